From an optimization exercise on the open Yosys and OpenROAD flow, aimed at small area, a short achievable clock period and few clock cycles; shortcuts taken in it are not production practice.
At most, simulation tests tie the RTL to the original design; equivalence was not proved.
Order is by start time. A run may have started before the one above it ended, and the first run may already hold edits.
Not every run is shown, and edits may drop behaviour that the tests do not exercise.
Only the layout flow was run in runs 6 to 8, 11, 13 and 14; the RTL was not checked for function there.
Power is estimated from default activity; no workload was simulated.

$ cat flow/config.mk
export PLATFORM = sky130hd
export DESIGN_NAME = matrix_cpu
export DESIGN_NICKNAME = matrix_cpu
export VERILOG_FILES = /design/flow/design.v
export SDC_FILE = /design/flow/constraint.sdc
export NUM_CORES = 8
export LEC_CHECK = 0
export CAP_MARGIN = 80
export CORE_MARGIN = 2
export CORE_UTILIZATION = 50
export SLEW_MARGIN = 80
$ cat flow/constraint.sdc
create_clock -name core_clock -period 11.0 [get_ports {clk}]
set_input_delay 2.2000 -clock core_clock [delete_from_list [all_inputs] [get_ports {clk}]]
set_output_delay 2.2000 -clock core_clock [all_outputs]
set_load 0.01 [all_outputs]
$ cat flow/design.v
`timescale 1ns / 1ns
module program_counter (address, enable, clk, reset);
output reg [3:0] address;
input wire enable;    
input wire clk, reset;
wire [3:0] offset = 4'b0001;
always @ (posedge clk)
  if (reset)
     address <= 4'b0000;
  else if (enable)
     address <= address + offset;
endmodule
`timescale 1ns / 1ns
module instr_mem(data,          
                 data_instr,
				 data_dest,
				 data_src1,
				 data_src2,
				 data_scalar,
				 read_data,     
				 data_from_bus,
				 reset, clk);
output reg [26:0] data;  
output wire [4:0] data_instr;
output wire [6:0] data_dest;
output wire [6:0] data_src1;
output wire [6:0] data_src2;
output wire [7:0] data_scalar;
input wire read_data;
input wire [26:0] data_from_bus;
input wire reset, clk;
always @ (posedge clk)
begin
	if(reset)                
	  begin
		data <= 27'b0;
	  end
	else if(read_data)       
	  begin
		data <= data_from_bus;  
	  end  
end  
assign data_instr  = data[26:22];
assign data_dest   = data[21:15];
assign data_src1   = data[14:8];
assign data_src2   = data[7:1];
assign data_scalar = data[7:0];
endmodule
`timescale 1ns / 1ns
module exe_engine (read_from,      
				   not_read_from,
				   write_to,
				   not_write_to,
				   add_en,
				   scale_en,
				   mult_en,
				   transpose_en,
				   add_or_sub,
                   instr,         
				   reset, clk); 
output reg read_from,
           not_read_from,      
		   write_to,
		   not_write_to,
		   add_en,
		   scale_en,
		   mult_en,
		   transpose_en,
		   add_or_sub;
input wire [4:0] instr;
input clk, reset;
parameter add       = 3'b000;
parameter sub       = 3'b001;
parameter scale     = 3'b010;
parameter mult      = 3'b011;
parameter transpose = 3'b100;
parameter stop      = 3'b111;
always @ (posedge clk)
begin
	if (reset)
	begin
		read_from     <= 1'b0;
		not_read_from <= 1'b1;
		write_to      <= 1'b0;
		not_write_to  <= 1'b1;
		add_en        <= 1'b0;
		scale_en      <= 1'b0;
		mult_en       <= 1'b0;
		transpose_en  <= 1'b0;
		add_or_sub    <= 1'b0;
	end
	else
	begin
	read_from     <= instr[0];
	write_to      <= instr[1];
	not_read_from <= !instr[0];
	not_write_to  <= !instr[1];
	case (instr[4:2])  
		add       : begin  
					    add_en       <= 1'b1;  
					    scale_en     <= 1'b0;
					    mult_en      <= 1'b0;
					    transpose_en <= 1'b0;
					    add_or_sub   <= 1'b0;  
					end
		sub       : begin  
					    add_en       <= 1'b1;  
					    scale_en     <= 1'b0;
					    mult_en      <= 1'b0;
					    transpose_en <= 1'b0;
					    add_or_sub   <= 1'b1;  
				    end
		scale  	  : begin  
					    add_en       <= 1'b0; 
					    scale_en     <= 1'b1;  
					    mult_en      <= 1'b0;
					    transpose_en <= 1'b0;
					    add_or_sub   <= 1'b0;  
					end
		mult      : begin  
					    add_en       <= 1'b0; 
					    scale_en     <= 1'b0; 
					    mult_en      <= 1'b1;  
					    transpose_en <= 1'b0;
					    add_or_sub   <= 1'b0;  
					end
		transpose : begin  
					    add_en       <= 1'b0; 
					    scale_en     <= 1'b0; 
					    mult_en      <= 1'b0; 
					    transpose_en <= 1'b1;  
					    add_or_sub   <= 1'b0;  
					end
		default   : begin  
					    add_en       <= 1'b0; 
					    scale_en     <= 1'b0; 
					    mult_en      <= 1'b0; 
					    transpose_en <= 1'b0; 
					    add_or_sub   <= 1'b0;
					end
	endcase  
	end
end  
endmodule
`timescale 1ns / 1ns
module output_reg(data, write_data, data_to_write, reset, clk);
output wire [255:0] data;  
input wire write_data;
input wire [255:0] data_to_write;
input wire reset, clk;
reg [255:0] mem ;  
always @ (posedge clk)
  begin
	if(reset)
	  begin
		mem <= 256'b0;  
	  end  
	else
	  begin
		if(write_data)  
		  begin
			mem <= data_to_write;  
		  end   
	  end  
  end  
assign data = mem;
endmodule
`timescale 1ns / 1ns
module add_sub (m_out,  
                m1,     
				m2, 
				select_op, enable, reset, clk); 
output reg [255:0] m_out;  
input wire [255:0] m1; 
input wire [255:0] m2;
input wire select_op, enable, clk, reset;
reg [15:0] mA [3:0][3:0];  
reg [15:0] mB [3:0][3:0];  
reg [15:0] mR [3:0][3:0];  
integer row, col;  
integer sum;  
always @ (posedge clk)
  begin
	if(enable)  
	  begin
		for(row = 0; row < 4; row=row+1)  
		  begin
			for(col = 0; col < 4; col=col+1)
			  begin
				mA[row][col] = m1[ (col*16 + row*64) +15 -: 16 ];  
			  end  
		  end  
		for(row = 0; row < 4; row=row+1)  
		  begin
			for(col = 0; col < 4; col=col+1)
			  begin
				mB[row][col] = m2[ (col*16 + row*64) +15 -: 16 ];  
			  end  
		  end  
	    for(row = 0; row < 4; row=row+1)  
	      begin
		    for(col = 0; col < 4; col=col+1)
		      begin
			    if(select_op)             
				  begin
				    mR[row][col] = mA[row][col] - mB[row][col];  
				  end  
			    else                      
				  begin
					mR[row][col] = mA[row][col] + mB[row][col];  
				  end  
		      end  
	      end  
	    for(row = 0; row < 4; row=row+1)  
	      begin
		    for(col = 0; col < 4; col=col+1)
		      begin
		    	m_out[ (col*16 + row*64) +15 -: 16 ] <= mR[row][col];
		      end  
	      end  
	  end  
	else  
	  begin
		m_out <= m_out;  
	  end  
  end  
endmodule
`timescale 1ns / 1ns
module scale_matrix (m_out,      
                     matrix,     
				     scalar, 
				     enable, reset, clk); 
input wire [255:0] matrix; 
input wire [7:0]   scalar;
input wire enable, reset, clk;
reg [15:0] m [3:0][3:0];  
reg [15:0] m_result [3:0][3:0];  
output reg [255:0] m_out;  
integer row, col;  
always @ (posedge clk)
  begin
	if(enable)  
	  begin
		for(row = 0; row < 4; row=row+1)  
		  begin
			for(col = 0; col < 4; col=col+1)
			  begin
				m[row][col] = matrix[ (col*16 + row*64) +15 -: 16 ];  
			  end  
		  end  
	    for(row = 0; row < 4; row=row+1)  
	      begin
		    for(col = 0; col < 4; col=col+1)
		      begin
			    m_result[row][col] = (scalar) * (m[row][col]);
		      end  
	      end  
	    for(row = 0; row < 4; row=row+1)  
	      begin
		    for(col = 0; col < 4; col=col+1)
		      begin
		    	m_out[ (col*16 + row*64) +15 -: 16 ] <= m_result[row][col];
		      end  
	      end  
	  end  
	  else  
	    begin
	      m_out <= m_out;  
	    end  
  end  
endmodule
`timescale 1ns / 1ns
module matrix_mult (m_out,  
                    m1,     
				    m2, 
				    enable, reset, clk); 
output reg [255:0] m_out;  
input wire [255:0] m1; 
input wire [255:0] m2;
input wire enable, clk, reset;
reg [15:0] mA [3:0][3:0];  
reg [15:0] mB [3:0][3:0];  
reg [15:0] mR [3:0][3:0];  
integer row, col, i;  
integer sum;  
always @ (posedge clk)
  begin
	if(enable)  
	  begin
		for(row = 0; row < 4; row=row+1)  
		  begin
			for(col = 0; col < 4; col=col+1)
			  begin
				mA[row][col] = m1[ (col*16 + row*64) +15 -: 16 ];  
			  end  
		  end  
		for(row = 0; row < 4; row=row+1)  
		  begin
			for(col = 0; col < 4; col=col+1)
			  begin
				mB[row][col] = m2[ (col*16 + row*64) +15 -: 16 ];  
			  end  
		  end  
	    for(row = 0; row < 4; row=row+1)  
	      begin
		    for(col = 0; col < 4; col=col+1)
		      begin
				sum = 0;
		    	for(i = 0; i < 4; i=i+1)
				  begin
				    sum = sum + mA[row][i] * mB[i][col];
					mR[row][col] = sum;
				  end  
		      end  
	      end  
	    for(row = 0; row < 4; row=row+1)  
	      begin
		    for(col = 0; col < 4; col=col+1)
		      begin
		    	m_out[ (col*16 + row*64) +15 -: 16 ] <= mR[row][col];
		      end  
	      end  
	  end  
	  else  
	    begin
	      m_out <= m_out;  
	    end  
  end  
endmodule
`timescale 1ns / 1ns
module transpose (m_out,      
                  matrix,     
			      enable, reset, clk); 
input wire [255:0] matrix; 
input wire enable, reset, clk;
reg [15:0] m [3:0][3:0];  
reg [15:0] m_result [3:0][3:0];  
output reg [255:0] m_out;  
integer row, col;  
always @ (posedge clk)
  begin
	if(enable)  
	  begin
		for(row = 0; row < 4; row=row+1)  
		  begin
			for(col = 0; col < 4; col=col+1)
			  begin
				m[row][col] = matrix[ (col*16 + row*64) +15 -: 16 ];  
			  end  
		  end  
	    for(row = 0; row < 4; row=row+1)  
	      begin
		    for(col = 0; col < 4; col=col+1)
		      begin
			    m_result[row][col] = m[col][row];  
		      end  
	      end  
	    for(row = 0; row < 4; row=row+1)  
	      begin
		    for(col = 0; col < 4; col=col+1)
		      begin
		    	m_out[ (col*16 + row*64) +15 -: 16 ] <= m_result[row][col];
		      end  
	      end  
	  end  
	else  
	  begin
	    m_out <= m_out;  
	  end  
  end  
endmodule
`timescale 1ns / 1ns
module matrix_cpu (
    input  wire         clk,
    input  wire         reset,
    input  wire         start,
    output wire         done,
    output wire [3:0]   imem_addr,
    input  wire [26:0]  imem_data,
    output wire [6:0]   mem_rd1_addr,
    input  wire [255:0] mem_rd1_data,
    output wire [6:0]   mem_rd2_addr,
    input  wire [255:0] mem_rd2_data,
    output wire         mem_we,
    output wire [6:0]   mem_waddr,
    output wire [255:0] mem_wdata
);
localparam S_IDLE   = 3'd0;
localparam S_FETCH  = 3'd1;
localparam S_DECODE = 3'd2;
localparam S_EXEC   = 3'd3;
localparam S_WB     = 3'd4;
reg [2:0] state;
wire launch = (state == S_IDLE) && start;
wire [3:0] address_of_next_instruction;
program_counter pc (address_of_next_instruction,
                    (state == S_FETCH),
                    clk, reset | launch);
assign imem_addr = address_of_next_instruction;
wire [26:0] current_opcode;
wire [4:0] instr;
wire [6:0] dest;
wire [6:0] src1;
wire [6:0] src2;
wire [7:0] scalar;
instr_mem instruction_mem (current_opcode,
                           instr,
                           dest,
                           src1,
                           src2,
                           scalar,
                           (state == S_FETCH),
                           imem_data,
                           reset, clk);
wire r_reg, not_r_reg, w_reg, not_w_reg;
wire enable_add, enable_scale, enable_mult, enable_transpose, add_or_sub;
exe_engine execution_engine(r_reg,
                            not_r_reg,
                            w_reg,
                            not_w_reg,
                            enable_add,
                            enable_scale,
                            enable_mult,
                            enable_transpose,
                            add_or_sub,
                            instr,
                            reset, clk);
wire [255:0] reg_data;
wire [255:0] output_of_math;
wire any_en = enable_add | enable_scale | enable_mult | enable_transpose;
output_reg output_register(reg_data,
                           (state == S_WB) & w_reg & any_en,
                           output_of_math,
                           reset, clk);
assign mem_rd1_addr = src1;
assign mem_rd2_addr = src2;
reg [255:0] src1_data;
reg [255:0] src2_data;
always @ (posedge clk)
  begin
    if (state == S_DECODE)
      begin
        src1_data <= instr[0] ? reg_data : mem_rd1_data;
        src2_data <= mem_rd2_data;
      end
  end
wire [255:0] add_out, scale_out, mult_out, transpose_out;
wire in_exec = (state == S_EXEC);
add_sub addition_subtraction(add_out,
                             src1_data,
                             src2_data,
                             add_or_sub, enable_add & in_exec, reset, clk);
scale_matrix scale (scale_out,
                    src1_data,
                    scalar,
                    enable_scale & in_exec,
                    reset, clk);
matrix_mult multiplier(mult_out,
                       src1_data,
                       src2_data,
                       enable_mult & in_exec, reset, clk);
transpose transp(transpose_out,
                 src1_data,
                 enable_transpose & in_exec,
                 reset, clk);
assign output_of_math = enable_add   ? add_out   :
                        enable_scale ? scale_out :
                        enable_mult  ? mult_out  :
                                       transpose_out;
assign mem_we    = (state == S_WB) & not_w_reg & any_en;
assign mem_waddr = dest;
assign mem_wdata = output_of_math;
always @ (posedge clk)
  begin
    if (reset)
      state <= S_IDLE;
    else
      case (state)
        S_IDLE   : if (start) state <= S_FETCH;
        S_FETCH  : state <= S_DECODE;
        S_DECODE : state <= (instr[4:2] == 3'b111) ? S_IDLE : S_EXEC;
        S_EXEC   : state <= S_WB;
        S_WB     : state <= S_FETCH;
        default  : state <= S_IDLE;
      endcase
  end
assign done = (state == S_IDLE);
endmodule
$ cat flow/run.sh
#!/bin/bash
# synth_recipe.tcl (not shown) runs the flow's synth.tcl, then flattens the netlist and writes it again
# the make line also repeats each setting of config.mk as NAME=value (left out here)
make -C /OpenROAD-flow-scripts/flow DESIGN_CONFIG=/design/flow/config.mk WORK_HOME=/design/flow/orfs CLKGATE_MAP_FILE= SYNTH_SCRIPT=/design/flow/synth_recipe.tcl finish
==> run summary, run 1 <==
DRT iter0 DRCs=37.6k; hold_buf cts=0; critical path's slowest cell=fa_1; CTS Buffer Depth=4; die area=0.789 mm^2; ANT nets after route=0; share of cells above drive strength 1=0.113; most common library cell in the layout ignoring fill and taps=inv_1; Final Setup Violations=0; antenna violations before repair=341; Synth Area in XOR/XNOR=0.0677; most frequent CP cell=fa_1; drt via density=5.77; Compound-Gate Fraction of Synth Area=0.0287; synthesized area per cell=9.22 um^2; Syn Inst Count=42.4k; global-route wire length before repair=2530000 um; Min-Delay Path Class=reg2reg; CP Capture Type=flop; placed cells=54.1k; status=complete, no violations; I/O Buffers=824; # Max-Cap Violations=0; Rel. slew slack=0.754; TritonCTS Buffers=242; DR pass1 iterations=7; post-CTS setup buffers=0; final non-filler cell total=55.0k; H-tree depth=4; die height=888 um; CTS tree=built; Area growth syn-to-layout=18.6%; Layout Nets=55.2k; Wirelength per Cell=33.2 um; Core Rows=324; sequential fraction of the synthesis area=0.133; Filler Cell Count=67.2k; flops & latches, synth=1833; FF-to-FF path depth=32; Adder-Cell Fraction of Synth Area=0.482; Syn. warnings=19; Synth cell types=73; post-cts gate resize count=0; Worst-Margin Slew=0.369 ns; Net Count, Synth=53.7k; largest net degree at the start of global routing=43; placement-stage worst setup slack=1.60 ns; Sink Count=1833; crit path DAT=10.51 ns; Skew-Pair Late Insertion Delay=1.17 ns; crit path launch=src2_data[18]; CTS clk-pin slew, worst paths=0.06 ns; width of the die=888 um; simple-gate share of the synthesized area=0.157; Root Buffer=clkbuf_16; hold path depth=2; Highest Clock Rate=0.103 GHz; via count=317k; number of placed I/O pins=825; Synth Cell Area=0.391 mm^2; post-synthesis mux area share=0.0143; post-route cell area=0.464 mm^2; hpwl dp=1510000 um; RSZ-0062 raised after global routing=no; final worst slack=1.27 ns; Max stage delay on crit path=0.65 ns; overflow left after global routing=0; fin crit share=0.884; reg2reg start=src2_data[18]; share of flip-flops with an asynchronous set or reset=0; Hold Fails Final Rpt=0; largest family of logic cells by synthesized area=adder cells; Fin Clk Skew=0.150 ns; GR Util All Layers=0.461; Main synth FF type=edfxtp_1; core area=0.779 mm^2; Placement Cell Area=0.451 mm^2; # DRC=0; gpl congestion=1.05; Initial Util=0.502; vias in the first global route=327k; critical path peak fanout=6; CP Class=reg2reg; startpoint types=flop; max-slew violations=0; final wirelength=1820000 um; hold_sp=instruction_mem.data[12]; number of synthesized flops with an enable pin=1536; WP data required=11.78 ns; fin crit period=9.73 ns; most frequent cells in the layout=inv_1, fa_1, nand2_1, and2_1, ha_1
## critical path, delay by kind of cell (launching register included)
kind,cells,cell delay [ns]
flip-flops,1,0.33
AO/OA/AOI/OAI,2,0.29
adder cells (fa/ha/maj),11,5.61
XOR/XNOR,1,0.09
buffers and inverters,15,2.76
AND/OR/NAND/NOR,3,0.33
## layer usage
| layer | wire (um) | global-route usage |
|---|---|---|
| met3 | 255000 | 0.179 |
| met4 | 177000 | 0.350 |
| met1 | 655000 | 0.573 |
| met2 | 737000 | 0.646 |
| met5 | 1380 | 0.00841 |
## cells in the mapped netlist (14+ instances only)
cell,n,area (um^2)
a211oi_1,261,1960
a21o_1,148,1110
a21oi_1,441,2210
a31oi_1,35,219
and2_1,4779,29900
and3_1,40,250
buf_1,166,623
buf_2,253,1270
buf_4,21,158
clkbuf_1,2051,7700
dfxtp_1,297,5950
edfxtp_1,1536,46100
fa_1,7216,144000
ha_1,3509,43900
inv_1,9568,35900
mux2_2,256,2880
mux2i_1,272,2720
nand2_1,5802,21800
nand2b_1,57,357
nand3_1,53,265
nor2_1,921,3460
nor2b_1,588,3680
nor3_1,161,806
nor3b_1,14,105
nor4_1,29,181
o21a_1,58,435
o21ai_0,134,671
o21ai_1,52,260
o21bai_1,114,856
o31ai_1,269,2020
o41a_1,20,225
o41ai_1,22,193
or2_2,16,100
or3_1,35,219
xnor2_1,2454,21500
xor2_1,564,4940
## flip-flops by register name, indices dropped and copies added, names as in the netlist
| signal | flops |
|---|---|
| addition_subtraction.m_out | 256 |
| multiplier.m_out | 256 |
| output_register.mem | 256 |
| scale.m_out | 256 |
| src1_data | 256 |
| src2_data | 256 |
| transp.m_out | 256 |
| instruction_mem.data | 27 |
| pc.address | 4 |
| state | 3 |
| execution_engine.add_en | 1 |
| execution_engine.add_or_sub | 1 |
| execution_engine.mult_en | 1 |
| execution_engine.not_write_to | 1 |
| execution_engine.scale_en | 1 |
| execution_engine.transpose_en | 1 |
| execution_engine.write_to | 1 |
## stage by stage
step           hold slack [ns]   TNS, ns  utilization
2_1_floorplan            0.421  -1360.78            -
3_3_place_gp             0.441         0        0.533
3_5_place_dp             0.449         0        0.580
4_1_cts                  0.458         0        0.590
5_1_grt                  0.481         0        0.595
6_report                 0.456         0        0.595
## area by class of cell
type	count	area (um^2)	share of cell area
diodes	445	1110	0.00240
clock buffers	310	6670	0.0144
clock inverters	144	1450	0.00312
inverters	9582	36200	0.0782
multi-input cells	28481	304000	0.655
flip-flops and latches	1833	52100	0.112
well taps	10432	13100	0.0282
repair buffers	3813	49100	0.106
## path summary, 6_finish.rpt
check	end	slack (ns)
setup / recovery	multiplier.m_out[31]	1.27
hold / removal	instruction_mem.data[12]	0.46
setup reg to reg	multiplier.m_out[31]	1.27
hold reg to reg	instruction_mem.data[12]	0.46
## cell families after synthesis
group                    after synthesis
AO/OA/AOI/OAI                       1664
XOR/XNOR                            3019
adder cells (fa/ha/maj)            10725
buffers and inverters              12078
flip-flops                          1833
multiplexers                         528
AND/OR/NAND/NOR                    12545
Testbench counts, summed over its fixed seeds: cycles 28,476.
Power of run 1 is left out: the tool's default activity adds up to more than one toggle a clock period on the data nets, which glitch-free logic cannot reach.
==> run 2: changes to the inputs <==
==> flow/design.v (replaced) <==
`timescale 1ns / 1ns
module program_counter (address, enable, clear, clk, reset);
output reg [3:0] address;
input wire enable, clear;
input wire clk, reset;
always @ (posedge clk)
  if (reset | clear)
     address <= 4'b0000;
  else if (enable)
     address <= address + 4'b0001;
endmodule
`timescale 1ns / 1ns
module exe_engine (
    input  wire        reset, start, busy,
    input  wire [26:0] instr,
    input  wire        xv, x_last, x_w,
    input  wire [6:0]  x_dest,
    input  wire        w_mem, w_out,
    input  wire [6:0]  wdest,
    output wire        accept, consume, fwd_a, fwd_b, stop_now
);
wire [2:0] op   = instr[26:24];
wire compute    = ~op[2] | (op[1:0] == 2'b00);      
wire is_stop    = (op == 3'b111);
wire r_out      = instr[22];
wire uses_s2    = ~op[2] & ~(op[1] & ~op[0]);       
wire [6:0] s1   = instr[14:8];
wire [6:0] s2   = instr[7:1];
wire x_free = ~xv | x_last;
wire haz = xv & ( x_w & r_out |
                 ~x_w & (~r_out & (s1 == x_dest) | uses_s2 & (s2 == x_dest)));
wire run = ~reset & (busy | start);
assign accept   = run & compute & x_free & ~haz;
assign consume  = accept | run & ~compute & ~is_stop;
assign stop_now = run & is_stop & (~xv | x_last & x_w);
assign fwd_a    = r_out ? w_out : w_mem & (s1 == wdest);
assign fwd_b    = w_mem & (s2 == wdest);
endmodule
`timescale 1ns / 1ns
module output_reg(data, write_data, data_to_write, reset, clk);
output reg [255:0] data;
input wire write_data;
input wire [255:0] data_to_write;
input wire reset, clk;
always @ (posedge clk)
  if (reset)
    data <= 256'b0;
  else if (write_data)
    data <= data_to_write;
endmodule
`timescale 1ns / 1ns
module matrix_mult (
    output wire [255:0] m_out,
    input  wire [255:0] a, b, acc,
    input  wire         c_add, c_sub, c_scl, c_mul, c_tr, acc_en,
    input  wire [63:0]  y
);
genvar r, c;
generate
for (c = 0; c < 4; c = c + 1) begin : col
    for (r = 0; r < 4; r = r + 1) begin : row
        wire [15:0] z = acc_en ? acc[r*64 + c*16 +: 16] :
                        (c_add | c_sub) ? (b[r*64 + c*16 +: 16] ^ {16{c_sub}}) :
                        c_tr ? a[c*64 + r*16 +: 16] : 16'd0;
        mac16 u (.x(a[r*64 + c*16 +: 16]), .y(y[c*16 +: 16]), .z(z), .cin(c_sub),
                 .o(m_out[r*64 + c*16 +: 16]));
    end
end
endgenerate
endmodule
module mac16(input [15:0] x, y, z, input cin, output [15:0] o);
wire p1;
wire p2;
wire p3;
wire p4;
wire p5;
wire p6;
wire p7;
wire p8;
wire p9;
wire p10;
wire p11;
wire p12;
wire p13;
wire p14;
wire p15;
wire p16;
wire p17;
wire p18;
wire p19;
wire p20;
wire p21;
wire p22;
wire p23;
wire p24;
wire p25;
wire p26;
wire p27;
wire p28;
wire p29;
wire p30;
wire p31;
wire p32;
wire p33;
wire p34;
wire p35;
wire p36;
wire p37;
wire p38;
wire p39;
wire p40;
wire p41;
wire p42;
wire p43;
wire p44;
wire p45;
wire p46;
wire p47;
wire p48;
wire p49;
wire p50;
wire p51;
wire p52;
wire p53;
wire p54;
wire p55;
wire p56;
wire p57;
wire p58;
wire p59;
wire p60;
wire p61;
wire p62;
wire p63;
wire p64;
wire p65;
wire p66;
wire p67;
wire p68;
wire p69;
wire p70;
wire p71;
wire p72;
wire p73;
wire p74;
wire p75;
wire p76;
wire p77;
wire p78;
wire p79;
wire p80;
wire p81;
wire p82;
wire p83;
wire p84;
wire p85;
wire p86;
wire p87;
wire p88;
wire p89;
wire p90;
wire p91;
wire p92;
wire p93;
wire p94;
wire p95;
wire p96;
wire p97;
wire p98;
wire p99;
wire p100;
wire p101;
wire p102;
wire p103;
wire p104;
wire p105;
wire p106;
wire p107;
wire p108;
wire p109;
wire p110;
wire p111;
wire p112;
wire p113;
wire p114;
wire p115;
wire p116;
wire p117;
wire p118;
wire p119;
wire p120;
wire p121;
wire p122;
wire p123;
wire p124;
wire p125;
wire p126;
wire p127;
wire p128;
wire p129;
wire p130;
wire p131;
wire p132;
wire p133;
wire p134;
wire p135;
wire p136;
wire s137;
wire c138;
wire s139;
wire c140;
wire s141;
wire c142;
wire s143;
wire c144;
wire s145;
wire c146;
wire s147;
wire c148;
wire s149;
wire c150;
wire s151;
wire c152;
wire s153;
wire c154;
wire s155;
wire c156;
wire s157;
wire c158;
wire s159;
wire c160;
wire s161;
wire c162;
wire s163;
wire c164;
wire s165;
wire c166;
wire s167;
wire c168;
wire s169;
wire c170;
wire s171;
wire c172;
wire s173;
wire c174;
wire s175;
wire c176;
wire s177;
wire c178;
wire s179;
wire c180;
wire s181;
wire c182;
wire s183;
wire c184;
wire s185;
wire c186;
wire s187;
wire c188;
wire s189;
wire c190;
wire s191;
wire c192;
wire s193;
wire c194;
wire s195;
wire c196;
wire s197;
wire c198;
wire s199;
wire c200;
wire s201;
wire c202;
wire s203;
wire c204;
wire s205;
wire c206;
wire s207;
wire c208;
wire s209;
wire c210;
wire s211;
wire c212;
wire s213;
wire c214;
wire s215;
wire c216;
wire s217;
wire c218;
wire s219;
wire c220;
wire s221;
wire c222;
wire s223;
wire c224;
wire s225;
wire c226;
wire s227;
wire c228;
wire s229;
wire c230;
wire s231;
wire c232;
wire s233;
wire c234;
wire s235;
wire c236;
wire s237;
wire c238;
wire s239;
wire c240;
wire s241;
wire c242;
wire s243;
wire c244;
wire s245;
wire c246;
wire s247;
wire c248;
wire s249;
wire c250;
wire s251;
wire c252;
wire s253;
wire c254;
wire s255;
wire c256;
wire s257;
wire c258;
wire s259;
wire c260;
wire s261;
wire c262;
wire s263;
wire c264;
wire s265;
wire c266;
wire s267;
wire c268;
wire s269;
wire c270;
wire s271;
wire c272;
wire s273;
wire c274;
wire s275;
wire c276;
wire s277;
wire c278;
wire s279;
wire c280;
wire s281;
wire c282;
wire s283;
wire c284;
wire s285;
wire c286;
wire s287;
wire c288;
wire s289;
wire c290;
wire s291;
wire c292;
wire s293;
wire c294;
wire s295;
wire c296;
wire s297;
wire c298;
wire s299;
wire c300;
wire s301;
wire c302;
wire s303;
wire c304;
wire s305;
wire c306;
wire s307;
wire c308;
wire s309;
wire c310;
wire s311;
wire c312;
wire s313;
wire c314;
wire s315;
wire c316;
wire s317;
wire c318;
wire s319;
wire c320;
wire s321;
wire c322;
wire s323;
wire c324;
wire s325;
wire c326;
wire s327;
wire c328;
wire s329;
wire c330;
wire s331;
wire c332;
wire s333;
wire c334;
wire s335;
wire c336;
wire s337;
wire c338;
wire s339;
wire c340;
wire s341;
wire c342;
wire s343;
wire c344;
wire s345;
wire c346;
wire s347;
wire c348;
wire s349;
wire c350;
wire s351;
wire c352;
wire s353;
wire c354;
wire s355;
wire c356;
wire s357;
wire c358;
wire s359;
wire c360;
wire s361;
wire c362;
wire s363;
wire c364;
wire s365;
wire c366;
wire s367;
wire c368;
wire s369;
wire c370;
wire s371;
wire c372;
wire s373;
wire c374;
wire s375;
wire c376;
wire s377;
wire c378;
assign p1 = x[0] & y[0];
assign p2 = x[1] & y[0];
assign p3 = x[2] & y[0];
assign p4 = x[3] & y[0];
assign p5 = x[4] & y[0];
assign p6 = x[5] & y[0];
assign p7 = x[6] & y[0];
assign p8 = x[7] & y[0];
assign p9 = x[8] & y[0];
assign p10 = x[9] & y[0];
assign p11 = x[10] & y[0];
assign p12 = x[11] & y[0];
assign p13 = x[12] & y[0];
assign p14 = x[13] & y[0];
assign p15 = x[14] & y[0];
assign p16 = x[15] & y[0];
assign p17 = x[0] & y[1];
assign p18 = x[1] & y[1];
assign p19 = x[2] & y[1];
assign p20 = x[3] & y[1];
assign p21 = x[4] & y[1];
assign p22 = x[5] & y[1];
assign p23 = x[6] & y[1];
assign p24 = x[7] & y[1];
assign p25 = x[8] & y[1];
assign p26 = x[9] & y[1];
assign p27 = x[10] & y[1];
assign p28 = x[11] & y[1];
assign p29 = x[12] & y[1];
assign p30 = x[13] & y[1];
assign p31 = x[14] & y[1];
assign p32 = x[0] & y[2];
assign p33 = x[1] & y[2];
assign p34 = x[2] & y[2];
assign p35 = x[3] & y[2];
assign p36 = x[4] & y[2];
assign p37 = x[5] & y[2];
assign p38 = x[6] & y[2];
assign p39 = x[7] & y[2];
assign p40 = x[8] & y[2];
assign p41 = x[9] & y[2];
assign p42 = x[10] & y[2];
assign p43 = x[11] & y[2];
assign p44 = x[12] & y[2];
assign p45 = x[13] & y[2];
assign p46 = x[0] & y[3];
assign p47 = x[1] & y[3];
assign p48 = x[2] & y[3];
assign p49 = x[3] & y[3];
assign p50 = x[4] & y[3];
assign p51 = x[5] & y[3];
assign p52 = x[6] & y[3];
assign p53 = x[7] & y[3];
assign p54 = x[8] & y[3];
assign p55 = x[9] & y[3];
assign p56 = x[10] & y[3];
assign p57 = x[11] & y[3];
assign p58 = x[12] & y[3];
assign p59 = x[0] & y[4];
assign p60 = x[1] & y[4];
assign p61 = x[2] & y[4];
assign p62 = x[3] & y[4];
assign p63 = x[4] & y[4];
assign p64 = x[5] & y[4];
assign p65 = x[6] & y[4];
assign p66 = x[7] & y[4];
assign p67 = x[8] & y[4];
assign p68 = x[9] & y[4];
assign p69 = x[10] & y[4];
assign p70 = x[11] & y[4];
assign p71 = x[0] & y[5];
assign p72 = x[1] & y[5];
assign p73 = x[2] & y[5];
assign p74 = x[3] & y[5];
assign p75 = x[4] & y[5];
assign p76 = x[5] & y[5];
assign p77 = x[6] & y[5];
assign p78 = x[7] & y[5];
assign p79 = x[8] & y[5];
assign p80 = x[9] & y[5];
assign p81 = x[10] & y[5];
assign p82 = x[0] & y[6];
assign p83 = x[1] & y[6];
assign p84 = x[2] & y[6];
assign p85 = x[3] & y[6];
assign p86 = x[4] & y[6];
assign p87 = x[5] & y[6];
assign p88 = x[6] & y[6];
assign p89 = x[7] & y[6];
assign p90 = x[8] & y[6];
assign p91 = x[9] & y[6];
assign p92 = x[0] & y[7];
assign p93 = x[1] & y[7];
assign p94 = x[2] & y[7];
assign p95 = x[3] & y[7];
assign p96 = x[4] & y[7];
assign p97 = x[5] & y[7];
assign p98 = x[6] & y[7];
assign p99 = x[7] & y[7];
assign p100 = x[8] & y[7];
assign p101 = x[0] & y[8];
assign p102 = x[1] & y[8];
assign p103 = x[2] & y[8];
assign p104 = x[3] & y[8];
assign p105 = x[4] & y[8];
assign p106 = x[5] & y[8];
assign p107 = x[6] & y[8];
assign p108 = x[7] & y[8];
assign p109 = x[0] & y[9];
assign p110 = x[1] & y[9];
assign p111 = x[2] & y[9];
assign p112 = x[3] & y[9];
assign p113 = x[4] & y[9];
assign p114 = x[5] & y[9];
assign p115 = x[6] & y[9];
assign p116 = x[0] & y[10];
assign p117 = x[1] & y[10];
assign p118 = x[2] & y[10];
assign p119 = x[3] & y[10];
assign p120 = x[4] & y[10];
assign p121 = x[5] & y[10];
assign p122 = x[0] & y[11];
assign p123 = x[1] & y[11];
assign p124 = x[2] & y[11];
assign p125 = x[3] & y[11];
assign p126 = x[4] & y[11];
assign p127 = x[0] & y[12];
assign p128 = x[1] & y[12];
assign p129 = x[2] & y[12];
assign p130 = x[3] & y[12];
assign p131 = x[0] & y[13];
assign p132 = x[1] & y[13];
assign p133 = x[2] & y[13];
assign p134 = x[0] & y[14];
assign p135 = x[1] & y[14];
assign p136 = x[0] & y[15];
assign s137 = p13 ^ p28;
assign c138 = p13 & p28;
assign s139 = p14 ^ p29 ^ p43;
assign c140 = (p14 & p29) | (p14 & p43) | (p29 & p43);
assign s141 = p56 ^ p68;
assign c142 = p56 & p68;
assign s143 = p15 ^ p30 ^ p44;
assign c144 = (p15 & p30) | (p15 & p44) | (p30 & p44);
assign s145 = p57 ^ p69 ^ p80;
assign c146 = (p57 & p69) | (p57 & p80) | (p69 & p80);
assign s147 = p90 ^ p99;
assign c148 = p90 & p99;
assign s149 = p16 ^ p31 ^ p45;
assign c150 = (p16 & p31) | (p16 & p45) | (p31 & p45);
assign s151 = p58 ^ p70 ^ p81;
assign c152 = (p58 & p70) | (p58 & p81) | (p70 & p81);
assign s153 = p91 ^ p100 ^ p108;
assign c154 = (p91 & p100) | (p91 & p108) | (p100 & p108);
assign s155 = p115 ^ p121;
assign c156 = p115 & p121;
assign s157 = p9 ^ p24;
assign c158 = p9 & p24;
assign s159 = p10 ^ p25 ^ p39;
assign c160 = (p10 & p25) | (p10 & p39) | (p25 & p39);
assign s161 = p52 ^ p64;
assign c162 = p52 & p64;
assign s163 = p11 ^ p26 ^ p40;
assign c164 = (p11 & p26) | (p11 & p40) | (p26 & p40);
assign s165 = p53 ^ p65 ^ p76;
assign c166 = (p53 & p65) | (p53 & p76) | (p65 & p76);
assign s167 = p86 ^ p95;
assign c168 = p86 & p95;
assign s169 = p12 ^ p27 ^ p41;
assign c170 = (p12 & p27) | (p12 & p41) | (p27 & p41);
assign s171 = p54 ^ p66 ^ p77;
assign c172 = (p54 & p66) | (p54 & p77) | (p66 & p77);
assign s173 = p87 ^ p96 ^ p104;
assign c174 = (p87 & p96) | (p87 & p104) | (p96 & p104);
assign s175 = p111 ^ p117;
assign c176 = p111 & p117;
assign s177 = s137 ^ p42 ^ p55;
assign c178 = (s137 & p42) | (s137 & p55) | (p42 & p55);
assign s179 = p67 ^ p78 ^ p88;
assign c180 = (p67 & p78) | (p67 & p88) | (p78 & p88);
assign s181 = p97 ^ p105 ^ p112;
assign c182 = (p97 & p105) | (p97 & p112) | (p105 & p112);
assign s183 = p118 ^ p123 ^ p127;
assign c184 = (p118 & p123) | (p118 & p127) | (p123 & p127);
assign s185 = c138 ^ s139 ^ s141;
assign c186 = (c138 & s139) | (c138 & s141) | (s139 & s141);
assign s187 = p79 ^ p89 ^ p98;
assign c188 = (p79 & p89) | (p79 & p98) | (p89 & p98);
assign s189 = p106 ^ p113 ^ p119;
assign c190 = (p106 & p113) | (p106 & p119) | (p113 & p119);
assign s191 = p124 ^ p128 ^ p131;
assign c192 = (p124 & p128) | (p124 & p131) | (p128 & p131);
assign s193 = c140 ^ c142 ^ s143;
assign c194 = (c140 & c142) | (c140 & s143) | (c142 & s143);
assign s195 = s145 ^ s147 ^ p107;
assign c196 = (s145 & s147) | (s145 & p107) | (s147 & p107);
assign s197 = p114 ^ p120 ^ p125;
assign c198 = (p114 & p120) | (p114 & p125) | (p120 & p125);
assign s199 = p129 ^ p132 ^ p134;
assign c200 = (p129 & p132) | (p129 & p134) | (p132 & p134);
assign s201 = c144 ^ c146 ^ c148;
assign c202 = (c144 & c146) | (c144 & c148) | (c146 & c148);
assign s203 = s149 ^ s151 ^ s153;
assign c204 = (s149 & s151) | (s149 & s153) | (s151 & s153);
assign s205 = s155 ^ p126 ^ p130;
assign c206 = (s155 & p126) | (s155 & p130) | (p126 & p130);
assign s207 = p133 ^ p135 ^ p136;
assign c208 = (p133 & p135) | (p133 & p136) | (p135 & p136);
assign s209 = p6 ^ p21;
assign c210 = p6 & p21;
assign s211 = p7 ^ p22 ^ p36;
assign c212 = (p7 & p22) | (p7 & p36) | (p22 & p36);
assign s213 = p49 ^ p61;
assign c214 = p49 & p61;
assign s215 = p8 ^ p23 ^ p37;
assign c216 = (p8 & p23) | (p8 & p37) | (p23 & p37);
assign s217 = p50 ^ p62 ^ p73;
assign c218 = (p50 & p62) | (p50 & p73) | (p62 & p73);
assign s219 = p83 ^ p92;
assign c220 = p83 & p92;
assign s221 = s157 ^ p38 ^ p51;
assign c222 = (s157 & p38) | (s157 & p51) | (p38 & p51);
assign s223 = p63 ^ p74 ^ p84;
assign c224 = (p63 & p74) | (p63 & p84) | (p74 & p84);
assign s225 = p93 ^ p101 ^ z[8];
assign c226 = (p93 & p101) | (p93 & z[8]) | (p101 & z[8]);
assign s227 = c158 ^ s159 ^ s161;
assign c228 = (c158 & s159) | (c158 & s161) | (s159 & s161);
assign s229 = p75 ^ p85 ^ p94;
assign c230 = (p75 & p85) | (p75 & p94) | (p85 & p94);
assign s231 = p102 ^ p109 ^ z[9];
assign c232 = (p102 & p109) | (p102 & z[9]) | (p109 & z[9]);
assign s233 = c160 ^ c162 ^ s163;
assign c234 = (c160 & c162) | (c160 & s163) | (c162 & s163);
assign s235 = s165 ^ s167 ^ p103;
assign c236 = (s165 & s167) | (s165 & p103) | (s167 & p103);
assign s237 = p110 ^ p116 ^ z[10];
assign c238 = (p110 & p116) | (p110 & z[10]) | (p116 & z[10]);
assign s239 = c164 ^ c166 ^ c168;
assign c240 = (c164 & c166) | (c164 & c168) | (c166 & c168);
assign s241 = s169 ^ s171 ^ s173;
assign c242 = (s169 & s171) | (s169 & s173) | (s171 & s173);
assign s243 = s175 ^ p122 ^ z[11];
assign c244 = (s175 & p122) | (s175 & z[11]) | (p122 & z[11]);
assign s245 = c170 ^ c172 ^ c174;
assign c246 = (c170 & c172) | (c170 & c174) | (c172 & c174);
assign s247 = c176 ^ s177 ^ s179;
assign c248 = (c176 & s177) | (c176 & s179) | (s177 & s179);
assign s249 = s181 ^ s183 ^ z[12];
assign c250 = (s181 & s183) | (s181 & z[12]) | (s183 & z[12]);
assign s251 = c178 ^ c180 ^ c182;
assign c252 = (c178 & c180) | (c178 & c182) | (c180 & c182);
assign s253 = c184 ^ s185 ^ s187;
assign c254 = (c184 & s185) | (c184 & s187) | (s185 & s187);
assign s255 = s189 ^ s191 ^ z[13];
assign c256 = (s189 & s191) | (s189 & z[13]) | (s191 & z[13]);
assign s257 = c186 ^ c188 ^ c190;
assign c258 = (c186 & c188) | (c186 & c190) | (c188 & c190);
assign s259 = c192 ^ s193 ^ s195;
assign c260 = (c192 & s193) | (c192 & s195) | (s193 & s195);
assign s261 = s197 ^ s199 ^ z[14];
assign c262 = (s197 & s199) | (s197 & z[14]) | (s199 & z[14]);
assign s263 = c194 ^ c196 ^ c198;
assign c264 = (c194 & c196) | (c194 & c198) | (c196 & c198);
assign s265 = c200 ^ s201 ^ s203;
assign c266 = (c200 & s201) | (c200 & s203) | (s201 & s203);
assign s267 = s205 ^ s207 ^ z[15];
assign c268 = (s205 & s207) | (s205 & z[15]) | (s207 & z[15]);
assign s269 = p4 ^ p19;
assign c270 = p4 & p19;
assign s271 = p5 ^ p20 ^ p34;
assign c272 = (p5 & p20) | (p5 & p34) | (p20 & p34);
assign s273 = p47 ^ p59;
assign c274 = p47 & p59;
assign s275 = s209 ^ p35 ^ p48;
assign c276 = (s209 & p35) | (s209 & p48) | (p35 & p48);
assign s277 = p60 ^ p71 ^ z[5];
assign c278 = (p60 & p71) | (p60 & z[5]) | (p71 & z[5]);
assign s279 = c210 ^ s211 ^ s213;
assign c280 = (c210 & s211) | (c210 & s213) | (s211 & s213);
assign s281 = p72 ^ p82 ^ z[6];
assign c282 = (p72 & p82) | (p72 & z[6]) | (p82 & z[6]);
assign s283 = c212 ^ c214 ^ s215;
assign c284 = (c212 & c214) | (c212 & s215) | (c214 & s215);
assign s285 = s217 ^ s219 ^ z[7];
assign c286 = (s217 & s219) | (s217 & z[7]) | (s219 & z[7]);
assign s287 = c216 ^ c218 ^ c220;
assign c288 = (c216 & c218) | (c216 & c220) | (c218 & c220);
assign s289 = s221 ^ s223 ^ s225;
assign c290 = (s221 & s223) | (s221 & s225) | (s223 & s225);
assign s291 = c222 ^ c224 ^ c226;
assign c292 = (c222 & c224) | (c222 & c226) | (c224 & c226);
assign s293 = s227 ^ s229 ^ s231;
assign c294 = (s227 & s229) | (s227 & s231) | (s229 & s231);
assign s295 = c228 ^ c230 ^ c232;
assign c296 = (c228 & c230) | (c228 & c232) | (c230 & c232);
assign s297 = s233 ^ s235 ^ s237;
assign c298 = (s233 & s235) | (s233 & s237) | (s235 & s237);
assign s299 = c234 ^ c236 ^ c238;
assign c300 = (c234 & c236) | (c234 & c238) | (c236 & c238);
assign s301 = s239 ^ s241 ^ s243;
assign c302 = (s239 & s241) | (s239 & s243) | (s241 & s243);
assign s303 = c240 ^ c242 ^ c244;
assign c304 = (c240 & c242) | (c240 & c244) | (c242 & c244);
assign s305 = s245 ^ s247 ^ s249;
assign c306 = (s245 & s247) | (s245 & s249) | (s247 & s249);
assign s307 = c246 ^ c248 ^ c250;
assign c308 = (c246 & c248) | (c246 & c250) | (c248 & c250);
assign s309 = s251 ^ s253 ^ s255;
assign c310 = (s251 & s253) | (s251 & s255) | (s253 & s255);
assign s311 = c252 ^ c254 ^ c256;
assign c312 = (c252 & c254) | (c252 & c256) | (c254 & c256);
assign s313 = s257 ^ s259 ^ s261;
assign c314 = (s257 & s259) | (s257 & s261) | (s259 & s261);
assign s315 = c258 ^ c260 ^ c262;
assign c316 = (c258 & c260) | (c258 & c262) | (c260 & c262);
assign s317 = s263 ^ s265 ^ s267;
assign c318 = (s263 & s265) | (s263 & s267) | (s265 & s267);
assign s319 = p3 ^ p18;
assign c320 = p3 & p18;
assign s321 = s269 ^ p33 ^ p46;
assign c322 = (s269 & p33) | (s269 & p46) | (p33 & p46);
assign s323 = c270 ^ s271 ^ s273;
assign c324 = (c270 & s271) | (c270 & s273) | (s271 & s273);
assign s325 = c272 ^ c274 ^ s275;
assign c326 = (c272 & c274) | (c272 & s275) | (c274 & s275);
assign s327 = c276 ^ c278 ^ s279;
assign c328 = (c276 & c278) | (c276 & s279) | (c278 & s279);
assign s329 = c280 ^ c282 ^ s283;
assign c330 = (c280 & c282) | (c280 & s283) | (c282 & s283);
assign s331 = c284 ^ c286 ^ s287;
assign c332 = (c284 & c286) | (c284 & s287) | (c286 & s287);
assign s333 = c288 ^ c290 ^ s291;
assign c334 = (c288 & c290) | (c288 & s291) | (c290 & s291);
assign s335 = c292 ^ c294 ^ s295;
assign c336 = (c292 & c294) | (c292 & s295) | (c294 & s295);
assign s337 = c296 ^ c298 ^ s299;
assign c338 = (c296 & c298) | (c296 & s299) | (c298 & s299);
assign s339 = c300 ^ c302 ^ s303;
assign c340 = (c300 & c302) | (c300 & s303) | (c302 & s303);
assign s341 = c304 ^ c306 ^ s307;
assign c342 = (c304 & c306) | (c304 & s307) | (c306 & s307);
assign s343 = c308 ^ c310 ^ s311;
assign c344 = (c308 & c310) | (c308 & s311) | (c310 & s311);
assign s345 = c312 ^ c314 ^ s315;
assign c346 = (c312 & c314) | (c312 & s315) | (c314 & s315);
assign s347 = p1 ^ z[0];
assign c348 = p1 & z[0];
assign s349 = p2 ^ p17 ^ z[1];
assign c350 = (p2 & p17) | (p2 & z[1]) | (p17 & z[1]);
assign s351 = s319 ^ p32 ^ z[2];
assign c352 = (s319 & p32) | (s319 & z[2]) | (p32 & z[2]);
assign s353 = c320 ^ s321 ^ z[3];
assign c354 = (c320 & s321) | (c320 & z[3]) | (s321 & z[3]);
assign s355 = c322 ^ s323 ^ z[4];
assign c356 = (c322 & s323) | (c322 & z[4]) | (s323 & z[4]);
assign s357 = c324 ^ s325 ^ s277;
assign c358 = (c324 & s325) | (c324 & s277) | (s325 & s277);
assign s359 = c326 ^ s327 ^ s281;
assign c360 = (c326 & s327) | (c326 & s281) | (s327 & s281);
assign s361 = c328 ^ s329 ^ s285;
assign c362 = (c328 & s329) | (c328 & s285) | (s329 & s285);
assign s363 = c330 ^ s331 ^ s289;
assign c364 = (c330 & s331) | (c330 & s289) | (s331 & s289);
assign s365 = c332 ^ s333 ^ s293;
assign c366 = (c332 & s333) | (c332 & s293) | (s333 & s293);
assign s367 = c334 ^ s335 ^ s297;
assign c368 = (c334 & s335) | (c334 & s297) | (s335 & s297);
assign s369 = c336 ^ s337 ^ s301;
assign c370 = (c336 & s337) | (c336 & s301) | (s337 & s301);
assign s371 = c338 ^ s339 ^ s305;
assign c372 = (c338 & s339) | (c338 & s305) | (s339 & s305);
assign s373 = c340 ^ s341 ^ s309;
assign c374 = (c340 & s341) | (c340 & s309) | (s341 & s309);
assign s375 = c342 ^ s343 ^ s313;
assign c376 = (c342 & s343) | (c342 & s313) | (s343 & s313);
assign s377 = c344 ^ s345 ^ s317;
assign c378 = (c344 & s345) | (c344 & s317) | (s345 & s317);
wire [15:0] ra = {c376, c374, c372, c370, c368, c366, c364, c362, c360, c358, c356, c354, c352, c350, c348, s347};
wire [15:0] rb = {s377, s375, s373, s371, s369, s367, s365, s363, s361, s359, s357, s355, s353, s351, s349, cin};
assign o = ra + rb;
endmodule
`timescale 1ns / 1ns
module matrix_cpu (
    input  wire         clk,
    input  wire         reset,
    input  wire         start,
    output wire         done,
    output wire [3:0]   imem_addr,
    input  wire [26:0]  imem_data,
    output wire [6:0]   mem_rd1_addr,
    input  wire [255:0] mem_rd1_data,
    output wire [6:0]   mem_rd2_addr,
    input  wire [255:0] mem_rd2_data,
    output wire         mem_we,
    output wire [6:0]   mem_waddr,
    output wire [255:0] mem_wdata
);
wire [255:0] out_q;         
reg  [255:0] opa, opb;      
reg  [255:0] res;           
reg  [63:0]  yv;            
reg          busy;          
wire [3:0]   pc;
reg          xv;            
reg          c_add, c_sub, c_scl, c_mul, c_tr;
reg          x_w;
reg  [6:0]   x_dest;
reg  [1:0]   k;             
reg          acc_en;        
reg          w_mem, w_out;
reg  [6:0]   wdest;
wire x_last = ~c_mul | (k == 2'd3);
wire        accept, consume, fwd_a, fwd_b, stop_now;
exe_engine ctl (
    .reset(reset), .start(start), .busy(busy), .instr(imem_data),
    .xv(xv), .x_last(x_last), .x_w(x_w), .x_dest(x_dest),
    .w_mem(w_mem), .w_out(w_out), .wdest(wdest),
    .accept(accept), .consume(consume), .fwd_a(fwd_a), .fwd_b(fwd_b),
    .stop_now(stop_now)
);
program_counter pcr (.address(pc), .clk(clk), .reset(reset),
                     .clear(~busy & ~start | stop_now),
                     .enable(consume));
assign imem_addr    = pc;
assign mem_rd1_addr = imem_data[14:8];
assign mem_rd2_addr = imem_data[7:1];
wire [2:0] op = imem_data[26:24];
wire [255:0] opa_rot, opb_rot;
genvar r, c;
generate
for (r = 0; r < 4; r = r + 1) begin : rot_r
    for (c = 0; c < 4; c = c + 1) begin : rot_c
        assign opa_rot[r*64 + c*16 +: 16] = opa[r*64 + ((c+1)%4)*16 +: 16];
        assign opb_rot[r*64 + c*16 +: 16] = opb[((r+1)%4)*64 + c*16 +: 16];
    end
end
endgenerate
wire [255:0] opb_in = fwd_b ? res : mem_rd2_data;
always @(posedge clk) begin
    if (accept) begin
        opa <= fwd_a ? res : (imem_data[22] ? out_q : mem_rd1_data);
        opb <= opb_in;
    end else begin
        opa <= opa_rot;
        opb <= opb_rot;
    end
end
generate
for (c = 0; c < 4; c = c + 1) begin : ycol
    always @(posedge clk)
        if (accept)
            yv[c*16 +: 16] <= (op == 3'b011) ? opb_in[c*64 + c*16 +: 16] :
                              (op == 3'b010) ? {8'b0, imem_data[7:0]} :
                              {15'd0, op[2:1] == 2'b00};
        else
            yv[c*16 +: 16] <= opb_rot[c*64 + c*16 +: 16];
end
endgenerate
always @(posedge clk) begin
    if (accept) begin
        c_add    <= (op == 3'b000);
        c_sub    <= (op == 3'b001);
        c_scl    <= (op == 3'b010);
        c_mul    <= (op == 3'b011);
        c_tr     <= (op == 3'b100);
        x_w      <= imem_data[23];
        x_dest   <= imem_data[21:15];
    end
end
wire [255:0] mac_out;
matrix_mult mm (
    .m_out(mac_out), .a(opa), .b(opb), .acc(res),
    .c_add(c_add), .c_sub(c_sub), .c_scl(c_scl), .c_mul(c_mul), .c_tr(c_tr),
    .acc_en(acc_en), .y(yv)
);
always @(posedge clk)
    res <= mac_out;
always @(posedge clk) begin
    if (reset) begin
        busy   <= 1'b0;
        xv     <= 1'b0;
        w_mem  <= 1'b0;
        w_out  <= 1'b0;
        k      <= 2'd0;
        acc_en <= 1'b0;
    end else begin
        busy   <= (busy | start) & ~stop_now;
        xv     <= accept | xv & ~x_last;
        w_mem  <= xv & x_last & ~x_w;
        w_out  <= xv & x_last & x_w;
        if (xv & c_mul) k <= k + 2'd1;
        acc_en <= xv & ~x_last;
    end
end
always @(posedge clk)
    if (xv & x_last) wdest <= x_dest;
output_reg outr (.data(out_q), .write_data(w_out), .data_to_write(res),
                 .reset(reset), .clk(clk));
assign done      = ~busy;
assign mem_we    = w_mem;
assign mem_waddr = wdest;
assign mem_wdata = res;
endmodule
==> flow/config.mk (replaced) <==
export PLATFORM = sky130hd
export DESIGN_NAME = matrix_cpu
export DESIGN_NICKNAME = matrix_cpu
export VERILOG_FILES = /design/flow/design.v
export SDC_FILE = /design/flow/constraint.sdc
export NUM_CORES = 8
export LEC_CHECK = 0
export CAP_MARGIN = 20
export CORE_MARGIN = 2
export CORE_UTILIZATION = 55
export SETUP_SLACK_MARGIN = 5
export SLEW_MARGIN = 20
==> run summary, run 2 <==
setup slack, reg-to-reg=5.15 ns (+3.88 ns); Adder-Cell Fraction of Synth Area=0.311 (-0.171); fin crit share=0.531 (-0.353); CTS tree=built; number of placed I/O pins=825 (unchanged); I/O Buffers=824 (unchanged); hold_sp=k[1]; drt via density=6.02 (+4.5%); fin crit period=5.85 ns (-3.88 ns); Psw=18.3 mW; RSZ-0062 raised after global routing=yes; Area growth syn-to-layout=12.8%; Gate power share=0.634; FF-to-FF path depth=20 (-38%); TritonCTS Buffers=139 (-43%); Net Count, Synth=16.2k (-70%); CTS clk-pin slew, worst paths=0.06 ns (about the same); Layout Nets=16.5k (-70%); hold path depth=2 (unchanged); number of synthesized flops with an enable pin=19 (-99%); cell area power density=283 mW/mm^2; Hold WS=0.469 ns (+0.0131 ns); placed cells=16.6k (-69%); post-synth top area share=0.260 (-0.110); Hold Path End=k[1]; Worst-Margin Slew=1.30 ns (+0.932 ns); Compound-Gate Fraction of Synth Area=0.104 (+0.0755); switching portion of total power=0.500; Synth cell types=65 (-11%); Root Buffer=clkbuf_16; share of flip-flops with an asynchronous set or reset=0 (unchanged); Synth Area in XOR/XNOR=0.0544 (-0.0133); WP data required=11.71 ns (-0.07 ns); largest net degree at the start of global routing=201 (+370%); Filler Cell Count=18.3k (-73%); final wirelength=497000 um (-73%); hpwl dp=365000 um (-76%); setup TNS=0 ns (unchanged); vias in the first global route=101k (-69%); GR Util All Layers=0.462 (+0.000628); ANT nets after route=0 (unchanged); # DRC=0 (unchanged); flops & latches, synth=1118 (-39%); DRT iter0 DRCs=11.9k (-68%); most frequent cells after synthesis=nand2_1, inv_1, fa_1, and2_1, dfxtp_1; synth top area cells=fa_1, dfxtp_1, nand2_1; die height=461 um (-48%); synthesized area per cell=8.37 um^2 (-9.3%); Highest Clock Rate=0.171 GHz (+66%); H-tree depth=4 (unchanged); Hold Fails Final Rpt=0 (unchanged); final worst slack=5.15 ns (+3.88 ns); Final Setup Violations=0 (unchanged); most common library cell in the layout ignoring fill and taps=nand2_1; Synth Cell Area=0.115 mm^2 (-71%); via count=102k (-68%); final non-filler cell total=16.9k (-69%); Fin Clk Skew=0.0342 ns (-0.115 ns); die area=0.212 mm^2 (-73%); Skew-Pair Late Insertion Delay=0.84 ns (-0.33 ns); # Max-Cap Violations=0 (unchanged); Leakage=57.1 nW; CP Class=reg2reg; Reg power frac=0.232; startpoint types=flop; hold_buf cts=0 (unchanged); end of the worst register-to-register path=res[95]; placement-stage worst setup slack=4.83 ns (+3.23 ns); Min-Delay Path Class=reg2reg; Synth area leader=fa_1; sequential fraction of the synthesis area=0.197 (+0.0636); maximum VDD drop=0.439 mV; most frequent cells in the layout=nand2_1, inv_1, fa_1, and2_1, dfxtp_1; status=complete, no violations; post-synthesis mux area share=0.0674 (+0.0530); DR pass1 iterations=6 (-1); P_int=18.3 mW; gpl congestion=1.01 (-4.2%); overflow left after global routing=0 (unchanged); antenna violations before repair=58 (-83%); Rel. slew slack=0.131 (-0.623); core area=0.207 mm^2 (-73%); CTS Buffer Depth=3 (-1); reg2reg start=c_sub; Core Rows=167 (-48%); max-slew violations=0 (unchanged); Wirelength per Cell=29.4 um (-11%); most numerous cell in the Yosys netlist=nand2_1; share of cells above drive strength 1=0.0359 (-0.0775); Final Total Pwr=36.6 mW; largest family of logic cells by synthesized area=adder cells; global-route wire length before repair=705000 um (-72%); Syn. warnings=3 (-16); Syn Inst Count=13.7k (-68%); Main synth FF type=dfxtp_1; critical path peak fanout=111 (+105); Sink Count=1118 (-39%); width of the die=461 um (-48%); simple-gate share of the synthesized area=0.170 (+0.0125); Initial Util=0.553 (+0.0514); crit path DAT=6.56 ns (-3.95 ns); CP Capture Type=flop; Clk pwr share=0.133
## run 2: cell types whose count changed in the layout (fill, tap and decap cells not counted), sizes merged, moves of 771 or more
cell | before | now
nand2 | 5802 | 2173
inv | 9609 | 1939
o21ai | 186 | 957
dfxtp | 297 | 1099
and2 | 4779 | 1179
fa | 7216 | 1488
xnor2 | 2455 | 549
buf | 2804 | 214
ha | 3509 | 466
edfxtp | 1536 | 19
## run 2: layout make-up
cell class / count / area (um^2) / area share
Sequential cell: 1118 / 22600 / 0.175
Clock buffer: 183 / 3920 / 0.0303
Inverter: 1929 / 7240 / 0.0560
Tap cell: 2788 / 3490 / 0.0270
Timing Repair Buffer: 1038 / 10200 / 0.0786
Antenna cell: 34 / 85.1 / 0.000658
Clock inverter: 71 / 812 / 0.00628
Multi-Input combinational cell: 9770 / 81000 / 0.626
## run 2: kinds of logic after synthesis
kind of cell / count (synthesis)
xor+xnor: 712
compound gates: 2058
flops: 1118
fa+ha+maj: 1954
mux: 772
simple gates: 4274
buf+inv: 2822
## run 2: power groups by stage
stage                     logic (mW)  registers (mW)  clock network (mW)
after global placement          22.1            8.34                   0
after detailed placement        22.7            8.33                   0
after global routing            25.8            8.35                5.05
final                           23.2            8.50                4.88
after floorplan                 16.4            6.49                   0
after CTS                       22.9            8.25                4.89
## run 2: metrics by stage
step,util,instance area (um^2)
after floorplan,-,115000
after global placement,0.600,124000
after detailed placement,0.600,124000
after CTS,0.623,129000
after global routing,0.624,129000
final,0.624,129000
## run 2: worst max-delay path by stage
stage	from	to	slack [ns]	cells past startpoint
after floorplan	c_sub	res[95]	5.51	22
after global placement	c_tr	res[111]	4.90	22
after detailed placement	c_tr	res[159]	4.83	22
after CTS	c_add	res[15]	5.10	20
after global routing	c_sub	res[95]	4.90	20
final	c_sub	res[95]	5.15	20
## run 2: critical path, stage by stage (launching register included)
cell and delay, ns:
edfxtp_1 0.54, buf_12 0.45, buf_4 0.51, a221oi_1 0.10, a211oi_1 0.26, a21o_1 0.15, fa_1 0.42, inv_1 0.08
fa_1 0.20, inv_1 0.07, fa_1 0.51, inv_1 0.05, fa_1 0.50, inv_1 0.04, ha_1 0.36, a21oi_1 0.26
nand2_1 0.11, a41o_1 0.22, a31oi_1 0.34, o21ai_0 0.18, xnor2_1 0.15
## run 2: metal layers
layer | GRT usage | part of all wire
met1 | 0.578 | 0.36
met2 | 0.676 | 0.42
met3 | 0.123 | 0.12
met4 | 0.363 | 0.092
met5 | 0 | 0.00044
## run 2: repair_timing
item	CTS	global route
setup buffers	0	2
setup endpoints to repair	4	40
endpoints found under the hold margin	0	0
cloned	0	4
gates resized for setup	2	20
pin swaps	0	0
Testbench counts for the RTL of run 2, summed over its fixed seeds: cycles 12,545.
==> run 3: changes to the inputs <==
==> flow/design.v (replaced) <==
`timescale 1ns / 1ns
module program_counter (address, enable, clear, clk, reset);
output reg [3:0] address;
input wire enable, clear;
input wire clk, reset;
always @ (posedge clk)
  if (reset | clear)
     address <= 4'b0000;
  else if (enable)
     address <= address + 4'b0001;
endmodule
`timescale 1ns / 1ns
module exe_engine (
    input  wire        reset, start, busy,
    input  wire [26:0] instr,
    input  wire        xv, x_last, x_w,
    input  wire [6:0]  x_dest,
    input  wire        w_mem, w_out,
    input  wire [6:0]  wdest,
    output wire        accept, consume, fwd_a, fwd_b, stop_now
);
wire [2:0] op   = instr[26:24];
wire compute    = ~op[2] | (op[1:0] == 2'b00);      
wire is_stop    = (op == 3'b111);
wire r_out      = instr[22];
wire uses_s2    = ~op[2] & ~(op[1] & ~op[0]);       
wire [6:0] s1   = instr[14:8];
wire [6:0] s2   = instr[7:1];
wire x_free = ~xv | x_last;
wire haz = xv & ( x_w & r_out |
                 ~x_w & (~r_out & (s1 == x_dest) | uses_s2 & (s2 == x_dest)));
wire run = ~reset & (busy | start);
assign accept   = run & compute & x_free & ~haz;
assign consume  = accept | run & ~compute & ~is_stop;
assign stop_now = run & is_stop & (~xv | x_last & x_w);
assign fwd_a    = r_out ? w_out : w_mem & (s1 == wdest);
assign fwd_b    = w_mem & (s2 == wdest);
endmodule
`timescale 1ns / 1ns
module output_reg(data, write_data, data_to_write, reset, clk);
output reg [255:0] data;
input wire write_data;
input wire [255:0] data_to_write;
input wire reset, clk;
always @ (posedge clk)
  if (reset)
    data <= 256'b0;
  else if (write_data)
    data <= data_to_write;
endmodule
`timescale 1ns / 1ns
module matrix_mult (
    output wire [255:0] m_out,
    input  wire [255:0] a, z,
    input  wire [95:0]  y,
    input  wire         cin
);
genvar r, c;
generate
for (c = 0; c < 4; c = c + 1) begin : col
    for (r = 0; r < 4; r = r + 1) begin : row
        mac16 u (.x(a[r*64 + c*16 +: 16]), .bo(y[c*24 +: 8]), .bt(y[c*24 + 8 +: 8]), .bn(y[c*24 + 16 +: 8]),
                 .z(z[r*64 + c*16 +: 16]), .cin(cin),
                 .o(m_out[r*64 + c*16 +: 16]));
    end
end
endgenerate
endmodule
module mac16(input [15:0] x, input [7:0] bo, bt, bn, input [15:0] z, input cin, output [15:0] o);
wire p1;
wire p2;
wire p3;
wire p4;
wire p5;
wire p6;
wire p7;
wire p8;
wire p9;
wire p10;
wire p11;
wire p12;
wire p13;
wire p14;
wire p15;
wire p16;
wire p17;
wire p18;
wire p19;
wire p20;
wire p21;
wire p22;
wire p23;
wire p24;
wire p25;
wire p26;
wire p27;
wire p28;
wire p29;
wire p30;
wire p31;
wire p32;
wire p33;
wire p34;
wire p35;
wire p36;
wire p37;
wire p38;
wire p39;
wire p40;
wire p41;
wire p42;
wire p43;
wire p44;
wire p45;
wire p46;
wire p47;
wire p48;
wire p49;
wire p50;
wire p51;
wire p52;
wire p53;
wire p54;
wire p55;
wire p56;
wire p57;
wire p58;
wire p59;
wire p60;
wire p61;
wire p62;
wire p63;
wire p64;
wire p65;
wire p66;
wire p67;
wire p68;
wire p69;
wire p70;
wire p71;
wire p72;
wire s73;
wire c74;
wire s75;
wire c76;
wire s77;
wire c78;
wire s79;
wire c80;
wire s81;
wire c82;
wire s83;
wire c84;
wire s85;
wire c86;
wire s87;
wire c88;
wire s89;
wire c90;
wire s91;
wire c92;
wire s93;
wire c94;
wire s95;
wire c96;
wire s97;
wire c98;
wire s99;
wire c100;
wire s101;
wire c102;
wire s103;
wire c104;
wire s105;
wire c106;
wire s107;
wire c108;
wire s109;
wire c110;
wire s111;
wire c112;
wire s113;
wire c114;
wire s115;
wire c116;
wire s117;
wire c118;
wire s119;
wire c120;
wire s121;
wire c122;
wire s123;
wire c124;
wire s125;
wire c126;
wire s127;
wire c128;
wire s129;
wire c130;
wire s131;
wire c132;
wire s133;
wire c134;
wire s135;
wire c136;
wire s137;
wire c138;
wire s139;
wire c140;
wire s141;
wire c142;
wire s143;
wire c144;
wire s145;
wire c146;
wire s147;
wire c148;
wire s149;
wire c150;
wire s151;
wire c152;
wire s153;
wire c154;
wire s155;
wire c156;
wire s157;
wire c158;
wire s159;
wire c160;
wire s161;
wire c162;
wire s163;
wire c164;
wire s165;
wire c166;
wire s167;
wire c168;
wire s169;
wire c170;
wire s171;
wire c172;
wire s173;
wire c174;
wire s175;
wire c176;
wire s177;
wire c178;
wire s179;
wire c180;
wire s181;
wire c182;
wire s183;
wire c184;
wire s185;
wire c186;
wire s187;
wire c188;
wire s189;
wire c190;
wire s191;
wire c192;
wire s193;
wire c194;
wire s195;
wire c196;
wire s197;
wire c198;
wire s199;
wire c200;
wire s201;
wire c202;
wire s203;
wire c204;
wire s205;
wire c206;
wire s207;
wire c208;
wire s209;
wire c210;
wire s211;
wire c212;
wire s213;
wire c214;
wire s215;
wire c216;
wire s217;
wire c218;
assign p1 = bn[0] ^ ((bo[0] & x[0]) | (bt[0] & 1'b0));
assign p2 = bn[0] ^ ((bo[0] & x[1]) | (bt[0] & x[0]));
assign p3 = bn[0] ^ ((bo[0] & x[2]) | (bt[0] & x[1]));
assign p4 = bn[0] ^ ((bo[0] & x[3]) | (bt[0] & x[2]));
assign p5 = bn[0] ^ ((bo[0] & x[4]) | (bt[0] & x[3]));
assign p6 = bn[0] ^ ((bo[0] & x[5]) | (bt[0] & x[4]));
assign p7 = bn[0] ^ ((bo[0] & x[6]) | (bt[0] & x[5]));
assign p8 = bn[0] ^ ((bo[0] & x[7]) | (bt[0] & x[6]));
assign p9 = bn[0] ^ ((bo[0] & x[8]) | (bt[0] & x[7]));
assign p10 = bn[0] ^ ((bo[0] & x[9]) | (bt[0] & x[8]));
assign p11 = bn[0] ^ ((bo[0] & x[10]) | (bt[0] & x[9]));
assign p12 = bn[0] ^ ((bo[0] & x[11]) | (bt[0] & x[10]));
assign p13 = bn[0] ^ ((bo[0] & x[12]) | (bt[0] & x[11]));
assign p14 = bn[0] ^ ((bo[0] & x[13]) | (bt[0] & x[12]));
assign p15 = bn[0] ^ ((bo[0] & x[14]) | (bt[0] & x[13]));
assign p16 = bn[0] ^ ((bo[0] & x[15]) | (bt[0] & x[14]));
assign p17 = bn[1] ^ ((bo[1] & x[0]) | (bt[1] & 1'b0));
assign p18 = bn[1] ^ ((bo[1] & x[1]) | (bt[1] & x[0]));
assign p19 = bn[1] ^ ((bo[1] & x[2]) | (bt[1] & x[1]));
assign p20 = bn[1] ^ ((bo[1] & x[3]) | (bt[1] & x[2]));
assign p21 = bn[1] ^ ((bo[1] & x[4]) | (bt[1] & x[3]));
assign p22 = bn[1] ^ ((bo[1] & x[5]) | (bt[1] & x[4]));
assign p23 = bn[1] ^ ((bo[1] & x[6]) | (bt[1] & x[5]));
assign p24 = bn[1] ^ ((bo[1] & x[7]) | (bt[1] & x[6]));
assign p25 = bn[1] ^ ((bo[1] & x[8]) | (bt[1] & x[7]));
assign p26 = bn[1] ^ ((bo[1] & x[9]) | (bt[1] & x[8]));
assign p27 = bn[1] ^ ((bo[1] & x[10]) | (bt[1] & x[9]));
assign p28 = bn[1] ^ ((bo[1] & x[11]) | (bt[1] & x[10]));
assign p29 = bn[1] ^ ((bo[1] & x[12]) | (bt[1] & x[11]));
assign p30 = bn[1] ^ ((bo[1] & x[13]) | (bt[1] & x[12]));
assign p31 = bn[2] ^ ((bo[2] & x[0]) | (bt[2] & 1'b0));
assign p32 = bn[2] ^ ((bo[2] & x[1]) | (bt[2] & x[0]));
assign p33 = bn[2] ^ ((bo[2] & x[2]) | (bt[2] & x[1]));
assign p34 = bn[2] ^ ((bo[2] & x[3]) | (bt[2] & x[2]));
assign p35 = bn[2] ^ ((bo[2] & x[4]) | (bt[2] & x[3]));
assign p36 = bn[2] ^ ((bo[2] & x[5]) | (bt[2] & x[4]));
assign p37 = bn[2] ^ ((bo[2] & x[6]) | (bt[2] & x[5]));
assign p38 = bn[2] ^ ((bo[2] & x[7]) | (bt[2] & x[6]));
assign p39 = bn[2] ^ ((bo[2] & x[8]) | (bt[2] & x[7]));
assign p40 = bn[2] ^ ((bo[2] & x[9]) | (bt[2] & x[8]));
assign p41 = bn[2] ^ ((bo[2] & x[10]) | (bt[2] & x[9]));
assign p42 = bn[2] ^ ((bo[2] & x[11]) | (bt[2] & x[10]));
assign p43 = bn[3] ^ ((bo[3] & x[0]) | (bt[3] & 1'b0));
assign p44 = bn[3] ^ ((bo[3] & x[1]) | (bt[3] & x[0]));
assign p45 = bn[3] ^ ((bo[3] & x[2]) | (bt[3] & x[1]));
assign p46 = bn[3] ^ ((bo[3] & x[3]) | (bt[3] & x[2]));
assign p47 = bn[3] ^ ((bo[3] & x[4]) | (bt[3] & x[3]));
assign p48 = bn[3] ^ ((bo[3] & x[5]) | (bt[3] & x[4]));
assign p49 = bn[3] ^ ((bo[3] & x[6]) | (bt[3] & x[5]));
assign p50 = bn[3] ^ ((bo[3] & x[7]) | (bt[3] & x[6]));
assign p51 = bn[3] ^ ((bo[3] & x[8]) | (bt[3] & x[7]));
assign p52 = bn[3] ^ ((bo[3] & x[9]) | (bt[3] & x[8]));
assign p53 = bn[4] ^ ((bo[4] & x[0]) | (bt[4] & 1'b0));
assign p54 = bn[4] ^ ((bo[4] & x[1]) | (bt[4] & x[0]));
assign p55 = bn[4] ^ ((bo[4] & x[2]) | (bt[4] & x[1]));
assign p56 = bn[4] ^ ((bo[4] & x[3]) | (bt[4] & x[2]));
assign p57 = bn[4] ^ ((bo[4] & x[4]) | (bt[4] & x[3]));
assign p58 = bn[4] ^ ((bo[4] & x[5]) | (bt[4] & x[4]));
assign p59 = bn[4] ^ ((bo[4] & x[6]) | (bt[4] & x[5]));
assign p60 = bn[4] ^ ((bo[4] & x[7]) | (bt[4] & x[6]));
assign p61 = bn[5] ^ ((bo[5] & x[0]) | (bt[5] & 1'b0));
assign p62 = bn[5] ^ ((bo[5] & x[1]) | (bt[5] & x[0]));
assign p63 = bn[5] ^ ((bo[5] & x[2]) | (bt[5] & x[1]));
assign p64 = bn[5] ^ ((bo[5] & x[3]) | (bt[5] & x[2]));
assign p65 = bn[5] ^ ((bo[5] & x[4]) | (bt[5] & x[3]));
assign p66 = bn[5] ^ ((bo[5] & x[5]) | (bt[5] & x[4]));
assign p67 = bn[6] ^ ((bo[6] & x[0]) | (bt[6] & 1'b0));
assign p68 = bn[6] ^ ((bo[6] & x[1]) | (bt[6] & x[0]));
assign p69 = bn[6] ^ ((bo[6] & x[2]) | (bt[6] & x[1]));
assign p70 = bn[6] ^ ((bo[6] & x[3]) | (bt[6] & x[2]));
assign p71 = bn[7] ^ ((bo[7] & x[0]) | (bt[7] & 1'b0));
assign p72 = bn[7] ^ ((bo[7] & x[1]) | (bt[7] & x[0]));
assign s73 = p15 ^ p29;
assign c74 = p15 & p29;
assign s75 = p16 ^ p30;
assign c76 = p16 & p30;
assign s77 = p9 ^ p23;
assign c78 = p9 & p23;
assign s79 = p10 ^ p24;
assign c80 = p10 & p24;
assign s81 = p11 ^ p25 ^ p37;
assign c82 = (p11 & p25) | (p11 & p37) | (p25 & p37);
assign s83 = p47 ^ p55;
assign c84 = p47 & p55;
assign s85 = p12 ^ p26 ^ p38;
assign c86 = (p12 & p26) | (p12 & p38) | (p26 & p38);
assign s87 = p48 ^ p56;
assign c88 = p48 & p56;
assign s89 = p13 ^ p27 ^ p39;
assign c90 = (p13 & p27) | (p13 & p39) | (p27 & p39);
assign s91 = p49 ^ p57 ^ p63;
assign c92 = (p49 & p57) | (p49 & p63) | (p57 & p63);
assign s93 = p67 ^ bn[6];
assign c94 = p67 & bn[6];
assign s95 = p14 ^ p28 ^ p40;
assign c96 = (p14 & p28) | (p14 & p40) | (p28 & p40);
assign s97 = p50 ^ p58 ^ p64;
assign c98 = (p50 & p58) | (p50 & p64) | (p58 & p64);
assign s99 = p68 ^ z[13];
assign c100 = p68 & z[13];
assign s101 = s73 ^ p41 ^ p51;
assign c102 = (s73 & p41) | (s73 & p51) | (p41 & p51);
assign s103 = p59 ^ p65 ^ p69;
assign c104 = (p59 & p65) | (p59 & p69) | (p65 & p69);
assign s105 = p71 ^ bn[7] ^ z[14];
assign c106 = (p71 & bn[7]) | (p71 & z[14]) | (bn[7] & z[14]);
assign s107 = c74 ^ s75 ^ p42;
assign c108 = (c74 & s75) | (c74 & p42) | (s75 & p42);
assign s109 = p52 ^ p60 ^ p66;
assign c110 = (p52 & p60) | (p52 & p66) | (p60 & p66);
assign s111 = p70 ^ p72 ^ z[15];
assign c112 = (p70 & p72) | (p70 & z[15]) | (p72 & z[15]);
assign s113 = p5 ^ p19;
assign c114 = p5 & p19;
assign s115 = p6 ^ p20;
assign c116 = p6 & p20;
assign s117 = p7 ^ p21 ^ p33;
assign c118 = (p7 & p21) | (p7 & p33) | (p21 & p33);
assign s119 = p43 ^ bn[3];
assign c120 = p43 & bn[3];
assign s121 = p8 ^ p22 ^ p34;
assign c122 = (p8 & p22) | (p8 & p34) | (p22 & p34);
assign s123 = p44 ^ z[7];
assign c124 = p44 & z[7];
assign s125 = s77 ^ p35 ^ p45;
assign c126 = (s77 & p35) | (s77 & p45) | (p35 & p45);
assign s127 = p53 ^ bn[4] ^ z[8];
assign c128 = (p53 & bn[4]) | (p53 & z[8]) | (bn[4] & z[8]);
assign s129 = c78 ^ s79 ^ p36;
assign c130 = (c78 & s79) | (c78 & p36) | (s79 & p36);
assign s131 = p46 ^ p54 ^ z[9];
assign c132 = (p46 & p54) | (p46 & z[9]) | (p54 & z[9]);
assign s133 = c80 ^ s81 ^ s83;
assign c134 = (c80 & s81) | (c80 & s83) | (s81 & s83);
assign s135 = p61 ^ bn[5] ^ z[10];
assign c136 = (p61 & bn[5]) | (p61 & z[10]) | (bn[5] & z[10]);
assign s137 = c82 ^ c84 ^ s85;
assign c138 = (c82 & c84) | (c82 & s85) | (c84 & s85);
assign s139 = s87 ^ p62 ^ z[11];
assign c140 = (s87 & p62) | (s87 & z[11]) | (p62 & z[11]);
assign s141 = c86 ^ c88 ^ s89;
assign c142 = (c86 & c88) | (c86 & s89) | (c88 & s89);
assign s143 = s91 ^ s93 ^ z[12];
assign c144 = (s91 & s93) | (s91 & z[12]) | (s93 & z[12]);
assign s145 = c90 ^ c92 ^ c94;
assign c146 = (c90 & c92) | (c90 & c94) | (c92 & c94);
assign s147 = s95 ^ s97 ^ s99;
assign c148 = (s95 & s97) | (s95 & s99) | (s97 & s99);
assign s149 = c96 ^ c98 ^ c100;
assign c150 = (c96 & c98) | (c96 & c100) | (c98 & c100);
assign s151 = s101 ^ s103 ^ s105;
assign c152 = (s101 & s103) | (s101 & s105) | (s103 & s105);
assign s153 = c102 ^ c104 ^ c106;
assign c154 = (c102 & c104) | (c102 & c106) | (c104 & c106);
assign s155 = s107 ^ s109 ^ s111;
assign c156 = (s107 & s109) | (s107 & s111) | (s109 & s111);
assign s157 = p1 ^ bn[0];
assign c158 = p1 & bn[0];
assign s159 = p3 ^ p17;
assign c160 = p3 & p17;
assign s161 = p4 ^ p18;
assign c162 = p4 & p18;
assign s163 = s113 ^ p31 ^ bn[2];
assign c164 = (s113 & p31) | (s113 & bn[2]) | (p31 & bn[2]);
assign s165 = c114 ^ s115 ^ p32;
assign c166 = (c114 & s115) | (c114 & p32) | (s115 & p32);
assign s167 = c116 ^ s117 ^ s119;
assign c168 = (c116 & s117) | (c116 & s119) | (s117 & s119);
assign s169 = c118 ^ c120 ^ s121;
assign c170 = (c118 & c120) | (c118 & s121) | (c120 & s121);
assign s171 = c122 ^ c124 ^ s125;
assign c172 = (c122 & c124) | (c122 & s125) | (c124 & s125);
assign s173 = c126 ^ c128 ^ s129;
assign c174 = (c126 & c128) | (c126 & s129) | (c128 & s129);
assign s175 = c130 ^ c132 ^ s133;
assign c176 = (c130 & c132) | (c130 & s133) | (c132 & s133);
assign s177 = c134 ^ c136 ^ s137;
assign c178 = (c134 & c136) | (c134 & s137) | (c136 & s137);
assign s179 = c138 ^ c140 ^ s141;
assign c180 = (c138 & c140) | (c138 & s141) | (c140 & s141);
assign s181 = c142 ^ c144 ^ s145;
assign c182 = (c142 & c144) | (c142 & s145) | (c144 & s145);
assign s183 = c146 ^ c148 ^ s149;
assign c184 = (c146 & c148) | (c146 & s149) | (c148 & s149);
assign s185 = c150 ^ c152 ^ s153;
assign c186 = (c150 & c152) | (c150 & s153) | (c152 & s153);
assign s187 = s157 ^ z[0];
assign c188 = s157 & z[0];
assign s189 = c158 ^ p2 ^ z[1];
assign c190 = (c158 & p2) | (c158 & z[1]) | (p2 & z[1]);
assign s191 = s159 ^ bn[1] ^ z[2];
assign c192 = (s159 & bn[1]) | (s159 & z[2]) | (bn[1] & z[2]);
assign s193 = c160 ^ s161 ^ z[3];
assign c194 = (c160 & s161) | (c160 & z[3]) | (s161 & z[3]);
assign s195 = c162 ^ s163 ^ z[4];
assign c196 = (c162 & s163) | (c162 & z[4]) | (s163 & z[4]);
assign s197 = c164 ^ s165 ^ z[5];
assign c198 = (c164 & s165) | (c164 & z[5]) | (s165 & z[5]);
assign s199 = c166 ^ s167 ^ z[6];
assign c200 = (c166 & s167) | (c166 & z[6]) | (s167 & z[6]);
assign s201 = c168 ^ s169 ^ s123;
assign c202 = (c168 & s169) | (c168 & s123) | (s169 & s123);
assign s203 = c170 ^ s171 ^ s127;
assign c204 = (c170 & s171) | (c170 & s127) | (s171 & s127);
assign s205 = c172 ^ s173 ^ s131;
assign c206 = (c172 & s173) | (c172 & s131) | (s173 & s131);
assign s207 = c174 ^ s175 ^ s135;
assign c208 = (c174 & s175) | (c174 & s135) | (s175 & s135);
assign s209 = c176 ^ s177 ^ s139;
assign c210 = (c176 & s177) | (c176 & s139) | (s177 & s139);
assign s211 = c178 ^ s179 ^ s143;
assign c212 = (c178 & s179) | (c178 & s143) | (s179 & s143);
assign s213 = c180 ^ s181 ^ s147;
assign c214 = (c180 & s181) | (c180 & s147) | (s181 & s147);
assign s215 = c182 ^ s183 ^ s151;
assign c216 = (c182 & s183) | (c182 & s151) | (s183 & s151);
assign s217 = c184 ^ s185 ^ s155;
assign c218 = (c184 & s185) | (c184 & s155) | (s185 & s155);
wire [15:0] ra = {c216, c214, c212, c210, c208, c206, c204, c202, c200, c198, c196, c194, c192, c190, c188, s187};
wire [15:0] rb = {s217, s215, s213, s211, s209, s207, s205, s203, s201, s199, s197, s195, s193, s191, s189, cin};
assign o = ra + rb;
endmodule
`timescale 1ns / 1ns
module matrix_cpu (
    input  wire         clk,
    input  wire         reset,
    input  wire         start,
    output wire         done,
    output wire [3:0]   imem_addr,
    input  wire [26:0]  imem_data,
    output wire [6:0]   mem_rd1_addr,
    input  wire [255:0] mem_rd1_data,
    output wire [6:0]   mem_rd2_addr,
    input  wire [255:0] mem_rd2_data,
    output wire         mem_we,
    output wire [6:0]   mem_waddr,
    output wire [255:0] mem_wdata
);
wire [255:0] out_q;         
reg  [255:0] opa;           
reg  [95:0]  ycur;          
reg  [191:0] ynext;         
function [23:0] booth;
    input [15:0] y;
    integer d;
    reg [16:0] yy;
    begin
        yy = {y, 1'b0};
        for (d = 0; d < 8; d = d + 1) begin
            booth[d]      = yy[2*d+1] ^ yy[2*d];                        
            booth[8 + d]  = (yy[2*d+2 -: 3] == 3'b011) | (yy[2*d+2 -: 3] == 3'b100);  
            booth[16 + d] = yy[2*d+2];                                   
        end
    end
endfunction
reg  [255:0] zr;            
reg  [255:0] res;           
reg          busy;          
wire [3:0]   pc;
reg          xv;            
reg          c_mul, c_sub;
reg          x_w;
reg  [6:0]   x_dest;
reg  [1:0]   k;             
reg          w_mem, w_out;
reg  [6:0]   wdest;
wire x_last = ~c_mul | (k == 2'd3);
wire        accept, consume, fwd_a, fwd_b, stop_now;
exe_engine ctl (
    .reset(reset), .start(start), .busy(busy), .instr(imem_data),
    .xv(xv), .x_last(x_last), .x_w(x_w), .x_dest(x_dest),
    .w_mem(w_mem), .w_out(w_out), .wdest(wdest),
    .accept(accept), .consume(consume), .fwd_a(fwd_a), .fwd_b(fwd_b),
    .stop_now(stop_now)
);
program_counter pcr (.address(pc), .clk(clk), .reset(reset),
                     .clear(~busy & ~start | stop_now),
                     .enable(consume));
assign imem_addr    = pc;
assign mem_rd1_addr = imem_data[14:8];
assign mem_rd2_addr = imem_data[7:1];
wire [2:0] op   = imem_data[26:24];
wire i_add = (op == 3'b000);
wire i_sub = (op == 3'b001);
wire i_scl = (op == 3'b010);
wire i_mul = (op == 3'b011);
wire i_tr  = (op == 3'b100);
wire [255:0] s1 = fwd_a ? res : (imem_data[22] ? out_q : mem_rd1_data);
wire [255:0] s2 = fwd_b ? res : mem_rd2_data;
wire [255:0] mac_out;
genvar r, c, j;
generate
for (r = 0; r < 4; r = r + 1) begin : g_r
    for (c = 0; c < 4; c = c + 1) begin : g_c
        always @(posedge clk)
            opa[r*64 + c*16 +: 16] <= accept ? s1[r*64 + c*16 +: 16]
                                             : opa[r*64 + ((c+1)%4)*16 +: 16];
        always @(posedge clk)
            zr[r*64 + c*16 +: 16] <= ~accept ? mac_out[r*64 + c*16 +: 16] :
                                     (i_add | i_sub) ? s2[r*64 + c*16 +: 16] ^ {16{i_sub}} :
                                     i_tr ? s1[c*64 + r*16 +: 16] : 16'd0;
    end
end
for (c = 0; c < 4; c = c + 1) begin : g_y
    wire [15:0] y_first = i_mul ? s2[c*64 + c*16 +: 16] :
                          i_scl ? {8'b0, imem_data[7:0]} :
                          {15'd0, i_add | i_sub};
    wire [15:0] y_now = accept ? y_first : ynext[c*48 +: 16];
    always @(posedge clk)
        ycur[c*24 +: 24] <= booth(y_now);
    for (j = 1; j < 4; j = j + 1) begin : g_yj
        always @(posedge clk)
            ynext[c*48 + (j-1)*16 +: 16] <= accept ? s2[((c+j)%4)*64 + c*16 +: 16] :
                                            (j < 3) ? ynext[c*48 + j*16 +: 16] : 16'd0;
    end
end
endgenerate
always @(posedge clk) begin
    if (accept) begin
        c_mul    <= i_mul;
        c_sub    <= i_sub;
        x_w      <= imem_data[23];
        x_dest   <= imem_data[21:15];
    end
end
matrix_mult mm (.m_out(mac_out), .a(opa), .y(ycur), .z(zr), .cin(c_sub));
always @(posedge clk)
    res <= mac_out;
always @(posedge clk) begin
    if (reset) begin
        busy   <= 1'b0;
        xv     <= 1'b0;
        w_mem  <= 1'b0;
        w_out  <= 1'b0;
        k      <= 2'd0;
    end else begin
        busy   <= (busy | start) & ~stop_now;
        xv     <= accept | xv & ~x_last;
        w_mem  <= xv & x_last & ~x_w;
        w_out  <= xv & x_last & x_w;
        if (xv & c_mul) k <= k + 2'd1;
    end
end
always @(posedge clk)
    if (xv & x_last) wdest <= x_dest;
output_reg outr (.data(out_q), .write_data(w_out), .data_to_write(res),
                 .reset(reset), .clk(clk));
assign done      = ~busy;
assign mem_we    = w_mem;
assign mem_waddr = wdest;
assign mem_wdata = res;
endmodule
==> flow/flow/run.sh (new file) <==
#!/bin/bash
set -euo pipefail
export SETUP_SLACK_MARGIN=6.5
bash standard.sh > make.log 2>&1
==> flow/standard.sh (new file) <==
#!/bin/bash
# synth_recipe.tcl (not shown) runs the flow's synth.tcl, then flattens the netlist and writes it again
# the make line also repeats each setting of config.mk as NAME=value (left out here)
make -C /OpenROAD-flow-scripts/flow DESIGN_CONFIG=/design/flow/config.mk WORK_HOME=/design/flow/orfs CLKGATE_MAP_FILE= SYNTH_SCRIPT=/design/flow/synth_recipe.tcl "${@:-finish}"
--- a/flow/config.mk
+++ b/flow/config.mk
@@ -8,5 +8,4 @@
 export CAP_MARGIN = 20
 export CORE_MARGIN = 2
 export CORE_UTILIZATION = 55
-export SETUP_SLACK_MARGIN = 5
 export SLEW_MARGIN = 20
removed: flow/run.sh
==> run summary, run 3 <==
crit path launch=ycur[24]; vias in the first global route=98.0k (-3.4%); antenna violations before repair=63 (+8.6%); # Max-Cap Violations=0 (unchanged); Final Setup Violations=0 (unchanged); crit path DAT=5.62 ns (-0.94 ns); ANT nets after route=0 (unchanged); Wirelength per Cell=34.8 um (+18%); flops & latches, synth=1339 (+20%); fin crit period=4.85 ns (-1.00 ns); largest net degree at the start of global routing=142 (-29%); GR Util All Layers=0.513 (+0.0508); Syn Inst Count=11.8k (-14%); reg2reg start=ycur[24]; H-tree depth=4 (unchanged); CP Capture Type=flop; final wirelength=526000 um (+5.7%); sequential fraction of the synthesis area=0.251 (+0.0545); core area=0.194 mm^2 (-6.2%); most numerous cell in the Yosys netlist=inv_1; overflow left after global routing=0 (unchanged); hpwl dp=354000 um (-3.1%); end of the worst register-to-register path=zr[95]; Synth Cell Area=0.107 mm^2 (-6.4%); RSZ-0062 raised after global routing=yes; CP Class=reg2reg; drt via density=6.58 (+9.3%); Main synth FF type=dfxtp_1; global-route wire length before repair=726000 um (+2.9%); CTS clk-pin slew, worst paths=0.07 ns (about the same); Worst-Margin Slew=1.34 ns (+0.0426 ns); Highest Clock Rate=0.206 GHz (+21%); status=complete, no violations; critical path peak fanout=4 (-96%); most frequent cells after synthesis=inv_1, dfxtp_1, xnor2_1, a22oi_1, mux2i_1; WP data required=11.77 ns (+0.06 ns); CTS tree=built; # DRC=0 (unchanged); crit path to=zr[95]; setup TNS=0 ns (unchanged); DRT iter0 DRCs=13.3k (+11%); most common library cell in the layout ignoring fill and taps=inv_1; DR pass1 iterations=7 (+1); Net Count, Synth=13.6k (-16%); Core Rows=162 (-3.0%); die height=446 um (-3.2%); most frequent cells in the layout=inv_1, xnor2_1, dfxtp_1, a22oi_1, mux2i_1; number of synthesized flops with an enable pin=17 (-2); gpl congestion=1.03 (+1.9%); Min-Delay Path Class=reg2reg; FF-to-FF path depth=16 (-20%); Syn. warnings=3 (unchanged); Root Buffer=clkbuf_16; Synth area leader=dfxtp_1; hold_buf cts=0 (unchanged); die area=0.199 mm^2 (-6.4%); max-slew violations=0 (unchanged); CTS Buffer Depth=3 (unchanged); via count=99.4k (-2.5%); Sink Count=1339 (+20%); Skew-Pair Late Insertion Delay=0.88 ns (+0.04 ns); post-synth top area share=0.247 (-0.0132); fin crit share=0.440 (-0.0910); share of flip-flops with an asynchronous set or reset=0 (unchanged); Initial Util=0.552 (-0.00110); width of the die=446 um (-3.2%); share of cells above drive strength 1=0.145 (+0.109); startpoint types=flop; Layout Nets=14.2k (-14%); I/O Buffers=824 (unchanged); synthesized area per cell=9.10 um^2 (+8.8%); Fin Clk Skew=0.0313 ns (-0.00294 ns); setup slack, reg-to-reg=6.15 ns (+1.00 ns); Synth cell types=73 (+12%); number of placed I/O pins=825 (unchanged); synth top area cells=dfxtp_1, fa_1, xnor2_1; Rel. slew slack=0.0981 (-0.0332); TritonCTS Buffers=154 (+11%); Area growth syn-to-layout=23.1%; Hold Fails Final Rpt=0 (unchanged)
[run 3: changes by cell type in the layout (fill, tap and decap cells not counted), sizes merged, moves of 150 or more]
cell,change
a22oi,+1037
fa,-736
dfxtp,+223
xnor2,+659
o21ai,-506
xor2,+397
a21oi,-192
o21a,+150
mux2,+172
inv,-573
nand2,-1556
buf,+344
and2,-1127
[run 3: critical path, stage by stage, from the launching register on]
cell     delay [ns]
dfxtp_4        0.40
buf_16         0.17
buf_12         0.13
a22oi_2        0.20
xnor2_2        0.10
fa_1           0.56
fa_1           0.43
fa_1           0.50
inv_2          0.04
fa_1           0.50
inv_1          0.05
ha_2           0.18
or3_4          0.40
o221a_4        0.31
o41ai_4        0.42
xnor2_2        0.16
o21a_1         0.20
[run 3: cell type report]
type | count | area, um^2
Antenna cell | 45 | 113
Multi-Input combinational cell | 8147 | 74600
Inverter | 1355 | 5120
Clock buffer | 224 | 4530
Clock inverter | 56 | 927
Sequential cell | 1339 | 27400
Tap cell | 2542 | 3180
Fill cell | 15533 | 62200
Timing Repair Buffer | 1402 | 16200
[run 3: timing repair]
action | in CTS | in global routing
gates cloned | 66 | 7
pin swaps | 189 | 241
resized for setup | 926 | 399
setup buffers | 213 | 95
setup endpoints to repair | 900 | 280
[run 3: cell families (layout without fill, tap and decap cells)]
| logic type | count (synthesis) | count (layout) | share of synthesized area |
|---|---|---|---|
| other | 0 | 45 | 0 |
| adders and majority gates | 1242 | 1242 | 0.197 |
| AOI/OAI and AO/OA | 2472 | 2472 | 0.160 |
| DFF | 1339 | 1339 | 0.251 |
| and+or+nand+nor | 1688 | 1690 | 0.0648 |
| xor gates and xnor gates | 1768 | 1768 | 0.144 |
| muxes | 975 | 975 | 0.0956 |
| buffers and inverters | 2310 | 3037 | 0.0861 |
[run 3: metal layers]
metal,global-route usage,vias up,part of all wire
li1,-,40576,-
met1,0.616,48581,0.35
met2,0.721,7862,0.41
met3,0.174,2382,0.13
met4,0.467,34,0.11
met5,0,-,0.00042
[run 3: worst min-delay path by stage]
stage                          start         end  slack, ns  cells after the start
final                      ynext[91]   ynext[75]       0.43                      2
after global routing       ynext[91]   ynext[75]       0.45                      2
after CTS                  ynext[71]   ynext[55]       0.42                      2
after detailed placement   ynext[67]   ynext[51]       0.42                      2
after global placement    ynext[142]  ynext[126]       0.41                      2
after floorplan           ynext[168]  ynext[152]       0.40                      2
[run 3: through the flow]
stage / cell area [um^2] / std cells / setup slack, ns / utilization / hold WS [ns]
after floorplan: 108000 / 11794 / 6.46 / - / 0.401
after global placement: 117000 / 14404 / 4.24 / 0.600 / 0.413
after detailed placement: 117000 / 14404 / 4.23 / 0.600 / 0.417
after CTS: 129000 / 14963 / 6.19 / 0.665 / 0.422
after global routing: 132000 / 15078 / 6.09 / 0.679 / 0.447
final: 132000 / 15110 / 6.15 / 0.680 / 0.426
Testbench counts for the RTL of run 3, summed over its fixed seeds: cycles 12,545.
Power of run 3 is left out: the tool's default activity adds up to more than one toggle a clock period on the data nets, which glitch-free logic cannot reach.
==> run 4: changes to the inputs <==
==> flow/flow/run.sh (replaced) <==
#!/bin/bash
set -euo pipefail
export SETUP_SLACK_MARGIN=6.3
export BUFFER_PORTS_ARGS="-buffer_cell sky130_fd_sc_hd__buf_2"
bash standard.sh > make.log 2>&1
==> run summary, run 4 <==
most frequent cells in the layout=inv_1, dfxtp_1, xnor2_1, a22oi_1, buf_2; die height=446 um (unchanged); RSZ-0062 raised after global routing=yes; I/O Buffers=824 (unchanged); largest net degree at the start of global routing=163 (+15%); core area=0.194 mm^2 (unchanged); status=complete, no violations; setup TNS=0 ns (unchanged); Initial Util=0.552 (unchanged); Area growth syn-to-layout=18.5%; Hold WS=0.435 ns (+0.00902 ns); reg2reg start=opa[229]; most frequent cells after synthesis=inv_1, dfxtp_1, xnor2_1, a22oi_1, mux2i_1; Skew-Pair Late Insertion Delay=0.90 ns (+0.02 ns); H-tree depth=4 (unchanged); fin crit period=4.91 ns (+0.0682 ns); Root Buffer=clkbuf_16; final wirelength=534000 um (+1.6%); Synth area leader=dfxtp_1; Wirelength per Cell=35.4 um (+1.7%); sequential fraction of the synthesis area=0.251 (unchanged); CTS clk-pin slew, worst paths=0.07 ns (about the same); width of the die=446 um (unchanged); Core Rows=162 (unchanged); Sink Count=1339 (unchanged); Rel. slew slack=0.142 (+0.0440); Final Setup Violations=0 (unchanged); CTS tree=built; CP Capture Type=flop; Net Count, Synth=13.6k (unchanged); end of the worst register-to-register path=zr[239]; via count=99.5k (+0.093%); post-synth top area share=0.247 (unchanged); critical path peak fanout=12 (+8); synthesized area per cell=9.10 um^2 (unchanged); Layout Nets=14.2k (-0.23%); Main synth FF type=dfxtp_1; DR pass1 iterations=7 (unchanged); TritonCTS Buffers=159 (+3.2%); number of synthesized flops with an enable pin=17 (unchanged); GR Util All Layers=0.516 (+0.00338); Hold Fails Final Rpt=0 (unchanged); placed cells=14.4k (+0.16%); hold_sp=ynext[34]; # DRC=0 (unchanged); Worst-Margin Slew=1.28 ns (-0.0655 ns); Synth cell types=73 (unchanged); CP Class=reg2reg; hold path depth=2 (unchanged); antenna violations before repair=51 (-19%); area occupied by multi-input gates=0.0742 mm^2 (-0.58%); synth top area cells=dfxtp_1, fa_1, xnor2_1; WP data required=11.78 ns (about the same); fin crit share=0.447 (+0.00620); share of flip-flops with an asynchronous set or reset=0 (unchanged); number of placed I/O pins=825 (unchanged); final non-filler cell total=15.1k (-0.17%); die area=0.199 mm^2 (unchanged); Syn Inst Count=11.8k (unchanged); crit path DAT=5.69 ns (+0.07 ns); share of cells above drive strength 1=0.199 (+0.0537); FF-to-FF path depth=17 (+1); global-route wire length before repair=730000 um (+0.49%); Synth Cell Area=0.107 mm^2 (unchanged); gpl congestion=1.02 (-1.0%); crit path launch=opa[229]; hold_buf cts=0 (unchanged); max-slew violations=0 (unchanged); # Max-Cap Violations=0 (unchanged); hpwl dp=358000 um (+1.3%); Highest Clock Rate=0.204 GHz (-1.4%); Seq. cell area=0.0274 mm^2 (-0.21%); DRT iter0 DRCs=14.3k (+8.1%); flops & latches, synth=1339 (unchanged); setup slack, reg-to-reg=6.09 ns (-0.07 ns); vias in the first global route=96.5k (-1.5%); drt via density=6.60 (+0.27%); Hold Path End=ynext[18]; ANT nets after route=0 (unchanged); most common library cell in the layout ignoring fill and taps=inv_1; Syn. warnings=3 (unchanged); Filler Cell Count=16.0k (+2.9%); CTS Buffer Depth=3 (unchanged); Min-Delay Path Class=reg2reg; overflow left after global routing=0 (unchanged); Fin Clk Skew=0.0331 ns (+0.00176 ns); most numerous cell in the Yosys netlist=inv_1; startpoint types=flop
## run 4: cell counts after synthesis
Identical to the previous run, type by type.
## run 4: through the flow
| stage | area [um^2] | setup slack, ns | util |
|---|---|---|---|
| 2_1_floorplan | 108000 | 6.30 | - |
| 3_3_place_gp | 113000 | 4.25 | 0.579 |
| 3_5_place_dp | 113000 | 4.14 | 0.579 |
| 4_1_cts | 124000 | 6.13 | 0.639 |
| 5_1_grt | 127000 | 6.00 | 0.654 |
| 6_report | 127000 | 6.09 | 0.654 |
## run 4: kinds of logic (layout without fill, tap and decap cells)
kind of cell | Yosys count | in the layout | synth area share
AOI/OAI and AO/OA | 2472 | 2472 | 0.160
xor gates and xnor gates | 1768 | 1768 | 0.144
adders and majority gates | 1242 | 1242 | 0.197
buffers and inverters | 2310 | 3017 | 0.0861
DFF | 1339 | 1339 | 0.251
muxes | 975 | 975 | 0.0956
other | 0 | 39 | 0
and+or+nand+nor | 1688 | 1690 | 0.0648
## run 4: worst max-delay path by stage
| stage | end | depth (start not counted) | slack [ns] |
|---|---|---|---|
| after CTS | zr[239] | 18 | 6.13 |
| final | zr[239] | 17 | 6.09 |
| after global routing | zr[239] | 18 | 6.00 |
| after detailed placement | ycur[58] | 13 | 4.14 |
| after floorplan | zr[63] | 20 | 6.30 |
| after global placement | ycur[35] | 13 | 4.25 |
## run 4: layer usage
| layer | track usage | routed length, um | vias to the layer above |
|---|---|---|---|
| li1 | - | - | 40531 |
| met1 | 0.619 | 185000 | 48944 |
| met5 | 0.000977 | 175 | - |
| met2 | 0.726 | 215000 | 7740 |
| met4 | 0.478 | 61500 | 26 |
| met3 | 0.172 | 71700 | 2286 |
## run 4: timing repair
action,CTS,global route
endpoints found under the setup margin,805,181
pin swaps,160,252
cloned,57,12
setup buffers,177,75
resized for setup,641,427
## run 4: layout make-up
type,instances,area share
timing repair inverter,2,0.000138
clock inverter,78,0.00748
clock buffer,219,0.0357
inverter,1355,0.0404
antenna,39,0.000767
tap,2542,0.0250
sequential,1339,0.215
timing repair buffer,1363,0.0917
multi-input combinational,8147,0.584
## run 4: critical path: stages (launching register included)
cell	delay, ns
dfxtp_4	0.52
a22oi_2	0.16
xor2_2	0.20
fa_1	0.51
fa_1	0.49
inv_1	0.05
fa_1	0.49
inv_2	0.04
fa_1	0.51
inv_2	0.05
ha_4	0.16
or3_4	0.40
a2111oi_4	0.39
o31ai_2	0.12
a21o_1	0.24
a21oi_4	0.20
xnor2_2	0.10
o21a_1	0.17
Power of run 4 is left out for the same reason.
==> run 5: changes to the inputs <==
==> flow/flow/run.sh (replaced) <==
#!/bin/bash
set -euo pipefail
export SETUP_SLACK_MARGIN=6.0
export BUFFER_PORTS_ARGS="-buffer_cell sky130_fd_sc_hd__buf_2"
bash standard.sh > make.log 2>&1
--- a/flow/config.mk
+++ b/flow/config.mk
@@ -7,5 +7,5 @@
 export LEC_CHECK = 0
 export CAP_MARGIN = 20
 export CORE_MARGIN = 2
-export CORE_UTILIZATION = 55
+export CORE_UTILIZATION = 65
 export SLEW_MARGIN = 20
==> run summary, run 5 <==
Buf/Inv on CP=4 (+1); share of cells above drive strength 1=0.151 (-0.0479); hold_sp=ynext[143]; Hold Fails Final Rpt=0 (unchanged); Syn Inst Count=11.8k (unchanged); CTS Buffer Depth=3 (unchanged); WP data required=11.72 ns (-0.06 ns); Rel. slew slack=0.0799 (-0.0622); most common library cell in the layout ignoring fill and taps=inv_1; overflow left after global routing=0 (unchanged); Hold Path End=ynext[127]; fin crit period=5.09 ns (+0.181 ns); synth top area cells=dfxtp_1, fa_1, xnor2_1; Syn. warnings=3 (unchanged); GR Util All Layers=0.542 (+0.0255); CP Class=in2reg; CP top delay family=buffers and inverters; DR pass1 iterations=8 (+1); Min-Delay Path Class=reg2reg; Main synth FF type=dfxtp_1; CP Capture Type=flop; most frequent cells in the layout=inv_1, xnor2_1, dfxtp_1, a22oi_1, buf_2; most numerous cell in the Yosys netlist=inv_1; Max stage delay on crit path=0.93 ns (+0.41 ns); crit-path cells=buf_12 -> nand2_1 -> or2_2 -> buf_4 -> clkinv_1 -> buf_4 -> a21oi_2 -> a21oi_1 -> nand2_1 -> nand2_1 -> ha_1 -> mux2_1; Sink Count=1339 (unchanged); width of the die=410 um (-7.9%); Area growth syn-to-layout=12.3%; CTS clk-pin slew, worst paths=0.06 ns (about the same); most frequent CP cell=nand2_1; antenna violations before repair=56 (+9.8%); setup TNS=0 ns (unchanged); Core Rows=149 (-8.0%); Final Setup Violations=0 (unchanged); H-tree depth=4 (unchanged); sequential fraction of the synthesis area=0.251 (unchanged); share of flip-flops with an asynchronous set or reset=0 (unchanged); end of the worst register-to-register path=zr[143]; ANT nets after route=0 (unchanged); # DRC=0 (unchanged); Synth cell types=73 (unchanged); hpwl dp=339000 um (-5.3%); Root Buffer=clkbuf_16; hold_buf cts=0 (unchanged); reg2reg start=opa[135]; Net Count, Synth=13.6k (unchanged); Synth area leader=dfxtp_1; die area=0.168 mm^2 (-15%); post-synth top area share=0.247 (unchanged); critical path's slowest cell=a21oi_2; fin crit share=0.463 (+0.0164); hold path depth=2 (unchanged); crit path DAT=5.81 ns (+0.12 ns); DRT iter0 DRCs=14.8k (+3.4%); CTS tree=built; RSZ-0062 raised after global routing=no; synthesized area per cell=9.10 um^2 (unchanged); I/O Buffers=824 (unchanged); Fin Clk Skew=0.0289 ns (-0.00416 ns); FF-to-FF path depth=15 (-2); setup slack, reg-to-reg=6.05 ns (-0.04 ns); largest net degree at the start of global routing=193 (+18%); final wirelength=475000 um (-11%); number of placed I/O pins=825 (unchanged); Wirelength per Cell=32.8 um (-7.3%); # Max-Cap Violations=0 (unchanged); Skew-Pair Late Insertion Delay=0.86 ns (-0.04 ns); gpl congestion=1.07 (+5.0%); critical path peak fanout=70 (+58); Initial Util=0.653 (+0.101); die height=410 um (-7.9%); max-slew violations=0 (unchanged); drt via density=6.79 (+2.9%); Layout Nets=13.9k (-1.7%); global-route wire length before repair=662000 um (-9.3%); via count=98.4k (-1.2%); vias in the first global route=95.1k (-1.4%); core area=0.164 mm^2 (-15%); Synth Cell Area=0.107 mm^2 (unchanged); TritonCTS Buffers=154 (-3.1%); status=complete, no violations; startpoint types=input pin; most frequent cells after synthesis=inv_1, dfxtp_1, xnor2_1, a22oi_1, mux2i_1; number of synthesized flops with an enable pin=17 (unchanged); Highest Clock Rate=0.196 GHz (-3.5%); flops & latches, synth=1339 (unchanged); Worst-Margin Slew=1.37 ns (+0.0875 ns); Hold WS=0.428 ns (-0.00691 ns)
-- run 5: cell counts after synthesis --
Identical to the previous run, type by type.
-- run 5: cells by family (layout without fill, tap and decap cells) --
family          count (synthesis)  in the layout  share of synthesized area
other cells                     0             57                          0
compound gates               2472           2472                      0.160
buf+inv                      2310           2759                     0.0861
simple gates                 1688           1690                     0.0648
xor+xnor                     1768           1768                      0.144
mux                           975            975                     0.0956
fa+ha+maj                    1242           1242                      0.197
flops                        1339           1339                      0.251
-- run 5: layer usage --
layer,GRT usage,wire length (um),vias to the layer above
met3,0.222,76800,2491
met4,0.454,50900,34
li1,-,-,40005
met5,0.0175,922,-
met1,0.651,160000,47180
met2,0.749,187000,8663
-- run 5: worst max-delay path by stage --
stage                             start  endpoint  slack, ns  cells past startpoint
after floorplan                 ycur[9]    zr[15]       6.03                     18
after global placement    imem_data[11]  ycur[63]       4.64                     12
after detailed placement  imem_data[24]  ycur[63]       4.58                     12
after CTS                      ycur[41]    zr[31]       5.95                     17
after global routing           ycur[72]    zr[63]       5.95                     19
final                     imem_data[24]  ycur[34]       5.91                     12
-- run 5: tightest hold or removal path, cell delays in order (launching register included) --
cell and delay [ns]:
dfxtp_1 0.30, nand2_1 0.05, o21ai_1 0.05
-- run 5: cell type report --
| cell class | count | area, um^2 |
|---|---|---|
| fill | 12403 | 43900 |
| multi-input combinational | 8147 | 71800 |
| tap | 2189 | 2740 |
| antenna | 57 | 143 |
| clock inverter | 71 | 813 |
| sequential | 1339 | 27300 |
| clock buffer | 207 | 4430 |
| timing repair inverter | 1 | 8.76 |
| timing repair buffer | 1125 | 8160 |
| inverter | 1355 | 5110 |
-- run 5: per-stage QoR --
step	setup slack [ns]	cell area, um^2	utilization	instances
floorplan	6.03	107000	-	11794
finish	5.91	121000	0.733	14491
global route	5.95	120000	0.732	14448
CTS	5.95	119000	0.723	14390
global placement	4.64	112000	0.679	14030
detailed placement	4.58	112000	0.679	14031
-- run 5: what timing repair did --
action / CTS / global route
setup buffers: 62 / 28
gates cloned: 19 / 14
endpoints found under the setup margin: 318 / 119
pin swaps: 7 / 54
gates resized for setup: 230 / 236
Power of run 5 is left out for the same reason.
==> run 6: changes to the inputs <==
--- a/flow/design.v
+++ b/flow/design.v
@@ -281,10 +281,6 @@
 wire c212;
 wire s213;
 wire c214;
-wire s215;
-wire c216;
-wire s217;
-wire c218;
 assign p1 = bn[0] ^ ((bo[0] & x[0]) | (bt[0] & 1'b0));
 assign p2 = bn[0] ^ ((bo[0] & x[1]) | (bt[0] & x[0]));
 assign p3 = bn[0] ^ ((bo[0] & x[2]) | (bt[0] & x[1]));
@@ -355,156 +351,152 @@
 assign p68 = bn[6] ^ ((bo[6] & x[1]) | (bt[6] & x[0]));
 assign p69 = bn[6] ^ ((bo[6] & x[2]) | (bt[6] & x[1]));
 assign p70 = bn[6] ^ ((bo[6] & x[3]) | (bt[6] & x[2]));
-assign p71 = bn[7] ^ ((bo[7] & x[0]) | (bt[7] & 1'b0));
-assign p72 = bn[7] ^ ((bo[7] & x[1]) | (bt[7] & x[0]));
-assign s73 = p15 ^ p29;
-assign c74 = p15 & p29;
-assign s75 = p16 ^ p30;
-assign c76 = p16 & p30;
-assign s77 = p9 ^ p23;
-assign c78 = p9 & p23;
-assign s79 = p10 ^ p24;
-assign c80 = p10 & p24;
-assign s81 = p11 ^ p25 ^ p37;
-assign c82 = (p11 & p25) | (p11 & p37) | (p25 & p37);
-assign s83 = p47 ^ p55;
-assign c84 = p47 & p55;
-assign s85 = p12 ^ p26 ^ p38;
-assign c86 = (p12 & p26) | (p12 & p38) | (p26 & p38);
-assign s87 = p48 ^ p56;
-assign c88 = p48 & p56;
-assign s89 = p13 ^ p27 ^ p39;
-assign c90 = (p13 & p27) | (p13 & p39) | (p27 & p39);
-assign s91 = p49 ^ p57 ^ p63;
-assign c92 = (p49 & p57) | (p49 & p63) | (p57 & p63);
-assign s93 = p67 ^ bn[6];
-assign c94 = p67 & bn[6];
-assign s95 = p14 ^ p28 ^ p40;
-assign c96 = (p14 & p28) | (p14 & p40) | (p28 & p40);
-assign s97 = p50 ^ p58 ^ p64;
-assign c98 = (p50 & p58) | (p50 & p64) | (p58 & p64);
-assign s99 = p68 ^ z[13];
-assign c100 = p68 & z[13];
-assign s101 = s73 ^ p41 ^ p51;
-assign c102 = (s73 & p41) | (s73 & p51) | (p41 & p51);
-assign s103 = p59 ^ p65 ^ p69;
-assign c104 = (p59 & p65) | (p59 & p69) | (p65 & p69);
-assign s105 = p71 ^ bn[7] ^ z[14];
-assign c106 = (p71 & bn[7]) | (p71 & z[14]) | (bn[7] & z[14]);
-assign s107 = c74 ^ s75 ^ p42;
-assign c108 = (c74 & s75) | (c74 & p42) | (s75 & p42);
-assign s109 = p52 ^ p60 ^ p66;
-assign c110 = (p52 & p60) | (p52 & p66) | (p60 & p66);
-assign s111 = p70 ^ p72 ^ z[15];
-assign c112 = (p70 & p72) | (p70 & z[15]) | (p72 & z[15]);
-assign s113 = p5 ^ p19;
-assign c114 = p5 & p19;
-assign s115 = p6 ^ p20;
-assign c116 = p6 & p20;
-assign s117 = p7 ^ p21 ^ p33;
-assign c118 = (p7 & p21) | (p7 & p33) | (p21 & p33);
-assign s119 = p43 ^ bn[3];
-assign c120 = p43 & bn[3];
-assign s121 = p8 ^ p22 ^ p34;
-assign c122 = (p8 & p22) | (p8 & p34) | (p22 & p34);
-assign s123 = p44 ^ z[7];
-assign c124 = p44 & z[7];
-assign s125 = s77 ^ p35 ^ p45;
-assign c126 = (s77 & p35) | (s77 & p45) | (p35 & p45);
-assign s127 = p53 ^ bn[4] ^ z[8];
-assign c128 = (p53 & bn[4]) | (p53 & z[8]) | (bn[4] & z[8]);
-assign s129 = c78 ^ s79 ^ p36;
-assign c130 = (c78 & s79) | (c78 & p36) | (s79 & p36);
-assign s131 = p46 ^ p54 ^ z[9];
-assign c132 = (p46 & p54) | (p46 & z[9]) | (p54 & z[9]);
-assign s133 = c80 ^ s81 ^ s83;
-assign c134 = (c80 & s81) | (c80 & s83) | (s81 & s83);
-assign s135 = p61 ^ bn[5] ^ z[10];
-assign c136 = (p61 & bn[5]) | (p61 & z[10]) | (bn[5] & z[10]);
+assign p71 = bo[7] & x[0];
+assign p72 = (bo[7] & (x[1] ^ (bn[7] & x[0]))) | (bt[7] & x[0]);
+assign s73 = p9 ^ p23;
+assign c74 = p9 & p23;
+assign s75 = p10 ^ p24;
+assign c76 = p10 & p24;
+assign s77 = p11 ^ p25 ^ p37;
+assign c78 = (p11 & p25) | (p11 & p37) | (p25 & p37);
+assign s79 = p47 ^ p55;
+assign c80 = p47 & p55;
+assign s81 = p12 ^ p26 ^ p38;
+assign c82 = (p12 & p26) | (p12 & p38) | (p26 & p38);
+assign s83 = p48 ^ p56;
+assign c84 = p48 & p56;
+assign s85 = p13 ^ p27 ^ p39;
+assign c86 = (p13 & p27) | (p13 & p39) | (p27 & p39);
+assign s87 = p49 ^ p57 ^ p63;
+assign c88 = (p49 & p57) | (p49 & p63) | (p57 & p63);
+assign s89 = p67 ^ bn[6];
+assign c90 = p67 & bn[6];
+assign s91 = p14 ^ p28 ^ p40;
+assign c92 = (p14 & p28) | (p14 & p40) | (p28 & p40);
+assign s93 = p50 ^ p58 ^ p64;
+assign c94 = (p50 & p58) | (p50 & p64) | (p58 & p64);
+assign s95 = p68 ^ z[13];
+assign c96 = p68 & z[13];
+assign s97 = p15 ^ p29 ^ p41;
+assign c98 = (p15 & p29) | (p15 & p41) | (p29 & p41);
+assign s99 = p51 ^ p59 ^ p65;
+assign c100 = (p51 & p59) | (p51 & p65) | (p59 & p65);
+assign s101 = p69 ^ p71 ^ z[14];
+assign c102 = (p69 & p71) | (p69 & z[14]) | (p71 & z[14]);
+assign s103 = p16 ^ p30 ^ p42;
+assign c104 = (p16 & p30) | (p16 & p42) | (p30 & p42);
+assign s105 = p52 ^ p60 ^ p66;
+assign c106 = (p52 & p60) | (p52 & p66) | (p60 & p66);
+assign s107 = p70 ^ p72 ^ z[15];
+assign c108 = (p70 & p72) | (p70 & z[15]) | (p72 & z[15]);
+assign s109 = p5 ^ p19;
+assign c110 = p5 & p19;
+assign s111 = p6 ^ p20;
+assign c112 = p6 & p20;
+assign s113 = p7 ^ p21 ^ p33;
+assign c114 = (p7 & p21) | (p7 & p33) | (p21 & p33);
+assign s115 = p43 ^ bn[3];
+assign c116 = p43 & bn[3];
+assign s117 = p8 ^ p22 ^ p34;
+assign c118 = (p8 & p22) | (p8 & p34) | (p22 & p34);
+assign s119 = p44 ^ z[7];
+assign c120 = p44 & z[7];
+assign s121 = s73 ^ p35 ^ p45;
+assign c122 = (s73 & p35) | (s73 & p45) | (p35 & p45);
+assign s123 = p53 ^ bn[4] ^ z[8];
+assign c124 = (p53 & bn[4]) | (p53 & z[8]) | (bn[4] & z[8]);
+assign s125 = c74 ^ s75 ^ p36;
+assign c126 = (c74 & s75) | (c74 & p36) | (s75 & p36);
+assign s127 = p46 ^ p54 ^ z[9];
+assign c128 = (p46 & p54) | (p46 & z[9]) | (p54 & z[9]);
+assign s129 = c76 ^ s77 ^ s79;
+assign c130 = (c76 & s77) | (c76 & s79) | (s77 & s79);
+assign s131 = p61 ^ bn[5] ^ z[10];
+assign c132 = (p61 & bn[5]) | (p61 & z[10]) | (bn[5] & z[10]);
+assign s133 = c78 ^ c80 ^ s81;
+assign c134 = (c78 & c80) | (c78 & s81) | (c80 & s81);
+assign s135 = s83 ^ p62 ^ z[11];
+assign c136 = (s83 & p62) | (s83 & z[11]) | (p62 & z[11]);
 assign s137 = c82 ^ c84 ^ s85;
 assign c138 = (c82 & c84) | (c82 & s85) | (c84 & s85);
-assign s139 = s87 ^ p62 ^ z[11];
-assign c140 = (s87 & p62) | (s87 & z[11]) | (p62 & z[11]);
-assign s141 = c86 ^ c88 ^ s89;
-assign c142 = (c86 & c88) | (c86 & s89) | (c88 & s89);
-assign s143 = s91 ^ s93 ^ z[12];
-assign c144 = (s91 & s93) | (s91 & z[12]) | (s93 & z[12]);
-assign s145 = c90 ^ c92 ^ c94;
-assign c146 = (c90 & c92) | (c90 & c94) | (c92 & c94);
-assign s147 = s95 ^ s97 ^ s99;
-assign c148 = (s95 & s97) | (s95 & s99) | (s97 & s99);
-assign s149 = c96 ^ c98 ^ c100;
-assign c150 = (c96 & c98) | (c96 & c100) | (c98 & c100);
-assign s151 = s101 ^ s103 ^ s105;
-assign c152 = (s101 & s103) | (s101 & s105) | (s103 & s105);
-assign s153 = c102 ^ c104 ^ c106;
-assign c154 = (c102 & c104) | (c102 & c106) | (c104 & c106);
-assign s155 = s107 ^ s109 ^ s111;
-assign c156 = (s107 & s109) | (s107 & s111) | (s109 & s111);
-assign s157 = p1 ^ bn[0];
-assign c158 = p1 & bn[0];
-assign s159 = p3 ^ p17;
-assign c160 = p3 & p17;
-assign s161 = p4 ^ p18;
-assign c162 = p4 & p18;
-assign s163 = s113 ^ p31 ^ bn[2];
-assign c164 = (s113 & p31) | (s113 & bn[2]) | (p31 & bn[2]);
-assign s165 = c114 ^ s115 ^ p32;
-assign c166 = (c114 & s115) | (c114 & p32) | (s115 & p32);
-assign s167 = c116 ^ s117 ^ s119;
-assign c168 = (c116 & s117) | (c116 & s119) | (s117 & s119);
-assign s169 = c118 ^ c120 ^ s121;
-assign c170 = (c118 & c120) | (c118 & s121) | (c120 & s121);
-assign s171 = c122 ^ c124 ^ s125;
-assign c172 = (c122 & c124) | (c122 & s125) | (c124 & s125);
-assign s173 = c126 ^ c128 ^ s129;
-assign c174 = (c126 & c128) | (c126 & s129) | (c128 & s129);
-assign s175 = c130 ^ c132 ^ s133;
-assign c176 = (c130 & c132) | (c130 & s133) | (c132 & s133);
-assign s177 = c134 ^ c136 ^ s137;
-assign c178 = (c134 & c136) | (c134 & s137) | (c136 & s137);
-assign s179 = c138 ^ c140 ^ s141;
-assign c180 = (c138 & c140) | (c138 & s141) | (c140 & s141);
-assign s181 = c142 ^ c144 ^ s145;
-assign c182 = (c142 & c144) | (c142 & s145) | (c144 & s145);
-assign s183 = c146 ^ c148 ^ s149;
-assign c184 = (c146 & c148) | (c146 & s149) | (c148 & s149);
-assign s185 = c150 ^ c152 ^ s153;
-assign c186 = (c150 & c152) | (c150 & s153) | (c152 & s153);
-assign s187 = s157 ^ z[0];
-assign c188 = s157 & z[0];
-assign s189 = c158 ^ p2 ^ z[1];
-assign c190 = (c158 & p2) | (c158 & z[1]) | (p2 & z[1]);
-assign s191 = s159 ^ bn[1] ^ z[2];
-assign c192 = (s159 & bn[1]) | (s159 & z[2]) | (bn[1] & z[2]);
-assign s193 = c160 ^ s161 ^ z[3];
-assign c194 = (c160 & s161) | (c160 & z[3]) | (s161 & z[3]);
-assign s195 = c162 ^ s163 ^ z[4];
-assign c196 = (c162 & s163) | (c162 & z[4]) | (s163 & z[4]);
-assign s197 = c164 ^ s165 ^ z[5];
-assign c198 = (c164 & s165) | (c164 & z[5]) | (s165 & z[5]);
-assign s199 = c166 ^ s167 ^ z[6];
-assign c200 = (c166 & s167) | (c166 & z[6]) | (s167 & z[6]);
-assign s201 = c168 ^ s169 ^ s123;
-assign c202 = (c168 & s169) | (c168 & s123) | (s169 & s123);
-assign s203 = c170 ^ s171 ^ s127;
-assign c204 = (c170 & s171) | (c170 & s127) | (s171 & s127);
-assign s205 = c172 ^ s173 ^ s131;
-assign c206 = (c172 & s173) | (c172 & s131) | (s173 & s131);
-assign s207 = c174 ^ s175 ^ s135;
-assign c208 = (c174 & s175) | (c174 & s135) | (s175 & s135);
-assign s209 = c176 ^ s177 ^ s139;
-assign c210 = (c176 & s177) | (c176 & s139) | (s177 & s139);
-assign s211 = c178 ^ s179 ^ s143;
-assign c212 = (c178 & s179) | (c178 & s143) | (s179 & s143);
-assign s213 = c180 ^ s181 ^ s147;
-assign c214 = (c180 & s181) | (c180 & s147) | (s181 & s147);
-assign s215 = c182 ^ s183 ^ s151;
-assign c216 = (c182 & s183) | (c182 & s151) | (s183 & s151);
-assign s217 = c184 ^ s185 ^ s155;
-assign c218 = (c184 & s185) | (c184 & s155) | (s185 & s155);
-wire [15:0] ra = {c216, c214, c212, c210, c208, c206, c204, c202, c200, c198, c196, c194, c192, c190, c188, s187};
-wire [15:0] rb = {s217, s215, s213, s211, s209, s207, s205, s203, s201, s199, s197, s195, s193, s191, s189, cin};
+assign s139 = s87 ^ s89 ^ z[12];
+assign c140 = (s87 & s89) | (s87 & z[12]) | (s89 & z[12]);
+assign s141 = c86 ^ c88 ^ c90;
+assign c142 = (c86 & c88) | (c86 & c90) | (c88 & c90);
+assign s143 = s91 ^ s93 ^ s95;
+assign c144 = (s91 & s93) | (s91 & s95) | (s93 & s95);
+assign s145 = c92 ^ c94 ^ c96;
+assign c146 = (c92 & c94) | (c92 & c96) | (c94 & c96);
+assign s147 = s97 ^ s99 ^ s101;
+assign c148 = (s97 & s99) | (s97 & s101) | (s99 & s101);
+assign s149 = c98 ^ c100 ^ c102;
+assign c150 = (c98 & c100) | (c98 & c102) | (c100 & c102);
+assign s151 = s103 ^ s105 ^ s107;
+assign c152 = (s103 & s105) | (s103 & s107) | (s105 & s107);
+assign s153 = p1 ^ bn[0];
+assign c154 = p1 & bn[0];
+assign s155 = p3 ^ p17;
+assign c156 = p3 & p17;
+assign s157 = p4 ^ p18;
+assign c158 = p4 & p18;
+assign s159 = s109 ^ p31 ^ bn[2];
+assign c160 = (s109 & p31) | (s109 & bn[2]) | (p31 & bn[2]);
+assign s161 = c110 ^ s111 ^ p32;
+assign c162 = (c110 & s111) | (c110 & p32) | (s111 & p32);
+assign s163 = c112 ^ s113 ^ s115;
+assign c164 = (c112 & s113) | (c112 & s115) | (s113 & s115);
+assign s165 = c114 ^ c116 ^ s117;
+assign c166 = (c114 & c116) | (c114 & s117) | (c116 & s117);
+assign s167 = c118 ^ c120 ^ s121;
+assign c168 = (c118 & c120) | (c118 & s121) | (c120 & s121);
+assign s169 = c122 ^ c124 ^ s125;
+assign c170 = (c122 & c124) | (c122 & s125) | (c124 & s125);
+assign s171 = c126 ^ c128 ^ s129;
+assign c172 = (c126 & c128) | (c126 & s129) | (c128 & s129);
+assign s173 = c130 ^ c132 ^ s133;
+assign c174 = (c130 & c132) | (c130 & s133) | (c132 & s133);
+assign s175 = c134 ^ c136 ^ s137;
+assign c176 = (c134 & c136) | (c134 & s137) | (c136 & s137);
+assign s177 = c138 ^ c140 ^ s141;
+assign c178 = (c138 & c140) | (c138 & s141) | (c140 & s141);
+assign s179 = c142 ^ c144 ^ s145;
+assign c180 = (c142 & c144) | (c142 & s145) | (c144 & s145);
+assign s181 = c146 ^ c148 ^ s149;
+assign c182 = (c146 & c148) | (c146 & s149) | (c148 & s149);
+assign s183 = s153 ^ z[0];
+assign c184 = s153 & z[0];
+assign s185 = c154 ^ p2 ^ z[1];
+assign c186 = (c154 & p2) | (c154 & z[1]) | (p2 & z[1]);
+assign s187 = s155 ^ bn[1] ^ z[2];
+assign c188 = (s155 & bn[1]) | (s155 & z[2]) | (bn[1] & z[2]);
+assign s189 = c156 ^ s157 ^ z[3];
+assign c190 = (c156 & s157) | (c156 & z[3]) | (s157 & z[3]);
+assign s191 = c158 ^ s159 ^ z[4];
+assign c192 = (c158 & s159) | (c158 & z[4]) | (s159 & z[4]);
+assign s193 = c160 ^ s161 ^ z[5];
+assign c194 = (c160 & s161) | (c160 & z[5]) | (s161 & z[5]);
+assign s195 = c162 ^ s163 ^ z[6];
+assign c196 = (c162 & s163) | (c162 & z[6]) | (s163 & z[6]);
+assign s197 = c164 ^ s165 ^ s119;
+assign c198 = (c164 & s165) | (c164 & s119) | (s165 & s119);
+assign s199 = c166 ^ s167 ^ s123;
+assign c200 = (c166 & s167) | (c166 & s123) | (s167 & s123);
+assign s201 = c168 ^ s169 ^ s127;
+assign c202 = (c168 & s169) | (c168 & s127) | (s169 & s127);
+assign s203 = c170 ^ s171 ^ s131;
+assign c204 = (c170 & s171) | (c170 & s131) | (s171 & s131);
+assign s205 = c172 ^ s173 ^ s135;
+assign c206 = (c172 & s173) | (c172 & s135) | (s173 & s135);
+assign s207 = c174 ^ s175 ^ s139;
+assign c208 = (c174 & s175) | (c174 & s139) | (s175 & s139);
+assign s209 = c176 ^ s177 ^ s143;
+assign c210 = (c176 & s177) | (c176 & s143) | (s177 & s143);
+assign s211 = c178 ^ s179 ^ s147;
+assign c212 = (c178 & s179) | (c178 & s147) | (s179 & s147);
+assign s213 = c180 ^ s181 ^ s151;
+assign c214 = (c180 & s181) | (c180 & s151) | (s181 & s151);
+wire [15:0] ra = {c212, c210, c208, c206, c204, c202, c200, c198, c196, c194, c192, c190, c188, c186, c184, s183};
+wire [15:0] rb = {s213, s211, s209, s207, s205, s203, s201, s199, s197, s195, s193, s191, s189, s187, s185, cin};
 assign o = ra + rb;
 endmodule
 `timescale 1ns / 1ns
==> flow/flow/run.sh (replaced) <==
#!/bin/bash
set -euo pipefail
export SETUP_SLACK_MARGIN=6.2
export BUFFER_PORTS_ARGS="-buffer_cell sky130_fd_sc_hd__buf_2"
bash standard.sh > make.log 2>&1
==> run summary, run 6 <==
RSZ-0062 raised after global routing=yes; Root Buffer=clkbuf_16; DR pass1 iterations=10 (+2); hold_sp=ynext[190]; gpl congestion=1.05 (-1.0%); Net Count, Synth=13.7k (+0.62%); Seq. cell area=0.0274 mm^2 (+0.41%); placement-stage worst setup slack=4.28 ns (-0.303 ns); critical path's slowest cell=a21oi_2; width of the die=411 um (+0.15%); reg2reg start=ycur[64]; die area=0.169 mm^2 (+0.30%); crit-path cells=buf_2 -> or2_2 -> buf_4 -> clkinv_1 -> buf_4 -> a21oi_2 -> a21oi_2 -> mux2i_4 -> inv_1 -> ha_1 -> mux2_4; final worst slack=6.03 ns (+0.120 ns); CTS clk-pin slew, worst paths=0.07 ns (about the same); synthesized area per cell=9.07 um^2 (-0.41%); Synth cell types=73 (unchanged); # Max-Cap Violations=0 (unchanged); H-tree depth=4 (unchanged); Min-Delay Path Class=reg2reg; Layout Nets=14.1k (+1.4%); number of synthesized flops with an enable pin=17 (unchanged); core area=0.165 mm^2 (+0.23%); CTS tree=built; Highest Clock Rate=0.201 GHz (+2.4%); WP data required=11.73 ns (about the same); fin crit share=0.452 (-0.0109); Area growth syn-to-layout=15.4%; overflow left after global routing=0 (unchanged); CP Class=in2reg; Sink Count=1339 (unchanged); Max stage delay on crit path=0.78 ns (-0.15 ns); Fin Clk Skew=0.0417 ns (+0.0128 ns); Synth area leader=dfxtp_1; setup slack, reg-to-reg=6.10 ns (+0.05 ns); Final Setup Violations=0 (unchanged); Adder-Cell Fraction of Synth Area=0.198 (+0.000519); placed cells=14.1k (+0.56%); post-synth top area share=0.246 (-0.000745); fin crit period=4.97 ns (-0.120 ns); hpwl dp=335000 um (-1.2%); drt via density=6.94 (+2.3%); Core Rows=149 (unchanged); largest family of logic cells by synthesized area=adder cells; hold path depth=2 (unchanged); Initial Util=0.653 (about the same); most numerous cell in the Yosys netlist=dfxtp_1; Syn Inst Count=11.9k (+0.71%); I/O Buffers=824 (unchanged); vias in the first global route=97.5k (+2.5%); synth top area cells=dfxtp_1, fa_1, xnor2_1; area occupied by multi-input gates=0.0736 mm^2 (+2.4%); number of placed I/O pins=825 (unchanged); crit path DAT=5.71 ns (-0.10 ns); status=complete, no violations; Rel. slew slack=0.132 (+0.0517); ANT nets after route=0 (unchanged); sequential fraction of the synthesis area=0.251 (-0.000759); global-route wire length before repair=685000 um (+3.6%); Synth Area in XOR/XNOR=0.141 (-0.00310); Wirelength per Cell=34.2 um (+4.2%); share of flip-flops with an asynchronous set or reset=0 (unchanged); Syn. warnings=3 (unchanged); largest net degree at the start of global routing=183 (-5.2%); die height=411 um (+0.15%); critical path peak fanout=36 (-49%); startpoint types=input pin; Hold Path End=ynext[174]; Filler Cell Count=11.8k (-4.6%); # DRC=0 (unchanged); GR Util All Layers=0.561 (+0.0191); final wirelength=502000 um (+5.7%); hold_buf cts=0 (unchanged); most frequent cells after synthesis=dfxtp_1, inv_1, xnor2_1, a22oi_1, mux2i_1; end of the worst register-to-register path=zr[110]; setup TNS=0 ns (unchanged); FF-to-FF path depth=18 (+3); CTS Buffer Depth=3 (unchanged); most frequent cells in the layout=inv_1, dfxtp_1, xnor2_1, a22oi_1, buf_2; TritonCTS Buffers=151 (-1.9%); Skew-Pair Late Insertion Delay=0.86 ns (about the same); flops & latches, synth=1339 (unchanged); DRT iter0 DRCs=17.1k (+16%); CP Capture Type=flop; final non-filler cell total=14.7k (+1.4%); post-synthesis mux area share=0.0964 (+0.000769); max-slew violations=0 (unchanged); Hold Fails Final Rpt=0 (unchanged); Synth Cell Area=0.108 mm^2 (+0.30%); Worst-Margin Slew=1.29 ns (-0.0767 ns); simple-gate share of the synthesized area=0.0675 (+0.00269); most common library cell in the layout ignoring fill and taps=inv_1; via count=102k (+3.7%); share of cells above drive strength 1=0.178 (+0.0270); Compound-Gate Fraction of Synth Area=0.163 (+0.00247); antenna violations before repair=57 (+1.8%); Main synth FF type=dfxtp_1
## run 6: changes by cell type in the layout (fill, tap and decap cells not counted), moves of 39 or more
cell | before | now
a21oi_1 | 308 | 347
o21ai_1 | 283 | 10
mux2_4 | 77 | 20
a22oi_1 | 1013 | 936
inv_1 | 1349 | 1295
a22oi_2 | 24 | 90
mux2_2 | 65 | 120
ha_1 | 483 | 424
o21ai_0 | 162 | 446
xnor2_1 | 1196 | 1098
buf_4 | 165 | 216
## run 6: layout make-up
class                      instances  area share
clock inverter                    67     0.00620
timing repair inverter             2    0.000262
timing repair buffer            1249      0.0825
sequential                      1339       0.220
inverter                        1321      0.0403
tap                             2189      0.0220
antenna                           55     0.00111
clock buffer                     209      0.0354
multi-input combinational       8257       0.592
## run 6: kinds of logic (layout without fill, tap and decap cells)
kind of cell	count (synthesis)	after routing
AOI/OAI and AO/OA	2566	2566
buffers and inverters	2284	2848
xor gates and xnor gates	1733	1733
and+or+nand+nor	1730	1732
DFF	1339	1339
adders and majority gates	1242	1242
muxes	984	984
other	0	55
## run 6: worst max-delay path: cells and delay by family
| kind | cells | cell delay, ns |
|---|---|---|
| buf+inv | 5 | 1.42 |
| compound gates | 2 | 1.06 |
| mux | 2 | 0.56 |
| fa+ha+maj | 1 | 0.20 |
| simple gates | 1 | 0.16 |
## run 6: per-stage QoR
step	hold slack, ns	area, um^2	utilization
after CTS	0.416	121000	0.733
after global placement	0.405	112000	0.681
after detailed placement	0.412	112000	0.681
final	0.425	124000	0.754
after global routing	0.439	124000	0.754
after floorplan	0.401	108000	-
## run 6: worst max-delay path by stage
stage / start / to / slack (ns) / depth (start not counted)
after floorplan: ycur[56] / zr[173] / 6.19 / 21
after global placement: imem_data[24] / ycur[14] / 4.40 / 13
after detailed placement: imem_data[24] / ycur[14] / 4.28 / 13
after CTS: ycur[41] / zr[94] / 6.14 / 17
after global routing: ycur[49] / zr[110] / 6.02 / 16
final: imem_data[26] / ycur[34] / 6.03 / 11
## run 6: what timing repair did
item | CTS | global route
endpoints found under the setup margin | 633 | 251
pin swaps | 49 | 191
buffers inserted | 86 | 95
gates cloned | 42 | 23
gates resized for setup | 355 | 465
## run 6: routing by layer
metal,GRT usage,wire (um)
met2,0.762,192000
met5,0.00141,790
met1,0.659,165000
met4,0.463,56000
met3,0.279,88000
Power of run 6 is left out for the same reason.
==> run 7: changes to the inputs <==
--- a/flow/design.v
+++ b/flow/design.v
@@ -580,13 +580,12 @@
                                      i_tr ? s1[c*64 + r*16 +: 16] : 16'd0;
     end
 end
+wire [23:0] y_const = i_scl ? booth({8'b0, imem_data[7:0]}) :
+                      {16'd0, 7'd0, i_add | i_sub};
 for (c = 0; c < 4; c = c + 1) begin : g_y
-    wire [15:0] y_first = i_mul ? s2[c*64 + c*16 +: 16] :
-                          i_scl ? {8'b0, imem_data[7:0]} :
-                          {15'd0, i_add | i_sub};
-    wire [15:0] y_now = accept ? y_first : ynext[c*48 +: 16];
+    wire [23:0] y_first = i_mul ? booth(s2[c*64 + c*16 +: 16]) : y_const;
     always @(posedge clk)
-        ycur[c*24 +: 24] <= booth(y_now);
+        ycur[c*24 +: 24] <= accept ? y_first : booth(ynext[c*48 +: 16]);
     for (j = 1; j < 4; j = j + 1) begin : g_yj
         always @(posedge clk)
             ynext[c*48 + (j-1)*16 +: 16] <= accept ? s2[((c+j)%4)*64 + c*16 +: 16] :
==> flow/flow/run.sh (replaced) <==
#!/bin/bash
set -euo pipefail
export SETUP_SLACK_MARGIN=6.0
export BUFFER_PORTS_ARGS="-buffer_cell sky130_fd_sc_hd__buf_2"
bash standard.sh > make.log 2>&1
--- a/flow/config.mk
+++ b/flow/config.mk
@@ -7,5 +7,5 @@
 export LEC_CHECK = 0
 export CAP_MARGIN = 20
 export CORE_MARGIN = 2
-export CORE_UTILIZATION = 65
+export CORE_UTILIZATION = 55
 export SLEW_MARGIN = 20
==> run summary, run 7 <==
placed cells=15.0k (+6.2%); crit path to=zr[111]; final wirelength=521000 um (+3.9%); Syn Inst Count=12.3k (+3.4%); number of synthesized flops with an enable pin=17 (unchanged); share of flip-flops with an asynchronous set or reset=0 (unchanged); Initial Util=0.553 (-0.0999); crit path launch=imem_data[24]; sequential fraction of the synthesis area=0.247 (-0.00338); synth top area cells=dfxtp_1, fa_1, xnor2_1; Crit. path cell count=8 (-3); CP Capture Type=flop; critical path's slowest cell=nand2b_4; crit-path cells=buf_8 -> buf_6 -> nand2b_2 -> buf_4 -> nand2b_4 -> buf_12 -> o221ai_1 -> o21a_1; DRT iter0 DRCs=14.5k (-15%); CTS clk-pin slew, worst paths=0.07 ns (about the same); Filler Cell Count=17.2k (+45%); CTS tree=built; end of the worst register-to-register path=zr[30]; Synth cell types=80 (+9.6%); most frequent cells in the layout=inv_1, dfxtp_1, xnor2_1, a22oi_1, mux2i_1; final non-filler cell total=15.4k (+5.1%); Fin Clk Skew=0.0498 ns (+0.00806 ns); Final Setup Violations=0 (unchanged); Synth Cell Area=0.109 mm^2 (+1.4%); WP data required=11.77 ns (+0.04 ns); width of the die=449 um (+9.4%); setup slack, reg-to-reg=5.99 ns (-0.11 ns); CP top delay family=buffers and inverters; Max stage delay on crit path=0.65 ns (-0.13 ns); Skew-Pair Late Insertion Delay=0.88 ns (+0.02 ns); hpwl dp=372000 um (+11%); Synth area leader=dfxtp_1; status=complete, no violations; Rel. slew slack=0.122 (-0.00923); flops & latches, synth=1339 (unchanged); Net Count, Synth=14.1k (+3.4%); Buf/Inv on CP=4 (-1); Min-Delay Path Class=reg2reg; H-tree depth=4 (unchanged); most numerous cell in the Yosys netlist=inv_1; Worst-Margin Slew=1.32 ns (+0.0275 ns); vias in the first global route=97.1k (-0.39%); startpoint types=input pin; die height=449 um (+9.4%); # Max-Cap Violations=0 (unchanged); largest net degree at the start of global routing=267 (+46%); # DRC=0 (unchanged); Area growth syn-to-layout=13.2%; CTS Buffer Depth=3 (unchanged); RSZ-0062 raised after global routing=yes; setup TNS=0 ns (unchanged); Hold Fails Final Rpt=0 (unchanged); Core Rows=163 (+9.4%); Highest Clock Rate=0.197 GHz (-2.0%); core area=0.197 mm^2 (+20%); antenna violations before repair=45 (-21%); CP Class=in2reg; Main synth FF type=dfxtp_1; global-route wire length before repair=718000 um (+4.7%); fin crit share=0.461 (+0.00916); Sink Count=1339 (unchanged); via count=101k (-0.93%); drt via density=6.54 (-5.8%); gpl congestion=1.03 (-2.3%); DR pass1 iterations=7 (-3); TritonCTS Buffers=157 (+4.0%); critical path peak fanout=104 (+190%); die area=0.202 mm^2 (+20%); share of cells above drive strength 1=0.145 (-0.0330); synthesized area per cell=8.88 um^2 (-2.0%); reg2reg start=ycur[24]; fin crit period=5.07 ns (+0.101 ns); number of placed I/O pins=825 (unchanged); most frequent cells after synthesis=inv_1, dfxtp_1, xnor2_1, a22oi_1, mux2i_1; I/O Buffers=824 (unchanged); GR Util All Layers=0.492 (-0.0685); max-slew violations=0 (unchanged); Layout Nets=14.5k (+2.7%); ANT nets after route=0 (unchanged); most common library cell in the layout ignoring fill and taps=inv_1; overflow left after global routing=0 (unchanged); Wirelength per Cell=33.8 um (-1.2%); crit path DAT=5.84 ns (+0.13 ns); FF-to-FF path depth=13 (-5); Root Buffer=clkbuf_16; Syn. warnings=3 (unchanged); post-synth top area share=0.242 (-0.00332)
## run 7: repair_timing
action,4_1_cts,5_1_grt
setup endpoints to repair,807,516
hold endpoints to repair,0,0
pin swaps,7,49
gates cloned,14,21
hold buffers,0,0
setup buffers,49,47
gates resized for setup,258,243
## run 7: worst reg2reg max path, stage by stage (launching register included)
cell	delay, ns
dfxtp_4	0.39
buf_6	0.20
buf_4	0.18
a22oi_1	0.26
xor2_1	0.60
fa_1	0.54
fa_1	0.55
inv_1	0.05
fa_1	0.51
ha_1	0.38
nand2b_1	0.42
a21oi_1	0.62
a211oi_1	0.13
nand3_1	0.12
## run 7: final cells by class
type	count	area (um^2)	area share
diodes	39	97.6	0.000790
clock buffers	214	4460	0.0361
clock inverters	73	951	0.00769
inverters	1401	5280	0.0427
multi-input cells	8566	73500	0.595
flip-flops and latches	1339	27300	0.221
well taps	2640	3300	0.0267
repair buffers	1169	8610	0.0696
repair inverters	1	8.76	0.0000709
## run 7: logic make-up (layout without fill, tap and decap cells)
| group | after synthesis | count (layout) | share of synthesized area |
|---|---|---|---|
| AOI/OAI and AO/OA | 2669 | 2669 | 0.163 |
| DFF | 1339 | 1339 | 0.247 |
| other | 0 | 39 | 0 |
| adders and majority gates | 1304 | 1304 | 0.202 |
| buffers and inverters | 2383 | 2858 | 0.0861 |
| and+or+nand+nor | 1924 | 1926 | 0.0745 |
| xor gates and xnor gates | 1733 | 1733 | 0.140 |
| muxes | 934 | 934 | 0.0867 |
## run 7: worst min-delay path by stage
| stage | start | to | slack [ns] | cells past startpoint |
|---|---|---|---|---|
| 6_report | ynext[144] | ycur[72] | 0.43 | 2 |
| 5_1_grt | ynext[66] | ynext[50] | 0.45 | 2 |
| 4_1_cts | ynext[144] | ycur[72] | 0.42 | 2 |
| 3_5_place_dp | ynext[28] | ynext[12] | 0.41 | 2 |
| 3_3_place_gp | ynext[76] | ynext[60] | 0.41 | 2 |
| 2_1_floorplan | ynext[16] | ynext[0] | 0.40 | 2 |
## run 7: layer usage
layer  GRT usage  up-vias  share of wire  wire length (um)
li1            -    41649              -                 -
met1       0.614    49497           0.36            186000
met2       0.696     7725           0.40            210000
met3       0.132     2147           0.13             66700
met4       0.438       22           0.11             58900
met5           0        -        0.00027               143
## run 7: stage by stage
stage / setup WS, ns / hold WS (ns) / utilization / instance area [um^2]
after floorplan: 6.00 / 0.401 / - / 109000
after global placement: 4.47 / 0.407 / 0.580 / 114000
after detailed placement: 4.34 / 0.410 / 0.580 / 114000
after CTS: 5.94 / 0.420 / 0.617 / 122000
after global routing: 5.84 / 0.447 / 0.626 / 124000
final: 5.93 / 0.426 / 0.627 / 124000
Power of run 7 is not shown: the default activity estimate is doubtful for this run.
==> run 8: changes to the inputs <==
--- a/flow/config.mk
+++ b/flow/config.mk
@@ -8,4 +8,5 @@
 export CAP_MARGIN = 20
 export CORE_MARGIN = 2
 export CORE_UTILIZATION = 55
+export CTS_BUF_LIST = sky130_fd_sc_hd__clkbuf_8
 export SLEW_MARGIN = 20
==> run summary, run 8 <==
width of the die=449 um (unchanged); critical path's slowest cell=a21oi_1; H-tree depth=4 (unchanged); share of flip-flops with an asynchronous set or reset=0 (unchanged); Hold Fails Final Rpt=0 (unchanged); ANT nets after route=0 (unchanged); Placement Cell Area=0.114 mm^2 (unchanged); Main synth FF type=dfxtp_1; CTS clk-pin slew, worst paths=0.07 ns (about the same); drt via density=6.49 (-0.86%); Fin Clk Skew=0.0914 ns (+0.0417 ns); sequential fraction of the synthesis area=0.247 (unchanged); # Max-Cap Violations=0 (unchanged); # DRC=0 (unchanged); Highest Clock Rate=0.192 GHz (-2.8%); DRT iter0 DRCs=14.1k (-3.0%); Syn Inst Count=12.3k (unchanged); Area growth syn-to-layout=12.8%; Final Util=0.624 (-0.00249); synth top area cells=dfxtp_1, fa_1, xnor2_1; status=complete, no violations; I/O Buffers=824 (unchanged); Layout Nets=14.6k (+0.53%); WP data required=11.89 ns (+0.12 ns); final non-filler cell total=15.6k (+0.89%); Worst-Margin Slew=1.30 ns (-0.0131 ns); Synth Cell Area=0.109 mm^2 (unchanged); GR Util All Layers=0.492 (-0.000697); DR pass1 iterations=9 (+2); fin crit period=5.22 ns (+0.145 ns); antenna violations before repair=51 (+13%); CTS Buffer Depth=3 (unchanged); flops & latches, synth=1339 (unchanged); die height=449 um (unchanged); post-synth top area share=0.242 (unchanged); most common library cell in the layout ignoring fill and taps=inv_1; crit path DAT=6.11 ns (+0.27 ns); RSZ-0062 raised after global routing=yes; setup slack, reg-to-reg=5.96 ns (-0.03 ns); hpwl dp=372000 um (unchanged); most numerous cell in the Yosys netlist=inv_1; number of placed I/O pins=825 (unchanged); hold_buf cts=0 (unchanged); most frequent cells in the layout=inv_1, dfxtp_1, xnor2_1, a22oi_1, mux2i_1; die area=0.202 mm^2 (unchanged); crit-path cells=buf_8 -> buf_4 -> nand2_1 -> o41ai_4 -> buf_4 -> buf_4 -> nor2_1 -> a21oi_1 -> o22ai_1 -> nand2_1 -> o21ai_0; Min-Delay Path Class=reg2reg; Rel. slew slack=0.106 (-0.0161); final wirelength=520000 um (-0.33%); vias in the first global route=97.7k (+0.59%); core area=0.197 mm^2 (unchanged); Initial Util=0.553 (unchanged); gpl congestion=1.03 (unchanged); Synth cell types=80 (unchanged); share of cells above drive strength 1=0.150 (+0.00464); Max stage delay on crit path=0.77 ns (+0.12 ns); synthesized area per cell=8.88 um^2 (unchanged); fin crit share=0.475 (+0.0132); most frequent CP cell=buf_4; most frequent cells after synthesis=inv_1, dfxtp_1, xnor2_1, a22oi_1, mux2i_1; CTS tree=built; Buf/Inv on CP=4 (unchanged); placed cells=15.0k (unchanged); via count=101k (+0.023%); Net Count, Synth=14.1k (unchanged); TritonCTS Buffers=238 (+52%); largest net degree at the start of global routing=267 (unchanged); CP Capture Type=flop; Skew-Pair Late Insertion Delay=1.11 ns (+0.23 ns); overflow left after global routing=0 (unchanged); global-route wire length before repair=717000 um (about the same); post-route cell area=0.123 mm^2 (-0.40%); CP Class=in2reg; Wirelength per Cell=33.4 um (-1.2%); Root Buffer=clkbuf_8; number of synthesized flops with an enable pin=17 (unchanged); Sink Count=1339 (unchanged); startpoint types=input pin; critical path peak fanout=53 (-49%); CP top delay family=buffers and inverters; Final Setup Violations=0 (unchanged); max-slew violations=0 (unchanged); Core Rows=163 (unchanged); Synth area leader=dfxtp_1; Syn. warnings=3 (unchanged); setup TNS=0 ns (unchanged)
==> run 8: cell count changes in the layout (fill, tap and decap cells not counted), sizes merged <==
cell      delta
buf          -3
clkbuf      +90
clkinv       -7
bufbuf       -1
diode        -1
bufinv       -3
clkinvlp     +4
inv         +59
==> run 8: cell type report <==
| type | instances | area [um^2] |
|---|---|---|
| Sequential cell | 1339 | 27300 |
| Tap cell | 2640 | 3300 |
| Inverter | 1401 | 5290 |
| Clock inverter | 127 | 951 |
| Clock buffer | 303 | 4170 |
| Multi-Input combinational cell | 8566 | 73500 |
| Antenna cell | 38 | 95.1 |
| Fill cell | 17365 | 74100 |
| Timing Repair Buffer | 1166 | 8470 |
==> run 8: metrics by stage <==
stage	hold WS, ns	worst slack [ns]
floorplan	0.401	6.00
global placement	0.407	4.47
detailed placement	0.410	4.34
CTS	0.396	5.98
global route	0.438	5.82
finish	0.417	5.78
==> run 8: path summary, 6_finish.rpt <==
| kind | startpoint | end | depth (start not counted) |
|---|---|---|---|
| setup / recovery | imem_data[22] | zr[85] | 11 |
| hold / removal | ynext[187] | ynext[171] | 2 |
| setup reg to reg | ycur[37] | zr[94] | 16 |
| hold reg to reg | ynext[187] | ynext[171] | 2 |
==> run 8: cells by family after synthesis <==
group	after synthesis	share of synthesized area
compound gates	2669	0.163
xor+xnor	1733	0.140
fa+ha+maj	1304	0.202
buf+inv	2383	0.0861
flops	1339	0.247
mux	934	0.0867
simple gates	1924	0.0745
==> run 8: layer usage <==
layer | global-route usage | wire [um] | up-vias
met5 | 0 | 271 | -
met4 | 0.437 | 56600 | 32
met3 | 0.136 | 67500 | 2081
met2 | 0.694 | 211000 | 7705
met1 | 0.612 | 185000 | 49413
li1 | - | - | 41832
==> run 8: repair_timing <==
item	CTS	global route
gates resized for setup	238	230
endpoints found under the setup margin	572	517
pin swaps	6	40
gates cloned	10	21
setup buffers	49	45
==> run 8: worst min-delay path, stage by stage (launching register included) <==
cell and delay (ns):
dfxtp_1 0.31, nand2_1 0.04, o21ai_0 0.07
Power of run 8 is not shown: the default activity estimate is doubtful for this run.
==> run 9: changes to the inputs <==
==> flow/design.v: back to that of run 3 <==
--- a/flow/config.mk
+++ b/flow/config.mk
@@ -8,5 +8,4 @@
 export CAP_MARGIN = 20
 export CORE_MARGIN = 2
 export CORE_UTILIZATION = 55
-export CTS_BUF_LIST = sky130_fd_sc_hd__clkbuf_8
 export SLEW_MARGIN = 20
==> run summary, run 9 <==
Syn. warnings=3 (unchanged); Synth Cell Area=0.107 mm^2 (-1.6%); Final Setup Violations=0 (unchanged); share of cells above drive strength 1=0.155 (+0.00543); number of placed I/O pins=825 (unchanged); Wirelength per Cell=33.2 um (-0.61%); via count=95.9k (-5.1%); hold_sp=ynext[72]; Placement Cell Area=0.112 mm^2 (-1.8%); die area=0.199 mm^2 (-1.6%); CTS clk-pin slew, worst paths=0.06 ns (about the same); synthesized area per cell=9.10 um^2 (+2.5%); CP Capture Type=flop; Net Count, Synth=13.6k (-3.9%); Hold Path End=ynext[56]; global-route wire length before repair=678000 um (-5.4%); fin crit share=0.453 (-0.0217); DRT iter0 DRCs=12.2k (-13%); Sink Count=1339 (unchanged); CP Class=reg2reg; fin crit period=4.98 ns (-0.239 ns); max-slew violations=0 (unchanged); ANT nets after route=0 (unchanged); die height=446 um (-0.82%); Rel. slew slack=0.136 (+0.0299); GR Util All Layers=0.474 (-0.0174); overflow left after global routing=0 (unchanged); Fin Clk Skew=0.0691 ns (-0.0223 ns); WP data required=11.73 ns (-0.16 ns); DR pass1 iterations=8 (-1); setup TNS=0 ns (unchanged); Area growth syn-to-layout=13.5%; placement-stage worst setup slack=3.80 ns (-0.548 ns); flops & latches, synth=1339 (unchanged); core area=0.194 mm^2 (-1.4%); vias in the first global route=93.2k (-4.6%); most numerous cell in the Yosys netlist=inv_1; Core Rows=162 (-0.61%); sequential fraction of the synthesis area=0.251 (+0.00414); final wirelength=493000 um (-5.1%); width of the die=446 um (-0.82%); crit path launch=ycur[42]; CTS Buffer Depth=3 (unchanged); H-tree depth=4 (unchanged); Initial Util=0.552 (-0.00119); Filler Cell Count=16.7k (-3.9%); crit path DAT=5.71 ns (-0.40 ns); post-synth top area share=0.247 (+0.00406); most frequent cells in the layout=inv_1, xnor2_1, dfxtp_1, a22oi_1, buf_2; I/O Buffers=824 (unchanged); Layout Nets=14.0k (-4.1%); Worst-Margin Slew=1.29 ns (-0.0161 ns); Syn Inst Count=11.8k (-4.0%); TritonCTS Buffers=159 (-33%); # Max-Cap Violations=0 (unchanged); hpwl dp=354000 um (-4.8%); largest net degree at the start of global routing=152 (-43%); Root Buffer=clkbuf_16; Min-Delay Path Class=reg2reg; CTS tree=built; reg2reg start=ycur[42]; antenna violations before repair=51 (unchanged); RSZ-0062 raised after global routing=yes; most frequent cells after synthesis=inv_1, dfxtp_1, xnor2_1, a22oi_1, mux2i_1; Main synth FF type=dfxtp_1; hold_buf cts=0 (unchanged); post-route cell area=0.122 mm^2 (-1.0%); final worst slack=6.02 ns (+0.239 ns); Highest Clock Rate=0.201 GHz (+4.8%); startpoint types=flop; end of the worst register-to-register path=zr[31]; hold path depth=2 (unchanged); FF-to-FF path depth=16 (unchanged); Skew-Pair Late Insertion Delay=0.88 ns (-0.23 ns); status=complete, no violations; most common library cell in the layout ignoring fill and taps=inv_1; Synth cell types=73 (-8.8%); drt via density=6.45 (-0.64%); gpl congestion=1.02 (-0.70%); critical path peak fanout=23 (-57%); synth top area cells=dfxtp_1, fa_1, xnor2_1; Synth area leader=dfxtp_1; share of flip-flops with an asynchronous set or reset=0 (unchanged); number of synthesized flops with an enable pin=17 (unchanged); Hold Fails Final Rpt=0 (unchanged); # DRC=0 (unchanged); setup slack, reg-to-reg=6.02 ns (+0.06 ns)
==> run 9: how the worst max path moves through the flow <==
stage	to	slack, ns	cells past startpoint
final	zr[31]	6.02	16
after global routing	zr[175]	5.89	16
after CTS	zr[191]	6.00	19
after detailed placement	ycur[82]	3.80	14
after global placement	ycur[84]	3.85	14
after floorplan	zr[15]	6.03	18
==> run 9: logic make-up (layout without fill, tap and decap cells) <==
kind of cell | Yosys count | in the layout | synth area share
AOI/OAI and AO/OA | 2472 | 2472 | 0.160
xor gates and xnor gates | 1768 | 1768 | 0.144
adders and majority gates | 1242 | 1242 | 0.197
buffers and inverters | 2310 | 2823 | 0.0861
DFF | 1339 | 1339 | 0.251
muxes | 975 | 975 | 0.0956
other | 0 | 30 | 0
and+or+nand+nor | 1688 | 1689 | 0.0648
==> run 9: per-layer routing <==
| metal | global-route usage | part of all wire |
|---|---|---|
| met1 | 0.595 | 0.37 |
| met2 | 0.687 | 0.41 |
| met3 | 0.126 | 0.12 |
| met4 | 0.379 | 0.10 |
| met5 | 0 | 0.00051 |
==> run 9: stage by stage <==
| stage | hold WS [ns] | util | instances |
|---|---|---|---|
| 3_3_place_gp | 0.412 | 0.578 | 14408 |
| 5_1_grt | 0.430 | 0.627 | 14862 |
| 3_5_place_dp | 0.414 | 0.578 | 14408 |
| 4_1_cts | 0.423 | 0.616 | 14765 |
| 6_report | 0.431 | 0.627 | 14880 |
| 2_1_floorplan | 0.401 | - | 11794 |
==> run 9: layout make-up <==
cell class	instances	area, um^2	area share
Tap cell	2542	3180	0.0261
Timing Repair Buffer	1178	8750	0.0718
Multi-Input combinational cell	8146	71800	0.590
Antenna cell	30	75.1	0.000616
Timing Repair inverter	1	8.76	0.0000719
Inverter	1355	5120	0.0420
Sequential cell	1339	27300	0.224
Clock inverter	65	1030	0.00848
Clock buffer	224	4540	0.0372
==> run 9: what timing repair did <==
| item | CTS | global route |
|---|---|---|
| pin swaps | 5 | 56 |
| endpoints found under the setup margin | 718 | 232 |
| endpoints found under the hold margin | 0 | 0 |
| resized for setup | 233 | 256 |
| buffers inserted | 53 | 59 |
| cloned | 15 | 25 |
==> run 9: worst max-delay path, stage by stage (launching register included) <==
cell and delay [ns]:
dfxtp_4 0.57, buf_8 0.36, xor2_1 0.23, fa_1 0.48, fa_1 0.51, inv_1 0.05, fa_1 0.47, inv_1 0.05
fa_1 0.49, inv_1 0.04, ha_1 0.33, o21a_1 0.19, nor2_1 0.17, a211oi_1 0.12, o41ai_2 0.36, xnor2_1 0.19
o21a_1 0.20
Testbench counts for the RTL of run 9, summed over its fixed seeds: cycles 12,545.
Power of run 9 is not shown: default switching activity piles up to over one toggle a cycle in this logic, so the estimate is an artifact.
==> run 10: changes to the inputs <==
--- a/flow/config.mk
+++ b/flow/config.mk
@@ -5,7 +5,9 @@
 export SDC_FILE = /design/flow/constraint.sdc
 export NUM_CORES = 8
 export LEC_CHECK = 0
-export CAP_MARGIN = 20
+export CAP_MARGIN = 10
 export CORE_MARGIN = 2
 export CORE_UTILIZATION = 55
-export SLEW_MARGIN = 20
+export CTS_CLUSTER_DIAMETER = 90
+export CTS_CLUSTER_SIZE = 22
+export SLEW_MARGIN = 10
==> run summary, run 10 <==
share of cells above drive strength 1=0.147 (-0.00823); DR pass1 iterations=7 (-1); end of the worst register-to-register path=zr[159]; hold_buf cts=0 (unchanged); vias in the first global route=92.5k (-0.67%); CTS clk-pin slew, worst paths=0.10 ns (+0.04 ns); Sink Count=1339 (unchanged); hold_sp=ynext[95]; H-tree depth=3 (-1); post-synth top area share=0.247 (unchanged); synthesized area per cell=9.10 um^2 (unchanged); core area=0.194 mm^2 (unchanged); die height=446 um (unchanged); Root Buffer=clkbuf_16; GR Util All Layers=0.474 (about the same); largest net degree at the start of global routing=152 (unchanged); Highest Clock Rate=0.198 GHz (-1.5%); Syn. warnings=3 (unchanged); crit path DAT=5.70 ns (about the same); max-slew violations=0 (unchanged); Main synth FF type=dfxtp_1; CP Class=in2reg; ANT nets after route=0 (unchanged); Final Setup Violations=0 (unchanged); hpwl dp=354000 um (about the same); # DRC=0 (unchanged); overflow left after global routing=0 (unchanged); met2 wire len=204000 um (about the same); fin crit share=0.460 (+0.00669); Synth area leader=dfxtp_1; Final Util=0.613 (-0.0139); Synth Cell Area=0.107 mm^2 (unchanged); Net Count, Synth=13.6k (unchanged); Initial Util=0.552 (unchanged); Filler Cell Count=16.9k (+1.6%); TritonCTS Buffers=87 (-45%); Core Rows=162 (unchanged); wl on met1=181000 um (+0.17%); Wirelength per Cell=33.4 um (+0.79%); CTS Buffer Depth=3 (unchanged); sequential fraction of the synthesis area=0.251 (unchanged); DRT iter0 DRCs=12.5k (+2.7%); setup slack, reg-to-reg=6.05 ns (+0.03 ns); drt via density=6.50 (+0.84%); global-route wire length before repair=678000 um (-0.10%); WP data required=11.65 ns (-0.08 ns); CP Capture Type=flop; share of flip-flops with an asynchronous set or reset=0 (unchanged); via count=95.7k (-0.23%); Area growth syn-to-layout=11.0%; Hold Path End=ynext[79]; routed wl met3=58400 um (-1.3%); status=complete, no violations; RSZ-0062 raised after global routing=yes; die area=0.199 mm^2 (unchanged); Min-Delay Path Class=reg2reg; I/O Buffers=824 (unchanged); FF-to-FF path depth=15 (-1); Hold Fails Final Rpt=0 (unchanged); most frequent cells after synthesis=inv_1, dfxtp_1, xnor2_1, a22oi_1, mux2i_1; hold path depth=2 (unchanged); Synth cell types=73 (unchanged); most common library cell in the layout ignoring fill and taps=inv_1; Worst-Margin Slew=1.45 ns (+0.164 ns); Rel. slew slack=0.0323 (-0.104); gpl congestion=1.02 (unchanged); antenna violations before repair=53 (+3.9%); final wirelength=492000 um (-0.29%); flops & latches, synth=1339 (unchanged); setup TNS=0 ns (unchanged); synth top area cells=dfxtp_1, fa_1, xnor2_1; highest metal used=met5; number of placed I/O pins=825 (unchanged); most numerous cell in the Yosys netlist=inv_1; # Max-Cap Violations=0 (unchanged); reg2reg start=ycur[32]; CTS tree=built; startpoint types=input pin; Syn Inst Count=11.8k (unchanged); Fin Clk Skew=0.0638 ns (-0.00538 ns); critical path peak fanout=151 (+560%); Skew-Pair Late Insertion Delay=0.83 ns (-0.05 ns); Layout Nets=13.9k (-0.55%); number of synthesized flops with an enable pin=17 (unchanged); most frequent cells in the layout=inv_1, xnor2_1, dfxtp_1, a22oi_1, buf_2; width of the die=446 um (unchanged); fin crit period=5.05 ns (+0.0736 ns)
## run 10: cell counts after synthesis
Identical to the previous run, type by type.
## run 10: worst max-delay path: stages
cell and delay [ns]:
buf_16 0.18, nand3b_1 0.25, o41ai_4 0.35, buf_12 0.57
buf_12 0.49, o21ai_1 0.55, a221oi_1 0.72, nor2_1 0.08
## run 10: area by class of cell
type,instances,area [um^2],share of cell area
tap,2542,3180,0.0267
sequential,1339,27300,0.229
clock inverter,41,632,0.00530
inverter,1355,5120,0.0430
antenna,26,65.1,0.000546
timing repair inverter,1,8.76,0.0000735
clock buffer,98,2270,0.0191
timing repair buffer,1173,8690,0.0730
multi-input combinational,8146,71800,0.603
## run 10: what timing repair did
item / CTS / global route
cloned: 20 / 19
gates resized for setup: 238 / 255
endpoints found under the setup margin: 721 / 184
pin swaps: 4 / 53
setup buffers: 58 / 50
## run 10: layer usage
layer,up-vias,global-route usage
met1,47449,0.598
met3,1656,0.123
li1,39876,-
met2,6668,0.687
met5,-,0
met4,34,0.375
## run 10: worst max path at each step
stage | startpoint | to | slack, ns | cells past startpoint
final | imem_data[22] | zr[144] | 5.95 | 8
after global routing | ycur[72] | zr[191] | 5.91 | 21
after CTS | ycur[24] | zr[159] | 6.00 | 15
after detailed placement | imem_data[22] | ycur[82] | 3.82 | 14
after global placement | imem_data[22] | ycur[84] | 3.85 | 14
after floorplan | ycur[9] | zr[15] | 6.03 | 18
## run 10: cell families after synthesis
kind of cell / after synthesis / synth area share
xor gates and xnor gates: 1768 / 0.144
AOI/OAI and AO/OA: 2472 / 0.160
adders and majority gates: 1242 / 0.197
and+or+nand+nor: 1688 / 0.0648
DFF: 1339 / 0.251
muxes: 975 / 0.0956
buffers and inverters: 2310 / 0.0861
## run 10: per-stage QoR
| step | hold slack, ns | instance area [um^2] | instances | worst slack, ns |
|---|---|---|---|---|
| 3_5_place_dp | 0.416 | 112000 | 14408 | 3.82 |
| 2_1_floorplan | 0.401 | 107000 | 11794 | 6.03 |
| 3_3_place_gp | 0.412 | 112000 | 14408 | 3.85 |
| 6_report | 0.407 | 119000 | 14721 | 5.95 |
| 5_1_grt | 0.445 | 119000 | 14700 | 5.91 |
| 4_1_cts | 0.430 | 117000 | 14625 | 6.00 |
Power of run 10 is left out for the same reason.
==> run 11: changes to the inputs <==
==> flow/design.v: back to that of run 7 <==
==> run summary, run 11 <==
status=complete, no violations; Wirelength per Cell=33.7 um (+0.85%); Skew-Pair Late Insertion Delay=0.81 ns (-0.02 ns); antenna violations before repair=45 (-15%); Hold WS=0.412 ns (+0.00532 ns); most frequent cells in the layout=inv_1, dfxtp_1, xnor2_1, a22oi_1, mux2i_1; core area=0.197 mm^2 (+1.5%); die area=0.202 mm^2 (+1.7%); Initial Util=0.553 (+0.00119); Final Util=0.614 (+0.00125); Synth Cell Area=0.109 mm^2 (+1.7%); crit path launch=ycur[27]; Synth Area in XOR/XNOR=0.140 (-0.00468); critical path peak fanout=30 (-80%); share of flip-flops with an asynchronous set or reset=0 (unchanged); CTS tree=built; critical path's slowest cell=fa_1; fin crit period=5.06 ns (+0.00958 ns); most frequent cells after synthesis=inv_1, dfxtp_1, xnor2_1, a22oi_1, mux2i_1; TritonCTS Buffers=87 (unchanged); GR Util All Layers=0.490 (+0.0154); final non-filler cell total=15.3k (+3.9%); vias in the first global route=96.1k (+3.8%); CTS Buffer Depth=3 (unchanged); post-synthesis mux area share=0.0867 (-0.00885); FF-to-FF path depth=16 (+1); synth top area cells=dfxtp_1, fa_1, xnor2_1; flops & latches, synth=1339 (unchanged); H-tree depth=3 (unchanged); Min-Delay Path Class=reg2reg; number of synthesized flops with an enable pin=17 (unchanged); crit path DAT=5.74 ns (+0.04 ns); Synth area leader=dfxtp_1; Rel. slew slack=0.0412 (+0.00895); CP Capture Type=flop; crit path to=zr[94]; max-slew violations=0 (unchanged); Filler Cell Count=17.4k (+2.7%); largest net degree at the start of global routing=267 (+76%); most common library cell in the layout ignoring fill and taps=inv_1; Adder-Cell Fraction of Synth Area=0.202 (+0.00496); Syn. warnings=3 (unchanged); number of placed I/O pins=825 (unchanged); Net Count, Synth=14.1k (+4.1%); die height=449 um (+0.83%); sequential fraction of the synthesis area=0.247 (-0.00414); I/O Buffers=824 (unchanged); Area growth syn-to-layout=11.0% (about the same); Sink Count=1339 (unchanged); reg2reg start=ycur[27]; RSZ-0062 raised after global routing=yes; DRT iter0 DRCs=14.2k (+13%); CP top delay family=adder cells; WP data required=11.67 ns (+0.02 ns); fin crit share=0.460 (+0.000871); Syn Inst Count=12.3k (+4.2%); # DRC=0 (unchanged); final wirelength=515000 um (+4.8%); Buf/Inv on CP=5 (+2); largest family of logic cells by synthesized area=adder cells; global-route wire length before repair=715000 um (+5.4%); share of cells above drive strength 1=0.139 (-0.00825); Root Buffer=clkbuf_16; Hold Fails Final Rpt=0 (unchanged); hpwl dp=371000 um (+4.9%); Layout Nets=14.4k (+3.8%); synthesized area per cell=8.88 um^2 (-2.4%); # Max-Cap Violations=0 (unchanged); Compound-Gate Fraction of Synth Area=0.163 (+0.00294); overflow left after global routing=0 (unchanged); CP Class=reg2reg; simple-gate share of the synthesized area=0.0745 (+0.00971); ANT nets after route=0 (unchanged); Crit. path cell count=16 (+8); Max stage delay on crit path=0.57 ns (-0.15 ns); Fin Clk Skew=0.0658 ns (+0.00206 ns); Highest Clock Rate=0.197 GHz (-0.19%); width of the die=449 um (+0.83%); Core Rows=163 (+0.62%); placed cells=15.0k (+4.0%); Main synth FF type=dfxtp_1; post-synth top area share=0.242 (-0.00406); drt via density=6.50 (about the same); DR pass1 iterations=10 (+3); via count=99.4k (+3.9%); Synth cell types=80 (+9.6%); most numerous cell in the Yosys netlist=inv_1; gpl congestion=1.03 (+0.70%); end of the worst register-to-register path=zr[94]; Final Setup Violations=0 (unchanged); hold_buf cts=0 (unchanged); Worst-Margin Slew=1.44 ns (-0.0134 ns); setup slack, reg-to-reg=5.94 ns (-0.11 ns); CTS clk-pin slew, worst paths=0.10 ns (about the same); crit-path cells=buf_12 -> a22oi_1 -> xor2_1 -> fa_1 -> inv_1 -> fa_1 -> fa_1 -> inv_1 -> fa_1 -> inv_1 -> ha_1 -> inv_1 -> nand3b_1 -> a22oi_1 -> a31oi_2 -> o311ai_1; setup TNS=0 ns (unchanged); startpoint types=flop
run 11: changes by cell type in the layout (fill, tap and decap cells not counted), moves of 45 or more:
| cell | delta |
|---|---|
| xnor2_1 | -89 |
| nand2_1 | +150 |
| xor2_1 | +46 |
| nand3_1 | +52 |
| a21oi_1 | +99 |
| o21ai_0 | +376 |
| mux2_4 | -77 |
| o21a_1 | -45 |
| o21ai_1 | -268 |
| a221oi_1 | -50 |
| o22ai_1 | +74 |
| inv_1 | +45 |
run 11: worst reg2reg max path, delay by kind of cell, from the launching register on:
family,cells,cell delay [ns]
flip-flops,1,0.50
AO/OA/AOI/OAI,4,1.06
adder cells (fa/ha/maj),5,2.36
AND/OR/NAND/NOR,1,0.32
buffers and inverters,5,0.53
XOR/XNOR,1,0.19
run 11: routing by layer:
metal  up-vias  routed length, um  GRT usage
met2      7218             209000      0.695
met1     48887             185000      0.608
li1      41427                  -          -
met5         -                280          0
met4        34              56200      0.432
met3      1867              64400      0.134
run 11: kinds of logic (layout without fill, tap and decap cells):
kind of cell             Yosys count  in the layout
multiplexers                     934            934
flip-flops                      1339           1339
AO/OA/AOI/OAI                   2669           2669
adder cells (fa/ha/maj)         1304           1304
other                              0             27
XOR/XNOR                        1733           1733
AND/OR/NAND/NOR                 1924           1926
buffers and inverters           2383           2719
run 11: repair_timing:
item,CTS,global route
gates resized for setup,269,273
setup buffers,51,55
pin swaps,7,42
cloned,14,14
hold endpoints to repair,0,0
setup endpoints to repair,816,513
run 11: metrics by stage:
stage,instance area (um^2),setup slack [ns]
final,121000,5.94
after global routing,121000,5.87
after CTS,119000,5.96
after detailed placement,114000,4.32
after global placement,114000,4.47
after floorplan,109000,6.00
run 11: how the worst min path moves through the flow:
stage,startpoint,to,slack (ns),depth (start not counted)
2_1_floorplan,ynext[16],ynext[0],0.40,2
3_3_place_gp,ynext[76],ynext[60],0.41,2
3_5_place_dp,ynext[71],ynext[55],0.41,2
4_1_cts,ynext[78],ynext[62],0.41,2
5_1_grt,ynext[78],ynext[62],0.44,2
6_report,ynext[182],ynext[166],0.41,2
run 11: final cells by class:
| class | instances | area [um^2] | area share |
|---|---|---|---|
| diodes | 27 | 67.6 | 0.000558 |
| clock buffers | 108 | 2420 | 0.0200 |
| clock inverters | 37 | 508 | 0.00419 |
| inverters | 1401 | 5280 | 0.0436 |
| multi-input cells | 8566 | 73700 | 0.608 |
| flip-flops and latches | 1339 | 27400 | 0.226 |
| well taps | 2640 | 3300 | 0.0273 |
| repair buffers | 1172 | 8510 | 0.0702 |
| repair inverters | 1 | 8.76 | 0.0000723 |
Power of run 11 is not shown: the default activity estimate is doubtful for this run.
==> run 12: changes to the inputs <==
==> flow/design.v: back to that of run 3 <==
==> flow/flow/run.sh (replaced) <==
#!/bin/bash
set -euo pipefail
export SETUP_SLACK_MARGIN=6.0
export BUFFER_PORTS_ARGS="-buffer_cell sky130_fd_sc_hd__buf_1"
bash standard.sh > make.log 2>&1
==> run summary, run 12 <==
flops & latches, synth=1339 (unchanged); drt via density=6.49 (-0.23%); vias in the first global route=92.5k (-3.8%); number of placed I/O pins=825 (unchanged); Filler Cell Count=17.1k (-1.7%); gpl congestion=1.06 (+3.1%); Main synth FF type=dfxtp_1; CTS Buffer Depth=3 (unchanged); ANT nets after route=0 (unchanged); status=complete, no violations; CTS clk-pin slew, worst paths=0.09 ns (about the same); CP Class=in2reg; share of cells above drive strength 1=0.0791 (-0.0594); met2 GRT Util=0.687 (-0.00854); Sink Count=1339 (unchanged); Core Rows=162 (-0.61%); met3 Use GR=0.134 (-0.000502); crit path to=ycur[11]; Synth Cell Area=0.107 mm^2 (-1.6%); critical path peak fanout=29 (-3.3%); sequential fraction of the synthesis area=0.251 (+0.00414); overflow left after global routing=0 (unchanged); most numerous cell in the Yosys netlist=inv_1; die height=446 um (-0.82%); Hold Fails Final Rpt=0 (unchanged); Synth area leader=dfxtp_1; most frequent cells after synthesis=inv_1, dfxtp_1, xnor2_1, a22oi_1, mux2i_1; share of flip-flops with an asynchronous set or reset=0 (unchanged); die area=0.199 mm^2 (-1.6%); Rel. slew slack=0.0729 (+0.0317); max-slew violations=0 (unchanged); I/O Buffers=824 (unchanged); Final Util=0.607 (-0.00728); GR Util All Layers=0.483 (-0.00686); setup slack, reg-to-reg=6.06 ns (+0.12 ns); Skew-Pair Late Insertion Delay=0.80 ns (about the same); Fin Clk Skew=0.0444 ns (-0.0214 ns); fin crit period=5.01 ns (-0.0537 ns); # Max-Cap Violations=0 (unchanged); RSZ-0062 raised after global routing=yes; synth top area cells=dfxtp_1, fa_1, xnor2_1; via count=95.5k (-4.0%); number of synthesized flops with an enable pin=17 (unchanged); Highest Clock Rate=0.200 GHz (+1.1%); area occupied by multi-input gates=0.0719 mm^2 (-2.4%); Syn. warnings=3 (unchanged); end of the worst register-to-register path=zr[143]; Root Buffer=clkbuf_16; Worst-Margin Slew=1.35 ns (-0.0862 ns); DRT iter0 DRCs=12.0k (-15%); crit path launch=imem_data[5]; M1 GR Usage=0.598 (-0.00984); antenna violations before repair=47 (+4.4%); final wirelength=502000 um (-2.6%); CP Capture Type=flop; grt peak-use layer=met2; # DRC=0 (unchanged); Area growth syn-to-layout=9.88%; Layout Nets=13.9k (-3.8%); Wirelength per Cell=34.1 um (+1.2%); Seq. cell area=0.0273 mm^2 (-0.10%); Min-Delay Path Class=reg2reg; most common library cell in the layout ignoring fill and taps=inv_1; setup TNS=0 ns (unchanged); crit path DAT=5.68 ns (-0.06 ns); DR pass1 iterations=8 (-2); width of the die=446 um (-0.82%); Final Setup Violations=0 (unchanged); startpoint types=input pin; global-route wire length before repair=686000 um (-3.9%); largest net degree at the start of global routing=145 (-46%); hpwl dp=361000 um (-2.9%); Initial Util=0.552 (-0.00119); TritonCTS Buffers=89 (+2.3%); core area=0.194 mm^2 (-1.4%); Synth cell types=73 (-8.8%); H-tree depth=3 (unchanged); most frequent cells in the layout=inv_1, xnor2_1, dfxtp_1, a22oi_1, buf_1; Net Count, Synth=13.6k (-3.9%); post-synth top area share=0.247 (+0.00406); reg2reg start=opa[134]; synthesized area per cell=9.10 um^2 (+2.5%); Syn Inst Count=11.8k (-4.0%); CTS tree=built; FF-to-FF path depth=15 (-1); fin crit share=0.456 (-0.00488); WP data required=11.67 ns (about the same)
==> run 12: cell types whose count changed after synthesis, moves of 53 or more <==
cell	delta
o21ai_0	-375
o21ai_1	+270
nand2_1	-150
a21oi_1	-113
xnor2_1	+88
mux2_4	+77
o22ai_1	-74
nand3_1	-53
==> run 12: worst min-delay path by stage <==
stage,from,to,slack (ns),cells after the start
after floorplan,ynext[168],ynext[152],0.40,2
after global placement,ynext[73],ynext[57],0.42,2
after detailed placement,ynext[74],ynext[58],0.42,2
after CTS,ynext[41],ynext[25],0.43,2
after global routing,ynext[32],ynext[16],0.45,2
final,ynext[41],ynext[25],0.42,2
==> run 12: layer usage <==
metal,routed length (um),vias up,share of wire
met3,62900,1775,0.13
met1,181000,46983,0.36
met4,53100,26,0.11
met5,173,-,0.00034
li1,-,39858,-
met2,205000,6825,0.41
==> run 12: timing repair <==
| action | in CTS | in global routing |
|---|---|---|
| setup buffers | 48 | 38 |
| hold endpoints to repair | 0 | 0 |
| gates resized for setup | 274 | 236 |
| endpoints found under the setup margin | 461 | 160 |
| hold buffers | 0 | 0 |
| cloned | 15 | 18 |
| pin swaps | 5 | 46 |
==> run 12: cell families (layout without fill, tap and decap cells) <==
group | Yosys count | count (layout) | share of synthesized area
muxes | 975 | 975 | 0.0956
DFF | 1339 | 1339 | 0.251
adders and majority gates | 1242 | 1242 | 0.197
other | 0 | 31 | 0
buffers and inverters | 2310 | 2658 | 0.0861
AOI/OAI and AO/OA | 2472 | 2472 | 0.160
xor gates and xnor gates | 1768 | 1768 | 0.144
and+or+nand+nor | 1688 | 1688 | 0.0648
==> run 12: area by class of cell <==
type	count	share of cell area
flip-flops and latches	1339	0.232
repair buffers	1153	0.0628
clock buffers	102	0.0198
clock inverters	48	0.00523
diodes	31	0.000658
inverters	1355	0.0434
well taps	2542	0.0270
multi-input cells	8145	0.609
==> run 12: worst max-delay path, cell delays in order <==
cell and delay (ns):
buf_1 0.39, xnor2_1 0.19, nand4_1 0.17, nor2_4 0.16, buf_6 0.46, buf_6 0.40, mux2i_1 0.64, a211oi_1 0.19
a21oi_2 0.21, inv_1 0.10, ha_1 0.20, mux2_1 0.28
==> run 12: per-stage QoR <==
stage | instance area, um^2 | cells | hold WS [ns] | setup WS, ns
2_1_floorplan | 107000 | 11794 | 0.401 | 6.03
3_3_place_gp | 111000 | 14414 | 0.417 | 4.66
3_5_place_dp | 111000 | 14415 | 0.415 | 4.70
4_1_cts | 116000 | 14628 | 0.426 | 5.93
5_1_grt | 118000 | 14692 | 0.448 | 5.92
6_report | 118000 | 14715 | 0.420 | 5.99
Testbench counts for the RTL of run 12, summed over its fixed seeds: cycles 12,545.
Power of run 12 is not shown: the default activity estimate is doubtful for this run.
==> run 13: changes to the inputs <==
--- a/flow/design.v
+++ b/flow/design.v
@@ -52,15 +52,15 @@
 module matrix_mult (
     output wire [255:0] m_out,
     input  wire [255:0] a, z,
-    input  wire [95:0]  y,
-    input  wire         cin
+    input  wire [95:0]  y, yn
 );
 genvar r, c;
 generate
 for (c = 0; c < 4; c = c + 1) begin : col
     for (r = 0; r < 4; r = r + 1) begin : row
-        mac16 u (.x(a[r*64 + c*16 +: 16]), .bo(y[c*24 +: 8]), .bt(y[c*24 + 8 +: 8]), .bn(y[c*24 + 16 +: 8]),
-                 .z(z[r*64 + c*16 +: 16]), .cin(cin),
+        wire [23:0] yc = (r < 2) ? y[c*24 +: 24] : ~yn[c*24 +: 24];
+        mac16 u (.x(a[r*64 + c*16 +: 16]), .bo(yc[7:0]), .bt(yc[15:8]), .bn(yc[23:16]),
+                 .z(z[r*64 + c*16 +: 16]), .cin(1'b0),
                  .o(m_out[r*64 + c*16 +: 16]));
     end
 end
@@ -281,10 +281,6 @@
 wire c212;
 wire s213;
 wire c214;
-wire s215;
-wire c216;
-wire s217;
-wire c218;
 assign p1 = bn[0] ^ ((bo[0] & x[0]) | (bt[0] & 1'b0));
 assign p2 = bn[0] ^ ((bo[0] & x[1]) | (bt[0] & x[0]));
 assign p3 = bn[0] ^ ((bo[0] & x[2]) | (bt[0] & x[1]));
@@ -355,156 +351,152 @@
 assign p68 = bn[6] ^ ((bo[6] & x[1]) | (bt[6] & x[0]));
 assign p69 = bn[6] ^ ((bo[6] & x[2]) | (bt[6] & x[1]));
 assign p70 = bn[6] ^ ((bo[6] & x[3]) | (bt[6] & x[2]));
-assign p71 = bn[7] ^ ((bo[7] & x[0]) | (bt[7] & 1'b0));
-assign p72 = bn[7] ^ ((bo[7] & x[1]) | (bt[7] & x[0]));
-assign s73 = p15 ^ p29;
-assign c74 = p15 & p29;
-assign s75 = p16 ^ p30;
-assign c76 = p16 & p30;
-assign s77 = p9 ^ p23;
-assign c78 = p9 & p23;
-assign s79 = p10 ^ p24;
-assign c80 = p10 & p24;
-assign s81 = p11 ^ p25 ^ p37;
-assign c82 = (p11 & p25) | (p11 & p37) | (p25 & p37);
-assign s83 = p47 ^ p55;
-assign c84 = p47 & p55;
-assign s85 = p12 ^ p26 ^ p38;
-assign c86 = (p12 & p26) | (p12 & p38) | (p26 & p38);
-assign s87 = p48 ^ p56;
-assign c88 = p48 & p56;
-assign s89 = p13 ^ p27 ^ p39;
-assign c90 = (p13 & p27) | (p13 & p39) | (p27 & p39);
-assign s91 = p49 ^ p57 ^ p63;
-assign c92 = (p49 & p57) | (p49 & p63) | (p57 & p63);
-assign s93 = p67 ^ bn[6];
-assign c94 = p67 & bn[6];
-assign s95 = p14 ^ p28 ^ p40;
-assign c96 = (p14 & p28) | (p14 & p40) | (p28 & p40);
-assign s97 = p50 ^ p58 ^ p64;
-assign c98 = (p50 & p58) | (p50 & p64) | (p58 & p64);
-assign s99 = p68 ^ z[13];
-assign c100 = p68 & z[13];
-assign s101 = s73 ^ p41 ^ p51;
-assign c102 = (s73 & p41) | (s73 & p51) | (p41 & p51);
-assign s103 = p59 ^ p65 ^ p69;
-assign c104 = (p59 & p65) | (p59 & p69) | (p65 & p69);
-assign s105 = p71 ^ bn[7] ^ z[14];
-assign c106 = (p71 & bn[7]) | (p71 & z[14]) | (bn[7] & z[14]);
-assign s107 = c74 ^ s75 ^ p42;
-assign c108 = (c74 & s75) | (c74 & p42) | (s75 & p42);
-assign s109 = p52 ^ p60 ^ p66;
-assign c110 = (p52 & p60) | (p52 & p66) | (p60 & p66);
-assign s111 = p70 ^ p72 ^ z[15];
-assign c112 = (p70 & p72) | (p70 & z[15]) | (p72 & z[15]);
-assign s113 = p5 ^ p19;
-assign c114 = p5 & p19;
-assign s115 = p6 ^ p20;
-assign c116 = p6 & p20;
-assign s117 = p7 ^ p21 ^ p33;
-assign c118 = (p7 & p21) | (p7 & p33) | (p21 & p33);
-assign s119 = p43 ^ bn[3];
-assign c120 = p43 & bn[3];
-assign s121 = p8 ^ p22 ^ p34;
-assign c122 = (p8 & p22) | (p8 & p34) | (p22 & p34);
-assign s123 = p44 ^ z[7];
-assign c124 = p44 & z[7];
-assign s125 = s77 ^ p35 ^ p45;
-assign c126 = (s77 & p35) | (s77 & p45) | (p35 & p45);
-assign s127 = p53 ^ bn[4] ^ z[8];
-assign c128 = (p53 & bn[4]) | (p53 & z[8]) | (bn[4] & z[8]);
-assign s129 = c78 ^ s79 ^ p36;
-assign c130 = (c78 & s79) | (c78 & p36) | (s79 & p36);
-assign s131 = p46 ^ p54 ^ z[9];
-assign c132 = (p46 & p54) | (p46 & z[9]) | (p54 & z[9]);
-assign s133 = c80 ^ s81 ^ s83;
-assign c134 = (c80 & s81) | (c80 & s83) | (s81 & s83);
-assign s135 = p61 ^ bn[5] ^ z[10];
-assign c136 = (p61 & bn[5]) | (p61 & z[10]) | (bn[5] & z[10]);
+assign p71 = bo[7] & x[0];
+assign p72 = (bo[7] & (x[1] ^ (bn[7] & x[0]))) | (bt[7] & x[0]);
+assign s73 = p9 ^ p23;
+assign c74 = p9 & p23;
+assign s75 = p10 ^ p24;
+assign c76 = p10 & p24;
+assign s77 = p11 ^ p25 ^ p37;
+assign c78 = (p11 & p25) | (p11 & p37) | (p25 & p37);
+assign s79 = p47 ^ p55;
+assign c80 = p47 & p55;
+assign s81 = p12 ^ p26 ^ p38;
+assign c82 = (p12 & p26) | (p12 & p38) | (p26 & p38);
+assign s83 = p48 ^ p56;
+assign c84 = p48 & p56;
+assign s85 = p13 ^ p27 ^ p39;
+assign c86 = (p13 & p27) | (p13 & p39) | (p27 & p39);
+assign s87 = p49 ^ p57 ^ p63;
+assign c88 = (p49 & p57) | (p49 & p63) | (p57 & p63);
+assign s89 = p67 ^ bn[6];
+assign c90 = p67 & bn[6];
+assign s91 = p14 ^ p28 ^ p40;
+assign c92 = (p14 & p28) | (p14 & p40) | (p28 & p40);
+assign s93 = p50 ^ p58 ^ p64;
+assign c94 = (p50 & p58) | (p50 & p64) | (p58 & p64);
+assign s95 = p68 ^ z[13];
+assign c96 = p68 & z[13];
+assign s97 = p15 ^ p29 ^ p41;
+assign c98 = (p15 & p29) | (p15 & p41) | (p29 & p41);
+assign s99 = p51 ^ p59 ^ p65;
+assign c100 = (p51 & p59) | (p51 & p65) | (p59 & p65);
+assign s101 = p69 ^ p71 ^ z[14];
+assign c102 = (p69 & p71) | (p69 & z[14]) | (p71 & z[14]);
+assign s103 = p16 ^ p30 ^ p42;
+assign c104 = (p16 & p30) | (p16 & p42) | (p30 & p42);
+assign s105 = p52 ^ p60 ^ p66;
+assign c106 = (p52 & p60) | (p52 & p66) | (p60 & p66);
+assign s107 = p70 ^ p72 ^ z[15];
+assign c108 = (p70 & p72) | (p70 & z[15]) | (p72 & z[15]);
+assign s109 = p5 ^ p19;
+assign c110 = p5 & p19;
+assign s111 = p6 ^ p20;
+assign c112 = p6 & p20;
+assign s113 = p7 ^ p21 ^ p33;
+assign c114 = (p7 & p21) | (p7 & p33) | (p21 & p33);
+assign s115 = p43 ^ bn[3];
+assign c116 = p43 & bn[3];
+assign s117 = p8 ^ p22 ^ p34;
+assign c118 = (p8 & p22) | (p8 & p34) | (p22 & p34);
+assign s119 = p44 ^ z[7];
+assign c120 = p44 & z[7];
+assign s121 = s73 ^ p35 ^ p45;
+assign c122 = (s73 & p35) | (s73 & p45) | (p35 & p45);
+assign s123 = p53 ^ bn[4] ^ z[8];
+assign c124 = (p53 & bn[4]) | (p53 & z[8]) | (bn[4] & z[8]);
+assign s125 = c74 ^ s75 ^ p36;
+assign c126 = (c74 & s75) | (c74 & p36) | (s75 & p36);
+assign s127 = p46 ^ p54 ^ z[9];
+assign c128 = (p46 & p54) | (p46 & z[9]) | (p54 & z[9]);
+assign s129 = c76 ^ s77 ^ s79;
+assign c130 = (c76 & s77) | (c76 & s79) | (s77 & s79);
+assign s131 = p61 ^ bn[5] ^ z[10];
+assign c132 = (p61 & bn[5]) | (p61 & z[10]) | (bn[5] & z[10]);
+assign s133 = c78 ^ c80 ^ s81;
+assign c134 = (c78 & c80) | (c78 & s81) | (c80 & s81);
+assign s135 = s83 ^ p62 ^ z[11];
+assign c136 = (s83 & p62) | (s83 & z[11]) | (p62 & z[11]);
 assign s137 = c82 ^ c84 ^ s85;
 assign c138 = (c82 & c84) | (c82 & s85) | (c84 & s85);
-assign s139 = s87 ^ p62 ^ z[11];
-assign c140 = (s87 & p62) | (s87 & z[11]) | (p62 & z[11]);
-assign s141 = c86 ^ c88 ^ s89;
-assign c142 = (c86 & c88) | (c86 & s89) | (c88 & s89);
-assign s143 = s91 ^ s93 ^ z[12];
-assign c144 = (s91 & s93) | (s91 & z[12]) | (s93 & z[12]);
-assign s145 = c90 ^ c92 ^ c94;
-assign c146 = (c90 & c92) | (c90 & c94) | (c92 & c94);
-assign s147 = s95 ^ s97 ^ s99;
-assign c148 = (s95 & s97) | (s95 & s99) | (s97 & s99);
-assign s149 = c96 ^ c98 ^ c100;
-assign c150 = (c96 & c98) | (c96 & c100) | (c98 & c100);
-assign s151 = s101 ^ s103 ^ s105;
-assign c152 = (s101 & s103) | (s101 & s105) | (s103 & s105);
-assign s153 = c102 ^ c104 ^ c106;
-assign c154 = (c102 & c104) | (c102 & c106) | (c104 & c106);
-assign s155 = s107 ^ s109 ^ s111;
-assign c156 = (s107 & s109) | (s107 & s111) | (s109 & s111);
-assign s157 = p1 ^ bn[0];
-assign c158 = p1 & bn[0];
-assign s159 = p3 ^ p17;
-assign c160 = p3 & p17;
-assign s161 = p4 ^ p18;
-assign c162 = p4 & p18;
-assign s163 = s113 ^ p31 ^ bn[2];
-assign c164 = (s113 & p31) | (s113 & bn[2]) | (p31 & bn[2]);
-assign s165 = c114 ^ s115 ^ p32;
-assign c166 = (c114 & s115) | (c114 & p32) | (s115 & p32);
-assign s167 = c116 ^ s117 ^ s119;
-assign c168 = (c116 & s117) | (c116 & s119) | (s117 & s119);
-assign s169 = c118 ^ c120 ^ s121;
-assign c170 = (c118 & c120) | (c118 & s121) | (c120 & s121);
-assign s171 = c122 ^ c124 ^ s125;
-assign c172 = (c122 & c124) | (c122 & s125) | (c124 & s125);
-assign s173 = c126 ^ c128 ^ s129;
-assign c174 = (c126 & c128) | (c126 & s129) | (c128 & s129);
-assign s175 = c130 ^ c132 ^ s133;
-assign c176 = (c130 & c132) | (c130 & s133) | (c132 & s133);
-assign s177 = c134 ^ c136 ^ s137;
-assign c178 = (c134 & c136) | (c134 & s137) | (c136 & s137);
-assign s179 = c138 ^ c140 ^ s141;
-assign c180 = (c138 & c140) | (c138 & s141) | (c140 & s141);
-assign s181 = c142 ^ c144 ^ s145;
-assign c182 = (c142 & c144) | (c142 & s145) | (c144 & s145);
-assign s183 = c146 ^ c148 ^ s149;
-assign c184 = (c146 & c148) | (c146 & s149) | (c148 & s149);
-assign s185 = c150 ^ c152 ^ s153;
-assign c186 = (c150 & c152) | (c150 & s153) | (c152 & s153);
-assign s187 = s157 ^ z[0];
-assign c188 = s157 & z[0];
-assign s189 = c158 ^ p2 ^ z[1];
-assign c190 = (c158 & p2) | (c158 & z[1]) | (p2 & z[1]);
-assign s191 = s159 ^ bn[1] ^ z[2];
-assign c192 = (s159 & bn[1]) | (s159 & z[2]) | (bn[1] & z[2]);
-assign s193 = c160 ^ s161 ^ z[3];
-assign c194 = (c160 & s161) | (c160 & z[3]) | (s161 & z[3]);
-assign s195 = c162 ^ s163 ^ z[4];
-assign c196 = (c162 & s163) | (c162 & z[4]) | (s163 & z[4]);
-assign s197 = c164 ^ s165 ^ z[5];
-assign c198 = (c164 & s165) | (c164 & z[5]) | (s165 & z[5]);
-assign s199 = c166 ^ s167 ^ z[6];
-assign c200 = (c166 & s167) | (c166 & z[6]) | (s167 & z[6]);
-assign s201 = c168 ^ s169 ^ s123;
-assign c202 = (c168 & s169) | (c168 & s123) | (s169 & s123);
-assign s203 = c170 ^ s171 ^ s127;
-assign c204 = (c170 & s171) | (c170 & s127) | (s171 & s127);
-assign s205 = c172 ^ s173 ^ s131;
-assign c206 = (c172 & s173) | (c172 & s131) | (s173 & s131);
-assign s207 = c174 ^ s175 ^ s135;
-assign c208 = (c174 & s175) | (c174 & s135) | (s175 & s135);
-assign s209 = c176 ^ s177 ^ s139;
-assign c210 = (c176 & s177) | (c176 & s139) | (s177 & s139);
-assign s211 = c178 ^ s179 ^ s143;
-assign c212 = (c178 & s179) | (c178 & s143) | (s179 & s143);
-assign s213 = c180 ^ s181 ^ s147;
-assign c214 = (c180 & s181) | (c180 & s147) | (s181 & s147);
-assign s215 = c182 ^ s183 ^ s151;
-assign c216 = (c182 & s183) | (c182 & s151) | (s183 & s151);
-assign s217 = c184 ^ s185 ^ s155;
-assign c218 = (c184 & s185) | (c184 & s155) | (s185 & s155);
-wire [15:0] ra = {c216, c214, c212, c210, c208, c206, c204, c202, c200, c198, c196, c194, c192, c190, c188, s187};
-wire [15:0] rb = {s217, s215, s213, s211, s209, s207, s205, s203, s201, s199, s197, s195, s193, s191, s189, cin};
+assign s139 = s87 ^ s89 ^ z[12];
+assign c140 = (s87 & s89) | (s87 & z[12]) | (s89 & z[12]);
+assign s141 = c86 ^ c88 ^ c90;
+assign c142 = (c86 & c88) | (c86 & c90) | (c88 & c90);
+assign s143 = s91 ^ s93 ^ s95;
+assign c144 = (s91 & s93) | (s91 & s95) | (s93 & s95);
+assign s145 = c92 ^ c94 ^ c96;
+assign c146 = (c92 & c94) | (c92 & c96) | (c94 & c96);
+assign s147 = s97 ^ s99 ^ s101;
+assign c148 = (s97 & s99) | (s97 & s101) | (s99 & s101);
+assign s149 = c98 ^ c100 ^ c102;
+assign c150 = (c98 & c100) | (c98 & c102) | (c100 & c102);
+assign s151 = s103 ^ s105 ^ s107;
+assign c152 = (s103 & s105) | (s103 & s107) | (s105 & s107);
+assign s153 = p1 ^ bn[0];
+assign c154 = p1 & bn[0];
+assign s155 = p3 ^ p17;
+assign c156 = p3 & p17;
+assign s157 = p4 ^ p18;
+assign c158 = p4 & p18;
+assign s159 = s109 ^ p31 ^ bn[2];
+assign c160 = (s109 & p31) | (s109 & bn[2]) | (p31 & bn[2]);
+assign s161 = c110 ^ s111 ^ p32;
+assign c162 = (c110 & s111) | (c110 & p32) | (s111 & p32);
+assign s163 = c112 ^ s113 ^ s115;
+assign c164 = (c112 & s113) | (c112 & s115) | (s113 & s115);
+assign s165 = c114 ^ c116 ^ s117;
+assign c166 = (c114 & c116) | (c114 & s117) | (c116 & s117);
+assign s167 = c118 ^ c120 ^ s121;
+assign c168 = (c118 & c120) | (c118 & s121) | (c120 & s121);
+assign s169 = c122 ^ c124 ^ s125;
+assign c170 = (c122 & c124) | (c122 & s125) | (c124 & s125);
+assign s171 = c126 ^ c128 ^ s129;
+assign c172 = (c126 & c128) | (c126 & s129) | (c128 & s129);
+assign s173 = c130 ^ c132 ^ s133;
+assign c174 = (c130 & c132) | (c130 & s133) | (c132 & s133);
+assign s175 = c134 ^ c136 ^ s137;
+assign c176 = (c134 & c136) | (c134 & s137) | (c136 & s137);
+assign s177 = c138 ^ c140 ^ s141;
+assign c178 = (c138 & c140) | (c138 & s141) | (c140 & s141);
+assign s179 = c142 ^ c144 ^ s145;
+assign c180 = (c142 & c144) | (c142 & s145) | (c144 & s145);
+assign s181 = c146 ^ c148 ^ s149;
+assign c182 = (c146 & c148) | (c146 & s149) | (c148 & s149);
+assign s183 = s153 ^ z[0];
+assign c184 = s153 & z[0];
+assign s185 = c154 ^ p2 ^ z[1];
+assign c186 = (c154 & p2) | (c154 & z[1]) | (p2 & z[1]);
+assign s187 = s155 ^ bn[1] ^ z[2];
+assign c188 = (s155 & bn[1]) | (s155 & z[2]) | (bn[1] & z[2]);
+assign s189 = c156 ^ s157 ^ z[3];
+assign c190 = (c156 & s157) | (c156 & z[3]) | (s157 & z[3]);
+assign s191 = c158 ^ s159 ^ z[4];
+assign c192 = (c158 & s159) | (c158 & z[4]) | (s159 & z[4]);
+assign s193 = c160 ^ s161 ^ z[5];
+assign c194 = (c160 & s161) | (c160 & z[5]) | (s161 & z[5]);
+assign s195 = c162 ^ s163 ^ z[6];
+assign c196 = (c162 & s163) | (c162 & z[6]) | (s163 & z[6]);
+assign s197 = c164 ^ s165 ^ s119;
+assign c198 = (c164 & s165) | (c164 & s119) | (s165 & s119);
+assign s199 = c166 ^ s167 ^ s123;
+assign c200 = (c166 & s167) | (c166 & s123) | (s167 & s123);
+assign s201 = c168 ^ s169 ^ s127;
+assign c202 = (c168 & s169) | (c168 & s127) | (s169 & s127);
+assign s203 = c170 ^ s171 ^ s131;
+assign c204 = (c170 & s171) | (c170 & s131) | (s171 & s131);
+assign s205 = c172 ^ s173 ^ s135;
+assign c206 = (c172 & s173) | (c172 & s135) | (s173 & s135);
+assign s207 = c174 ^ s175 ^ s139;
+assign c208 = (c174 & s175) | (c174 & s139) | (s175 & s139);
+assign s209 = c176 ^ s177 ^ s143;
+assign c210 = (c176 & s177) | (c176 & s143) | (s177 & s143);
+assign s211 = c178 ^ s179 ^ s147;
+assign c212 = (c178 & s179) | (c178 & s147) | (s179 & s147);
+assign s213 = c180 ^ s181 ^ s151;
+assign c214 = (c180 & s181) | (c180 & s151) | (s181 & s151);
+wire [15:0] ra = {c212, c210, c208, c206, c204, c202, c200, c198, c196, c194, c192, c190, c188, c186, c184, s183};
+wire [15:0] rb = {s213, s211, s209, s207, s205, s203, s201, s199, s197, s195, s193, s191, s189, s187, s185, cin};
 assign o = ra + rb;
 endmodule
 `timescale 1ns / 1ns
@@ -526,6 +518,7 @@
 wire [255:0] out_q;         
 reg  [255:0] opa;           
 reg  [95:0]  ycur;          
+reg  [95:0]  ycurn;         
 reg  [191:0] ynext;         
 function [23:0] booth;
     input [15:0] y;
@@ -545,7 +538,7 @@
 reg          busy;          
 wire [3:0]   pc;
 reg          xv;            
-reg          c_mul, c_sub;
+reg          c_mul;
 reg          x_w;
 reg  [6:0]   x_dest;
 reg  [1:0]   k;             
@@ -580,21 +573,27 @@
 for (r = 0; r < 4; r = r + 1) begin : g_r
     for (c = 0; c < 4; c = c + 1) begin : g_c
         always @(posedge clk)
-            opa[r*64 + c*16 +: 16] <= accept ? s1[r*64 + c*16 +: 16]
-                                             : opa[r*64 + ((c+1)%4)*16 +: 16];
+            opa[r*64 + c*16 +: 16] <= ~accept ? opa[r*64 + ((c+1)%4)*16 +: 16] :
+                                      (i_add | i_sub) ? s2[r*64 + c*16 +: 16] :
+                                      s1[r*64 + c*16 +: 16];
         always @(posedge clk)
             zr[r*64 + c*16 +: 16] <= ~accept ? mac_out[r*64 + c*16 +: 16] :
-                                     (i_add | i_sub) ? s2[r*64 + c*16 +: 16] ^ {16{i_sub}} :
+                                     (i_add | i_sub) ? s1[r*64 + c*16 +: 16] :
                                      i_tr ? s1[c*64 + r*16 +: 16] : 16'd0;
     end
 end
+wire [23:0] y_const = i_scl ? booth({8'b0, imem_data[7:0]}) :
+                      i_add ? 24'h000001 :
+                      i_sub ? 24'hFF0001 : 24'd0;
 for (c = 0; c < 4; c = c + 1) begin : g_y
-    wire [15:0] y_first = i_mul ? s2[c*64 + c*16 +: 16] :
-                          i_scl ? {8'b0, imem_data[7:0]} :
-                          {15'd0, i_add | i_sub};
-    wire [15:0] y_now = accept ? y_first : ynext[c*48 +: 16];
-    always @(posedge clk)
-        ycur[c*24 +: 24] <= booth(y_now);
+    wire [23:0] y_first = ~i_mul ? y_const :
+                          fwd_b ? booth(res[c*64 + c*16 +: 16]) :
+                          booth(mem_rd2_data[c*64 + c*16 +: 16]);
+    wire [23:0] y_next = accept ? y_first : booth(ynext[c*48 +: 16]);
+    always @(posedge clk) begin
+        ycur[c*24 +: 24]  <= y_next;
+        ycurn[c*24 +: 24] <= ~y_next;
+    end
     for (j = 1; j < 4; j = j + 1) begin : g_yj
         always @(posedge clk)
             ynext[c*48 + (j-1)*16 +: 16] <= accept ? s2[((c+j)%4)*64 + c*16 +: 16] :
@@ -605,12 +604,11 @@
 always @(posedge clk) begin
     if (accept) begin
         c_mul    <= i_mul;
-        c_sub    <= i_sub;
         x_w      <= imem_data[23];
         x_dest   <= imem_data[21:15];
     end
 end
-matrix_mult mm (.m_out(mac_out), .a(opa), .y(ycur), .z(zr), .cin(c_sub));
+matrix_mult mm (.m_out(mac_out), .a(opa), .y(ycur), .yn(ycurn), .z(zr));
 always @(posedge clk)
     res <= mac_out;
 always @(posedge clk) begin
==> run summary, run 13 <==
Hold Fails Final Rpt=0 (unchanged); Placement Cell Area=0.117 mm^2 (+4.9%); ANT nets after route=0 (unchanged); Net Count, Synth=15.0k (+10%); die height=456 um (+2.2%); Synth area leader=dfxtp_1; largest net degree at the start of global routing=182 (+26%); Hold WS=0.444 ns (+0.0235 ns); share of cells above drive strength 1=0.0880 (+0.00887); sequential fraction of the synthesis area=0.257 (+0.00582); crit path to=zr[137]; hpwl dp=435000 um (+21%); end of the worst register-to-register path=zr[201]; flops & latches, synth=1434 (+7.1%); Sink Count=1434 (+7.1%); CTS clk-pin slew, worst paths=0.09 ns (about the same); CP Capture Type=flop; WP data required=11.78 ns (+0.11 ns); antenna violations before repair=97 (+110%); via count=110k (+15%); H-tree depth=3 (unchanged); Worst-Margin Slew=1.53 ns (+0.178 ns); CTS tree=built; crit path DAT=5.95 ns (+0.27 ns); simple-gate share of the synthesized area=0.0859 (+0.0210); # DRC=0 (unchanged); global-route wire length before repair=802000 um (+17%); reg2reg start=ycurn[1]; Synth Cell Area=0.112 mm^2 (+4.6%); Adder-Cell Fraction of Synth Area=0.204 (+0.00645); post-synthesis mux area share=0.0718 (-0.0238); post-route cell area=0.126 mm^2 (+7.0%); gpl congestion=1.12 (+5.7%); I/O Buffers=824 (unchanged); final non-filler cell total=16.4k (+11%); synthesized area per cell=8.59 um^2 (-5.7%); most frequent cells after synthesis=inv_1, dfxtp_1, xnor2_1, nor2_1, nand2_1; Compound-Gate Fraction of Synth Area=0.172 (+0.0113); Initial Util=0.554 (+0.00213); Min-Delay Path Class=reg2reg; vias in the first global route=102k (+11%); Area growth syn-to-layout=12.5%; most numerous cell in the Yosys netlist=inv_1; width of the die=456 um (+2.2%); RSZ-0062 raised after global routing=yes; overflow left after global routing=0 (unchanged); fin crit period=5.17 ns (+0.163 ns); die area=0.208 mm^2 (+4.5%); CP Class=in2reg; largest family of logic cells by synthesized area=adder cells; fin crit share=0.470 (+0.0148); hold_buf cts=0 (unchanged); Highest Clock Rate=0.193 GHz (-3.2%); number of placed I/O pins=825 (unchanged); setup slack, reg-to-reg=5.91 ns (-0.15 ns); SO Viols=capacitance limit, slew limit; Synth cell types=74 (+1.4%); FF-to-FF path depth=15 (unchanged); GR Util All Layers=0.545 (+0.0624); Rel. slew slack=-0.0269 (-0.0998); critical path peak fanout=52 (+79%); post-synth top area share=0.253 (+0.00630); most frequent cells in the layout=inv_1, dfxtp_1, nor2_1, xnor2_1, nand2_1; Synth Area in XOR/XNOR=0.118 (-0.0269); setup TNS=0 ns (unchanged); most common library cell in the layout ignoring fill and taps=inv_1; number of synthesized flops with an enable pin=16 (-1); DR pass1 iterations=11 (+3); CTS Buffer Depth=3 (unchanged); Skew-Pair Late Insertion Delay=0.86 ns (+0.06 ns); crit path launch=imem_data[22]; DRT iter0 DRCs=18.4k (+53%); Main synth FF type=dfxtp_1; Layout Nets=15.5k (+12%); Syn Inst Count=13.1k (+11%); final wirelength=596000 um (+19%); # Max-Cap Violations=2 (+2); Syn. warnings=3 (unchanged); startpoint types=input pin; core area=0.203 mm^2 (+4.2%); TritonCTS Buffers=95 (+6.7%); Fin Clk Skew=0.0561 ns (+0.0117 ns); synth top area cells=dfxtp_1, fa_1, xnor2_1; Root Buffer=clkbuf_16; max-slew violations=8 (+8); status=failed layout checks; placed cells=15.9k (+10%); Final Setup Violations=0 (unchanged); share of flip-flops with an asynchronous set or reset=0 (unchanged); Wirelength per Cell=36.3 um (+6.6%); drt via density=6.69 (+3.1%); Core Rows=165 (+1.9%)
[run 13: cell count changes in the layout (fill, tap and decap cells not counted), moves of 192 or more]
| cell | delta |
|---|---|
| nand2_1 | +292 |
| buf_4 | +197 |
| o21ai_1 | -202 |
| o22ai_1 | +496 |
| xor2_1 | -192 |
| o21ai_0 | +388 |
| a22oi_1 | -522 |
| a21oi_1 | +212 |
| inv_1 | +211 |
| nor2_1 | +299 |
[run 13: cells by family (layout without fill, tap and decap cells)]
group                    count (synthesis)  count (layout)
AO/OA/AOI/OAI                         2984            2984
XOR/XNOR                              1495            1495
adder cells (fa/ha/maj)               1368            1368
buffers and inverters                 2635            3214
flip-flops                            1434            1434
multiplexers                           803             803
other                                    0              63
AND/OR/NAND/NOR                       2359            2359
[run 13: timing repair]
item / CTS / global route
buffers inserted: 110 / 162
pin swaps: 13 / 121
setup endpoints to repair: 425 / 225
gates cloned: 19 / 20
gates resized for setup: 343 / 402
[run 13: area by class of cell]
| class | count | area (um^2) |
|---|---|---|
| Fill cell | 17678 | 76300 |
| Multi-Input combinational cell | 9009 | 74200 |
| Sequential cell | 1434 | 29200 |
| Timing Repair Buffer | 1390 | 9640 |
| Inverter | 1667 | 6570 |
| Tap cell | 2672 | 3340 |
| Clock buffer | 103 | 2420 |
| Clock inverter | 53 | 687 |
| Antenna cell | 63 | 158 |
| Timing Repair inverter | 1 | 5.00 |
[run 13: how the worst min path moves through the flow]
stage / cells past startpoint / start / slack [ns] / end
floorplan: 2 / ynext[16] / 0.40 / ynext[0]
global placement: 2 / ynext[136] / 0.41 / ynext[120]
detailed placement: 2 / ynext[136] / 0.42 / ynext[120]
CTS: 2 / ynext[136] / 0.44 / ynext[120]
global route: 2 / ynext[133] / 0.46 / ynext[117]
finish: 2 / ynext[133] / 0.44 / ynext[117]
[run 13: critical path, cell delays in order]
cell and delay, ns:
clkbuf_8 0.38, buf_4 0.55, buf_6 0.63, mux2i_1 0.26
o21ai_1 1.21, a221oi_2 0.35, nor2_1 0.22
[run 13: metal layers]
metal	up-vias	share of wire	GRT usage
met5	-	0.00065	0.0117
met4	44	0.12	0.475
met3	2863	0.17	0.253
met2	9781	0.38	0.734
met1	52520	0.34	0.646
li1	44390	-	-
[run 13: through the flow]
| step | util | setup WS [ns] |
|---|---|---|
| after global placement | 0.577 | 4.50 |
| final | 0.623 | 5.83 |
| after global routing | 0.623 | 5.83 |
| after detailed placement | 0.577 | 4.49 |
| after CTS | 0.606 | 5.97 |
| after floorplan | - | 6.06 |
Power of run 13 is left out: the tool's default activity adds up to more than one toggle a clock period on the data nets, which glitch-free logic cannot reach.
==> run 14: changes to the inputs <==
==> flow/design.v: back to that of run 6 <==
==> run summary, run 14 <==
status=complete, no violations; synth top area cells=dfxtp_1, fa_1, xnor2_1; Syn Inst Count=11.9k (-9.2%); CP Class=in2reg; most common library cell in the layout ignoring fill and taps=inv_1; CTS Buffer Depth=3 (unchanged); Max stage delay on crit path=0.72 ns (-0.49 ns); # Max-Cap Violations=0 (-2); Sink Count=1339 (-6.6%); Hold Fails Final Rpt=0 (unchanged); WP data required=11.70 ns (-0.08 ns); core area=0.195 mm^2 (-3.8%); number of placed I/O pins=825 (unchanged); Final Setup Violations=0 (unchanged); Core Rows=162 (-1.8%); CTS clk-pin slew, worst paths=0.09 ns (about the same); critical path peak fanout=30 (-42%); Synth Cell Area=0.108 mm^2 (-4.1%); Synth cell types=73 (-1.4%); number of synthesized flops with an enable pin=17 (+1); die height=446 um (-2.1%); Worst-Margin Slew=1.38 ns (-0.149 ns); synthesized area per cell=9.07 um^2 (+5.6%); Initial Util=0.553 (-0.00161); gpl congestion=1.04 (-7.5%); Highest Clock Rate=0.192 GHz (-0.69%); Root Buffer=clkbuf_16; fin crit share=0.474 (+0.00329); ANT nets after route=0 (unchanged); setup TNS=0 ns (unchanged); Net Count, Synth=13.7k (-8.8%); Wirelength per Cell=34.5 um (-5.0%); vias in the first global route=92.7k (-9.5%); Skew-Pair Late Insertion Delay=0.83 ns (-0.03 ns); share of flip-flops with an asynchronous set or reset=0 (unchanged); Seq. cell area=0.0273 mm^2 (-6.5%); CTS tree=built; Min-Delay Path Class=reg2reg; antenna violations before repair=55 (-43%); crit-path cells=clkbuf_8 -> nand2_2 -> or2_4 -> clkinv_1 -> buf_6 -> a21oi_2 -> a21oi_1 -> mux2i_4 -> inv_1 -> ha_1 -> mux2_4; max-slew violations=0 (-8); DRT iter0 DRCs=13.7k (-26%); hpwl dp=358000 um (-18%); Main synth FF type=dfxtp_1; via count=97.8k (-11%); Rel. slew slack=0.0532 (+0.0800); Syn. warnings=3 (unchanged); crit path DAT=5.91 ns (-0.04 ns); I/O Buffers=824 (unchanged); most frequent cells after synthesis=dfxtp_1, inv_1, xnor2_1, a22oi_1, mux2i_1; width of the die=446 um (-2.1%); Area growth syn-to-layout=11.1%; CP Capture Type=flop; H-tree depth=3 (unchanged); die area=0.199 mm^2 (-4.1%); # DRC=0 (unchanged); Filler Cell Count=17.1k (-3.0%); area occupied by multi-input gates=0.0725 mm^2 (-2.3%); fin crit period=5.21 ns (+0.0362 ns); sequential fraction of the synthesis area=0.251 (-0.00658); DR pass1 iterations=9 (-2); largest net degree at the start of global routing=174 (-4.4%); Layout Nets=14.0k (-9.6%); Synth area leader=dfxtp_1; final wirelength=517000 um (-13%); GR Util All Layers=0.490 (-0.0552); critical path's slowest cell=a21oi_2; overflow left after global routing=0 (unchanged); most frequent cells in the layout=inv_1, dfxtp_1, xnor2_1, a22oi_1, buf_1; TritonCTS Buffers=90 (-5.3%); global-route wire length before repair=695000 um (-13%); startpoint types=input pin; most numerous cell in the Yosys netlist=dfxtp_1; setup slack, reg-to-reg=5.95 ns (+0.04 ns); flops & latches, synth=1339 (-6.6%); post-synth top area share=0.246 (-0.00704); Fin Clk Skew=0.0470 ns (-0.00911 ns); RSZ-0062 raised after global routing=yes; drt via density=6.53 (-2.3%); share of cells above drive strength 1=0.0854 (-0.00261)
## run 14: area by class of cell
cell class                 count  area share
clock buffer                 106      0.0205
inverter                    1321      0.0418
sequential                  1339       0.228
timing repair inverter         2    0.000230
tap                         2624      0.0274
timing repair buffer        1220      0.0691
multi-input combinational   8258       0.606
clock inverter                49     0.00554
antenna                       56     0.00117
## run 14: final timing paths
kind	startpoint	endpoint	depth (start not counted)
setup reg to reg	ycur[64]	zr[239]	20
hold / removal	ynext[80]	ynext[64]	2
hold reg to reg	ynext[80]	ynext[64]	2
setup / recovery	imem_data[24]	ycur[34]	11
## run 14: stage by stage
step	area [um^2]	hold slack [ns]	utilization	worst slack, ns	std cells
after CTS	117000	0.427	0.603	5.99	14817
after floorplan	108000	0.401	-	6.02	11878
final	120000	0.426	0.614	5.79	14975
after detailed placement	112000	0.412	0.575	3.91	14580
after global routing	120000	0.442	0.614	5.87	14945
after global placement	112000	0.406	0.575	4.04	14580
## run 14: logic make-up (layout without fill, tap and decap cells)
group / Yosys count / in the layout / share of synthesized area
AOI/OAI and AO/OA: 2566 / 2566 / 0.163
buffers and inverters: 2284 / 2698 / 0.0835
xor gates and xnor gates: 1733 / 1733 / 0.141
and+or+nand+nor: 1730 / 1733 / 0.0675
DFF: 1339 / 1339 / 0.251
adders and majority gates: 1242 / 1242 / 0.198
muxes: 984 / 984 / 0.0964
other: 0 / 56 / 0
## run 14: repair_timing
| item | CTS | global route |
|---|---|---|
| hold buffers | 0 | 0 |
| resized for setup | 260 | 264 |
| setup endpoints to repair | 729 | 155 |
| pin swaps | 7 | 56 |
| cloned | 24 | 29 |
| buffers inserted | 58 | 71 |
## run 14: per-layer routing
metal / GRT usage / vias to the layer above / wire length (um)
met2: 0.692 / 7299 / 208000
met1: 0.609 / 48035 / 183000
li1: - / 40413 / -
met5: 0 / - / 301
met3: 0.138 / 2061 / 66400
met4: 0.434 / 38 / 59100
## run 14: worst max-delay path: cells and delay by family
family	cells	cell delay (ns)
buf+inv	4	1.13
compound gates	2	0.95
simple gates	2	0.85
mux	2	0.50
fa+ha+maj	1	0.20
Power of run 14 is not shown: the default activity estimate is doubtful for this run.
==> run 15: changes to the inputs <==
==> flow/design.v: back to that of run 3 <==
--- a/flow/config.mk
+++ b/flow/config.mk
@@ -7,7 +7,7 @@
 export LEC_CHECK = 0
 export CAP_MARGIN = 10
 export CORE_MARGIN = 2
-export CORE_UTILIZATION = 55
+export CORE_UTILIZATION = 50
 export CTS_CLUSTER_DIAMETER = 90
 export CTS_CLUSTER_SIZE = 22
 export SLEW_MARGIN = 10
==> run summary, run 15 <==
WP data required=11.73 ns (+0.03 ns); antenna violations before repair=43 (-22%); most frequent cells after synthesis=inv_1, dfxtp_1, xnor2_1, a22oi_1, mux2i_1; RSZ-0062 raised after global routing=yes; Net Count, Synth=13.6k (-0.61%); Hold Path End=ynext[62]; via count=95.7k (-2.2%); Hold WS=0.438 ns (+0.0124 ns); share of flip-flops with an asynchronous set or reset=0 (unchanged); Final Setup Violations=0 (unchanged); ANT nets after route=0 (unchanged); Placement Cell Area=0.112 mm^2 (-0.24%); DRT iter0 DRCs=12.1k (-11%); H-tree depth=3 (unchanged); I/O Buffers=824 (unchanged); Highest Clock Rate=0.197 GHz (+2.8%); post-synth top area share=0.247 (+0.000745); Synth area leader=dfxtp_1; die area=0.218 mm^2 (+9.6%); synthesized area per cell=9.10 um^2 (+0.41%); hold path depth=2 (unchanged); Syn. warnings=3 (unchanged); Sink Count=1339 (unchanged); Initial Util=0.502 (-0.0511); TritonCTS Buffers=94 (+4.4%); global-route wire length before repair=692000 um (-0.49%); sequential fraction of the synthesis area=0.251 (+0.000759); met2 GRT Util=0.637 (-0.0551); Fin Clk Skew=0.0483 ns (+0.00137 ns); Synth cell types=73 (unchanged); # Max-Cap Violations=0 (unchanged); fin crit period=5.07 ns (-0.142 ns); Syn Inst Count=11.8k (-0.71%); DR pass1 iterations=9 (unchanged); most common library cell in the layout ignoring fill and taps=inv_1; Skew-Pair Late Insertion Delay=0.83 ns (about the same); end of the worst register-to-register path=zr[239]; Hold Fails Final Rpt=0 (unchanged); GR Util All Layers=0.442 (-0.0478); CTS tree=built; Main synth FF type=dfxtp_1; vias in the first global route=92.6k (-0.065%); number of synthesized flops with an enable pin=17 (unchanged); Core Rows=170 (+4.9%); most frequent cells in the layout=inv_1, xnor2_1, dfxtp_1, a22oi_1, buf_1; Root Buffer=clkbuf_16; CP Class=in2reg; Worst-Margin Slew=1.40 ns (+0.0172 ns); M1 GR Usage=0.555 (-0.0540); Layout Nets=13.9k (-0.63%); critical path peak fanout=80 (+170%); gpl congestion=1.03 (-0.92%); CP Capture Type=flop; Wirelength per Cell=34.0 um (-1.5%); most numerous cell in the Yosys netlist=inv_1; Min-Delay Path Class=reg2reg; Rel. slew slack=0.0618 (+0.00864); CTS Buffer Depth=3 (unchanged); # DRC=0 (unchanged); fin crit share=0.461 (-0.0129); hpwl dp=360000 um (+0.63%); width of the die=467 um (+4.7%); final wirelength=512000 um (-0.90%); hold_sp=ynext[78]; Synth Cell Area=0.107 mm^2 (-0.30%); grt peak-use layer=met2; post-route cell area=0.119 mm^2 (-0.18%); FF-to-FF path depth=17 (-15%); CTS clk-pin slew, worst paths=0.09 ns (about the same); share of cells above drive strength 1=0.0846 (-0.000812); drt via density=6.35 (-2.8%); number of placed I/O pins=825 (unchanged); Filler Cell Count=19.6k (+15%); setup slack, reg-to-reg=5.99 ns (+0.04 ns); met3 Use GR=0.140 (+0.00223); Area growth syn-to-layout=11.3%; core area=0.214 mm^2 (+9.9%); setup TNS=0 ns (unchanged); startpoint types=input pin; max-slew violations=0 (unchanged); die height=467 um (+4.7%); flops & latches, synth=1339 (unchanged); crit path DAT=5.80 ns (-0.11 ns); hold_buf cts=0 (unchanged); Final Util=0.558 (-0.0561); overflow left after global routing=0 (unchanged); synth top area cells=dfxtp_1, fa_1, xnor2_1; reg2reg start=opa[233]; status=complete, no violations; largest net degree at the start of global routing=148 (-15%)
## run 15: cell count changes in the layout (fill, tap and decap cells not counted), moves of 53 or more
| cell | delta |
|---|---|
| mux2_2 | -55 |
| mux2_4 | +57 |
| a21oi_1 | -53 |
| o21ai_1 | +271 |
| xnor2_1 | +73 |
| o21ai_0 | -281 |
## run 15: through the flow
step	worst slack (ns)	cells
after detailed placement	4.51	14705
after CTS	5.89	14951
after global placement	4.48	14705
after global routing	5.83	15059
final	5.93	15073
after floorplan	6.03	11794
## run 15: worst max-delay path, stage by stage
cell	delay [ns]
clkbuf_8	0.27
nand3b_1	0.29
o41ai_4	0.34
buf_4	0.43
buf_4	0.75
nor2_1	0.12
a21oi_1	0.96
o221ai_1	0.21
o21a_1	0.15
## run 15: repair_timing
item                       4_1_cts  5_1_grt
pin swaps                        3       53
cloned                          16       32
resized for setup              245      258
hold endpoints to repair         0        0
setup endpoints to repair      356      107
buffers inserted                65       66
## run 15: layout make-up
type                    count  area (um^2)  area share
flip-flops and latches   1339        27300       0.229
repair buffers           1206         8230      0.0689
well taps                2838         3550      0.0297
multi-input cells        8146        71900       0.602
diodes                     23         57.6    0.000482
clock buffers             108         2540      0.0213
inverters                1355         5120      0.0429
clock inverters            57          744     0.00623
repair inverters            1         8.76   0.0000733
## run 15: cells by family (layout without fill, tap and decap cells)
| family | after synthesis | count (layout) | synth area share |
|---|---|---|---|
| AO/OA/AOI/OAI | 2472 | 2472 | 0.160 |
| XOR/XNOR | 1768 | 1768 | 0.144 |
| adder cells (fa/ha/maj) | 1242 | 1242 | 0.197 |
| buffers and inverters | 2310 | 2727 | 0.0861 |
| flip-flops | 1339 | 1339 | 0.251 |
| multiplexers | 975 | 975 | 0.0956 |
| other | 0 | 23 | 0 |
| AND/OR/NAND/NOR | 1688 | 1689 | 0.0648 |
## run 15: worst max-delay path by stage
stage	start	slack, ns	end
after global placement	imem_data[22]	4.48	ycur[82]
final	imem_data[22]	5.93	zr[216]
after global routing	ycur[60]	5.83	zr[239]
after CTS	ycur[65]	5.89	zr[239]
after detailed placement	imem_data[22]	4.51	ycur[82]
after floorplan	ycur[9]	6.03	zr[15]
## run 15: layer usage
metal	vias up	part of all wire
li1	39947	-
met1	47310	0.37
met2	6703	0.40
met3	1748	0.13
met4	24	0.097
met5	-	0.00029
Testbench counts for the RTL of run 15, summed over its fixed seeds: cycles 12,545.
Power of run 15 is not shown: the default activity estimate is doubtful for this run.
==> run 16: changes to the inputs <==
--- a/flow/config.mk
+++ b/flow/config.mk
@@ -7,7 +7,8 @@
 export LEC_CHECK = 0
 export CAP_MARGIN = 10
 export CORE_MARGIN = 2
-export CORE_UTILIZATION = 50
+export CORE_UTILIZATION = 55
 export CTS_CLUSTER_DIAMETER = 90
 export CTS_CLUSTER_SIZE = 22
+export PLACE_DENSITY = 0.7
 export SLEW_MARGIN = 10
==> run summary, run 16 <==
status=complete, no violations; most numerous cell in the Yosys netlist=inv_1; CTS Buffer Depth=3 (unchanged); Worst-Margin Slew=1.32 ns (-0.0756 ns); I/O Buffers=824 (unchanged); Hold Fails Final Rpt=0 (unchanged); Max stage delay on crit path=1.00 ns (+0.04 ns); antenna violations before repair=36 (-16%); Seq. cell area=0.0273 mm^2 (-0.11%); Placement Cell Area=0.111 mm^2 (-0.31%); # DRC=0 (unchanged); Fin Clk Skew=0.0538 ns (+0.00551 ns); # Max-Cap Violations=0 (unchanged); Synth area leader=dfxtp_1; post-route cell area=0.118 mm^2 (-1.1%); CP Capture Type=flop; CTS tree=built; CP Class=in2reg; placed cells=14.4k (-2.0%); max-slew violations=0 (unchanged); synthesized area per cell=9.10 um^2 (unchanged); Layout Nets=13.9k (-0.34%); Filler Cell Count=16.9k (-14%); setup TNS=0 ns (unchanged); fin crit share=0.458 (-0.00254); sequential fraction of the synthesis area=0.251 (unchanged); vias in the first global route=92.7k (+0.0065%); hold_buf cts=0 (unchanged); hpwl dp=353000 um (-2.0%); ANT nets after route=0 (unchanged); startpoint types=input pin; most frequent cells after synthesis=inv_1, dfxtp_1, xnor2_1, a22oi_1, mux2i_1; most frequent cells in the layout=inv_1, xnor2_1, dfxtp_1, a22oi_1, buf_1; share of flip-flops with an asynchronous set or reset=0 (unchanged); overflow left after global routing=0 (unchanged); GR Util All Layers=0.476 (+0.0341); TritonCTS Buffers=86 (-8.5%); Net Count, Synth=13.6k (unchanged); share of cells above drive strength 1=0.0803 (-0.00431); fin crit period=5.04 ns (-0.0279 ns); Final Setup Violations=0 (unchanged); gpl congestion=1.05 (+2.1%); drt via density=6.54 (+2.9%); Skew-Pair Late Insertion Delay=0.81 ns (-0.02 ns); die area=0.199 mm^2 (-9.0%); Main synth FF type=dfxtp_1; number of placed I/O pins=825 (unchanged); via count=96.2k (+0.45%); critical path peak fanout=52 (-35%); crit-path cells=buf_2 -> xnor2_1 -> nand4_1 -> nor2_4 -> buf_12 -> mux2i_1 -> a211oi_1 -> a21oi_2 -> inv_1 -> ha_1 -> mux2_1; RSZ-0062 raised after global routing=yes; Core Rows=162 (-4.7%); area occupied by multi-input gates=0.0721 mm^2 (+0.30%); global-route wire length before repair=680000 um (-1.6%); die height=446 um (-4.6%); Rel. slew slack=0.0932 (+0.0314); final non-filler cell total=14.7k (-2.4%); Highest Clock Rate=0.198 GHz (+0.55%); Sink Count=1339 (unchanged); Wirelength per Cell=33.7 um (-0.99%); DRT iter0 DRCs=13.7k (+14%); Synth Cell Area=0.107 mm^2 (unchanged); Area growth syn-to-layout=10.0%; most common library cell in the layout ignoring fill and taps=inv_1; synth top area cells=dfxtp_1, fa_1, xnor2_1; critical path's slowest cell=mux2i_1; number of synthesized flops with an enable pin=17 (unchanged); core area=0.194 mm^2 (-9.2%); Initial Util=0.552 (+0.0506); crit path DAT=5.71 ns (-0.09 ns); post-synth top area share=0.247 (unchanged); H-tree depth=3 (unchanged); final wirelength=495000 um (-3.4%); Root Buffer=clkbuf_16; width of the die=446 um (-4.6%); Min-Delay Path Class=reg2reg; WP data required=11.67 ns (-0.06 ns); DR pass1 iterations=8 (-1); largest net degree at the start of global routing=167 (+13%); CTS clk-pin slew, worst paths=0.10 ns (about the same); Synth cell types=73 (unchanged); Syn Inst Count=11.8k (unchanged); flops & latches, synth=1339 (unchanged); Syn. warnings=3 (unchanged)
==> run 16: worst max-delay path: cells and delay by family <==
family / cells / cell delay, ns
buf+inv: 3 / 0.77
xor+xnor: 1 / 0.18
compound gates: 2 / 0.42
simple gates: 2 / 0.36
mux: 2 / 1.30
fa+ha+maj: 1 / 0.20
==> run 16: cell type report <==
class / instances / area share
inverters: 1355 / 0.0433
flip-flops and latches: 1339 / 0.231
repair buffers: 1166 / 0.0640
clock inverters: 40 / 0.00416
repair inverters: 1 / 0.0000742
diodes: 21 / 0.000445
multi-input cells: 8146 / 0.611
clock buffers: 98 / 0.0194
well taps: 2542 / 0.0269
==> run 16: cell families (layout without fill, tap and decap cells) <==
kind of cell / count (synthesis) / after routing / synth area share
adder cells (fa/ha/maj): 1242 / 1242 / 0.197
other: 0 / 21 / 0
XOR/XNOR: 1768 / 1768 / 0.144
buffers and inverters: 2310 / 2660 / 0.0861
AO/OA/AOI/OAI: 2472 / 2472 / 0.160
AND/OR/NAND/NOR: 1688 / 1689 / 0.0648
multiplexers: 975 / 975 / 0.0956
flip-flops: 1339 / 1339 / 0.251
==> run 16: final timing paths <==
kind / start / end / slack (ns) / cells past startpoint
worst max-delay path: imem_data[3] / ycur[10] / 5.96 / 11
worst min-delay path: ynext[76] / ynext[60] / 0.43 / 2
worst max register to register: opa[37] / zr[47] / 6.03 / 17
worst min register to register: ynext[76] / ynext[60] / 0.43 / 2
==> run 16: per-layer routing <==
metal,up-vias,part of all wire,wire [um],track usage
li1,39863,-,-,-
met1,47067,0.35,175000,0.584
met2,7276,0.41,201000,0.677
met3,1931,0.13,64800,0.145
met4,26,0.11,53900,0.415
met5,-,0.00036,176,0
==> run 16: repair_timing <==
| item | in CTS | in global routing |
|---|---|---|
| endpoints found under the setup margin | 708 | 210 |
| gates cloned | 14 | 17 |
| endpoints found under the hold margin | 0 | 0 |
| gates resized for setup | 278 | 258 |
| buffers inserted | 46 | 64 |
| pin swaps | 7 | 62 |
==> run 16: per-stage QoR <==
stage           util  setup WS, ns  hold slack, ns
6_report       0.608          5.96           0.427
5_1_grt        0.607          5.87           0.453
4_1_cts        0.597          6.00           0.435
3_5_place_dp   0.573          4.03           0.419
3_3_place_gp   0.573          4.06           0.416
2_1_floorplan      -          6.03           0.401
Power of run 16 is not shown: the default activity estimate is doubtful for this run.
==> run 17: changes to the inputs <==
==> flow/flow/run.sh (replaced) <==
#!/bin/bash
set -euo pipefail
export SETUP_SLACK_MARGIN=6.4
export BUFFER_PORTS_ARGS="-buffer_cell sky130_fd_sc_hd__buf_1"
bash standard.sh > make.log 2>&1
--- a/flow/config.mk
+++ b/flow/config.mk
@@ -10,5 +10,4 @@
 export CORE_UTILIZATION = 55
 export CTS_CLUSTER_DIAMETER = 90
 export CTS_CLUSTER_SIZE = 22
-export PLACE_DENSITY = 0.7
 export SLEW_MARGIN = 10
==> run summary, run 17 <==
status=complete, no violations; Root Buffer=clkbuf_16; sequential fraction of the synthesis area=0.251 (unchanged); Syn. warnings=3 (unchanged); Wirelength per Cell=35.4 um (+5.2%); most frequent cells after synthesis=inv_1, dfxtp_1, xnor2_1, a22oi_1, mux2i_1; setup TNS=0 ns (unchanged); crit path DAT=5.63 ns (-0.08 ns); ANT nets after route=0 (unchanged); H-tree depth=3 (unchanged); Highest Clock Rate=0.203 GHz (+2.5%); gpl congestion=1.05 (-0.28%); RSZ-0062 raised after global routing=yes; Hold Fails Final Rpt=0 (unchanged); startpoint types=flop; Buf/Inv on CP=5 (+2); critical path peak fanout=3 (-94%); Seq. cell area=0.0274 mm^2 (+0.28%); most common library cell in the layout ignoring fill and taps=inv_1; most frequent CP cell=fa_1; DRT iter0 DRCs=14.0k (+2.0%); DR pass1 iterations=7 (-1); vias in the first global route=94.7k (+2.2%); CP Class=reg2reg; Core Rows=162 (unchanged); die height=446 um (unchanged); overflow left after global routing=0 (unchanged); fin crit period=4.91 ns (-0.125 ns); post-synth top area share=0.247 (unchanged); # DRC=0 (unchanged); fin crit share=0.447 (-0.0114); critical path's slowest cell=fa_1; Filler Cell Count=16.6k (-2.0%); CP Capture Type=flop; area occupied by multi-input gates=0.0744 mm^2 (+3.2%); CTS clk-pin slew, worst paths=0.09 ns (about the same); crit-path cells=buf_12 -> buf_16 -> a22oi_2 -> xor2_1 -> fa_1 -> fa_1 -> inv_1 -> fa_1 -> inv_2 -> fa_1 -> inv_2 -> ha_4 -> or3_4 -> a2111oi_4 -> o31ai_2 -> a21o_1 -> a21oi_2 -> xnor2_1 -> o21a_1; Syn Inst Count=11.8k (unchanged); width of the die=446 um (unchanged); via count=98.8k (+2.7%); global-route wire length before repair=720000 um (+5.8%); share of cells above drive strength 1=0.133 (+0.0528); Skew-Pair Late Insertion Delay=0.82 ns (about the same); CTS Buffer Depth=3 (unchanged); hold path depth=2 (unchanged); Synth cell types=73 (unchanged); TritonCTS Buffers=87 (+1.2%); CTS tree=built; Worst-Margin Slew=1.38 ns (+0.0589 ns); hold_buf cts=0 (unchanged); hpwl dp=358000 um (+1.4%); Rel. slew slack=0.0529 (-0.0404); Min-Delay Path Class=reg2reg; Synth area leader=dfxtp_1; Initial Util=0.552 (unchanged); core area=0.194 mm^2 (unchanged); antenna violations before repair=58 (+61%); Final Setup Violations=0 (unchanged); max-slew violations=0 (unchanged); Sink Count=1339 (unchanged); Synth Cell Area=0.107 mm^2 (unchanged); FF-to-FF path depth=19 (+2); die area=0.199 mm^2 (unchanged); flops & latches, synth=1339 (unchanged); number of placed I/O pins=825 (unchanged); synthesized area per cell=9.10 um^2 (unchanged); Main synth FF type=dfxtp_1; number of synthesized flops with an enable pin=17 (unchanged); Net Count, Synth=13.6k (unchanged); Area growth syn-to-layout=15.9%; # Max-Cap Violations=0 (unchanged); most numerous cell in the Yosys netlist=inv_1; Max stage delay on crit path=0.52 ns (-0.48 ns); share of flip-flops with an asynchronous set or reset=0 (unchanged); GR Util All Layers=0.509 (+0.0331); I/O Buffers=824 (unchanged); Layout Nets=14.1k (+1.8%); final wirelength=530000 um (+7.1%); WP data required=11.71 ns (+0.04 ns); most frequent cells in the layout=inv_1, dfxtp_1, xnor2_1, a22oi_1, mux2i_1; Crit. path cell count=19 (+8); drt via density=6.59 (+0.84%); Fin Clk Skew=0.0476 ns (-0.00627 ns); largest net degree at the start of global routing=154 (-7.8%); CP top delay family=adder cells; synth top area cells=dfxtp_1, fa_1, xnor2_1
run 17: cell counts after synthesis:
Identical to the previous run, type by type.
run 17: layout make-up:
class | count | area share
inverters | 1355 | 0.0411
repair inverters | 1 | 0.0000704
flip-flops and latches | 1339 | 0.220
diodes | 33 | 0.000664
well taps | 2542 | 0.0256
clock buffers | 100 | 0.0183
repair buffers | 1413 | 0.0909
clock inverters | 51 | 0.00503
multi-input cells | 8147 | 0.598
run 17: worst paths after layout:
check	start	end	slack [ns]
worst max-delay path	ycur[82]	zr[63]	6.09
worst min-delay path	ynext[68]	ynext[52]	0.43
worst max register to register	ycur[82]	zr[63]	6.09
worst min register to register	ynext[68]	ynext[52]	0.43
run 17: worst register-to-register path: stages (launching register included):
cell       delay, ns
dfxtp_4         0.36
buf_12          0.13
buf_16          0.14
a22oi_2         0.20
xor2_1          0.23
fa_1            0.49
fa_1            0.51
inv_1           0.05
fa_1            0.50
inv_2           0.04
fa_1            0.53
inv_2           0.05
ha_4            0.15
or3_4           0.37
a2111oi_4       0.28
o31ai_2         0.14
a21o_1          0.21
a21oi_2         0.17
xnor2_1         0.11
o21a_1          0.18
run 17: logic make-up (layout without fill, tap and decap cells):
family | Yosys count | count (layout) | synth area share
compound gates | 2472 | 2472 | 0.160
fa+ha+maj | 1242 | 1242 | 0.197
other cells | 0 | 33 | 0
flops | 1339 | 1339 | 0.251
xor+xnor | 1768 | 1768 | 0.144
buf+inv | 2310 | 2920 | 0.0861
mux | 975 | 975 | 0.0956
simple gates | 1688 | 1690 | 0.0648
run 17: per-layer routing:
| metal | wire (um) | vias up | global-route usage |
|---|---|---|---|
| li1 | - | 40385 | - |
| met3 | 69900 | 2074 | 0.157 |
| met5 | 448 | - | 0 |
| met4 | 58500 | 46 | 0.446 |
| met1 | 187000 | 48661 | 0.627 |
| met2 | 214000 | 7607 | 0.719 |
run 17: timing repair:
action                     CTS  global route
pin swaps                  101           279
setup endpoints to repair  849           386
cloned                      53            18
buffers inserted           181           130
gates resized for setup    681           513
run 17: stage by stage:
stage                     worst slack (ns)  hold WS, ns  utilization  cell area [um^2]  std cells
final                                 6.09        0.434        0.640            124000      14981
after global routing                  5.92        0.439        0.640            124000      14962
after CTS                             6.14        0.429        0.619            120000      14800
after detailed placement              4.22        0.419        0.574            111000      14415
after global placement                4.28        0.410        0.574            111000      14415
after floorplan                       6.36        0.401            -            108000      11794
Power of run 17 is left out: the tool's default activity adds up to more than one toggle a clock period on the data nets, which glitch-free logic cannot reach.
==> run 18: changes to the inputs <==
==> flow/flow/run.sh (replaced) <==
#!/bin/bash
set -euo pipefail
export SETUP_SLACK_MARGIN=6.2
export BUFFER_PORTS_ARGS="-buffer_cell sky130_fd_sc_hd__buf_1"
bash standard.sh > make.log 2>&1
==> run summary, run 18 <==
number of synthesized flops with an enable pin=17 (unchanged); synth top area cells=dfxtp_1, fa_1, xnor2_1; vias in the first global route=92.1k (-2.7%); # DRC=0 (unchanged); crit-path cells=buf_4 -> buf_12 -> buf_4 -> mux2i_1 -> o21ai_0 -> a221oi_1 -> nor2_1; CP top delay family=buffers and inverters; global-route wire length before repair=683000 um (-5.0%); Layout Nets=13.9k (-1.5%); Hold WS=0.432 ns (-0.00214 ns); Initial Util=0.552 (unchanged); setup slack, reg-to-reg=6.21 ns (+0.12 ns); most frequent cells after synthesis=inv_1, dfxtp_1, xnor2_1, a22oi_1, mux2i_1; width of the die=446 um (unchanged); WP data required=11.71 ns (about the same); die area=0.199 mm^2 (unchanged); sequential fraction of the synthesis area=0.251 (unchanged); Core Rows=162 (unchanged); ANT nets after route=0 (unchanged); Main synth FF type=dfxtp_1; antenna violations before repair=41 (-29%); TritonCTS Buffers=87 (unchanged); H-tree depth=3 (unchanged); most common library cell in the layout ignoring fill and taps=inv_1; Crit. path cell count=7 (-12); critical path peak fanout=73 (+70); status=complete, no violations; GR Util All Layers=0.480 (-0.0293); hpwl dp=354000 um (-1.1%); most numerous cell in the Yosys netlist=inv_1; CP Capture Type=flop; die height=446 um (unchanged); CTS Buffer Depth=3 (unchanged); Min-Delay Path Class=reg2reg; CP Class=in2reg; CTS tree=built; max-slew violations=0 (unchanged); post-synth top area share=0.247 (unchanged); Area growth syn-to-layout=11.2%; crit path to=zr[148]; Final Setup Violations=0 (unchanged); flops & latches, synth=1339 (unchanged); share of flip-flops with an asynchronous set or reset=0 (unchanged); crit path DAT=5.59 ns (-0.04 ns); FF-to-FF path depth=19 (unchanged); synthesized area per cell=9.10 um^2 (unchanged); startpoint types=input pin; core area=0.194 mm^2 (unchanged); Hold Fails Final Rpt=0 (unchanged); Root Buffer=clkbuf_16; Synth cell types=73 (unchanged); end of the worst register-to-register path=zr[63]; hold_buf cts=0 (unchanged); Placement Cell Area=0.111 mm^2 (-0.13%); Synth area leader=dfxtp_1; DR pass1 iterations=8 (+1); setup TNS=0 ns (unchanged); gpl congestion=1.02 (-2.2%); number of placed I/O pins=825 (unchanged); Synth Cell Area=0.107 mm^2 (unchanged); crit path launch=imem_data[22]; I/O Buffers=824 (unchanged); DRT iter0 DRCs=13.0k (-7.3%); Wirelength per Cell=33.8 um (-4.5%); most frequent CP cell=buf_4; Skew-Pair Late Insertion Delay=0.81 ns (about the same); overflow left after global routing=0 (unchanged); drt via density=6.45 (-2.2%); post-route cell area=0.119 mm^2 (-4.0%); Worst-Margin Slew=1.37 ns (-0.0115 ns); critical path's slowest cell=o21ai_0; Filler Cell Count=17.0k (+2.5%); Final Util=0.614 (-0.0257); final wirelength=499000 um (-5.9%); most frequent cells in the layout=inv_1, xnor2_1, dfxtp_1, a22oi_1, buf_1; fin crit share=0.443 (-0.00386); Highest Clock Rate=0.205 GHz (+0.87%); CTS clk-pin slew, worst paths=0.09 ns (about the same); Max stage delay on crit path=0.92 ns (+0.40 ns); largest net degree at the start of global routing=155 (+0.65%); Net Count, Synth=13.6k (unchanged); Syn. warnings=3 (unchanged); share of cells above drive strength 1=0.0936 (-0.0395); Fin Clk Skew=0.0495 ns (+0.00192 ns); Buf/Inv on CP=3 (-2); Syn Inst Count=11.8k (unchanged); Sink Count=1339 (unchanged); fin crit period=4.87 ns (-0.0424 ns); RSZ-0062 raised after global routing=yes; reg2reg start=ycur[75]; # Max-Cap Violations=0 (unchanged); via count=95.1k (-3.7%); Rel. slew slack=0.0772 (+0.0243)
-- run 18: tightest hold or removal path: cells and delay by family, from the launching register on --
family | cells | cell delay, ns
AOI/OAI and AO/OA | 1 | 0.05
DFF | 1 | 0.31
and+or+nand+nor | 1 | 0.05
-- run 18: layout make-up --
class / instances / area [um^2] / area share
Antenna cell: 18 / 45.0 / 0.000377
Clock buffer: 94 / 2210 / 0.0185
Clock inverter: 50 / 577 / 0.00483
Inverter: 1355 / 5130 / 0.0429
Multi-Input combinational cell: 8147 / 72600 / 0.608
Sequential cell: 1339 / 27400 / 0.230
Tap cell: 2542 / 3180 / 0.0266
Timing Repair Buffer: 1204 / 8190 / 0.0686
Timing Repair inverter: 1 / 8.76 / 0.0000734
-- run 18: cells by family after synthesis --
| logic type | synth area share |
|---|---|
| xor gates and xnor gates | 0.144 |
| and+or+nand+nor | 0.0648 |
| adders and majority gates | 0.197 |
| AOI/OAI and AO/OA | 0.160 |
| buffers and inverters | 0.0861 |
| DFF | 0.251 |
| muxes | 0.0956 |
-- run 18: worst min path at each step --
stage,from,end,slack [ns],depth (start not counted)
6_report,ynext[47],ynext[31],0.43,2
5_1_grt,ynext[40],ynext[24],0.44,2
4_1_cts,ynext[47],ynext[31],0.43,2
3_5_place_dp,ynext[72],ynext[56],0.42,2
3_3_place_gp,ynext[66],ynext[50],0.42,2
2_1_floorplan,ynext[168],ynext[152],0.40,2
-- run 18: per-layer routing --
metal,share of wire,GRT usage
met3,0.12,0.129
met2,0.41,0.689
met5,0.00040,0
met4,0.10,0.388
met1,0.37,0.605
-- run 18: repair_timing --
action / in CTS / in global routing
pin swaps: 51 / 99
setup buffers: 83 / 40
cloned: 30 / 17
gates resized for setup: 405 / 306
setup endpoints to repair: 646 / 172
-- run 18: stage by stage --
stage	cells	setup slack (ns)
CTS	14675	6.19
global route	14746	6.05
finish	14750	6.13
detailed placement	14418	4.39
floorplan	11794	6.13
global placement	14418	4.39
Power of run 18 is not shown: the default activity estimate is doubtful for this run.
==> run 19: changes to the inputs <==
--- a/flow/config.mk
+++ b/flow/config.mk
@@ -10,4 +10,5 @@
 export CORE_UTILIZATION = 55
 export CTS_CLUSTER_DIAMETER = 90
 export CTS_CLUSTER_SIZE = 22
+export PLACE_DENSITY = 0.7
 export SLEW_MARGIN = 10
==> run summary, run 19 <==
status=failed layout checks; SO Viols=slew limit; Hold Path End=ynext[73]; die area=0.199 mm^2 (unchanged); Fin Clk Skew=0.0612 ns (+0.0117 ns); Hold Fails Final Rpt=0 (unchanged); FF-to-FF path depth=16 (-3); Syn Inst Count=11.8k (unchanged); Synth Cell Area=0.107 mm^2 (unchanged); simple-gate share of the synthesized area=0.0648 (unchanged); Compound-Gate Fraction of Synth Area=0.160 (unchanged); RSZ-0062 raised after global routing=yes; hold_sp=ynext[89]; CTS clk-pin slew, worst paths=0.10 ns (about the same); Filler Cell Count=16.6k (-2.4%); crit-path cells=clkbuf_4 -> buf_12 -> buf_6 -> mux2i_1 -> o21ai_0 -> a221oi_1 -> nor2_1; GR Util All Layers=0.499 (+0.0189); post-synthesis mux area share=0.0956 (unchanged); Main synth FF type=dfxtp_1; Syn. warnings=3 (unchanged); Initial Util=0.552 (unchanged); Root Buffer=clkbuf_16; critical path peak fanout=105 (+44%); hold path depth=2 (unchanged); CP Class=in2reg; area occupied by multi-input gates=0.0731 mm^2 (+0.59%); Layout Nets=14.0k (+0.50%); wl on met1=178000 um (-2.3%); share of cells above drive strength 1=0.105 (+0.0111); gpl congestion=1.04 (+1.7%); vias in the first global route=95.6k (+3.7%); Synth area leader=dfxtp_1; Final Util=0.623 (+0.00922); core area=0.194 mm^2 (unchanged); CP Capture Type=flop; # Max-Cap Violations=1 (+1); I/O Buffers=824 (unchanged); setup TNS=0 ns (unchanged); Highest Clock Rate=0.196 GHz (-4.3%); antenna violations before repair=33 (-20%); largest family of logic cells by synthesized area=adder cells; Core Rows=162 (unchanged); most common library cell in the layout ignoring fill and taps=inv_1; die height=446 um (unchanged); number of placed I/O pins=825 (unchanged); number of synthesized flops with an enable pin=17 (unchanged); highest metal used=met5; flops & latches, synth=1339 (unchanged); overflow left after global routing=0 (unchanged); Wirelength per Cell=35.0 um (+3.6%); largest net degree at the start of global routing=156 (+0.65%); most numerous cell in the Yosys netlist=inv_1; Adder-Cell Fraction of Synth Area=0.197 (unchanged); DR pass1 iterations=9 (+1); DRT iter0 DRCs=14.6k (+12%); Hold WS=0.434 ns (+0.00255 ns); most frequent cells in the layout=inv_1, xnor2_1, dfxtp_1, a22oi_1, buf_1; final wirelength=519000 um (+4.1%); reg2reg start=ycur[57]; max-slew violations=59 (+59); # DRC=0 (unchanged); width of the die=446 um (unchanged); global-route wire length before repair=709000 um (+3.8%); sequential fraction of the synthesis area=0.251 (unchanged); Area growth syn-to-layout=12.9%; fin crit share=0.463 (+0.0201); Skew-Pair Late Insertion Delay=0.83 ns (+0.02 ns); fin crit period=5.09 ns (+0.221 ns); Sink Count=1339 (unchanged); share of flip-flops with an asynchronous set or reset=0 (unchanged); startpoint types=input pin; post-synth top area share=0.247 (unchanged); via count=98.7k (+3.7%); synth top area cells=dfxtp_1, fa_1, xnor2_1; crit path DAT=5.82 ns (+0.23 ns); Final Setup Violations=0 (unchanged); H-tree depth=3 (unchanged); TritonCTS Buffers=91 (+4.6%); Max stage delay on crit path=0.79 ns (-0.13 ns); Synth cell types=73 (unchanged); Seq. cell area=0.0274 mm^2 (-0.13%); CTS Buffer Depth=3 (unchanged); setup slack, reg-to-reg=6.07 ns (-0.14 ns); WP data required=11.73 ns (+0.02 ns); hpwl dp=357000 um (+0.91%); most frequent cells after synthesis=inv_1, dfxtp_1, xnor2_1, a22oi_1, mux2i_1; Synth Area in XOR/XNOR=0.144 (unchanged); final non-filler cell total=14.8k (+0.47%); placed cells=14.4k (-0.035%); routed wl met3=74000 um (+19%); critical path's slowest cell=o21ai_0; drt via density=6.66 (+3.3%); Rel. slew slack=-0.0683 (-0.145); met2 wire len=207000 um (+1.6%); CTS tree=built; end of the worst register-to-register path=zr[174]; Net Count, Synth=13.6k (unchanged); ANT nets after route=0 (unchanged); synthesized area per cell=9.10 um^2 (unchanged); Worst-Margin Slew=1.60 ns (+0.233 ns); Min-Delay Path Class=reg2reg
-- run 19: layout make-up --
type                    instances  area share
diodes                         14    0.000289
well taps                    2542      0.0262
multi-input cells            8147       0.603
flip-flops and latches       1339       0.226
inverters                    1355      0.0423
clock buffers                  98      0.0193
repair buffers               1269      0.0766
clock inverters                54     0.00640
repair inverters                1   0.0000723
-- run 19: cell families (layout without fill, tap and decap cells) --
group	count (synthesis)	count (layout)
DFF	1339	1339
buffers and inverters	2310	2777
and+or+nand+nor	1688	1690
AOI/OAI and AO/OA	2472	2472
xor gates and xnor gates	1768	1768
adders and majority gates	1242	1242
muxes	975	975
other	0	14
-- run 19: critical path, delay by kind of cell --
family                 cells  cell delay [ns]
muxes                      1             0.18
AOI/OAI and AO/OA          2             1.10
and+or+nand+nor            1             0.19
buffers and inverters      3             1.31
-- run 19: per-stage QoR --
step / cell area [um^2] / setup slack [ns]
2_1_floorplan: 107000 / 6.13
3_3_place_gp: 111000 / 3.82
3_5_place_dp: 111000 / 3.83
4_1_cts: 119000 / 6.01
5_1_grt: 121000 / 5.93
6_report: 121000 / 5.91
-- run 19: repair_timing --
item | CTS | global route
resized for setup | 496 | 342
endpoints found under the setup margin | 736 | 292
buffers inserted | 115 | 65
pin swaps | 67 | 155
cloned | 43 | 17
hold buffers | 0 | 0
-- run 19: worst max path at each step --
| stage | end | cells after the start | from | slack (ns) |
|---|---|---|---|---|
| after floorplan | zr[63] | 18 | ycur[90] | 6.13 |
| after global placement | ycur[81] | 14 | imem_data[24] | 3.82 |
| after detailed placement | ycur[81] | 14 | imem_data[24] | 3.83 |
| after CTS | ycur[35] | 14 | imem_data[25] | 6.01 |
| after global routing | zr[174] | 16 | ycur[57] | 5.93 |
| final | zr[154] | 7 | imem_data[22] | 5.91 |
-- run 19: layer usage --
layer | up-vias | global-route usage
li1 | 40084 | -
met1 | 48244 | 0.595
met2 | 7901 | 0.704
met3 | 2384 | 0.185
met4 | 40 | 0.435
met5 | - | 0
Power of run 19 is left out: the tool's default activity adds up to more than one toggle a clock period on the data nets, which glitch-free logic cannot reach.
==> run 20: changes to the inputs <==
--- a/flow/design.v
+++ b/flow/design.v
@@ -540,7 +540,8 @@
         end
     end
 endfunction
-reg  [255:0] zr;            
+reg  [255:0] zc;            
+reg          acc_en;        
 reg  [255:0] res;           
 reg          busy;          
 wire [3:0]   pc;
@@ -583,8 +584,7 @@
             opa[r*64 + c*16 +: 16] <= accept ? s1[r*64 + c*16 +: 16]
                                              : opa[r*64 + ((c+1)%4)*16 +: 16];
         always @(posedge clk)
-            zr[r*64 + c*16 +: 16] <= ~accept ? mac_out[r*64 + c*16 +: 16] :
-                                     (i_add | i_sub) ? s2[r*64 + c*16 +: 16] ^ {16{i_sub}} :
+            zc[r*64 + c*16 +: 16] <= (i_add | i_sub) ? s2[r*64 + c*16 +: 16] ^ {16{i_sub}} :
                                      i_tr ? s1[c*64 + r*16 +: 16] : 16'd0;
     end
 end
@@ -610,7 +610,7 @@
         x_dest   <= imem_data[21:15];
     end
 end
-matrix_mult mm (.m_out(mac_out), .a(opa), .y(ycur), .z(zr), .cin(c_sub));
+matrix_mult mm (.m_out(mac_out), .a(opa), .y(ycur), .z(acc_en ? res : zc), .cin(c_sub));
 always @(posedge clk)
     res <= mac_out;
 always @(posedge clk) begin
@@ -620,12 +620,14 @@
         w_mem  <= 1'b0;
         w_out  <= 1'b0;
         k      <= 2'd0;
+        acc_en <= 1'b0;
     end else begin
         busy   <= (busy | start) & ~stop_now;
         xv     <= accept | xv & ~x_last;
         w_mem  <= xv & x_last & ~x_w;
         w_out  <= xv & x_last & x_w;
         if (xv & c_mul) k <= k + 2'd1;
+        acc_en <= xv & ~x_last;
     end
 end
 always @(posedge clk)
--- a/flow/config.mk
+++ b/flow/config.mk
@@ -10,5 +10,4 @@
 export CORE_UTILIZATION = 55
 export CTS_CLUSTER_DIAMETER = 90
 export CTS_CLUSTER_SIZE = 22
-export PLACE_DENSITY = 0.7
 export SLEW_MARGIN = 10
==> run summary, run 20 <==
CP Capture Type=flop; antenna violations before repair=54 (+64%); startpoint types=input pin; critical path's slowest cell=o21ai_0; Fin Clk Skew=0.0507 ns (-0.0105 ns); CP top delay family=buffers and inverters; overflow left after global routing=0 (unchanged); drt via density=6.43 (-3.5%); flops & latches, synth=1340 (+0.075%); fin crit share=0.448 (-0.0152); setup TNS=0 ns (unchanged); hold path depth=2 (unchanged); Net Count, Synth=13.7k (+0.63%); CTS tree=built; Seq. cell area=0.0274 mm^2 (about the same); Layout Nets=14.0k (-0.23%); core area=0.195 mm^2 (+0.21%); Placement Cell Area=0.112 mm^2 (+0.44%); synthesized area per cell=9.07 um^2 (-0.39%); Filler Cell Count=17.3k (+4.6%); Synth Cell Area=0.108 mm^2 (+0.33%); synth top area cells=dfxtp_1, fa_1, xnor2_1; area occupied by multi-input gates=0.0727 mm^2 (-0.51%); post-route cell area=0.118 mm^2 (-2.4%); ANT nets after route=0 (unchanged); Min-Delay Path Class=reg2reg; Hold Path End=ynext[30]; DR pass1 iterations=9 (unchanged); share of cells above drive strength 1=0.0857 (-0.0190); Synth area leader=dfxtp_1; crit-path cells=clkbuf_8 -> buf_4 -> buf_16 -> mux2i_1 -> o21ai_0 -> a21oi_1 -> nor2_1; Wirelength per Cell=33.7 um (-3.8%); post-synth top area share=0.246 (-0.000630); Highest Clock Rate=0.203 GHz (+3.4%); Crit. path cell count=7 (unchanged); Syn Inst Count=11.9k (+0.72%); Sink Count=1340 (+0.075%); max-slew violations=0 (-100%); CP Class=in2reg; TritonCTS Buffers=89 (-2.2%); via count=95.7k (-3.0%); final wirelength=501000 um (-3.4%); end of the worst register-to-register path=res[127]; Final Total Pwr=40.1 mW; number of placed I/O pins=825 (unchanged); crit path DAT=5.65 ns (-0.17 ns); I/O Buffers=824 (unchanged); critical path peak fanout=114 (+8.6%); # DRC=0 (unchanged); CTS Buffer Depth=3 (unchanged); setup slack, reg-to-reg=6.24 ns (+0.17 ns); Worst-Margin Slew=1.46 ns (-0.145 ns); hold_sp=ynext[46]; reg2reg start=opa[122]; FF-to-FF path depth=14 (-2); most numerous cell in the Yosys netlist=dfxtp_1; share of flip-flops with an asynchronous set or reset=0 (unchanged); largest net degree at the start of global routing=212 (+36%); Leakage=47.6 nW; gpl congestion=1.06 (+1.3%); Buf/Inv on CP=3 (unchanged); GR Util All Layers=0.481 (-0.0185); Synth cell types=69 (-5.5%); Area growth syn-to-layout=9.81%; Initial Util=0.553 (+0.000681); global-route wire length before repair=685000 um (-3.4%); hpwl dp=355000 um (-0.58%); Main synth FF type=dfxtp_1; vias in the first global route=91.8k (-3.9%); width of the die=447 um (+0.16%); Skew-Pair Late Insertion Delay=0.81 ns (-0.02 ns); Syn. warnings=3 (unchanged); Core Rows=162 (unchanged); RSZ-0062 raised after global routing=yes; fin crit period=4.93 ns (-0.167 ns); maximum VDD drop=0.520 mV; CTS clk-pin slew, worst paths=0.09 ns (about the same); sequential fraction of the synthesis area=0.251 (-0.000646); H-tree depth=3 (unchanged); number of synthesized flops with an enable pin=17 (unchanged); most common library cell in the layout ignoring fill and taps=xnor2_1; DRT iter0 DRCs=13.4k (-8.0%); die height=447 um (+0.16%); # Max-Cap Violations=0 (-1); Hold Fails Final Rpt=0 (unchanged); cell area power density=339 mW/mm^2; status=complete, no violations; Final Setup Violations=0 (unchanged); most frequent cells after synthesis=dfxtp_1, xnor2_1, inv_1, a22oi_1, mux2i_1; most frequent cells in the layout=xnor2_1, inv_1, dfxtp_1, a22oi_1, mux2i_1; WP data required=11.73 ns (about the same); Rel. slew slack=0.0183 (+0.0866); Max stage delay on crit path=0.87 ns (+0.08 ns); die area=0.199 mm^2 (+0.33%); Root Buffer=clkbuf_16
==> run 20: changes by cell type after synthesis, moves of 77 or more <==
cell | before | now
o21ai_1 | 277 | 41
nor2_1 | 784 | 883
mux2_4 | 77 | 0
nor2b_1 | 60 | 151
mux2i_1 | 803 | 957
o22ai_1 | 1 | 109
a21oi_1 | 319 | 486
o221ai_1 | 146 | 0
o21a_1 | 183 | 35
inv_1 | 1349 | 1150
mux2_2 | 65 | 256
o21ai_0 | 174 | 432
a221oi_1 | 99 | 5
==> run 20: tightest hold or removal path, cell delays in order, from the launching register on <==
cell and delay [ns]:
dfxtp_1 0.32, nand2_1 0.04, o21ai_0 0.05
==> run 20: how the worst max path moves through the flow <==
stage                     endpoint  slack (ns)          start
after floorplan           res[190]        6.21       ycur[89]
final                       zc[71]        6.07  imem_data[22]
after global routing      res[237]        6.11       ycur[58]
after global placement    ycur[33]        4.69  imem_data[22]
after CTS                 res[175]        6.17       ycur[50]
after detailed placement  ycur[33]        4.65  imem_data[22]
==> run 20: metal layers <==
layer  GRT usage  part of all wire
met2       0.688              0.41
met5           0            0.0011
met1       0.606              0.37
met4       0.388              0.10
met3       0.131              0.12
==> run 20: final cells by class <==
class | count | area share
multi-input combinational | 8430 | 0.615
sequential | 1340 | 0.232
timing repair buffer | 1155 | 0.0626
inverter | 1155 | 0.0369
tap | 2624 | 0.0278
clock buffer | 109 | 0.0208
clock inverter | 44 | 0.00506
antenna | 28 | 0.000592
timing repair inverter | 1 | 0.0000740
==> run 20: what timing repair did <==
item,in CTS,in global routing
hold buffers,0,0
cloned,11,19
setup buffers,75,37
resized for setup,269,196
pin swaps,4,27
endpoints found under the setup margin,362,94
==> run 20: where the power goes <==
| group | switching (mW) | internal, mW | total, mW |
|---|---|---|---|
| registers | 2.71 | 6.22 | 8.92 |
| clock network | 2.11 | 1.77 | 3.87 |
| logic | 15.3 | 12.0 | 27.3 |
| total | 20.1 | 20.0 | 40.1 |
==> run 20: through the flow <==
| step | util | worst slack [ns] | hold slack (ns) | cells |
|---|---|---|---|---|
| 4_1_cts | 0.600 | 6.17 | 0.417 | 14802 |
| 6_report | 0.607 | 6.07 | 0.416 | 14886 |
| 3_5_place_dp | 0.574 | 4.65 | 0.413 | 14563 |
| 2_1_floorplan | - | 6.21 | 0.401 | 11879 |
| 5_1_grt | 0.607 | 6.11 | 0.415 | 14862 |
| 3_3_place_gp | 0.574 | 4.69 | 0.406 | 14563 |
==> run 20: cells by family (layout without fill, tap and decap cells) <==
group | count (synthesis) | in the layout | share of synthesized area
AOI/OAI and AO/OA | 2370 | 2370 | 0.143
xor gates and xnor gates | 1778 | 1778 | 0.145
adders and majority gates | 1242 | 1242 | 0.197
buffers and inverters | 2110 | 2464 | 0.0782
DFF | 1340 | 1340 | 0.251
muxes | 1219 | 1219 | 0.116
other | 0 | 28 | 0
and+or+nand+nor | 1820 | 1821 | 0.0707
Testbench counts for the RTL of run 20, summed over its fixed seeds: cycles 12,545.
==> run 21: changes to the inputs <==
==> flow/flow/run.sh (replaced) <==
#!/bin/bash
set -euo pipefail
export SETUP_SLACK_MARGIN=6.0
export BUFFER_PORTS_ARGS="-buffer_cell sky130_fd_sc_hd__buf_1"
bash standard.sh > make.log 2>&1
==> run summary, run 21 <==
status=complete, no violations; crit path DAT=5.80 ns (+0.15 ns); most frequent cells after synthesis=dfxtp_1, xnor2_1, inv_1, a22oi_1, mux2i_1; ANT nets after route=0 (unchanged); largest net degree at the start of global routing=158 (-25%); final wirelength=492000 um (-1.8%); Synth area leader=dfxtp_1; most common library cell in the layout ignoring fill and taps=dfxtp_1; FF-to-FF path depth=14 (unchanged); vias in the first global route=91.6k (-0.20%); Leakage=47.3 nW (-0.80%); WP data required=11.71 ns (-0.02 ns); CTS tree=built; Skew-Pair Late Insertion Delay=0.83 ns (+0.02 ns); post-synthesis mux area share=0.116 (unchanged); overflow left after global routing=0 (unchanged); Synth cell types=69 (unchanged); GR Util All Layers=0.477 (-0.00347); CP Capture Type=flop; hpwl dp=353000 um (-0.46%); H-tree depth=3 (unchanged); global-route wire length before repair=680000 um (-0.70%); Min-Delay Path Class=reg2reg; Adder-Cell Fraction of Synth Area=0.197 (unchanged); crit path to=ycur[57]; CP Class=in2reg; number of placed I/O pins=825 (unchanged); simple-gate share of the synthesized area=0.0707 (unchanged); Core Rows=162 (unchanged); DRT iter0 DRCs=12.3k (-8.3%); fin crit share=0.463 (+0.0151); reg2reg start=opa[84]; DR pass1 iterations=9 (unchanged); most numerous cell in the Yosys netlist=dfxtp_1; Layout Nets=13.9k (-0.17%); RSZ-0062 raised after global routing=yes; Filler Cell Count=17.5k (+0.80%); Syn Inst Count=11.9k (unchanged); flops & latches, synth=1340 (unchanged); Main synth FF type=dfxtp_1; synthesized area per cell=9.07 um^2 (unchanged); critical path peak fanout=41 (-64%); synth top area cells=dfxtp_1, fa_1, xnor2_1; antenna violations before repair=51 (-5.6%); Worst-Margin Slew=1.41 ns (-0.0513 ns); share of flip-flops with an asynchronous set or reset=0 (unchanged); Wirelength per Cell=33.2 um (-1.5%); Area growth syn-to-layout=8.68%; startpoint types=input pin; setup TNS=0 ns (unchanged); width of the die=447 um (unchanged); area occupied by multi-input gates=0.0725 mm^2 (-0.28%); cell area power density=335 mW/mm^2 (-1.2%); Final Total Pwr=39.2 mW (-2.2%); Final Setup Violations=0 (unchanged); Synth Area in XOR/XNOR=0.145 (unchanged); Highest Clock Rate=0.196 GHz (-3.3%); Fin Clk Skew=0.0438 ns (-0.00689 ns); Synth Cell Area=0.108 mm^2 (unchanged); max-slew violations=0 (unchanged); fin crit period=5.09 ns (+0.167 ns); Root Buffer=clkbuf_16; Seq. cell area=0.0272 mm^2 (-0.68%); die height=447 um (unchanged); largest family of logic cells by synthesized area=adder cells; core area=0.195 mm^2 (unchanged); Initial Util=0.553 (unchanged); Hold WS=0.429 ns (+0.0126 ns); end of the worst register-to-register path=res[95]; # DRC=0 (unchanged); most frequent cells in the layout=dfxtp_1, xnor2_1, inv_1, a22oi_1, mux2i_1; crit path launch=imem_data[25]; # Max-Cap Violations=0 (unchanged); via count=94.2k (-1.5%); Rel. slew slack=0.0528 (+0.0345); Compound-Gate Fraction of Synth Area=0.143 (unchanged); TritonCTS Buffers=86 (-3.4%); maximum VDD drop=0.654 mV (+26%); I/O Buffers=824 (unchanged); post-synth top area share=0.246 (unchanged); sequential fraction of the synthesis area=0.251 (unchanged); share of cells above drive strength 1=0.0734 (-0.0122); Hold Fails Final Rpt=0 (unchanged); Sink Count=1340 (unchanged); setup slack, reg-to-reg=6.11 ns (-0.13 ns); die area=0.199 mm^2 (unchanged); Net Count, Synth=13.7k (unchanged); drt via density=6.35 (-1.3%); CTS clk-pin slew, worst paths=0.09 ns (about the same); gpl congestion=1.02 (-2.9%); Final Util=0.601 (-0.00621); Syn. warnings=3 (unchanged); CTS Buffer Depth=3 (unchanged); number of synthesized flops with an enable pin=17 (unchanged)
[run 21: cell counts after synthesis]
No cell type changed its count.
[run 21: cell families (layout without fill, tap and decap cells)]
family,count (synthesis),count (layout)
buffers and inverters,2110,2431
AOI/OAI and AO/OA,2370,2370
DFF,1340,1340
other,0,19
and+or+nand+nor,1820,1820
xor gates and xnor gates,1778,1778
muxes,1219,1219
adders and majority gates,1242,1242
[run 21: worst min-delay path by stage]
stage,to,slack (ns),from,depth (start not counted)
floorplan,ynext[0],0.40,ynext[16],2
global placement,ynext[127],0.42,ynext[143],2
detailed placement,ynext[61],0.41,ynext[77],2
CTS,ynext[172],0.42,ynext[188],2
global route,ynext[127],0.45,ynext[143],2
finish,ynext[172],0.43,ynext[188],2
[run 21: report_power, final]
group	switching [mW]	leakage [nW]	internal (mW)	total, mW
Combinational	14.9	34.7	11.7	26.6
Sequential	2.61	11.1	6.19	8.81
Clock	2.07	1.42	1.71	3.78
Total	19.6	47.3	19.6	39.2
[run 21: stage by stage]
stage / cell area [um^2] / instances / setup slack, ns
after global routing: 117000 / 14830 / 5.96
after CTS: 116000 / 14763 / 5.98
after detailed placement: 112000 / 14586 / 4.20
final: 117000 / 14843 / 5.91
after floorplan: 108000 / 11879 / 6.17
after global placement: 112000 / 14586 / 4.26
[run 21: cell type report]
| type | count | area share |
|---|---|---|
| clock inverter | 41 | 0.00523 |
| sequential | 1340 | 0.232 |
| tap | 2624 | 0.0280 |
| timing repair buffer | 1136 | 0.0578 |
| antenna | 19 | 0.000406 |
| inverter | 1155 | 0.0373 |
| clock buffer | 99 | 0.0196 |
| multi-input combinational | 8429 | 0.619 |
[run 21: layer usage]
metal  vias up  part of all wire  track usage
met5         -           0.00074     0.000733
met1     46583              0.37        0.592
met3      1576              0.11        0.135
li1      39841                 -            -
met2      6155              0.41        0.687
met4        48              0.10        0.393
[run 21: timing repair]
action / 4_1_cts / 5_1_grt
resized for setup: 136 / 130
gates cloned: 8 / 9
pin swaps: 1 / 2
hold buffers: 0 / 0
setup endpoints to repair: 423 / 85
buffers inserted: 29 / 52
[run 21: critical path, cell delays in order]
cell and delay (ns):
clkbuf_4 0.54, nor2b_1 0.24, nor2b_2 0.15, buf_4 0.54, nand2_2 0.80, o21ai_0 0.49
nand2_1 0.13, and2_1 0.21, ha_1 0.19, mux2_1 0.27
==> run 22: changes to the inputs <==
==> flow/flow/run.sh (replaced) <==
#!/bin/bash
set -euo pipefail
export SETUP_SLACK_MARGIN=6.2
export BUFFER_PORTS_ARGS="-buffer_cell sky130_fd_sc_hd__buf_1"
bash standard.sh > make.log 2>&1
--- a/flow/config.mk
+++ b/flow/config.mk
@@ -5,9 +5,9 @@
 export SDC_FILE = /design/flow/constraint.sdc
 export NUM_CORES = 8
 export LEC_CHECK = 0
-export CAP_MARGIN = 10
+export CAP_MARGIN = 20
 export CORE_MARGIN = 2
 export CORE_UTILIZATION = 55
 export CTS_CLUSTER_DIAMETER = 90
 export CTS_CLUSTER_SIZE = 22
-export SLEW_MARGIN = 10
+export SLEW_MARGIN = 20
==> run summary, run 22 <==
maximum VDD drop=0.664 mV (+1.5%); Synth Area in XOR/XNOR=0.145 (unchanged); CTS Buffer Depth=3 (unchanged); CP Capture Type=output port; I/O Buffers=824 (unchanged); max-slew violations=0 (unchanged); number of synthesized flops with an enable pin=17 (unchanged); startpoint types=input pin; P_int=20.1 mW (+2.5%); Sink Count=1340 (unchanged); Leakage=47.6 nW (+0.82%); die height=447 um (unchanged); Syn. warnings=3 (unchanged); Area growth syn-to-layout=9.87%; via count=95.6k (+1.5%); Psw=20.2 mW (+2.8%); Synth cell types=69 (unchanged); global-route wire length before repair=689000 um (+1.3%); Rel. slew slack=0.124 (+0.0711); flops & latches, synth=1340 (unchanged); Main synth FF type=dfxtp_1; Clk pwr share=0.097 (about the same); CTS clk-pin slew, worst paths=0.09 ns (about the same); overflow left after global routing=0 (unchanged); Max stage delay on crit path=0.16 ns (-0.64 ns); Hold Path End=ynext[30]; Hold Fails Final Rpt=0 (unchanged); CTS tree=built; antenna violations before repair=53 (+3.9%); critical path peak fanout=5 (-88%); H-tree depth=3 (unchanged); end of the worst register-to-register path=res[31]; Compound-Gate Fraction of Synth Area=0.143 (unchanged); simple-gate share of the synthesized area=0.0707 (unchanged); # DRC=0 (unchanged); share of flip-flops with an asynchronous set or reset=0 (unchanged); fin crit share=0.438 (-0.0250); vias in the first global route=92.0k (+0.48%); Worst-Margin Slew=1.30 ns (-0.106 ns); hold path depth=2 (unchanged); WP data required=8.80 ns (-2.91 ns); DR pass1 iterations=7 (-2); hpwl dp=355000 um (+0.43%); sequential fraction of the synthesis area=0.251 (unchanged); Synth Cell Area=0.108 mm^2 (unchanged); synth top area cells=dfxtp_1, fa_1, xnor2_1; # Max-Cap Violations=0 (unchanged); setup TNS=0 ns (unchanged); CP Class=in2out; Adder-Cell Fraction of Synth Area=0.197 (unchanged); hold_buf cts=0 (unchanged); Skew-Pair Late Insertion Delay=0.81 ns (-0.02 ns); crit path DAT=2.62 ns (-3.18 ns); crit-path cells=buf_6 -> buf_12 -> buf_8; Min-Delay Path Class=reg2reg; post-synthesis mux area share=0.116 (unchanged); Filler Cell Count=17.5k (-0.21%); post-synth top area share=0.246 (unchanged); DRT iter0 DRCs=12.9k (+4.9%); number of placed I/O pins=825 (unchanged); most frequent cells after synthesis=dfxtp_1, xnor2_1, inv_1, a22oi_1, mux2i_1; RSZ-0062 raised after global routing=yes; synthesized area per cell=9.07 um^2 (unchanged); Fin Clk Skew=0.0386 ns (-0.00519 ns); gpl congestion=1.06 (+3.0%); die area=0.199 mm^2 (unchanged); FF-to-FF path depth=16 (+2); status=complete, no violations; Layout Nets=14.0k (+0.14%); Core Rows=162 (unchanged); Net Count, Synth=13.7k (unchanged); GR Util All Layers=0.484 (+0.00719); Final Total Pwr=40.3 mW (+2.6%); Initial Util=0.553 (unchanged); critical path's slowest cell=buf_12; Reg power frac=0.222 (-0.003); most common library cell in the layout ignoring fill and taps=xnor2_1; Syn Inst Count=11.9k (unchanged); Root Buffer=clkbuf_16; hold_sp=ynext[46]; switching portion of total power=0.501 (+0.000666); largest family of logic cells by synthesized area=adder cells; core area=0.195 mm^2 (unchanged); TritonCTS Buffers=89 (+3.5%); share of cells above drive strength 1=0.0869 (+0.0134); fin crit period=4.82 ns (-0.275 ns); most frequent cells in the layout=xnor2_1, inv_1, dfxtp_1, a22oi_1, mux2i_1; Wirelength per Cell=33.7 um (+1.6%); width of the die=447 um (unchanged); drt via density=6.43 (+1.3%); cell area power density=340 mW/mm^2 (+1.5%); Final Setup Violations=0 (unchanged); largest net degree at the start of global routing=212 (+34%); Synth area leader=dfxtp_1; most numerous cell in the Yosys netlist=dfxtp_1; setup slack, reg-to-reg=6.26 ns (+0.15 ns); Highest Clock Rate=0.208 GHz (+5.7%); final wirelength=501000 um (+1.8%); reg2reg start=ycur[41]; ANT nets after route=0 (unchanged); Gate power share=0.682 (+0.003)
==> run 22: cell types whose count changed in the layout (fill, tap and decap cells not counted), sizes merged <==
| cell | delta |
|---|---|
| diode | +7 |
| clkinvlp | +3 |
| buf | +2 |
| nand3 | +1 |
| clkbuf | +14 |
| bufbuf | +2 |
| bufinv | -1 |
| inv | -4 |
| clkinv | +7 |
==> run 22: what timing repair did <==
item | CTS | global route
gates resized for setup | 267 | 222
gates cloned | 12 | 15
pin swaps | 3 | 21
setup endpoints to repair | 352 | 110
setup buffers | 84 | 24
==> run 22: layer usage <==
layer  vias up  GRT usage  routed length [um]
li1      39932          -                   -
met1     47230      0.606              184000
met2      6628      0.690              205000
met4        44      0.394               51000
met5         -     0.0115                 608
met3      1750      0.140               60600
==> run 22: cell families (layout without fill, tap and decap cells) <==
group,count (synthesis),in the layout
muxes,1219,1219
DFF,1340,1340
and+or+nand+nor,1820,1821
xor gates and xnor gates,1778,1778
adders and majority gates,1242,1242
AOI/OAI and AO/OA,2370,2370
other,0,26
buffers and inverters,2110,2454
==> run 22: power by group through the flow <==
stage	clock, mW	combinational (mW)	sequential [mW]
finish	3.90	27.4	8.92
global route	4.04	30.4	8.80
CTS	3.89	26.3	8.69
detailed placement	0	25.6	8.86
global placement	0	25.1	8.87
floorplan	0	19.9	7.17
==> run 22: layout make-up <==
cell class / instances / area, um^2 / share of cell area
multi-input combinational: 8430 / 72800 / 0.615
sequential: 1340 / 27400 / 0.232
timing repair buffer: 1150 / 7350 / 0.0621
inverter: 1155 / 4360 / 0.0369
tap: 2624 / 3280 / 0.0277
clock buffer: 103 / 2440 / 0.0206
clock inverter: 45 / 641 / 0.00541
antenna: 26 / 65.1 / 0.000550
timing repair inverter: 1 / 8.76 / 0.0000740
==> run 22: how the worst max path moves through the flow <==
stage | start | end | slack, ns | cells after the start
finish | imem_data[3] | mem_rd2_addr[2] | 6.18 | 3
global route | imem_data[5] | ycur[61] | 6.12 | 15
CTS | imem_data[26] | ycur[11] | 6.17 | 11
detailed placement | imem_data[22] | ycur[33] | 4.67 | 11
global placement | imem_data[22] | ycur[33] | 4.69 | 11
floorplan | ycur[89] | res[190] | 6.21 | 17
==> run 22: worst max-delay path, delay by kind of cell <==
family,cells,cell delay (ns)
buffers and inverters,3,0.41
==> run 22: through the flow <==
stage	hold WS (ns)	setup slack (ns)	cells	util	area [um^2]
finish	0.442	6.18	14874	0.608	118000
global route	0.459	6.12	14852	0.607	118000
CTS	0.436	6.17	14808	0.600	117000
global placement	0.406	4.69	14563	0.574	112000
floorplan	0.401	6.21	11879	-	108000
detailed placement	0.413	4.67	14564	0.574	112000
==> run 23: changes to the inputs <==
--- a/flow/config.mk
+++ b/flow/config.mk
@@ -5,9 +5,9 @@
 export SDC_FILE = /design/flow/constraint.sdc
 export NUM_CORES = 8
 export LEC_CHECK = 0
-export CAP_MARGIN = 20
+export CAP_MARGIN = 30
 export CORE_MARGIN = 2
 export CORE_UTILIZATION = 55
 export CTS_CLUSTER_DIAMETER = 90
 export CTS_CLUSTER_SIZE = 22
-export SLEW_MARGIN = 20
+export SLEW_MARGIN = 30
==> run summary, run 23 <==
status=complete, no violations; grt peak-use layer=met2; Min-Delay Path Class=reg2reg; vias in the first global route=91.9k (-0.19%); die height=447 um (unchanged); I/O Buffers=824 (unchanged); M1 GR Usage=0.605 (-0.000624); Fin Clk Skew=0.0310 ns (-0.00763 ns); Synth Area in XOR/XNOR=0.145 (unchanged); max-slew violations=0 (unchanged); core area=0.195 mm^2 (unchanged); Root Buffer=clkbuf_16; CTS tree=built; Synth area leader=dfxtp_1; synth top area cells=dfxtp_1, fa_1, xnor2_1; share of cells above drive strength 1=0.0877 (+0.000799); most frequent cells after synthesis=dfxtp_1, xnor2_1, inv_1, a22oi_1, mux2i_1; Reg power frac=0.222 (about the same); Adder-Cell Fraction of Synth Area=0.197 (unchanged); met3 Use GR=0.126 (-0.0136); CP top delay family=buffers and inverters; Sink Count=1340 (unchanged); antenna violations before repair=63 (+19%); global-route wire length before repair=685000 um (-0.64%); overflow left after global routing=0 (unchanged); Rel. slew slack=0.168 (+0.0437); final worst slack=6.19 ns (+0.00511 ns); crit path DAT=2.61 ns (about the same); CTS Buffer Depth=3 (unchanged); CP Capture Type=output port; Syn Inst Count=11.9k (unchanged); Layout Nets=14.0k (+0.093%); most frequent cells in the layout=xnor2_1, inv_1, dfxtp_1, a22oi_1, mux2i_1; post-synthesis mux area share=0.116 (unchanged); ANT nets after route=0 (unchanged); placed cells=14.6k (unchanged); number of synthesized flops with an enable pin=17 (unchanged); post-synth top area share=0.246 (unchanged); die area=0.199 mm^2 (unchanged); crit path launch=imem_data[3]; switching portion of total power=0.501 (about the same); H-tree depth=3 (unchanged); largest net degree at the start of global routing=212 (unchanged); via count=95.9k (+0.32%); flops & latches, synth=1340 (unchanged); synthesized area per cell=9.07 um^2 (unchanged); number of placed I/O pins=825 (unchanged); placement-stage worst setup slack=4.66 ns (-0.00372 ns); Core Rows=162 (unchanged); sequential fraction of the synthesis area=0.251 (unchanged); Worst-Margin Slew=1.24 ns (-0.0648 ns); Main synth FF type=dfxtp_1; CP Class=in2out; fin crit period=4.81 ns (-0.00511 ns); most common library cell in the layout ignoring fill and taps=xnor2_1; Synth cell types=69 (unchanged); Leakage=47.7 nW (+0.21%); critical path peak fanout=5 (unchanged); CTS clk-pin slew, worst paths=0.09 ns (about the same); drt via density=6.44 (+0.21%); # Max-Cap Violations=0 (unchanged); Final Setup Violations=0 (unchanged); fin crit share=0.437 (-0.000465); met2 GRT Util=0.690 (about the same); share of flip-flops with an asynchronous set or reset=0 (unchanged); Skew-Pair Late Insertion Delay=0.79 ns (-0.02 ns); largest family of logic cells by synthesized area=adder cells; # DRC=0 (unchanged); Compound-Gate Fraction of Synth Area=0.143 (unchanged); P_int=20.0 mW (-0.37%); setup TNS=0 ns (unchanged); reg2reg start=ycur[29]; gpl congestion=1.06 (unchanged); cell area power density=339 mW/mm^2 (-0.43%); RSZ-0062 raised after global routing=yes; Wirelength per Cell=33.9 um (+0.52%); simple-gate share of the synthesized area=0.0707 (unchanged); GR Util All Layers=0.481 (-0.00340); TritonCTS Buffers=89 (unchanged); Net Count, Synth=13.7k (unchanged); Buf/Inv on CP=3 (unchanged); startpoint types=input pin; Synth Cell Area=0.108 mm^2 (unchanged); critical path's slowest cell=buf_12; Clk pwr share=0.096 (about the same); most numerous cell in the Yosys netlist=dfxtp_1; Syn. warnings=3 (unchanged); maximum VDD drop=0.564 mV (-15%); Gate power share=0.682 (about the same); Max stage delay on crit path=0.16 ns (about the same); final wirelength=504000 um (+0.63%); Psw=20.1 mW (-0.22%); Hold Fails Final Rpt=0 (unchanged); final non-filler cell total=14.9k (+0.11%); DR pass1 iterations=9 (+2); hpwl dp=356000 um (+0.16%); width of the die=447 um (unchanged); Initial Util=0.553 (unchanged); DRT iter0 DRCs=12.8k (-0.73%); Highest Clock Rate=0.208 GHz (+0.11%); Area growth syn-to-layout=10.0%; hold_sp=ynext[46]; WP data required=8.80 ns (about the same); crit-path cells=buf_6 -> buf_12 -> buf_8
-- run 23: cell counts after synthesis --
No cell type changed its count.
-- run 23: timing repair --
action,in CTS,in global routing
hold buffers,0,0
pin swaps,3,28
setup endpoints to repair,374,116
hold endpoints to repair,0,0
cloned,10,22
resized for setup,261,219
buffers inserted,64,52
-- run 23: worst register-to-register path: cells and delay by family (launching register included) --
kind                     cells  cell delay, ns
adder cells (fa/ha/maj)      5            2.23
flip-flops                   1            1.01
buffers and inverters        3            0.49
AO/OA/AOI/OAI                2            0.44
AND/OR/NAND/NOR              2            0.27
XOR/XNOR                     1            0.19
-- run 23: final cells by class --
type                            count  area (um^2)
Clock buffer                      102         2410
Timing Repair Buffer             1163         7590
Inverter                         1155         4360
Fill cell                       17350        76300
Sequential cell                  1340        27400
Tap cell                         2624         3280
Multi-Input combinational cell   8430        72800
Clock inverter                     47          597
Antenna cell                       28         70.1
Timing Repair inverter              1         8.76
-- run 23: worst paths after layout --
check	to	slack, ns	cells after the start
max reg2reg	res[94]	6.22	13
min reg2reg	ynext[30]	0.42	2
min	ynext[30]	0.42	2
max	mem_rd2_addr[2]	6.19	3
-- run 23: metrics by stage --
step / util / hold WS [ns] / total power [mW] / instance area (um^2)
floorplan: - / 0.401 / 27.1 / 108000
global placement: 0.574 / 0.406 / 34.0 / 112000
detailed placement: 0.574 / 0.413 / 34.5 / 112000
CTS: 0.599 / 0.417 / 38.8 / 117000
global route: 0.608 / 0.443 / 43.0 / 118000
finish: 0.608 / 0.418 / 40.1 / 119000
-- run 23: logic make-up (layout without fill, tap and decap cells) --
logic type                 Yosys count  after routing
AOI/OAI and AO/OA                 2370           2370
buffers and inverters             2110           2468
and+or+nand+nor                   1820           1821
xor gates and xnor gates          1778           1778
DFF                               1340           1340
adders and majority gates         1242           1242
muxes                             1219           1219
other                                0             28
-- run 23: power by group through the flow --
stage	clock [mW]	sequential (mW)	combinational [mW]
final	3.85	8.91	27.4
after CTS	3.84	8.69	26.3
after global placement	0	8.87	25.1
after detailed placement	0	8.86	25.6
after global routing	3.99	8.78	30.3
after floorplan	0	7.17	19.9
-- run 23: layer usage --
layer / vias to the layer above / part of all wire
met4: 46 / 0.10
met2: 6935 / 0.41
met3: 1777 / 0.12
met5: - / 0.00070
met1: 47197 / 0.36
li1: 39934 / -
==> run 24: changes to the inputs <==
==> flow/flow/run.sh (replaced) <==
#!/bin/bash
set -euo pipefail
export SETUP_SLACK_MARGIN=6.35
export BUFFER_PORTS_ARGS="-buffer_cell sky130_fd_sc_hd__buf_1"
bash standard.sh > make.log 2>&1
==> run summary, run 24 <==
final wirelength=532000 um (+5.5%); ANT nets after route=0 (unchanged); Root Buffer=clkbuf_16; Highest Clock Rate=0.206 GHz (-0.76%); fin crit period=4.85 ns (+0.0371 ns); CTS clk-pin slew, worst paths=0.09 ns (about the same); critical path peak fanout=2 (-3); I/O Buffers=824 (unchanged); largest family of logic cells by synthesized area=adder cells; DR pass1 iterations=19 (+10); Final Setup Violations=0 (unchanged); CTS tree=built; number of synthesized flops with an enable pin=17 (unchanged); global-route wire length before repair=714000 um (+4.3%); share of cells above drive strength 1=0.106 (+0.0180); hold_sp=ynext[83]; most frequent CP cell=buf_6; number of placed I/O pins=825 (unchanged); drt via density=6.59 (+2.4%); most common library cell in the layout ignoring fill and taps=xnor2_1; Fin Clk Skew=0.0662 ns (+0.0352 ns); most frequent cells after synthesis=dfxtp_1, xnor2_1, inv_1, a22oi_1, mux2i_1; synthesized area per cell=9.07 um^2 (unchanged); DRT iter0 DRCs=14.3k (+11%); Synth area leader=dfxtp_1; # Max-Cap Violations=0 (unchanged); setup slack, reg-to-reg=6.26 ns (+0.04 ns); largest net degree at the start of global routing=136 (-36%); share of flip-flops with an asynchronous set or reset=0 (unchanged); Adder-Cell Fraction of Synth Area=0.197 (unchanged); critical path's slowest cell=buf_12; setup TNS=0 ns (unchanged); Seq. cell area=0.0275 mm^2 (+0.22%); max-slew violations=0 (unchanged); most frequent cells in the layout=xnor2_1, inv_1, dfxtp_1, a22oi_1, mux2i_1; TritonCTS Buffers=95 (+6.7%); FF-to-FF path depth=16 (+3); width of the die=447 um (unchanged); post-route cell area=0.122 mm^2 (+2.5%); die area=0.199 mm^2 (unchanged); end of the worst register-to-register path=res[46]; Skew-Pair Late Insertion Delay=0.85 ns (+0.06 ns); sequential fraction of the synthesis area=0.251 (unchanged); Leakage=49.0 nW (+2.6%); RSZ-0062 raised after global routing=yes; vias in the first global route=94.0k (+2.3%); Rel. slew slack=0.231 (+0.0635); maximum VDD drop=0.563 mV (-0.15%); fin crit share=0.441 (+0.00337); post-synth top area share=0.246 (unchanged); GR Util All Layers=0.505 (+0.0242); Filler Cell Count=16.9k (-2.6%); core area=0.195 mm^2 (unchanged); crit path DAT=2.65 ns (+0.04 ns); Area growth syn-to-layout=12.8%; hpwl dp=361000 um (+1.4%); Synth Cell Area=0.108 mm^2 (unchanged); area occupied by multi-input gates=0.0735 mm^2 (+1.0%); Max stage delay on crit path=0.12 ns (-0.04 ns); Core Rows=162 (unchanged); gpl congestion=1.06 (+0.67%); CP Class=in2out; WP data required=8.80 ns (about the same); crit path launch=imem_data[7]; Initial Util=0.553 (unchanged); Synth Area in XOR/XNOR=0.145 (unchanged); via count=98.9k (+3.1%); synth top area cells=dfxtp_1, fa_1, xnor2_1; Syn Inst Count=11.9k (unchanged); # DRC=0 (unchanged); Placement Cell Area=0.112 mm^2 (about the same); status=complete, no violations; CTS Buffer Depth=3 (unchanged); Hold Path End=ynext[67]; Hold Fails Final Rpt=0 (unchanged); CP Capture Type=output port; simple-gate share of the synthesized area=0.0707 (unchanged); startpoint types=input pin; H-tree depth=3 (unchanged); Main synth FF type=dfxtp_1; antenna violations before repair=77 (+22%); Synth cell types=69 (unchanged); Sink Count=1340 (unchanged); Min-Delay Path Class=reg2reg; Worst-Margin Slew=1.14 ns (-0.0943 ns); cell area power density=348 mW/mm^2 (+2.6%); post-synthesis mux area share=0.116 (unchanged); Compound-Gate Fraction of Synth Area=0.143 (unchanged); Net Count, Synth=13.7k (unchanged); die height=447 um (unchanged); most numerous cell in the Yosys netlist=dfxtp_1; Syn. warnings=3 (unchanged); Wirelength per Cell=35.5 um (+4.7%); hold path depth=2 (unchanged); Layout Nets=14.0k (+0.59%); overflow left after global routing=0 (unchanged); crit-path cells=buf_6 -> buf_12 -> buf_16 -> buf_6; reg2reg start=ycur[48]; flops & latches, synth=1340 (unchanged)
## run 24: cell count changes in the layout (fill, tap and decap cells not counted), sizes merged
cell,before,now
clkbuf,136,138
clkinvlp,2,5
diode,28,47
buf,1121,1167
bufinv,3,5
inv,1180,1190
clkinv,18,17
bufbuf,8,36
## run 24: final cells by class
class | count | share of cell area
Antenna cell | 47 | 0.000968
Multi-Input combinational cell | 8430 | 0.605
Inverter | 1155 | 0.0360
Tap cell | 2624 | 0.0270
Sequential cell | 1340 | 0.226
Clock inverter | 62 | 0.00722
Clock buffer | 101 | 0.0201
Timing Repair Buffer | 1240 | 0.0778
## run 24: cell families after synthesis
group           Yosys count
flops                  1340
xor+xnor               1778
simple gates           1820
compound gates         2370
buf+inv                2110
mux                    1219
fa+ha+maj              1242
## run 24: power breakdown
part           total [mW]  switching, mW  internal [mW]
Sequential           9.11           2.89           6.22
Clock                4.10           2.25           1.85
Combinational        29.0           16.1           12.9
## run 24: how the worst max path moves through the flow
stage | end | cells past startpoint
after detailed placement | ycur[15] | 11
final | mem_rd2_addr[6] | 4
after floorplan | res[79] | 18
after global placement | ycur[14] | 11
after CTS | mem_rd2_addr[6] | 4
after global routing | mem_rd2_addr[6] | 4
## run 24: repair_timing
item | 4_1_cts | 5_1_grt
resized for setup | 480 | 301
gates cloned | 43 | 29
hold buffers | 0 | 0
setup endpoints to repair | 749 | 153
pin swaps | 16 | 96
buffers inserted | 86 | 59
## run 24: worst max-delay path, delay by kind of cell
family                 cells  cell delay [ns]
buffers and inverters      4             0.45
## run 24: stage by stage
| stage | std cells | setup slack [ns] | utilization | hold slack [ns] | total power, mW |
|---|---|---|---|---|---|
| 6_report | 14999 | 6.15 | 0.624 | 0.428 | 42.2 |
| 4_1_cts | 14863 | 6.16 | 0.611 | 0.438 | 39.7 |
| 3_5_place_dp | 14571 | 4.24 | 0.574 | 0.414 | 34.6 |
| 2_1_floorplan | 11879 | 6.27 | - | 0.401 | 27.1 |
| 3_3_place_gp | 14569 | 4.29 | 0.574 | 0.410 | 34.2 |
| 5_1_grt | 14965 | 6.15 | 0.623 | 0.448 | 44.9 |
## run 24: metal layers
layer	wire length (um)	track usage	vias to the layer above
li1	-	-	40212
met1	188000	0.619	48348
met2	214000	0.715	7933
met3	73300	0.169	2332
met4	57200	0.420	48
met5	338	0	-
==> run 25: changes to the inputs <==
==> flow/flow/run.sh (replaced) <==
#!/bin/bash
set -euo pipefail
export SETUP_SLACK_MARGIN=6.2
export BUFFER_PORTS_ARGS="-buffer_cell sky130_fd_sc_hd__buf_1"
bash standard.sh > make.log 2>&1
--- a/flow/config.mk
+++ b/flow/config.mk
@@ -5,9 +5,9 @@
 export SDC_FILE = /design/flow/constraint.sdc
 export NUM_CORES = 8
 export LEC_CHECK = 0
-export CAP_MARGIN = 30
+export CAP_MARGIN = 40
 export CORE_MARGIN = 2
 export CORE_UTILIZATION = 55
 export CTS_CLUSTER_DIAMETER = 90
 export CTS_CLUSTER_SIZE = 22
-export SLEW_MARGIN = 30
+export SLEW_MARGIN = 40
==> run summary, run 25 <==
ANT nets after route=0 (unchanged); Layout Nets=13.9k (-0.75%); Core Rows=162 (unchanged); I/O Buffers=824 (unchanged); Final Setup Violations=0 (unchanged); WP data required=8.80 ns (about the same); Min-Delay Path Class=reg2reg; share of flip-flops with an asynchronous set or reset=0 (unchanged); most numerous cell in the Yosys netlist=dfxtp_1; Skew-Pair Late Insertion Delay=0.82 ns (-0.03 ns); largest net degree at the start of global routing=212 (+56%); final wirelength=500000 um (-6.0%); sequential fraction of the synthesis area=0.251 (unchanged); placed cells=14.6k (-0.014%); startpoint types=input pin; Synth cell types=69 (unchanged); core area=0.195 mm^2 (unchanged); Psw=20.1 mW (-5.6%); Synth area leader=dfxtp_1; Reg power frac=0.223 (+0.007); H-tree depth=3 (unchanged); crit path DAT=2.62 ns (-0.03 ns); Wirelength per Cell=33.7 um (-5.1%); post-synth top area share=0.246 (unchanged); fin crit share=0.438 (-0.00260); DRT iter0 DRCs=12.3k (-13%); Fin Clk Skew=0.0540 ns (-0.0122 ns); Hold Fails Final Rpt=0 (unchanged); # Max-Cap Violations=0 (unchanged); share of cells above drive strength 1=0.0858 (-0.0199); synthesized area per cell=9.07 um^2 (unchanged); width of the die=447 um (unchanged); Synth Cell Area=0.108 mm^2 (unchanged); die height=447 um (unchanged); Final Total Pwr=40.0 mW (-5.3%); critical path peak fanout=5 (+3); cell area power density=338 mW/mm^2 (-2.7%); vias in the first global route=91.4k (-2.7%); RSZ-0062 raised after global routing=yes; status=complete, no violations; CTS clk-pin slew, worst paths=0.09 ns (about the same); Main synth FF type=dfxtp_1; most frequent cells after synthesis=dfxtp_1, xnor2_1, inv_1, a22oi_1, mux2i_1; Rel. slew slack=0.302 (+0.0709); Filler Cell Count=17.3k (+2.4%); CTS tree=built; TritonCTS Buffers=88 (-7.4%); Leakage=47.6 nW (-2.8%); Clk pwr share=0.095 (-0.002); Highest Clock Rate=0.207 GHz (+0.59%); drt via density=6.41 (-2.7%); DR pass1 iterations=7 (-12); # DRC=0 (unchanged); hpwl dp=356000 um (-1.2%); Area growth syn-to-layout=9.80%; Net Count, Synth=13.7k (unchanged); max-slew violations=0 (unchanged); synth top area cells=dfxtp_1, fa_1, xnor2_1; Sink Count=1340 (unchanged); Syn. warnings=3 (unchanged); switching portion of total power=0.502 (-0.00177); maximum VDD drop=0.498 mV (-12%); via count=95.3k (-3.6%); Syn Inst Count=11.9k (unchanged); Worst-Margin Slew=1.02 ns (-0.123 ns); Initial Util=0.553 (unchanged); most common library cell in the layout ignoring fill and taps=xnor2_1; flops & latches, synth=1340 (unchanged); global-route wire length before repair=683000 um (-4.3%); antenna violations before repair=49 (-36%); CP Class=in2out; GR Util All Layers=0.480 (-0.0255); CTS Buffer Depth=3 (unchanged); CP Capture Type=output port; fin crit period=4.82 ns (-0.0286 ns); die area=0.199 mm^2 (unchanged); P_int=19.9 mW (-5.0%); setup TNS=0 ns (unchanged); hold_buf cts=0 (unchanged); number of placed I/O pins=825 (unchanged); overflow left after global routing=0 (unchanged); Root Buffer=clkbuf_16; Final Util=0.607 (-0.0166); gpl congestion=1.06 (-0.67%); most frequent cells in the layout=xnor2_1, inv_1, dfxtp_1, a22oi_1, mux2i_1; number of synthesized flops with an enable pin=17 (unchanged); Gate power share=0.682 (-0.005); final non-filler cell total=14.9k (-0.95%)
[run 25: cell counts after synthesis]
Identical to the previous run, type by type.
[run 25: power by group through the flow]
stage | logic (mW) | clock network, mW | registers, mW
after floorplan | 19.9 | 0 | 7.17
after global placement | 25.1 | 0 | 8.87
after detailed placement | 25.6 | 0 | 8.86
after CTS | 26.3 | 3.77 | 8.68
after global routing | 30.2 | 3.95 | 8.79
final | 27.3 | 3.79 | 8.92
[run 25: cell type report]
| cell class | instances | area [um^2] | share of cell area |
|---|---|---|---|
| Clock buffer | 102 | 2330 | 0.0197 |
| Clock inverter | 43 | 609 | 0.00515 |
| Sequential cell | 1340 | 27400 | 0.232 |
| Tap cell | 2624 | 3280 | 0.0278 |
| Timing Repair Buffer | 1141 | 7440 | 0.0629 |
| Inverter | 1155 | 4360 | 0.0369 |
| Antenna cell | 21 | 52.6 | 0.000444 |
| Multi-Input combinational cell | 8430 | 72800 | 0.615 |
| Timing Repair inverter | 1 | 8.76 | 0.0000741 |
[run 25: cell families (layout without fill, tap and decap cells)]
| logic type | count (synthesis) | in the layout | synth area share |
|---|---|---|---|
| other | 0 | 21 | 0 |
| AOI/OAI and AO/OA | 2370 | 2370 | 0.143 |
| muxes | 1219 | 1219 | 0.116 |
| adders and majority gates | 1242 | 1242 | 0.197 |
| xor gates and xnor gates | 1778 | 1778 | 0.145 |
| and+or+nand+nor | 1820 | 1821 | 0.0707 |
| DFF | 1340 | 1340 | 0.251 |
| buffers and inverters | 2110 | 2442 | 0.0782 |
[run 25: path summary, 6_finish.rpt]
kind / startpoint / endpoint / slack, ns / cells past startpoint
worst max-delay path: imem_data[3] / mem_rd2_addr[2] / 6.18 / 3
worst min-delay path: ynext[46] / ynext[30] / 0.42 / 2
worst max register to register: opa[18] / res[31] / 6.25 / 15
worst min register to register: ynext[46] / ynext[30] / 0.42 / 2
[run 25: stage by stage]
| stage | cell area [um^2] | hold WS [ns] | setup WS, ns |
|---|---|---|---|
| after floorplan | 108000 | 0.401 | 6.21 |
| after global placement | 112000 | 0.406 | 4.69 |
| after detailed placement | 112000 | 0.411 | 4.66 |
| after CTS | 117000 | 0.415 | 6.08 |
| after global routing | 118000 | 0.432 | 6.12 |
| final | 118000 | 0.417 | 6.18 |
[run 25: per-layer routing]
metal / vias to the layer above / global-route usage / part of all wire
met4: 40 / 0.392 / 0.10
met5: - / 0 / 0.00062
met2: 6616 / 0.687 / 0.41
met3: 1787 / 0.135 / 0.12
met1: 46929 / 0.600 / 0.37
li1: 39895 / - / -
[run 25: worst max-delay path, cell delays in order]
cell	delay [ns]
buf_6	0.10
buf_12	0.16
buf_8	0.15
[run 25: what timing repair did]
item | in CTS | in global routing
setup buffers | 74 | 14
gates resized for setup | 239 | 192
gates cloned | 10 | 20
endpoints found under the setup margin | 335 | 74
pin swaps | 3 | 25

[static timing again, ports no longer ideal]
The results above use ideal ports. As a check the final layouts listed here were re-extracted and re-timed, cells and wires unchanged.
Step 1 sets driving cells, clkbuf_16 on the clock port and buf_2 on the other inputs (assumed; they add their load-dependent delay and slew).
Step 2 moves the port delays by t, midway between the first and last clock arrival at a register: inputs arrive t later, outputs are due t later. That takes back most of the time a late clock gives input paths.
a / b / c = ideal ports / drivers / drivers and shift; a / b = the first two.
| run | t, ns | setup WS [ns] | hold WS [ns] | pins driven straight from the clock port |
|---|---|---|---|---|
| run 1 | 1.260 | 1.273 / 1.273 / 1.273 | 0.456 / 0.456 / 0.456 | 1 |
| run 2 | 0.930 | 5.154 / 5.154 / 4.798 | 0.469 / 0.469 / 0.469 | 1 |
| run 3 | 0.968 | 6.155 / 6.155 / 5.478 | 0.426 / 0.426 / 0.426 | 1 |
| run 4 | 0.966 | 6.087 / 6.087 / 5.354 | 0.435 / 0.435 / 0.435 | 1 |
| run 5 | 0.942 | 5.906 / 5.957 / 5.015 | 0.428 / 0.428 / 0.428 | 1 |
| run 6 | 0.936 | 6.026 / 5.948 / 5.011 | 0.425 / 0.425 / 0.425 | 1 |
| run 7 | 0.955 | 5.925 / 5.973 / 5.018 | 0.426 / 0.426 / 0.426 | 1 |
| run 8 | 1.153 | 5.780 / 5.825 / 4.672 | 0.417 / 0.417 / 0.417 | 1 |
| run 9 | 0.947 | 6.019 / 5.953 / 5.007 | 0.431 / 0.431 / 0.431 | 1 |
| run 10 | 0.897 | 5.945 / 5.884 / 4.987 | 0.407 / 0.407 / 0.407 | 1 |
| run 11 | 0.877 | 5.935 / 5.935 / 5.117 | 0.412 / 0.412 / 0.412 | 1 |
| run 12 | 0.884 | 5.989 / 5.982 / 5.183 | 0.420 / 0.420 / 0.420 | 1 |
| run 13 | 0.946 | 5.826 / 5.898 / 4.953 | 0.444 / 0.444 / 0.444 | 1 |
| run 14 | 0.903 | 5.790 / 5.856 / 4.953 | 0.426 / 0.426 / 0.426 | 1 |
| run 15 | 0.913 | 5.932 / 5.966 / 5.092 | 0.438 / 0.438 / 0.438 | 1 |
| run 16 | 0.881 | 5.960 / 6.027 / 5.152 | 0.427 / 0.427 / 0.427 | 1 |
| run 17 | 0.901 | 6.085 / 6.085 / 5.447 | 0.434 / 0.434 / 0.434 | 1 |
| run 18 | 0.889 | 6.128 / 6.192 / 5.303 | 0.432 / 0.432 / 0.432 | 1 |
| run 19 | 0.901 | 5.907 / 5.983 / 5.082 | 0.434 / 0.434 / 0.434 | 1 |
| run 20 | 0.900 | 6.074 / 6.094 / 5.245 | 0.416 / 0.416 / 0.416 | 1 |
| run 21 | 0.908 | 5.907 / 5.972 / 5.065 | 0.429 / 0.429 / 0.429 | 1 |
| run 22 | 0.895 | 6.183 / 6.102 / 5.376 | 0.442 / 0.442 / 0.442 | 1 |
| run 23 | 0.881 | 6.188 / 6.100 / 5.376 | 0.418 / 0.418 / 0.418 | 1 |
| run 24 | 0.916 | 6.151 / 6.117 / 5.450 | 0.428 / 0.428 / 0.428 | 1 |
| run 25 | 0.902 | 6.179 / 6.109 / 5.356 | 0.417 / 0.417 / 0.417 | 1 |
The setup slack of run 8, which loses most, moves by +0.045 ns with the drivers and by -1.108 ns with both steps.
